This design comes from an exercise in tuning for small area, a short achievable clock period and few clock cycles per item on the open sky130 flow, not from production work. RTL that was checked went through simulation tests only; none was proved equivalent to the original. The runs stand in the order in which they began. Some may have run side by side, so a run need not build on the results above it, and the first need not be the original design. Not every run is shown, and edits may drop behaviour that the tests do not exercise. No functional check of the RTL was part of runs 3 to 6, 8, 14 to 19, 23 to 27, 36 to 41 and 45.

==> flow/design.v <==
`timescale 1ns / 1ps
module Control(
    input [1:0] Opcode,
    output [7:0] CtrlSign
    );
	assign CtrlSign = (Opcode == 2'b00) ? 8'b11000001 :
					(Opcode == 2'b01) ? 8'b01101010 :
					(Opcode == 2'b10) ? 8'b00100100 :
					8'b00010000;
endmodule
`timescale 1ns / 1ps
module State_Control(
    input [1:0] State,
    output State_Reg_Write,
    output State_Memory,
    output State_PC
    );
	assign State_Memory = (State == 2'b00);
	assign State_Reg_Write = (State == 2'b01);
	assign State_PC = (State == 2'b10);
endmodule
`timescale 1ns / 1ps
module Freq_Div(
    input CLK_IN,
    input RST,
    output reg [1:0] State
    );
	always @(posedge CLK_IN or posedge RST) begin
		if(RST) begin
			State <= 2'b00;
		end else begin
			if(State == 2'b10) begin
				State <= 2'b00;
			end else begin
				State <= State + 2'b01;
			end
		end
	end
endmodule
`timescale 1ns / 1ps
module PC(
    input CLK,
    input RST,
    input State_PC,
    input [7:0] NewPC,
    output reg [7:0] PCout
    );
	always @(posedge CLK or posedge RST) begin
		if(RST) begin
			PCout <= 0;
		end else begin
			if(State_PC == 1'b1) begin
				PCout <= NewPC;
			end
		end
	end
endmodule
`timescale 1ns / 1ps
module MUX(
    input [7:0] NumA,
    input [7:0] NumB,
    input Select,
    output [7:0] Result
    );
	assign Result = (Select == 1'b0) ? NumA : NumB;
endmodule
`timescale 1ns / 1ps
module Reg_Data_Select_Converter(
    input [3:0] IN,
    output reg [1:0] OUT
    );
	always @(*) begin
		if(IN[0] == 1) begin
			OUT = 2'b00;
		end else if(IN[1] == 1) begin
			OUT = 2'b01;
		end else if(IN[2] == 1) begin
			OUT = 2'b10;
		end else if(IN[3] == 1) begin
			OUT = 2'b11;
		end else begin
			OUT = 2'b00;
		end
	end
endmodule
`timescale 1ns / 1ps
module Registers(
    input CLK,
    input RST,
    input State_Reg_Write,
    input [1:0] Read_Reg1,
    input [1:0] Read_Reg2,
    input [1:0] Write_Reg,
    input [7:0] Reg_Write_Data,
    input RegWrite,
	input [1:0] Reg_Data_Select,
	output [7:0] Reg_Data,
    output [7:0] Read_Data1,
    output [7:0] Read_Data2,
    output reg [7:0] Reg_Write_Data_Save
    );
	reg [7:0] register0;
	reg [7:0] register1;
	reg [7:0] register2;
	reg [7:0] register3;
	assign Read_Data1 = (Read_Reg1 == 2'b00) ? register0 :
						(Read_Reg1 == 2'b01) ? register1 :
						(Read_Reg1 == 2'b10) ? register2 :
						register3;
	assign Read_Data2 = (Read_Reg2 == 2'b00) ? register0 :
						(Read_Reg2 == 2'b01) ? register1 :
						(Read_Reg2 == 2'b10) ? register2 :
						register3;
	assign Reg_Data = (Reg_Data_Select == 2'b00) ? register0 :
					  (Reg_Data_Select == 2'b01) ? register1 :
					  (Reg_Data_Select == 2'b10) ? register2 :
					  register3;
	always @(posedge CLK or posedge RST) begin
		if(RST) begin
			register0 <= 0;
			register1 <= 0;
			register2 <= 0;
			register3 <= 0;
			Reg_Write_Data_Save <= 0;
		end else begin
			if(State_Reg_Write == 1'b1) begin
				Reg_Write_Data_Save <= Reg_Write_Data;
				if(RegWrite == 1'b1) begin
					case(Write_Reg)
						2'b00 : register0 <= Reg_Write_Data;
						2'b01 : register1 <= Reg_Write_Data;
						2'b10 : register2 <= Reg_Write_Data;
						2'b11 : register3 <= Reg_Write_Data;
					endcase
				end
			end
		end
	end
endmodule
`timescale 1ns / 1ps
module ALU(
    input [7:0] NumA,
    input [7:0] NumB,
    input ALUOP,
    output [7:0] Result
    );
	assign Result = NumA + NumB;
endmodule
`timescale 1ns / 1ps
module v8_to_5_Compressor(
    input [7:0] Address8bits,
    output [4:0] Address5bits
    );
	assign Address5bits = Address8bits[4:0];
endmodule
`timescale 1ns / 1ps
module Data_Memory(
    input CLK,
    input RST,
    input State_Memory,
    input [4:0] Address,
    input [7:0] Write_Data,
    input MemRead,
    input MemWrite,
    output reg [7:0] Read_Data
    );
	reg [255:0] mem;
	genvar i;
	generate
		for(i = 0; i < 32; i = i + 1) begin : word
			always @(posedge CLK or posedge RST) begin
				if(RST) begin
					mem[8*i +: 8] <= (i < 16) ? i : (16 - i);
				end else begin
					if(State_Memory == 1'b1 && MemWrite == 1'b1 && Address == i) begin
						mem[8*i +: 8] <= Write_Data;
					end
				end
			end
		end
	endgenerate
	always @(posedge CLK) begin
		if(State_Memory == 1'b1 && MemRead == 1'b1) begin
			Read_Data <= mem[8*Address +: 8];
		end
	end
endmodule
`timescale 1ns / 1ps
module Sign_Extend(
    input [1:0] IN,
    output [7:0] OUT
    );
	assign OUT = (IN[1] == 1) ? 8'b11111100 + IN : 8'b00000000 + IN;
endmodule
`timescale 1ns / 1ps
module v7_Segment(
    input [3:0] hex,
    output reg [6:0] seg
    );
	always @(*) begin
		case(hex)
			4'b0000 : seg = 7'b0111111;
			4'b0001 : seg = 7'b0000110;
			4'b0010 : seg = 7'b1011011;
			4'b0011 : seg = 7'b1001111;
			4'b0100 : seg = 7'b1100110;
			4'b0101 : seg = 7'b1101101;
			4'b0110 : seg = 7'b1111101;
			4'b0111 : seg = 7'b0000111;
			4'b1000 : seg = 7'b1111111;
			4'b1001 : seg = 7'b1101111;
			4'b1010 : seg = 7'b1110111;
			4'b1011 : seg = 7'b1111100;
			4'b1100 : seg = 7'b0111001;
			4'b1101 : seg = 7'b1011110;
			4'b1110 : seg = 7'b1111001;
			4'b1111 : seg = 7'b1110001;
		endcase
	end
endmodule
`timescale 1ns / 1ps
module Microprocessor(
    input [7:0] Instruction,
    input CLK_IN,
    input RST,
	input [3:0] SEL_REG,
    output [7:0] Read_Address,	 
    output [6:0] SEG1,   
	output [6:0] SEG2,	 
	output [6:0] SEG3,   
	output [6:0] SEG4,	 
	output [6:0] SEG5,   
	output [6:0] SEG6	 
    );
	wire CLK;				 
	wire State_PC;			 
	wire [1:0] State;		 
	wire [7:0] CtrlSign;	 
	wire [7:0] Imm;			 
	wire [7:0] Read_Data1;		 
	wire [7:0] Read_Data2;		 
	wire [7:0] ALU_Result;	 
	wire [7:0] Read_Data;	 
	wire [7:0] Reg_Write_Data_Save;	 
	wire State_Reg_Write;	 
	wire State_Memory;		 
	wire [7:0] NewPC;
	wire [1:0] Write_Reg;
	wire [7:0] Reg_Write_Data;	
	wire [7:0] ALU_Input2;
	wire [4:0] ALU_Result_5;		 
	wire [1:0] Reg_Data_Select;		 
	wire [7:0] Reg_Data;
	assign CLK = CLK_IN;
	Freq_Div FD1(.CLK_IN(CLK_IN), .RST(RST), .State(State));	 
	State_Control SC1(.State(State), .State_Reg_Write(State_Reg_Write), .State_Memory(State_Memory), .State_PC(State_PC));	 
	Control C1(.Opcode(Instruction[7:6]), .CtrlSign(CtrlSign));	 
	PC P1(.CLK(CLK), .RST(RST), .State_PC(State_PC), .NewPC(CtrlSign[4] ? (Read_Address + 8'b00000001 + Imm) : (Read_Address + 8'b00000001)), .PCout(Read_Address));
	assign Write_Reg = (CtrlSign[7] == 1) ? Instruction[1:0] : Instruction[3:2];
	MUX M2(.NumA(ALU_Result), .NumB(Read_Data), .Select(CtrlSign[1]), .Result(Reg_Write_Data));
	Reg_Data_Select_Converter RDSC1(.IN(SEL_REG), .OUT(Reg_Data_Select));
	Registers R1(.CLK(CLK), .RST(RST), .State_Reg_Write(State_Reg_Write), .Read_Reg1(Instruction[5:4]), 
				.Read_Reg2(Instruction[3:2]), .Write_Reg(Write_Reg), .Reg_Write_Data(Reg_Write_Data), 
				.RegWrite(CtrlSign[6]), .Read_Data1(Read_Data1), .Read_Data2(Read_Data2), 
				.Reg_Write_Data_Save(Reg_Write_Data_Save), .Reg_Data_Select(Reg_Data_Select),
				.Reg_Data(Reg_Data));
	MUX M3(.NumA(Read_Data2), .NumB(Imm), .Select(CtrlSign[5]), .Result(ALU_Input2));
	ALU A1(.NumA(Read_Data1), .NumB(ALU_Input2), .ALUOP(CtrlSign[0]), .Result(ALU_Result));
	v8_to_5_Compressor COMP1(.Address8bits(ALU_Result), .Address5bits(ALU_Result_5));
	Data_Memory D1(.CLK(CLK), .RST(RST), .State_Memory(State_Memory), .Address(ALU_Result_5),
				.Write_Data(Read_Data2), .MemRead(CtrlSign[3]), .MemWrite(CtrlSign[2]), .Read_Data(Read_Data));
	Sign_Extend SE1(.IN(Instruction[1:0]), .OUT(Imm));
	v7_Segment V1(.hex(Reg_Write_Data_Save[7:4]), .seg(SEG1));
	v7_Segment V2(.hex(Reg_Write_Data_Save[3:0]), .seg(SEG2));
	v7_Segment V3(.hex(Read_Address[7:4]), .seg(SEG3));
	v7_Segment V4(.hex(Read_Address[3:0]), .seg(SEG4));
	v7_Segment V5(.hex(Reg_Data[7:4]), .seg(SEG5));
	v7_Segment V6(.hex(Reg_Data[3:0]), .seg(SEG6));
endmodule
==> flow/run.sh <==
#!/bin/bash
# synth_recipe.tcl (not shown) runs the flow's synth.tcl, then flattens the netlist and writes it again
# the make line also repeats each setting of config.mk as NAME=value (left out here)
make -C /OpenROAD-flow-scripts/flow DESIGN_CONFIG=/design/flow/config.mk WORK_HOME=/design/flow/orfs CLKGATE_MAP_FILE= SYNTH_SCRIPT=/design/flow/synth_recipe.tcl finish
==> flow/config.mk <==
export PLATFORM = sky130hd
export DESIGN_NAME = Microprocessor
export DESIGN_NICKNAME = Microprocessor
export VERILOG_FILES = /design/flow/design.v
export SDC_FILE = /design/flow/constraint.sdc
export NUM_CORES = 4
export LEC_CHECK = 0
export CAP_MARGIN = 20
export CORE_MARGIN = 2
export CORE_UTILIZATION = 40
export SLEW_MARGIN = 20
==> flow/constraint.sdc <==
create_clock -name core_clock -period 6.0 [get_ports {CLK_IN}]
set_input_delay 1.2000 -clock core_clock [delete_from_list [all_inputs] [get_ports {CLK_IN}]]
set_output_delay 1.2000 -clock core_clock [all_outputs]
set_load 0.01 [all_outputs]
==> results.sh, run 1 <==
export IMPL_status="timing/DRC/antenna clean"
export IMPL_synth_async_sr_flop_share_pct=97.5
export IMPL_multi_input_area_um2=8980
export IMPL_arrival_ns=4.46
export IMPL_use_met3_pct=2.07
export IMPL_numPortBuffers=63
export IMPL_synth_ff_type="dfrtp_1"
export IMPL_end_kind="output port"
export IMPL_antenna_found_initial=0
export IMPL_hpwl_um=27000
export IMPL_clock_path_buffers=3
export IMPL_synth_edf_count=8
export IMPL_cts_max_level=2
export IMPL_drt_total_wl_um=40600
export IMPL_numCtsBuffers=35
export IMPL_fin_crit_ns=5.66
export IMPL_crit_chain="clkdlybuf4s50_1 > nor3_2 > nor2_1 > mux2i_1 > inv_1 > ha_1 > nor2_1 > a211oi_1 > a21o_1 > clkdlybuf4s50_1"
export IMPL_synthesis_area_um2=17500
export IMPL_yosysSeqAreaShare_pct=45.9
export IMPL_hp_start="D1.mem[9]$_DFFE_PP0P_"
export IMPL_tightestPinTransition_ns=0.865
export IMPL_worstSkewPairLatency_ns=0.52
export IMPL_grt_max_degree=129
export IMPL_cp_slowest_stage_delay_ns=0.76
export IMPL_gp_congestion=0.811
export IMPL_start_util_pct=40.6
export IMPL_clk_pin_slew_worst_paths_ns=0.06
export IMPL_post_route_cell_area_um2=20000
export IMPL_critPathTopFamily="buffers and inverters"
export IMPL_vias=10900
export IMPL_synthesis_instances=1324
export IMPL_max_cap_violations=0
export IMPL_fillers=3914
export IMPL_synth_largest_area_cell="dfrtp_1"
export IMPL_synth_top_family_by_area="multiplexers"
export IMPL_rsz0062_at_grt="no"
export IMPL_grt_overflow_total=0
export IMPL_synthAdderAreaFrac_pct=4.58
export IMPL_criticalPathCategory="input pin to output port"
export IMPL_synth_top_area_share_pct=26.0
export IMPL_antennaDiodeCount=0
export IMPL_drive_gt1_share_pct=43.6
export IMPL_detail_route_wl_per_cell_um=20.5
export IMPL_yosys_area_share_simple_pct=7.91
export IMPL_drc_errors=0
export IMPL_hold_viol=0
export IMPL_finalCritPeriodShare_pct=94.4
export IMPL_dieArea_um2=45500
export IMPL_rows=76
export IMPL_max_slew_margin_rel_pct=42.3
export IMPL_finalSetupViolations=0
export IMPL_areaGrowthSynthToFinish_pct=14.2
export IMPL_coreArea_um2=43200
export IMPL_grt_pass1_vias=11100
export IMPL_syn_avg_cell_area_um2=13.2
export IMPL_crit_start="SEL_REG[1]"
export IMPL_fin_setup_tns_ns=0
export IMPL_synth_compound_area_share_pct=6.54
export IMPL_track_usage_pct=18.2
export IMPL_die_h_um=213
export IMPL_r2r_start="R1.register0[0]$_DFFE_PP0P_"
export IMPL_whs_ns=0.490
export IMPL_ios=64
export IMPL_dpl_cell_area_um2=18900
export IMPL_yosys_area_share_xor_xnor_pct=1.46
export IMPL_root_buffer="clkbuf_16"
export IMPL_drtPass1Iterations=5
export IMPL_hold_class="flop to flop"
export IMPL_synthTopCellsByArea="dfrtp_1 (26%), dfstp_2 (19%), mux2_2 (16%)"
export IMPL_seqCellArea_um2=8050
export IMPL_final_nets=1450
export IMPL_use_met1_pct=25.3
export IMPL_yosys_warnings=6
export IMPL_drv_slew=0
export IMPL_crit_buf_inv=3
export IMPL_drt_iter0_markers=644
export IMPL_synth_seq_cells=314
export IMPL_postCtsSetupRepairBufs=0
export IMPL_synthDistinctLibCells=68
export IMPL_vias_per_cell=5.50
export IMPL_fmax_mhz=177
export IMPL_cts_tree="yes"
export IMPL_cp_start_kind="input pin"
export IMPL_crit_slowest_cell="clkdlybuf4s50_1"
export IMPL_dieWidth_um=213
export IMPL_crit_required_ns=4.80
export IMPL_cts_num_sinks=314
export IMPL_grt_pass1_wl_um=64400
export IMPL_crit_fanout=14
export IMPL_syn_nets=1401
export IMPL_synth_mux_area_share_pct=30.4
export IMPL_ant_nets=0
export IMPL_cts_resized=0
export IMPL_skew_ns=0.0184
export IMPL_met2_usage_pct=30.9
export IMPL_grt_busiest_layer="met2"
export IMPL_cts_hold_buf=0
==> cell type report <==
cell class / count / share of cell area (%)
inverters: 46 / 0.881
multi-input cells: 877 / 44.8
repair buffers: 99 / 4.93
clock inverters: 9 / 0.331
well taps: 585 / 3.65
flip-flops and latches: 314 / 40.2
clock buffers: 53 / 5.17
==> sequential cells by signal, summed over array words and instances, names as in the netlist <==
signal,count
D1.mem,256
D1.Read_Data,8
P1.PCout,8
R1.Reg_Write_Data_Save,8
R1.register0,8
R1.register1,8
R1.register2,8
R1.register3,8
FD1.State,2
==> layout by cell type, fill, tap and decap left out, types with 8 or more instances in the layout <==
cell type,n
nand2_1,90
mux2_2,247
mux2i_1,17
xnor2_1,9
buf_4,29
mux2_1,12
nor2_1,50
nor2b_1,12
edfxtp_1,8
a21o_1,10
a21oi_1,51
inv_1,45
dfrtp_1,182
clkbuf_16,36
clkdlybuf4s50_1,63
mux4_2,100
o21ai_0,59
a22oi_1,13
ha_1,60
dfstp_2,124
nor3_4,19
nand2b_1,9
clkbuf_1,10
nor3_1,11
==> kinds of logic (layout without fill, tap and decap cells) <==
family	after synthesis	after routing
AND/OR/NAND/NOR	233	233
multiplexers	376	376
buffers and inverters	133	207
AO/OA/AOI/OAI	184	184
XOR/XNOR	21	21
flip-flops	314	314
adder cells (fa/ha/maj)	63	63
==> worst reg2reg max path, delay by kind of cell, from the launching register on <==
family | cells | cell delay [ns]
adders and majority gates | 2 | 0.98
buffers and inverters | 1 | 0.08
DFF | 1 | 0.44
muxes | 3 | 1.25
and+or+nand+nor | 3 | 1.08
==> layer usage <==
metal	vias to the layer above	share of wire [%]
li1	4963	-
met4	0	1.6
met1	5682	46
met3	42	3.8
met5	-	0
met2	218	49
==> synth_stat cells (all sizes together) (4+ instances only) <==
cell / n
mux2: 259
dfrtp: 182
dfstp: 124
mux4: 100
nand2: 93
clkbuf: 61
ha: 61
o21ai: 61
a21oi: 52
nor2: 50
inv: 46
nor3: 36
buf: 26
mux2i: 17
nand3: 14
a22oi: 13
nor2b: 12
xnor2: 11
a21o: 10
nand2b: 10
xor2: 10
edfxtp: 8
and3: 7
o32a: 6
a211oi: 5
a31oi: 5
nor3b: 5
o21bai: 4
o22a: 4
==> through the flow <==
stage          cells  setup WS, ns  util, %
2_1_floorplan   1324         0.830        -
3_3_place_gp    1921         0.335     43.8
3_5_place_dp    1921         0.251     43.8
4_1_cts         1983         0.235     46.4
5_1_grt         1983        0.0505     46.4
6_report        1983         0.336     46.4
==> path summary, 6_finish.rpt <==
path                       cells past startpoint  slack [ns]                       to
hold reg to reg                                1        0.49    D1.mem[9]$_DFFE_PP0P_
max in group asynchronous                      3        4.00   D1.mem[43]$_DFFE_PP0P_
setup / recovery                              10        0.34                  SEG6[3]
min in group asynchronous                      2        1.17  D1.mem[113]$_DFFE_PP1P_
setup reg to reg                               9        2.06   D1.mem[63]$_DFFE_PP0P_
hold / removal                                 1        0.49    D1.mem[9]$_DFFE_PP0P_
Testbench counts, summed over its fixed seeds: cycles 18,231, instructions 6,109.
Power of run 1 is not shown: the default activity estimate is doubtful for this run.
==> run 2: changes to the inputs <==
--- a/flow/design.v
+++ b/flow/design.v
@@ -41,17 +41,15 @@
 module PC(
     input CLK,
     input RST,
-    input State_PC,
-    input [7:0] NewPC,
+    input Jump,
+    input [7:0] Imm,
     output reg [7:0] PCout
     );
 	always @(posedge CLK or posedge RST) begin
 		if(RST) begin
 			PCout <= 0;
 		end else begin
-			if(State_PC == 1'b1) begin
-				PCout <= NewPC;
-			end
+			PCout <= PCout + 8'd1 + (Jump ? Imm : 8'd0);
 		end
 	end
 endmodule
@@ -87,12 +85,12 @@
 module Registers(
     input CLK,
     input RST,
-    input State_Reg_Write,
     input [1:0] Read_Reg1,
     input [1:0] Read_Reg2,
     input [1:0] Write_Reg,
     input [7:0] Reg_Write_Data,
     input RegWrite,
+    input [7:0] Result,
 	input [1:0] Reg_Data_Select,
 	output [7:0] Reg_Data,
     output [7:0] Read_Data1,
@@ -115,25 +113,26 @@
 					  (Reg_Data_Select == 2'b01) ? register1 :
 					  (Reg_Data_Select == 2'b10) ? register2 :
 					  register3;
-	always @(posedge CLK or posedge RST) begin
+	always @(posedge CLK) begin
 		if(RST) begin
 			register0 <= 0;
 			register1 <= 0;
 			register2 <= 0;
 			register3 <= 0;
+		end else if(RegWrite == 1'b1) begin
+			case(Write_Reg)
+				2'b00 : register0 <= Reg_Write_Data;
+				2'b01 : register1 <= Reg_Write_Data;
+				2'b10 : register2 <= Reg_Write_Data;
+				2'b11 : register3 <= Reg_Write_Data;
+			endcase
+		end
+	end
+	always @(posedge CLK or posedge RST) begin
+		if(RST) begin
 			Reg_Write_Data_Save <= 0;
 		end else begin
-			if(State_Reg_Write == 1'b1) begin
-				Reg_Write_Data_Save <= Reg_Write_Data;
-				if(RegWrite == 1'b1) begin
-					case(Write_Reg)
-						2'b00 : register0 <= Reg_Write_Data;
-						2'b01 : register1 <= Reg_Write_Data;
-						2'b10 : register2 <= Reg_Write_Data;
-						2'b11 : register3 <= Reg_Write_Data;
-					endcase
-				end
-			end
+			Reg_Write_Data_Save <= Result;
 		end
 	end
 endmodule
@@ -157,33 +156,25 @@
 module Data_Memory(
     input CLK,
     input RST,
-    input State_Memory,
     input [4:0] Address,
     input [7:0] Write_Data,
-    input MemRead,
     input MemWrite,
-    output reg [7:0] Read_Data
+    output [7:0] Read_Data
     );
 	reg [255:0] mem;
 	genvar i;
 	generate
 		for(i = 0; i < 32; i = i + 1) begin : word
-			always @(posedge CLK or posedge RST) begin
+			always @(posedge CLK) begin
 				if(RST) begin
 					mem[8*i +: 8] <= (i < 16) ? i : (16 - i);
-				end else begin
-					if(State_Memory == 1'b1 && MemWrite == 1'b1 && Address == i) begin
-						mem[8*i +: 8] <= Write_Data;
-					end
+				end else if(MemWrite == 1'b1 && Address == i) begin
+					mem[8*i +: 8] <= Write_Data;
 				end
 			end
 		end
 	endgenerate
-	always @(posedge CLK) begin
-		if(State_Memory == 1'b1 && MemRead == 1'b1) begin
-			Read_Data <= mem[8*Address +: 8];
-		end
-	end
+	assign Read_Data = mem[8*Address +: 8];
 endmodule
 `timescale 1ns / 1ps
 module Sign_Extend(
@@ -232,44 +223,32 @@
 	output [6:0] SEG5,   
 	output [6:0] SEG6	 
     );
-	wire CLK;				 
-	wire State_PC;			 
-	wire [1:0] State;		 
-	wire [7:0] CtrlSign;	 
-	wire [7:0] Imm;			 
-	wire [7:0] Read_Data1;		 
-	wire [7:0] Read_Data2;		 
-	wire [7:0] ALU_Result;	 
-	wire [7:0] Read_Data;	 
-	wire [7:0] Reg_Write_Data_Save;	 
-	wire State_Reg_Write;	 
-	wire State_Memory;		 
-	wire [7:0] NewPC;
-	wire [1:0] Write_Reg;
-	wire [7:0] Reg_Write_Data;	
-	wire [7:0] ALU_Input2;
-	wire [4:0] ALU_Result_5;		 
-	wire [1:0] Reg_Data_Select;		 
+	wire [1:0] op = Instruction[7:6];
+	wire [1:0] rs = Instruction[5:4];
+	wire [1:0] rt = Instruction[3:2];
+	wire [1:0] rd = Instruction[1:0];
+	wire [7:0] Imm;
+	wire [7:0] Read_Data1, Read_Data2, Read_Data;
 	wire [7:0] Reg_Data;
-	assign CLK = CLK_IN;
-	Freq_Div FD1(.CLK_IN(CLK_IN), .RST(RST), .State(State));	 
-	State_Control SC1(.State(State), .State_Reg_Write(State_Reg_Write), .State_Memory(State_Memory), .State_PC(State_PC));	 
-	Control C1(.Opcode(Instruction[7:6]), .CtrlSign(CtrlSign));	 
-	PC P1(.CLK(CLK), .RST(RST), .State_PC(State_PC), .NewPC(CtrlSign[4] ? (Read_Address + 8'b00000001 + Imm) : (Read_Address + 8'b00000001)), .PCout(Read_Address));
-	assign Write_Reg = (CtrlSign[7] == 1) ? Instruction[1:0] : Instruction[3:2];
-	MUX M2(.NumA(ALU_Result), .NumB(Read_Data), .Select(CtrlSign[1]), .Result(Reg_Write_Data));
+	wire [7:0] Reg_Write_Data_Save;
+	wire [1:0] Reg_Data_Select;
+	Sign_Extend SE1(.IN(Instruction[1:0]), .OUT(Imm));
+	wire is_load  = (op == 2'b01);
+	wire is_store = (op == 2'b10);
+	wire is_jump  = (op == 2'b11);
+	wire [7:0] Sum  = Read_Data1 + Read_Data2;	 
+	wire [7:0] Addr = Read_Data1 + Imm;		 
+	wire [7:0] Result = is_load ? Read_Data : (is_store ? Addr : Sum);
+	PC P1(.CLK(CLK_IN), .RST(RST), .Jump(is_jump), .Imm(Imm), .PCout(Read_Address));
 	Reg_Data_Select_Converter RDSC1(.IN(SEL_REG), .OUT(Reg_Data_Select));
-	Registers R1(.CLK(CLK), .RST(RST), .State_Reg_Write(State_Reg_Write), .Read_Reg1(Instruction[5:4]), 
-				.Read_Reg2(Instruction[3:2]), .Write_Reg(Write_Reg), .Reg_Write_Data(Reg_Write_Data), 
-				.RegWrite(CtrlSign[6]), .Read_Data1(Read_Data1), .Read_Data2(Read_Data2), 
-				.Reg_Write_Data_Save(Reg_Write_Data_Save), .Reg_Data_Select(Reg_Data_Select),
-				.Reg_Data(Reg_Data));
-	MUX M3(.NumA(Read_Data2), .NumB(Imm), .Select(CtrlSign[5]), .Result(ALU_Input2));
-	ALU A1(.NumA(Read_Data1), .NumB(ALU_Input2), .ALUOP(CtrlSign[0]), .Result(ALU_Result));
-	v8_to_5_Compressor COMP1(.Address8bits(ALU_Result), .Address5bits(ALU_Result_5));
-	Data_Memory D1(.CLK(CLK), .RST(RST), .State_Memory(State_Memory), .Address(ALU_Result_5),
-				.Write_Data(Read_Data2), .MemRead(CtrlSign[3]), .MemWrite(CtrlSign[2]), .Read_Data(Read_Data));
-	Sign_Extend SE1(.IN(Instruction[1:0]), .OUT(Imm));
+	Registers R1(.CLK(CLK_IN), .RST(RST), .Read_Reg1(rs), .Read_Reg2(rt),
+				.Write_Reg(is_load ? rt : rd), .Reg_Write_Data(is_load ? Read_Data : Sum),
+				.RegWrite(op[1] == 1'b0), .Result(Result),
+				.Read_Data1(Read_Data1), .Read_Data2(Read_Data2),
+				.Reg_Write_Data_Save(Reg_Write_Data_Save),
+				.Reg_Data_Select(Reg_Data_Select), .Reg_Data(Reg_Data));
+	Data_Memory D1(.CLK(CLK_IN), .RST(RST), .Address(Addr[4:0]),
+				.Write_Data(Read_Data2), .MemWrite(is_store), .Read_Data(Read_Data));
 	v7_Segment V1(.hex(Reg_Write_Data_Save[7:4]), .seg(SEG1));
 	v7_Segment V2(.hex(Reg_Write_Data_Save[3:0]), .seg(SEG2));
 	v7_Segment V3(.hex(Read_Address[7:4]), .seg(SEG3));
==> run 2 against run 1 <==
Still clean on timing, DRC and antenna. Fmax up 1.3%. Cell area down 8.0%. Flip-flop and latch count down 10. Synthesized cell count grew 26%. Critical path type unchanged.
==> results.sh, run 2 <==
export IMPL_status="timing/DRC/antenna clean"
export IMPL_drc_errors=0
export IMPL_drv_slew=0
export IMPL_root_buffer="clkbuf_16"
export IMPL_max_slew_margin_rel_pct=37.1
export IMPL_timing_rr_end="R1.register3[6]$_SDFFE_PP0P_"
export IMPL_crit_chain="clkdlybuf4s50_1 > nor2b_1 > a22oi_1 > nor2_1 > a21oi_1 > o21ai_0 > inv_1 > ha_1 > mux4_2 > inv_1 > clkdlybuf4s50_1"
export IMPL_synth_seq_cells=304
export IMPL_rsz0062_at_grt="no"
export IMPL_drive_gt1_share_pct=15.0
export IMPL_route_met3_wl_um=2580
export IMPL_syn_avg_cell_area_um2=9.55
export IMPL_cts_hold_buf=0
export IMPL_end_kind="output port"
export IMPL_vias=12600
export IMPL_synth_ff_type="dfxtp_1"
export IMPL_start_util_pct=40.3
export IMPL_critPathTopFamily="buffers and inverters"
export IMPL_worst_r2r_path_depth=11
export IMPL_crit_required_ns=4.80
export IMPL_synth_edf_count=0
export IMPL_final_nets=1787
export IMPL_crit_buf_inv=4
export IMPL_skew_ns=0.0161
export IMPL_drtPass1Iterations=7
export IMPL_min_to="D1.mem[193]$_SDFFE_PP0P_"
export IMPL_grt_pass1_wl_um=68000
export IMPL_layout_commonest_cell="dfxtp_1"
export IMPL_dp_cells=2193
export IMPL_drt_total_wl_um=42300
export IMPL_crit_fanout=11
export IMPL_arrival_ns=4.39
export IMPL_die_h_um=203
export IMPL_yosysSeqAreaShare_pct=38.7
export IMPL_yosys_warnings=5
export IMPL_antennaDiodeCount=0
export IMPL_antenna_found_initial=0
export IMPL_ios=64
export IMPL_rows=73
export IMPL_grt_overflow_total=0
export IMPL_clock_path_buffers=3
export IMPL_numCtsBuffers=35
export IMPL_cts_max_level=2
export IMPL_crit_slowest_cell="clkdlybuf4s50_1"
export IMPL_coreArea_um2=39500
export IMPL_synthesis_area_um2=15900
export IMPL_yosysMostFrequentCell="dfxtp_1"
export IMPL_synthDistinctLibCells=58
export IMPL_dieArea_um2=41400
export IMPL_wl_met1_um=18900
export IMPL_tightestPinTransition_ns=0.943
export IMPL_areaGrowthSynthToFinish_pct=15.8
export IMPL_max_cap_violations=0
export IMPL_grt_max_degree=112
export IMPL_criticalPathCategory="input pin to output port"
export IMPL_finalCritPeriodShare_pct=93.2
export IMPL_maxUsedRoutingLayer="met4"
export IMPL_stdcell_count=2255
export IMPL_postCtsSetupRepairBufs=0
export IMPL_vias_per_cell=5.60
export IMPL_clk_pin_slew_worst_paths_ns=0.06
export IMPL_dr_wl_met2_um=19700
export IMPL_hold_class="flop to flop"
export IMPL_synthesis_instances=1667
export IMPL_hp_start="D1.mem[193]$_SDFFE_PP0P_"
export IMPL_syn_nets=1749
export IMPL_r2r_start="R1.register3[0]$_SDFFE_PP0P_"
export IMPL_cts_resized=0
export IMPL_cp_start_kind="input pin"
export IMPL_track_usage_pct=20.5
export IMPL_cts_num_sinks=304
export IMPL_hpwl_um=28600
export IMPL_synth_largest_area_cell="dfxtp_1"
export IMPL_dieWidth_um=203
export IMPL_synth_async_sr_flop_share_pct=5.26
export IMPL_synth_top_area_share_pct=36.2
export IMPL_synthTopCellsByArea="dfxtp_1 (36%), mux4_2 (12%), mux2i_1 (8.7%)"
export IMPL_largest_reg_flops=256
export IMPL_fin_setup_tns_ns=0
export IMPL_detail_route_wl_per_cell_um=18.7
export IMPL_ant_nets=0
export IMPL_whs_path_depth=2
export IMPL_finalSetupViolations=0
export IMPL_gp_congestion=0.889
export IMPL_grt_pass1_vias=12200
export IMPL_drt_iter0_markers=1119
export IMPL_hold_viol=0
export IMPL_numPortBuffers=63
export IMPL_fmax_mhz=179
export IMPL_ys_top_cells_by_count="dfxtp_1 (288), nand2_1 (213), nor2_1 (173)"
export IMPL_worstSkewPairLatency_ns=0.51
export IMPL_top_register="D1.mem"
export IMPL_fillers=3695
export IMPL_r2r_slack_ns=1.93
export IMPL_cp_slowest_stage_delay_ns=0.60
export IMPL_mostFrequentLayoutCells="dfxtp_1 (288), nand2_1 (213), nor2_1 (172)"
export IMPL_fin_crit_ns=5.59
export IMPL_cts_tree="yes"
[run 2: cell count changes after synthesis, moves of 55 or more]
| cell | previous run | this run |
|---|---|---|
| a21oi_1 | 51 | 106 |
| dfrtp_1 | 182 | 16 |
| dfstp_2 | 124 | 0 |
| dfxtp_1 | 0 | 288 |
| mux2_2 | 247 | 12 |
| mux2i_1 | 17 | 139 |
| nand2_1 | 90 | 213 |
| nor2_1 | 50 | 173 |
| o211ai_1 | 2 | 97 |
[run 2: final cells by class]
| cell class | instances | area [um^2] | area share [%] |
|---|---|---|---|
| clock buffers | 48 | 1000 | 5.45 |
| clock inverters | 14 | 133 | 0.719 |
| inverters | 46 | 175 | 0.950 |
| multi-input cells | 1186 | 9090 | 49.3 |
| flip-flops and latches | 304 | 6170 | 33.4 |
| well taps | 525 | 657 | 3.56 |
| repair buffers | 132 | 1210 | 6.58 |
[run 2: per-stage QoR]
step	setup slack [ns]	instance area (um^2)	hold WS [ns]	util, %
final	0.409	18400	0.455	46.6
after global placement	0.426	17300	0.440	43.7
after CTS	0.409	18400	0.452	46.6
after global routing	0.0611	18400	0.474	46.6
after detailed placement	0.396	17300	0.444	43.7
after floorplan	1.46	15900	0.433	-
[run 2: routing by layer]
metal | vias to the layer above | track usage, %
li1 | 6051 | -
met1 | 6109 | 28.3
met2 | 392 | 33.4
met3 | 67 | 3.21
met4 | 0 | 5.94
met5 | - | 0
[run 2: worst reg2reg max path: stages (launching register included)]
cell	delay [ns]
dfxtp_1	0.42
mux4_2	0.32
ha_4	0.14
inv_1	0.05
fa_4	0.94
buf_12	0.31
mux4_2	0.38
mux2i_1	0.32
nand2_1	0.10
a32oi_1	0.35
a21boi_1	0.46
a211oi_1	0.15
[run 2: worst max path at each step]
stage                              start  slack (ns)                      endpoint  cells past startpoint
after CTS                     SEL_REG[1]        0.41                       SEG5[3]                     11
after global placement    Instruction[4]        0.43  R1.register0[6]$_SDFFE_PP0P_                     12
after detailed placement      SEL_REG[1]        0.40                       SEG6[3]                     11
final                         SEL_REG[1]        0.41                       SEG5[3]                     11
after floorplan               SEL_REG[1]        1.46                       SEG5[3]                      9
after global routing          SEL_REG[1]        0.06                       SEG6[3]                     11
[run 2: cell families after synthesis]
| family | Yosys count | share of synthesized area (%) |
|---|---|---|
| compound gates | 361 | 14.3 |
| xor+xnor | 25 | 1.42 |
| mux | 236 | 21.6 |
| buf+inv | 177 | 4.61 |
| simple gates | 496 | 13.8 |
| flops | 304 | 38.7 |
| fa+ha+maj | 68 | 5.49 |
Testbench counts for the RTL of run 2, summed over its fixed seeds: cycles 6,109, instructions 6,109.
Power of run 2 is not shown: the default activity estimate is doubtful for this run.
==> run 3: changes to the inputs <==
--- a/flow/design.v
+++ b/flow/design.v
@@ -162,14 +162,16 @@
     output [7:0] Read_Data
     );
 	reg [255:0] mem;
+	wire [7:0] wd_lo = Write_Data & {8{~RST}};
+	wire [7:0] wd_hi = Write_Data | {8{RST}};
 	genvar i;
 	generate
 		for(i = 0; i < 32; i = i + 1) begin : word
+			wire [7:0] init = (i < 16) ? i : (16 - i);
+			wire       en   = RST | (MemWrite && Address == i);
 			always @(posedge CLK) begin
-				if(RST) begin
-					mem[8*i +: 8] <= (i < 16) ? i : (16 - i);
-				end else if(MemWrite == 1'b1 && Address == i) begin
-					mem[8*i +: 8] <= Write_Data;
+				if(en) begin
+					mem[8*i +: 8] <= (init & wd_hi) | (~init & wd_lo);
 				end
 			end
 		end
--- a/flow/config.mk
+++ b/flow/config.mk
@@ -8,4 +8,5 @@
 export CAP_MARGIN = 20
 export CORE_MARGIN = 2
 export CORE_UTILIZATION = 40
+export SETUP_SLACK_MARGIN = 0
 export SLEW_MARGIN = 20
==> run 3 against run 2 <==
Setup slack worse by 0.11 ns. Sequential share of layout area increased by 17 points. First-iteration DRC count shrank 37%. Flip-flop and latch count unchanged. Largest cell class is now sequential cells. Wire length is 13% lower. Critical path depth is 1 lower. Register-to-register slack lost 0.11 ns. Via count shrank 26%. Die area decreased by 4.6%. Cell area fell by 5.8%. Cell count shrank 25%. Fmax is 1.9% lower. Still clean on timing, DRC and antenna. Highest routed layer unchanged.
==> results.sh, run 3 <==
export IMPL_status="timing/DRC/antenna clean"
export IMPL_largest_reg_flops=256
export IMPL_ios=64
export IMPL_crit_buf_inv=4
export IMPL_max_cap_violations=0
export IMPL_hp_start="R1.register3[2]$_SDFFE_PP0P_"
export IMPL_drive_gt1_share_pct=15.2
export IMPL_synth_edf_count=256
export IMPL_synthDistinctLibCells=62
export IMPL_r2r_slack_ns=1.82
export IMPL_die_h_um=199
export IMPL_synth_ff_type="edfxtp_1"
export IMPL_root_buffer="clkbuf_16"
export IMPL_detail_route_wl_per_cell_um=21.8
export IMPL_cts_resized=0
export IMPL_dieArea_um2=39500
export IMPL_crit_chain="clkdlybuf4s50_1 > nor2b_1 > a22oi_1 > o21ai_0 > mux2_2 > inv_1 > ha_1 > mux4_2 > inv_1 > clkdlybuf4s50_1"
export IMPL_crit_fanout=12
export IMPL_dp_cells=1632
export IMPL_drt_iter0_markers=701
export IMPL_synth_top_area_share_pct=50.7
export IMPL_seqCellArea_um2=8730
export IMPL_hold_class="flop to flop"
export IMPL_drc_errors=0
export IMPL_grt_max_degree=42
export IMPL_arrival_ns=4.50
export IMPL_cp_slowest_stage_delay_ns=0.64
export IMPL_synthesis_instances=1090
export IMPL_min_to="R1.register3[2]$_SDFFE_PP0P_"
export IMPL_fmax_mhz=176
export IMPL_track_usage_pct=18.7
export IMPL_cts_hold_buf=0
export IMPL_skew_ns=0.0483
export IMPL_criticalPathCategory="input pin to output port"
export IMPL_yosysMostFrequentCell="edfxtp_1"
export IMPL_drv_slew=0
export IMPL_drt_total_wl_um=36700
export IMPL_grt_pass1_vias=8999
export IMPL_clk_pin_slew_worst_paths_ns=0.06
export IMPL_critPathTopFamily="buffers and inverters"
export IMPL_yosys_warnings=5
export IMPL_antennaDiodeCount=0
export IMPL_clock_path_buffers=3
export IMPL_grt_pass1_wl_um=55400
export IMPL_tightestPinTransition_ns=0.989
export IMPL_fin_setup_tns_ns=0
export IMPL_coreArea_um2=37500
export IMPL_postCtsSetupRepairBufs=0
export IMPL_cp_start_kind="input pin"
export IMPL_numPortBuffers=63
export IMPL_dieWidth_um=199
export IMPL_crit_slowest_cell="clkdlybuf4s50_1"
export IMPL_start_util_pct=40.5
export IMPL_stdcell_count=1687
export IMPL_whs_path_depth=2
export IMPL_grt_overflow_total=0
export IMPL_synthTopCellsByArea="edfxtp_1 (51%), mux4_2 (13%), ha_1 (5.4%)"
export IMPL_fillers=3318
export IMPL_end_kind="output port"
export IMPL_syn_nets=1171
export IMPL_hold_viol=0
export IMPL_vias=9315
export IMPL_final_nets=1234
export IMPL_hpwl_um=25300
export IMPL_vias_per_cell=5.52
export IMPL_ys_top_cells_by_count="edfxtp_1 (256), nand2_1 (148), mux4_2 (88)"
export IMPL_antenna_found_initial=0
export IMPL_mostFrequentLayoutCells="edfxtp_1 (256), nand2_1 (148), mux4_2 (88)"
export IMPL_synth_largest_area_cell="edfxtp_1"
export IMPL_timing_rr_end="R1.register1[3]$_SDFFE_PP0P_"
export IMPL_areaGrowthSynthToFinish_pct=14.4
export IMPL_cts_num_sinks=304
export IMPL_r2r_start="R1.register2[0]$_SDFFE_PP0P_"
export IMPL_worst_r2r_path_depth=12
export IMPL_finalSetupViolations=0
export IMPL_synth_seq_cells=304
export IMPL_cts_tree="yes"
export IMPL_worstSkewPairLatency_ns=0.59
export IMPL_drtPass1Iterations=5
export IMPL_multi_input_area_um2=6050
export IMPL_dpl_cell_area_um2=16400
export IMPL_post_route_cell_area_um2=17400
export IMPL_synthesis_area_um2=15200
export IMPL_numCtsBuffers=30
export IMPL_layout_commonest_cell="edfxtp_1"
export IMPL_cts_max_level=1
export IMPL_top_register="D1.mem"
export IMPL_fin_crit_ns=5.70
export IMPL_ant_nets=0
export IMPL_gp_congestion=0.840
export IMPL_syn_avg_cell_area_um2=13.9
export IMPL_max_slew_margin_rel_pct=33.8
export IMPL_rows=71
export IMPL_rsz0062_at_grt="no"
export IMPL_finalCritPeriodShare_pct=94.9
export IMPL_yosysSeqAreaShare_pct=57.5
export IMPL_crit_required_ns=4.80
export IMPL_synth_async_sr_flop_share_pct=5.26
-- run 3: cell types whose count changed after synthesis, moves of 19 or more --
cell      previous run  this run
o211ai_1            97         1
nand2_1            213       148
mux2i_1            139        34
nand3_1             43        10
o21ai_0             75        42
nor2_1             173        65
edfxtp_1             0       256
buf_2               26         7
clkbuf_1            96        37
dfxtp_1            288        32
a21oi_1            106        45
-- run 3: final cells by class --
class	count	area share, %
clock buffer	33	4.39
inverter	42	0.908
multi-input combinational	690	34.9
tap	511	3.68
timing repair buffer	85	4.80
sequential	304	50.3
clock inverter	22	1.10
-- run 3: kinds of logic (layout without fill, tap and decap cells) --
group / Yosys count / after routing / synth area share [%]
flops: 304 / 304 / 57.5
mux: 140 / 140 / 17.3
fa+ha+maj: 67 / 67 / 5.62
compound gates: 171 / 171 / 7.17
buf+inv: 96 / 182 / 2.71
xor+xnor: 26 / 26 / 1.55
simple gates: 286 / 286 / 8.16
-- run 3: metrics by stage --
step	hold WS, ns	setup WS, ns	utilization (%)
final	0.508	0.303	46.3
after detailed placement	0.496	0.401	43.8
after floorplan	0.450	1.37	-
after global routing	0.526	0.169	46.3
after CTS	0.503	0.377	46.3
after global placement	0.481	0.421	43.8
-- run 3: tightest hold or removal path, delay by kind of cell, from the launching register on --
kind,cells,cell delay [ns]
flip-flops,1,0.34
AND/OR/NAND/NOR,1,0.07
AO/OA/AOI/OAI,1,0.05
-- run 3: worst max-delay path by stage --
stage,startpoint,to,cells past startpoint
2_1_floorplan,Instruction[4],R1.register2[2]$_SDFFE_PP0P_,14
3_3_place_gp,Instruction[4],R1.register1[3]$_SDFFE_PP0P_,12
3_5_place_dp,SEL_REG[1],SEG5[3],10
4_1_cts,SEL_REG[1],SEG5[3],10
5_1_grt,SEL_REG[1],SEG5[3],10
6_report,SEL_REG[1],SEG5[3],10
-- run 3: layer usage --
metal / vias up / track usage, % / wire (um)
met1: 4723 / 26.7 / 16500
met3: 55 / 3.10 / 2150
met4: 0 / 4.78 / 933
li1: 4259 / - / -
met5: - / 0 / 0
met2: 278 / 29.8 / 17100
Power of run 3 is not shown: the default activity estimate is doubtful for this run.
==> run 4: changes to the inputs <==
--- a/flow/config.mk
+++ b/flow/config.mk
@@ -8,5 +8,5 @@
 export CAP_MARGIN = 20
 export CORE_MARGIN = 2
 export CORE_UTILIZATION = 40
-export SETUP_SLACK_MARGIN = 0
+export SETUP_SLACK_MARGIN = 2
 export SLEW_MARGIN = 20
==> run 4 against run 3 <==
Sequential share of layout area fell by 4.5 points. Flip-flop and latch count unchanged. Via count is 6.5% higher. First-iteration DRC count is 11% higher. Core utilization is 4.5 points higher. Register-to-register slack better by 0.39 ns. Worst hold slack got worse by 0.019 ns. Synthesized cell count unchanged. Highest routed layer unchanged. Setup slack better by 1.4 ns.
==> results.sh, run 4 <==
export IMPL_crit_fanout=5
export IMPL_ios=64
export IMPL_coreArea_um2=37500
export IMPL_numCtsBuffers=34
export IMPL_cts_max_level=2
export IMPL_drive_gt1_share_pct=32.4
export IMPL_drt_iter0_markers=776
export IMPL_clk_pin_slew_worst_paths_ns=0.06
export IMPL_synth_ff_type="edfxtp_1"
export IMPL_syn_avg_cell_area_um2=13.9
export IMPL_drt_total_wl_um=39700
export IMPL_grt_overflow_total=0
export IMPL_skew_ns=0.0176
export IMPL_largest_reg_flops=256
export IMPL_synth_async_sr_flop_share_pct=5.26
export IMPL_ys_top_cells_by_count="edfxtp_1 (256), nand2_1 (148), mux4_2 (88)"
export IMPL_cp_start_kind="input pin"
export IMPL_fillers=3135
export IMPL_root_buffer="clkbuf_16"
export IMPL_vias=9918
export IMPL_layout_commonest_cell="edfxtp_1"
export IMPL_syn_nets=1171
export IMPL_crit_slowest_cell="mux4_2"
export IMPL_fmax_mhz=234
export IMPL_synthTopCellsByArea="edfxtp_1 (51%), mux4_2 (13%), ha_1 (5.4%)"
export IMPL_crit_chain="buf_8 > buf_6 > buf_6 > a22oi_2 > o21ai_1 > mux2_4 > ha_4 > inv_2 > mux4_2 > inv_2 > buf_6"
export IMPL_yosysMostFrequentCell="edfxtp_1"
export IMPL_cpMostUsedCell="buf_6"
export IMPL_cts_num_sinks=304
export IMPL_top_register="D1.mem"
export IMPL_arrival_ns=3.07
export IMPL_cts_hold_buf=0
export IMPL_synth_top_area_share_pct=50.7
export IMPL_max_slew_margin_rel_pct=27.8
export IMPL_multi_input_area_um2=6830
export IMPL_numPortBuffers=63
export IMPL_antennaDiodeCount=0
export IMPL_antenna_found_initial=1
export IMPL_synthesis_area_um2=15200
export IMPL_ant_nets=0
export IMPL_worstSkewPairLatency_ns=0.51
export IMPL_track_usage_pct=20.3
export IMPL_hpwl_um=25500
export IMPL_synth_largest_area_cell="edfxtp_1"
export IMPL_criticalPathCategory="input pin to output port"
export IMPL_yosysSeqAreaShare_pct=57.5
export IMPL_synthDistinctLibCells=62
export IMPL_fin_setup_tns_ns=0
export IMPL_dieArea_um2=39500
export IMPL_grt_pass1_wl_um=59100
export IMPL_vias_per_cell=5.63
export IMPL_post_route_cell_area_um2=19100
export IMPL_rsz0062_at_grt="yes"
export IMPL_gp_congestion=0.844
export IMPL_finalSetupViolations=0
export IMPL_hold_class="flop to flop"
export IMPL_drtPass1Iterations=5
export IMPL_whs_ns=0.489
export IMPL_final_nets=1307
export IMPL_dpl_cell_area_um2=16500
export IMPL_cp_slowest_stage_delay_ns=0.45
export IMPL_areaGrowthSynthToFinish_pct=25.7
export IMPL_grt_pass1_vias=9417
export IMPL_rows=71
export IMPL_yosys_warnings=5
export IMPL_die_h_um=199
export IMPL_seqCellArea_um2=8730
export IMPL_detail_route_wl_per_cell_um=22.5
export IMPL_crit_required_ns=4.80
export IMPL_hold_viol=0
export IMPL_synthesis_instances=1090
export IMPL_grt_max_degree=53
export IMPL_drc_errors=0
export IMPL_tightestPinTransition_ns=1.08
export IMPL_start_util_pct=40.5
export IMPL_synth_seq_cells=304
export IMPL_cts_tree="yes"
export IMPL_status="timing/DRC/antenna clean"
export IMPL_drv_slew=0
export IMPL_mostFrequentLayoutCells="edfxtp_1 (256), nand2_1 (104), mux4_2 (89)"
export IMPL_fin_crit_ns=4.27
export IMPL_clock_path_buffers=3
export IMPL_end_kind="output port"
export IMPL_dieWidth_um=199
export IMPL_max_cap_violations=0
export IMPL_synth_edf_count=256
export IMPL_finalCritPeriodShare_pct=71.1
-- run 4: changes by cell type in the layout (fill, tap and decap cells not counted), sizes merged --
cell | previous run | this run
buf | 22 | 108
clkbuf | 33 | 47
clkdlybuf4s50 | 63 | 41
clkinv | 18 | 13
clkinvlp | 1 | 0
dlygate4sd2 | 0 | 2
inv | 43 | 42
mux2 | 12 | 13
-- run 4: timing repair --
action | in CTS | in global routing
gates cloned | 5 | 2
setup endpoints to repair | 310 | 290
pin swaps | 23 | 33
gates resized for setup | 189 | 111
buffers inserted | 43 | 21
-- run 4: worst paths after layout --
kind	start	endpoint	slack, ns	depth (start not counted)
hold reg to reg	R1.register3[4]$_SDFFE_PP0P_	R1.register3[4]$_SDFFE_PP0P_	0.49	2
min in group asynchronous	RST	R1.Reg_Write_Data_Save[7]$_DFF_PP0_	2.20	4
setup reg to reg	R1.register1[1]$_SDFFE_PP0P_	R1.register0[4]$_SDFFE_PP0P_	2.21	14
setup / recovery	SEL_REG[1]	SEG6[3]	1.73	11
hold / removal	R1.register3[4]$_SDFFE_PP0P_	R1.register3[4]$_SDFFE_PP0P_	0.49	2
max in group asynchronous	RST	P1.PCout[5]$_DFF_PP0_	3.61	4
-- run 4: worst max-delay path, delay by kind of cell --
family / cells / cell delay, ns
AOI/OAI and AO/OA: 2 / 0.29
adders and majority gates: 1 / 0.28
buffers and inverters: 6 / 0.54
muxes: 2 / 0.77
-- run 4: routing by layer --
layer	routed length [um]	global-route usage [%]	vias to the layer above
li1	-	-	4415
met1	16500	27.9	5069
met2	19700	33.8	378
met5	0	0	-
met4	816	5.00	0
met3	2650	3.17	56
-- run 4: final cells by class --
class	count	share of cell area, %
flip-flops and latches	304	45.8
clock buffers	45	4.79
inverters	42	0.899
well taps	511	3.35
clock inverters	15	0.623
repair buffers	153	8.75
multi-input cells	691	35.8
-- run 4: cells by family (layout without fill, tap and decap cells) --
logic type / after synthesis / after routing / share of synthesized area [%]
flip-flops: 304 / 304 / 57.5
AND/OR/NAND/NOR: 286 / 286 / 8.16
AO/OA/AOI/OAI: 171 / 171 / 7.17
multiplexers: 140 / 141 / 17.3
buffers and inverters: 96 / 255 / 2.71
adder cells (fa/ha/maj): 67 / 67 / 5.62
XOR/XNOR: 26 / 26 / 1.55
-- run 4: per-stage QoR --
stage / utilization (%) / std cells / worst slack [ns]
CTS: 49.4 / 1738 / 1.71
global route: 50.9 / 1761 / 1.66
floorplan: - / 1090 / 1.57
global placement: 44.1 / 1630 / 0.383
finish: 50.9 / 1761 / 1.73
detailed placement: 44.1 / 1630 / 0.368
Power of run 4 is not shown: the default activity estimate is doubtful for this run.
==> run 5: changes to the inputs <==
--- a/flow/design.v
+++ b/flow/design.v
@@ -164,11 +164,12 @@
 	reg [255:0] mem;
 	wire [7:0] wd_lo = Write_Data & {8{~RST}};
 	wire [7:0] wd_hi = Write_Data | {8{RST}};
+	wire [31:0] sel = 32'd1 << Address;
 	genvar i;
 	generate
 		for(i = 0; i < 32; i = i + 1) begin : word
 			wire [7:0] init = (i < 16) ? i : (16 - i);
-			wire       en   = RST | (MemWrite && Address == i);
+			wire       en   = RST | (MemWrite & sel[i]);
 			always @(posedge CLK) begin
 				if(en) begin
 					mem[8*i +: 8] <= (init & wd_hi) | (~init & wd_lo);
@@ -176,7 +177,14 @@
 			end
 		end
 	endgenerate
-	assign Read_Data = mem[8*Address +: 8];
+	reg [7:0] rd;
+	integer j;
+	always @(*) begin
+		rd = 8'd0;
+		for(j = 0; j < 32; j = j + 1)
+			rd = rd | (mem[8*j +: 8] & {8{sel[j]}});
+	end
+	assign Read_Data = rd;
 endmodule
 `timescale 1ns / 1ps
 module Sign_Extend(
==> run 5 against run 4 <==
Critical path depth up 5. Flip-flop and latch count unchanged. Still clean on timing, DRC and antenna. Via count up 38%.
==> results.sh, run 5 <==
export IMPL_top_register="D1.mem"
export IMPL_areaGrowthSynthToFinish_pct=34.0
export IMPL_criticalPathCategory="input pin to flop"
export IMPL_syn_nets=1486
export IMPL_grt_overflow_total=0
export IMPL_rows=73
export IMPL_setup_slack_ns=1.55
export IMPL_max_slew_margin_rel_pct=22.3
export IMPL_ant_nets=0
export IMPL_detail_route_wl_per_cell_um=27.6
export IMPL_status="timing/DRC/antenna clean"
export IMPL_grt_pass1_wl_um=87100
export IMPL_synth_largest_area_cell="edfxtp_1"
export IMPL_synth_top_area_share_pct=47.9
export IMPL_cts_max_level=2
export IMPL_drv_slew=0
export IMPL_critPathTopFamily="multiplexers"
export IMPL_drt_total_wl_um=59800
export IMPL_drtPass1Iterations=6
export IMPL_synth_ff_type="edfxtp_1"
export IMPL_finalCritPeriodShare_pct=74.2
export IMPL_drc_errors=0
export IMPL_yosysSeqAreaShare_pct=54.4
export IMPL_arrival_ns=4.84
export IMPL_track_usage_pct=28.5
export IMPL_crit_fanout=5
export IMPL_fin_crit_ns=4.45
export IMPL_yosys_warnings=5
export IMPL_yosysMostFrequentCell="edfxtp_1"
export IMPL_synth_async_sr_flop_share_pct=5.26
export IMPL_synth_edf_count=256
export IMPL_synthDistinctLibCells=83
export IMPL_fin_setup_tns_ns=0
export IMPL_numPortBuffers=63
export IMPL_grt_pass1_vias=13200
export IMPL_hold_viol=0
export IMPL_final_nets=1698
export IMPL_antenna_found_initial=2
export IMPL_largest_reg_flops=256
export IMPL_cpMostUsedCell="buf_6"
export IMPL_clk_pin_slew_worst_paths_ns=0.06
export IMPL_mostFrequentLayoutCells="edfxtp_1 (256), buf_4 (135), nand2_1 (108)"
export IMPL_fmax_mhz=225
export IMPL_cp_start_kind="input pin"
export IMPL_grt_max_degree=34
export IMPL_finalSetupViolations=0
export IMPL_skew_ns=0.0176
export IMPL_layout_commonest_cell="edfxtp_1"
export IMPL_synth_seq_cells=304
export IMPL_ios=64
export IMPL_cts_num_sinks=304
export IMPL_crit_required_ns=6.39
export IMPL_worstSkewPairLatency_ns=0.54
export IMPL_max_cap_violations=0
export IMPL_start_util_pct=40.5
export IMPL_gp_congestion=0.978
export IMPL_vias_per_cell=6.33
export IMPL_hold_class="flop to flop"
export IMPL_fin_util_pct=54.3
export IMPL_antennaDiodeCount=0
export IMPL_dieWidth_um=204
export IMPL_cts_tree="yes"
export IMPL_end_kind="flop"
export IMPL_cp_slowest_stage_delay_ns=0.64
export IMPL_synthTopCellsByArea="edfxtp_1 (48%), ha_1 (4.9%), dfxtp_1 (4.0%)"
export IMPL_seqCellArea_um2=8730
export IMPL_tightestPinTransition_ns=1.16
export IMPL_coreArea_um2=39600
export IMPL_drt_iter0_markers=1947
export IMPL_die_h_um=204
export IMPL_clock_path_buffers=3
export IMPL_syn_avg_cell_area_um2=11.4
export IMPL_ys_top_cells_by_count="edfxtp_1 (256), nand2_1 (135), o21ai_0 (86)"
export IMPL_crit_chain="buf_8 > mux4_2 > ha_4 > fa_2 > buf_6 > buf_6 > buf_6 > buf_12 > mux2_4 > o211ai_1 > a21oi_2 > a2111oi_4 > nand4_1 > buf_6 > nor3_2 > o22ai_1"
export IMPL_whs_ns=0.489
export IMPL_crit_slowest_cell="fa_2"
export IMPL_root_buffer="clkbuf_16"
export IMPL_fillers=3268
export IMPL_post_place_ws_ns=-0.0678
export IMPL_drive_gt1_share_pct=33.1
export IMPL_synthesis_area_um2=16000
export IMPL_rsz0062_at_grt="yes"
export IMPL_numCtsBuffers=34
export IMPL_dieArea_um2=41700
export IMPL_crit_buf_inv=6
export IMPL_multi_input_area_um2=8130
export IMPL_synthesis_instances=1406
export IMPL_hpwl_um=37700
export IMPL_vias=13700
[run 5: cell types whose count changed in the layout (fill, tap and decap cells not counted), sizes merged, moves of 15 or more]
| cell | previous run | this run |
|---|---|---|
| o211ai | 1 | 18 |
| buf | 108 | 224 |
| nand3 | 10 | 64 |
| mux4 | 94 | 21 |
| nor3 | 13 | 29 |
| a21oi | 47 | 76 |
| o21ai | 52 | 89 |
| nand4 | 0 | 33 |
| o22ai | 1 | 16 |
| and3 | 4 | 25 |
[run 5: repair_timing]
item / CTS / global route
setup endpoints to repair: 310 / 179
buffers inserted: 104 / 31
pin swaps: 81 / 53
cloned: 6 / 0
gates resized for setup: 317 / 77
hold buffers: 0 / 0
[run 5: final cells by class]
type                       count  share of cell area [%]
clock buffer                  40                    4.16
clock inverter                20                   0.762
inverter                      49                   0.942
multi-input combinational    956                    37.8
sequential                   304                    40.6
tap                          525                    3.05
timing repair buffer         273                    12.7
[run 5: logic make-up (layout without fill, tap and decap cells)]
| logic type | count (synthesis) | count (layout) | share of synthesized area, % |
|---|---|---|---|
| simple gates | 430 | 430 | 13.4 |
| compound gates | 362 | 362 | 15.2 |
| flops | 304 | 304 | 54.4 |
| buf+inv | 147 | 382 | 3.85 |
| mux | 78 | 79 | 6.71 |
| fa+ha+maj | 66 | 66 | 5.29 |
| xor+xnor | 19 | 19 | 1.13 |
[run 5: final timing paths]
| path | start | endpoint | slack, ns | cells after the start |
|---|---|---|---|---|
| worst max-delay path | Instruction[4] | R1.Reg_Write_Data_Save[4]$_DFF_PP0_ | 1.55 | 16 |
| worst min-delay path | R1.register3[3]$_SDFFE_PP0P_ | R1.register3[3]$_SDFFE_PP0P_ | 0.49 | 2 |
| worst max register to register | R1.register2[0]$_SDFFE_PP0P_ | R1.Reg_Write_Data_Save[4]$_DFF_PP0_ | 1.97 | 15 |
| worst min register to register | R1.register3[3]$_SDFFE_PP0P_ | R1.register3[3]$_SDFFE_PP0P_ | 0.49 | 2 |
| max in group asynchronous | RST | P1.PCout[0]$_DFF_PP0_ | 3.59 | 4 |
| min in group asynchronous | RST | R1.Reg_Write_Data_Save[2]$_DFF_PP0_ | 1.52 | 3 |
[run 5: per-stage QoR]
stage / instance area, um^2 / instances
floorplan: 16600 / 1406
finish: 21500 / 2167
CTS: 20900 / 2135
global placement: 17900 / 1965
global route: 21500 / 2167
detailed placement: 17900 / 1965
[run 5: metal layers]
layer | track usage [%] | routed length (um)
met4 | 13.7 | 3490
met1 | 37.8 | 23000
met2 | 43.7 | 26300
met3 | 7.29 | 6900
met5 | 0 | 13
[run 5: worst register-to-register path, cell delays in order, from the launching register on]
cell and delay [ns]:
dfxtp_1 0.35, mux4_2 0.55, ha_4 0.21, fa_2 0.64
buf_6 0.13, buf_6 0.09, buf_6 0.09, buf_12 0.12
mux2_4 0.30, o211ai_1 0.11, a21oi_2 0.13, a2111oi_4 0.45
nand4_1 0.27, buf_6 0.22, nor3_2 0.11, o22ai_1 0.12
Power of run 5 is not shown: the default activity estimate is doubtful for this run.
==> run 6: changes to the inputs <==
--- a/flow/design.v
+++ b/flow/design.v
@@ -91,8 +91,9 @@
     input [7:0] Reg_Write_Data,
     input RegWrite,
     input [7:0] Result,
-	input [1:0] Reg_Data_Select,
-	output [7:0] Reg_Data,
+	input [3:0] SEL_REG,
+	output [6:0] SEG_High,
+	output [6:0] SEG_Low,
     output [7:0] Read_Data1,
     output [7:0] Read_Data2,
     output reg [7:0] Reg_Write_Data_Save
@@ -109,24 +110,32 @@
 						(Read_Reg2 == 2'b01) ? register1 :
 						(Read_Reg2 == 2'b10) ? register2 :
 						register3;
-	assign Reg_Data = (Reg_Data_Select == 2'b00) ? register0 :
-					  (Reg_Data_Select == 2'b01) ? register1 :
-					  (Reg_Data_Select == 2'b10) ? register2 :
-					  register3;
+	wire [6:0] s0h, s0l, s1h, s1l, s2h, s2l, s3h, s3l;
+	v7_Segment V0H(.hex(register0[7:4]), .seg(s0h));
+	v7_Segment V0L(.hex(register0[3:0]), .seg(s0l));
+	v7_Segment V1H(.hex(register1[7:4]), .seg(s1h));
+	v7_Segment V1L(.hex(register1[3:0]), .seg(s1l));
+	v7_Segment V2H(.hex(register2[7:4]), .seg(s2h));
+	v7_Segment V2L(.hex(register2[3:0]), .seg(s2l));
+	v7_Segment V3H(.hex(register3[7:4]), .seg(s3h));
+	v7_Segment V3L(.hex(register3[3:0]), .seg(s3l));
+	wire p0 = SEL_REG[0] | (SEL_REG[3:1] == 3'b000);
+	wire p1 = ~SEL_REG[0] & SEL_REG[1];
+	wire p2 = ~SEL_REG[0] & ~SEL_REG[1] & SEL_REG[2];
+	wire p3 = ~SEL_REG[0] & ~SEL_REG[1] & ~SEL_REG[2] & SEL_REG[3];
+	assign SEG_High = ({7{p0}} & s0h) | ({7{p1}} & s1h) | ({7{p2}} & s2h) | ({7{p3}} & s3h);
+	assign SEG_Low  = ({7{p0}} & s0l) | ({7{p1}} & s1l) | ({7{p2}} & s2l) | ({7{p3}} & s3l);
+	wire [7:0] wd = Reg_Write_Data & {8{~RST}};
+	wire we = RegWrite & ~RST;
+	wire en0 = RST | (we & (Write_Reg == 2'b00));
+	wire en1 = RST | (we & (Write_Reg == 2'b01));
+	wire en2 = RST | (we & (Write_Reg == 2'b10));
+	wire en3 = RST | (we & (Write_Reg == 2'b11));
 	always @(posedge CLK) begin
-		if(RST) begin
-			register0 <= 0;
-			register1 <= 0;
-			register2 <= 0;
-			register3 <= 0;
-		end else if(RegWrite == 1'b1) begin
-			case(Write_Reg)
-				2'b00 : register0 <= Reg_Write_Data;
-				2'b01 : register1 <= Reg_Write_Data;
-				2'b10 : register2 <= Reg_Write_Data;
-				2'b11 : register3 <= Reg_Write_Data;
-			endcase
-		end
+		if(en0) register0 <= wd;
+		if(en1) register1 <= wd;
+		if(en2) register2 <= wd;
+		if(en3) register3 <= wd;
 	end
 	always @(posedge CLK or posedge RST) begin
 		if(RST) begin
@@ -239,9 +248,7 @@
 	wire [1:0] rd = Instruction[1:0];
 	wire [7:0] Imm;
 	wire [7:0] Read_Data1, Read_Data2, Read_Data;
-	wire [7:0] Reg_Data;
 	wire [7:0] Reg_Write_Data_Save;
-	wire [1:0] Reg_Data_Select;
 	Sign_Extend SE1(.IN(Instruction[1:0]), .OUT(Imm));
 	wire is_load  = (op == 2'b01);
 	wire is_store = (op == 2'b10);
@@ -250,19 +257,16 @@
 	wire [7:0] Addr = Read_Data1 + Imm;		 
 	wire [7:0] Result = is_load ? Read_Data : (is_store ? Addr : Sum);
 	PC P1(.CLK(CLK_IN), .RST(RST), .Jump(is_jump), .Imm(Imm), .PCout(Read_Address));
-	Reg_Data_Select_Converter RDSC1(.IN(SEL_REG), .OUT(Reg_Data_Select));
 	Registers R1(.CLK(CLK_IN), .RST(RST), .Read_Reg1(rs), .Read_Reg2(rt),
 				.Write_Reg(is_load ? rt : rd), .Reg_Write_Data(is_load ? Read_Data : Sum),
 				.RegWrite(op[1] == 1'b0), .Result(Result),
 				.Read_Data1(Read_Data1), .Read_Data2(Read_Data2),
 				.Reg_Write_Data_Save(Reg_Write_Data_Save),
-				.Reg_Data_Select(Reg_Data_Select), .Reg_Data(Reg_Data));
+				.SEL_REG(SEL_REG), .SEG_High(SEG5), .SEG_Low(SEG6));
 	Data_Memory D1(.CLK(CLK_IN), .RST(RST), .Address(Addr[4:0]),
 				.Write_Data(Read_Data2), .MemWrite(is_store), .Read_Data(Read_Data));
 	v7_Segment V1(.hex(Reg_Write_Data_Save[7:4]), .seg(SEG1));
 	v7_Segment V2(.hex(Reg_Write_Data_Save[3:0]), .seg(SEG2));
 	v7_Segment V3(.hex(Read_Address[7:4]), .seg(SEG3));
 	v7_Segment V4(.hex(Read_Address[3:0]), .seg(SEG4));
-	v7_Segment V5(.hex(Reg_Data[7:4]), .seg(SEG5));
-	v7_Segment V6(.hex(Reg_Data[3:0]), .seg(SEG6));
-endmodule
+endmodule
==> run 6 against run 5 <==
Global-route usage about the same. Cell area grew 28%. Critical path depth increased by 3. Die area up 19%. Cell count is 25% higher. Register-to-register slack worse by 0.60 ns. Fmax is 10% lower. Core utilization increased by 3.6 points. First-iteration DRC count down 7.3%. Count of clock-buffer cells in the layout increased by 7. Setup slack got worse by 0.52 ns. Worst hold slack improved by 0.18 ns.
==> results.sh, run 6 <==
export IMPL_ant_nets=0
export IMPL_cp_slowest_stage_delay_ns=0.55
export IMPL_dieArea_um2=49800
export IMPL_fin_crit_ns=4.97
export IMPL_skew_ns=0.0328
export IMPL_post_place_ws_ns=-0.419
export IMPL_rows=80
export IMPL_crit_slowest_cell="mux4_2"
export IMPL_synth_largest_area_cell="edfxtp_1"
export IMPL_synthAdderAreaFrac_pct=7.15
export IMPL_fillers=3792
export IMPL_gp_congestion=1.00
export IMPL_areaGrowthSynthToFinish_pct=43.1
export IMPL_dieWidth_um=223
export IMPL_final_nets=2186
export IMPL_ys_top_cells_by_count="edfxtp_1 (288), nand2_1 (164), ha_1 (105)"
export IMPL_yosys_area_share_xor_xnor_pct=1.32
export IMPL_fin_setup_tns_ns=0
export IMPL_synthDistinctLibCells=105
export IMPL_syn_avg_cell_area_um2=11.7
export IMPL_numCtsBuffers=40
export IMPL_synth_top_family_by_area="compound AO/OA/AOI/OAI gates"
export IMPL_yosysSeqAreaShare_pct=52.9
export IMPL_synth_async_sr_flop_share_pct=4.44
export IMPL_grt_pass1_vias=15900
export IMPL_layout_commonest_cell="buf_4"
export IMPL_synth_mux_area_share_pct=6.64
export IMPL_cts_max_level=2
export IMPL_fin_util_pct=57.8
export IMPL_vias_per_cell=6.04
export IMPL_synthTopCellsByArea="edfxtp_1 (45%), ha_1 (6.8%), dfxtp_1 (5.8%)"
export IMPL_root_buffer="clkbuf_16"
export IMPL_drv_slew=0
export IMPL_synth_edf_count=288
export IMPL_whs_ns=0.670
export IMPL_synthesis_instances=1640
export IMPL_crit_buf_inv=6
export IMPL_vias=16400
export IMPL_fmax_mhz=201
export IMPL_drtPass1Iterations=5
export IMPL_hpwl_um=49500
export IMPL_arrival_ns=5.45
export IMPL_numPortBuffers=63
export IMPL_critPathTopFamily="compound AO/OA/AOI/OAI gates"
export IMPL_cts_num_sinks=360
export IMPL_tightestPinTransition_ns=1.08
export IMPL_cpMostUsedCell="buf_4"
export IMPL_synth_seq_cells=360
export IMPL_drc_errors=0
export IMPL_start_util_pct=40.4
export IMPL_criticalPathCategory="input pin to flop"
export IMPL_status="timing/DRC/antenna clean"
export IMPL_crit_fanout=6
export IMPL_finalCritPeriodShare_pct=82.8
export IMPL_setup_slack_ns=1.03
export IMPL_syn_nets=1762
export IMPL_clk_pin_slew_worst_paths_ns=0.06
export IMPL_finalSetupViolations=0
export IMPL_top_register="D1.mem"
export IMPL_grt_max_degree=39
export IMPL_max_cap_violations=0
export IMPL_drt_iter0_markers=1805
export IMPL_track_usage_pct=28.5
export IMPL_crit_chain="buf_4 > mux4_2 > ha_4 > fa_2 > buf_12 > xnor2_4 > buf_12 > buf_4 > nor3_1 > a221o_1 > a211oi_2 > buf_4 > a41oi_2 > buf_6 > nand2_2 > nand2_4 > ha_4 > mux2_2 > a32oi_2"
export IMPL_crit_required_ns=6.48
export IMPL_ios=64
export IMPL_worstSkewPairLatency_ns=0.59
export IMPL_rsz0062_at_grt="yes"
export IMPL_max_slew_margin_rel_pct=27.7
export IMPL_coreArea_um2=47500
export IMPL_hold_class="flop to flop"
export IMPL_clock_path_buffers=3
export IMPL_antenna_found_initial=2
export IMPL_synth_ff_type="edfxtp_1"
export IMPL_drt_total_wl_um=72600
export IMPL_synth_top_area_share_pct=45.0
export IMPL_yosys_warnings=4
export IMPL_die_h_um=223
export IMPL_largest_reg_flops=256
export IMPL_mostFrequentLayoutCells="buf_4 (308), edfxtp_1 (288), nand2_1 (134)"
export IMPL_yosysMostFrequentCell="edfxtp_1"
export IMPL_detail_route_wl_per_cell_um=26.8
export IMPL_end_kind="flop"
export IMPL_cts_tree="yes"
export IMPL_yosys_area_share_simple_pct=12.2
export IMPL_synth_compound_area_share_pct=16.0
export IMPL_hold_viol=0
export IMPL_synthesis_area_um2=19200
export IMPL_grt_pass1_wl_um=105000
export IMPL_grt_overflow_total=0
export IMPL_cp_start_kind="input pin"
export IMPL_drive_gt1_share_pct=42.7
export IMPL_cts_hold_buf=0
## run 6: cell families (layout without fill, tap and decap cells)
family                   count (synthesis)  after routing
AO/OA/AOI/OAI                          402            403
XOR/XNOR                                25             25
adder cells (fa/ha/maj)                108            108
buffers and inverters                  167            621
flip-flops                             360            360
multiplexers                            97             97
other                                    0              1
AND/OR/NAND/NOR                        481            481
## run 6: repair_timing
item	4_1_cts	5_1_grt
gates resized for setup	312	204
buffers inserted	76	31
pin swaps	119	88
endpoints found under the setup margin	366	239
cloned	4	3
## run 6: final cells by class
cell class / count / area, um^2 / area share (%)
multi-input cells: 1114 / 10600 / 38.6
flip-flops and latches: 360 / 10200 / 37.0
repair buffers: 477 / 4320 / 15.7
clock buffers: 47 / 1040 / 3.80
well taps: 615 / 769 / 2.80
inverters: 71 / 309 / 1.12
clock inverters: 26 / 279 / 1.01
diodes: 1 / 2.50 / 0.00910
## run 6: final timing paths
| kind | slack [ns] | from | cells after the start | end |
|---|---|---|---|---|
| setup / recovery | 1.03 | Instruction[5] | 19 | R1.s1l[1]$_DFF_P_ |
| hold / removal | 0.67 | P1.PCout[1]$_DFF_PP0_ | 1 | P1.PCout[1]$_DFF_PP0_ |
| setup reg to reg | 1.37 | R1.register3[0]$_DFFE_PN_ | 18 | R1.s1l[1]$_DFF_P_ |
| hold reg to reg | 0.67 | P1.PCout[1]$_DFF_PP0_ | 1 | P1.PCout[1]$_DFF_PP0_ |
| max in group asynchronous | 3.79 | RST | 4 | P1.PCout[1]$_DFF_PP0_ |
| min in group asynchronous | 1.84 | RST | 4 | P1.PCout[5]$_DFF_PP0_ |
## run 6: per-layer routing
layer,global-route usage (%),up-vias,wire length [um]
met2,42.9,925,31500
met1,39.2,8147,29800
met5,0,-,0
met4,10.6,0,3360
met3,8.01,188,7920
li1,-,7120,-
## run 6: through the flow
stage | instances | cell area [um^2]
finish | 2711 | 27500
global route | 2710 | 27500
CTS | 2676 | 26300
detailed placement | 2523 | 23100
global placement | 2523 | 23100
floorplan | 1640 | 19800
## run 6: worst register-to-register path, delay by kind of cell (launching register included)
family	cells	cell delay, ns
compound gates	4	1.02
xor+xnor	1	0.23
fa+ha+maj	3	0.92
buf+inv	5	0.87
flops	1	0.42
mux	2	0.81
simple gates	3	0.29
Power of run 6 is not shown: the default activity estimate is doubtful for this run.
==> run 7: changes to the inputs <==
--- a/flow/design.v
+++ b/flow/design.v
@@ -91,9 +91,8 @@
     input [7:0] Reg_Write_Data,
     input RegWrite,
     input [7:0] Result,
-	input [3:0] SEL_REG,
-	output [6:0] SEG_High,
-	output [6:0] SEG_Low,
+	input [1:0] Reg_Data_Select,
+	output [7:0] Reg_Data,
     output [7:0] Read_Data1,
     output [7:0] Read_Data2,
     output reg [7:0] Reg_Write_Data_Save
@@ -110,32 +109,24 @@
 						(Read_Reg2 == 2'b01) ? register1 :
 						(Read_Reg2 == 2'b10) ? register2 :
 						register3;
-	wire [6:0] s0h, s0l, s1h, s1l, s2h, s2l, s3h, s3l;
-	v7_Segment V0H(.hex(register0[7:4]), .seg(s0h));
-	v7_Segment V0L(.hex(register0[3:0]), .seg(s0l));
-	v7_Segment V1H(.hex(register1[7:4]), .seg(s1h));
-	v7_Segment V1L(.hex(register1[3:0]), .seg(s1l));
-	v7_Segment V2H(.hex(register2[7:4]), .seg(s2h));
-	v7_Segment V2L(.hex(register2[3:0]), .seg(s2l));
-	v7_Segment V3H(.hex(register3[7:4]), .seg(s3h));
-	v7_Segment V3L(.hex(register3[3:0]), .seg(s3l));
-	wire p0 = SEL_REG[0] | (SEL_REG[3:1] == 3'b000);
-	wire p1 = ~SEL_REG[0] & SEL_REG[1];
-	wire p2 = ~SEL_REG[0] & ~SEL_REG[1] & SEL_REG[2];
-	wire p3 = ~SEL_REG[0] & ~SEL_REG[1] & ~SEL_REG[2] & SEL_REG[3];
-	assign SEG_High = ({7{p0}} & s0h) | ({7{p1}} & s1h) | ({7{p2}} & s2h) | ({7{p3}} & s3h);
-	assign SEG_Low  = ({7{p0}} & s0l) | ({7{p1}} & s1l) | ({7{p2}} & s2l) | ({7{p3}} & s3l);
-	wire [7:0] wd = Reg_Write_Data & {8{~RST}};
-	wire we = RegWrite & ~RST;
-	wire en0 = RST | (we & (Write_Reg == 2'b00));
-	wire en1 = RST | (we & (Write_Reg == 2'b01));
-	wire en2 = RST | (we & (Write_Reg == 2'b10));
-	wire en3 = RST | (we & (Write_Reg == 2'b11));
+	assign Reg_Data = (Reg_Data_Select == 2'b00) ? register0 :
+					  (Reg_Data_Select == 2'b01) ? register1 :
+					  (Reg_Data_Select == 2'b10) ? register2 :
+					  register3;
 	always @(posedge CLK) begin
-		if(en0) register0 <= wd;
-		if(en1) register1 <= wd;
-		if(en2) register2 <= wd;
-		if(en3) register3 <= wd;
+		if(RST) begin
+			register0 <= 0;
+			register1 <= 0;
+			register2 <= 0;
+			register3 <= 0;
+		end else if(RegWrite == 1'b1) begin
+			case(Write_Reg)
+				2'b00 : register0 <= Reg_Write_Data;
+				2'b01 : register1 <= Reg_Write_Data;
+				2'b10 : register2 <= Reg_Write_Data;
+				2'b11 : register3 <= Reg_Write_Data;
+			endcase
+		end
 	end
 	always @(posedge CLK or posedge RST) begin
 		if(RST) begin
@@ -173,12 +164,11 @@
 	reg [255:0] mem;
 	wire [7:0] wd_lo = Write_Data & {8{~RST}};
 	wire [7:0] wd_hi = Write_Data | {8{RST}};
-	wire [31:0] sel = 32'd1 << Address;
 	genvar i;
 	generate
 		for(i = 0; i < 32; i = i + 1) begin : word
 			wire [7:0] init = (i < 16) ? i : (16 - i);
-			wire       en   = RST | (MemWrite & sel[i]);
+			wire       en   = RST | (MemWrite && Address == i);
 			always @(posedge CLK) begin
 				if(en) begin
 					mem[8*i +: 8] <= (init & wd_hi) | (~init & wd_lo);
@@ -186,14 +176,7 @@
 			end
 		end
 	endgenerate
-	reg [7:0] rd;
-	integer j;
-	always @(*) begin
-		rd = 8'd0;
-		for(j = 0; j < 32; j = j + 1)
-			rd = rd | (mem[8*j +: 8] & {8{sel[j]}});
-	end
-	assign Read_Data = rd;
+	assign Read_Data = mem[8*Address +: 8];
 endmodule
 `timescale 1ns / 1ps
 module Sign_Extend(
@@ -202,31 +185,14 @@
     );
 	assign OUT = (IN[1] == 1) ? 8'b11111100 + IN : 8'b00000000 + IN;
 endmodule
-`timescale 1ns / 1ps
-module v7_Segment(
-    input [3:0] hex,
-    output reg [6:0] seg
-    );
-	always @(*) begin
-		case(hex)
-			4'b0000 : seg = 7'b0111111;
-			4'b0001 : seg = 7'b0000110;
-			4'b0010 : seg = 7'b1011011;
-			4'b0011 : seg = 7'b1001111;
-			4'b0100 : seg = 7'b1100110;
-			4'b0101 : seg = 7'b1101101;
-			4'b0110 : seg = 7'b1111101;
-			4'b0111 : seg = 7'b0000111;
-			4'b1000 : seg = 7'b1111111;
-			4'b1001 : seg = 7'b1101111;
-			4'b1010 : seg = 7'b1110111;
-			4'b1011 : seg = 7'b1111100;
-			4'b1100 : seg = 7'b0111001;
-			4'b1101 : seg = 7'b1011110;
-			4'b1110 : seg = 7'b1111001;
-			4'b1111 : seg = 7'b1110001;
-		endcase
-	end
+module v7_Segment(input [3:0] hex, output [6:0] seg); wire [3:0] h = hex;
+assign seg[0] = ~((~h[3] & ~h[2] & ~h[1] & h[0]) | (~h[3] & h[2] & ~h[1] & ~h[0]) | (h[3] & ~h[2] & h[1] & h[0]) | (h[3] & h[2] & ~h[1] & h[0]));
+assign seg[1] = ~((~h[3] & h[2] & ~h[1] & h[0]) | (h[3] & h[2] & ~h[0]) | (h[3] & h[1] & h[0]) | (h[2] & h[1] & ~h[0]));
+assign seg[2] = ~((~h[3] & ~h[2] & h[1] & ~h[0]) | (h[3] & h[2] & h[1]) | (h[3] & h[2] & ~h[0]));
+assign seg[3] = ~((~h[3] & ~h[2] & ~h[1] & h[0]) | (~h[3] & h[2] & ~h[1] & ~h[0]) | (h[3] & ~h[2] & h[1] & ~h[0]) | (h[2] & h[1] & h[0]));
+assign seg[4] = ~((~h[3] & h[2] & ~h[1]) | (~h[3] & h[0]) | (~h[2] & ~h[1] & h[0]));
+assign seg[5] = ~((~h[3] & ~h[2] & h[1]) | (~h[3] & ~h[2] & h[0]) | (~h[3] & h[1] & h[0]) | (h[3] & h[2] & ~h[1] & h[0]));
+assign seg[6] = ~((~h[3] & ~h[2] & ~h[1]) | (~h[3] & h[2] & h[1] & h[0]) | (h[3] & h[2] & ~h[1] & ~h[0]));
 endmodule
 `timescale 1ns / 1ps
 module Microprocessor(
@@ -248,7 +214,9 @@
 	wire [1:0] rd = Instruction[1:0];
 	wire [7:0] Imm;
 	wire [7:0] Read_Data1, Read_Data2, Read_Data;
+	wire [7:0] Reg_Data;
 	wire [7:0] Reg_Write_Data_Save;
+	wire [1:0] Reg_Data_Select;
 	Sign_Extend SE1(.IN(Instruction[1:0]), .OUT(Imm));
 	wire is_load  = (op == 2'b01);
 	wire is_store = (op == 2'b10);
@@ -257,16 +225,19 @@
 	wire [7:0] Addr = Read_Data1 + Imm;		 
 	wire [7:0] Result = is_load ? Read_Data : (is_store ? Addr : Sum);
 	PC P1(.CLK(CLK_IN), .RST(RST), .Jump(is_jump), .Imm(Imm), .PCout(Read_Address));
+	Reg_Data_Select_Converter RDSC1(.IN(SEL_REG), .OUT(Reg_Data_Select));
 	Registers R1(.CLK(CLK_IN), .RST(RST), .Read_Reg1(rs), .Read_Reg2(rt),
 				.Write_Reg(is_load ? rt : rd), .Reg_Write_Data(is_load ? Read_Data : Sum),
 				.RegWrite(op[1] == 1'b0), .Result(Result),
 				.Read_Data1(Read_Data1), .Read_Data2(Read_Data2),
 				.Reg_Write_Data_Save(Reg_Write_Data_Save),
-				.SEL_REG(SEL_REG), .SEG_High(SEG5), .SEG_Low(SEG6));
+				.Reg_Data_Select(Reg_Data_Select), .Reg_Data(Reg_Data));
 	Data_Memory D1(.CLK(CLK_IN), .RST(RST), .Address(Addr[4:0]),
 				.Write_Data(Read_Data2), .MemWrite(is_store), .Read_Data(Read_Data));
 	v7_Segment V1(.hex(Reg_Write_Data_Save[7:4]), .seg(SEG1));
 	v7_Segment V2(.hex(Reg_Write_Data_Save[3:0]), .seg(SEG2));
 	v7_Segment V3(.hex(Read_Address[7:4]), .seg(SEG3));
 	v7_Segment V4(.hex(Read_Address[3:0]), .seg(SEG4));
-endmodule
+	v7_Segment V5(.hex(Reg_Data[7:4]), .seg(SEG5));
+	v7_Segment V6(.hex(Reg_Data[3:0]), .seg(SEG6));
+endmodule
==> run 7 against run 6 <==
Still clean on timing, DRC and antenna. Setup slack improved by 0.93 ns. Cell count is 32% lower. Core utilization down 7.5 points. Non-clock buffer count fell by 309. Sequential share of layout area is 9.3 points higher. Synthesized cell count decreased by 28%. Register-to-register slack gained 1.0 ns. Fmax increased by 23%. Wire length fell by 39%. Critical endpoint is now SEG5[3].
==> results.sh, run 7 <==
export IMPL_cts_max_level=2
export IMPL_grt_pass1_wl_um=65100
export IMPL_clk_pin_slew_worst_paths_ns=0.06
export IMPL_start_util_pct=40.4
export IMPL_criticalPathCategory="input pin to output port"
export IMPL_synth_top_area_share_pct=50.8
export IMPL_yosys_area_share_xor_xnor_pct=2.26
export IMPL_layout_commonest_cell="edfxtp_1"
export IMPL_fin_crit_ns=4.04
export IMPL_synth_top_family_by_area="multiplexers"
export IMPL_cpMostUsedCell="buf_6"
export IMPL_numPortBuffers=63
export IMPL_rows=71
export IMPL_fmax_mhz=248
export IMPL_yosys_area_share_simple_pct=11.1
export IMPL_areaGrowthSynthToFinish_pct=24.6
export IMPL_synth_seq_cells=304
export IMPL_clock_path_buffers=3
export IMPL_die_h_um=199
export IMPL_crit_slowest_cell="o41ai_4"
export IMPL_finalSetupViolations=0
export IMPL_cp_slowest_stage_delay_ns=0.29
export IMPL_synth_edf_count=256
export IMPL_drv_slew=0
export IMPL_cp_start_kind="input pin"
export IMPL_ios=64
export IMPL_status="timing/DRC/antenna clean"
export IMPL_timing_rr_end="R1.register0[5]$_SDFFE_PP0P_"
export IMPL_fin_setup_tns_ns=0
export IMPL_drive_gt1_share_pct=28.0
export IMPL_synthesis_instances=1180
export IMPL_crit_start="SEL_REG[0]"
export IMPL_numCtsBuffers=34
export IMPL_synthAdderAreaFrac_pct=2.17
export IMPL_worstSetupPathDepth=11
export IMPL_grt_max_degree=61
export IMPL_ys_top_cells_by_count="edfxtp_1 (256), nand2_1 (169), nor2_1 (73)"
export IMPL_hold_viol=0
export IMPL_end_kind="output port"
export IMPL_worstSkewPairLatency_ns=0.55
export IMPL_ant_nets=0
export IMPL_drt_iter0_markers=952
export IMPL_dieWidth_um=199
export IMPL_r2r_start="R1.register3[0]$_SDFFE_PP0P_"
export IMPL_syn_avg_cell_area_um2=12.8
export IMPL_hpwl_um=27900
export IMPL_grt_pass1_vias=10400
export IMPL_mostFrequentLayoutCells="edfxtp_1 (256), nand2_1 (139), buf_4 (72)"
export IMPL_dieArea_um2=39400
export IMPL_cts_tree="yes"
export IMPL_yosysSeqAreaShare_pct=57.6
export IMPL_tightestPinTransition_ns=1.01
export IMPL_critPathTopFamily="compound AO/OA/AOI/OAI gates"
export IMPL_final_nets=1349
export IMPL_finalCritPeriodShare_pct=67.3
export IMPL_grt_overflow_total=0
export IMPL_synthesis_area_um2=15100
export IMPL_antenna_found_initial=1
export IMPL_synth_ff_type="edfxtp_1"
export IMPL_hold_class="flop to flop"
export IMPL_crit_required_ns=4.80
export IMPL_crit_fanout=6
export IMPL_coreArea_um2=37500
export IMPL_rsz0062_at_grt="yes"
export IMPL_synthDistinctLibCells=79
export IMPL_syn_nets=1219
export IMPL_vias=10900
export IMPL_drtPass1Iterations=5
export IMPL_detail_route_wl_per_cell_um=24.0
export IMPL_crit_chain="buf_6 > o21ba_4 > buf_12 > nor2_4 > o41ai_4 > buf_6 > nor2b_4 > and2b_1 > nand3b_1 > o31ai_1 > buf_2"
export IMPL_synth_mux_area_share_pct=12.9
export IMPL_antennaDiodeCount=0
export IMPL_track_usage_pct=22.4
export IMPL_synth_compound_area_share_pct=11.0
export IMPL_largest_reg_flops=256
export IMPL_vias_per_cell=5.89
export IMPL_drc_errors=0
export IMPL_gp_congestion=0.902
export IMPL_synth_largest_area_cell="edfxtp_1"
export IMPL_synth_async_sr_flop_share_pct=5.26
export IMPL_root_buffer="clkbuf_16"
export IMPL_top_register="D1.mem"
export IMPL_yosys_warnings=4
export IMPL_yosysMostFrequentCell="edfxtp_1"
export IMPL_crit_buf_inv=4
export IMPL_max_slew_margin_rel_pct=32.7
export IMPL_cts_hold_buf=0
export IMPL_skew_ns=0.0405
export IMPL_synthTopCellsByArea="edfxtp_1 (51%), mux4_2 (9.2%), dfxtp_1 (4.2%)"
export IMPL_crit_path_end="SEG5[3]"
export IMPL_r2r_slack_ns=2.41
export IMPL_drt_total_wl_um=44200
export IMPL_worst_r2r_path_depth=14
export IMPL_cts_num_sinks=304
export IMPL_arrival_ns=2.84
export IMPL_max_cap_violations=0
run 7: changes by cell type after synthesis, moves of 22 or more:
cell / change
ha_1: -82
nor2_1: -22
a21oi_1: -34
mux2i_1: -26
nand3_1: -35
dfxtp_1: -24
mux4_2: +40
edfxtp_1: -32
inv_1: -41
run 7: kinds of logic after synthesis:
group,count (synthesis)
simple gates,369
flops,304
compound gates,246
mux,103
buf+inv,99
xor+xnor,34
fa+ha+maj,25
run 7: worst min path at each step:
stage | startpoint | endpoint | depth (start not counted)
finish | R1.register2[7]$_SDFFE_PP0P_ | R1.register2[7]$_SDFFE_PP0P_ | 2
global route | R1.register1[7]$_SDFFE_PP0P_ | R1.register1[7]$_SDFFE_PP0P_ | 2
CTS | R1.register2[7]$_SDFFE_PP0P_ | R1.register2[7]$_SDFFE_PP0P_ | 2
detailed placement | R1.register0[7]$_SDFFE_PP0P_ | R1.register0[7]$_SDFFE_PP0P_ | 2
global placement | R1.register0[7]$_SDFFE_PP0P_ | R1.register0[7]$_SDFFE_PP0P_ | 2
floorplan | R1.register0[7]$_SDFFE_PP0P_ | R1.register0[7]$_SDFFE_PP0P_ | 2
run 7: metal layers:
| layer | track usage, % | vias to the layer above | part of all wire, % |
|---|---|---|---|
| met1 | 30.3 | 5505 | 41 |
| met5 | 0 | - | 0.029 |
| met4 | 7.57 | 2 | 3.3 |
| li1 | - | 4773 | - |
| met2 | 36.8 | 483 | 48 |
| met3 | 3.66 | 109 | 7.2 |
run 7: cell type report:
type / instances / area (um^2)
Fill cell: 3224 / 18600
Sequential cell: 304 / 8730
Multi-Input combinational cell: 777 / 6640
Timing Repair Buffer: 168 / 1660
Clock buffer: 42 / 891
Tap cell: 511 / 639
Clock inverter: 18 / 211
Inverter: 25 / 97.6
run 7: per-stage QoR:
step                      setup slack, ns  instance area (um^2)  instances  hold slack [ns]  util (%)
after floorplan                      1.71                 15300       1180            0.471         -
after global placement              0.557                 16500       1704            0.511      43.9
after detailed placement            0.493                 16500       1704            0.511      43.9
after CTS                            1.99                 18300       1821            0.517      48.8
after global routing                 1.87                 18900       1845            0.546      50.3
final                                1.96                 18900       1845            0.517      50.3
run 7: timing repair:
item	CTS	global route
gates cloned	2	0
pin swaps	25	31
endpoints found under the setup margin	310	259
buffers inserted	55	24
resized for setup	159	72
run 7: tightest hold or removal path: cells and delay by family, from the launching register on:
family | cells | cell delay [ns]
AOI/OAI and AO/OA | 1 | 0.07
and+or+nand+nor | 1 | 0.07
DFF | 1 | 0.33
Testbench counts for the RTL of run 7, summed over its fixed seeds: cycles 6,109, instructions 6,109.
Power of run 7 is not shown: the default activity estimate is doubtful for this run.
==> run 8: changes to the inputs <==
--- a/flow/design.v
+++ b/flow/design.v
@@ -91,8 +91,9 @@
     input [7:0] Reg_Write_Data,
     input RegWrite,
     input [7:0] Result,
-	input [1:0] Reg_Data_Select,
-	output [7:0] Reg_Data,
+	input [3:0] SEL_REG,
+	output [6:0] SEG_High,
+	output [6:0] SEG_Low,
     output [7:0] Read_Data1,
     output [7:0] Read_Data2,
     output reg [7:0] Reg_Write_Data_Save
@@ -109,24 +110,32 @@
 						(Read_Reg2 == 2'b01) ? register1 :
 						(Read_Reg2 == 2'b10) ? register2 :
 						register3;
-	assign Reg_Data = (Reg_Data_Select == 2'b00) ? register0 :
-					  (Reg_Data_Select == 2'b01) ? register1 :
-					  (Reg_Data_Select == 2'b10) ? register2 :
-					  register3;
+	wire [6:0] s0h, s0l, s1h, s1l, s2h, s2l, s3h, s3l;
+	v7_Segment V0H(.hex(register0[7:4]), .seg(s0h));
+	v7_Segment V0L(.hex(register0[3:0]), .seg(s0l));
+	v7_Segment V1H(.hex(register1[7:4]), .seg(s1h));
+	v7_Segment V1L(.hex(register1[3:0]), .seg(s1l));
+	v7_Segment V2H(.hex(register2[7:4]), .seg(s2h));
+	v7_Segment V2L(.hex(register2[3:0]), .seg(s2l));
+	v7_Segment V3H(.hex(register3[7:4]), .seg(s3h));
+	v7_Segment V3L(.hex(register3[3:0]), .seg(s3l));
+	wire p0 = SEL_REG[0] | (SEL_REG[3:1] == 3'b000);
+	wire p1 = ~SEL_REG[0] & SEL_REG[1];
+	wire p2 = ~SEL_REG[0] & ~SEL_REG[1] & SEL_REG[2];
+	wire p3 = ~SEL_REG[0] & ~SEL_REG[1] & ~SEL_REG[2] & SEL_REG[3];
+	assign SEG_High = ({7{p0}} & s0h) | ({7{p1}} & s1h) | ({7{p2}} & s2h) | ({7{p3}} & s3h);
+	assign SEG_Low  = ({7{p0}} & s0l) | ({7{p1}} & s1l) | ({7{p2}} & s2l) | ({7{p3}} & s3l);
+	wire [7:0] wd = Reg_Write_Data & {8{~RST}};
+	wire we = RegWrite & ~RST;
+	wire en0 = RST | (we & (Write_Reg == 2'b00));
+	wire en1 = RST | (we & (Write_Reg == 2'b01));
+	wire en2 = RST | (we & (Write_Reg == 2'b10));
+	wire en3 = RST | (we & (Write_Reg == 2'b11));
 	always @(posedge CLK) begin
-		if(RST) begin
-			register0 <= 0;
-			register1 <= 0;
-			register2 <= 0;
-			register3 <= 0;
-		end else if(RegWrite == 1'b1) begin
-			case(Write_Reg)
-				2'b00 : register0 <= Reg_Write_Data;
-				2'b01 : register1 <= Reg_Write_Data;
-				2'b10 : register2 <= Reg_Write_Data;
-				2'b11 : register3 <= Reg_Write_Data;
-			endcase
-		end
+		if(en0) register0 <= wd;
+		if(en1) register1 <= wd;
+		if(en2) register2 <= wd;
+		if(en3) register3 <= wd;
 	end
 	always @(posedge CLK or posedge RST) begin
 		if(RST) begin
@@ -214,9 +223,7 @@
 	wire [1:0] rd = Instruction[1:0];
 	wire [7:0] Imm;
 	wire [7:0] Read_Data1, Read_Data2, Read_Data;
-	wire [7:0] Reg_Data;
 	wire [7:0] Reg_Write_Data_Save;
-	wire [1:0] Reg_Data_Select;
 	Sign_Extend SE1(.IN(Instruction[1:0]), .OUT(Imm));
 	wire is_load  = (op == 2'b01);
 	wire is_store = (op == 2'b10);
@@ -225,19 +232,16 @@
 	wire [7:0] Addr = Read_Data1 + Imm;		 
 	wire [7:0] Result = is_load ? Read_Data : (is_store ? Addr : Sum);
 	PC P1(.CLK(CLK_IN), .RST(RST), .Jump(is_jump), .Imm(Imm), .PCout(Read_Address));
-	Reg_Data_Select_Converter RDSC1(.IN(SEL_REG), .OUT(Reg_Data_Select));
 	Registers R1(.CLK(CLK_IN), .RST(RST), .Read_Reg1(rs), .Read_Reg2(rt),
 				.Write_Reg(is_load ? rt : rd), .Reg_Write_Data(is_load ? Read_Data : Sum),
 				.RegWrite(op[1] == 1'b0), .Result(Result),
 				.Read_Data1(Read_Data1), .Read_Data2(Read_Data2),
 				.Reg_Write_Data_Save(Reg_Write_Data_Save),
-				.Reg_Data_Select(Reg_Data_Select), .Reg_Data(Reg_Data));
+				.SEL_REG(SEL_REG), .SEG_High(SEG5), .SEG_Low(SEG6));
 	Data_Memory D1(.CLK(CLK_IN), .RST(RST), .Address(Addr[4:0]),
 				.Write_Data(Read_Data2), .MemWrite(is_store), .Read_Data(Read_Data));
 	v7_Segment V1(.hex(Reg_Write_Data_Save[7:4]), .seg(SEG1));
 	v7_Segment V2(.hex(Reg_Write_Data_Save[3:0]), .seg(SEG2));
 	v7_Segment V3(.hex(Read_Address[7:4]), .seg(SEG3));
 	v7_Segment V4(.hex(Read_Address[3:0]), .seg(SEG4));
-	v7_Segment V5(.hex(Reg_Data[7:4]), .seg(SEG5));
-	v7_Segment V6(.hex(Reg_Data[3:0]), .seg(SEG6));
-endmodule
+endmodule
==> run 8 against run 7 <==
Sequential share of layout area up 1.9 points. Cell area down 0.32%. Register-to-register slack worse by 0.50 ns. Wire length down 8.1%. Die area up 2.8%. Critical path depth unchanged. First-iteration DRC count down 0.11%. Fmax down 3.9%. Synthesized area up 2.8%. Still clean on timing, DRC and antenna. Critical endpoint is now R1.register0[7]$_DFFE_PP_. Setup slack worse by 0.16 ns. Global-route usage down 2.8 points.
==> results.sh, run 8 <==
export IMPL_status="timing/DRC/antenna clean"
export IMPL_grt_pass1_wl_um=60700
export IMPL_dieArea_um2=40500
export IMPL_finalSetupViolations=0
export IMPL_crit_start="Instruction[1]"
export IMPL_final_nets=1321
export IMPL_top_register="D1.mem"
export IMPL_min_to="P1.PCout[0]$_DFF_PP0_"
export IMPL_hold_viol=0
export IMPL_start_util_pct=40.4
export IMPL_cts_max_level=1
export IMPL_hold_class="flop to flop"
export IMPL_r2r_start="R1.register0[2]$_DFFE_PP_"
export IMPL_finalCritPeriodShare_pct=70.0
export IMPL_worst_r2r_path_depth=10
export IMPL_timing_rr_end="R1.register0[7]$_DFFE_PP_"
export IMPL_hp_start="P1.PCout[0]$_DFF_PP0_"
export IMPL_crit_required_ns=6.28
export IMPL_skew_ns=0.0150
export IMPL_synth_top_area_share_pct=55.6
export IMPL_root_buffer="clkbuf_16"
export IMPL_max_cap_violations=0
export IMPL_synthesis_instances=1195
export IMPL_synth_seq_cells=304
export IMPL_detail_route_wl_per_cell_um=22.3
export IMPL_tightestPinTransition_ns=1.07
export IMPL_cts_hold_buf=0
export IMPL_fin_crit_ns=4.20
export IMPL_clock_path_buffers=3
export IMPL_drv_slew=0
export IMPL_antenna_found_initial=0
export IMPL_cts_num_sinks=304
export IMPL_synth_largest_area_cell="edfxtp_1"
export IMPL_drt_total_wl_um=40600
export IMPL_worstSkewPairLatency_ns=0.58
export IMPL_cts_tree="yes"
export IMPL_whs_path_depth=3
export IMPL_synth_edf_count=288
export IMPL_drive_gt1_share_pct=24.1
export IMPL_vias_per_cell=5.78
export IMPL_fin_util_pct=48.8
export IMPL_fin_setup_tns_ns=0
export IMPL_criticalPathCategory="input pin to flop"
export IMPL_track_usage_pct=19.6
export IMPL_drt_iter0_markers=951
export IMPL_areaGrowthSynthToFinish_pct=20.8
export IMPL_dieWidth_um=201
export IMPL_yosysMostFrequentCell="edfxtp_1"
export IMPL_vias=10500
export IMPL_layout_commonest_cell="edfxtp_1"
export IMPL_rsz0062_at_grt="yes"
export IMPL_grt_max_degree=35
export IMPL_numPortBuffers=63
export IMPL_yosysSeqAreaShare_pct=58.1
export IMPL_arrival_ns=4.48
export IMPL_synthesis_area_um2=15600
export IMPL_multi_input_area_um2=6490
export IMPL_fmax_mhz=238
export IMPL_antennaDiodeCount=0
export IMPL_synthTopCellsByArea="edfxtp_1 (56%), mux4_2 (13%), nand2_1 (4.2%)"
export IMPL_cp_start_kind="input pin"
export IMPL_synth_async_sr_flop_share_pct=5.26
export IMPL_r2r_slack_ns=1.91
export IMPL_yosys_warnings=3
export IMPL_grt_pass1_vias=10000
export IMPL_drtPass1Iterations=6
export IMPL_numCtsBuffers=31
export IMPL_mostFrequentLayoutCells="edfxtp_1 (288), nand2_1 (146), mux4_2 (87)"
export IMPL_ys_top_cells_by_count="edfxtp_1 (288), nand2_1 (175), mux4_2 (87)"
export IMPL_syn_avg_cell_area_um2=13.0
export IMPL_drc_errors=0
export IMPL_end_kind="flop"
export IMPL_ant_nets=0
export IMPL_rows=72
export IMPL_grt_overflow_total=0
export IMPL_largest_reg_flops=256
export IMPL_gp_congestion=0.877
export IMPL_hpwl_um=26600
export IMPL_crit_fanout=5
export IMPL_max_slew_margin_rel_pct=28.6
export IMPL_clk_pin_slew_worst_paths_ns=0.06
export IMPL_ios=64
export IMPL_fillers=3383
export IMPL_coreArea_um2=38600
export IMPL_synth_ff_type="edfxtp_1"
export IMPL_synthDistinctLibCells=63
export IMPL_seqCellArea_um2=9050
export IMPL_syn_nets=1234
export IMPL_die_h_um=201
[run 8: cell type report]
type	instances	area share [%]
Tap cell	518	3.45
Timing Repair Buffer	139	7.77
Multi-Input combinational cell	777	34.5
Inverter	29	0.579
Clock buffer	35	4.20
Sequential cell	304	48.1
Clock inverter	21	1.37
[run 8: how the worst max path moves through the flow]
stage | end | slack [ns] | cells after the start
4_1_cts | R1.register2[6]$_DFFE_PP_ | 1.79 | 14
6_report | R1.register0[7]$_DFFE_PP_ | 1.80 | 11
2_1_floorplan | R1.register0[3]$_DFFE_PP_ | 1.62 | 12
5_1_grt | R1.register0[7]$_DFFE_PP_ | 1.76 | 13
3_3_place_gp | R1.register0[0]$_DFFE_PP_ | 0.34 | 13
3_5_place_dp | R1.register0[0]$_DFFE_PP_ | 0.33 | 13
[run 8: layer usage]
layer	GRT usage, %	wire length [um]	vias up
li1	-	-	4770
met1	26.5	17000	5283
met2	32.6	19600	398
met3	3.17	2770	82
met4	5.67	1220	0
met5	0	0	-
[run 8: kinds of logic (layout without fill, tap and decap cells)]
group | after synthesis | count (layout) | synth area share, %
AND/OR/NAND/NOR | 371 | 371 | 10.9
flip-flops | 304 | 304 | 58.1
AO/OA/AOI/OAI | 243 | 243 | 10.2
buffers and inverters | 114 | 224 | 3.00
multiplexers | 105 | 105 | 13.8
XOR/XNOR | 33 | 33 | 1.86
adder cells (fa/ha/maj) | 25 | 25 | 2.11
[run 8: critical path, cell delays in order]
cell and delay, ns:
clkdlybuf4s50_1 0.50, inv_2 0.08, fa_4 0.55, xnor2_4 0.17
buf_12 0.15, buf_12 0.13, buf_8 0.12, mux4_2 0.53
mux4_2 0.57, a211oi_4 0.38, nor3_4 0.08
[run 8: metrics by stage]
step	hold WS, ns	area (um^2)	cells	worst slack (ns)
global placement	0.866	16800	1716	0.337
global route	0.962	18800	1823	1.76
CTS	0.892	18500	1811	1.79
floorplan	0.683	15700	1195	1.62
detailed placement	0.872	16800	1716	0.327
finish	0.894	18800	1823	1.80
[run 8: repair_timing]
action | in CTS | in global routing
endpoints found under the setup margin | 310 | 206
setup buffers | 37 | 10
gates resized for setup | 108 | 42
gates cloned | 2 | 2
pin swaps | 19 | 14
Power of run 8 is not shown: the default activity estimate is doubtful for this run.
==> run 9: changes to the inputs <==
==> flow/design.v: back to that of run 7 <==
--- a/flow/config.mk
+++ b/flow/config.mk
@@ -5,6 +5,7 @@
 export SDC_FILE = /design/flow/constraint.sdc
 export NUM_CORES = 4
 export LEC_CHECK = 0
+export ABC_CLOCK_PERIOD_IN_PS = 3000
 export CAP_MARGIN = 20
 export CORE_MARGIN = 2
 export CORE_UTILIZATION = 40
==> run 9 against run 8 <==
Still clean on timing, DRC and antenna. Non-clock buffer count is 29 higher. Flip-flop and latch count stayed put. Synthesized area is 2.7% lower. Worst hold slack worse by 0.38 ns. Clock skew is 0.025 ns higher. Die area is 2.7% lower. Via count is 3.2% higher. Critical path type is now input pin to output port. Critical endpoint is now SEG5[3]. Highest routed layer is now met5.
==> results.sh, run 9 <==
export IMPL_status="timing/DRC/antenna clean"
export IMPL_hpwl_um=27900
export IMPL_yosysSeqAreaShare_pct=57.6
export IMPL_numCtsBuffers=34
export IMPL_whs_path_depth=2
export IMPL_grt_pass1_vias=10400
export IMPL_largest_reg_flops=256
export IMPL_syn_avg_cell_area_um2=12.8
export IMPL_dieWidth_um=199
export IMPL_cp_start_kind="input pin"
export IMPL_fin_crit_ns=4.04
export IMPL_grt_max_degree=61
export IMPL_max_slew_margin_rel_pct=32.7
export IMPL_drt_iter0_markers=952
export IMPL_fmax_mhz=248
export IMPL_die_h_um=199
export IMPL_layout_commonest_cell="edfxtp_1"
export IMPL_vias=10900
export IMPL_detail_route_wl_per_cell_um=24.0
export IMPL_finalSetupViolations=0
export IMPL_ys_top_cells_by_count="edfxtp_1 (256), nand2_1 (169), nor2_1 (73)"
export IMPL_crit_fanout=6
export IMPL_yosys_warnings=4
export IMPL_drt_total_wl_um=44200
export IMPL_top_register="D1.mem"
export IMPL_track_usage_pct=22.4
export IMPL_rows=71
export IMPL_end_kind="output port"
export IMPL_syn_nets=1219
export IMPL_cts_max_level=2
export IMPL_synth_async_sr_flop_share_pct=5.26
export IMPL_criticalPathCategory="input pin to output port"
export IMPL_synthesis_instances=1180
export IMPL_clk_pin_slew_worst_paths_ns=0.06
export IMPL_synth_seq_cells=304
export IMPL_areaGrowthSynthToFinish_pct=24.6
export IMPL_final_nets=1349
export IMPL_yosysMostFrequentCell="edfxtp_1"
export IMPL_tightestPinTransition_ns=1.01
export IMPL_ios=64
export IMPL_synth_largest_area_cell="edfxtp_1"
export IMPL_synth_top_area_share_pct=50.8
export IMPL_antenna_found_initial=1
export IMPL_synth_ff_type="edfxtp_1"
export IMPL_crit_required_ns=4.80
export IMPL_cts_tree="yes"
export IMPL_worstSkewPairLatency_ns=0.55
export IMPL_drc_errors=0
export IMPL_finalCritPeriodShare_pct=67.3
export IMPL_drtPass1Iterations=5
export IMPL_synthTopCellsByArea="edfxtp_1 (51%), mux4_2 (9.2%), dfxtp_1 (4.2%)"
export IMPL_numPortBuffers=63
export IMPL_vias_per_cell=5.89
export IMPL_synthesis_area_um2=15100
export IMPL_clock_path_buffers=3
export IMPL_start_util_pct=40.4
export IMPL_synthDistinctLibCells=79
export IMPL_synth_edf_count=256
export IMPL_rsz0062_at_grt="yes"
export IMPL_gp_congestion=0.902
export IMPL_coreArea_um2=37500
export IMPL_fillers=3224
export IMPL_ant_nets=0
export IMPL_hold_class="flop to flop"
export IMPL_worst_r2r_path_depth=14
export IMPL_mostFrequentLayoutCells="edfxtp_1 (256), nand2_1 (139), buf_4 (72)"
export IMPL_max_cap_violations=0
export IMPL_arrival_ns=2.84
export IMPL_fin_setup_tns_ns=0
export IMPL_hold_viol=0
export IMPL_grt_overflow_total=0
export IMPL_drive_gt1_share_pct=28.0
export IMPL_whs_ns=0.517
export IMPL_root_buffer="clkbuf_16"
export IMPL_antennaDiodeCount=0
export IMPL_skew_ns=0.0405
export IMPL_dieArea_um2=39400
export IMPL_grt_pass1_wl_um=65100
export IMPL_drv_slew=0
export IMPL_cts_num_sinks=304
## run 9: worst max-delay path, stage by stage
cell      delay [ns]
buf_6           0.10
o21ba_4         0.28
buf_12          0.13
nor2_4          0.03
o41ai_4         0.29
buf_6           0.17
nor2b_4         0.04
and2b_1         0.18
nand3b_1        0.17
o31ai_1         0.07
buf_2           0.17
## run 9: area by class of cell
cell class | count | area, um^2 | share of cell area (%)
sequential | 304 | 8730 | 46.3
multi-input combinational | 777 | 6640 | 35.2
timing repair buffer | 168 | 1660 | 8.82
clock buffer | 42 | 891 | 4.72
tap | 511 | 639 | 3.39
clock inverter | 18 | 211 | 1.12
inverter | 25 | 97.6 | 0.517
## run 9: cells by family after synthesis
logic type / synth area share (%)
DFF: 57.6
AOI/OAI and AO/OA: 11.0
and+or+nand+nor: 11.1
xor gates and xnor gates: 2.26
buffers and inverters: 2.98
adders and majority gates: 2.17
muxes: 12.9
## run 9: timing repair
action	in CTS	in global routing
hold buffers	0	0
buffers inserted	55	24
endpoints found under the setup margin	310	259
cloned	2	0
pin swaps	25	31
gates resized for setup	159	72
## run 9: worst paths after layout
kind | start | end | slack (ns)
setup / recovery | SEL_REG[0] | SEG5[3] | 1.96
hold / removal | R1.register2[7]$_SDFFE_PP0P_ | R1.register2[7]$_SDFFE_PP0P_ | 0.52
setup reg to reg | R1.register3[0]$_SDFFE_PP0P_ | R1.register0[5]$_SDFFE_PP0P_ | 2.41
hold reg to reg | R1.register2[7]$_SDFFE_PP0P_ | R1.register2[7]$_SDFFE_PP0P_ | 0.52
max in group asynchronous | RST | R1.Reg_Write_Data_Save[6]$_DFF_PP0_ | 3.40
min in group asynchronous | RST | R1.Reg_Write_Data_Save[5]$_DFF_PP0_ | 2.35
## run 9: stage by stage
stage | setup WS [ns] | area [um^2] | util (%) | cells
2_1_floorplan | 1.71 | 15300 | - | 1180
3_3_place_gp | 0.557 | 16500 | 43.9 | 1704
3_5_place_dp | 0.493 | 16500 | 43.9 | 1704
4_1_cts | 1.99 | 18300 | 48.8 | 1821
5_1_grt | 1.87 | 18900 | 50.3 | 1845
6_report | 1.96 | 18900 | 50.3 | 1845
## run 9: metal layers
metal / track usage (%) / routed length [um] / vias to the layer above
li1: - / - / 4773
met4: 7.57 / 1450 / 2
met2: 36.8 / 21400 / 483
met3: 3.66 / 3190 / 109
met5: 0 / 13 / -
met1: 30.3 / 18200 / 5505
Testbench counts for the RTL of run 9, summed over its fixed seeds: cycles 6,109, instructions 6,109.
Power of run 9 is not shown: the default activity estimate is doubtful for this run.
==> run 10: changes to the inputs <==
--- a/flow/config.mk
+++ b/flow/config.mk
@@ -5,9 +5,8 @@
 export SDC_FILE = /design/flow/constraint.sdc
 export NUM_CORES = 4
 export LEC_CHECK = 0
-export ABC_CLOCK_PERIOD_IN_PS = 3000
 export CAP_MARGIN = 20
 export CORE_MARGIN = 2
 export CORE_UTILIZATION = 40
-export SETUP_SLACK_MARGIN = 2
+export SETUP_SLACK_MARGIN = 3
 export SLEW_MARGIN = 20
==> run 10 against run 9 <==
Cell count rose by 5.5%. Die area did not move. Fmax fell by 3.2%. Clock skew fell by 0.030 ns. Global-route usage rose by 1.1 points. Synthesized area did not move. Cell area rose by 11%. First-iteration DRC count rose by 7.5%. Via count rose by 5.3%. Setup slack got worse by 0.13 ns. Critical path depth fell by 1. Critical path type unchanged. Critical endpoint is now SEG5[1]. Largest cell class unchanged.
==> results.sh, run 10 <==
export IMPL_status="timing/DRC/antenna clean"
export IMPL_layout_commonest_cell="edfxtp_1"
export IMPL_numPortBuffers=63
export IMPL_arrival_ns=2.97
export IMPL_antenna_found_initial=0
export IMPL_drive_gt1_share_pct=45.6
export IMPL_synthesis_area_um2=15100
export IMPL_ant_nets=0
export IMPL_grt_overflow_total=0
export IMPL_cts_num_sinks=304
export IMPL_max_cap_violations=0
export IMPL_ys_top_cells_by_count="edfxtp_1 (256), nand2_1 (169), nor2_1 (73)"
export IMPL_fin_crit_ns=4.17
export IMPL_dieArea_um2=39400
export IMPL_fin_setup_tns_ns=0
export IMPL_cts_max_level=1
export IMPL_skew_ns=0.0109
export IMPL_die_h_um=199
export IMPL_hold_viol=0
export IMPL_synth_edf_count=256
export IMPL_ios=64
export IMPL_hpwl_um=29200
export IMPL_areaGrowthSynthToFinish_pct=38.2
export IMPL_finalSetupViolations=0
export IMPL_drtPass1Iterations=5
export IMPL_dp_cells=1714
export IMPL_clock_path_buffers=3
export IMPL_coreArea_um2=37500
export IMPL_fillers=2946
export IMPL_mostFrequentLayoutCells="edfxtp_1 (256), buf_4 (118), nand2_1 (93)"
export IMPL_rsz0062_at_grt="yes"
export IMPL_drc_errors=0
export IMPL_synthDistinctLibCells=79
export IMPL_crit_chain="buf_6 > o21ba_4 > buf_6 > nor2_4 > o41ai_4 > buf_6 > nor2_1 > xor2_1 > a22oi_1 > buf_2"
export IMPL_fmax_mhz=240
export IMPL_drt_iter0_markers=1023
export IMPL_track_usage_pct=23.4
export IMPL_end_kind="output port"
export IMPL_synth_async_sr_flop_share_pct=5.26
export IMPL_root_buffer="clkbuf_16"
export IMPL_synth_ff_type="edfxtp_1"
export IMPL_rows=71
export IMPL_cp_slowest_stage_delay_ns=0.31
export IMPL_gp_congestion=0.940
export IMPL_yosysMostFrequentCell="edfxtp_1"
export IMPL_syn_avg_cell_area_um2=12.8
export IMPL_clk_pin_slew_worst_paths_ns=0.06
export IMPL_grt_pass1_wl_um=68300
export IMPL_final_nets=1449
export IMPL_syn_nets=1219
export IMPL_criticalPathCategory="input pin to output port"
export IMPL_tightestPinTransition_ns=0.972
export IMPL_synth_largest_area_cell="edfxtp_1"
export IMPL_stdcell_count=1946
export IMPL_crit_slowest_cell="o41ai_4"
export IMPL_largest_reg_flops=256
export IMPL_hold_class="flop to flop"
export IMPL_vias_per_cell=5.88
export IMPL_dieWidth_um=199
export IMPL_crit_required_ns=4.80
export IMPL_top_register="D1.mem"
export IMPL_grt_pass1_vias=11000
export IMPL_yosys_warnings=4
export IMPL_detail_route_wl_per_cell_um=24.6
export IMPL_grt_max_degree=36
export IMPL_drv_slew=0
export IMPL_start_util_pct=40.4
export IMPL_cts_tree="yes"
export IMPL_vias=11400
export IMPL_synthTopCellsByArea="edfxtp_1 (51%), mux4_2 (9.2%), dfxtp_1 (4.2%)"
export IMPL_synth_seq_cells=304
export IMPL_drt_total_wl_um=47900
export IMPL_cp_start_kind="input pin"
export IMPL_numCtsBuffers=31
export IMPL_max_slew_margin_rel_pct=35.2
export IMPL_crit_fanout=7
export IMPL_synthesis_instances=1180
export IMPL_yosysSeqAreaShare_pct=57.6
export IMPL_finalCritPeriodShare_pct=69.5
export IMPL_antennaDiodeCount=0
export IMPL_cpMostUsedCell="buf_6"
export IMPL_worstSkewPairLatency_ns=0.60
export IMPL_synth_top_area_share_pct=50.8
-- run 10: cell counts after synthesis --
No cell type changed its count.
-- run 10: timing repair --
item / 4_1_cts / 5_1_grt
hold buffers: 0 / 0
resized for setup: 385 / 202
setup endpoints to repair: 600 / 340
gates cloned: 6 / 3
buffers inserted: 126 / 39
pin swaps: 54 / 76
-- run 10: cells by family after synthesis --
kind of cell | Yosys count | synth area share (%)
and+or+nand+nor | 369 | 11.1
AOI/OAI and AO/OA | 246 | 11.0
DFF | 304 | 57.6
xor gates and xnor gates | 34 | 2.26
buffers and inverters | 99 | 2.98
muxes | 103 | 12.9
adders and majority gates | 25 | 2.17
-- run 10: path summary, 6_finish.rpt --
kind                                         startpoint                             endpoint  slack, ns  depth (start not counted)
min in group asynchronous                           RST  R1.Reg_Write_Data_Save[7]$_DFF_PP0_       1.85                          4
max                                          SEL_REG[0]                              SEG5[1]       1.83                         10
max in group asynchronous                           RST                P1.PCout[6]$_DFF_PP0_       3.90                          4
max reg2reg                R1.register0[3]$_SDFFE_PP0P_         R1.register1[2]$_SDFFE_PP0P_       2.45                         16
min                        R1.register2[7]$_SDFFE_PP0P_         R1.register2[7]$_SDFFE_PP0P_       0.52                          2
min reg2reg                R1.register2[7]$_SDFFE_PP0P_         R1.register2[7]$_SDFFE_PP0P_       0.52                          2
-- run 10: final cells by class --
type	count	area, um^2	area share, %
clock buffers	34	787	3.76
clock inverters	24	229	1.09
inverters	25	96.3	0.460
multi-input cells	779	7720	36.9
flip-flops and latches	304	8750	41.8
well taps	511	639	3.06
repair buffers	269	2700	12.9
-- run 10: metal layers --
metal	wire, um	GRT usage, %	part of all wire (%)	up-vias
met1	19100	31.2	40	5758
met5	0	0	0	-
met2	23500	38.7	49	545
met4	1840	9.43	3.8	0
li1	-	-	-	5014
met3	3420	3.53	7.2	126
-- run 10: stage by stage --
| stage | util, % | setup slack [ns] | hold WS, ns | cell area (um^2) |
|---|---|---|---|---|
| final | 55.8 | 1.83 | 0.521 | 20900 |
| after floorplan | - | 1.71 | 0.473 | 15700 |
| after global routing | 55.8 | 1.77 | 0.537 | 20900 |
| after detailed placement | 44.8 | 0.650 | 0.514 | 16800 |
| after global placement | 44.8 | 0.685 | 0.506 | 16800 |
| after CTS | 52.7 | 1.93 | 0.514 | 19800 |
-- run 10: worst max-delay path, delay by kind of cell --
family                    cells  cell delay (ns)
AOI/OAI and AO/OA             3             0.90
xor gates and xnor gates      1             0.17
and+or+nand+nor               2             0.09
buffers and inverters         4             0.61
Power of run 10 is not shown: the default activity estimate is doubtful for this run.
==> run 11: changes to the inputs <==
--- a/flow/config.mk
+++ b/flow/config.mk
@@ -8,5 +8,6 @@
 export CAP_MARGIN = 20
 export CORE_MARGIN = 2
 export CORE_UTILIZATION = 40
-export SETUP_SLACK_MARGIN = 3
+export CTS_BUF_LIST = sky130_fd_sc_hd__clkbuf_8
+export SETUP_SLACK_MARGIN = 2
 export SLEW_MARGIN = 20
==> run 11 against run 10 <==
Sequential share of layout area is 5.1 points higher. Fmax increased by 2.0%. Synthesized area unchanged. Non-clock buffer count shrank 99. Cell area shrank 11%. Via count fell by 4.9%. Largest cell class unchanged.
==> results.sh, run 11 <==
export IMPL_status="timing/DRC/antenna clean"
export IMPL_synth_top_area_share_pct=50.8
export IMPL_antennaDiodeCount=0
export IMPL_grt_pass1_wl_um=65100
export IMPL_crit_buf_inv=4
export IMPL_critPathTopFamily="compound AO/OA/AOI/OAI gates"
export IMPL_drc_errors=0
export IMPL_synth_ff_type="edfxtp_1"
export IMPL_drt_total_wl_um=44300
export IMPL_numPortBuffers=63
export IMPL_finalSetupViolations=0
export IMPL_crit_fanout=6
export IMPL_drtPass1Iterations=5
export IMPL_synth_largest_area_cell="edfxtp_1"
export IMPL_hold_class="flop to flop"
export IMPL_min_to="R1.register2[7]$_SDFFE_PP0P_"
export IMPL_largest_reg_flops=256
export IMPL_drive_gt1_share_pct=28.3
export IMPL_ys_top_cells_by_count="edfxtp_1 (256), nand2_1 (169), nor2_1 (73)"
export IMPL_die_h_um=199
export IMPL_grt_pass1_vias=10500
export IMPL_hold_viol=0
export IMPL_coreArea_um2=37500
export IMPL_yosysSeqAreaShare_pct=57.6
export IMPL_hp_start="R1.register2[7]$_SDFFE_PP0P_"
export IMPL_syn_avg_cell_area_um2=12.8
export IMPL_crit_slowest_cell="o21ba_4"
export IMPL_cts_tree="yes"
export IMPL_crit_chain="buf_6 > o21ba_4 > nor2_4 > o41ai_4 > buf_4 > buf_6 > or2_4 > nor2_1 > o31ai_2 > buf_2"
export IMPL_crit_required_ns=4.80
export IMPL_arrival_ns=2.89
export IMPL_synthTopCellsByArea="edfxtp_1 (51%), mux4_2 (9.2%), dfxtp_1 (4.2%)"
export IMPL_track_usage_pct=22.4
export IMPL_ios=64
export IMPL_r2r_start="R1.register3[1]$_SDFFE_PP0P_"
export IMPL_final_nets=1367
export IMPL_gp_congestion=0.902
export IMPL_cts_num_sinks=304
export IMPL_timing_rr_end="D1.mem[157]$_DFFE_PP_"
export IMPL_dp_cells=1704
export IMPL_ant_nets=0
export IMPL_post_place_ws_ns=0.493
export IMPL_rsz0062_at_grt="yes"
export IMPL_dpl_cell_area_um2=16500
export IMPL_tightestPinTransition_ns=0.996
export IMPL_synthesis_instances=1180
export IMPL_cts_max_level=2
export IMPL_yosysMostFrequentCell="edfxtp_1"
export IMPL_worst_r2r_path_depth=12
export IMPL_top_register="D1.mem"
export IMPL_start_util_pct=40.4
export IMPL_grt_overflow_total=0
export IMPL_synth_async_sr_flop_share_pct=5.26
export IMPL_max_slew_margin_rel_pct=33.6
export IMPL_mostFrequentLayoutCells="edfxtp_1 (256), nand2_1 (142), buf_4 (79)"
export IMPL_fmax_mhz=245
export IMPL_root_buffer="clkbuf_8"
export IMPL_grt_max_degree=61
export IMPL_cp_slowest_stage_delay_ns=0.32
export IMPL_numCtsBuffers=50
export IMPL_drt_iter0_markers=888
export IMPL_detail_route_wl_per_cell_um=23.6
export IMPL_finalCritPeriodShare_pct=68.1
export IMPL_fin_setup_tns_ns=0
export IMPL_syn_nets=1219
export IMPL_post_route_cell_area_um2=18600
export IMPL_cpMostUsedCell="buf_6"
export IMPL_fin_crit_ns=4.09
export IMPL_hpwl_um=27900
export IMPL_max_cap_violations=0
export IMPL_clk_pin_slew_worst_paths_ns=0.06
export IMPL_stdcell_count=1877
export IMPL_cp_start_kind="input pin"
export IMPL_drv_slew=0
export IMPL_clock_path_buffers=3
export IMPL_skew_ns=0.0308
export IMPL_yosys_warnings=4
export IMPL_layout_commonest_cell="edfxtp_1"
export IMPL_rows=71
export IMPL_vias=10900
export IMPL_synthesis_area_um2=15100
export IMPL_synth_edf_count=256
export IMPL_setup_slack_ns=1.91
export IMPL_vias_per_cell=5.80
export IMPL_r2r_slack_ns=2.47
export IMPL_dieArea_um2=39400
export IMPL_criticalPathCategory="input pin to output port"
export IMPL_whs_path_depth=2
export IMPL_synthDistinctLibCells=79
export IMPL_antenna_found_initial=0
export IMPL_cts_hold_buf=0
export IMPL_areaGrowthSynthToFinish_pct=22.9
export IMPL_end_kind="output port"
export IMPL_synth_seq_cells=304
export IMPL_dieWidth_um=199
export IMPL_worstSkewPairLatency_ns=0.61
## run 11: cell types whose count changed in the layout (fill, tap and decap cells not counted), sizes merged, moves of 7 or more
| cell | before | now |
|---|---|---|
| clkinv | 14 | 23 |
| clkbuf | 44 | 53 |
| buf | 238 | 124 |
| inv | 28 | 39 |
| clkdlybuf4s50 | 8 | 40 |
| clkdlybuf4s15 | 7 | 0 |
## run 11: logic make-up after synthesis
logic type | Yosys count | share of synthesized area (%)
adders and majority gates | 25 | 2.17
DFF | 304 | 57.6
muxes | 103 | 12.9
and+or+nand+nor | 369 | 11.1
AOI/OAI and AO/OA | 246 | 11.0
xor gates and xnor gates | 34 | 2.26
buffers and inverters | 99 | 2.98
## run 11: how the worst max path moves through the flow
stage / start / endpoint / slack, ns / cells past startpoint
final: SEL_REG[0] / SEG5[3] / 1.91 / 10
after global routing: SEL_REG[0] / SEG6[0] / 1.83 / 10
after CTS: Instruction[1] / R1.register3[4]$_SDFFE_PP0P_ / 1.98 / 12
after detailed placement: SEL_REG[1] / SEG6[3] / 0.49 / 8
after global placement: SEL_REG[1] / SEG6[3] / 0.56 / 8
after floorplan: Instruction[4] / R1.Reg_Write_Data_Save[3]$_DFF_PP0_ / 1.71 / 12
## run 11: worst register-to-register path: stages (launching register included)
cell and delay, ns:
dfxtp_1 0.44, mux4_2 0.36, inv_1 0.09, fa_2 0.42
nand2b_4 0.16, a21oi_4 0.22, xor2_4 0.24, buf_4 0.16
buf_4 0.17, nand2_1 0.27, nor2_2 0.29, nand2_1 0.11
nand2_2 0.27
## run 11: what timing repair did
item,4_1_cts,5_1_grt
gates cloned,3,1
endpoints found under the setup margin,310,286
buffers inserted,54,25
gates resized for setup,152,60
pin swaps,23,20
## run 11: final cells by class
type | count | area (um^2)
flip-flops and latches | 304 | 8730
fillers | 3266 | 18900
clock buffers | 50 | 688
well taps | 511 | 639
multi-input cells | 777 | 6590
inverters | 25 | 97.6
repair buffers | 170 | 1640
clock inverters | 40 | 220
## run 11: through the flow
stage	hold WS, ns	util, %
finish	0.527	49.6
global route	0.549	49.6
CTS	0.520	48.3
detailed placement	0.511	43.9
global placement	0.511	43.9
floorplan	0.471	-
## run 11: metal layers
layer	wire, um	track usage (%)	up-vias
met4	1550	8.15	0
met1	18400	30.1	5483
met3	3190	3.61	110
met5	0	0	-
li1	-	-	4836
met2	21100	36.8	453
Power of run 11 is not shown: the default activity estimate is doubtful for this run.
==> run 12: changes to the inputs <==
--- a/flow/config.mk
+++ b/flow/config.mk
@@ -7,7 +7,6 @@
 export LEC_CHECK = 0
 export CAP_MARGIN = 20
 export CORE_MARGIN = 2
-export CORE_UTILIZATION = 40
-export CTS_BUF_LIST = sky130_fd_sc_hd__clkbuf_8
+export CORE_UTILIZATION = 60
 export SETUP_SLACK_MARGIN = 2
 export SLEW_MARGIN = 20
==> run 12 against run 11 <==
Fmax grew 0.63%. Still clean on timing, DRC and antenna. Synthesized cell count is the same. Register-to-register slack lost 0.03 ns. Via count is essentially flat. Critical endpoint is now SEG6[2]. Largest cell class unchanged. Critical path type unchanged. Critical path depth shrank 1. Cell area shrank 1.1%. Worst hold slack lost 0.0053 ns. Flip-flop and latch count is the same. Wire length shrank 1.7%. Sequential share of layout area grew 0.51 points.
==> results.sh, run 12 <==
export IMPL_rows=58
export IMPL_fillers=1639
export IMPL_largest_reg_flops=256
export IMPL_numCtsBuffers=31
export IMPL_gp_congestion=0.953
export IMPL_synthTopCellsByArea="edfxtp_1 (51%), mux4_2 (9.2%), dfxtp_1 (4.2%)"
export IMPL_drtPass1Iterations=5
export IMPL_tightestPinTransition_ns=0.945
export IMPL_max_cap_violations=0
export IMPL_skew_ns=0.0115
export IMPL_cts_hold_buf=0
export IMPL_clk_pin_slew_worst_paths_ns=0.07
export IMPL_hold_class="flop to flop"
export IMPL_worstSkewPairLatency_ns=0.56
export IMPL_grt_overflow_total=0
export IMPL_cts_num_sinks=304
export IMPL_ys_top_cells_by_count="edfxtp_1 (256), nand2_1 (169), nor2_1 (73)"
export IMPL_hold_viol=0
export IMPL_finalCritPeriodShare_pct=67.7
export IMPL_layout_commonest_cell="edfxtp_1"
export IMPL_cts_max_level=1
export IMPL_arrival_ns=2.86
export IMPL_crit_buf_inv=4
export IMPL_end_kind="output port"
export IMPL_clock_path_buffers=3
export IMPL_track_usage_pct=32.8
export IMPL_cp_slowest_stage_delay_ns=0.37
export IMPL_synthesis_area_um2=15100
export IMPL_finalSetupViolations=0
export IMPL_coreArea_um2=25000
export IMPL_cpMostUsedCell="buf_6"
export IMPL_synth_ff_type="edfxtp_1"
export IMPL_grt_pass1_wl_um=63900
export IMPL_rsz0062_at_grt="yes"
export IMPL_cp_start_kind="input pin"
export IMPL_numPortBuffers=63
export IMPL_synthDistinctLibCells=79
export IMPL_vias=10900
export IMPL_synth_async_sr_flop_share_pct=5.26
export IMPL_mostFrequentLayoutCells="edfxtp_1 (256), nand2_1 (137), buf_4 (84)"
export IMPL_fmax_mhz=246
export IMPL_synthesis_instances=1180
export IMPL_die_h_um=163
export IMPL_detail_route_wl_per_cell_um=26.0
export IMPL_cts_tree="yes"
export IMPL_syn_avg_cell_area_um2=12.8
export IMPL_grt_max_degree=43
export IMPL_status="timing/DRC/antenna clean"
export IMPL_dieArea_um2=26500
export IMPL_dieWidth_um=163
export IMPL_final_nets=1355
export IMPL_max_slew_margin_rel_pct=36.9
export IMPL_crit_fanout=7
export IMPL_root_buffer="clkbuf_16"
export IMPL_drv_slew=0
export IMPL_crit_chain="buf_6 > o21ba_4 > buf_6 > nor2_4 > o41a_1 > buf_6 > nor4_4 > a31oi_2 > buf_2"
export IMPL_synth_seq_cells=304
export IMPL_top_register="D1.mem"
export IMPL_ios=64
export IMPL_synth_largest_area_cell="edfxtp_1"
export IMPL_fin_crit_ns=4.06
export IMPL_vias_per_cell=6.52
export IMPL_drt_iter0_markers=1336
export IMPL_antenna_found_initial=1
export IMPL_drive_gt1_share_pct=27.7
export IMPL_start_util_pct=60.7
export IMPL_yosysSeqAreaShare_pct=57.6
export IMPL_antennaDiodeCount=0
export IMPL_grt_pass1_vias=10300
export IMPL_ant_nets=0
export IMPL_drt_total_wl_um=43500
export IMPL_drc_errors=0
export IMPL_synth_top_area_share_pct=50.8
export IMPL_criticalPathCategory="input pin to output port"
export IMPL_crit_slowest_cell="o41a_1"
export IMPL_critPathTopFamily="compound AO/OA/AOI/OAI gates"
export IMPL_hpwl_um=27700
export IMPL_yosys_warnings=4
export IMPL_areaGrowthSynthToFinish_pct=21.6
export IMPL_yosysMostFrequentCell="edfxtp_1"
export IMPL_fin_setup_tns_ns=0
export IMPL_crit_required_ns=4.80
export IMPL_syn_nets=1219
export IMPL_synth_edf_count=256
[run 12: cell count changes in the layout (fill, tap and decap cells not counted), sizes merged, moves of 2 or more]
cell	change
clkinv	-10
buf	+8
bufinv	+2
inv	-13
clkdlybuf4s15	+2
clkbuf	-13
[run 12: logic make-up after synthesis]
group	Yosys count	synth area share (%)
AOI/OAI and AO/OA	246	11.0
xor gates and xnor gates	34	2.26
adders and majority gates	25	2.17
buffers and inverters	99	2.98
DFF	304	57.6
muxes	103	12.9
and+or+nand+nor	369	11.1
[run 12: final timing paths]
check                                             start                                  end  slack [ns]  depth (start not counted)
setup / recovery                             SEL_REG[0]                              SEG6[2]        1.94                          9
hold / removal             R1.register3[7]$_SDFFE_PP0P_         R1.register3[7]$_SDFFE_PP0P_        0.52                          2
setup reg to reg           R1.register2[0]$_SDFFE_PP0P_  R1.Reg_Write_Data_Save[5]$_DFF_PP0_        2.44                         13
hold reg to reg            R1.register3[7]$_SDFFE_PP0P_         R1.register3[7]$_SDFFE_PP0P_        0.52                          2
max in group asynchronous                           RST  R1.Reg_Write_Data_Save[5]$_DFF_PP0_        3.71                          4
min in group asynchronous                           RST  R1.Reg_Write_Data_Save[2]$_DFF_PP0_        1.51                          3
[run 12: routing by layer]
layer  global-route usage, %  up-vias  part of all wire (%)
met4                    13.5        0                   4.9
met5                       0        -                     0
li1                        -     4795                     -
met1                    45.7     5334                    39
met3                    4.13      146                   8.4
met2                    53.0      617                    48
[run 12: cell type report]
class | instances | area, um^2 | area share [%]
Tap cell | 330 | 413 | 2.24
Clock buffer | 38 | 802 | 4.36
Sequential cell | 304 | 8730 | 47.4
Timing Repair Buffer | 177 | 1640 | 8.91
Inverter | 25 | 97.6 | 0.530
Clock inverter | 20 | 185 | 1.01
Multi-Input combinational cell | 777 | 6540 | 35.5
[run 12: stage by stage]
stage          hold WS, ns  setup slack, ns  area (um^2)  utilization, %  instances
6_report             0.521             1.94        18400            73.7       1671
2_1_floorplan        0.471             1.71        15300               -       1180
5_1_grt              0.554             1.89        18400            73.7       1671
3_5_place_dp         0.512            0.603        16300            65.4       1540
3_3_place_gp         0.509            0.636        16300            65.4       1540
4_1_cts              0.518             1.97        18000            72.2       1654
[run 12: what timing repair did]
item / 4_1_cts / 5_1_grt
endpoints found under the setup margin: 310 / 262
pin swaps: 21 / 21
hold endpoints to repair: 0 / 0
gates resized for setup: 142 / 71
gates cloned: 2 / 1
buffers inserted: 54 / 16
[run 12: tightest hold or removal path, stage by stage (launching register included)]
cell and delay (ns):
dfxtp_1 0.34, nand2_1 0.07, o32ai_1 0.07
Power of run 12 is not shown: the default activity estimate is doubtful for this run.
==> run 13: changes to the inputs <==
==> flow/flow/run.sh (new file) <==
#!/bin/bash
# The standard layout (standard.sh: unchanged synthesis, floorplan,
# placement, CTS, routing), with the port buffers that buffer_ports inserts
# made plain buffers instead of the default delay-cell buffers.
set -euo pipefail
export BUFFER_PORTS_ARGS="-buffer_cell sky130_fd_sc_hd__buf_2"
bash standard.sh > standard.log 2>&1
==> flow/standard.sh (new file) <==
#!/bin/bash
# synth_recipe.tcl (not shown) runs the flow's synth.tcl, then flattens the netlist and writes it again
# the make line also repeats each setting of config.mk as NAME=value (left out here)
make -C /OpenROAD-flow-scripts/flow DESIGN_CONFIG=/design/flow/config.mk WORK_HOME=/design/flow/orfs CLKGATE_MAP_FILE= SYNTH_SCRIPT=/design/flow/synth_recipe.tcl "${@:-finish}"
--- a/flow/config.mk
+++ b/flow/config.mk
@@ -7,6 +7,6 @@
 export LEC_CHECK = 0
 export CAP_MARGIN = 20
 export CORE_MARGIN = 2
-export CORE_UTILIZATION = 60
+export CORE_UTILIZATION = 40
 export SETUP_SLACK_MARGIN = 2
 export SLEW_MARGIN = 20
removed: flow/run.sh
==> run 13 against run 12 <==
Still clean. Synthesized area unchanged. Setup slack improved by 0.038 ns. Clock skew increased by 0.015 ns. Fmax increased by 0.95%. Cell area decreased by 0.56%. Count of clock-buffer cells in the layout decreased by 1. Critical path depth unchanged.
==> results.sh, run 13 <==
export IMPL_grt_max_degree=37
export IMPL_route_met3_wl_um=3360
export IMPL_cts_num_sinks=304
export IMPL_synth_async_sr_flop_share_pct=5.26
export IMPL_die_h_um=199
export IMPL_arrival_ns=2.82
export IMPL_dp_cells=1704
export IMPL_hold_class="flop to flop"
export IMPL_worst_r2r_path_depth=11
export IMPL_cts_max_level=2
export IMPL_fillers=3262
export IMPL_synth_top_area_share_pct=50.8
export IMPL_dieWidth_um=199
export IMPL_numPortBuffers=63
export IMPL_ant_nets=0
export IMPL_yosysSeqAreaShare_pct=57.6
export IMPL_start_util_pct=40.4
export IMPL_maxUsedRoutingLayer="met4"
export IMPL_final_nets=1330
export IMPL_syn_avg_cell_area_um2=12.8
export IMPL_drc_errors=0
export IMPL_clock_path_buffers=3
export IMPL_numCtsBuffers=34
export IMPL_finalCritPeriodShare_pct=67.1
export IMPL_top_register="D1.mem"
export IMPL_synthDistinctLibCells=79
export IMPL_cp_start_kind="input pin"
export IMPL_detail_route_wl_per_cell_um=24.2
export IMPL_criticalPathCategory="input pin to output port"
export IMPL_largest_reg_flops=256
export IMPL_cts_tree="yes"
export IMPL_drtPass1Iterations=5
export IMPL_cts_hold_buf=0
export IMPL_rsz0062_at_grt="yes"
export IMPL_fin_crit_ns=4.02
export IMPL_synthesis_instances=1180
export IMPL_grt_pass1_wl_um=64500
export IMPL_synth_ff_type="edfxtp_1"
export IMPL_tightestPinTransition_ns=0.935
export IMPL_status="timing/DRC/antenna clean"
export IMPL_coreArea_um2=37500
export IMPL_crit_fanout=6
export IMPL_drt_iter0_markers=1057
export IMPL_dr_wl_met2_um=20800
export IMPL_hold_viol=0
export IMPL_multi_input_area_um2=6480
export IMPL_ios=64
export IMPL_areaGrowthSynthToFinish_pct=20.9
export IMPL_finalSetupViolations=0
export IMPL_grt_pass1_vias=10200
export IMPL_timing_rr_end="D1.mem[9]$_DFFE_PP_"
export IMPL_synth_edf_count=256
export IMPL_gp_congestion=0.902
export IMPL_worstSkewPairLatency_ns=0.54
export IMPL_rows=71
export IMPL_track_usage_pct=22.5
export IMPL_vias=10700
export IMPL_end_kind="output port"
export IMPL_ys_top_cells_by_count="edfxtp_1 (256), nand2_1 (169), nor2_1 (73)"
export IMPL_stdcell_count=1828
export IMPL_whs_path_depth=2
export IMPL_yosysMostFrequentCell="edfxtp_1"
export IMPL_synthesis_area_um2=15100
export IMPL_hp_start="R1.register3[7]$_SDFFE_PP0P_"
export IMPL_synth_seq_cells=304
export IMPL_clk_pin_slew_worst_paths_ns=0.06
export IMPL_crit_start="SEL_REG[0]"
export IMPL_fin_util_pct=48.8
export IMPL_max_cap_violations=0
export IMPL_antenna_found_initial=1
export IMPL_drive_gt1_share_pct=29.1
export IMPL_fmax_mhz=249
export IMPL_min_to="R1.register3[7]$_SDFFE_PP0P_"
export IMPL_r2r_start="R1.register2[0]$_SDFFE_PP0P_"
export IMPL_root_buffer="clkbuf_16"
export IMPL_crit_required_ns=4.80
export IMPL_vias_per_cell=5.87
export IMPL_synthTopCellsByArea="edfxtp_1 (51%), mux4_2 (9.2%), dfxtp_1 (4.2%)"
export IMPL_skew_ns=0.0264
export IMPL_dieArea_um2=39400
export IMPL_mostFrequentLayoutCells="edfxtp_1 (256), nand2_1 (142), buf_4 (67)"
export IMPL_seqCellArea_um2=8730
export IMPL_fin_setup_tns_ns=0
export IMPL_synth_largest_area_cell="edfxtp_1"
export IMPL_r2r_slack_ns=2.51
export IMPL_drt_total_wl_um=44300
export IMPL_wl_met1_um=18200
export IMPL_grt_overflow_total=0
export IMPL_max_slew_margin_rel_pct=37.7
export IMPL_layout_commonest_cell="edfxtp_1"
export IMPL_drv_slew=0
export IMPL_syn_nets=1219
export IMPL_yosys_warnings=4
export IMPL_hpwl_um=28100
-- run 13: repair_timing --
item                                    CTS  global route
pin swaps                                24            16
cloned                                    3             0
endpoints found under the setup margin  294            76
buffers inserted                         43            16
resized for setup                        54            44
-- run 13: logic make-up (layout without fill, tap and decap cells) --
kind of cell | count (synthesis) | after routing | share of synthesized area [%]
buffers and inverters | 99 | 235 | 2.98
AND/OR/NAND/NOR | 369 | 369 | 11.1
AO/OA/AOI/OAI | 246 | 246 | 11.0
flip-flops | 304 | 304 | 57.6
adder cells (fa/ha/maj) | 25 | 25 | 2.17
multiplexers | 103 | 103 | 12.9
XOR/XNOR | 34 | 34 | 2.26
other | 0 | 1 | 0
-- run 13: worst max-delay path by stage --
stage | to | slack (ns) | depth (start not counted)
after floorplan | R1.Reg_Write_Data_Save[3]$_DFF_PP0_ | 1.71 | 12
after global placement | R1.Reg_Write_Data_Save[7]$_DFF_PP0_ | 0.90 | 11
after detailed placement | R1.register0[1]$_SDFFE_PP0P_ | 0.86 | 13
after CTS | SEG5[3] | 1.95 | 9
after global routing | SEG6[3] | 1.90 | 9
final | SEG5[3] | 1.98 | 9
-- run 13: cell type report --
class / count / share of cell area [%]
Timing Repair Buffer: 149 / 6.63
Antenna cell: 1 / 0.0137
Clock inverter: 24 / 1.54
Multi-Input combinational cell: 777 / 35.4
Inverter: 25 / 0.533
Tap cell: 511 / 3.49
Sequential cell: 304 / 47.7
Clock buffer: 37 / 4.71
-- run 13: routing by layer --
metal  vias up  GRT usage [%]
met4         0           10.2
met2       466           35.9
met5         -              0
met1      5404           29.7
li1       4755              -
met3       110           4.54
-- run 13: worst max-delay path, stage by stage --
cell,delay (ns)
buf_16,0.10
o21ba_4,0.29
nor2_4,0.06
o41ai_4,0.40
buf_4,0.20
or2_4,0.14
nor2_2,0.04
o31ai_2,0.21
buf_2,0.18
-- run 13: through the flow --
stage / cell area (um^2) / worst slack [ns] / hold slack (ns)
CTS: 18000 / 1.95 / 0.521
global route: 18300 / 1.90 / 0.540
detailed placement: 16100 / 0.861 / 0.500
floorplan: 15300 / 1.71 / 0.471
global placement: 16100 / 0.897 / 0.502
finish: 18300 / 1.98 / 0.523
Power of run 13 is not shown: the default activity estimate is doubtful for this run.
==> run 14: changes to the inputs <==
--- a/flow/design.v
+++ b/flow/design.v
@@ -91,8 +91,13 @@
     input [7:0] Reg_Write_Data,
     input RegWrite,
     input [7:0] Result,
-	input [1:0] Reg_Data_Select,
-	output [7:0] Reg_Data,
+	input [3:0] SEL_REG,
+	output [6:0] SEG_High,
+	output [6:0] SEG_Low,
+    output [4:0] Low0,
+    output [4:0] Low1,
+    output [4:0] Low2,
+    output [4:0] Low3,
     output [7:0] Read_Data1,
     output [7:0] Read_Data2,
     output reg [7:0] Reg_Write_Data_Save
@@ -101,6 +106,10 @@
 	reg [7:0] register1;
 	reg [7:0] register2;
 	reg [7:0] register3;
+	assign Low0 = register0[4:0];
+	assign Low1 = register1[4:0];
+	assign Low2 = register2[4:0];
+	assign Low3 = register3[4:0];
 	assign Read_Data1 = (Read_Reg1 == 2'b00) ? register0 :
 						(Read_Reg1 == 2'b01) ? register1 :
 						(Read_Reg1 == 2'b10) ? register2 :
@@ -109,10 +118,21 @@
 						(Read_Reg2 == 2'b01) ? register1 :
 						(Read_Reg2 == 2'b10) ? register2 :
 						register3;
-	assign Reg_Data = (Reg_Data_Select == 2'b00) ? register0 :
-					  (Reg_Data_Select == 2'b01) ? register1 :
-					  (Reg_Data_Select == 2'b10) ? register2 :
-					  register3;
+	wire [6:0] s0h, s0l, s1h, s1l, s2h, s2l, s3h, s3l;
+	v7_Segment V0H(.hex(register0[7:4]), .seg(s0h));
+	v7_Segment V0L(.hex(register0[3:0]), .seg(s0l));
+	v7_Segment V1H(.hex(register1[7:4]), .seg(s1h));
+	v7_Segment V1L(.hex(register1[3:0]), .seg(s1l));
+	v7_Segment V2H(.hex(register2[7:4]), .seg(s2h));
+	v7_Segment V2L(.hex(register2[3:0]), .seg(s2l));
+	v7_Segment V3H(.hex(register3[7:4]), .seg(s3h));
+	v7_Segment V3L(.hex(register3[3:0]), .seg(s3l));
+	wire p0 = SEL_REG[0] | (SEL_REG[3:1] == 3'b000);
+	wire p1 = ~SEL_REG[0] & SEL_REG[1];
+	wire p2 = ~SEL_REG[0] & ~SEL_REG[1] & SEL_REG[2];
+	wire p3 = ~SEL_REG[0] & ~SEL_REG[1] & ~SEL_REG[2] & SEL_REG[3];
+	assign SEG_High = ({7{p0}} & s0h) | ({7{p1}} & s1h) | ({7{p2}} & s2h) | ({7{p3}} & s3h);
+	assign SEG_Low  = ({7{p0}} & s0l) | ({7{p1}} & s1l) | ({7{p2}} & s2l) | ({7{p3}} & s3l);
 	always @(posedge CLK) begin
 		if(RST) begin
 			register0 <= 0;
@@ -147,16 +167,45 @@
 endmodule
 `timescale 1ns / 1ps
 module v8_to_5_Compressor(
-    input [7:0] Address8bits,
-    output [4:0] Address5bits
-    );
-	assign Address5bits = Address8bits[4:0];
+    input [4:0] R0,
+    input [4:0] R1,
+    input [4:0] R2,
+    input [4:0] R3,
+    input [1:0] rs,
+    input [1:0] imm,
+    output [31:0] Line
+    );
+	function [3:0] dec2(input [1:0] v);
+		dec2 = 4'b0001 << v;
+	endfunction
+	function [7:0] dec3(input [2:0] v);
+		dec3 = 8'b00000001 << v;
+	endfunction
+	wire [3:0] L0 = dec2(R0[1:0]), L1 = dec2(R1[1:0]), L2 = dec2(R2[1:0]), L3 = dec2(R3[1:0]);
+	wire [7:0] H0 = dec3(R0[4:2]), H1 = dec3(R1[4:2]), H2 = dec3(R2[4:2]), H3 = dec3(R3[4:2]);
+	wire [3:0] r = dec2(rs);
+	wire [3:0] k = dec2(imm);
+	wire [3:0] L = ({4{r[0]}} & L0) | ({4{r[1]}} & L1) | ({4{r[2]}} & L2) | ({4{r[3]}} & L3);
+	wire [7:0] H = ({8{r[0]}} & H0) | ({8{r[1]}} & H1) | ({8{r[2]}} & H2) | ({8{r[3]}} & H3);
+	wire [3:0] Lr = ({4{k[0]}} & L) | ({4{k[1]}} & {L[2:0], L[3]}) |
+	                ({4{k[2]}} & {L[1:0], L[3:2]}) | ({4{k[3]}} & {L[0], L[3:1]});
+	wire c = (k[1] & L[3]) | (k[2] & (L[2] | L[3])) | (k[3] & ~L[0]);
+	wire up   = c & ~imm[1];
+	wire down = ~c & imm[1];
+	wire keep = ~(up | down);
+	wire [7:0] Hr = ({8{keep}} & H) | ({8{up}} & {H[6:0], H[7]}) | ({8{down}} & {H[0], H[7:1]});
+	genvar i;
+	generate
+		for(i = 0; i < 32; i = i + 1) begin : line
+			assign Line[i] = Lr[i % 4] & Hr[i / 4];
+		end
+	endgenerate
 endmodule
 `timescale 1ns / 1ps
 module Data_Memory(
     input CLK,
     input RST,
-    input [4:0] Address,
+    input [31:0] Line,
     input [7:0] Write_Data,
     input MemWrite,
     output [7:0] Read_Data
@@ -168,7 +217,7 @@
 	generate
 		for(i = 0; i < 32; i = i + 1) begin : word
 			wire [7:0] init = (i < 16) ? i : (16 - i);
-			wire       en   = RST | (MemWrite && Address == i);
+			wire       en   = RST | (MemWrite & Line[i]);
 			always @(posedge CLK) begin
 				if(en) begin
 					mem[8*i +: 8] <= (init & wd_hi) | (~init & wd_lo);
@@ -176,7 +225,14 @@
 			end
 		end
 	endgenerate
-	assign Read_Data = mem[8*Address +: 8];
+	reg [7:0] rd;
+	integer j;
+	always @(*) begin
+		rd = 8'd0;
+		for(j = 0; j < 32; j = j + 1)
+			rd = rd | (mem[8*j +: 8] & {8{Line[j]}});
+	end
+	assign Read_Data = rd;
 endmodule
 `timescale 1ns / 1ps
 module Sign_Extend(
@@ -214,9 +270,9 @@
 	wire [1:0] rd = Instruction[1:0];
 	wire [7:0] Imm;
 	wire [7:0] Read_Data1, Read_Data2, Read_Data;
-	wire [7:0] Reg_Data;
 	wire [7:0] Reg_Write_Data_Save;
-	wire [1:0] Reg_Data_Select;
+	wire [4:0] Low0, Low1, Low2, Low3;
+	wire [31:0] Line;
 	Sign_Extend SE1(.IN(Instruction[1:0]), .OUT(Imm));
 	wire is_load  = (op == 2'b01);
 	wire is_store = (op == 2'b10);
@@ -225,19 +281,19 @@
 	wire [7:0] Addr = Read_Data1 + Imm;		 
 	wire [7:0] Result = is_load ? Read_Data : (is_store ? Addr : Sum);
 	PC P1(.CLK(CLK_IN), .RST(RST), .Jump(is_jump), .Imm(Imm), .PCout(Read_Address));
-	Reg_Data_Select_Converter RDSC1(.IN(SEL_REG), .OUT(Reg_Data_Select));
 	Registers R1(.CLK(CLK_IN), .RST(RST), .Read_Reg1(rs), .Read_Reg2(rt),
 				.Write_Reg(is_load ? rt : rd), .Reg_Write_Data(is_load ? Read_Data : Sum),
 				.RegWrite(op[1] == 1'b0), .Result(Result),
+				.Low0(Low0), .Low1(Low1), .Low2(Low2), .Low3(Low3),
 				.Read_Data1(Read_Data1), .Read_Data2(Read_Data2),
 				.Reg_Write_Data_Save(Reg_Write_Data_Save),
-				.Reg_Data_Select(Reg_Data_Select), .Reg_Data(Reg_Data));
-	Data_Memory D1(.CLK(CLK_IN), .RST(RST), .Address(Addr[4:0]),
+				.SEL_REG(SEL_REG), .SEG_High(SEG5), .SEG_Low(SEG6));
+	v8_to_5_Compressor COMP1(.R0(Low0), .R1(Low1), .R2(Low2), .R3(Low3),
+				.rs(rs), .imm(Instruction[1:0]), .Line(Line));
+	Data_Memory D1(.CLK(CLK_IN), .RST(RST), .Line(Line),
 				.Write_Data(Read_Data2), .MemWrite(is_store), .Read_Data(Read_Data));
 	v7_Segment V1(.hex(Reg_Write_Data_Save[7:4]), .seg(SEG1));
 	v7_Segment V2(.hex(Reg_Write_Data_Save[3:0]), .seg(SEG2));
 	v7_Segment V3(.hex(Read_Address[7:4]), .seg(SEG3));
 	v7_Segment V4(.hex(Read_Address[3:0]), .seg(SEG4));
-	v7_Segment V5(.hex(Reg_Data[7:4]), .seg(SEG5));
-	v7_Segment V6(.hex(Reg_Data[3:0]), .seg(SEG6));
-endmodule
+endmodule
--- a/flow/config.mk
+++ b/flow/config.mk
@@ -10,3 +10,4 @@
 export CORE_UTILIZATION = 40
 export SETUP_SLACK_MARGIN = 2
 export SLEW_MARGIN = 20
+export SYNTH_HIERARCHICAL = 1
==> run 14 against run 13 <==
Via count is 15% higher. Cell count is 12% higher. Worst hold slack better by 0.15 ns.
==> results.sh, run 14 <==
export IMPL_hp_start="R1.register1[1]$_SDFFE_PP0P_"
export IMPL_die_h_um=211
export IMPL_grt_pass1_wl_um=70700
export IMPL_arrival_ns=4.66
export IMPL_crit_start="Instruction[4]"
export IMPL_crit_fanout=8
export IMPL_drt_iter0_markers=1138
export IMPL_mostFrequentLayoutCells="edfxtp_1 (256), a22oi_1 (95), nor2_1 (86)"
export IMPL_layout_commonest_cell="edfxtp_1"
export IMPL_top_register="D1.mem"
export IMPL_synth_seq_cells=304
export IMPL_synth_top_area_share_pct=44.8
export IMPL_grt_overflow_total=0
export IMPL_finalSetupViolations=0
export IMPL_vias=12400
export IMPL_root_buffer="clkbuf_16"
export IMPL_dieArea_um2=44600
export IMPL_grt_pass1_vias=11800
export IMPL_antennaDiodeCount=0
export IMPL_hpwl_um=31300
export IMPL_fin_setup_tns_ns=0
export IMPL_areaGrowthSynthToFinish_pct=11.8
export IMPL_drive_gt1_share_pct=25.7
export IMPL_max_slew_margin_rel_pct=23.8
export IMPL_cts_tree="yes"
export IMPL_yosysSeqAreaShare_pct=50.8
export IMPL_track_usage_pct=20.6
export IMPL_drt_total_wl_um=46400
export IMPL_hold_viol=0
export IMPL_synthesis_instances=1502
export IMPL_start_util_pct=40.8
export IMPL_final_nets=1528
export IMPL_r2r_start="R1.register1[3]$_SDFFE_PP0P_"
export IMPL_synthDistinctLibCells=78
export IMPL_synth_edf_count=256
export IMPL_criticalPathCategory="input pin to flop"
export IMPL_rsz0062_at_grt="yes"
export IMPL_synth_async_sr_flop_share_pct=5.26
export IMPL_ios=64
export IMPL_yosys_warnings=10
export IMPL_yosysMostFrequentCell="edfxtp_1"
export IMPL_dieWidth_um=211
export IMPL_drv_slew=0
export IMPL_syn_avg_cell_area_um2=11.4
export IMPL_antenna_found_initial=0
export IMPL_stdcell_count=2051
export IMPL_synth_largest_area_cell="edfxtp_1"
export IMPL_status="timing/DRC/antenna clean"
export IMPL_clock_path_buffers=3
export IMPL_fmax_mhz=238
export IMPL_cp_start_kind="input pin"
export IMPL_hold_class="flop to flop"
export IMPL_gp_congestion=0.898
export IMPL_clk_pin_slew_worst_paths_ns=0.07
export IMPL_dp_cells=1973
export IMPL_coreArea_um2=42100
export IMPL_crit_required_ns=6.45
export IMPL_finalCritPeriodShare_pct=70.2
export IMPL_grt_max_degree=44
export IMPL_largest_reg_flops=256
export IMPL_skew_ns=0.0124
export IMPL_synth_ff_type="edfxtp_1"
export IMPL_fin_crit_ns=4.21
export IMPL_syn_nets=1542
export IMPL_worstSkewPairLatency_ns=0.59
export IMPL_end_kind="flop"
export IMPL_numPortBuffers=63
export IMPL_synthesis_area_um2=17200
export IMPL_drtPass1Iterations=6
export IMPL_synthTopCellsByArea="edfxtp_1 (45%), a22oi_1 (5.8%), dfxtp_1 (3.7%)"
export IMPL_drc_errors=0
export IMPL_numCtsBuffers=31
export IMPL_cts_num_sinks=304
export IMPL_tightestPinTransition_ns=1.14
export IMPL_max_cap_violations=0
export IMPL_whs_ns=0.673
export IMPL_vias_per_cell=6.04
export IMPL_cts_max_level=1
export IMPL_ys_top_cells_by_count="edfxtp_1 (256), a22oi_1 (133), nor2_1 (106)"
export IMPL_rows=75
export IMPL_detail_route_wl_per_cell_um=22.6
export IMPL_ant_nets=0
[run 14: cell types whose count changed in the layout (fill, tap and decap cells not counted), moves of 41 or more]
cell | before | now
a22oi_1 | 7 | 95
mux4_2 | 63 | 19
buf_4 | 67 | 26
nor3_1 | 11 | 80
nand2_1 | 142 | 72
a22oi_2 | 1 | 59
[run 14: worst max-delay path, cell delays in order]
cell,delay (ns)
buf_8,0.09
mux4_2,0.54
a21oi_2,0.17
o221a_4,0.21
ha_4,0.23
a222oi_1,0.31
buf_4,0.27
nor2_4,0.10
a22oi_2,0.23
nand4_1,0.17
or4_4,0.59
nand2_4,0.10
a21bo_4,0.24
mux2i_1,0.15
nor2_1,0.07
[run 14: timing repair]
| item | CTS | global route |
|---|---|---|
| gates cloned | 0 | 1 |
| resized for setup | 65 | 50 |
| setup endpoints to repair | 48 | 40 |
| hold buffers | 0 | 0 |
| pin swaps | 27 | 20 |
| setup buffers | 6 | 14 |
[run 14: area by class of cell]
type                            instances  area [um^2]
Sequential cell                       304         8740
Tap cell                              539          674
Clock inverter                         22          362
Fill cell                            3785        22900
Clock buffer                           35          791
Timing Repair Buffer                   95          653
Multi-Input combinational cell       1011         7810
Inverter                               45          169
[run 14: modules after synthesis, one instance, submodules excluded]
module	area (um^2)	flops+latches	copies in the design	cells inside
v7_Segment	225	0	12	33
Sign_Extend	60.1	0	1	8
PC	561	8	1	57
Microprocessor	1010	0	1	157
Registers	2420	40	1	224
v8_to_5_Compressor	938	0	1	148
Data_Memory	9480	256	1	512
[run 14: kinds of logic (layout without fill, tap and decap cells)]
| logic type | count (synthesis) | in the layout | synth area share (%) |
|---|---|---|---|
| mux | 71 | 71 | 5.66 |
| buf+inv | 188 | 197 | 6.60 |
| compound gates | 406 | 406 | 17.4 |
| fa+ha+maj | 26 | 26 | 2.03 |
| flops | 304 | 304 | 50.8 |
| simple gates | 481 | 482 | 16.1 |
| xor+xnor | 26 | 26 | 1.33 |
[run 14: path summary, 6_finish.rpt]
path	slack, ns	to	depth (start not counted)
worst max-delay path	1.79	R1.register0[7]$_SDFFE_PP0P_	15
worst min-delay path	0.67	R1.register1[1]$_SDFFE_PP0P_	2
worst max register to register	1.85	R1.register0[7]$_SDFFE_PP0P_	13
worst min register to register	0.67	R1.register1[1]$_SDFFE_PP0P_	2
max in group asynchronous	4.78	P1.PCout[7]$_DFF_PP0_	2
min in group asynchronous	0.96	R1.Reg_Write_Data_Save[3]$_DFF_PP0_	2
[run 14: stage by stage]
stage          area, um^2  utilization [%]  worst slack (ns)
4_1_cts             18800             44.7              1.83
3_3_place_gp        17400             41.2             0.788
6_report            19200             45.6              1.79
3_5_place_dp        17400             41.2             0.747
2_1_floorplan       17300                -              1.51
5_1_grt             19200             45.6              1.72
[run 14: metal layers]
| metal | global-route usage (%) | part of all wire (%) |
|---|---|---|
| met4 | 5.85 | 2.7 |
| met1 | 29.2 | 45 |
| met2 | 33.1 | 47 |
| met3 | 2.66 | 5.8 |
| met5 | 0 | 0 |
Power of run 14 is not shown: the default activity estimate is doubtful for this run.
==> run 15: changes to the inputs <==
--- a/flow/config.mk
+++ b/flow/config.mk
@@ -10,4 +10,3 @@
 export CORE_UTILIZATION = 40
 export SETUP_SLACK_MARGIN = 2
 export SLEW_MARGIN = 20
-export SYNTH_HIERARCHICAL = 1
==> run 15 against run 14 <==
Synthesized cell count up 0.87%. Sequential share of layout area up 0.63 points. Critical path depth down 8. Setup slack better by 0.24 ns. Count of clock-buffer cells in the layout up 5. Global-route usage up 4.7 points. Largest cell class unchanged. First-iteration DRC count up 68%. Die area down 4.5%. Clock skew up 0.020 ns. Cell area down 1.4%.
==> results.sh, run 15 <==
export IMPL_status="timing/DRC/antenna clean"
export IMPL_dpl_cell_area_um2=17400
export IMPL_hold_viol=0
export IMPL_largest_reg_flops=256
export IMPL_grt_overflow_total=0
export IMPL_crit_required_ns=6.27
export IMPL_synth_ff_type="edfxtp_1"
export IMPL_post_place_ws_ns=0.631
export IMPL_grt_pass1_vias=12500
export IMPL_worst_r2r_path_depth=7
export IMPL_whs_path_depth=2
export IMPL_clk_pin_slew_worst_paths_ns=0.06
export IMPL_layout_commonest_cell="edfxtp_1"
export IMPL_track_usage_pct=25.3
export IMPL_synthesis_area_um2=16400
export IMPL_yosysSeqAreaShare_pct=53.2
export IMPL_grt_pass1_wl_um=80200
export IMPL_fillers=3702
export IMPL_timing_rr_end="D1.mem[124]$_DFFE_PP_"
export IMPL_cts_tree="yes"
export IMPL_max_slew_margin_rel_pct=39.4
export IMPL_fmax_mhz=252
export IMPL_synthesis_instances=1515
export IMPL_r2r_slack_ns=2.16
export IMPL_cts_hold_buf=0
export IMPL_synth_top_area_share_pct=46.9
export IMPL_min_to="R1.register2[1]$_SDFFE_PP0P_"
export IMPL_hold_class="flop to flop"
export IMPL_hpwl_um=37000
export IMPL_rows=74
export IMPL_rsz0062_at_grt="yes"
export IMPL_post_route_cell_area_um2=18900
export IMPL_synthTopCellsByArea="edfxtp_1 (47%), dfxtp_1 (3.9%), o21ai_0 (3.4%)"
export IMPL_cts_max_level=1
export IMPL_synth_async_sr_flop_share_pct=5.26
export IMPL_final_nets=1588
export IMPL_numPortBuffers=63
export IMPL_mostFrequentLayoutCells="edfxtp_1 (256), nand2_1 (99), a21oi_1 (96)"
export IMPL_dieArea_um2=42600
export IMPL_vias=13500
export IMPL_synth_largest_area_cell="edfxtp_1"
export IMPL_antenna_found_initial=0
export IMPL_tightestPinTransition_ns=0.902
export IMPL_skew_ns=0.0328
export IMPL_fin_crit_ns=3.97
export IMPL_cp_start_kind="input pin"
export IMPL_detail_route_wl_per_cell_um=26.0
export IMPL_grt_max_degree=50
export IMPL_drv_slew=0
export IMPL_root_buffer="clkbuf_16"
export IMPL_gp_congestion=0.877
export IMPL_drc_errors=0
export IMPL_drt_iter0_markers=1910
export IMPL_fin_setup_tns_ns=0
export IMPL_synth_edf_count=256
export IMPL_dieWidth_um=206
export IMPL_arrival_ns=4.24
export IMPL_yosys_warnings=4
export IMPL_finalCritPeriodShare_pct=66.1
export IMPL_criticalPathCategory="input pin to flop"
export IMPL_crit_fanout=25
export IMPL_synth_seq_cells=304
export IMPL_drt_total_wl_um=54700
export IMPL_ys_top_cells_by_count="edfxtp_1 (256), o21ai_0 (113), nand2_1 (100)"
export IMPL_end_kind="flop"
export IMPL_antennaDiodeCount=0
export IMPL_syn_nets=1555
export IMPL_drive_gt1_share_pct=20.9
export IMPL_ios=64
export IMPL_worstSkewPairLatency_ns=0.59
export IMPL_hp_start="R1.register2[1]$_SDFFE_PP0P_"
export IMPL_cts_num_sinks=304
export IMPL_max_cap_violations=0
export IMPL_ant_nets=0
export IMPL_syn_avg_cell_area_um2=10.8
export IMPL_coreArea_um2=40600
export IMPL_synthDistinctLibCells=87
export IMPL_yosysMostFrequentCell="edfxtp_1"
export IMPL_vias_per_cell=6.39
export IMPL_drtPass1Iterations=7
export IMPL_numCtsBuffers=31
export IMPL_clock_path_buffers=3
export IMPL_stdcell_count=2105
export IMPL_areaGrowthSynthToFinish_pct=15.5
export IMPL_r2r_start="R1.register3[0]$_SDFFE_PP0P_"
export IMPL_top_register="D1.mem"
export IMPL_setup_slack_ns=2.03
export IMPL_finalSetupViolations=0
export IMPL_dp_cells=2016
export IMPL_start_util_pct=40.3
export IMPL_die_h_um=206
## run 15: cell count changes in the layout (fill, tap and decap cells not counted), sizes merged, moves of 27 or more
cell / delta
a21o: -27
a21oi: +70
a22o: +30
a22oi: -118
mux2i: -46
nand3: +49
nor3: -68
o21ai: +71
## run 15: critical path, stage by stage
cell	delay, ns
buf_8	0.18
mux4_2	0.62
a32oi_2	0.54
nand2_1	0.53
buf_4	0.38
o21ai_1	0.49
buf_4	0.28
## run 15: final cells by class
class                      count  area (um^2)  share of cell area (%)
clock buffer                  40          820                    4.33
tap                          532          666                    3.51
sequential                   304         8740                    46.1
inverter                      36          136                   0.720
timing repair buffer         120          817                    4.31
clock inverter                18          183                   0.964
multi-input combinational   1055         7580                    40.0
## run 15: kinds of logic (layout without fill, tap and decap cells)
family | after synthesis | in the layout | share of synthesized area [%]
xor+xnor | 31 | 31 | 1.66
flops | 304 | 304 | 53.2
fa+ha+maj | 28 | 28 | 2.24
mux | 27 | 27 | 3.12
simple gates | 464 | 465 | 14.6
compound gates | 504 | 504 | 20.9
buf+inv | 157 | 214 | 4.27
## run 15: worst max path at each step
stage	startpoint	cells past startpoint	to	slack (ns)
after floorplan	Instruction[4]	15	R1.Reg_Write_Data_Save[2]$_DFF_PP0_	1.76
after global placement	Instruction[5]	15	R1.Reg_Write_Data_Save[0]$_DFF_PP0_	0.71
after detailed placement	Instruction[5]	15	R1.Reg_Write_Data_Save[0]$_DFF_PP0_	0.63
after CTS	Instruction[4]	15	R1.register1[5]$_SDFFE_PP0P_	2.00
after global routing	Instruction[4]	15	R1.register1[0]$_SDFFE_PP0P_	1.90
final	Instruction[5]	7	D1.mem[124]$_DFFE_PP_	2.03
## run 15: routing by layer
| metal | GRT usage (%) | share of wire, % | vias to the layer above | wire [um] |
|---|---|---|---|---|
| li1 | - | - | 5992 | - |
| met1 | 33.4 | 40 | 6692 | 22000 |
| met2 | 42.7 | 49 | 670 | 26600 |
| met3 | 3.63 | 7.8 | 105 | 4270 |
| met4 | 8.42 | 3.2 | 0 | 1730 |
| met5 | 0 | 0 | - | 0 |
## run 15: metrics by stage
stage | hold WS, ns | util [%]
after CTS | 0.610 | 46.2
after global routing | 0.640 | 46.6
after detailed placement | 0.650 | 42.7
final | 0.605 | 46.6
after floorplan | 0.601 | -
after global placement | 0.634 | 42.7
## run 15: repair_timing
item	in CTS	in global routing
setup endpoints to repair	301	59
pin swaps	15	6
buffers inserted	16	14
cloned	1	0
gates resized for setup	55	23
Power of run 15 is not shown: the default activity estimate is doubtful for this run.
==> run 16: changes to the inputs <==
--- a/flow/design.v
+++ b/flow/design.v
@@ -94,10 +94,6 @@
 	input [3:0] SEL_REG,
 	output [6:0] SEG_High,
 	output [6:0] SEG_Low,
-    output [4:0] Low0,
-    output [4:0] Low1,
-    output [4:0] Low2,
-    output [4:0] Low3,
     output [7:0] Read_Data1,
     output [7:0] Read_Data2,
     output reg [7:0] Reg_Write_Data_Save
@@ -106,10 +102,6 @@
 	reg [7:0] register1;
 	reg [7:0] register2;
 	reg [7:0] register3;
-	assign Low0 = register0[4:0];
-	assign Low1 = register1[4:0];
-	assign Low2 = register2[4:0];
-	assign Low3 = register3[4:0];
 	assign Read_Data1 = (Read_Reg1 == 2'b00) ? register0 :
 						(Read_Reg1 == 2'b01) ? register1 :
 						(Read_Reg1 == 2'b10) ? register2 :
@@ -167,45 +159,16 @@
 endmodule
 `timescale 1ns / 1ps
 module v8_to_5_Compressor(
-    input [4:0] R0,
-    input [4:0] R1,
-    input [4:0] R2,
-    input [4:0] R3,
-    input [1:0] rs,
-    input [1:0] imm,
-    output [31:0] Line
-    );
-	function [3:0] dec2(input [1:0] v);
-		dec2 = 4'b0001 << v;
-	endfunction
-	function [7:0] dec3(input [2:0] v);
-		dec3 = 8'b00000001 << v;
-	endfunction
-	wire [3:0] L0 = dec2(R0[1:0]), L1 = dec2(R1[1:0]), L2 = dec2(R2[1:0]), L3 = dec2(R3[1:0]);
-	wire [7:0] H0 = dec3(R0[4:2]), H1 = dec3(R1[4:2]), H2 = dec3(R2[4:2]), H3 = dec3(R3[4:2]);
-	wire [3:0] r = dec2(rs);
-	wire [3:0] k = dec2(imm);
-	wire [3:0] L = ({4{r[0]}} & L0) | ({4{r[1]}} & L1) | ({4{r[2]}} & L2) | ({4{r[3]}} & L3);
-	wire [7:0] H = ({8{r[0]}} & H0) | ({8{r[1]}} & H1) | ({8{r[2]}} & H2) | ({8{r[3]}} & H3);
-	wire [3:0] Lr = ({4{k[0]}} & L) | ({4{k[1]}} & {L[2:0], L[3]}) |
-	                ({4{k[2]}} & {L[1:0], L[3:2]}) | ({4{k[3]}} & {L[0], L[3:1]});
-	wire c = (k[1] & L[3]) | (k[2] & (L[2] | L[3])) | (k[3] & ~L[0]);
-	wire up   = c & ~imm[1];
-	wire down = ~c & imm[1];
-	wire keep = ~(up | down);
-	wire [7:0] Hr = ({8{keep}} & H) | ({8{up}} & {H[6:0], H[7]}) | ({8{down}} & {H[0], H[7:1]});
-	genvar i;
-	generate
-		for(i = 0; i < 32; i = i + 1) begin : line
-			assign Line[i] = Lr[i % 4] & Hr[i / 4];
-		end
-	endgenerate
+    input [7:0] Address8bits,
+    output [4:0] Address5bits
+    );
+	assign Address5bits = Address8bits[4:0];
 endmodule
 `timescale 1ns / 1ps
 module Data_Memory(
     input CLK,
     input RST,
-    input [31:0] Line,
+    input [4:0] Address,
     input [7:0] Write_Data,
     input MemWrite,
     output [7:0] Read_Data
@@ -217,7 +180,7 @@
 	generate
 		for(i = 0; i < 32; i = i + 1) begin : word
 			wire [7:0] init = (i < 16) ? i : (16 - i);
-			wire       en   = RST | (MemWrite & Line[i]);
+			wire       en   = RST | (MemWrite && Address == i);
 			always @(posedge CLK) begin
 				if(en) begin
 					mem[8*i +: 8] <= (init & wd_hi) | (~init & wd_lo);
@@ -225,14 +188,7 @@
 			end
 		end
 	endgenerate
-	reg [7:0] rd;
-	integer j;
-	always @(*) begin
-		rd = 8'd0;
-		for(j = 0; j < 32; j = j + 1)
-			rd = rd | (mem[8*j +: 8] & {8{Line[j]}});
-	end
-	assign Read_Data = rd;
+	assign Read_Data = mem[8*Address +: 8];
 endmodule
 `timescale 1ns / 1ps
 module Sign_Extend(
@@ -271,8 +227,6 @@
 	wire [7:0] Imm;
 	wire [7:0] Read_Data1, Read_Data2, Read_Data;
 	wire [7:0] Reg_Write_Data_Save;
-	wire [4:0] Low0, Low1, Low2, Low3;
-	wire [31:0] Line;
 	Sign_Extend SE1(.IN(Instruction[1:0]), .OUT(Imm));
 	wire is_load  = (op == 2'b01);
 	wire is_store = (op == 2'b10);
@@ -284,13 +238,10 @@
 	Registers R1(.CLK(CLK_IN), .RST(RST), .Read_Reg1(rs), .Read_Reg2(rt),
 				.Write_Reg(is_load ? rt : rd), .Reg_Write_Data(is_load ? Read_Data : Sum),
 				.RegWrite(op[1] == 1'b0), .Result(Result),
-				.Low0(Low0), .Low1(Low1), .Low2(Low2), .Low3(Low3),
 				.Read_Data1(Read_Data1), .Read_Data2(Read_Data2),
 				.Reg_Write_Data_Save(Reg_Write_Data_Save),
 				.SEL_REG(SEL_REG), .SEG_High(SEG5), .SEG_Low(SEG6));
-	v8_to_5_Compressor COMP1(.R0(Low0), .R1(Low1), .R2(Low2), .R3(Low3),
-				.rs(rs), .imm(Instruction[1:0]), .Line(Line));
-	Data_Memory D1(.CLK(CLK_IN), .RST(RST), .Line(Line),
+	Data_Memory D1(.CLK(CLK_IN), .RST(RST), .Address(Addr[4:0]),
 				.Write_Data(Read_Data2), .MemWrite(is_store), .Read_Data(Read_Data));
 	v7_Segment V1(.hex(Reg_Write_Data_Save[7:4]), .seg(SEG1));
 	v7_Segment V2(.hex(Reg_Write_Data_Save[3:0]), .seg(SEG2));
==> run 16 against run 15 <==
Still clean. Cell area shrank 1.8%. Clock skew shrank 0.010 ns. Die area shrank 4.1%. Cell count shrank 9.2%. First-iteration DRC count shrank 33%. Critical path type unchanged. Highest routed layer unchanged.
==> results.sh, run 16 <==
export IMPL_status="timing/DRC/antenna clean"
export IMPL_synthesis_instances=1297
export IMPL_synth_top_area_share_pct=48.9
export IMPL_seqCellArea_um2=8730
export IMPL_numCtsBuffers=34
export IMPL_vias_per_cell=5.83
export IMPL_cts_num_sinks=304
export IMPL_synth_mux_area_share_pct=13.9
export IMPL_detail_route_wl_per_cell_um=22.4
export IMPL_fin_crit_ns=4.27
export IMPL_synth_compound_area_share_pct=12.0
export IMPL_grt_pass1_wl_um=64500
export IMPL_synth_async_sr_flop_share_pct=5.26
export IMPL_grt_overflow_total=0
export IMPL_antennaDiodeCount=0
export IMPL_hp_start="R1.register2[6]$_SDFFE_PP0P_"
export IMPL_fin_util_pct=48.0
export IMPL_start_util_pct=40.6
export IMPL_synth_edf_count=256
export IMPL_areaGrowthSynthToFinish_pct=18.4
export IMPL_ant_nets=0
export IMPL_cts_max_level=2
export IMPL_final_nets=1409
export IMPL_drc_errors=0
export IMPL_crit_fanout=7
export IMPL_hold_viol=0
export IMPL_dpl_cell_area_um2=16600
export IMPL_drtPass1Iterations=6
export IMPL_synth_ff_type="edfxtp_1"
export IMPL_max_cap_violations=0
export IMPL_synthAdderAreaFrac_pct=2.09
export IMPL_numPortBuffers=63
export IMPL_yosys_area_share_xor_xnor_pct=2.33
export IMPL_post_route_cell_area_um2=18600
export IMPL_hold_class="flop to flop"
export IMPL_yosysSeqAreaShare_pct=55.6
export IMPL_multi_input_area_um2=6970
export IMPL_criticalPathCategory="input pin to flop"
export IMPL_hpwl_um=26800
export IMPL_clk_pin_slew_worst_paths_ns=0.05
export IMPL_drt_total_wl_um=42800
export IMPL_fillers=3361
export IMPL_ios=64
export IMPL_gp_congestion=0.848
export IMPL_yosysMostFrequentCell="edfxtp_1"
export IMPL_cts_tree="yes"
export IMPL_synth_seq_cells=304
export IMPL_worstSkewPairLatency_ns=0.52
export IMPL_max_slew_margin_rel_pct=12.5
export IMPL_fmax_mhz=234
export IMPL_yosys_warnings=3
export IMPL_antenna_found_initial=0
export IMPL_critPathTopFamily="multiplexers"
export IMPL_syn_nets=1336
export IMPL_cp_slowest_stage_delay_ns=0.53
export IMPL_crit_start="Instruction[4]"
export IMPL_largest_reg_flops=256
export IMPL_die_h_um=202
export IMPL_dieWidth_um=202
export IMPL_crit_slowest_cell="mux4_2"
export IMPL_finalSetupViolations=0
export IMPL_root_buffer="clkbuf_16"
export IMPL_track_usage_pct=20.7
export IMPL_top_register="D1.mem"
export IMPL_rsz0062_at_grt="yes"
export IMPL_synthesis_area_um2=15700
export IMPL_layout_commonest_cell="edfxtp_1"
export IMPL_crit_required_ns=6.39
export IMPL_synthDistinctLibCells=69
export IMPL_end_kind="flop"
export IMPL_dieArea_um2=40900
export IMPL_mostFrequentLayoutCells="edfxtp_1 (256), nand2_1 (136), a21oi_1 (101)"
export IMPL_cts_hold_buf=0
export IMPL_fin_setup_tns_ns=0
export IMPL_crit_buf_inv=5
export IMPL_grt_pass1_vias=10400
export IMPL_arrival_ns=4.66
export IMPL_coreArea_um2=38700
export IMPL_drt_iter0_markers=1279
export IMPL_skew_ns=0.0227
export IMPL_r2r_start="R1.register0[0]$_SDFFE_PP0P_"
export IMPL_syn_avg_cell_area_um2=12.1
export IMPL_finalCritPeriodShare_pct=71.1
export IMPL_drive_gt1_share_pct=25.8
export IMPL_vias=11200
export IMPL_cp_start_kind="input pin"
export IMPL_ys_top_cells_by_count="edfxtp_1 (256), nand2_1 (172), a21oi_1 (106)"
export IMPL_rows=72
export IMPL_synthTopCellsByArea="edfxtp_1 (49%), mux4_2 (11%), nand2_1 (4.1%)"
export IMPL_clock_path_buffers=3
export IMPL_synth_top_family_by_area="multiplexers"
export IMPL_crit_chain="buf_12 > mux4_2 > ha_4 > inv_2 > fa_4 > xnor2_4 > buf_6 > buf_12 > buf_12 > mux4_2 > mux4_2 > nand2_2 > o211ai_1 > o211a_1 > a21o_1"
export IMPL_grt_max_degree=66
export IMPL_synth_largest_area_cell="edfxtp_1"
export IMPL_drv_slew=0
export IMPL_yosys_area_share_simple_pct=10.9
export IMPL_tightestPinTransition_ns=1.31
## run 16: cell count changes after synthesis, sizes merged, moves of 32 or more
cell,before,now
a22oi,36,4
nand3,71,13
o22ai,47,2
nand2,100,172
o21ai,124,88
mux4,19,85
## run 16: final cells by class
| class | instances | share of cell area [%] |
|---|---|---|
| Clock buffer | 41 | 4.77 |
| Clock inverter | 19 | 0.679 |
| Inverter | 31 | 0.632 |
| Multi-Input combinational cell | 866 | 37.5 |
| Sequential cell | 304 | 46.9 |
| Tap cell | 518 | 3.48 |
| Timing Repair Buffer | 133 | 6.06 |
## run 16: what timing repair did
item                                    in CTS  in global routing
buffers inserted                            31                 19
endpoints found under the setup margin     301                254
pin swaps                                   22                  9
gates cloned                                 3                  0
resized for setup                           50                 68
endpoints found under the hold margin        0                  0
## run 16: worst register-to-register path, delay by kind of cell (launching register included)
family	cells	cell delay, ns
mux	3	1.44
flops	1	0.68
compound gates	3	0.62
fa+ha+maj	2	0.61
buf+inv	4	0.43
xor+xnor	1	0.18
simple gates	1	0.09
## run 16: worst paths after layout
check                                                           end  slack (ns)  cells after the start
worst max-delay path                   R1.register2[0]$_SDFFE_PP0P_        1.73                     15
worst min-delay path                   R1.register2[6]$_SDFFE_PP0P_        0.66                      2
worst max register to register         R1.register2[0]$_SDFFE_PP0P_        1.84                     14
worst min register to register         R1.register2[6]$_SDFFE_PP0P_        0.66                      2
max in group asynchronous       R1.Reg_Write_Data_Save[3]$_DFF_PP0_        3.73                      3
min in group asynchronous       R1.Reg_Write_Data_Save[4]$_DFF_PP0_        1.30                      2
## run 16: logic make-up after synthesis
logic type               after synthesis
XOR/XNOR                              41
flip-flops                           304
adder cells (fa/ha/maj)               25
AND/OR/NAND/NOR                      383
multiplexers                         108
AO/OA/AOI/OAI                        309
buffers and inverters                127
## run 16: through the flow
| stage | worst slack (ns) | std cells | hold WS, ns |
|---|---|---|---|
| after floorplan | 1.56 | 1297 | 0.650 |
| after global placement | 0.743 | 1799 | 0.637 |
| after detailed placement | 0.672 | 1799 | 0.653 |
| after CTS | 1.75 | 1893 | 0.650 |
| after global routing | 1.67 | 1912 | 0.689 |
| final | 1.73 | 1912 | 0.661 |
## run 16: routing by layer
metal	up-vias	global-route usage, %	wire, um
met2	438	33.9	20600
met1	5583	28.8	18300
met3	62	3.66	3060
met4	0	4.98	872
met5	-	0	0
li1	5069	-	-
Power of run 16 is not shown: the default activity estimate is doubtful for this run.
==> run 17: changes to the inputs <==
==> flow/design.v: back to that of run 14 <==
--- a/flow/config.mk
+++ b/flow/config.mk
@@ -8,5 +8,5 @@
 export CAP_MARGIN = 20
 export CORE_MARGIN = 2
 export CORE_UTILIZATION = 40
-export SETUP_SLACK_MARGIN = 2
+export SETUP_SLACK_MARGIN = 3
 export SLEW_MARGIN = 20
==> run 17 against run 16 <==
Sequential share of layout area decreased by 6.4 points. Worst hold slack got worse by 0.11 ns. First-iteration DRC count grew 41%. Cell count up 17%. Synthesized cell count up 17%. Cell area is 17% higher. Register-to-register slack better by 0.31 ns. Die area rose by 4.2%. Highest routed layer unchanged.
==> results.sh, run 17 <==
export IMPL_start_util_pct=40.3
export IMPL_arrival_ns=4.39
export IMPL_yosysSeqAreaShare_pct=53.2
export IMPL_grt_overflow_total=0
export IMPL_cp_slowest_stage_delay_ns=0.62
export IMPL_tightestPinTransition_ns=1.07
export IMPL_numCtsBuffers=31
export IMPL_cts_hold_buf=0
export IMPL_fin_crit_ns=3.95
export IMPL_ys_top_cells_by_count="edfxtp_1 (256), o21ai_0 (113), nand2_1 (100)"
export IMPL_hpwl_um=37800
export IMPL_status="timing/DRC/antenna clean"
export IMPL_vias_per_cell=6.48
export IMPL_largest_reg_flops=256
export IMPL_cts_max_level=1
export IMPL_cpMostUsedCell="buf_12"
export IMPL_synth_seq_cells=304
export IMPL_synthesis_area_um2=16400
export IMPL_ios=64
export IMPL_crit_buf_inv=3
export IMPL_drive_gt1_share_pct=36.1
export IMPL_grt_pass1_vias=13400
export IMPL_synth_top_area_share_pct=46.9
export IMPL_cts_tree="yes"
export IMPL_fin_setup_tns_ns=0
export IMPL_fmax_mhz=253
export IMPL_crit_fanout=7
export IMPL_max_slew_margin_rel_pct=28.8
export IMPL_crit_chain="buf_12 > buf_12 > nor4_2 > a31oi_4 > nand3_1 > o21a_1 > o22ai_4 > ha_4 > buf_6 > a221o_4 > a222oi_1 > and4b_2 > nand2_1 > a221o_1"
export IMPL_synthTopCellsByArea="edfxtp_1 (47%), dfxtp_1 (3.9%), o21ai_0 (3.4%)"
export IMPL_synth_ff_type="edfxtp_1"
export IMPL_synthesis_instances=1515
export IMPL_final_nets=1722
export IMPL_antenna_found_initial=1
export IMPL_drt_iter0_markers=1809
export IMPL_yosysMostFrequentCell="edfxtp_1"
export IMPL_crit_slowest_cell="a222oi_1"
export IMPL_vias=14500
export IMPL_clk_pin_slew_worst_paths_ns=0.06
export IMPL_cts_num_sinks=304
export IMPL_track_usage_pct=27.3
export IMPL_synthDistinctLibCells=87
export IMPL_skew_ns=0.0289
export IMPL_layout_commonest_cell="edfxtp_1"
export IMPL_grt_max_degree=47
export IMPL_synth_largest_area_cell="edfxtp_1"
export IMPL_detail_route_wl_per_cell_um=27.1
export IMPL_dieWidth_um=206
export IMPL_cp_start_kind="input pin"
export IMPL_synth_edf_count=256
export IMPL_clock_path_buffers=3
export IMPL_max_cap_violations=0
export IMPL_crit_required_ns=6.44
export IMPL_r2r_slack_ns=2.15
export IMPL_finalCritPeriodShare_pct=65.8
export IMPL_hold_class="flop to flop"
export IMPL_rsz0062_at_grt="yes"
export IMPL_rows=74
export IMPL_coreArea_um2=40600
export IMPL_critPathTopFamily="compound AO/OA/AOI/OAI gates"
export IMPL_end_kind="flop"
export IMPL_areaGrowthSynthToFinish_pct=32.5
export IMPL_ant_nets=0
export IMPL_numPortBuffers=63
export IMPL_root_buffer="clkbuf_16"
export IMPL_drv_slew=0
export IMPL_drtPass1Iterations=6
export IMPL_syn_nets=1555
export IMPL_die_h_um=206
export IMPL_dieArea_um2=42600
export IMPL_finalSetupViolations=0
export IMPL_yosys_warnings=4
export IMPL_hold_viol=0
export IMPL_synth_async_sr_flop_share_pct=5.26
export IMPL_top_register="D1.mem"
export IMPL_worstSkewPairLatency_ns=0.59
export IMPL_drt_total_wl_um=60700
export IMPL_grt_pass1_wl_um=86300
export IMPL_criticalPathCategory="input pin to flop"
export IMPL_gp_congestion=0.897
export IMPL_antennaDiodeCount=0
export IMPL_drc_errors=0
export IMPL_mostFrequentLayoutCells="edfxtp_1 (256), a21oi_1 (89), nand2_1 (88), buf_4 (88), nor2_1 (78)"
export IMPL_syn_avg_cell_area_um2=10.8
## run 17: area by class of cell
cell class                      count  area (um^2)
Fill cell                        3363        18900
Sequential cell                   304         8810
Multi-Input combinational cell   1060         8700
Timing Repair Buffer              249         2480
Clock buffer                       45          842
Tap cell                          532          666
Inverter                           36          138
Clock inverter                     11         88.8
## run 17: per-stage QoR
step | utilization, % | hold WS, ns | cells | instance area, um^2 | setup WS [ns]
after floorplan | - | 0.601 | 1515 | 17200 | 1.76
after global placement | 43.5 | 0.612 | 2020 | 17700 | 0.765
after detailed placement | 43.5 | 0.631 | 2020 | 17700 | 0.678
after CTS | 51.1 | 0.566 | 2198 | 20800 | 2.18
after global routing | 53.5 | 0.581 | 2237 | 21700 | 1.99
final | 53.5 | 0.552 | 2237 | 21700 | 2.05
## run 17: what timing repair did
item,CTS,global route
setup buffers,116,37
gates resized for setup,227,145
hold endpoints to repair,0,0
pin swaps,80,72
endpoints found under the setup margin,321,329
cloned,6,2
## run 17: final timing paths
kind                                              start                             endpoint  cells after the start
setup / recovery                         Instruction[4]  R1.Reg_Write_Data_Save[2]$_DFF_PP0_                     14
hold / removal             R1.register0[2]$_SDFFE_PP0P_         R1.register0[2]$_SDFFE_PP0P_                      2
setup reg to reg           R1.register3[0]$_SDFFE_PP0P_  R1.Reg_Write_Data_Save[2]$_DFF_PP0_                     11
hold reg to reg            R1.register0[2]$_SDFFE_PP0P_         R1.register0[2]$_SDFFE_PP0P_                      2
max in group asynchronous                           RST                P1.PCout[2]$_DFF_PP0_                      2
min in group asynchronous                           RST  R1.Reg_Write_Data_Save[0]$_DFF_PP0_                      2
## run 17: tightest hold or removal path, stage by stage, from the launching register on
cell and delay (ns):
dfxtp_4 0.38, nand3_1 0.09, o21ai_2 0.05
## run 17: kinds of logic (layout without fill, tap and decap cells)
family          Yosys count  count (layout)  share of synthesized area [%]
compound gates          504             504                           20.9
simple gates            464             470                           14.6
flops                   304             304                           53.2
buf+inv                 157             341                           4.27
xor+xnor                 31              31                           1.66
fa+ha+maj                28              28                           2.24
mux                      27              27                           3.12
## run 17: metal layers
metal / global-route usage, % / wire length, um / vias to the layer above
met1: 36.1 / 23600 / 7196
met4: 10.5 / 2760 / 0
met2: 44.8 / 28800 / 855
li1: - / - / 6280
met5: 0 / 0 / -
met3: 4.48 / 5600 / 165
Power of run 17 is not shown: the default activity estimate is doubtful for this run.
==> run 18: changes to the inputs <==
--- a/flow/config.mk
+++ b/flow/config.mk
@@ -8,5 +8,5 @@
 export CAP_MARGIN = 20
 export CORE_MARGIN = 2
 export CORE_UTILIZATION = 40
-export SETUP_SLACK_MARGIN = 3
+export SETUP_SLACK_MARGIN = 2.5
 export SLEW_MARGIN = 20
==> run 18 against run 17 <==
Still clean on timing, DRC and antenna. Worst hold slack gained 0.021 ns. Cell area shrank 3.8%. Global-route usage shrank 0.40 points. Cell count shrank 2.1%. Core utilization shrank 2.0 points. Setup slack gained 0.060 ns. Sequential share of layout area grew 1.3 points. Synthesized cell count is the same. Flip-flop and latch count is the same. Count of clock-buffer cells in the layout shrank 7. Via count shrank 2.8%. Clock skew shrank 0.0022 ns.
==> results.sh, run 18 <==
export IMPL_drt_total_wl_um=58300
export IMPL_hold_viol=0
export IMPL_yosysSeqAreaShare_pct=53.2
export IMPL_ys_top_cells_by_count="edfxtp_1 (256), o21ai_0 (113), nand2_1 (100)"
export IMPL_gp_congestion=0.909
export IMPL_drt_iter0_markers=1953
export IMPL_syn_nets=1555
export IMPL_synth_ff_type="edfxtp_1"
export IMPL_final_nets=1673
export IMPL_drive_gt1_share_pct=32.4
export IMPL_fmax_mhz=257
export IMPL_ant_nets=0
export IMPL_arrival_ns=4.29
export IMPL_detail_route_wl_per_cell_um=26.6
export IMPL_synth_largest_area_cell="edfxtp_1"
export IMPL_track_usage_pct=26.9
export IMPL_numCtsBuffers=34
export IMPL_grt_pass1_wl_um=84500
export IMPL_grt_pass1_vias=13000
export IMPL_crit_buf_inv=7
export IMPL_worstSkewPairLatency_ns=0.54
export IMPL_synth_seq_cells=304
export IMPL_finalSetupViolations=0
export IMPL_finalCritPeriodShare_pct=64.8
export IMPL_fin_setup_tns_ns=0
export IMPL_synthesis_instances=1515
export IMPL_max_slew_margin_rel_pct=26.8
export IMPL_rsz0062_at_grt="yes"
export IMPL_dp_cells=2025
export IMPL_worst_r2r_path_depth=12
export IMPL_top_register="D1.mem"
export IMPL_cp_start_kind="input pin"
export IMPL_vias=14100
export IMPL_grt_overflow_total=0
export IMPL_fin_crit_ns=3.89
export IMPL_mostFrequentLayoutCells="edfxtp_1 (256), buf_4 (95), a21oi_1 (93)"
export IMPL_whs_path_depth=2
export IMPL_antenna_found_initial=2
export IMPL_hold_class="flop to flop"
export IMPL_die_h_um=206
export IMPL_crit_fanout=6
export IMPL_grt_max_degree=44
export IMPL_synthTopCellsByArea="edfxtp_1 (47%), dfxtp_1 (3.9%), o21ai_0 (3.4%)"
export IMPL_dieArea_um2=42600
export IMPL_drtPass1Iterations=9
export IMPL_stdcell_count=2190
export IMPL_crit_slowest_cell="mux4_2"
export IMPL_cp_slowest_stage_delay_ns=0.52
export IMPL_syn_avg_cell_area_um2=10.8
export IMPL_root_buffer="clkbuf_16"
export IMPL_crit_chain="buf_12 > mux4_2 > inv_2 > o21a_1 > o22ai_4 > ha_4 > buf_12 > buf_6 > o21ai_4 > buf_12 > nand3_4 > buf_6 > a221oi_1 > nand4_1 > a211oi_4 > buf_6 > o31ai_1"
export IMPL_cts_tree="yes"
export IMPL_fillers=3496
export IMPL_hpwl_um=37300
export IMPL_end_kind="flop"
export IMPL_cts_max_level=2
export IMPL_clock_path_buffers=3
export IMPL_dieWidth_um=206
export IMPL_ios=64
export IMPL_areaGrowthSynthToFinish_pct=27.5
export IMPL_crit_path_end="R1.register3[5]$_SDFFE_PP0P_"
export IMPL_skew_ns=0.0267
export IMPL_timing_rr_end="R1.register0[0]$_SDFFE_PP0P_"
export IMPL_drv_slew=0
export IMPL_drc_errors=0
export IMPL_synthesis_area_um2=16400
export IMPL_crit_required_ns=6.40
export IMPL_layout_commonest_cell="edfxtp_1"
export IMPL_criticalPathCategory="input pin to flop"
export IMPL_synth_top_area_share_pct=46.9
export IMPL_yosys_warnings=4
export IMPL_cts_num_sinks=304
export IMPL_synth_edf_count=256
export IMPL_clk_pin_slew_worst_paths_ns=0.06
export IMPL_rows=74
export IMPL_max_cap_violations=0
export IMPL_yosysMostFrequentCell="edfxtp_1"
export IMPL_critPathTopFamily="compound AO/OA/AOI/OAI gates"
export IMPL_largest_reg_flops=256
export IMPL_start_util_pct=40.3
export IMPL_vias_per_cell=6.43
export IMPL_coreArea_um2=40600
export IMPL_antennaDiodeCount=0
export IMPL_tightestPinTransition_ns=1.10
export IMPL_synth_async_sr_flop_share_pct=5.26
export IMPL_crit_start="Instruction[4]"
export IMPL_r2r_start="R1.register1[1]$_SDFFE_PP0P_"
export IMPL_synthDistinctLibCells=87
export IMPL_worstSetupPathDepth=17
export IMPL_status="timing/DRC/antenna clean"
export IMPL_r2r_slack_ns=2.24
export IMPL_numPortBuffers=63
-- run 18: metrics by stage --
step / util, % / hold slack, ns / instance area, um^2 / setup slack, ns
2_1_floorplan: - / 0.601 / 17100 / 1.76
3_3_place_gp: 43.4 / 0.604 / 17600 / 0.677
3_5_place_dp: 43.4 / 0.624 / 17600 / 0.617
4_1_cts: 49.6 / 0.569 / 20200 / 2.11
5_1_grt: 51.4 / 0.594 / 20900 / 1.98
6_report: 51.4 / 0.573 / 20900 / 2.11
-- run 18: how the worst min path moves through the flow --
stage                                       startpoint                             endpoint  slack, ns
after global placement    R1.register0[2]$_SDFFE_PP0P_         R1.register0[2]$_SDFFE_PP0P_       0.60
after CTS                 R1.register0[2]$_SDFFE_PP0P_         R1.register0[2]$_SDFFE_PP0P_       0.57
after global routing      R1.register0[2]$_SDFFE_PP0P_         R1.register0[2]$_SDFFE_PP0P_       0.59
after floorplan                   D1.mem[45]$_DFFE_PP_  R1.Reg_Write_Data_Save[5]$_DFF_PP0_       0.60
final                     R1.register0[2]$_SDFFE_PP0P_         R1.register0[2]$_SDFFE_PP0P_       0.57
after detailed placement  R1.register0[2]$_SDFFE_PP0P_         R1.register0[2]$_SDFFE_PP0P_       0.62
-- run 18: kinds of logic after synthesis --
group | count (synthesis) | share of synthesized area [%]
flops | 304 | 53.2
xor+xnor | 31 | 1.66
buf+inv | 157 | 4.27
fa+ha+maj | 28 | 2.24
compound gates | 504 | 20.9
mux | 27 | 3.12
simple gates | 464 | 14.6
-- run 18: area by class of cell --
class / instances / area, um^2 / share of cell area [%]
Multi-Input combinational cell: 1058 / 8470 / 40.5
Clock inverter: 23 / 243 / 1.16
Clock buffer: 38 / 887 / 4.24
Inverter: 36 / 138 / 0.658
Tap cell: 532 / 666 / 3.18
Timing Repair Buffer: 199 / 1750 / 8.37
Sequential cell: 304 / 8760 / 41.9
-- run 18: what timing repair did --
action / in CTS / in global routing
setup endpoints to repair: 310 / 231
cloned: 4 / 1
buffers inserted: 73 / 26
pin swaps: 55 / 60
resized for setup: 187 / 87
hold buffers: 0 / 0
-- run 18: per-layer routing --
layer,wire (um),GRT usage [%]
met5,0,0
met3,5180,4.68
met1,23400,36.1
met4,2490,10.0
met2,27300,43.5
-- run 18: tightest hold or removal path: stages (launching register included) --
cell,delay (ns)
dfxtp_2,0.39
nand3_1,0.09
o21ai_1,0.06
Power of run 18 is not shown: the default activity estimate is doubtful for this run.
==> run 19: changes to the inputs <==
==> flow/flow/run.sh (replaced) <==
#!/bin/bash
# The standard layout (standard.sh), with the standard synthesis run
# unchanged first. The layout steps then run with:
#  - plain buffers (buf_2) on the ports instead of delay-cell buffers,
#  - timing repair allowed to change a cell's footprint (sky130hd's
#    config.mk restricts the floorplan and CTS repairs to same-footprint
#    swaps).
set -euo pipefail
bash standard.sh synth > synth.log 2>&1
bash standard.sh "BUFFER_PORTS_ARGS=-buffer_cell sky130_fd_sc_hd__buf_2" MATCH_CELL_FOOTPRINT=0 finish > layout.log 2>&1
--- a/flow/config.mk
+++ b/flow/config.mk
@@ -8,5 +8,5 @@
 export CAP_MARGIN = 20
 export CORE_MARGIN = 2
 export CORE_UTILIZATION = 40
-export SETUP_SLACK_MARGIN = 2.5
+export SETUP_SLACK_MARGIN = 2
 export SLEW_MARGIN = 20
==> run 19 against run 18 <==
Still clean. Via count decreased by 2.1%. Non-clock buffer count down 41. Cell area is 6.5% lower. Die area unchanged. Largest cell class unchanged.
==> results.sh, run 19 <==
export IMPL_cp_slowest_stage_delay_ns=0.58
export IMPL_mostFrequentLayoutCells="edfxtp_1 (256), nand2_1 (99), a21oi_1 (96)"
export IMPL_crit_chain="buf_16 > mux4_2 > inv_2 > o21a_1 > o22ai_4 > ha_4 > buf_12 > o21ai_2 > nand3_4 > buf_4 > a22oi_1 > o22ai_1 > or4_4 > nor4_4 > buf_4 > o31ai_1"
export IMPL_start_util_pct=40.3
export IMPL_clock_path_buffers=3
export IMPL_top_register="D1.mem"
export IMPL_crit_slowest_cell="or4_4"
export IMPL_numPortBuffers=63
export IMPL_largest_reg_flops=256
export IMPL_max_slew_margin_rel_pct=31.5
export IMPL_drtPass1Iterations=8
export IMPL_yosysSeqAreaShare_pct=53.2
export IMPL_track_usage_pct=25.6
export IMPL_criticalPathCategory="input pin to flop"
export IMPL_hpwl_um=37700
export IMPL_cts_hold_buf=0
export IMPL_whs_ns=0.606
export IMPL_arrival_ns=4.40
export IMPL_cts_tree="yes"
export IMPL_layout_commonest_cell="edfxtp_1"
export IMPL_finalSetupViolations=0
export IMPL_synth_top_area_share_pct=46.9
export IMPL_synthesis_area_um2=16400
export IMPL_grt_overflow_total=0
export IMPL_worstSkewPairLatency_ns=0.56
export IMPL_vias_per_cell=6.44
export IMPL_syn_nets=1555
export IMPL_detail_route_wl_per_cell_um=26.4
export IMPL_final_nets=1627
export IMPL_end_kind="flop"
export IMPL_synth_edf_count=256
export IMPL_syn_avg_cell_area_um2=10.8
export IMPL_hold_class="flop to flop"
export IMPL_grt_max_degree=44
export IMPL_drc_errors=0
export IMPL_drt_iter0_markers=2292
export IMPL_grt_pass1_vias=12300
export IMPL_synth_async_sr_flop_share_pct=5.26
export IMPL_cp_start_kind="input pin"
export IMPL_ys_top_cells_by_count="edfxtp_1 (256), o21ai_0 (113), nand2_1 (100)"
export IMPL_post_route_cell_area_um2=19500
export IMPL_finalCritPeriodShare_pct=66.3
export IMPL_hold_viol=0
export IMPL_synth_ff_type="edfxtp_1"
export IMPL_synth_largest_area_cell="edfxtp_1"
export IMPL_rsz0062_at_grt="yes"
export IMPL_yosys_warnings=4
export IMPL_max_cap_violations=0
export IMPL_cts_max_level=1
export IMPL_grt_pass1_wl_um=80800
export IMPL_yosysMostFrequentCell="edfxtp_1"
export IMPL_areaGrowthSynthToFinish_pct=19.2
export IMPL_numCtsBuffers=31
export IMPL_dpl_cell_area_um2=17400
export IMPL_root_buffer="clkbuf_16"
export IMPL_gp_congestion=0.939
export IMPL_skew_ns=0.0105
export IMPL_status="timing/DRC/antenna clean"
export IMPL_fmax_mhz=251
export IMPL_synthTopCellsByArea="edfxtp_1 (47%), dfxtp_1 (3.9%), o21ai_0 (3.4%)"
export IMPL_synthesis_instances=1515
export IMPL_dieWidth_um=206
export IMPL_clk_pin_slew_worst_paths_ns=0.06
export IMPL_synthDistinctLibCells=87
export IMPL_cts_num_sinks=304
export IMPL_cpMostUsedCell="buf_4"
export IMPL_synth_seq_cells=304
export IMPL_vias=13800
export IMPL_fin_setup_tns_ns=0
export IMPL_ios=64
export IMPL_die_h_um=206
export IMPL_crit_fanout=6
export IMPL_antenna_found_initial=1
export IMPL_coreArea_um2=40600
export IMPL_crit_required_ns=6.42
export IMPL_dieArea_um2=42600
export IMPL_rows=74
export IMPL_tightestPinTransition_ns=1.02
export IMPL_drive_gt1_share_pct=23.6
export IMPL_drt_total_wl_um=56600
export IMPL_ant_nets=0
export IMPL_fin_crit_ns=3.98
export IMPL_drv_slew=0
-- run 19: cell counts after synthesis --
Identical to the previous run, type by type.
-- run 19: cell families (layout without fill, tap and decap cells) --
group | count (synthesis) | in the layout | share of synthesized area (%)
fa+ha+maj | 28 | 28 | 2.24
compound gates | 504 | 505 | 20.9
mux | 27 | 27 | 3.12
buf+inv | 157 | 249 | 4.27
flops | 304 | 304 | 53.2
other cells | 0 | 1 | 0
simple gates | 464 | 465 | 14.6
xor+xnor | 31 | 31 | 1.66
-- run 19: critical path, delay by kind of cell --
kind            cells  cell delay, ns
fa+ha+maj           1            0.25
buf+inv             5            0.72
simple gates        3            0.94
mux                 1            0.52
compound gates      6            0.76
-- run 19: metrics by stage --
step	setup slack, ns	utilization (%)	instances
after floorplan	1.78	-	1515
after global placement	0.268	42.9	2016
after detailed placement	0.260	42.9	2016
after CTS	2.00	46.6	2099
after global routing	1.91	48.1	2141
final	2.02	48.1	2142
-- run 19: cell type report --
type,count,area [um^2]
clock buffer,35,791
sequential,304,8740
fill,3608,21100
inverter,36,136
antenna,1,2.50
tap,532,666
clock inverter,20,255
multi-input combinational,1056,7740
timing repair buffer,158,1210
-- run 19: path summary, 6_finish.rpt --
path                                              start                                   to  slack (ns)  cells after the start
setup / recovery                         Instruction[4]         R1.register0[0]$_SDFFE_PP0P_        2.02                     16
hold / removal             R1.register2[1]$_SDFFE_PP0P_         R1.register2[1]$_SDFFE_PP0P_        0.61                      2
setup reg to reg           R1.register1[1]$_SDFFE_PP0P_         R1.register0[0]$_SDFFE_PP0P_        2.16                     14
hold reg to reg            R1.register2[1]$_SDFFE_PP0P_         R1.register2[1]$_SDFFE_PP0P_        0.61                      2
max in group asynchronous                           RST  R1.Reg_Write_Data_Save[0]$_DFF_PP0_        4.43                      2
min in group asynchronous                           RST                P1.PCout[2]$_DFF_PP0_        1.09                      2
-- run 19: timing repair --
action / CTS / global route
setup endpoints to repair: 289 / 52
cloned: 1 / 3
pin swaps: 11 / 22
resized for setup: 57 / 51
buffers inserted: 27 / 39
-- run 19: per-layer routing --
| layer | track usage, % | share of wire [%] | wire, um | up-vias |
|---|---|---|---|---|
| met2 | 40.2 | 46 | 26100 | 826 |
| met1 | 35.5 | 40 | 22900 | 6775 |
| met4 | 9.92 | 4.1 | 2300 | 0 |
| met5 | 0 | 0 | 0 | - |
| li1 | - | - | - | 6066 |
| met3 | 4.24 | 9.5 | 5350 | 128 |
Power of run 19 is not shown: the default activity estimate is doubtful for this run.
==> run 20: changes to the inputs <==
==> flow/design.v: back to that of run 7 <==
==> run 20 against run 19 <==
Setup slack got worse by 0.082 ns. First-iteration DRC count fell by 50%. Sequential share of layout area rose by 2.2 points. Still clean on timing, DRC and antenna. Wire length fell by 19%. Synthesized area fell by 7.6%. Core utilization rose by 1.5 points. Flip-flop and latch count did not move. Clock skew rose by 0.013 ns. Critical path depth fell by 7. Fmax fell by 2.0%. Critical endpoint is now SEG5[6]. Global-route usage fell by 3.1 points. Count of clock-buffer cells in the layout rose by 11.
==> results.sh, run 20 <==
export IMPL_cts_tree="yes"
export IMPL_cp_start_kind="input pin"
export IMPL_mostFrequentLayoutCells="edfxtp_1 (256), nand2_1 (136), buf_4 (88)"
export IMPL_synth_largest_area_cell="edfxtp_1"
export IMPL_worst_r2r_path_depth=11
export IMPL_yosysMostFrequentCell="edfxtp_1"
export IMPL_synthesis_area_um2=15100
export IMPL_ios=64
export IMPL_synthDistinctLibCells=79
export IMPL_timing_rr_end="R1.register0[6]$_SDFFE_PP0P_"
export IMPL_drive_gt1_share_pct=30.6
export IMPL_yosys_area_share_xor_xnor_pct=2.26
export IMPL_track_usage_pct=22.5
export IMPL_yosys_warnings=4
export IMPL_dieArea_um2=39400
export IMPL_antenna_found_initial=0
export IMPL_synth_async_sr_flop_share_pct=5.26
export IMPL_post_route_cell_area_um2=18600
export IMPL_synthAdderAreaFrac_pct=2.17
export IMPL_vias_per_cell=5.92
export IMPL_coreArea_um2=37500
export IMPL_numPortBuffers=63
export IMPL_cts_num_sinks=304
export IMPL_end_kind="output port"
export IMPL_synth_top_area_share_pct=50.8
export IMPL_max_cap_violations=0
export IMPL_hold_class="flop to flop"
export IMPL_yosys_area_share_simple_pct=11.1
export IMPL_syn_nets=1219
export IMPL_fmax_mhz=246
export IMPL_clock_path_buffers=3
export IMPL_grt_max_degree=33
export IMPL_top_register="D1.mem"
export IMPL_drc_errors=0
export IMPL_drv_slew=0
export IMPL_worstSkewPairLatency_ns=0.53
export IMPL_max_slew_margin_rel_pct=20.8
export IMPL_die_h_um=199
export IMPL_grt_pass1_wl_um=65100
export IMPL_status="timing/DRC/antenna clean"
export IMPL_dieWidth_um=199
export IMPL_synth_compound_area_share_pct=11.0
export IMPL_yosysSeqAreaShare_pct=57.6
export IMPL_synthesis_instances=1180
export IMPL_synth_edf_count=256
export IMPL_min_to="R1.register2[7]$_SDFFE_PP0P_"
export IMPL_layout_commonest_cell="edfxtp_1"
export IMPL_clk_pin_slew_worst_paths_ns=0.06
export IMPL_synthTopCellsByArea="edfxtp_1 (51%), mux4_2 (9.2%), dfxtp_1 (4.2%)"
export IMPL_synth_seq_cells=304
export IMPL_use_met1_pct=30.6
export IMPL_grt_overflow_total=0
export IMPL_ant_nets=0
export IMPL_hp_start="R1.register2[7]$_SDFFE_PP0P_"
export IMPL_finalCritPeriodShare_pct=67.7
export IMPL_use_met3_pct=3.83
export IMPL_synth_mux_area_share_pct=12.9
export IMPL_cts_max_level=2
export IMPL_syn_avg_cell_area_um2=12.8
export IMPL_detail_route_wl_per_cell_um=24.5
export IMPL_crit_required_ns=4.80
export IMPL_largest_reg_flops=256
export IMPL_rows=71
export IMPL_ys_top_cells_by_count="edfxtp_1 (256), nand2_1 (169), nor2_1 (73)"
export IMPL_hpwl_um=29400
export IMPL_skew_ns=0.0234
export IMPL_fin_crit_ns=4.06
export IMPL_numCtsBuffers=34
export IMPL_drt_total_wl_um=45600
export IMPL_finalSetupViolations=0
export IMPL_vias=11000
export IMPL_criticalPathCategory="input pin to output port"
export IMPL_synth_ff_type="edfxtp_1"
export IMPL_drt_iter0_markers=1138
export IMPL_rsz0062_at_grt="yes"
export IMPL_dpl_cell_area_um2=16100
export IMPL_hold_viol=0
export IMPL_synth_top_family_by_area="multiplexers"
export IMPL_grt_pass1_vias=10200
export IMPL_whs_path_depth=2
export IMPL_grt_busiest_layer="met2"
export IMPL_arrival_ns=2.86
export IMPL_root_buffer="clkbuf_16"
export IMPL_crit_fanout=8
export IMPL_drtPass1Iterations=6
export IMPL_r2r_start="R1.register1[0]$_SDFFE_PP0P_"
export IMPL_areaGrowthSynthToFinish_pct=22.8
export IMPL_met2_usage_pct=36.4
export IMPL_gp_congestion=0.913
export IMPL_r2r_slack_ns=2.40
export IMPL_final_nets=1362
export IMPL_tightestPinTransition_ns=1.19
export IMPL_fin_setup_tns_ns=0
export IMPL_start_util_pct=40.4
[run 20: changes by cell type in the layout (fill, tap and decap cells not counted), sizes merged, moves of 28 or more]
| cell | delta |
|---|---|
| a21oi | -50 |
| a22o | -30 |
| a22oi | -28 |
| mux4 | +51 |
| nand2 | +69 |
| nand3 | -47 |
| o21ai | -59 |
[run 20: repair_timing]
item | 4_1_cts | 5_1_grt
resized for setup | 56 | 67
hold buffers | 0 | 0
gates cloned | 1 | 4
setup endpoints to repair | 310 | 178
endpoints found under the hold margin | 0 | 0
pin swaps | 21 | 28
buffers inserted | 52 | 35
[run 20: final cells by class]
class                           count  area (um^2)
Tap cell                          511          639
Fill cell                        3230        18900
Clock inverter                     15          125
Multi-Input combinational cell    777         6510
Inverter                           25         97.6
Clock buffer                       46          937
Timing Repair Buffer              181         1550
Antenna cell                        1         2.50
Sequential cell                   304         8730
[run 20: kinds of logic after synthesis]
| kind of cell | after synthesis |
|---|---|
| adder cells (fa/ha/maj) | 25 |
| buffers and inverters | 99 |
| AND/OR/NAND/NOR | 369 |
| multiplexers | 103 |
| flip-flops | 304 |
| AO/OA/AOI/OAI | 246 |
| XOR/XNOR | 34 |
[run 20: through the flow]
step	instances	util (%)	hold slack, ns	setup WS, ns
final	1860	49.6	0.555	1.94
after global routing	1859	49.6	0.577	1.88
after floorplan	1180	-	0.471	1.71
after detailed placement	1706	43.0	0.541	0.882
after CTS	1820	47.8	0.543	1.97
after global placement	1706	43.0	0.526	0.866
[run 20: how the worst max path moves through the flow]
stage | start | endpoint | slack (ns) | cells after the start
after global placement | Instruction[4] | R1.register3[4]$_SDFFE_PP0P_ | 0.87 | 11
after detailed placement | Instruction[4] | R1.register3[4]$_SDFFE_PP0P_ | 0.88 | 11
after CTS | SEL_REG[0] | SEG6[3] | 1.97 | 9
after global routing | SEL_REG[0] | SEG5[0] | 1.88 | 9
after floorplan | Instruction[4] | R1.Reg_Write_Data_Save[3]$_DFF_PP0_ | 1.71 | 12
final | SEL_REG[1] | SEG5[6] | 1.94 | 9
[run 20: routing by layer]
| layer | part of all wire [%] | wire length [um] |
|---|---|---|
| met4 | 3.8 | 1750 |
| met2 | 47 | 21500 |
| met5 | 0 | 0 |
| met3 | 8.2 | 3750 |
| met1 | 41 | 18600 |
[run 20: critical path: stages]
cell and delay, ns:
buf_12 0.09, nand2b_4 0.22, buf_6 0.13, o22ai_4 0.05
o41a_1 0.54, nand2b_1 0.25, a21oi_2 0.16, a31oi_1 0.06
buf_2 0.15
Testbench counts for the RTL of run 20, summed over its fixed seeds: cycles 6,109, instructions 6,109.
Power of run 20 is not shown: the default activity estimate is doubtful for this run.
==> run 21: changes to the inputs <==
==> flow/flow/run.sh (replaced) <==
#!/bin/bash
# The standard layout (standard.sh: unchanged synthesis, floorplan,
# placement, CTS, routing), with the port buffers that buffer_ports inserts
# made plain buffers instead of the default delay-cell buffers.
set -euo pipefail
export BUFFER_PORTS_ARGS="-buffer_cell sky130_fd_sc_hd__buf_2"
bash standard.sh > standard.log 2>&1
--- a/flow/config.mk
+++ b/flow/config.mk
@@ -8,5 +8,6 @@
 export CAP_MARGIN = 20
 export CORE_MARGIN = 2
 export CORE_UTILIZATION = 40
+export CTS_BUF_LIST = sky130_fd_sc_hd__clkbuf_8
 export SETUP_SLACK_MARGIN = 2
 export SLEW_MARGIN = 20
==> run 21 against run 20 <==
Setup slack better by 0.032 ns. Largest cell class unchanged. Register-to-register slack better by 0.04 ns. Critical endpoint unchanged. Die area stayed put. Still clean on timing, DRC and antenna. Cell count is 0.65% lower.
==> results.sh, run 21 <==
export IMPL_gp_congestion=0.902
export IMPL_synthDistinctLibCells=79
export IMPL_tightestPinTransition_ns=0.941
export IMPL_numCtsBuffers=49
export IMPL_layout_commonest_cell="edfxtp_1"
export IMPL_top_register="D1.mem"
export IMPL_rsz0062_at_grt="yes"
export IMPL_finalCritPeriodShare_pct=67.1
export IMPL_max_cap_violations=0
export IMPL_grt_overflow_total=0
export IMPL_drv_slew=0
export IMPL_yosys_warnings=4
export IMPL_yosysSeqAreaShare_pct=57.6
export IMPL_syn_avg_cell_area_um2=12.8
export IMPL_synth_async_sr_flop_share_pct=5.26
export IMPL_ys_top_cells_by_count="edfxtp_1 (256), nand2_1 (169), nor2_1 (73)"
export IMPL_synth_largest_area_cell="edfxtp_1"
export IMPL_grt_pass1_vias=10200
export IMPL_end_kind="output port"
export IMPL_cts_num_sinks=304
export IMPL_ant_nets=0
export IMPL_post_place_ws_ns=0.861
export IMPL_multi_input_area_um2=6390
export IMPL_synthesis_instances=1180
export IMPL_arrival_ns=2.83
export IMPL_fmax_mhz=248
export IMPL_syn_nets=1219
export IMPL_status="timing/DRC/antenna clean"
export IMPL_fin_crit_ns=4.03
export IMPL_root_buffer="clkbuf_8"
export IMPL_largest_reg_flops=256
export IMPL_synthesis_area_um2=15100
export IMPL_hold_viol=0
export IMPL_criticalPathCategory="input pin to output port"
export IMPL_skew_ns=0.0282
export IMPL_synth_edf_count=256
export IMPL_whs_ns=0.525
export IMPL_cp_slowest_stage_delay_ns=0.41
export IMPL_cts_max_level=2
export IMPL_crit_required_ns=4.80
export IMPL_grt_pass1_wl_um=63900
export IMPL_dieArea_um2=39400
export IMPL_rows=71
export IMPL_vias=10800
export IMPL_cp_start_kind="input pin"
export IMPL_hpwl_um=28100
export IMPL_crit_slowest_cell="o41ai_4"
export IMPL_die_h_um=199
export IMPL_vias_per_cell=5.83
export IMPL_antennaDiodeCount=0
export IMPL_drtPass1Iterations=6
export IMPL_fin_setup_tns_ns=0
export IMPL_drive_gt1_share_pct=27.7
export IMPL_crit_chain="buf_16 > o21ba_4 > nor2_4 > o41ai_4 > buf_4 > and2_4 > nand2b_4 > a21oi_2 > a31oi_1 > buf_2"
export IMPL_max_slew_margin_rel_pct=37.2
export IMPL_drt_iter0_markers=1092
export IMPL_crit_buf_inv=3
export IMPL_coreArea_um2=37500
export IMPL_dieWidth_um=199
export IMPL_worstSkewPairLatency_ns=0.61
export IMPL_final_nets=1335
export IMPL_grt_max_degree=37
export IMPL_stdcell_count=1848
export IMPL_drc_errors=0
export IMPL_clk_pin_slew_worst_paths_ns=0.06
export IMPL_critPathTopFamily="compound AO/OA/AOI/OAI gates"
export IMPL_start_util_pct=40.4
export IMPL_detail_route_wl_per_cell_um=23.9
export IMPL_cts_hold_buf=0
export IMPL_dp_cells=1704
export IMPL_drt_total_wl_um=44200
export IMPL_hold_class="flop to flop"
export IMPL_synth_seq_cells=304
export IMPL_fillers=3349
export IMPL_synth_ff_type="edfxtp_1"
export IMPL_synthTopCellsByArea="edfxtp_1 (51%), mux4_2 (9.2%), dfxtp_1 (4.2%)"
export IMPL_mostFrequentLayoutCells="edfxtp_1 (256), nand2_1 (142), nor2_1 (67)"
export IMPL_setup_slack_ns=1.97
export IMPL_yosysMostFrequentCell="edfxtp_1"
export IMPL_ios=64
export IMPL_areaGrowthSynthToFinish_pct=18.0
export IMPL_seqCellArea_um2=8730
export IMPL_numPortBuffers=63
export IMPL_crit_fanout=6
export IMPL_antenna_found_initial=2
export IMPL_finalSetupViolations=0
export IMPL_track_usage_pct=22.2
export IMPL_cts_tree="yes"
export IMPL_synth_top_area_share_pct=50.8
export IMPL_clock_path_buffers=3
run 21: cell count changes in the layout (fill, tap and decap cells not counted), moves of 6 or more:
cell / change
buf_4: -30
clkbuf_1: -9
clkbuf_16: -39
clkbuf_8: +47
inv_1: +22
nand2_1: +6
nand2_2: -6
run 21: timing repair:
action / 4_1_cts / 5_1_grt
gates cloned: 2 / 1
endpoints found under the setup margin: 294 / 97
gates resized for setup: 46 / 37
setup buffers: 29 / 20
pin swaps: 17 / 17
run 21: tightest hold or removal path: stages, from the launching register on:
cell and delay [ns]:
dfxtp_1 0.34, nand2_1 0.07, o32ai_1 0.07
run 21: through the flow:
step	instance area [um^2]	util, %
floorplan	15300	-
global placement	16100	43.0
detailed placement	16100	43.0
CTS	17500	46.7
global route	17900	47.7
finish	17900	47.7
run 21: worst paths after layout:
path	endpoint	start	slack, ns	cells after the start
worst max-delay path	SEG5[6]	SEL_REG[0]	1.97	10
worst min-delay path	R1.register1[7]$_SDFFE_PP0P_	R1.register1[7]$_SDFFE_PP0P_	0.52	2
worst max register to register	R1.Reg_Write_Data_Save[3]$_DFF_PP0_	R1.register2[0]$_SDFFE_PP0P_	2.44	13
worst min register to register	R1.register1[7]$_SDFFE_PP0P_	R1.register1[7]$_SDFFE_PP0P_	0.52	2
max in group asynchronous	R1.Reg_Write_Data_Save[6]$_DFF_PP0_	RST	4.06	3
min in group asynchronous	P1.PCout[7]$_DFF_PP0_	RST	1.70	3
run 21: final cells by class:
| type | count | share of cell area [%] |
|---|---|---|
| Tap cell | 511 | 3.58 |
| Multi-Input combinational cell | 777 | 35.8 |
| Timing Repair Buffer | 139 | 6.24 |
| Sequential cell | 304 | 48.8 |
| Inverter | 25 | 0.546 |
| Clock buffer | 49 | 3.77 |
| Clock inverter | 43 | 1.26 |
run 21: logic make-up after synthesis:
group / count (synthesis) / share of synthesized area (%)
AOI/OAI and AO/OA: 246 / 11.0
and+or+nand+nor: 369 / 11.1
buffers and inverters: 99 / 2.98
muxes: 103 / 12.9
DFF: 304 / 57.6
adders and majority gates: 25 / 2.17
xor gates and xnor gates: 34 / 2.26
run 21: per-layer routing:
metal,vias up,global-route usage (%),routed length (um)
li1,4756,-,-
met1,5337,29.0,17800
met2,554,35.4,20600
met3,136,4.90,3880
met4,0,10.1,1970
met5,-,0,0
Power of run 21 is not shown: the default activity estimate is doubtful for this run.
==> run 22: changes to the inputs <==
--- a/flow/config.mk
+++ b/flow/config.mk
@@ -8,6 +8,6 @@
 export CAP_MARGIN = 20
 export CORE_MARGIN = 2
 export CORE_UTILIZATION = 40
-export CTS_BUF_LIST = sky130_fd_sc_hd__clkbuf_8
+export CTS_BUF_LIST = sky130_fd_sc_hd__clkbuf_4 sky130_fd_sc_hd__clkbuf_8
 export SETUP_SLACK_MARGIN = 2
 export SLEW_MARGIN = 20
==> run 22 against run 21 <==
Critical endpoint is now SEG5[0]. Die area stayed put. Highest routed layer unchanged. Cell count is 1.1% higher. Worst hold slack got worse by 0.0013 ns.
==> results.sh, run 22 <==
export IMPL_detail_route_wl_per_cell_um=23.7
export IMPL_clock_path_buffers=3
export IMPL_clk_pin_slew_worst_paths_ns=0.06
export IMPL_ys_top_cells_by_count="edfxtp_1 (256), nand2_1 (169), nor2_1 (73)"
export IMPL_finalCritPeriodShare_pct=68.0
export IMPL_synthesis_area_um2=15100
export IMPL_drt_iter0_markers=1107
export IMPL_largest_reg_flops=256
export IMPL_drive_gt1_share_pct=30.8
export IMPL_r2r_start="R1.register2[0]$_SDFFE_PP0P_"
export IMPL_fin_crit_ns=4.08
export IMPL_hold_viol=0
export IMPL_max_cap_violations=0
export IMPL_post_route_cell_area_um2=18200
export IMPL_synth_top_area_share_pct=50.8
export IMPL_grt_max_degree=37
export IMPL_skew_ns=0.0280
export IMPL_crit_start="SEL_REG[1]"
export IMPL_track_usage_pct=22.1
export IMPL_synthTopCellsByArea="edfxtp_1 (51%), mux4_2 (9.2%), dfxtp_1 (4.2%)"
export IMPL_vias=10800
export IMPL_areaGrowthSynthToFinish_pct=19.9
export IMPL_coreArea_um2=37500
export IMPL_worstSkewPairLatency_ns=0.61
export IMPL_hold_class="flop to flop"
export IMPL_grt_overflow_total=0
export IMPL_arrival_ns=2.88
export IMPL_whs_path_depth=2
export IMPL_crit_path_end="SEG5[0]"
export IMPL_synth_ff_type="edfxtp_1"
export IMPL_grt_pass1_wl_um=63800
export IMPL_crit_fanout=7
export IMPL_timing_rr_end="D1.mem[91]$_DFFE_PP_"
export IMPL_numPortBuffers=63
export IMPL_drv_slew=0
export IMPL_fmax_mhz=245
export IMPL_rows=71
export IMPL_synth_seq_cells=304
export IMPL_worst_r2r_path_depth=12
export IMPL_yosysMostFrequentCell="edfxtp_1"
export IMPL_dieWidth_um=199
export IMPL_rsz0062_at_grt="yes"
export IMPL_mostFrequentLayoutCells="edfxtp_1 (256), nand2_1 (141), buf_4 (73)"
export IMPL_layout_commonest_cell="edfxtp_1"
export IMPL_die_h_um=199
export IMPL_final_nets=1353
export IMPL_dieArea_um2=39400
export IMPL_status="timing/DRC/antenna clean"
export IMPL_drc_errors=0
export IMPL_cts_num_sinks=304
export IMPL_antenna_found_initial=1
export IMPL_cp_start_kind="input pin"
export IMPL_yosysSeqAreaShare_pct=57.6
export IMPL_numCtsBuffers=49
export IMPL_max_slew_margin_rel_pct=38.4
export IMPL_synth_async_sr_flop_share_pct=5.26
export IMPL_yosys_warnings=4
export IMPL_cts_hold_buf=0
export IMPL_criticalPathCategory="input pin to output port"
export IMPL_tightestPinTransition_ns=0.924
export IMPL_finalSetupViolations=0
export IMPL_end_kind="output port"
export IMPL_drt_total_wl_um=44400
export IMPL_crit_required_ns=4.80
export IMPL_dpl_cell_area_um2=16100
export IMPL_gp_congestion=0.902
export IMPL_drtPass1Iterations=6
export IMPL_top_register="D1.mem"
export IMPL_cts_max_level=2
export IMPL_vias_per_cell=5.79
export IMPL_ios=64
export IMPL_synth_largest_area_cell="edfxtp_1"
export IMPL_grt_pass1_vias=10300
export IMPL_root_buffer="clkbuf_8"
export IMPL_syn_nets=1219
export IMPL_syn_avg_cell_area_um2=12.8
export IMPL_cts_tree="yes"
export IMPL_start_util_pct=40.4
export IMPL_fin_setup_tns_ns=0
export IMPL_ant_nets=0
export IMPL_r2r_slack_ns=2.43
export IMPL_hpwl_um=28100
export IMPL_synthesis_instances=1180
export IMPL_synthDistinctLibCells=79
export IMPL_synth_edf_count=256
==> run 22: per-layer routing <==
| metal | GRT usage [%] | up-vias | wire (um) |
|---|---|---|---|
| li1 | - | 4794 | - |
| met1 | 29.0 | 5407 | 18200 |
| met2 | 35.4 | 490 | 20700 |
| met3 | 4.73 | 123 | 3540 |
| met4 | 10.1 | 0 | 1980 |
| met5 | 0 | - | 0 |
==> run 22: final cells by class <==
cell class	instances	area, um^2
multi-input combinational	777	6430
timing repair buffer	157	1270
clock buffer	71	840
clock inverter	21	143
fill	3315	19300
tap	511	639
antenna	2	5.00
sequential	304	8730
inverter	25	97.6
==> run 22: repair_timing <==
item | in CTS | in global routing
cloned | 2 | 1
setup endpoints to repair | 294 | 96
gates resized for setup | 46 | 48
hold endpoints to repair | 0 | 0
setup buffers | 29 | 38
pin swaps | 17 | 23
==> run 22: kinds of logic (layout without fill, tap and decap cells) <==
family                     after synthesis  count (layout)  share of synthesized area [%]
AOI/OAI and AO/OA                      246             246                           11.0
xor gates and xnor gates                34              34                           2.26
adders and majority gates               25              25                           2.17
buffers and inverters                   99             274                           2.98
DFF                                    304             304                           57.6
muxes                                  103             103                           12.9
other                                    0               2                              0
and+or+nand+nor                        369             369                           11.1
==> run 22: worst max-delay path, cell delays in order <==
cell and delay, ns:
buf_8 0.09, nand2b_4 0.16, buf_12 0.12, o22ai_4 0.06, o41ai_4 0.34, buf_6 0.18
nor2b_4 0.05, and2b_1 0.16, buf_4 0.13, mux2i_1 0.18, buf_2 0.18
==> run 22: metrics by stage <==
step / hold slack (ns) / setup WS, ns / std cells / util (%)
2_1_floorplan: 0.471 / 1.71 / 1180 / -
3_3_place_gp: 0.502 / 0.897 / 1704 / 43.0
3_5_place_dp: 0.500 / 0.861 / 1704 / 43.0
4_1_cts: 0.521 / 1.95 / 1827 / 47.0
5_1_grt: 0.540 / 1.87 / 1866 / 48.4
6_report: 0.523 / 1.92 / 1868 / 48.4
==> run 22: worst min path at each step <==
| stage | start | to | slack [ns] |
|---|---|---|---|
| 2_1_floorplan | R1.register0[7]$_SDFFE_PP0P_ | R1.register0[7]$_SDFFE_PP0P_ | 0.47 |
| 3_3_place_gp | R1.register2[7]$_SDFFE_PP0P_ | R1.register2[7]$_SDFFE_PP0P_ | 0.50 |
| 3_5_place_dp | R1.register3[7]$_SDFFE_PP0P_ | R1.register3[7]$_SDFFE_PP0P_ | 0.50 |
| 4_1_cts | R1.register3[7]$_SDFFE_PP0P_ | R1.register3[7]$_SDFFE_PP0P_ | 0.52 |
| 5_1_grt | R1.register3[7]$_SDFFE_PP0P_ | R1.register3[7]$_SDFFE_PP0P_ | 0.54 |
| 6_report | R1.register1[7]$_SDFFE_PP0P_ | R1.register1[7]$_SDFFE_PP0P_ | 0.52 |
Power of run 22 is not shown: the default activity estimate is doubtful for this run.
==> run 23: changes to the inputs <==
--- a/flow/design.v
+++ b/flow/design.v
@@ -113,7 +113,7 @@
 					  (Reg_Data_Select == 2'b01) ? register1 :
 					  (Reg_Data_Select == 2'b10) ? register2 :
 					  register3;
-	always @(posedge CLK) begin
+	always @(posedge CLK or posedge RST) begin
 		if(RST) begin
 			register0 <= 0;
 			register1 <= 0;
--- a/flow/config.mk
+++ b/flow/config.mk
@@ -8,6 +8,6 @@
 export CAP_MARGIN = 20
 export CORE_MARGIN = 2
 export CORE_UTILIZATION = 40
-export CTS_BUF_LIST = sky130_fd_sc_hd__clkbuf_4 sky130_fd_sc_hd__clkbuf_8
+export CTS_BUF_LIST = sky130_fd_sc_hd__clkbuf_8
 export SETUP_SLACK_MARGIN = 2
 export SLEW_MARGIN = 20
==> run 23 against run 22 <==
Sequential share of layout area up 2.8 points. Core utilization down 0.37 points. Highest routed layer unchanged. Clock skew down 0.0025 ns. Synthesized cell count down 11%. Die area down 3.2%. Cell area down 3.8%. Cell count down 11%. Largest cell class unchanged.
==> results.sh, run 23 <==
export IMPL_status="timing/DRC/antenna clean"
export IMPL_grt_overflow_total=0
export IMPL_min_to="R1.register3[7]$_DFFE_PP0P_"
export IMPL_hold_viol=0
export IMPL_syn_nets=1085
export IMPL_layout_commonest_cell="edfxtp_1"
export IMPL_grt_busiest_layer="met2"
export IMPL_grt_pass1_vias=9259
export IMPL_rsz0062_at_grt="yes"
export IMPL_yosys_warnings=4
export IMPL_cp_start_kind="input pin"
export IMPL_synth_seq_cells=304
export IMPL_r2r_start="R1.register0[1]$_DFFE_PP0P_"
export IMPL_skew_ns=0.0256
export IMPL_whs_path_depth=2
export IMPL_areaGrowthSynthToFinish_pct=19.2
export IMPL_drtPass1Iterations=5
export IMPL_numCtsBuffers=48
export IMPL_arrival_ns=4.60
export IMPL_cts_hold_buf=0
export IMPL_rows=70
export IMPL_start_util_pct=40.3
export IMPL_track_usage_pct=20.2
export IMPL_cts_max_level=2
export IMPL_gp_congestion=0.811
export IMPL_ios=64
export IMPL_vias=9548
export IMPL_drive_gt1_share_pct=32.5
export IMPL_max_slew_margin_rel_pct=43.6
export IMPL_vias_per_cell=5.72
export IMPL_coreArea_um2=36300
export IMPL_synth_async_sr_flop_share_pct=15.8
export IMPL_finalSetupViolations=0
export IMPL_grt_pass1_wl_um=57800
export IMPL_fmax_mhz=240
export IMPL_yosysSeqAreaShare_pct=60.7
export IMPL_ant_nets=0
export IMPL_synthDistinctLibCells=57
export IMPL_clock_path_buffers=3
export IMPL_synth_edf_count=256
export IMPL_worst_r2r_path_depth=13
export IMPL_max_cap_violations=0
export IMPL_root_buffer="clkbuf_8"
export IMPL_met2_usage_pct=33.0
export IMPL_fin_setup_tns_ns=0
export IMPL_hp_start="R1.register3[7]$_DFFE_PP0P_"
export IMPL_drt_total_wl_um=38600
export IMPL_crit_required_ns=6.43
export IMPL_numPortBuffers=63
export IMPL_timing_rr_end="R1.register1[4]$_DFFE_PP0P_"
export IMPL_antennaDiodeCount=0
export IMPL_whs_ns=0.546
export IMPL_drt_iter0_markers=753
export IMPL_dieArea_um2=38200
export IMPL_use_met1_pct=28.2
export IMPL_crit_fanout=7
export IMPL_hpwl_um=24400
export IMPL_finalCritPeriodShare_pct=69.4
export IMPL_synth_top_area_share_pct=52.5
export IMPL_synth_largest_area_cell="edfxtp_1"
export IMPL_drv_slew=0
export IMPL_yosysMostFrequentCell="edfxtp_1"
export IMPL_drc_errors=0
export IMPL_final_nets=1202
export IMPL_syn_avg_cell_area_um2=14.0
export IMPL_ys_top_cells_by_count="edfxtp_1 (256), nand2_1 (154), mux4_2 (92)"
export IMPL_criticalPathCategory="input pin to flop"
export IMPL_detail_route_wl_per_cell_um=23.2
export IMPL_largest_reg_flops=256
export IMPL_r2r_slack_ns=2.20
export IMPL_use_met3_pct=3.44
export IMPL_cts_tree="yes"
export IMPL_cts_num_sinks=304
export IMPL_hold_class="flop to flop"
export IMPL_die_h_um=195
export IMPL_synthesis_instances=1046
export IMPL_synthesis_area_um2=14700
export IMPL_mostFrequentLayoutCells="edfxtp_1 (256), nand2_1 (130), mux4_2 (92)"
export IMPL_top_register="D1.mem"
export IMPL_synthTopCellsByArea="edfxtp_1 (52%), mux4_2 (14%), dfrtp_1 (8.2%)"
export IMPL_worstSkewPairLatency_ns=0.59
export IMPL_synth_ff_type="edfxtp_1"
export IMPL_antenna_found_initial=0
export IMPL_tightestPinTransition_ns=0.845
export IMPL_fin_crit_ns=4.17
export IMPL_end_kind="flop"
export IMPL_grt_max_degree=54
export IMPL_dieWidth_um=195
export IMPL_clk_pin_slew_worst_paths_ns=0.06
-- run 23: cell types whose count changed in the layout (fill, tap and decap cells not counted), moves of 11 or more --
| cell | previous run | this run |
|---|---|---|
| buf_4 | 73 | 42 |
| nand3_1 | 24 | 6 |
| mux4_2 | 63 | 92 |
| nor2_1 | 66 | 51 |
| mux2i_1 | 24 | 7 |
| o22ai_1 | 17 | 1 |
| o21ai_0 | 47 | 30 |
| dfxtp_1 | 32 | 0 |
| dfrtp_1 | 16 | 48 |
| clkbuf_4 | 23 | 0 |
| nand2_1 | 141 | 130 |
-- run 23: timing repair --
| item | CTS | global route |
|---|---|---|
| resized for setup | 51 | 51 |
| pin swaps | 25 | 18 |
| setup buffers | 39 | 12 |
| cloned | 2 | 3 |
| setup endpoints to repair | 294 | 94 |
-- run 23: area by class of cell --
class / instances / area [um^2]
Inverter: 22 / 83.8
Sequential cell: 304 / 8890
Fill cell: 3091 / 18900
Tap cell: 468 / 586
Multi-Input combinational cell: 659 / 5910
Timing Repair Buffer: 128 / 1090
Clock buffer: 51 / 702
Clock inverter: 36 / 211
-- run 23: metrics by stage --
step,cells,util (%),setup slack [ns],area [um^2]
2_1_floorplan,1046,-,1.73,14900
3_3_place_gp,1525,42.9,0.583,15600
3_5_place_dp,1525,42.9,0.584,15600
4_1_cts,1653,47.2,1.77,17200
5_1_grt,1668,48.1,1.78,17500
6_report,1668,48.1,1.83,17500
-- run 23: how the worst max path moves through the flow --
stage	slack (ns)	end	start
after floorplan	1.73	R1.register0[6]$_DFFE_PP0P_	Instruction[4]
after global placement	0.58	R1.register0[7]$_DFFE_PP0P_	Instruction[4]
after detailed placement	0.58	R1.register0[7]$_DFFE_PP0P_	Instruction[4]
after CTS	1.77	R1.register1[3]$_DFFE_PP0P_	Instruction[4]
after global routing	1.78	R1.register1[4]$_DFFE_PP0P_	Instruction[4]
final	1.83	R1.register1[4]$_DFFE_PP0P_	Instruction[4]
-- run 23: logic make-up (layout without fill, tap and decap cells) --
family / count (synthesis) / in the layout / synth area share (%)
DFF: 304 / 304 / 60.7
and+or+nand+nor: 296 / 296 / 8.92
AOI/OAI and AO/OA: 192 / 192 / 8.28
muxes: 112 / 115 / 15.6
buffers and inverters: 86 / 237 / 2.40
xor gates and xnor gates: 30 / 30 / 1.84
adders and majority gates: 26 / 26 / 2.31
-- run 23: critical path, stage by stage --
cell and delay, ns:
buf_12 0.11, mux4_2 0.38, ha_4 0.15, inv_2 0.03
fa_4 0.47, xnor2_4 0.21, buf_12 0.16, buf_8 0.12
buf_16 0.13, buf_6 0.10, mux4_2 0.55, mux4_2 0.50
a22oi_2 0.18, and2b_2 0.22, o21ai_1 0.07
-- run 23: layer usage --
metal	vias up	part of all wire, %
met5	-	0
met4	0	2.0
met3	59	7.0
met2	387	48
met1	4851	42
li1	4251	-
Power of run 23 is not shown: the default activity estimate is doubtful for this run.
==> run 24: changes to the inputs <==
--- a/flow/design.v
+++ b/flow/design.v
@@ -91,8 +91,13 @@
     input [7:0] Reg_Write_Data,
     input RegWrite,
     input [7:0] Result,
-	input [1:0] Reg_Data_Select,
-	output [7:0] Reg_Data,
+	input [3:0] SEL_REG,
+	output [6:0] SEG_High,
+	output [6:0] SEG_Low,
+    output [4:0] Low0,
+    output [4:0] Low1,
+    output [4:0] Low2,
+    output [4:0] Low3,
     output [7:0] Read_Data1,
     output [7:0] Read_Data2,
     output reg [7:0] Reg_Write_Data_Save
@@ -101,6 +106,10 @@
 	reg [7:0] register1;
 	reg [7:0] register2;
 	reg [7:0] register3;
+	assign Low0 = register0[4:0];
+	assign Low1 = register1[4:0];
+	assign Low2 = register2[4:0];
+	assign Low3 = register3[4:0];
 	assign Read_Data1 = (Read_Reg1 == 2'b00) ? register0 :
 						(Read_Reg1 == 2'b01) ? register1 :
 						(Read_Reg1 == 2'b10) ? register2 :
@@ -109,10 +118,21 @@
 						(Read_Reg2 == 2'b01) ? register1 :
 						(Read_Reg2 == 2'b10) ? register2 :
 						register3;
-	assign Reg_Data = (Reg_Data_Select == 2'b00) ? register0 :
-					  (Reg_Data_Select == 2'b01) ? register1 :
-					  (Reg_Data_Select == 2'b10) ? register2 :
-					  register3;
+	wire [6:0] s0h, s0l, s1h, s1l, s2h, s2l, s3h, s3l;
+	v7_Segment V0H(.hex(register0[7:4]), .seg(s0h));
+	v7_Segment V0L(.hex(register0[3:0]), .seg(s0l));
+	v7_Segment V1H(.hex(register1[7:4]), .seg(s1h));
+	v7_Segment V1L(.hex(register1[3:0]), .seg(s1l));
+	v7_Segment V2H(.hex(register2[7:4]), .seg(s2h));
+	v7_Segment V2L(.hex(register2[3:0]), .seg(s2l));
+	v7_Segment V3H(.hex(register3[7:4]), .seg(s3h));
+	v7_Segment V3L(.hex(register3[3:0]), .seg(s3l));
+	wire p0 = SEL_REG[0] | (SEL_REG[3:1] == 3'b000);
+	wire p1 = ~SEL_REG[0] & SEL_REG[1];
+	wire p2 = ~SEL_REG[0] & ~SEL_REG[1] & SEL_REG[2];
+	wire p3 = ~SEL_REG[0] & ~SEL_REG[1] & ~SEL_REG[2] & SEL_REG[3];
+	assign SEG_High = ({7{p0}} & s0h) | ({7{p1}} & s1h) | ({7{p2}} & s2h) | ({7{p3}} & s3h);
+	assign SEG_Low  = ({7{p0}} & s0l) | ({7{p1}} & s1l) | ({7{p2}} & s2l) | ({7{p3}} & s3l);
 	always @(posedge CLK or posedge RST) begin
 		if(RST) begin
 			register0 <= 0;
@@ -147,16 +167,45 @@
 endmodule
 `timescale 1ns / 1ps
 module v8_to_5_Compressor(
-    input [7:0] Address8bits,
-    output [4:0] Address5bits
-    );
-	assign Address5bits = Address8bits[4:0];
+    input [4:0] R0,
+    input [4:0] R1,
+    input [4:0] R2,
+    input [4:0] R3,
+    input [1:0] rs,
+    input [1:0] imm,
+    output [31:0] Line
+    );
+	function [3:0] dec2(input [1:0] v);
+		dec2 = 4'b0001 << v;
+	endfunction
+	function [7:0] dec3(input [2:0] v);
+		dec3 = 8'b00000001 << v;
+	endfunction
+	wire [3:0] L0 = dec2(R0[1:0]), L1 = dec2(R1[1:0]), L2 = dec2(R2[1:0]), L3 = dec2(R3[1:0]);
+	wire [7:0] H0 = dec3(R0[4:2]), H1 = dec3(R1[4:2]), H2 = dec3(R2[4:2]), H3 = dec3(R3[4:2]);
+	wire [3:0] r = dec2(rs);
+	wire [3:0] k = dec2(imm);
+	wire [3:0] L = ({4{r[0]}} & L0) | ({4{r[1]}} & L1) | ({4{r[2]}} & L2) | ({4{r[3]}} & L3);
+	wire [7:0] H = ({8{r[0]}} & H0) | ({8{r[1]}} & H1) | ({8{r[2]}} & H2) | ({8{r[3]}} & H3);
+	wire [3:0] Lr = ({4{k[0]}} & L) | ({4{k[1]}} & {L[2:0], L[3]}) |
+	                ({4{k[2]}} & {L[1:0], L[3:2]}) | ({4{k[3]}} & {L[0], L[3:1]});
+	wire c = (k[1] & L[3]) | (k[2] & (L[2] | L[3])) | (k[3] & ~L[0]);
+	wire up   = c & ~imm[1];
+	wire down = ~c & imm[1];
+	wire keep = ~(up | down);
+	wire [7:0] Hr = ({8{keep}} & H) | ({8{up}} & {H[6:0], H[7]}) | ({8{down}} & {H[0], H[7:1]});
+	genvar i;
+	generate
+		for(i = 0; i < 32; i = i + 1) begin : line
+			assign Line[i] = Lr[i % 4] & Hr[i / 4];
+		end
+	endgenerate
 endmodule
 `timescale 1ns / 1ps
 module Data_Memory(
     input CLK,
     input RST,
-    input [4:0] Address,
+    input [31:0] Line,
     input [7:0] Write_Data,
     input MemWrite,
     output [7:0] Read_Data
@@ -168,7 +217,7 @@
 	generate
 		for(i = 0; i < 32; i = i + 1) begin : word
 			wire [7:0] init = (i < 16) ? i : (16 - i);
-			wire       en   = RST | (MemWrite && Address == i);
+			wire       en   = RST | (MemWrite & Line[i]);
 			always @(posedge CLK) begin
 				if(en) begin
 					mem[8*i +: 8] <= (init & wd_hi) | (~init & wd_lo);
@@ -176,7 +225,14 @@
 			end
 		end
 	endgenerate
-	assign Read_Data = mem[8*Address +: 8];
+	reg [7:0] rd;
+	integer j;
+	always @(*) begin
+		rd = 8'd0;
+		for(j = 0; j < 32; j = j + 1)
+			rd = rd | (mem[8*j +: 8] & {8{Line[j]}});
+	end
+	assign Read_Data = rd;
 endmodule
 `timescale 1ns / 1ps
 module Sign_Extend(
@@ -214,9 +270,9 @@
 	wire [1:0] rd = Instruction[1:0];
 	wire [7:0] Imm;
 	wire [7:0] Read_Data1, Read_Data2, Read_Data;
-	wire [7:0] Reg_Data;
 	wire [7:0] Reg_Write_Data_Save;
-	wire [1:0] Reg_Data_Select;
+	wire [4:0] Low0, Low1, Low2, Low3;
+	wire [31:0] Line;
 	Sign_Extend SE1(.IN(Instruction[1:0]), .OUT(Imm));
 	wire is_load  = (op == 2'b01);
 	wire is_store = (op == 2'b10);
@@ -225,19 +281,19 @@
 	wire [7:0] Addr = Read_Data1 + Imm;		 
 	wire [7:0] Result = is_load ? Read_Data : (is_store ? Addr : Sum);
 	PC P1(.CLK(CLK_IN), .RST(RST), .Jump(is_jump), .Imm(Imm), .PCout(Read_Address));
-	Reg_Data_Select_Converter RDSC1(.IN(SEL_REG), .OUT(Reg_Data_Select));
 	Registers R1(.CLK(CLK_IN), .RST(RST), .Read_Reg1(rs), .Read_Reg2(rt),
 				.Write_Reg(is_load ? rt : rd), .Reg_Write_Data(is_load ? Read_Data : Sum),
 				.RegWrite(op[1] == 1'b0), .Result(Result),
+				.Low0(Low0), .Low1(Low1), .Low2(Low2), .Low3(Low3),
 				.Read_Data1(Read_Data1), .Read_Data2(Read_Data2),
 				.Reg_Write_Data_Save(Reg_Write_Data_Save),
-				.Reg_Data_Select(Reg_Data_Select), .Reg_Data(Reg_Data));
-	Data_Memory D1(.CLK(CLK_IN), .RST(RST), .Address(Addr[4:0]),
+				.SEL_REG(SEL_REG), .SEG_High(SEG5), .SEG_Low(SEG6));
+	v8_to_5_Compressor COMP1(.R0(Low0), .R1(Low1), .R2(Low2), .R3(Low3),
+				.rs(rs), .imm(Instruction[1:0]), .Line(Line));
+	Data_Memory D1(.CLK(CLK_IN), .RST(RST), .Line(Line),
 				.Write_Data(Read_Data2), .MemWrite(is_store), .Read_Data(Read_Data));
 	v7_Segment V1(.hex(Reg_Write_Data_Save[7:4]), .seg(SEG1));
 	v7_Segment V2(.hex(Reg_Write_Data_Save[3:0]), .seg(SEG2));
 	v7_Segment V3(.hex(Read_Address[7:4]), .seg(SEG3));
 	v7_Segment V4(.hex(Read_Address[3:0]), .seg(SEG4));
-	v7_Segment V5(.hex(Reg_Data[7:4]), .seg(SEG5));
-	v7_Segment V6(.hex(Reg_Data[3:0]), .seg(SEG6));
-endmodule
+endmodule
==> run 24 against run 23 <==
Via count grew 46%. Non-clock buffer count up 38. Critical path depth down 5. Largest cell class unchanged. Critical path type unchanged. Synthesized area rose by 12%. Highest routed layer unchanged. Clock skew is 0.0098 ns higher. Synthesized cell count is 39% higher. Count of clock-buffer cells in the layout up 2. Wire length is 54% higher. Flip-flop and latch count stayed put. Cell area grew 11%. Register-to-register slack got worse by 0.17 ns. Setup slack better by 0.088 ns.
==> results.sh, run 24 <==
export IMPL_status="timing/DRC/antenna clean"
export IMPL_mostFrequentLayoutCells="edfxtp_1 (256), nand2_1 (111), nor2_1 (90)"
export IMPL_clk_pin_slew_worst_paths_ns=0.06
export IMPL_maxUsedRoutingLayer="met4"
export IMPL_whs_path_depth=2
export IMPL_ant_nets=0
export IMPL_drc_errors=0
export IMPL_crit_chain="buf_12 > buf_4 > or3b_2 > o32ai_1 > o21ai_0 > nand3_4 > buf_4 > buf_4 > nand2_1 > o21ai_2"
export IMPL_grt_overflow_total=0
export IMPL_drtPass1Iterations=6
export IMPL_r2r_slack_ns=2.03
export IMPL_drv_slew=0
export IMPL_synthTopCellsByArea="edfxtp_1 (47%), dfrtp_1 (7.3%), o21ai_0 (3.3%)"
export IMPL_rsz0062_at_grt="yes"
export IMPL_yosysMostFrequentCell="edfxtp_1"
export IMPL_ios=64
export IMPL_cts_num_sinks=304
export IMPL_syn_nets=1499
export IMPL_layout_commonest_cell="edfxtp_1"
export IMPL_numPortBuffers=63
export IMPL_detail_route_wl_per_cell_um=27.9
export IMPL_synth_async_sr_flop_share_pct=15.8
export IMPL_numCtsBuffers=49
export IMPL_areaGrowthSynthToFinish_pct=18.2
export IMPL_cp_start_kind="input pin"
export IMPL_dieWidth_um=206
export IMPL_r2r_start="R1.register0[0]$_DFFE_PP0P_"
export IMPL_dr_wl_met2_um=27000
export IMPL_top_register="D1.mem"
export IMPL_route_met3_wl_um=6420
export IMPL_root_buffer="clkbuf_8"
export IMPL_grt_pass1_vias=12600
export IMPL_yosys_warnings=4
export IMPL_synth_largest_area_cell="edfxtp_1"
export IMPL_cp_slowest_stage_delay_ns=0.72
export IMPL_syn_avg_cell_area_um2=11.2
export IMPL_worstSkewPairLatency_ns=0.63
export IMPL_largest_reg_flops=256
export IMPL_synthesis_instances=1459
export IMPL_clock_path_buffers=3
export IMPL_min_to="R1.register1[0]$_DFFE_PP0P_"
export IMPL_finalSetupViolations=0
export IMPL_crit_buf_inv=4
export IMPL_grt_max_degree=56
export IMPL_hold_viol=0
export IMPL_cts_max_level=2
export IMPL_synth_seq_cells=304
export IMPL_hp_start="R1.register1[0]$_DFFE_PP0P_"
export IMPL_arrival_ns=4.32
export IMPL_vias=13900
export IMPL_timing_rr_end="R1.register0[7]$_DFFE_PP0P_"
export IMPL_wl_met1_um=23000
export IMPL_drive_gt1_share_pct=24.0
export IMPL_fin_setup_tns_ns=0
export IMPL_criticalPathCategory="input pin to flop"
export IMPL_drt_iter0_markers=2081
export IMPL_fillers=3661
export IMPL_track_usage_pct=27.4
export IMPL_crit_required_ns=6.24
export IMPL_antennaDiodeCount=0
export IMPL_max_slew_margin_rel_pct=16.4
export IMPL_synthDistinctLibCells=83
export IMPL_worst_r2r_path_depth=12
export IMPL_hpwl_um=39900
export IMPL_dieArea_um2=42500
export IMPL_hold_class="flop to flop"
export IMPL_end_kind="flop"
export IMPL_crit_fanout=17
export IMPL_fmax_mhz=245
export IMPL_start_util_pct=40.3
export IMPL_synth_top_area_share_pct=47.0
export IMPL_finalCritPeriodShare_pct=68.0
export IMPL_critPathTopFamily="compound AO/OA/AOI/OAI gates"
export IMPL_drt_total_wl_um=59400
export IMPL_vias_per_cell=6.53
export IMPL_ys_top_cells_by_count="edfxtp_1 (256), nand2_1 (113), o21ai_0 (107)"
export IMPL_tightestPinTransition_ns=1.25
export IMPL_synthesis_area_um2=16300
export IMPL_max_cap_violations=0
export IMPL_rows=74
export IMPL_die_h_um=206
export IMPL_final_nets=1604
export IMPL_cts_tree="yes"
export IMPL_fin_crit_ns=4.08
export IMPL_grt_pass1_wl_um=84600
export IMPL_antenna_found_initial=1
export IMPL_yosysSeqAreaShare_pct=54.4
export IMPL_crit_slowest_cell="o21ai_2"
export IMPL_cpMostUsedCell="buf_4"
export IMPL_coreArea_um2=40600
export IMPL_skew_ns=0.0354
export IMPL_synth_ff_type="edfxtp_1"
export IMPL_synth_edf_count=256
export IMPL_gp_congestion=0.955
[run 24: how the worst max path moves through the flow]
stage,cells after the start,to,slack (ns),from
after floorplan,16,R1.register0[2]$_DFFE_PP0P_,1.53,Instruction[5]
after global placement,15,R1.Reg_Write_Data_Save[1]$_DFF_PP0_,0.68,Instruction[5]
after detailed placement,16,R1.register3[7]$_DFFE_PP0P_,0.54,Instruction[5]
after CTS,15,R1.register1[7]$_DFFE_PP0P_,1.95,Instruction[4]
after global routing,16,R1.register1[7]$_DFFE_PP0P_,1.89,Instruction[5]
final,10,D1.mem[133]$_DFFE_PP_,1.92,Instruction[4]
[run 24: cell type report]
type                            instances  area [um^2]  share of cell area (%)
Timing Repair Buffer                  166         1200                    6.19
Clock buffer                           53          729                    3.78
Clock inverter                         34          184                   0.952
Tap cell                              532          666                    3.45
Sequential cell                       304         8900                    46.1
Multi-Input combinational cell       1001         7480                    38.7
Inverter                               42          165                   0.855
[run 24: repair_timing]
| action | CTS | global route |
|---|---|---|
| gates cloned | 4 | 1 |
| endpoints found under the setup margin | 282 | 78 |
| buffers inserted | 24 | 22 |
| gates resized for setup | 69 | 45 |
| pin swaps | 25 | 36 |
| hold buffers | 0 | 0 |
[run 24: through the flow]
stage               std cells  instance area, um^2  utilization [%]  hold slack, ns  worst slack (ns)
global placement         1994                17500             43.2           0.677             0.679
floorplan                1459                16700                -           0.610              1.53
global route             2132                19300             47.6           0.711              1.89
detailed placement       1994                17500             43.2           0.707             0.541
finish                   2132                19300             47.6           0.680              1.92
CTS                      2109                18900             46.7           0.685              1.95
[run 24: worst reg2reg max path: stages (launching register included)]
cell and delay (ns):
dfrtp_2 0.54, nand2_1 0.17, mux4_2 0.54, o22ai_4 0.23, ha_4 0.22, a21boi_1 0.56
nor3_4 0.12, nor2_1 0.54, a221o_1 0.36, nor2_1 0.07, nor4b_4 0.15, buf_6 0.15
o31ai_1 0.22
[run 24: per-layer routing]
layer	vias up	track usage (%)
met2	922	43.2
met4	0	12.0
met1	6841	36.5
met5	-	0
met3	198	5.90
li1	5961	-
[run 24: cells by family (layout without fill, tap and decap cells)]
group / Yosys count / after routing / synth area share (%)
buffers and inverters: 158 / 295 / 4.02
flip-flops: 304 / 304 / 54.4
AND/OR/NAND/NOR: 421 / 424 / 13.3
adder cells (fa/ha/maj): 27 / 27 / 2.19
AO/OA/AOI/OAI: 492 / 493 / 21.4
multiplexers: 24 / 24 / 2.94
XOR/XNOR: 33 / 33 / 1.77
Power of run 24 is not shown: the default activity estimate is doubtful for this run.
==> run 25: changes to the inputs <==
--- a/flow/design.v
+++ b/flow/design.v
@@ -91,13 +91,8 @@
     input [7:0] Reg_Write_Data,
     input RegWrite,
     input [7:0] Result,
-	input [3:0] SEL_REG,
-	output [6:0] SEG_High,
-	output [6:0] SEG_Low,
-    output [4:0] Low0,
-    output [4:0] Low1,
-    output [4:0] Low2,
-    output [4:0] Low3,
+	input [1:0] Reg_Data_Select,
+	output [7:0] Reg_Data,
     output [7:0] Read_Data1,
     output [7:0] Read_Data2,
     output reg [7:0] Reg_Write_Data_Save
@@ -106,10 +101,6 @@
 	reg [7:0] register1;
 	reg [7:0] register2;
 	reg [7:0] register3;
-	assign Low0 = register0[4:0];
-	assign Low1 = register1[4:0];
-	assign Low2 = register2[4:0];
-	assign Low3 = register3[4:0];
 	assign Read_Data1 = (Read_Reg1 == 2'b00) ? register0 :
 						(Read_Reg1 == 2'b01) ? register1 :
 						(Read_Reg1 == 2'b10) ? register2 :
@@ -118,21 +109,10 @@
 						(Read_Reg2 == 2'b01) ? register1 :
 						(Read_Reg2 == 2'b10) ? register2 :
 						register3;
-	wire [6:0] s0h, s0l, s1h, s1l, s2h, s2l, s3h, s3l;
-	v7_Segment V0H(.hex(register0[7:4]), .seg(s0h));
-	v7_Segment V0L(.hex(register0[3:0]), .seg(s0l));
-	v7_Segment V1H(.hex(register1[7:4]), .seg(s1h));
-	v7_Segment V1L(.hex(register1[3:0]), .seg(s1l));
-	v7_Segment V2H(.hex(register2[7:4]), .seg(s2h));
-	v7_Segment V2L(.hex(register2[3:0]), .seg(s2l));
-	v7_Segment V3H(.hex(register3[7:4]), .seg(s3h));
-	v7_Segment V3L(.hex(register3[3:0]), .seg(s3l));
-	wire p0 = SEL_REG[0] | (SEL_REG[3:1] == 3'b000);
-	wire p1 = ~SEL_REG[0] & SEL_REG[1];
-	wire p2 = ~SEL_REG[0] & ~SEL_REG[1] & SEL_REG[2];
-	wire p3 = ~SEL_REG[0] & ~SEL_REG[1] & ~SEL_REG[2] & SEL_REG[3];
-	assign SEG_High = ({7{p0}} & s0h) | ({7{p1}} & s1h) | ({7{p2}} & s2h) | ({7{p3}} & s3h);
-	assign SEG_Low  = ({7{p0}} & s0l) | ({7{p1}} & s1l) | ({7{p2}} & s2l) | ({7{p3}} & s3l);
+	assign Reg_Data = (Reg_Data_Select == 2'b00) ? register0 :
+					  (Reg_Data_Select == 2'b01) ? register1 :
+					  (Reg_Data_Select == 2'b10) ? register2 :
+					  register3;
 	always @(posedge CLK or posedge RST) begin
 		if(RST) begin
 			register0 <= 0;
@@ -167,45 +147,16 @@
 endmodule
 `timescale 1ns / 1ps
 module v8_to_5_Compressor(
-    input [4:0] R0,
-    input [4:0] R1,
-    input [4:0] R2,
-    input [4:0] R3,
-    input [1:0] rs,
-    input [1:0] imm,
-    output [31:0] Line
-    );
-	function [3:0] dec2(input [1:0] v);
-		dec2 = 4'b0001 << v;
-	endfunction
-	function [7:0] dec3(input [2:0] v);
-		dec3 = 8'b00000001 << v;
-	endfunction
-	wire [3:0] L0 = dec2(R0[1:0]), L1 = dec2(R1[1:0]), L2 = dec2(R2[1:0]), L3 = dec2(R3[1:0]);
-	wire [7:0] H0 = dec3(R0[4:2]), H1 = dec3(R1[4:2]), H2 = dec3(R2[4:2]), H3 = dec3(R3[4:2]);
-	wire [3:0] r = dec2(rs);
-	wire [3:0] k = dec2(imm);
-	wire [3:0] L = ({4{r[0]}} & L0) | ({4{r[1]}} & L1) | ({4{r[2]}} & L2) | ({4{r[3]}} & L3);
-	wire [7:0] H = ({8{r[0]}} & H0) | ({8{r[1]}} & H1) | ({8{r[2]}} & H2) | ({8{r[3]}} & H3);
-	wire [3:0] Lr = ({4{k[0]}} & L) | ({4{k[1]}} & {L[2:0], L[3]}) |
-	                ({4{k[2]}} & {L[1:0], L[3:2]}) | ({4{k[3]}} & {L[0], L[3:1]});
-	wire c = (k[1] & L[3]) | (k[2] & (L[2] | L[3])) | (k[3] & ~L[0]);
-	wire up   = c & ~imm[1];
-	wire down = ~c & imm[1];
-	wire keep = ~(up | down);
-	wire [7:0] Hr = ({8{keep}} & H) | ({8{up}} & {H[6:0], H[7]}) | ({8{down}} & {H[0], H[7:1]});
-	genvar i;
-	generate
-		for(i = 0; i < 32; i = i + 1) begin : line
-			assign Line[i] = Lr[i % 4] & Hr[i / 4];
-		end
-	endgenerate
+    input [7:0] Address8bits,
+    output [4:0] Address5bits
+    );
+	assign Address5bits = Address8bits[4:0];
 endmodule
 `timescale 1ns / 1ps
 module Data_Memory(
     input CLK,
     input RST,
-    input [31:0] Line,
+    input [4:0] Address,
     input [7:0] Write_Data,
     input MemWrite,
     output [7:0] Read_Data
@@ -217,7 +168,7 @@
 	generate
 		for(i = 0; i < 32; i = i + 1) begin : word
 			wire [7:0] init = (i < 16) ? i : (16 - i);
-			wire       en   = RST | (MemWrite & Line[i]);
+			wire       en   = RST | (MemWrite && Address == i);
 			always @(posedge CLK) begin
 				if(en) begin
 					mem[8*i +: 8] <= (init & wd_hi) | (~init & wd_lo);
@@ -225,14 +176,19 @@
 			end
 		end
 	endgenerate
-	reg [7:0] rd;
-	integer j;
-	always @(*) begin
-		rd = 8'd0;
-		for(j = 0; j < 32; j = j + 1)
-			rd = rd | (mem[8*j +: 8] & {8{Line[j]}});
-	end
-	assign Read_Data = rd;
+	function [7:0] sel4(input [1:0] s, input [7:0] a, input [7:0] b, input [7:0] c, input [7:0] d);
+		sel4 = s[1] ? (s[0] ? d : c) : (s[0] ? b : a);
+	endfunction
+	wire [7:0] l1 [0:7];
+	generate
+		for(i = 0; i < 8; i = i + 1) begin : lev1
+			assign l1[i] = sel4(Address[1:0], mem[32*i +: 8], mem[32*i+8 +: 8],
+								mem[32*i+16 +: 8], mem[32*i+24 +: 8]);
+		end
+	endgenerate
+	wire [7:0] l2a = sel4(Address[3:2], l1[0], l1[1], l1[2], l1[3]);
+	wire [7:0] l2b = sel4(Address[3:2], l1[4], l1[5], l1[6], l1[7]);
+	assign Read_Data = Address[4] ? l2b : l2a;
 endmodule
 `timescale 1ns / 1ps
 module Sign_Extend(
@@ -270,9 +226,9 @@
 	wire [1:0] rd = Instruction[1:0];
 	wire [7:0] Imm;
 	wire [7:0] Read_Data1, Read_Data2, Read_Data;
+	wire [7:0] Reg_Data;
 	wire [7:0] Reg_Write_Data_Save;
-	wire [4:0] Low0, Low1, Low2, Low3;
-	wire [31:0] Line;
+	wire [1:0] Reg_Data_Select;
 	Sign_Extend SE1(.IN(Instruction[1:0]), .OUT(Imm));
 	wire is_load  = (op == 2'b01);
 	wire is_store = (op == 2'b10);
@@ -281,19 +237,19 @@
 	wire [7:0] Addr = Read_Data1 + Imm;		 
 	wire [7:0] Result = is_load ? Read_Data : (is_store ? Addr : Sum);
 	PC P1(.CLK(CLK_IN), .RST(RST), .Jump(is_jump), .Imm(Imm), .PCout(Read_Address));
+	Reg_Data_Select_Converter RDSC1(.IN(SEL_REG), .OUT(Reg_Data_Select));
 	Registers R1(.CLK(CLK_IN), .RST(RST), .Read_Reg1(rs), .Read_Reg2(rt),
 				.Write_Reg(is_load ? rt : rd), .Reg_Write_Data(is_load ? Read_Data : Sum),
 				.RegWrite(op[1] == 1'b0), .Result(Result),
-				.Low0(Low0), .Low1(Low1), .Low2(Low2), .Low3(Low3),
 				.Read_Data1(Read_Data1), .Read_Data2(Read_Data2),
 				.Reg_Write_Data_Save(Reg_Write_Data_Save),
-				.SEL_REG(SEL_REG), .SEG_High(SEG5), .SEG_Low(SEG6));
-	v8_to_5_Compressor COMP1(.R0(Low0), .R1(Low1), .R2(Low2), .R3(Low3),
-				.rs(rs), .imm(Instruction[1:0]), .Line(Line));
-	Data_Memory D1(.CLK(CLK_IN), .RST(RST), .Line(Line),
+				.Reg_Data_Select(Reg_Data_Select), .Reg_Data(Reg_Data));
+	Data_Memory D1(.CLK(CLK_IN), .RST(RST), .Address(Addr[4:0]),
 				.Write_Data(Read_Data2), .MemWrite(is_store), .Read_Data(Read_Data));
 	v7_Segment V1(.hex(Reg_Write_Data_Save[7:4]), .seg(SEG1));
 	v7_Segment V2(.hex(Reg_Write_Data_Save[3:0]), .seg(SEG2));
 	v7_Segment V3(.hex(Read_Address[7:4]), .seg(SEG3));
 	v7_Segment V4(.hex(Read_Address[3:0]), .seg(SEG4));
-endmodule
+	v7_Segment V5(.hex(Reg_Data[7:4]), .seg(SEG5));
+	v7_Segment V6(.hex(Reg_Data[3:0]), .seg(SEG6));
+endmodule
==> run 25 against run 24 <==
Critical endpoint is now R1.register3[6]$_DFFE_PP0P_. First-iteration DRC count down 68%. Count of clock-buffer cells in the layout rose by 4. Die area is 10% lower. Synthesized cell count shrank 32%. Register-to-register slack about the same. Synthesized area fell by 10%. Non-clock buffer count fell by 29. Critical path type unchanged. Cell count shrank 23%. Clock skew is 0.022 ns higher. Cell area decreased by 6.1%. Setup slack lost 0.21 ns.
==> results.sh, run 25 <==
export IMPL_synth_compound_area_share_pct=7.34
export IMPL_grt_pass1_wl_um=56900
export IMPL_top_register="D1.mem"
export IMPL_cp_start_kind="input pin"
export IMPL_status="timing/DRC/antenna clean"
export IMPL_detail_route_wl_per_cell_um=23.3
export IMPL_largest_reg_flops=256
export IMPL_fmax_mhz=233
export IMPL_gp_congestion=0.800
export IMPL_synth_async_sr_flop_share_pct=15.8
export IMPL_arrival_ns=4.77
export IMPL_crit_required_ns=6.48
export IMPL_seqCellArea_um2=8890
export IMPL_fin_setup_tns_ns=0
export IMPL_grt_overflow_total=0
export IMPL_synthTopCellsByArea="edfxtp_1 (52%), mux4_2 (15%), dfrtp_1 (8.2%)"
export IMPL_vias=9353
export IMPL_ys_top_cells_by_count="edfxtp_1 (256), mux4_2 (95), nand2_1 (89)"
export IMPL_areaGrowthSynthToFinish_pct=23.9
export IMPL_finalCritPeriodShare_pct=71.6
export IMPL_clk_pin_slew_worst_paths_ns=0.06
export IMPL_yosysSeqAreaShare_pct=60.7
export IMPL_yosys_warnings=4
export IMPL_crit_path_end="R1.register3[6]$_DFFE_PP0P_"
export IMPL_syn_nets=1029
export IMPL_worst_r2r_path_depth=13
export IMPL_drt_total_wl_um=37900
export IMPL_synth_top_family_by_area="multiplexers"
export IMPL_mostFrequentLayoutCells="edfxtp_1 (256), mux4_2 (95), nand2_1 (69)"
export IMPL_yosysMostFrequentCell="edfxtp_1"
export IMPL_tightestPinTransition_ns=1.13
export IMPL_numPortBuffers=63
export IMPL_criticalPathCategory="input pin to flop"
export IMPL_fin_util_pct=49.9
export IMPL_crit_start="Instruction[4]"
export IMPL_r2r_slack_ns=2.02
export IMPL_vias_per_cell=5.73
export IMPL_skew_ns=0.0573
export IMPL_grt_busiest_layer="met2"
export IMPL_antenna_found_initial=0
export IMPL_drtPass1Iterations=5
export IMPL_synth_mux_area_share_pct=18.6
export IMPL_cts_max_level=2
export IMPL_hold_class="flop to flop"
export IMPL_dieArea_um2=38200
export IMPL_die_h_um=195
export IMPL_synth_ff_type="edfxtp_1"
export IMPL_hold_viol=0
export IMPL_numCtsBuffers=52
export IMPL_yosys_area_share_simple_pct=6.73
export IMPL_hpwl_um=23700
export IMPL_drc_errors=0
export IMPL_rsz0062_at_grt="yes"
export IMPL_max_cap_violations=0
export IMPL_crit_fanout=8
export IMPL_finalSetupViolations=0
export IMPL_use_met1_pct=26.4
export IMPL_r2r_start="R1.register0[1]$_DFFE_PP0P_"
export IMPL_synthAdderAreaFrac_pct=2.31
export IMPL_multi_input_area_um2=6200
export IMPL_drive_gt1_share_pct=38.1
export IMPL_fin_crit_ns=4.29
export IMPL_synthDistinctLibCells=50
export IMPL_coreArea_um2=36300
export IMPL_fillers=3026
export IMPL_cts_tree="yes"
export IMPL_post_route_cell_area_um2=18100
export IMPL_rows=70
export IMPL_drv_slew=0
export IMPL_max_slew_margin_rel_pct=24.7
export IMPL_hp_start="R1.register3[2]$_DFFE_PP0P_"
export IMPL_use_met3_pct=3.92
export IMPL_whs_path_depth=1
export IMPL_met2_usage_pct=33.5
export IMPL_yosys_area_share_xor_xnor_pct=1.91
export IMPL_drt_iter0_markers=663
export IMPL_synth_seq_cells=304
export IMPL_final_nets=1163
export IMPL_start_util_pct=40.3
export IMPL_dieWidth_um=195
export IMPL_synthesis_area_um2=14600
export IMPL_ios=64
export IMPL_layout_commonest_cell="edfxtp_1"
export IMPL_synth_edf_count=256
export IMPL_grt_max_degree=50
export IMPL_worstSkewPairLatency_ns=0.62
export IMPL_synth_largest_area_cell="edfxtp_1"
export IMPL_syn_avg_cell_area_um2=14.8
export IMPL_grt_pass1_vias=9251
export IMPL_cts_num_sinks=304
export IMPL_clock_path_buffers=3
export IMPL_ant_nets=0
export IMPL_timing_rr_end="R1.register3[6]$_DFFE_PP0P_"
export IMPL_track_usage_pct=19.9
export IMPL_end_kind="flop"
export IMPL_root_buffer="clkbuf_8"
export IMPL_synthesis_instances=990
export IMPL_synth_top_area_share_pct=52.5
export IMPL_dpl_cell_area_um2=15800
## run 25: changes by cell type after synthesis, sizes merged, moves of 28 or more
cell / change
mux4: +76
nor2: -53
o21ai: -51
a22oi: -43
clkbuf: -42
mux2: +31
nand4: -28
## run 25: how the worst min path moves through the flow
stage	end	slack, ns
2_1_floorplan	R1.register0[2]$_DFFE_PP0P_	0.51
5_1_grt	R1.register3[2]$_DFFE_PP0P_	0.58
3_5_place_dp	R1.register3[2]$_DFFE_PP0P_	0.55
4_1_cts	R1.register3[2]$_DFFE_PP0P_	0.56
3_3_place_gp	R1.register1[6]$_DFFE_PP0P_	0.54
6_report	R1.register3[2]$_DFFE_PP0P_	0.57
## run 25: final cells by class
| class | count | area share, % |
|---|---|---|
| flip-flops and latches | 304 | 49.0 |
| multi-input cells | 601 | 34.1 |
| repair buffers | 137 | 7.03 |
| clock buffers | 57 | 4.32 |
| well taps | 468 | 3.23 |
| clock inverters | 34 | 1.67 |
| inverters | 28 | 0.607 |
| diodes | 2 | 0.0276 |
## run 25: metrics by stage
step | hold WS [ns] | setup slack (ns) | instances
floorplan | 0.512 | 1.45 | 990
global placement | 0.540 | 0.570 | 1481
detailed placement | 0.546 | 0.522 | 1481
CTS | 0.559 | 1.69 | 1609
global route | 0.579 | 1.64 | 1629
finish | 0.565 | 1.71 | 1631
## run 25: repair_timing
| item | CTS | global route |
|---|---|---|
| hold buffers | 0 | 0 |
| cloned | 3 | 2 |
| setup endpoints to repair | 212 | 277 |
| buffers inserted | 34 | 18 |
| pin swaps | 16 | 26 |
| gates resized for setup | 77 | 71 |
## run 25: logic make-up after synthesis
group,after synthesis
fa+ha+maj,26
mux,149
xor+xnor,32
simple gates,213
buf+inv,87
compound gates,179
flops,304
## run 25: layer usage
metal	vias to the layer above	routed length, um
met5	-	0
met4	0	884
met3	66	2070
met2	291	19000
met1	4853	16000
li1	4143	-
## run 25: worst max-delay path: stages
cell and delay (ns):
buf_4 0.19, mux4_2 0.61, ha_2 0.44, xnor2_4 0.15, buf_8 0.15, buf_12 0.14, buf_12 0.12, mux4_2 0.49
mux4_2 0.53, mux2i_4 0.20, nand2_1 0.08, o21a_2 0.18, mux2_4 0.26
Power of run 25 is not shown: the default activity estimate is doubtful for this run.
==> run 26: changes to the inputs <==
--- a/flow/design.v
+++ b/flow/design.v
@@ -55,43 +55,36 @@
 endmodule
 `timescale 1ns / 1ps
 module MUX(
-    input [7:0] NumA,
-    input [7:0] NumB,
-    input Select,
-    output [7:0] Result
-    );
-	assign Result = (Select == 1'b0) ? NumA : NumB;
+    input [3:0] S,
+    input [7:0] A,
+    input [7:0] B,
+    input [7:0] C,
+    input [7:0] D,
+    output [7:0] Y
+    );
+	assign Y = ({8{S[0]}} & A) | ({8{S[1]}} & B) | ({8{S[2]}} & C) | ({8{S[3]}} & D);
 endmodule
 `timescale 1ns / 1ps
 module Reg_Data_Select_Converter(
     input [3:0] IN,
-    output reg [1:0] OUT
-    );
-	always @(*) begin
-		if(IN[0] == 1) begin
-			OUT = 2'b00;
-		end else if(IN[1] == 1) begin
-			OUT = 2'b01;
-		end else if(IN[2] == 1) begin
-			OUT = 2'b10;
-		end else if(IN[3] == 1) begin
-			OUT = 2'b11;
-		end else begin
-			OUT = 2'b00;
-		end
-	end
+    output [3:0] OUT
+    );
+	assign OUT[0] = IN[0] | (IN[3:1] == 3'b000);
+	assign OUT[1] = ~IN[0] & IN[1];
+	assign OUT[2] = ~IN[0] & ~IN[1] & IN[2];
+	assign OUT[3] = ~IN[0] & ~IN[1] & ~IN[2] & IN[3];
 endmodule
 `timescale 1ns / 1ps
 module Registers(
     input CLK,
     input RST,
-    input [1:0] Read_Reg1,
-    input [1:0] Read_Reg2,
+    input [3:0] Read_Reg1,	 
+    input [3:0] Read_Reg2,	 
     input [1:0] Write_Reg,
     input [7:0] Reg_Write_Data,
     input RegWrite,
     input [7:0] Result,
-	input [1:0] Reg_Data_Select,
+	input [3:0] Reg_Data_Select,	 
 	output [7:0] Reg_Data,
     output [7:0] Read_Data1,
     output [7:0] Read_Data2,
@@ -101,18 +94,9 @@
 	reg [7:0] register1;
 	reg [7:0] register2;
 	reg [7:0] register3;
-	assign Read_Data1 = (Read_Reg1 == 2'b00) ? register0 :
-						(Read_Reg1 == 2'b01) ? register1 :
-						(Read_Reg1 == 2'b10) ? register2 :
-						register3;
-	assign Read_Data2 = (Read_Reg2 == 2'b00) ? register0 :
-						(Read_Reg2 == 2'b01) ? register1 :
-						(Read_Reg2 == 2'b10) ? register2 :
-						register3;
-	assign Reg_Data = (Reg_Data_Select == 2'b00) ? register0 :
-					  (Reg_Data_Select == 2'b01) ? register1 :
-					  (Reg_Data_Select == 2'b10) ? register2 :
-					  register3;
+	MUX RM1(.S(Read_Reg1), .A(register0), .B(register1), .C(register2), .D(register3), .Y(Read_Data1));
+	MUX RM2(.S(Read_Reg2), .A(register0), .B(register1), .C(register2), .D(register3), .Y(Read_Data2));
+	MUX RM3(.S(Reg_Data_Select), .A(register0), .B(register1), .C(register2), .D(register3), .Y(Reg_Data));
 	always @(posedge CLK or posedge RST) begin
 		if(RST) begin
 			register0 <= 0;
@@ -176,18 +160,18 @@
 			end
 		end
 	endgenerate
-	function [7:0] sel4(input [1:0] s, input [7:0] a, input [7:0] b, input [7:0] c, input [7:0] d);
-		sel4 = s[1] ? (s[0] ? d : c) : (s[0] ? b : a);
-	endfunction
+	wire [3:0] s10 = 4'b0001 << Address[1:0];
+	wire [3:0] s32 = 4'b0001 << Address[3:2];
 	wire [7:0] l1 [0:7];
 	generate
 		for(i = 0; i < 8; i = i + 1) begin : lev1
-			assign l1[i] = sel4(Address[1:0], mem[32*i +: 8], mem[32*i+8 +: 8],
-								mem[32*i+16 +: 8], mem[32*i+24 +: 8]);
+			MUX M(.S(s10), .A(mem[32*i +: 8]), .B(mem[32*i+8 +: 8]),
+				.C(mem[32*i+16 +: 8]), .D(mem[32*i+24 +: 8]), .Y(l1[i]));
 		end
 	endgenerate
-	wire [7:0] l2a = sel4(Address[3:2], l1[0], l1[1], l1[2], l1[3]);
-	wire [7:0] l2b = sel4(Address[3:2], l1[4], l1[5], l1[6], l1[7]);
+	wire [7:0] l2a, l2b;
+	MUX M2A(.S(s32), .A(l1[0]), .B(l1[1]), .C(l1[2]), .D(l1[3]), .Y(l2a));
+	MUX M2B(.S(s32), .A(l1[4]), .B(l1[5]), .C(l1[6]), .D(l1[7]), .Y(l2b));
 	assign Read_Data = Address[4] ? l2b : l2a;
 endmodule
 `timescale 1ns / 1ps
@@ -228,8 +212,19 @@
 	wire [7:0] Read_Data1, Read_Data2, Read_Data;
 	wire [7:0] Reg_Data;
 	wire [7:0] Reg_Write_Data_Save;
-	wire [1:0] Reg_Data_Select;
-	Sign_Extend SE1(.IN(Instruction[1:0]), .OUT(Imm));
+	wire [3:0] Reg_Data_Select;
+	assign Imm = {{6{Instruction[1]}}, Instruction[1:0]};
+	function [6:0] seg7(input [3:0] h);
+		begin
+		seg7[0] = ~((~h[3] & ~h[2] & ~h[1] & h[0]) | (~h[3] & h[2] & ~h[1] & ~h[0]) | (h[3] & ~h[2] & h[1] & h[0]) | (h[3] & h[2] & ~h[1] & h[0]));
+		seg7[1] = ~((~h[3] & h[2] & ~h[1] & h[0]) | (h[3] & h[2] & ~h[0]) | (h[3] & h[1] & h[0]) | (h[2] & h[1] & ~h[0]));
+		seg7[2] = ~((~h[3] & ~h[2] & h[1] & ~h[0]) | (h[3] & h[2] & h[1]) | (h[3] & h[2] & ~h[0]));
+		seg7[3] = ~((~h[3] & ~h[2] & ~h[1] & h[0]) | (~h[3] & h[2] & ~h[1] & ~h[0]) | (h[3] & ~h[2] & h[1] & ~h[0]) | (h[2] & h[1] & h[0]));
+		seg7[4] = ~((~h[3] & h[2] & ~h[1]) | (~h[3] & h[0]) | (~h[2] & ~h[1] & h[0]));
+		seg7[5] = ~((~h[3] & ~h[2] & h[1]) | (~h[3] & ~h[2] & h[0]) | (~h[3] & h[1] & h[0]) | (h[3] & h[2] & ~h[1] & h[0]));
+		seg7[6] = ~((~h[3] & ~h[2] & ~h[1]) | (~h[3] & h[2] & h[1] & h[0]) | (h[3] & h[2] & ~h[1] & ~h[0]));
+		end
+	endfunction
 	wire is_load  = (op == 2'b01);
 	wire is_store = (op == 2'b10);
 	wire is_jump  = (op == 2'b11);
@@ -238,7 +233,7 @@
 	wire [7:0] Result = is_load ? Read_Data : (is_store ? Addr : Sum);
 	PC P1(.CLK(CLK_IN), .RST(RST), .Jump(is_jump), .Imm(Imm), .PCout(Read_Address));
 	Reg_Data_Select_Converter RDSC1(.IN(SEL_REG), .OUT(Reg_Data_Select));
-	Registers R1(.CLK(CLK_IN), .RST(RST), .Read_Reg1(rs), .Read_Reg2(rt),
+	Registers R1(.CLK(CLK_IN), .RST(RST), .Read_Reg1(4'b0001 << rs), .Read_Reg2(4'b0001 << rt),
 				.Write_Reg(is_load ? rt : rd), .Reg_Write_Data(is_load ? Read_Data : Sum),
 				.RegWrite(op[1] == 1'b0), .Result(Result),
 				.Read_Data1(Read_Data1), .Read_Data2(Read_Data2),
@@ -246,10 +241,10 @@
 				.Reg_Data_Select(Reg_Data_Select), .Reg_Data(Reg_Data));
 	Data_Memory D1(.CLK(CLK_IN), .RST(RST), .Address(Addr[4:0]),
 				.Write_Data(Read_Data2), .MemWrite(is_store), .Read_Data(Read_Data));
-	v7_Segment V1(.hex(Reg_Write_Data_Save[7:4]), .seg(SEG1));
-	v7_Segment V2(.hex(Reg_Write_Data_Save[3:0]), .seg(SEG2));
-	v7_Segment V3(.hex(Read_Address[7:4]), .seg(SEG3));
-	v7_Segment V4(.hex(Read_Address[3:0]), .seg(SEG4));
-	v7_Segment V5(.hex(Reg_Data[7:4]), .seg(SEG5));
-	v7_Segment V6(.hex(Reg_Data[3:0]), .seg(SEG6));
-endmodule
+	assign SEG1 = seg7(Reg_Write_Data_Save[7:4]);
+	assign SEG2 = seg7(Reg_Write_Data_Save[3:0]);
+	assign SEG3 = seg7(Read_Address[7:4]);
+	assign SEG4 = seg7(Read_Address[3:0]);
+	assign SEG5 = seg7(Reg_Data[7:4]);
+	assign SEG6 = seg7(Reg_Data[3:0]);
+endmodule
==> run 26 against run 25 <==
Critical path depth decreased by 2. Flip-flop and latch count unchanged. Synthesized cell count increased by 4.0%. Cell area increased by 0.20%. Global-route usage increased by 0.22 points. Setup slack improved by 0.16 ns. Synthesized area increased by 0.34%. Count of clock-buffer cells in the layout decreased by 3. Core utilization about the same. Critical endpoint is now SEG6[0]. First-iteration DRC count increased by 17%. Fmax increased by 3.9%.
==> results.sh, run 26 <==
export IMPL_ios=64
export IMPL_final_nets=1218
export IMPL_min_to="R1.register1[4]$_DFFE_PP0P_"
export IMPL_timing_rr_end="R1.register0[3]$_DFFE_PP0P_"
export IMPL_track_usage_pct=20.1
export IMPL_cts_num_sinks=304
export IMPL_antenna_found_initial=2
export IMPL_worstSkewPairLatency_ns=0.61
export IMPL_cts_hold_buf=0
export IMPL_rsz0062_at_grt="yes"
export IMPL_tightestPinTransition_ns=0.964
export IMPL_clk_pin_slew_worst_paths_ns=0.05
export IMPL_synth_edf_count=256
export IMPL_synthesis_area_um2=14700
export IMPL_cts_max_level=2
export IMPL_fmax_mhz=242
export IMPL_max_slew_margin_rel_pct=35.7
export IMPL_r2r_slack_ns=2.23
export IMPL_syn_avg_cell_area_um2=14.3
export IMPL_finalCritPeriodShare_pct=68.9
export IMPL_hp_start="R1.register1[4]$_DFFE_PP0P_"
export IMPL_wl_met1_um=16800
export IMPL_yosysSeqAreaShare_pct=60.5
export IMPL_drt_iter0_markers=777
export IMPL_top_register="D1.mem"
export IMPL_end_kind="output port"
export IMPL_dieArea_um2=38300
export IMPL_hold_class="flop to flop"
export IMPL_dieWidth_um=196
export IMPL_crit_required_ns=4.80
export IMPL_drive_gt1_share_pct=36.6
export IMPL_synth_async_sr_flop_share_pct=15.8
export IMPL_coreArea_um2=36400
export IMPL_start_util_pct=40.3
export IMPL_status="timing/DRC/antenna clean"
export IMPL_cts_tree="yes"
export IMPL_gp_congestion=0.836
export IMPL_synth_ff_type="edfxtp_1"
export IMPL_maxUsedRoutingLayer="met5"
export IMPL_crit_buf_inv=5
export IMPL_syn_nets=1069
export IMPL_dr_wl_met2_um=18600
export IMPL_synth_seq_cells=304
export IMPL_detail_route_wl_per_cell_um=23.1
export IMPL_cp_slowest_stage_delay_ns=0.35
export IMPL_grt_pass1_wl_um=57600
export IMPL_synthDistinctLibCells=72
export IMPL_grt_overflow_total=0
export IMPL_fin_crit_ns=4.13
export IMPL_criticalPathCategory="input pin to output port"
export IMPL_crit_chain="buf_12 > o31ai_1 > buf_4 > a222oi_1 > buf_4 > buf_6 > and2_4 > o21ai_2 > o21ai_2 > a22oi_2 > buf_2"
export IMPL_synthesis_instances=1030
export IMPL_cp_start_kind="input pin"
export IMPL_grt_max_degree=49
export IMPL_numPortBuffers=63
export IMPL_drt_total_wl_um=39100
export IMPL_die_h_um=196
export IMPL_yosys_warnings=4
export IMPL_yosysMostFrequentCell="edfxtp_1"
export IMPL_mostFrequentLayoutCells="edfxtp_1 (256), mux4_2 (68), buf_4 (68)"
export IMPL_ys_top_cells_by_count="edfxtp_1 (256), nand2_1 (94), nor2_1 (70)"
export IMPL_synthTopCellsByArea="edfxtp_1 (52%), mux4_2 (9.5%), dfrtp_1 (8.2%)"
export IMPL_drv_slew=0
export IMPL_r2r_start="R1.register3[0]$_DFFE_PP0P_"
export IMPL_antennaDiodeCount=0
export IMPL_crit_fanout=7
export IMPL_grt_pass1_vias=9328
export IMPL_vias=9822
export IMPL_numCtsBuffers=51
export IMPL_vias_per_cell=5.81
export IMPL_drc_errors=0
export IMPL_drtPass1Iterations=5
export IMPL_rows=70
export IMPL_worst_r2r_path_depth=13
export IMPL_hpwl_um=24000
export IMPL_arrival_ns=2.93
export IMPL_synth_top_area_share_pct=52.3
export IMPL_fin_setup_tns_ns=0
export IMPL_route_met3_wl_um=2670
export IMPL_skew_ns=0.0449
export IMPL_root_buffer="clkbuf_8"
export IMPL_synth_largest_area_cell="edfxtp_1"
export IMPL_areaGrowthSynthToFinish_pct=23.7
export IMPL_critPathTopFamily="compound AO/OA/AOI/OAI gates"
export IMPL_crit_slowest_cell="o31ai_1"
export IMPL_hold_viol=0
export IMPL_largest_reg_flops=256
export IMPL_whs_path_depth=2
export IMPL_ant_nets=0
export IMPL_finalSetupViolations=0
export IMPL_max_cap_violations=0
export IMPL_layout_commonest_cell="edfxtp_1"
export IMPL_clock_path_buffers=3
## run 26: changes by cell type in the layout (fill, tap and decap cells not counted), moves of 7 or more
cell     previous run  this run
nand2_2            14        23
o21ai_1            13         5
buf_4              43        68
nor2_1             38        54
o21ai_0            31        24
mux2_4             28         0
buf_12             23        16
mux4_2             95        68
nor2_2              3        11
mux4_1              0        13
a21oi_2             5        16
## run 26: worst min-delay path: stages (launching register included)
cell     delay, ns
dfrtp_1       0.41
inv_1         0.07
mux2i_1       0.06
## run 26: area by class of cell
class                      count  area (um^2)
timing repair buffer         162         1450
clock buffer                  54          743
fill                        3041        18300
clock inverter                42          248
inverter                      23         92.6
sequential                   304         8890
multi-input combinational    637         6180
tap                          468          586
## run 26: timing repair
item                                   4_1_cts  5_1_grt
pin swaps                                   30       50
gates resized for setup                     96       70
setup endpoints to repair                  310      231
buffers inserted                            40       32
cloned                                       4        2
endpoints found under the hold margin        0        0
## run 26: per-stage QoR
| step | instance area (um^2) | hold WS, ns | std cells | worst slack [ns] | utilization, % |
|---|---|---|---|---|---|
| 6_report | 18200 | 0.572 | 1690 | 1.87 | 49.9 |
| 3_3_place_gp | 15700 | 0.558 | 1516 | 0.996 | 43.2 |
| 3_5_place_dp | 15700 | 0.570 | 1516 | 0.933 | 43.2 |
| 2_1_floorplan | 15100 | 0.518 | 1030 | 1.87 | - |
| 5_1_grt | 18200 | 0.606 | 1690 | 1.80 | 49.9 |
| 4_1_cts | 17500 | 0.580 | 1656 | 1.86 | 48.1 |
## run 26: kinds of logic after synthesis
group,count (synthesis),share of synthesized area (%)
simple gates,251,7.82
xor+xnor,26,1.55
fa+ha+maj,25,2.28
compound gates,228,10.2
flops,304,60.5
mux,107,14.7
buf+inv,89,2.97
## run 26: worst max path at each step
stage          slack (ns)                                   to  cells after the start      startpoint
3_5_place_dp         0.93          R1.register0[6]$_DFFE_PP0P_                     13  Instruction[5]
3_3_place_gp          1.0  R1.Reg_Write_Data_Save[1]$_DFF_PP0_                      9  Instruction[5]
5_1_grt              1.80                              SEG6[0]                     11      SEL_REG[1]
4_1_cts              1.86          R1.register0[6]$_DFFE_PP0P_                     13  Instruction[5]
6_report             1.87                              SEG6[0]                     11      SEL_REG[1]
2_1_floorplan        1.87                D1.mem[128]$_DFFE_PP_                     11  Instruction[5]
## run 26: routing by layer
| metal | track usage [%] | vias to the layer above |
|---|---|---|
| met5 | 0 | - |
| met3 | 4.25 | 73 |
| met4 | 6.37 | 2 |
| met2 | 32.2 | 375 |
| li1 | - | 4349 |
| met1 | 27.8 | 5023 |
Power of run 26 is not shown: the default activity estimate is doubtful for this run.
==> run 27: changes to the inputs <==
--- a/flow/config.mk
+++ b/flow/config.mk
@@ -11,3 +11,4 @@
 export CTS_BUF_LIST = sky130_fd_sc_hd__clkbuf_8
 export SETUP_SLACK_MARGIN = 2
 export SLEW_MARGIN = 20
+export SYNTH_HIERARCHICAL = 1
==> run 27 against run 26 <==
First-iteration DRC count decreased by 2.8%. Sequential share of layout area down 0.76 points. Still clean on timing, DRC and antenna. Synthesized cell count grew 14%. Flip-flop and latch count stayed put. Synthesized area up 4.7%. Die area up 4.6%. Clock skew shrank 0.028 ns.
==> results.sh, run 27 <==
export IMPL_status="timing/DRC/antenna clean"
export IMPL_synthDistinctLibCells=69
export IMPL_fmax_mhz=234
export IMPL_detail_route_wl_per_cell_um=23.2
export IMPL_fin_util_pct=48.9
export IMPL_fin_crit_ns=4.27
export IMPL_start_util_pct=40.8
export IMPL_top_register="D1.mem"
export IMPL_clock_path_buffers=3
export IMPL_antenna_found_initial=1
export IMPL_arrival_ns=4.71
export IMPL_criticalPathCategory="input pin to flop"
export IMPL_gp_congestion=0.855
export IMPL_vias_per_cell=5.72
export IMPL_timing_rr_end="R1.register0[7]$_DFFE_PP0P_"
export IMPL_numPortBuffers=63
export IMPL_vias=10600
export IMPL_synthesis_instances=1177
export IMPL_ys_top_cells_by_count="edfxtp_1 (256), a22oi_1 (143), nand2_1 (123)"
export IMPL_whs_ns=0.564
export IMPL_finalSetupViolations=0
export IMPL_hold_viol=0
export IMPL_whs_path_depth=1
export IMPL_synthTopCellsByArea="edfxtp_1 (50%), dfrtp_1 (7.8%), a22oi_1 (7.0%)"
export IMPL_drive_gt1_share_pct=37.6
export IMPL_synth_seq_cells=304
export IMPL_cts_num_sinks=304
export IMPL_dieArea_um2=40100
export IMPL_r2r_start="R1.register2[0]$_DFFE_PP0P_"
export IMPL_drtPass1Iterations=7
export IMPL_grt_pass1_wl_um=63600
export IMPL_ios=64
export IMPL_cts_tree="yes"
export IMPL_end_kind="flop"
export IMPL_drv_slew=0
export IMPL_numCtsBuffers=49
export IMPL_max_cap_violations=0
export IMPL_hp_start="R1.register3[2]$_DFFE_PP0P_"
export IMPL_drt_total_wl_um=42700
export IMPL_cp_start_kind="input pin"
export IMPL_ant_nets=0
export IMPL_drc_errors=0
export IMPL_synth_largest_area_cell="edfxtp_1"
export IMPL_setup_slack_ns=1.73
export IMPL_drt_iter0_markers=755
export IMPL_crit_required_ns=6.44
export IMPL_synth_edf_count=256
export IMPL_yosysSeqAreaShare_pct=57.8
export IMPL_rows=71
export IMPL_hpwl_um=25500
export IMPL_grt_max_degree=51
export IMPL_largest_reg_flops=256
export IMPL_track_usage_pct=20.6
export IMPL_r2r_slack_ns=2.22
export IMPL_yosysMostFrequentCell="edfxtp_1"
export IMPL_worstSkewPairLatency_ns=0.56
export IMPL_hold_class="flop to flop"
export IMPL_tightestPinTransition_ns=1.04
export IMPL_synth_async_sr_flop_share_pct=15.8
export IMPL_layout_commonest_cell="edfxtp_1"
export IMPL_skew_ns=0.0168
export IMPL_yosys_warnings=10
export IMPL_antennaDiodeCount=0
export IMPL_min_to="R1.register3[2]$_DFFE_PP0P_"
export IMPL_post_place_ws_ns=0.731
export IMPL_final_nets=1333
export IMPL_syn_avg_cell_area_um2=13.1
export IMPL_grt_overflow_total=0
export IMPL_synth_top_area_share_pct=50.0
export IMPL_clk_pin_slew_worst_paths_ns=0.06
export IMPL_coreArea_um2=37800
export IMPL_rsz0062_at_grt="yes"
export IMPL_crit_fanout=8
export IMPL_root_buffer="clkbuf_8"
export IMPL_die_h_um=200
export IMPL_max_slew_margin_rel_pct=30.0
export IMPL_crit_start="Instruction[5]"
export IMPL_mostFrequentLayoutCells="edfxtp_1 (256), a22oi_2 (140), nand2_1 (102)"
export IMPL_areaGrowthSynthToFinish_pct=20.0
export IMPL_dieWidth_um=200
export IMPL_synth_ff_type="edfxtp_1"
export IMPL_cts_max_level=2
export IMPL_synthesis_area_um2=15400
export IMPL_syn_nets=1215
export IMPL_worst_r2r_path_depth=16
export IMPL_finalCritPeriodShare_pct=71.1
export IMPL_fin_setup_tns_ns=0
export IMPL_grt_pass1_vias=10500
==> run 27: cell types whose count changed after synthesis, sizes merged, moves of 27 or more <==
cell,delta
nor2,-50
mux2,+42
mux4,-81
a21oi,-37
nand2,+28
buf,+27
a22oi,+198
==> run 27: timing repair <==
item | in CTS | in global routing
gates resized for setup | 88 | 70
hold buffers | 0 | 0
setup endpoints to repair | 142 | 70
pin swaps | 34 | 34
buffers inserted | 22 | 14
gates cloned | 11 | 5
==> run 27: worst max-delay path by stage <==
stage,end,cells past startpoint
final,R1.register1[4]$_DFFE_PP0P_,21
after global placement,R1.register0[6]$_DFFE_PP0P_,19
after floorplan,R1.register1[0]$_DFFE_PP0P_,18
after CTS,R1.register3[4]$_DFFE_PP0P_,21
after detailed placement,R1.register3[3]$_DFFE_PP0P_,18
after global routing,R1.register1[7]$_DFFE_PP0P_,21
==> run 27: per-layer routing <==
metal  track usage (%)  wire [um]  share of wire [%]
met5                 0          0                  0
met4              7.46       1590                3.7
met3              3.45       2410                5.7
met2              33.8      20300                 48
met1              27.6      18400                 43
==> run 27: critical path: stages <==
cell        delay [ns]
buf_12            0.09
nor2b_4           0.20
a22oi_2           0.10
nand2_2           0.11
ha_4              0.14
inv_2             0.04
fa_1              0.59
inv_2             0.08
buf_12            0.13
nand2b_4          0.08
clkinvlp_4        0.12
buf_12            0.17
buf_12            0.14
buf_16            0.15
a22oi_2           0.16
nand2_1           0.09
a22oi_2           0.13
nand2_1           0.11
mux2_4            0.31
mux2_4            0.30
mux2_4            0.27
==> run 27: layout make-up <==
class / count / area (um^2)
clock buffers: 50 / 688
fillers: 3250 / 19300
well taps: 511 / 639
repair buffers: 153 / 1470
multi-input cells: 749 / 6340
inverters: 38 / 168
clock inverters: 40 / 272
flip-flops and latches: 304 / 8890
==> run 27: metrics by stage <==
stage | cells | instance area, um^2
after global routing | 1845 | 18500
after global placement | 1703 | 16200
after floorplan | 1177 | 15600
final | 1845 | 18500
after detailed placement | 1703 | 16200
after CTS | 1826 | 18000
==> run 27: logic make-up after synthesis <==
| kind of cell | after synthesis | synth area share [%] |
|---|---|---|
| xor+xnor | 20 | 1.19 |
| fa+ha+maj | 24 | 2.10 |
| flops | 304 | 57.8 |
| simple gates | 265 | 9.03 |
| mux | 53 | 3.81 |
| compound gates | 385 | 20.4 |
| buf+inv | 126 | 5.72 |
==> run 27: modules after synthesis (local to each module, per instance) <==
module                     cell area [um^2]  copies in the design  cells inside
Data_Memory                            8330                     1           340
Microprocessor                         2110                     1           334
Registers                              1420                     1            77
PC                                      561                     1            57
MUX                                     225                    13            28
Reg_Data_Select_Converter              40.0                     1             5
Power of run 27 is not shown: the default activity estimate is doubtful for this run.
==> run 28: changes to the inputs <==
==> flow/design.v: back to that of run 7 <==
--- a/flow/config.mk
+++ b/flow/config.mk
@@ -7,8 +7,8 @@
 export LEC_CHECK = 0
 export CAP_MARGIN = 20
 export CORE_MARGIN = 2
-export CORE_UTILIZATION = 40
+export CORE_UTILIZATION = 55
 export CTS_BUF_LIST = sky130_fd_sc_hd__clkbuf_8
+export PLACE_DENSITY = 0.75
 export SETUP_SLACK_MARGIN = 2
 export SLEW_MARGIN = 20
-export SYNTH_HIERARCHICAL = 1
==> run 28 against run 27 <==
Sequential share of layout area up 0.48 points. Core utilization up 18 points. Cell area down 2.8%. Count of clock-buffer cells in the layout up 3. Still clean on timing, DRC and antenna. Cell count down 8.5%. Via count up 6.1%. Flip-flop and latch count unchanged. Register-to-register slack better by 0.15 ns. Highest routed layer unchanged. Critical endpoint is now SEG5[3].
==> results.sh, run 28 <==
export IMPL_synth_top_area_share_pct=50.8
export IMPL_vias=11200
export IMPL_finalCritPeriodShare_pct=70.2
export IMPL_synthTopCellsByArea="edfxtp_1 (51%), mux4_2 (9.2%), dfxtp_1 (4.2%)"
export IMPL_yosysMostFrequentCell="edfxtp_1"
export IMPL_crit_chain="buf_8 > nand2b_4 > buf_12 > buf_6 > o22ai_4 > o41a_1 > buf_1 > o31ai_1 > buf_2"
export IMPL_ys_top_cells_by_count="edfxtp_1 (256), nand2_1 (169), nor2_1 (73)"
export IMPL_numPortBuffers=63
export IMPL_syn_avg_cell_area_um2=12.8
export IMPL_synthesis_area_um2=15100
export IMPL_crit_fanout=5
export IMPL_synthesis_instances=1180
export IMPL_crit_required_ns=4.80
export IMPL_hold_class="flop to flop"
export IMPL_drt_iter0_markers=1535
export IMPL_coreArea_um2=27000
export IMPL_crit_path_end="SEG5[3]"
export IMPL_timing_rr_end="R1.register0[3]$_SDFFE_PP0P_"
export IMPL_synth_edf_count=256
export IMPL_grt_overflow_total=0
export IMPL_cp_slowest_stage_delay_ns=0.41
export IMPL_mostFrequentLayoutCells="edfxtp_1 (256), nand2_1 (140), nor2_1 (65)"
export IMPL_drt_total_wl_um=43000
export IMPL_vias_per_cell=6.64
export IMPL_tightestPinTransition_ns=1.08
export IMPL_post_place_ws_ns=0.957
export IMPL_rows=60
export IMPL_grt_max_degree=44
export IMPL_grt_pass1_wl_um=62300
export IMPL_setup_slack_ns=1.79
export IMPL_clk_pin_slew_worst_paths_ns=0.06
export IMPL_cts_max_level=2
export IMPL_track_usage_pct=29.0
export IMPL_status="timing/DRC/antenna clean"
export IMPL_synth_ff_type="edfxtp_1"
export IMPL_skew_ns=0.0314
export IMPL_hold_viol=0
export IMPL_fmax_mhz=238
export IMPL_cts_tree="yes"
export IMPL_synthDistinctLibCells=79
export IMPL_layout_commonest_cell="edfxtp_1"
export IMPL_hpwl_um=27000
export IMPL_fin_crit_ns=4.21
export IMPL_crit_slowest_cell="o41a_1"
export IMPL_post_route_cell_area_um2=18000
export IMPL_synth_async_sr_flop_share_pct=5.26
export IMPL_clock_path_buffers=3
export IMPL_grt_pass1_vias=10500
export IMPL_fin_setup_tns_ns=0
export IMPL_arrival_ns=3.01
export IMPL_root_buffer="clkbuf_8"
export IMPL_dpl_cell_area_um2=15900
export IMPL_rsz0062_at_grt="yes"
export IMPL_synth_seq_cells=304
export IMPL_synth_largest_area_cell="edfxtp_1"
export IMPL_final_nets=1353
export IMPL_top_register="D1.mem"
export IMPL_start_util_pct=56.0
export IMPL_worst_r2r_path_depth=11
export IMPL_r2r_slack_ns=2.37
export IMPL_largest_reg_flops=256
export IMPL_whs_path_depth=2
export IMPL_criticalPathCategory="input pin to output port"
export IMPL_numCtsBuffers=48
export IMPL_yosys_warnings=4
export IMPL_drv_slew=0
export IMPL_fin_util_pct=66.5
export IMPL_areaGrowthSynthToFinish_pct=18.6
export IMPL_r2r_start="R1.register3[1]$_SDFFE_PP0P_"
export IMPL_end_kind="output port"
export IMPL_cp_start_kind="input pin"
export IMPL_ios=64
export IMPL_antenna_found_initial=0
export IMPL_die_h_um=170
export IMPL_crit_start="SEL_REG[1]"
export IMPL_max_cap_violations=0
export IMPL_finalSetupViolations=0
export IMPL_ant_nets=0
export IMPL_crit_buf_inv=5
export IMPL_cts_num_sinks=304
export IMPL_yosysSeqAreaShare_pct=57.6
export IMPL_worstSkewPairLatency_ns=0.59
export IMPL_gp_congestion=0.939
export IMPL_critPathTopFamily="compound AO/OA/AOI/OAI gates"
export IMPL_dieWidth_um=170
export IMPL_dieArea_um2=28900
export IMPL_drtPass1Iterations=7
export IMPL_detail_route_wl_per_cell_um=25.5
export IMPL_worstSetupPathDepth=9
export IMPL_drive_gt1_share_pct=29.3
export IMPL_syn_nets=1219
export IMPL_max_slew_margin_rel_pct=28.2
export IMPL_antennaDiodeCount=0
export IMPL_drc_errors=0
==> run 28: layer usage <==
metal  GRT usage, %  routed length, um
met1           38.7              15800
met3           5.40               4620
met5              0                  0
met2           47.2              20500
met4           12.5               2150
==> run 28: cell type report <==
| cell class | count | area, um^2 |
|---|---|---|
| Tap cell | 341 | 427 |
| Multi-Input combinational cell | 777 | 6490 |
| Clock buffer | 53 | 729 |
| Clock inverter | 30 | 191 |
| Fill cell | 1872 | 9060 |
| Timing Repair Buffer | 158 | 1300 |
| Inverter | 25 | 97.6 |
| Sequential cell | 304 | 8730 |
==> run 28: cell families after synthesis <==
kind of cell	share of synthesized area, %
simple gates	11.1
mux	12.9
fa+ha+maj	2.17
xor+xnor	2.26
buf+inv	2.98
compound gates	11.0
flops	57.6
==> run 28: worst min-delay path by stage <==
stage	start	endpoint
after floorplan	R1.register0[7]$_SDFFE_PP0P_	R1.register0[7]$_SDFFE_PP0P_
after global placement	R1.register2[7]$_SDFFE_PP0P_	R1.register2[7]$_SDFFE_PP0P_
after detailed placement	R1.register1[7]$_SDFFE_PP0P_	R1.register1[7]$_SDFFE_PP0P_
after CTS	R1.register1[7]$_SDFFE_PP0P_	R1.register1[7]$_SDFFE_PP0P_
after global routing	R1.register1[7]$_SDFFE_PP0P_	R1.register1[7]$_SDFFE_PP0P_
final	R1.register3[7]$_SDFFE_PP0P_	R1.register3[7]$_SDFFE_PP0P_
==> run 28: per-stage QoR <==
stage	std cells	hold WS [ns]
after floorplan	1180	0.471
after global placement	1535	0.497
after detailed placement	1535	0.506
after CTS	1661	0.518
after global routing	1688	0.563
final	1688	0.539
==> run 28: worst reg2reg max path, delay by kind of cell (launching register included) <==
family          cells  cell delay, ns
mux                 2            0.90
compound gates      3            0.80
xor+xnor            1            0.34
simple gates        2            0.34
fa+ha+maj           1            0.46
buf+inv             2            0.25
flops               1            0.42
==> run 28: timing repair <==
| action | in CTS | in global routing |
|---|---|---|
| endpoints found under the setup margin | 304 | 159 |
| gates cloned | 0 | 2 |
| setup buffers | 43 | 25 |
| gates resized for setup | 28 | 81 |
| hold buffers | 0 | 0 |
| pin swaps | 15 | 22 |
Testbench counts for the RTL of run 28, summed over its fixed seeds: cycles 6,109, instructions 6,109.
Power of run 28 is not shown: the default activity estimate is doubtful for this run.
==> run 29: changes to the inputs <==
--- a/flow/config.mk
+++ b/flow/config.mk
@@ -7,8 +7,7 @@
 export LEC_CHECK = 0
 export CAP_MARGIN = 20
 export CORE_MARGIN = 2
-export CORE_UTILIZATION = 55
+export CORE_UTILIZATION = 40
 export CTS_BUF_LIST = sky130_fd_sc_hd__clkbuf_8
-export PLACE_DENSITY = 0.75
-export SETUP_SLACK_MARGIN = 2
+export SETUP_SLACK_MARGIN = 2.3
 export SLEW_MARGIN = 20
==> run 29 against run 28 <==
Still clean on timing, DRC and antenna. Non-clock buffer count up 46. Register-to-register slack gained 0.12 ns. Global-route usage fell by 6.0 points. Core utilization fell by 15 points. Highest routed layer is now met5. Fmax up 4.7%. Synthesized area is the same. Wire length up 7.8%. Count of clock-buffer cells in the layout down 2. Sequential share of layout area down 3.7 points. First-iteration DRC count down 39%. Setup slack better by 0.19 ns.
==> results.sh, run 29 <==
export IMPL_syn_nets=1219
export IMPL_mostFrequentLayoutCells="edfxtp_1 (256), nand2_1 (124), buf_4 (81)"
export IMPL_max_slew_margin_rel_pct=13.9
export IMPL_fillers=3185
export IMPL_cts_num_sinks=304
export IMPL_yosysSeqAreaShare_pct=57.6
export IMPL_tightestPinTransition_ns=1.29
export IMPL_grt_pass1_wl_um=67000
export IMPL_drt_total_wl_um=46400
export IMPL_synth_edf_count=256
export IMPL_end_kind="output port"
export IMPL_drv_slew=0
export IMPL_die_h_um=199
export IMPL_crit_required_ns=4.80
export IMPL_antennaDiodeCount=0
export IMPL_ant_nets=0
export IMPL_drt_iter0_markers=944
export IMPL_synth_ff_type="edfxtp_1"
export IMPL_dieWidth_um=199
export IMPL_synthDistinctLibCells=79
export IMPL_numPortBuffers=63
export IMPL_yosys_warnings=4
export IMPL_root_buffer="clkbuf_8"
export IMPL_worst_r2r_path_depth=12
export IMPL_timing_rr_end="R1.Reg_Write_Data_Save[4]$_DFF_PP0_"
export IMPL_numCtsBuffers=50
export IMPL_rsz0062_at_grt="yes"
export IMPL_finalSetupViolations=0
export IMPL_synth_async_sr_flop_share_pct=5.26
export IMPL_synth_seq_cells=304
export IMPL_start_util_pct=40.4
export IMPL_vias=11200
export IMPL_route_met3_wl_um=3680
export IMPL_yosysMostFrequentCell="edfxtp_1"
export IMPL_areaGrowthSynthToFinish_pct=28.5
export IMPL_cts_max_level=2
export IMPL_worstSkewPairLatency_ns=0.62
export IMPL_synthTopCellsByArea="edfxtp_1 (51%), mux4_2 (9.2%), dfxtp_1 (4.2%)"
export IMPL_detail_route_wl_per_cell_um=24.3
export IMPL_layout_commonest_cell="edfxtp_1"
export IMPL_drc_errors=0
export IMPL_skew_ns=0.0445
export IMPL_cp_start_kind="input pin"
export IMPL_rows=71
export IMPL_r2r_slack_ns=2.49
export IMPL_dieArea_um2=39400
export IMPL_grt_overflow_total=0
export IMPL_seqCellArea_um2=8730
export IMPL_criticalPathCategory="input pin to output port"
export IMPL_grt_max_degree=43
export IMPL_crit_start="SEL_REG[0]"
export IMPL_largest_reg_flops=256
export IMPL_antenna_found_initial=1
export IMPL_ys_top_cells_by_count="edfxtp_1 (256), nand2_1 (169), nor2_1 (73)"
export IMPL_hold_viol=0
export IMPL_synthesis_area_um2=15100
export IMPL_fin_setup_tns_ns=0
export IMPL_grt_pass1_vias=10400
export IMPL_arrival_ns=2.82
export IMPL_final_nets=1401
export IMPL_clk_pin_slew_worst_paths_ns=0.05
export IMPL_wl_met1_um=19400
export IMPL_drive_gt1_share_pct=38.5
export IMPL_fmax_mhz=249
export IMPL_ios=64
export IMPL_clock_path_buffers=3
export IMPL_syn_avg_cell_area_um2=12.8
export IMPL_hp_start="R1.register2[7]$_SDFFE_PP0P_"
export IMPL_track_usage_pct=23.0
export IMPL_crit_fanout=6
export IMPL_multi_input_area_um2=7070
export IMPL_fin_crit_ns=4.02
export IMPL_r2r_start="R1.register0[0]$_SDFFE_PP0P_"
export IMPL_crit_path_end="SEG6[0]"
export IMPL_finalCritPeriodShare_pct=67.0
export IMPL_gp_congestion=0.881
export IMPL_status="timing/DRC/antenna clean"
export IMPL_dr_wl_met2_um=21500
export IMPL_maxUsedRoutingLayer="met5"
export IMPL_cts_hold_buf=0
export IMPL_hpwl_um=28800
export IMPL_coreArea_um2=37500
export IMPL_synth_top_area_share_pct=50.8
export IMPL_hold_class="flop to flop"
export IMPL_top_register="D1.mem"
export IMPL_synth_largest_area_cell="edfxtp_1"
export IMPL_drtPass1Iterations=6
export IMPL_vias_per_cell=5.87
export IMPL_cts_tree="yes"
export IMPL_max_cap_violations=0
export IMPL_synthesis_instances=1180
## run 29: repair_timing
action,4_1_cts,5_1_grt
resized for setup,72,158
cloned,7,5
pin swaps,31,59
setup endpoints to repair,310,294
buffers inserted,63,42
## run 29: cell families (layout without fill, tap and decap cells)
family / after synthesis / after routing / share of synthesized area, %
AO/OA/AOI/OAI: 246 / 246 / 11.0
XOR/XNOR: 34 / 34 / 2.26
adder cells (fa/ha/maj): 25 / 25 / 2.17
buffers and inverters: 99 / 318 / 2.98
flip-flops: 304 / 304 / 57.6
multiplexers: 103 / 103 / 12.9
AND/OR/NAND/NOR: 369 / 369 / 11.1
## run 29: area by class of cell
class,instances,area share (%)
clock buffer,51,3.61
clock inverter,38,1.22
inverter,25,0.502
multi-input combinational,777,36.3
sequential,304,44.9
tap,511,3.29
timing repair buffer,204,10.2
## run 29: worst max-delay path: stages
cell,delay (ns)
buf_16,0.10
o21ba_4,0.28
nor2_1,0.09
o41a_1,0.49
buf_6,0.17
xnor2_2,0.12
o21ai_1,0.16
a22oi_2,0.06
buf_2,0.14
## run 29: metal layers
metal	GRT usage, %	vias up
met4	7.90	2
met2	36.6	530
met1	31.7	5668
met3	4.54	113
met5	0	-
li1	-	4895
## run 29: worst min path at each step
stage | endpoint | slack [ns] | cells after the start
after global placement | R1.register2[7]$_SDFFE_PP0P_ | 0.50 | 2
after detailed placement | R1.register2[7]$_SDFFE_PP0P_ | 0.51 | 2
after CTS | R1.register2[7]$_SDFFE_PP0P_ | 0.51 | 2
after floorplan | R1.register0[7]$_SDFFE_PP0P_ | 0.47 | 2
after global routing | R1.register2[7]$_SDFFE_PP0P_ | 0.53 | 2
final | R1.register2[7]$_SDFFE_PP0P_ | 0.51 | 2
## run 29: metrics by stage
step	setup WS (ns)	hold slack, ns	instance area (um^2)	util [%]	instances
final	1.98	0.510	19500	51.9	1910
after floorplan	1.71	0.473	15700	-	1180
after global placement	1.10	0.504	16400	43.7	1704
after global routing	1.91	0.528	19500	51.9	1910
after CTS	2.01	0.508	18400	49.0	1863
after detailed placement	1.07	0.507	16400	43.7	1704
Power of run 29 is not shown: the default activity estimate is doubtful for this run.
==> run 30: changes to the inputs <==
--- a/flow/config.mk
+++ b/flow/config.mk
@@ -9,5 +9,5 @@
 export CORE_MARGIN = 2
 export CORE_UTILIZATION = 40
 export CTS_BUF_LIST = sky130_fd_sc_hd__clkbuf_8
-export SETUP_SLACK_MARGIN = 2.3
+export SETUP_SLACK_MARGIN = 1.8
 export SLEW_MARGIN = 20
==> run 30 against run 29 <==
Register-to-register slack got worse by 0.16 ns. Count of clock-buffer cells in the layout down 1. Setup slack lost 0.14 ns. Critical path depth grew 3. Synthesized area is the same. Cell count decreased by 4.1%. Die area unchanged. Sequential share of layout area grew 4.9 points. Critical endpoint is now R1.Reg_Write_Data_Save[3]$_DFF_PP0_. Largest cell class unchanged.
==> results.sh, run 30 <==
export IMPL_synthDistinctLibCells=79
export IMPL_top_register="D1.mem"
export IMPL_crit_buf_inv=4
export IMPL_post_place_ws_ns=0.928
export IMPL_largest_reg_flops=256
export IMPL_fmax_mhz=240
export IMPL_yosys_warnings=4
export IMPL_syn_avg_cell_area_um2=12.8
export IMPL_hpwl_um=29400
export IMPL_fin_crit_ns=4.16
export IMPL_final_nets=1325
export IMPL_clock_path_buffers=3
export IMPL_layout_commonest_cell="edfxtp_1"
export IMPL_areaGrowthSynthToFinish_pct=15.9
export IMPL_cts_hold_buf=0
export IMPL_crit_chain="buf_4 > mux4_2 > ha_4 > inv_2 > fa_2 > xnor2_4 > buf_4 > bufbuf_16 > mux4_2 > a22oi_1 > and4_1 > o22ai_1"
export IMPL_ant_nets=0
export IMPL_track_usage_pct=22.5
export IMPL_crit_required_ns=6.44
export IMPL_numCtsBuffers=50
export IMPL_hold_class="flop to flop"
export IMPL_critPathTopFamily="multiplexers"
export IMPL_synth_top_area_share_pct=50.8
export IMPL_synth_seq_cells=304
export IMPL_cts_num_sinks=304
export IMPL_worstSetupPathDepth=12
export IMPL_vias=10700
export IMPL_detail_route_wl_per_cell_um=24.2
export IMPL_drv_slew=0
export IMPL_synth_ff_type="edfxtp_1"
export IMPL_clk_pin_slew_worst_paths_ns=0.06
export IMPL_rows=71
export IMPL_worst_r2r_path_depth=11
export IMPL_synth_largest_area_cell="edfxtp_1"
export IMPL_dieArea_um2=39400
export IMPL_tightestPinTransition_ns=1.06
export IMPL_vias_per_cell=5.84
export IMPL_grt_max_degree=38
export IMPL_cp_slowest_stage_delay_ns=0.50
export IMPL_yosysMostFrequentCell="edfxtp_1"
export IMPL_status="timing/DRC/antenna clean"
export IMPL_synthesis_instances=1180
export IMPL_ys_top_cells_by_count="edfxtp_1 (256), nand2_1 (169), nor2_1 (73)"
export IMPL_cp_start_kind="input pin"
export IMPL_drc_errors=0
export IMPL_crit_slowest_cell="mux4_2"
export IMPL_grt_pass1_vias=10000
export IMPL_max_slew_margin_rel_pct=29.1
export IMPL_drt_total_wl_um=44300
export IMPL_finalSetupViolations=0
export IMPL_grt_overflow_total=0
export IMPL_synthesis_area_um2=15100
export IMPL_numPortBuffers=63
export IMPL_criticalPathCategory="input pin to flop"
export IMPL_mostFrequentLayoutCells="edfxtp_1 (256), nand2_1 (144), nor2_1 (70)"
export IMPL_gp_congestion=0.893
export IMPL_cts_tree="yes"
export IMPL_synth_edf_count=256
export IMPL_r2r_start="R1.register1[0]$_SDFFE_PP0P_"
export IMPL_finalCritPeriodShare_pct=69.4
export IMPL_timing_rr_end="R1.Reg_Write_Data_Save[3]$_DFF_PP0_"
export IMPL_hold_viol=0
export IMPL_skew_ns=0.0507
export IMPL_drt_iter0_markers=967
export IMPL_arrival_ns=4.60
export IMPL_setup_slack_ns=1.84
export IMPL_crit_path_end="R1.Reg_Write_Data_Save[3]$_DFF_PP0_"
export IMPL_crit_start="Instruction[4]"
export IMPL_root_buffer="clkbuf_8"
export IMPL_synth_async_sr_flop_share_pct=5.26
export IMPL_grt_pass1_wl_um=64700
export IMPL_fin_util_pct=46.8
export IMPL_start_util_pct=40.4
export IMPL_fin_setup_tns_ns=0
export IMPL_end_kind="flop"
export IMPL_worstSkewPairLatency_ns=0.62
export IMPL_antenna_found_initial=0
export IMPL_synthTopCellsByArea="edfxtp_1 (51%), mux4_2 (9.2%), dfxtp_1 (4.2%)"
export IMPL_crit_fanout=19
export IMPL_yosysSeqAreaShare_pct=57.6
export IMPL_drive_gt1_share_pct=25.4
export IMPL_r2r_slack_ns=2.33
export IMPL_dieWidth_um=199
export IMPL_hp_start="R1.register1[7]$_SDFFE_PP0P_"
export IMPL_coreArea_um2=37500
export IMPL_rsz0062_at_grt="yes"
export IMPL_die_h_um=199
export IMPL_drtPass1Iterations=5
export IMPL_ios=64
export IMPL_cts_max_level=2
export IMPL_max_cap_violations=0
export IMPL_syn_nets=1219
run 30: logic make-up after synthesis:
family,after synthesis,share of synthesized area (%)
fa+ha+maj,25,2.17
buf+inv,99,2.98
flops,304,57.6
xor+xnor,34,2.26
simple gates,369,11.1
compound gates,246,11.0
mux,103,12.9
run 30: worst min-delay path by stage:
| stage | to | slack (ns) | cells after the start |
|---|---|---|---|
| after global placement | R1.register3[7]$_SDFFE_PP0P_ | 0.51 | 2 |
| after CTS | R1.register1[7]$_SDFFE_PP0P_ | 0.53 | 2 |
| after floorplan | R1.register0[7]$_SDFFE_PP0P_ | 0.47 | 2 |
| after detailed placement | R1.register2[7]$_SDFFE_PP0P_ | 0.51 | 2 |
| after global routing | R1.register1[7]$_SDFFE_PP0P_ | 0.54 | 2 |
| final | R1.register1[7]$_SDFFE_PP0P_ | 0.53 | 2 |
run 30: layout make-up:
class | instances | area, um^2
Tap cell | 511 | 639
Antenna cell | 1 | 2.50
Clock buffer | 50 | 688
Sequential cell | 304 | 8730
Fill cell | 3406 | 19900
Timing Repair Buffer | 127 | 903
Clock inverter | 36 | 189
Inverter | 25 | 101
Multi-Input combinational cell | 778 | 6290
run 30: timing repair:
item,4_1_cts,5_1_grt
pin swaps,4,9
endpoints found under the setup margin,182,112
cloned,2,0
setup buffers,16,19
gates resized for setup,18,26
run 30: stage by stage:
step	instances	hold WS (ns)	area, um^2
finish	1832	0.528	17500
global route	1831	0.540	17500
global placement	1708	0.506	16100
detailed placement	1708	0.514	16100
floorplan	1180	0.465	15200
CTS	1812	0.528	17300
run 30: worst register-to-register path, cell delays in order (launching register included):
cell	delay, ns
dfxtp_1	0.38
mux4_2	0.31
ha_4	0.15
inv_2	0.04
fa_2	0.48
xnor2_4	0.33
buf_4	0.20
bufbuf_16	0.32
mux4_2	0.51
a22oi_1	0.19
and4_1	0.45
o22ai_1	0.17
run 30: per-layer routing:
| metal | track usage [%] | up-vias | wire (um) |
|---|---|---|---|
| met4 | 7.77 | 0 | 1410 |
| met3 | 3.24 | 92 | 3110 |
| met5 | 0 | - | 0 |
| met1 | 30.6 | 5389 | 18600 |
| li1 | - | 4742 | - |
| met2 | 36.9 | 473 | 21100 |
Power of run 30 is not shown: the default activity estimate is doubtful for this run.
==> run 31: changes to the inputs <==
--- a/flow/config.mk
+++ b/flow/config.mk
@@ -9,5 +9,7 @@
 export CORE_MARGIN = 2
 export CORE_UTILIZATION = 40
 export CTS_BUF_LIST = sky130_fd_sc_hd__clkbuf_8
-export SETUP_SLACK_MARGIN = 1.8
+export CTS_CLUSTER_DIAMETER = 50
+export CTS_CLUSTER_SIZE = 18
+export SETUP_SLACK_MARGIN = 2
 export SLEW_MARGIN = 20
==> run 31 against run 30 <==
Still clean. Register-to-register slack gained 0.07 ns. Worst hold slack gained 0.0036 ns. Flip-flop and latch count is the same. Cell area grew 1.6%. Sequential share of layout area shrank 0.76 points. Synthesized cell count is the same. Cell count shrank 0.44%. Via count shrank 0.53%. Global-route usage shrank 0.66 points. Synthesized area is the same. Non-clock buffer count grew 28. Highest routed layer unchanged.
==> results.sh, run 31 <==
export IMPL_status="timing/DRC/antenna clean"
export IMPL_numCtsBuffers=29
export IMPL_synthesis_instances=1180
export IMPL_final_nets=1331
export IMPL_r2r_slack_ns=2.40
export IMPL_dieArea_um2=39400
export IMPL_ios=64
export IMPL_synth_ff_type="edfxtp_1"
export IMPL_drive_gt1_share_pct=28.8
export IMPL_r2r_start="R1.register3[0]$_SDFFE_PP0P_"
export IMPL_coreArea_um2=37500
export IMPL_areaGrowthSynthToFinish_pct=17.7
export IMPL_skew_ns=0.0380
export IMPL_fin_crit_ns=4.03
export IMPL_dp_cells=1704
export IMPL_fillers=3331
export IMPL_cts_num_sinks=304
export IMPL_layout_commonest_cell="edfxtp_1"
export IMPL_gp_congestion=0.902
export IMPL_vias=10600
export IMPL_grt_pass1_wl_um=63000
export IMPL_dieWidth_um=199
export IMPL_synthesis_area_um2=15100
export IMPL_worstSetupPathDepth=11
export IMPL_end_kind="output port"
export IMPL_numPortBuffers=63
export IMPL_clk_pin_slew_worst_paths_ns=0.10
export IMPL_start_util_pct=40.4
export IMPL_drc_errors=0
export IMPL_synth_seq_cells=304
export IMPL_synth_top_area_share_pct=50.8
export IMPL_max_cap_violations=0
export IMPL_crit_fanout=8
export IMPL_detail_route_wl_per_cell_um=24.1
export IMPL_hpwl_um=28100
export IMPL_syn_avg_cell_area_um2=12.8
export IMPL_ant_nets=0
export IMPL_hold_viol=0
export IMPL_seqCellArea_um2=8730
export IMPL_cp_slowest_stage_delay_ns=0.33
export IMPL_clock_path_buffers=3
export IMPL_fin_util_pct=47.5
export IMPL_min_to="R1.register3[7]$_SDFFE_PP0P_"
export IMPL_rsz0062_at_grt="yes"
export IMPL_dpl_cell_area_um2=16100
export IMPL_max_slew_margin_rel_pct=36.7
export IMPL_ys_top_cells_by_count="edfxtp_1 (256), nand2_1 (169), nor2_1 (73)"
export IMPL_mostFrequentLayoutCells="edfxtp_1 (256), nand2_1 (141), buf_4 (71)"
export IMPL_antenna_found_initial=1
export IMPL_grt_max_degree=37
export IMPL_fmax_mhz=248
export IMPL_crit_slowest_cell="o41ai_4"
export IMPL_hp_start="R1.register3[7]$_SDFFE_PP0P_"
export IMPL_stdcell_count=1824
export IMPL_synthTopCellsByArea="edfxtp_1 (51%), mux4_2 (9.2%), dfxtp_1 (4.2%)"
export IMPL_finalCritPeriodShare_pct=67.1
export IMPL_tightestPinTransition_ns=0.950
export IMPL_worstSkewPairLatency_ns=0.66
export IMPL_drv_slew=0
export IMPL_drt_iter0_markers=1303
export IMPL_multi_input_area_um2=6410
export IMPL_crit_required_ns=4.80
export IMPL_drtPass1Iterations=5
export IMPL_critPathTopFamily="buffers and inverters"
export IMPL_synth_async_sr_flop_share_pct=5.26
export IMPL_cts_max_level=1
export IMPL_timing_rr_end="R1.Reg_Write_Data_Save[6]$_DFF_PP0_"
export IMPL_syn_nets=1219
export IMPL_synth_largest_area_cell="edfxtp_1"
export IMPL_yosysSeqAreaShare_pct=57.6
export IMPL_synthDistinctLibCells=79
export IMPL_largest_reg_flops=256
export IMPL_hold_class="flop to flop"
export IMPL_finalSetupViolations=0
export IMPL_die_h_um=199
export IMPL_cts_hold_buf=0
export IMPL_top_register="D1.mem"
export IMPL_drt_total_wl_um=44000
export IMPL_whs_path_depth=2
export IMPL_vias_per_cell=5.83
export IMPL_post_route_cell_area_um2=17800
export IMPL_yosys_warnings=4
export IMPL_cp_start_kind="input pin"
export IMPL_cts_tree="yes"
export IMPL_yosysMostFrequentCell="edfxtp_1"
export IMPL_criticalPathCategory="input pin to output port"
export IMPL_fin_setup_tns_ns=0
export IMPL_grt_overflow_total=0
export IMPL_arrival_ns=2.83
export IMPL_root_buffer="clkbuf_8"
export IMPL_worst_r2r_path_depth=13
export IMPL_synth_edf_count=256
export IMPL_track_usage_pct=21.8
export IMPL_crit_buf_inv=5
export IMPL_rows=71
export IMPL_crit_chain="buf_6 > nor3_4 > buf_4 > buf_4 > o41ai_4 > buf_6 > nor2b_4 > and2b_1 > nand3b_1 > o31ai_2 > buf_2"
export IMPL_grt_pass1_vias=9962
export IMPL_antennaDiodeCount=0
-- run 31: cell families after synthesis --
family | synth area share, %
AND/OR/NAND/NOR | 11.1
flip-flops | 57.6
AO/OA/AOI/OAI | 11.0
multiplexers | 12.9
buffers and inverters | 2.98
XOR/XNOR | 2.26
adder cells (fa/ha/maj) | 2.17
-- run 31: worst min-delay path, cell delays in order (launching register included) --
cell	delay (ns)
dfxtp_1	0.35
nand2_1	0.07
o32ai_1	0.07
-- run 31: layer usage --
layer  wire length [um]  part of all wire (%)  global-route usage [%]  vias to the layer above
met4               1920                   4.4                    9.07                        0
li1                   -                     -                       -                     4731
met3               3080                   7.0                    3.98                      114
met5                  0                     0                       0                        -
met2              20600                    47                    34.9                      475
met1              18300                    42                    29.4                     5319
-- run 31: final cells by class --
cell class | count | share of cell area (%)
multi-input combinational | 777 | 36.0
tap | 511 | 3.59
timing repair buffer | 155 | 6.95
clock buffer | 29 | 2.24
inverter | 25 | 0.548
sequential | 304 | 49.0
clock inverter | 23 | 1.69
-- run 31: worst max path at each step --
stage                         startpoint                                  end  slack (ns)
after floorplan           Instruction[4]  R1.Reg_Write_Data_Save[3]$_DFF_PP0_        1.71
after global placement    Instruction[4]  R1.Reg_Write_Data_Save[7]$_DFF_PP0_        0.90
after detailed placement  Instruction[4]         R1.register0[1]$_SDFFE_PP0P_        0.86
after CTS                     SEL_REG[0]                              SEG5[3]        1.97
after global routing          SEL_REG[1]                              SEG5[3]        1.87
final                         SEL_REG[2]                              SEG5[3]        1.97
-- run 31: per-stage QoR --
step | hold WS (ns) | worst slack [ns]
final | 0.531 | 1.97
after floorplan | 0.471 | 1.71
after global placement | 0.502 | 0.897
after detailed placement | 0.500 | 0.861
after CTS | 0.525 | 1.97
after global routing | 0.545 | 1.87
-- run 31: what timing repair did --
item / 4_1_cts / 5_1_grt
cloned: 2 / 1
endpoints found under the setup margin: 286 / 143
setup buffers: 29 / 36
pin swaps: 15 / 24
gates resized for setup: 49 / 35
Power of run 31 is not shown: the default activity estimate is doubtful for this run.
==> run 32: changes to the inputs <==
==> flow/design.v (replaced) <==
`timescale 1ns / 1ps
module Control(
    input [1:0] Opcode,
    output [7:0] CtrlSign
    );
	assign CtrlSign = (Opcode == 2'b00) ? 8'b11000001 :
					(Opcode == 2'b01) ? 8'b01101010 :
					(Opcode == 2'b10) ? 8'b00100100 :
					8'b00010000;
endmodule
`timescale 1ns / 1ps
module State_Control(
    input [1:0] State,
    output State_Reg_Write,
    output State_Memory,
    output State_PC
    );
	assign State_Memory = (State == 2'b00);
	assign State_Reg_Write = (State == 2'b01);
	assign State_PC = (State == 2'b10);
endmodule
`timescale 1ns / 1ps
module Freq_Div(
    input CLK_IN,
    input RST,
    output reg [1:0] State
    );
	always @(posedge CLK_IN or posedge RST) begin
		if(RST) begin
			State <= 2'b00;
		end else begin
			if(State == 2'b10) begin
				State <= 2'b00;
			end else begin
				State <= State + 2'b01;
			end
		end
	end
endmodule
`timescale 1ns / 1ps
module PC(
    input CLK,
    input RST,
    input Jump,
    input [7:0] Imm,
    output reg [7:0] PCout
    );
	always @(posedge CLK or posedge RST) begin
		if(RST) begin
			PCout <= 0;
		end else begin
			PCout <= PCout + 8'd1 + (Jump ? Imm : 8'd0);
		end
	end
endmodule
`timescale 1ns / 1ps
module MUX(
    input [3:0] S,
    input [7:0] A,
    input [7:0] B,
    input [7:0] C,
    input [7:0] D,
    output [7:0] Y
    );
	assign Y = ({8{S[0]}} & A) | ({8{S[1]}} & B) | ({8{S[2]}} & C) | ({8{S[3]}} & D);
endmodule
`timescale 1ns / 1ps
module Reg_Data_Select_Converter(
    input [3:0] IN,
    output [3:0] OUT
    );
	assign OUT[0] = IN[0] | (IN[3:1] == 3'b000);
	assign OUT[1] = ~IN[0] & IN[1];
	assign OUT[2] = ~IN[0] & ~IN[1] & IN[2];
	assign OUT[3] = ~IN[0] & ~IN[1] & ~IN[2] & IN[3];
endmodule
`timescale 1ns / 1ps
module Registers(
    input CLK,
    input RST,
    input [3:0] Read_Reg1,	 
    input [3:0] Read_Reg2,	 
	input [3:0] Reg_Data_Select,	 
    input [7:0] Mem_Low,
    input [7:0] Mem_High,
    input [7:0] Sum,
    input [3:0] Sel_Low,
    input [3:0] Sel_High,
    input [3:0] Sel_Sum,
    input [7:0] Result_Other,	 
    input [3:0] Result_Sel,	 
	output [7:0] Reg_Data,
    output [7:0] Read_Data1,
    output [7:0] Read_Data2,
    output [1:0] Low0,
    output [1:0] Low1,
    output [1:0] Low2,
    output [1:0] Low3,
    output reg [7:0] Reg_Write_Data_Save
    );
	reg [7:0] register0;
	reg [7:0] register1;
	reg [7:0] register2;
	reg [7:0] register3;
	assign Low0 = register0[1:0];
	assign Low1 = register1[1:0];
	assign Low2 = register2[1:0];
	assign Low3 = register3[1:0];
	MUX RM1(.S(Read_Reg1), .A(register0), .B(register1), .C(register2), .D(register3), .Y(Read_Data1));
	MUX RM2(.S(Read_Reg2), .A(register0), .B(register1), .C(register2), .D(register3), .Y(Read_Data2));
	MUX RM3(.S(Reg_Data_Select), .A(register0), .B(register1), .C(register2), .D(register3), .Y(Reg_Data));
	wire [3:0] hold = ~(Sel_Low | Sel_High | Sel_Sum);
	wire [7:0] n0, n1, n2, n3, nr;
	ALU W0(.S({hold[0], Sel_Sum[0], Sel_High[0], Sel_Low[0]}), .A(Mem_Low), .B(Mem_High), .C(Sum), .D(register0), .Y(n0));
	ALU W1(.S({hold[1], Sel_Sum[1], Sel_High[1], Sel_Low[1]}), .A(Mem_Low), .B(Mem_High), .C(Sum), .D(register1), .Y(n1));
	ALU W2(.S({hold[2], Sel_Sum[2], Sel_High[2], Sel_Low[2]}), .A(Mem_Low), .B(Mem_High), .C(Sum), .D(register2), .Y(n2));
	ALU W3(.S({hold[3], Sel_Sum[3], Sel_High[3], Sel_Low[3]}), .A(Mem_Low), .B(Mem_High), .C(Sum), .D(register3), .Y(n3));
	ALU WR(.S(Result_Sel), .A(Mem_Low), .B(Mem_High), .C(Sum), .D(Result_Other), .Y(nr));
	always @(posedge CLK or posedge RST) begin
		if(RST) begin
			register0 <= 0;
			register1 <= 0;
			register2 <= 0;
			register3 <= 0;
			Reg_Write_Data_Save <= 0;
		end else begin
			register0 <= n0;
			register1 <= n1;
			register2 <= n2;
			register3 <= n3;
			Reg_Write_Data_Save <= nr;
		end
	end
endmodule
`timescale 1ns / 1ps
module ALU(
    input [3:0] S,
    input [7:0] A,
    input [7:0] B,
    input [7:0] C,
    input [7:0] D,
    output [7:0] Y
    );
	assign Y = ({8{S[0]}} & A) | ({8{S[1]}} & B) | ({8{S[2]}} & C) | ({8{S[3]}} & D);
endmodule
`timescale 1ns / 1ps
module v8_to_5_Compressor(
    input [1:0] R0,
    input [1:0] R1,
    input [1:0] R2,
    input [1:0] R3,
    input [3:0] rs,		 
    input [3:0] imm,	 
    output [3:0] Line
    );
	wire [3:0] L0 = 4'b0001 << R0;
	wire [3:0] L1 = 4'b0001 << R1;
	wire [3:0] L2 = 4'b0001 << R2;
	wire [3:0] L3 = 4'b0001 << R3;
	wire [3:0] L = ({4{rs[0]}} & L0) | ({4{rs[1]}} & L1) | ({4{rs[2]}} & L2) | ({4{rs[3]}} & L3);
	assign Line = ({4{imm[0]}} & L) | ({4{imm[1]}} & {L[2:0], L[3]}) |
	              ({4{imm[2]}} & {L[1:0], L[3:2]}) | ({4{imm[3]}} & {L[0], L[3:1]});
endmodule
`timescale 1ns / 1ps
module Data_Memory(
    input CLK,
    input RST,
    input [3:0] Low,		 
    input [4:2] Address,	 
    input [7:0] Write_Data,
    input MemWrite,
    output [7:0] Read_Low,	 
    output [7:0] Read_High	 
    );
	reg [255:0] mem;
	wire [7:0] wd_lo = Write_Data & {8{~RST}};
	wire [7:0] wd_hi = Write_Data | {8{RST}};
	wire [7:0] High = 8'b00000001 << Address[4:2];
	genvar i;
	generate
		for(i = 0; i < 32; i = i + 1) begin : word
			wire [7:0] init = (i < 16) ? i : (16 - i);
			wire       en   = RST | (MemWrite & Low[i % 4] & High[i / 4]);
			always @(posedge CLK) begin
				if(en) begin
					mem[8*i +: 8] <= (init & wd_hi) | (~init & wd_lo);
				end
			end
		end
	endgenerate
	wire [3:0] s32 = 4'b0001 << Address[3:2];
	wire [7:0] l1 [0:7];
	generate
		for(i = 0; i < 8; i = i + 1) begin : lev1
			MUX M(.S(Low), .A(mem[32*i +: 8]), .B(mem[32*i+8 +: 8]),
				.C(mem[32*i+16 +: 8]), .D(mem[32*i+24 +: 8]), .Y(l1[i]));
		end
	endgenerate
	MUX M2A(.S(s32), .A(l1[0]), .B(l1[1]), .C(l1[2]), .D(l1[3]), .Y(Read_Low));
	MUX M2B(.S(s32), .A(l1[4]), .B(l1[5]), .C(l1[6]), .D(l1[7]), .Y(Read_High));
endmodule
`timescale 1ns / 1ps
module Sign_Extend(
    input [1:0] IN,
    output [7:0] OUT
    );
	assign OUT = (IN[1] == 1) ? 8'b11111100 + IN : 8'b00000000 + IN;
endmodule
module v7_Segment(input [3:0] hex, output [6:0] seg); wire [3:0] h = hex;
assign seg[0] = ~((~h[3] & ~h[2] & ~h[1] & h[0]) | (~h[3] & h[2] & ~h[1] & ~h[0]) | (h[3] & ~h[2] & h[1] & h[0]) | (h[3] & h[2] & ~h[1] & h[0]));
assign seg[1] = ~((~h[3] & h[2] & ~h[1] & h[0]) | (h[3] & h[2] & ~h[0]) | (h[3] & h[1] & h[0]) | (h[2] & h[1] & ~h[0]));
assign seg[2] = ~((~h[3] & ~h[2] & h[1] & ~h[0]) | (h[3] & h[2] & h[1]) | (h[3] & h[2] & ~h[0]));
assign seg[3] = ~((~h[3] & ~h[2] & ~h[1] & h[0]) | (~h[3] & h[2] & ~h[1] & ~h[0]) | (h[3] & ~h[2] & h[1] & ~h[0]) | (h[2] & h[1] & h[0]));
assign seg[4] = ~((~h[3] & h[2] & ~h[1]) | (~h[3] & h[0]) | (~h[2] & ~h[1] & h[0]));
assign seg[5] = ~((~h[3] & ~h[2] & h[1]) | (~h[3] & ~h[2] & h[0]) | (~h[3] & h[1] & h[0]) | (h[3] & h[2] & ~h[1] & h[0]));
assign seg[6] = ~((~h[3] & ~h[2] & ~h[1]) | (~h[3] & h[2] & h[1] & h[0]) | (h[3] & h[2] & ~h[1] & ~h[0]));
endmodule
`timescale 1ns / 1ps
module Microprocessor(
    input [7:0] Instruction,
    input CLK_IN,
    input RST,
	input [3:0] SEL_REG,
    output [7:0] Read_Address,	 
    output [6:0] SEG1,   
	output [6:0] SEG2,	 
	output [6:0] SEG3,   
	output [6:0] SEG4,	 
	output [6:0] SEG5,   
	output [6:0] SEG6	 
    );
	wire [1:0] op = Instruction[7:6];
	wire [1:0] rs = Instruction[5:4];
	wire [1:0] rt = Instruction[3:2];
	wire [1:0] rd = Instruction[1:0];
	wire [7:0] Imm;
	wire [7:0] Read_Data1, Read_Data2;
	wire [7:0] Reg_Data;
	wire [7:0] Reg_Write_Data_Save;
	wire [3:0] Reg_Data_Select;
	assign Imm = {{6{Instruction[1]}}, Instruction[1:0]};
	function [6:0] seg7(input [3:0] h);
		begin
		seg7[0] = ~((~h[3] & ~h[2] & ~h[1] & h[0]) | (~h[3] & h[2] & ~h[1] & ~h[0]) | (h[3] & ~h[2] & h[1] & h[0]) | (h[3] & h[2] & ~h[1] & h[0]));
		seg7[1] = ~((~h[3] & h[2] & ~h[1] & h[0]) | (h[3] & h[2] & ~h[0]) | (h[3] & h[1] & h[0]) | (h[2] & h[1] & ~h[0]));
		seg7[2] = ~((~h[3] & ~h[2] & h[1] & ~h[0]) | (h[3] & h[2] & h[1]) | (h[3] & h[2] & ~h[0]));
		seg7[3] = ~((~h[3] & ~h[2] & ~h[1] & h[0]) | (~h[3] & h[2] & ~h[1] & ~h[0]) | (h[3] & ~h[2] & h[1] & ~h[0]) | (h[2] & h[1] & h[0]));
		seg7[4] = ~((~h[3] & h[2] & ~h[1]) | (~h[3] & h[0]) | (~h[2] & ~h[1] & h[0]));
		seg7[5] = ~((~h[3] & ~h[2] & h[1]) | (~h[3] & ~h[2] & h[0]) | (~h[3] & h[1] & h[0]) | (h[3] & h[2] & ~h[1] & h[0]));
		seg7[6] = ~((~h[3] & ~h[2] & ~h[1]) | (~h[3] & h[2] & h[1] & h[0]) | (h[3] & h[2] & ~h[1] & ~h[0]));
		end
	endfunction
	wire is_load  = (op == 2'b01);
	wire is_store = (op == 2'b10);
	wire is_jump  = (op == 2'b11);
	wire [7:0] Sum  = Read_Data1 + Read_Data2;	 
	wire [7:0] Addr = Read_Data1 + Imm;		 
	wire [3:0] rs1 = 4'b0001 << rs;
	wire [3:0] rt1 = 4'b0001 << rt;
	wire [3:0] rd1 = 4'b0001 << rd;
	wire [3:0] im1 = 4'b0001 << Instruction[1:0];
	PC P1(.CLK(CLK_IN), .RST(RST), .Jump(is_jump), .Imm(Imm), .PCout(Read_Address));
	Reg_Data_Select_Converter RDSC1(.IN(SEL_REG), .OUT(Reg_Data_Select));
	wire [1:0] Low0, Low1, Low2, Low3;
	wire [3:0] Low;
	v8_to_5_Compressor COMP1(.R0(Low0), .R1(Low1), .R2(Low2), .R3(Low3),
				.rs(rs1), .imm(im1), .Line(Low));
	wire [7:0] Mem_Low, Mem_High;
	Data_Memory D1(.CLK(CLK_IN), .RST(RST), .Low(Low), .Address(Addr[4:2]),
				.Write_Data(Read_Data2), .MemWrite(is_store),
				.Read_Low(Mem_Low), .Read_High(Mem_High));
	wire is_add = (op == 2'b00);
	wire [3:0] ld = {4{is_load}} & rt1;
	wire [3:0] Sel_Low  = ld & {4{~Addr[4]}};
	wire [3:0] Sel_High = ld & {4{Addr[4]}};
	wire [3:0] Sel_Sum  = {4{is_add}} & rd1;
	wire [3:0] Result_Sel = {is_store, op[1] == op[0], is_load & Addr[4], is_load & ~Addr[4]};
	Registers R1(.CLK(CLK_IN), .RST(RST), .Read_Reg1(rs1), .Read_Reg2(rt1),
				.Reg_Data_Select(Reg_Data_Select),
				.Mem_Low(Mem_Low), .Mem_High(Mem_High), .Sum(Sum),
				.Sel_Low(Sel_Low), .Sel_High(Sel_High), .Sel_Sum(Sel_Sum),
				.Result_Other(Addr), .Result_Sel(Result_Sel),
				.Reg_Data(Reg_Data), .Read_Data1(Read_Data1), .Read_Data2(Read_Data2),
				.Low0(Low0), .Low1(Low1), .Low2(Low2), .Low3(Low3),
				.Reg_Write_Data_Save(Reg_Write_Data_Save));
	assign SEG1 = seg7(Reg_Write_Data_Save[7:4]);
	assign SEG2 = seg7(Reg_Write_Data_Save[3:0]);
	assign SEG3 = seg7(Read_Address[7:4]);
	assign SEG4 = seg7(Read_Address[3:0]);
	assign SEG5 = seg7(Reg_Data[7:4]);
	assign SEG6 = seg7(Reg_Data[3:0]);
endmodule
--- a/flow/config.mk
+++ b/flow/config.mk
@@ -13,3 +13,4 @@
 export CTS_CLUSTER_SIZE = 18
 export SETUP_SLACK_MARGIN = 2
 export SLEW_MARGIN = 20
+export SYNTH_HIERARCHICAL = 1
==> run 32 against run 31 <==
Via count up 7.2%. Non-clock buffer count rose by 7. First-iteration DRC count is 2.7% lower. Register-to-register slack gained 0.02 ns. Synthesized cell count increased by 9.6%. Critical path depth decreased by 1. Sequential share of layout area rose by 0.10 points. Cell count up 5.4%.
==> results.sh, run 32 <==
export IMPL_cp_start_kind="input pin"
export IMPL_vias=11400
export IMPL_synth_compound_area_share_pct=23.9
export IMPL_coreArea_um2=39800
export IMPL_vias_per_cell=5.94
export IMPL_cp_slowest_stage_delay_ns=0.30
export IMPL_cts_tree="yes"
export IMPL_cts_hold_buf=0
export IMPL_synthesis_instances=1293
export IMPL_rsz0062_at_grt="yes"
export IMPL_root_buffer="clkbuf_8"
export IMPL_end_kind="output port"
export IMPL_setup_slack_ns=2.02
export IMPL_antenna_found_initial=0
export IMPL_fin_crit_ns=3.98
export IMPL_cts_max_level=1
export IMPL_synth_mux_area_share_pct=0.434
export IMPL_ys_top_cells_by_count="edfxtp_1 (256), a22oi_1 (192), nand2_1 (158)"
export IMPL_track_usage_pct=21.6
export IMPL_synthAdderAreaFrac_pct=2.31
export IMPL_drtPass1Iterations=7
export IMPL_yosys_area_share_simple_pct=9.87
export IMPL_finalSetupViolations=0
export IMPL_cpMostUsedCell="buf_6"
export IMPL_synth_largest_area_cell="edfxtp_1"
export IMPL_synth_top_family_by_area="compound AO/OA/AOI/OAI gates"
export IMPL_antennaDiodeCount=0
export IMPL_synth_edf_count=256
export IMPL_dieArea_um2=42000
export IMPL_synth_async_sr_flop_share_pct=15.8
export IMPL_synthesis_area_um2=16100
export IMPL_largest_reg_flops=256
export IMPL_fmax_mhz=251
export IMPL_drive_gt1_share_pct=29.1
export IMPL_syn_avg_cell_area_um2=12.5
export IMPL_cts_num_sinks=304
export IMPL_synth_seq_cells=304
export IMPL_yosysMostFrequentCell="edfxtp_1"
export IMPL_crit_fanout=8
export IMPL_rows=73
export IMPL_yosys_area_share_xor_xnor_pct=1.03
export IMPL_hold_viol=0
export IMPL_grt_max_degree=51
export IMPL_hpwl_um=30100
export IMPL_numCtsBuffers=29
export IMPL_ant_nets=0
export IMPL_synthTopCellsByArea="edfxtp_1 (48%), a22oi_1 (8.9%), a22oi_2 (8.4%)"
export IMPL_drt_iter0_markers=1268
export IMPL_tightestPinTransition_ns=1.12
export IMPL_drv_slew=0
export IMPL_layout_commonest_cell="edfxtp_1"
export IMPL_areaGrowthSynthToFinish_pct=12.2
export IMPL_drt_total_wl_um=45900
export IMPL_gp_congestion=0.906
export IMPL_mostFrequentLayoutCells="edfxtp_1 (256), a22oi_1 (184), nand2_1 (147)"
export IMPL_synth_top_area_share_pct=47.6
export IMPL_clock_path_buffers=3
export IMPL_start_util_pct=40.5
export IMPL_top_register="D1.mem"
export IMPL_drc_errors=0
export IMPL_hold_class="flop to flop"
export IMPL_arrival_ns=2.78
export IMPL_dieWidth_um=205
export IMPL_final_nets=1418
export IMPL_finalCritPeriodShare_pct=66.4
export IMPL_criticalPathCategory="input pin to output port"
export IMPL_worstSkewPairLatency_ns=0.64
export IMPL_max_slew_margin_rel_pct=24.9
export IMPL_fin_setup_tns_ns=0
export IMPL_fin_util_pct=45.5
export IMPL_detail_route_wl_per_cell_um=23.9
export IMPL_status="timing/DRC/antenna clean"
export IMPL_grt_pass1_vias=11000
export IMPL_grt_overflow_total=0
export IMPL_yosys_warnings=10
export IMPL_max_cap_violations=0
export IMPL_yosysSeqAreaShare_pct=55.1
export IMPL_synthDistinctLibCells=52
export IMPL_grt_pass1_wl_um=67900
export IMPL_ios=64
export IMPL_skew_ns=0.0305
export IMPL_numPortBuffers=63
export IMPL_crit_chain="buf_6 > nor3_2 > or2_4 > a22oi_2 > nand2_2 > buf_6 > xnor2_2 > a21oi_1 > o32a_1 > buf_2"
export IMPL_clk_pin_slew_worst_paths_ns=0.08
export IMPL_crit_slowest_cell="a22oi_2"
export IMPL_die_h_um=205
export IMPL_crit_required_ns=4.80
export IMPL_post_place_ws_ns=0.785
export IMPL_synth_ff_type="edfxtp_1"
export IMPL_syn_nets=1335
[run 32: changes by cell type after synthesis, sizes merged, moves of 15 or more]
| cell | delta |
|---|---|
| o21bai | +38 |
| buf | +55 |
| dfxtp | -32 |
| o22ai | -24 |
| o21ai | -27 |
| clkbuf | -15 |
| nor2 | -59 |
| inv | +20 |
| mux2i | -19 |
| a21oi | -17 |
| mux4 | -70 |
| dfrtp | +32 |
| a22oi | +292 |
[run 32: layout make-up]
| class | count | area, um^2 |
|---|---|---|
| well taps | 525 | 657 |
| fillers | 3675 | 21700 |
| clock inverters | 23 | 250 |
| clock buffers | 29 | 399 |
| multi-input cells | 834 | 6600 |
| repair buffers | 162 | 1140 |
| inverters | 45 | 173 |
| flip-flops and latches | 304 | 8890 |
[run 32: per-stage QoR]
| stage | cells | hold WS [ns] | area [um^2] |
|---|---|---|---|
| finish | 1922 | 0.592 | 18100 |
| global route | 1922 | 0.607 | 18100 |
| CTS | 1905 | 0.580 | 17700 |
| detailed placement | 1836 | 0.553 | 16700 |
| global placement | 1835 | 0.548 | 16700 |
| floorplan | 1293 | 0.511 | 16100 |
[run 32: modules after synthesis, one instance, submodules excluded]
module | cells | times used
ALU | 28 | 5
Data_Memory | 329 | 1
MUX | 28 | 13
Microprocessor | 308 | 1
PC | 57 | 1
Reg_Data_Select_Converter | 5 | 1
Registers | 53 | 1
v8_to_5_Compressor | 37 | 1
[run 32: kinds of logic after synthesis]
| kind of cell | after synthesis |
|---|---|
| and+or+nand+nor | 314 |
| DFF | 304 |
| xor gates and xnor gates | 19 |
| buffers and inverters | 159 |
| muxes | 7 |
| AOI/OAI and AO/OA | 462 |
| adders and majority gates | 28 |
[run 32: worst paths after layout]
path                            slack (ns)  cells past startpoint                       from                        end
worst max-delay path                  2.02                     10                 SEL_REG[1]                    SEG6[0]
worst min-delay path                  0.59                      2  R1.register1[2]$_DFF_PP0_  R1.register1[2]$_DFF_PP0_
worst max register to register        2.42                     11  R1.register1[1]$_DFF_PP0_  R1.register1[2]$_DFF_PP0_
worst min register to register        0.59                      2  R1.register1[2]$_DFF_PP0_  R1.register1[2]$_DFF_PP0_
max in group asynchronous             4.50                      3                        RST  R1.register1[7]$_DFF_PP0_
min in group asynchronous             0.96                      2                        RST      P1.PCout[0]$_DFF_PP0_
[run 32: routing by layer]
layer	GRT usage (%)	routed length [um]	up-vias
met3	2.61	2950	98
met4	8.09	1660	0
met1	28.8	19300	5725
met5	0	0	-
met2	36.0	22000	407
li1	-	-	5180
[run 32: critical path, delay by kind of cell]
family,cells,cell delay [ns]
xor+xnor,1,0.11
buf+inv,3,0.38
simple gates,3,0.47
compound gates,3,0.60
[run 32: timing repair]
item                       in CTS  in global routing
pin swaps                      12                 22
buffers inserted               15                 15
gates resized for setup        42                 51
gates cloned                    2                  2
setup endpoints to repair     310                202
Testbench counts for the RTL of run 32, summed over its fixed seeds: cycles 6,109, instructions 6,109.
Power of run 32 is not shown: the default activity estimate is doubtful for this run.
==> run 33: changes to the inputs <==
--- a/flow/config.mk
+++ b/flow/config.mk
@@ -11,6 +11,6 @@
 export CTS_BUF_LIST = sky130_fd_sc_hd__clkbuf_8
 export CTS_CLUSTER_DIAMETER = 50
 export CTS_CLUSTER_SIZE = 18
-export SETUP_SLACK_MARGIN = 2
+export SETUP_SLACK_MARGIN = 2.6
 export SLEW_MARGIN = 20
 export SYNTH_HIERARCHICAL = 1
==> run 33 against run 32 <==
Still clean. Cell area rose by 15%. First-iteration DRC count is 2.0% higher. Cell count is 5.4% higher. Flip-flop and latch count stayed put. Critical path type unchanged.
==> results.sh, run 33 <==
export IMPL_status="timing/DRC/antenna clean"
export IMPL_layout_commonest_cell="edfxtp_1"
export IMPL_end_kind="output port"
export IMPL_tightestPinTransition_ns=1.10
export IMPL_root_buffer="clkbuf_8"
export IMPL_drive_gt1_share_pct=44.6
export IMPL_max_cap_violations=0
export IMPL_die_h_um=205
export IMPL_r2r_slack_ns=2.66
export IMPL_grt_max_degree=51
export IMPL_fmax_mhz=254
export IMPL_cts_max_level=1
export IMPL_mostFrequentLayoutCells="edfxtp_1 (256), a22oi_2 (172), nand2_1 (130)"
export IMPL_drt_total_wl_um=48600
export IMPL_dieArea_um2=42000
export IMPL_met2_usage_pct=35.8
export IMPL_whs_path_depth=2
export IMPL_syn_avg_cell_area_um2=12.5
export IMPL_multi_input_area_um2=7740
export IMPL_numPortBuffers=63
export IMPL_drtPass1Iterations=9
export IMPL_crit_fanout=5
export IMPL_hp_start="R1.register2[2]$_DFF_PP0_"
export IMPL_max_slew_margin_rel_pct=26.9
export IMPL_ys_top_cells_by_count="edfxtp_1 (256), a22oi_1 (192), nand2_1 (158)"
export IMPL_timing_rr_end="R1.register1[6]$_DFF_PP0_"
export IMPL_fillers=3234
export IMPL_min_to="R1.register2[2]$_DFF_PP0_"
export IMPL_synthTopCellsByArea="edfxtp_1 (48%), a22oi_1 (8.9%), a22oi_2 (8.4%)"
export IMPL_cts_tree="yes"
export IMPL_crit_required_ns=4.80
export IMPL_worstSkewPairLatency_ns=0.64
export IMPL_stdcell_count=2025
export IMPL_cp_start_kind="input pin"
export IMPL_finalCritPeriodShare_pct=65.7
export IMPL_drt_iter0_markers=1293
export IMPL_synth_seq_cells=304
export IMPL_hold_viol=0
export IMPL_areaGrowthSynthToFinish_pct=28.5
export IMPL_setup_slack_ns=2.06
export IMPL_rows=73
export IMPL_antenna_found_initial=0
export IMPL_yosysSeqAreaShare_pct=55.1
export IMPL_grt_pass1_wl_um=71600
export IMPL_use_met3_pct=3.25
export IMPL_synth_edf_count=256
export IMPL_fin_crit_ns=3.94
export IMPL_synthesis_area_um2=16100
export IMPL_criticalPathCategory="input pin to output port"
export IMPL_r2r_start="R1.register2[0]$_DFF_PP0_"
export IMPL_synth_ff_type="edfxtp_1"
export IMPL_dieWidth_um=205
export IMPL_top_register="D1.mem"
export IMPL_vias=12100
export IMPL_synthesis_instances=1293
export IMPL_rsz0062_at_grt="yes"
export IMPL_seqCellArea_um2=8890
export IMPL_dp_cells=1803
export IMPL_yosysMostFrequentCell="edfxtp_1"
export IMPL_arrival_ns=2.74
export IMPL_hold_class="flop to flop"
export IMPL_track_usage_pct=22.4
export IMPL_synth_async_sr_flop_share_pct=15.8
export IMPL_yosys_warnings=10
export IMPL_synth_largest_area_cell="edfxtp_1"
export IMPL_finalSetupViolations=0
export IMPL_post_place_ws_ns=0.868
export IMPL_grt_busiest_layer="met2"
export IMPL_grt_overflow_total=0
export IMPL_synth_top_area_share_pct=47.6
export IMPL_use_met1_pct=30.5
export IMPL_numCtsBuffers=31
export IMPL_drc_errors=0
export IMPL_detail_route_wl_per_cell_um=24.0
export IMPL_fin_setup_tns_ns=0
export IMPL_largest_reg_flops=256
export IMPL_ios=64
export IMPL_hpwl_um=29000
export IMPL_ant_nets=0
export IMPL_gp_congestion=0.887
export IMPL_synthDistinctLibCells=52
export IMPL_cts_num_sinks=304
export IMPL_drv_slew=0
export IMPL_cts_hold_buf=0
export IMPL_final_nets=1517
export IMPL_clock_path_buffers=3
export IMPL_syn_nets=1335
export IMPL_skew_ns=0.0301
export IMPL_grt_pass1_vias=11600
export IMPL_coreArea_um2=39800
export IMPL_worst_r2r_path_depth=15
export IMPL_clk_pin_slew_worst_paths_ns=0.10
export IMPL_start_util_pct=40.5
export IMPL_vias_per_cell=5.98
run 33: per-stage QoR:
stage	area, um^2	utilization [%]	hold WS, ns
2_1_floorplan	16700	-	0.511
3_3_place_gp	16900	42.5	0.552
3_5_place_dp	16900	42.5	0.573
4_1_cts	19900	50.0	0.588
5_1_grt	20700	52.1	0.647
6_report	20700	52.1	0.614
run 33: repair_timing:
action,CTS,global route
buffers inserted,113,41
gates resized for setup,205,92
setup endpoints to repair,310,313
gates cloned,8,2
pin swaps,119,78
run 33: area by class of cell:
class | instances | area share [%]
tap | 525 | 3.17
multi-input combinational | 836 | 37.3
clock buffer | 31 | 2.06
inverter | 45 | 0.911
timing repair buffer | 257 | 12.1
clock inverter | 26 | 1.47
antenna | 1 | 0.0121
sequential | 304 | 42.9
run 33: critical path, cell delays in order:
cell and delay (ns):
buf_8 0.11, nor4b_4 0.27, buf_6 0.18, a22oi_2 0.07, nand2_2 0.15, inv_2 0.08, or3_1 0.38, o21ai_2 0.08
a21oi_2 0.07, buf_2 0.15
run 33: cells by family (layout without fill, tap and decap cells):
group | after synthesis | in the layout | share of synthesized area [%]
compound gates | 462 | 465 | 23.9
simple gates | 314 | 317 | 9.87
flops | 304 | 304 | 55.1
buf+inv | 159 | 359 | 7.35
fa+ha+maj | 28 | 28 | 2.31
xor+xnor | 19 | 19 | 1.03
mux | 7 | 7 | 0.434
other cells | 0 | 1 | 0
run 33: worst max path at each step:
stage | from | end | slack, ns
after detailed placement | Instruction[5] | R1.Reg_Write_Data_Save[0]$_DFF_PP0_ | 0.87
after CTS | SEL_REG[1] | SEG6[3] | 2.08
after floorplan | Instruction[5] | D1.mem[104]$_DFFE_PP_ | 2.24
after global routing | SEL_REG[1] | SEG6[2] | 2.02
after global placement | Instruction[5] | R1.Reg_Write_Data_Save[0]$_DFF_PP0_ | 0.94
final | SEL_REG[1] | SEG6[6] | 2.06
run 33: modules after synthesis, one instance, submodules excluded:
module / copies in the design / area [um^2] / cells
Microprocessor: 1 / 1930 / 308
Data_Memory: 1 / 8160 / 329
Reg_Data_Select_Converter: 1 / 40.0 / 5
ALU: 5 / 225 / 28
MUX: 13 / 225 / 28
Registers: 1 / 1100 / 53
PC: 1 / 561 / 57
v8_to_5_Compressor: 1 / 289 / 37
run 33: metal layers:
metal	up-vias	wire length [um]
li1	5381	-
met1	6095	20400
met2	514	22900
met3	119	3310
met4	0	2010
met5	-	0
Power of run 33 is not shown: the default activity estimate is doubtful for this run.
==> run 34: changes to the inputs <==
--- a/flow/config.mk
+++ b/flow/config.mk
@@ -11,6 +11,5 @@
 export CTS_BUF_LIST = sky130_fd_sc_hd__clkbuf_8
 export CTS_CLUSTER_DIAMETER = 50
 export CTS_CLUSTER_SIZE = 18
-export SETUP_SLACK_MARGIN = 2.6
+export SETUP_SLACK_MARGIN = 2.4
 export SLEW_MARGIN = 20
-export SYNTH_HIERARCHICAL = 1
==> run 34 against run 33 <==
Still clean on timing, DRC and antenna. Critical path depth increased by 1. Via count decreased by 8.7%. Sequential share of layout area increased by 5.7 points. Core utilization decreased by 0.74 points. Register-to-register slack got worse by 0.29 ns. Count of clock-buffer cells in the layout increased by 2. First-iteration DRC count increased by 6.9%. Cell area decreased by 12%. Flip-flop and latch count unchanged. Setup slack got worse by 0.11 ns. Clock skew decreased by 0.011 ns. Die area decreased by 9.8%. Critical endpoint is now SEG5[3]. Highest routed layer unchanged.
==> results.sh, run 34 <==
export IMPL_drt_total_wl_um=45700
export IMPL_areaGrowthSynthToFinish_pct=25.9
export IMPL_dieWidth_um=195
export IMPL_max_cap_violations=0
export IMPL_rows=69
export IMPL_fin_util_pct=51.3
export IMPL_setup_slack_ns=1.95
export IMPL_skew_ns=0.0192
export IMPL_start_util_pct=40.7
export IMPL_synth_ff_type="edfxtp_1"
export IMPL_synth_async_sr_flop_share_pct=15.8
export IMPL_r2r_slack_ns=2.37
export IMPL_ys_top_cells_by_count="edfxtp_1 (256), a22oi_1 (114), nand2_1 (113)"
export IMPL_worstSkewPairLatency_ns=0.61
export IMPL_hp_start="R1.register3[4]$_DFF_PP0_"
export IMPL_fin_crit_ns=4.05
export IMPL_crit_start="SEL_REG[1]"
export IMPL_track_usage_pct=23.5
export IMPL_yosys_warnings=4
export IMPL_cts_tree="yes"
export IMPL_timing_rr_end="R1.register3[7]$_DFF_PP0_"
export IMPL_fmax_mhz=247
export IMPL_ios=64
export IMPL_largest_reg_flops=256
export IMPL_grt_max_degree=70
export IMPL_dp_cells=1591
export IMPL_hold_class="flop to flop"
export IMPL_tightestPinTransition_ns=1.08
export IMPL_cp_slowest_stage_delay_ns=0.38
export IMPL_antennaDiodeCount=0
export IMPL_hold_viol=0
export IMPL_ant_nets=0
export IMPL_numPortBuffers=63
export IMPL_root_buffer="clkbuf_8"
export IMPL_drtPass1Iterations=7
export IMPL_top_register="D1.mem"
export IMPL_drive_gt1_share_pct=36.3
export IMPL_r2r_start="R1.register0[1]$_DFF_PP0_"
export IMPL_worst_r2r_path_depth=10
export IMPL_hpwl_um=26600
export IMPL_yosysMostFrequentCell="edfxtp_1"
export IMPL_syn_avg_cell_area_um2=12.9
export IMPL_grt_pass1_wl_um=67500
export IMPL_critPathTopFamily="simple AND/OR/NAND/NOR gates"
export IMPL_grt_pass1_vias=10600
export IMPL_drc_errors=0
export IMPL_arrival_ns=2.85
export IMPL_drv_slew=0
export IMPL_synth_largest_area_cell="edfxtp_1"
export IMPL_crit_fanout=8
export IMPL_yosysSeqAreaShare_pct=61.2
export IMPL_clock_path_buffers=3
export IMPL_antenna_found_initial=0
export IMPL_criticalPathCategory="input pin to output port"
export IMPL_status="timing/DRC/antenna clean"
export IMPL_cts_num_sinks=304
export IMPL_post_place_ws_ns=1.25
export IMPL_drt_iter0_markers=1382
export IMPL_crit_buf_inv=4
export IMPL_min_to="R1.register3[4]$_DFF_PP0_"
export IMPL_synth_top_area_share_pct=52.9
export IMPL_gp_congestion=0.926
export IMPL_synth_seq_cells=304
export IMPL_synthesis_instances=1127
export IMPL_finalCritPeriodShare_pct=67.5
export IMPL_end_kind="output port"
export IMPL_finalSetupViolations=0
export IMPL_clk_pin_slew_worst_paths_ns=0.09
export IMPL_die_h_um=195
export IMPL_cts_max_level=1
export IMPL_stdcell_count=1750
export IMPL_synth_edf_count=256
export IMPL_fin_setup_tns_ns=0
export IMPL_final_nets=1307
export IMPL_whs_path_depth=2
export IMPL_cp_start_kind="input pin"
export IMPL_numCtsBuffers=30
export IMPL_max_slew_margin_rel_pct=27.7
export IMPL_mostFrequentLayoutCells="edfxtp_1 (256), a22oi_1 (87), buf_4 (79)"
export IMPL_synthDistinctLibCells=51
export IMPL_detail_route_wl_per_cell_um=26.1
export IMPL_crit_required_ns=4.80
export IMPL_syn_nets=1169
export IMPL_layout_commonest_cell="edfxtp_1"
export IMPL_grt_overflow_total=0
export IMPL_crit_chain="buf_12 > nor3b_4 > buf_6 > a22oi_2 > nor2_1 > a221oi_2 > buf_4 > or3_1 > a21oi_2 > nor2_2 > buf_2"
export IMPL_synthTopCellsByArea="edfxtp_1 (53%), dfrtp_1 (8.3%), a22oi_1 (5.9%)"
export IMPL_vias_per_cell=6.32
export IMPL_dieArea_um2=37900
export IMPL_crit_slowest_cell="or3_1"
export IMPL_synthesis_area_um2=14500
export IMPL_vias=11100
export IMPL_rsz0062_at_grt="yes"
export IMPL_coreArea_um2=35700
run 34: layout make-up:
type | count | area, um^2
repair buffers | 169 | 1460
multi-input cells | 733 | 6650
clock buffers | 33 | 454
flip-flops and latches | 304 | 8890
inverters | 27 | 116
well taps | 461 | 577
fillers | 2973 | 17400
clock inverters | 23 | 154
run 34: timing repair:
| item | 4_1_cts | 5_1_grt |
|---|---|---|
| gates cloned | 8 | 2 |
| gates resized for setup | 96 | 73 |
| pin swaps | 28 | 31 |
| hold buffers | 0 | 0 |
| endpoints found under the setup margin | 310 | 310 |
| setup buffers | 64 | 29 |
| endpoints found under the hold margin | 0 | 0 |
run 34: worst register-to-register path, delay by kind of cell, from the launching register on:
kind	cells	cell delay [ns]
compound gates	5	1.14
buf+inv	2	0.40
flops	1	0.54
mux	2	1.20
simple gates	1	0.21
run 34: through the flow:
step	instance area [um^2]	hold slack [ns]
6_report	18300	0.610
2_1_floorplan	15400	0.510
5_1_grt	18300	0.628
3_3_place_gp	15800	0.560
3_5_place_dp	15800	0.566
4_1_cts	17600	0.593
run 34: how the worst max path moves through the flow:
stage	to	slack, ns	cells after the start
2_1_floorplan	SEG6[0]	2.08	9
3_3_place_gp	R1.Reg_Write_Data_Save[1]$_DFF_PP0_	1.24	10
3_5_place_dp	R1.Reg_Write_Data_Save[2]$_DFF_PP0_	1.25	10
4_1_cts	SEG5[0]	2.02	12
5_1_grt	SEG5[3]	1.87	11
6_report	SEG5[3]	1.95	11
run 34: kinds of logic (layout without fill, tap and decap cells):
logic type | after synthesis | count (layout) | share of synthesized area [%]
adder cells (fa/ha/maj) | 28 | 28 | 2.57
flip-flops | 304 | 304 | 61.2
AO/OA/AOI/OAI | 388 | 388 | 19.5
multiplexers | 26 | 31 | 3.78
XOR/XNOR | 29 | 29 | 1.75
AND/OR/NAND/NOR | 254 | 257 | 8.53
buffers and inverters | 98 | 252 | 2.71
run 34: layer usage:
metal	up-vias	GRT usage [%]	routed length, um
met2	598	36.5	21100
met4	0	8.06	1400
met3	94	4.23	4290
met5	-	0	0
met1	5562	33.3	18900
li1	4801	-	-
Power of run 34 is not shown: the default activity estimate is doubtful for this run.
==> run 35: changes to the inputs <==
--- a/flow/config.mk
+++ b/flow/config.mk
@@ -11,5 +11,5 @@
 export CTS_BUF_LIST = sky130_fd_sc_hd__clkbuf_8
 export CTS_CLUSTER_DIAMETER = 50
 export CTS_CLUSTER_SIZE = 18
-export SETUP_SLACK_MARGIN = 2.4
+export SETUP_SLACK_MARGIN = 2
 export SLEW_MARGIN = 20
==> run 35 against run 34 <==
Non-clock buffer count decreased by 60. Wire length decreased by 11%. Global-route usage decreased by 2.4 points. Highest routed layer unchanged. Worst hold slack improved by 0.0036 ns. First-iteration DRC count decreased by 11%. Via count decreased by 5.0%. Sequential share of layout area increased by 4.6 points. Synthesized area unchanged. Setup slack improved by 0.029 ns. Core utilization decreased by 4.4 points.
==> results.sh, run 35 <==
export IMPL_tightestPinTransition_ns=0.995
export IMPL_cp_start_kind="input pin"
export IMPL_drt_total_wl_um=40700
export IMPL_syn_avg_cell_area_um2=12.9
export IMPL_grt_overflow_total=0
export IMPL_die_h_um=195
export IMPL_worst_r2r_path_depth=8
export IMPL_synthTopCellsByArea="edfxtp_1 (53%), dfrtp_1 (8.3%), a22oi_1 (5.9%)"
export IMPL_hold_viol=0
export IMPL_cts_tree="yes"
export IMPL_grt_pass1_wl_um=62000
export IMPL_ant_nets=0
export IMPL_status="timing/DRC/antenna clean"
export IMPL_rsz0062_at_grt="yes"
export IMPL_coreArea_um2=35700
export IMPL_top_register="D1.mem"
export IMPL_start_util_pct=40.7
export IMPL_synth_seq_cells=304
export IMPL_finalCritPeriodShare_pct=67.0
export IMPL_r2r_slack_ns=2.31
export IMPL_max_cap_violations=0
export IMPL_mostFrequentLayoutCells="edfxtp_1 (256), a22oi_1 (107), nand2_1 (75)"
export IMPL_synth_top_area_share_pct=52.9
export IMPL_clk_pin_slew_worst_paths_ns=0.11
export IMPL_track_usage_pct=21.1
export IMPL_numCtsBuffers=29
export IMPL_antennaDiodeCount=0
export IMPL_crit_required_ns=4.80
export IMPL_gp_congestion=0.919
export IMPL_whs_path_depth=2
export IMPL_drive_gt1_share_pct=24.3
export IMPL_vias=10500
export IMPL_layout_commonest_cell="edfxtp_1"
export IMPL_hold_class="flop to flop"
export IMPL_hpwl_um=25900
export IMPL_drv_slew=0
export IMPL_finalSetupViolations=0
export IMPL_max_slew_margin_rel_pct=33.7
export IMPL_root_buffer="clkbuf_8"
export IMPL_drtPass1Iterations=6
export IMPL_synth_edf_count=256
export IMPL_fin_crit_ns=4.02
export IMPL_fin_util_pct=46.9
export IMPL_worstSkewPairLatency_ns=0.60
export IMPL_synthesis_instances=1127
export IMPL_yosysMostFrequentCell="edfxtp_1"
export IMPL_rows=69
export IMPL_syn_nets=1169
export IMPL_vias_per_cell=6.24
export IMPL_largest_reg_flops=256
export IMPL_grt_pass1_vias=10100
export IMPL_cts_hold_buf=0
export IMPL_ys_top_cells_by_count="edfxtp_1 (256), a22oi_1 (114), nand2_1 (113)"
export IMPL_drc_errors=0
export IMPL_grt_max_degree=73
export IMPL_criticalPathCategory="input pin to output port"
export IMPL_whs_ns=0.613
export IMPL_fmax_mhz=249
export IMPL_yosys_warnings=4
export IMPL_numPortBuffers=63
export IMPL_dieArea_um2=37900
export IMPL_final_nets=1241
export IMPL_r2r_start="R1.register0[1]$_DFF_PP0_"
export IMPL_ios=64
export IMPL_synth_ff_type="edfxtp_1"
export IMPL_synth_async_sr_flop_share_pct=15.8
export IMPL_end_kind="output port"
export IMPL_synth_largest_area_cell="edfxtp_1"
export IMPL_drt_iter0_markers=1230
export IMPL_clock_path_buffers=3
export IMPL_antenna_found_initial=0
export IMPL_synthesis_area_um2=14500
export IMPL_areaGrowthSynthToFinish_pct=15.1
export IMPL_hp_start="R1.register3[5]$_DFF_PP0_"
export IMPL_yosysSeqAreaShare_pct=61.2
export IMPL_skew_ns=0.0270
export IMPL_min_to="R1.register3[5]$_DFF_PP0_"
export IMPL_cts_max_level=1
export IMPL_arrival_ns=2.82
export IMPL_detail_route_wl_per_cell_um=24.2
export IMPL_fin_setup_tns_ns=0
export IMPL_timing_rr_end="R1.register1[2]$_DFF_PP0_"
export IMPL_cts_num_sinks=304
export IMPL_synthDistinctLibCells=51
export IMPL_crit_fanout=8
export IMPL_dieWidth_um=195
## run 35: critical path, cell delays in order
cell	delay [ns]
buf_8	0.10
nor3b_4	0.23
buf_12	0.16
a22oi_2	0.06
nor2_1	0.16
a221oi_2	0.05
buf_4	0.16
or3_4	0.38
a21oi_2	0.12
nor2_1	0.06
buf_2	0.14
## run 35: cell type report
cell class / count / area, um^2
clock inverter: 24 / 290
fill: 3118 / 18900
tap: 461 / 577
sequential: 304 / 8890
inverter: 27 / 105
timing repair buffer: 109 / 729
multi-input combinational: 728 / 5730
clock buffer: 29 / 399
## run 35: kinds of logic (layout without fill, tap and decap cells)
| family | after synthesis | in the layout | synth area share (%) |
|---|---|---|---|
| AOI/OAI and AO/OA | 388 | 388 | 19.5 |
| adders and majority gates | 28 | 28 | 2.57 |
| muxes | 26 | 28 | 3.78 |
| xor gates and xnor gates | 29 | 29 | 1.75 |
| and+or+nand+nor | 254 | 255 | 8.53 |
| DFF | 304 | 304 | 61.2 |
| buffers and inverters | 98 | 189 | 2.71 |
## run 35: metrics by stage
stage,setup WS [ns],cell area [um^2],std cells
finish,1.98,16700,1682
floorplan,1.99,14700,1127
CTS,1.92,16400,1668
global placement,1.16,15300,1593
global route,1.89,16700,1682
detailed placement,1.06,15300,1593
## run 35: worst max-delay path by stage
stage,from,to,cells after the start
after floorplan,Instruction[4],D1.mem[120]$_DFFE_PP_,11
after global placement,Instruction[5],R1.Reg_Write_Data_Save[5]$_DFF_PP0_,10
after detailed placement,Instruction[5],R1.register0[0]$_DFF_PP0_,10
after CTS,Instruction[4],D1.mem[53]$_DFFE_PP_,13
after global routing,SEL_REG[2],SEG5[3],11
final,SEL_REG[2],SEG5[3],11
## run 35: per-layer routing
layer  global-route usage, %  vias to the layer above  share of wire [%]
met5                       0                        -                  0
met4                    6.44                        0                2.7
met3                    2.76                       69                7.1
met2                    33.5                      497                 47
met1                    30.2                     5283                 44
li1                        -                     4648                  -
## run 35: what timing repair did
| action | in CTS | in global routing |
|---|---|---|
| pin swaps | 10 | 19 |
| gates cloned | 3 | 1 |
| endpoints found under the hold margin | 0 | 0 |
| gates resized for setup | 40 | 56 |
| endpoints found under the setup margin | 270 | 304 |
| buffers inserted | 19 | 13 |
Power of run 35 is not shown: the default activity estimate is doubtful for this run.
==> run 36: changes to the inputs <==
--- a/flow/design.v
+++ b/flow/design.v
@@ -80,7 +80,6 @@
     input RST,
     input [3:0] Read_Reg1,	 
     input [3:0] Read_Reg2,	 
-	input [3:0] Reg_Data_Select,	 
     input [7:0] Mem_Low,
     input [7:0] Mem_High,
     input [7:0] Sum,
@@ -89,7 +88,10 @@
     input [3:0] Sel_Sum,
     input [7:0] Result_Other,	 
     input [3:0] Result_Sel,	 
-	output [7:0] Reg_Data,
+    output [7:0] Reg0,
+    output [7:0] Reg1,
+    output [7:0] Reg2,
+    output [7:0] Reg3,
     output [7:0] Read_Data1,
     output [7:0] Read_Data2,
     output [1:0] Low0,
@@ -108,28 +110,27 @@
 	assign Low3 = register3[1:0];
 	MUX RM1(.S(Read_Reg1), .A(register0), .B(register1), .C(register2), .D(register3), .Y(Read_Data1));
 	MUX RM2(.S(Read_Reg2), .A(register0), .B(register1), .C(register2), .D(register3), .Y(Read_Data2));
-	MUX RM3(.S(Reg_Data_Select), .A(register0), .B(register1), .C(register2), .D(register3), .Y(Reg_Data));
-	wire [3:0] hold = ~(Sel_Low | Sel_High | Sel_Sum);
+	assign Reg0 = register0;
+	assign Reg1 = register1;
+	assign Reg2 = register2;
+	assign Reg3 = register3;
+	wire [3:0] sl = Sel_Low & {4{~RST}};
+	wire [3:0] sh = Sel_High & {4{~RST}};
+	wire [3:0] ss = Sel_Sum & {4{~RST}};
+	wire [3:0] hold = ~(Sel_Low | Sel_High | Sel_Sum) & {4{~RST}};
+	wire [3:0] rsel = Result_Sel & {4{~RST}};
 	wire [7:0] n0, n1, n2, n3, nr;
-	ALU W0(.S({hold[0], Sel_Sum[0], Sel_High[0], Sel_Low[0]}), .A(Mem_Low), .B(Mem_High), .C(Sum), .D(register0), .Y(n0));
-	ALU W1(.S({hold[1], Sel_Sum[1], Sel_High[1], Sel_Low[1]}), .A(Mem_Low), .B(Mem_High), .C(Sum), .D(register1), .Y(n1));
-	ALU W2(.S({hold[2], Sel_Sum[2], Sel_High[2], Sel_Low[2]}), .A(Mem_Low), .B(Mem_High), .C(Sum), .D(register2), .Y(n2));
-	ALU W3(.S({hold[3], Sel_Sum[3], Sel_High[3], Sel_Low[3]}), .A(Mem_Low), .B(Mem_High), .C(Sum), .D(register3), .Y(n3));
-	ALU WR(.S(Result_Sel), .A(Mem_Low), .B(Mem_High), .C(Sum), .D(Result_Other), .Y(nr));
-	always @(posedge CLK or posedge RST) begin
-		if(RST) begin
-			register0 <= 0;
-			register1 <= 0;
-			register2 <= 0;
-			register3 <= 0;
-			Reg_Write_Data_Save <= 0;
-		end else begin
-			register0 <= n0;
-			register1 <= n1;
-			register2 <= n2;
-			register3 <= n3;
-			Reg_Write_Data_Save <= nr;
-		end
+	ALU W0(.S({hold[0], ss[0], sh[0], sl[0]}), .A(Mem_Low), .B(Mem_High), .C(Sum), .D(register0), .Y(n0));
+	ALU W1(.S({hold[1], ss[1], sh[1], sl[1]}), .A(Mem_Low), .B(Mem_High), .C(Sum), .D(register1), .Y(n1));
+	ALU W2(.S({hold[2], ss[2], sh[2], sl[2]}), .A(Mem_Low), .B(Mem_High), .C(Sum), .D(register2), .Y(n2));
+	ALU W3(.S({hold[3], ss[3], sh[3], sl[3]}), .A(Mem_Low), .B(Mem_High), .C(Sum), .D(register3), .Y(n3));
+	ALU WR(.S(rsel), .A(Mem_Low), .B(Mem_High), .C(Sum), .D(Result_Other), .Y(nr));
+	always @(posedge CLK) begin
+		register0 <= n0;
+		register1 <= n1;
+		register2 <= n2;
+		register3 <= n3;
+		Reg_Write_Data_Save <= nr;
 	end
 endmodule
 `timescale 1ns / 1ps
@@ -235,7 +236,7 @@
 	wire [1:0] rd = Instruction[1:0];
 	wire [7:0] Imm;
 	wire [7:0] Read_Data1, Read_Data2;
-	wire [7:0] Reg_Data;
+	wire [7:0] Reg0, Reg1, Reg2, Reg3;
 	wire [7:0] Reg_Write_Data_Save;
 	wire [3:0] Reg_Data_Select;
 	assign Imm = {{6{Instruction[1]}}, Instruction[1:0]};
@@ -276,17 +277,19 @@
 	wire [3:0] Sel_Sum  = {4{is_add}} & rd1;
 	wire [3:0] Result_Sel = {is_store, op[1] == op[0], is_load & Addr[4], is_load & ~Addr[4]};
 	Registers R1(.CLK(CLK_IN), .RST(RST), .Read_Reg1(rs1), .Read_Reg2(rt1),
-				.Reg_Data_Select(Reg_Data_Select),
 				.Mem_Low(Mem_Low), .Mem_High(Mem_High), .Sum(Sum),
 				.Sel_Low(Sel_Low), .Sel_High(Sel_High), .Sel_Sum(Sel_Sum),
 				.Result_Other(Addr), .Result_Sel(Result_Sel),
-				.Reg_Data(Reg_Data), .Read_Data1(Read_Data1), .Read_Data2(Read_Data2),
+				.Reg0(Reg0), .Reg1(Reg1), .Reg2(Reg2), .Reg3(Reg3), .Read_Data1(Read_Data1), .Read_Data2(Read_Data2),
 				.Low0(Low0), .Low1(Low1), .Low2(Low2), .Low3(Low3),
 				.Reg_Write_Data_Save(Reg_Write_Data_Save));
 	assign SEG1 = seg7(Reg_Write_Data_Save[7:4]);
 	assign SEG2 = seg7(Reg_Write_Data_Save[3:0]);
 	assign SEG3 = seg7(Read_Address[7:4]);
 	assign SEG4 = seg7(Read_Address[3:0]);
-	assign SEG5 = seg7(Reg_Data[7:4]);
-	assign SEG6 = seg7(Reg_Data[3:0]);
-endmodule
+	wire [6:0] h0 = seg7(Reg0[7:4]), h1 = seg7(Reg1[7:4]), h2 = seg7(Reg2[7:4]), h3 = seg7(Reg3[7:4]);
+	wire [6:0] l0 = seg7(Reg0[3:0]), l1 = seg7(Reg1[3:0]), l2 = seg7(Reg2[3:0]), l3 = seg7(Reg3[3:0]);
+	wire [3:0] p = Reg_Data_Select;
+	assign SEG5 = ({7{p[0]}} & h0) | ({7{p[1]}} & h1) | ({7{p[2]}} & h2) | ({7{p[3]}} & h3);
+	assign SEG6 = ({7{p[0]}} & l0) | ({7{p[1]}} & l1) | ({7{p[2]}} & l2) | ({7{p[3]}} & l3);
+endmodule
--- a/flow/config.mk
+++ b/flow/config.mk
@@ -11,5 +11,5 @@
 export CTS_BUF_LIST = sky130_fd_sc_hd__clkbuf_8
 export CTS_CLUSTER_DIAMETER = 50
 export CTS_CLUSTER_SIZE = 18
-export SETUP_SLACK_MARGIN = 2
+export SETUP_SLACK_MARGIN = 2.2
 export SLEW_MARGIN = 20
==> run 36 against run 35 <==
Critical path depth down 2. Count of clock-buffer cells in the layout decreased by 2. Fmax is 7.0% higher. Still clean on timing, DRC and antenna. Worst hold slack better by 0.026 ns.
==> results.sh, run 36 <==
export IMPL_yosysSeqAreaShare_pct=55.8
export IMPL_tightestPinTransition_ns=1.05
export IMPL_fmax_mhz=266
export IMPL_synthDistinctLibCells=61
export IMPL_vias=12100
export IMPL_clock_path_buffers=3
export IMPL_crit_slowest_cell="mux4_2"
export IMPL_syn_avg_cell_area_um2=11.4
export IMPL_crit_required_ns=6.46
export IMPL_drt_total_wl_um=47300
export IMPL_layout_commonest_cell="edfxtp_1"
export IMPL_cts_num_sinks=304
export IMPL_cts_tree="yes"
export IMPL_syn_nets=1408
export IMPL_yosys_warnings=4
export IMPL_largest_reg_flops=256
export IMPL_synth_edf_count=256
export IMPL_antennaDiodeCount=0
export IMPL_grt_pass1_vias=11300
export IMPL_gp_congestion=0.929
export IMPL_whs_ns=0.639
export IMPL_numCtsBuffers=27
export IMPL_root_buffer="clkbuf_8"
export IMPL_timing_rr_end="R1.Reg_Write_Data_Save[4]$_DFF_P_"
export IMPL_drv_slew=0
export IMPL_ys_top_cells_by_count="edfxtp_1 (256), nand2_1 (150), a22oi_1 (120)"
export IMPL_post_route_cell_area_um2=17700
export IMPL_hold_viol=0
export IMPL_skew_ns=0.0203
export IMPL_final_nets=1439
export IMPL_finalSetupViolations=0
export IMPL_fin_util_pct=45.9
export IMPL_hold_class="flop to flop"
export IMPL_fin_setup_tns_ns=0
export IMPL_synthesis_instances=1366
export IMPL_synth_top_area_share_pct=49.4
export IMPL_rows=72
export IMPL_crit_chain="buf_6 > mux4_2 > mux4_2 > buf_6 > a22o_1 > a221oi_1 > o22ai_1 > nor3_4 > o221ai_1"
export IMPL_max_cap_violations=0
export IMPL_die_h_um=201
export IMPL_drc_errors=0
export IMPL_critPathTopFamily="multiplexers"
export IMPL_status="timing/DRC/antenna clean"
export IMPL_yosysMostFrequentCell="edfxtp_1"
export IMPL_drive_gt1_share_pct=20.2
export IMPL_top_register="D1.mem"
export IMPL_finalCritPeriodShare_pct=62.6
export IMPL_hpwl_um=30100
export IMPL_whs_path_depth=2
export IMPL_seqCellArea_um2=8700
export IMPL_cp_slowest_stage_delay_ns=0.68
export IMPL_clk_pin_slew_worst_paths_ns=0.10
export IMPL_synth_ff_type="edfxtp_1"
export IMPL_dieArea_um2=40500
export IMPL_vias_per_cell=6.24
export IMPL_dpl_cell_area_um2=16400
export IMPL_synth_largest_area_cell="edfxtp_1"
export IMPL_synth_seq_cells=304
export IMPL_hp_start="R1.register1[7]$_DFF_P_"
export IMPL_coreArea_um2=38600
export IMPL_crit_buf_inv=2
export IMPL_synthTopCellsByArea="edfxtp_1 (49%), a22oi_1 (5.8%), dfxtp_1 (5.1%)"
export IMPL_cts_max_level=1
export IMPL_mostFrequentLayoutCells="edfxtp_1 (256), a22oi_1 (119), nand2_1 (113)"
export IMPL_antenna_found_initial=0
export IMPL_synth_async_sr_flop_share_pct=2.63
export IMPL_ant_nets=0
export IMPL_fillers=3549
export IMPL_numPortBuffers=63
export IMPL_start_util_pct=40.4
export IMPL_arrival_ns=4.21
export IMPL_dieWidth_um=201
export IMPL_rsz0062_at_grt="yes"
export IMPL_crit_start="Instruction[5]"
export IMPL_drtPass1Iterations=5
export IMPL_grt_max_degree=40
export IMPL_grt_overflow_total=0
export IMPL_cp_start_kind="input pin"
export IMPL_track_usage_pct=22.6
export IMPL_r2r_slack_ns=2.28
export IMPL_max_slew_margin_rel_pct=29.8
export IMPL_cts_hold_buf=0
export IMPL_multi_input_area_um2=6770
export IMPL_crit_fanout=12
export IMPL_fin_crit_ns=3.76
export IMPL_end_kind="flop"
export IMPL_ios=64
export IMPL_criticalPathCategory="input pin to flop"
export IMPL_worst_r2r_path_depth=9
export IMPL_detail_route_wl_per_cell_um=24.4
export IMPL_r2r_start="R1.register3[0]$_DFF_P_"
export IMPL_worstSkewPairLatency_ns=0.59
export IMPL_min_to="R1.register1[7]$_DFF_P_"
export IMPL_areaGrowthSynthToFinish_pct=13.5
export IMPL_grt_pass1_wl_um=70500
export IMPL_synthesis_area_um2=15600
export IMPL_drt_iter0_markers=1386
[run 36: cell count changes after synthesis, moves of 12 or more]
cell      before  now
a21oi_1       63  101
a221oi_1      39   24
dfxtp_1        0   40
clkbuf_1      59   86
dfrtp_1       48    8
inv_1         26   40
nand2_1      113  150
nor2b_1       16   29
o311ai_0       0   12
o221ai_1      36   52
o21ai_0       32   57
nor3_1         5   18
[run 36: area by class of cell]
cell class              count  area share, %
flip-flops and latches    304           49.2
multi-input cells         918           38.3
repair buffers            106           4.66
well taps                 518           3.67
clock buffers              27           2.10
clock inverters            23           1.23
inverters                  40          0.849
[run 36: cell families after synthesis]
logic type      Yosys count  share of synthesized area (%)
fa+ha+maj                29                           2.46
xor+xnor                 30                           1.69
flops                   304                           55.8
buf+inv                 148                           3.83
mux                      29                           3.74
simple gates            352                           11.1
compound gates          474                           21.4
[run 36: worst max path at each step]
stage               cells past startpoint  slack [ns]                                end
floorplan                              12        2.20               D1.mem[24]$_DFFE_PP_
global route                           10        2.16            R1.register0[7]$_DFF_P_
finish                                  9        2.24  R1.Reg_Write_Data_Save[4]$_DFF_P_
detailed placement                      8        1.06  R1.Reg_Write_Data_Save[2]$_DFF_P_
global placement                        8        1.09  R1.Reg_Write_Data_Save[2]$_DFF_P_
CTS                                     9        2.17               D1.mem[97]$_DFFE_PP_
[run 36: timing repair]
action,in CTS,in global routing
setup endpoints to repair,297,297
setup buffers,11,13
hold endpoints to repair,0,0
resized for setup,23,49
gates cloned,4,2
pin swaps,3,8
[run 36: through the flow]
step           instances  setup WS (ns)
2_1_floorplan       1366           2.20
3_3_place_gp        1856           1.09
3_5_place_dp        1856           1.06
4_1_cts             1921           2.17
5_1_grt             1936           2.16
6_report            1936           2.24
[run 36: worst register-to-register path: cells and delay by family (launching register included)]
kind,cells,cell delay (ns)
AOI/OAI and AO/OA,4,0.98
and+or+nand+nor,2,0.69
buffers and inverters,1,0.21
DFF,1,0.48
muxes,2,1.23
[run 36: layer usage]
layer  track usage (%)  wire length (um)
met5                 0                 0
met4              6.28              1410
met3              3.22              3400
met2              37.0             22200
met1              31.6             20200
Power of run 36 is not shown: the default activity estimate is doubtful for this run.
==> run 37: changes to the inputs <==
--- a/flow/config.mk
+++ b/flow/config.mk
@@ -11,5 +11,5 @@
 export CTS_BUF_LIST = sky130_fd_sc_hd__clkbuf_8
 export CTS_CLUSTER_DIAMETER = 50
 export CTS_CLUSTER_SIZE = 18
-export SETUP_SLACK_MARGIN = 2.2
+export SETUP_SLACK_MARGIN = 2.5
 export SLEW_MARGIN = 20
==> run 37 against run 36 <==
Non-clock buffer count increased by 32. Register-to-register slack improved by 0.21 ns. Highest routed layer unchanged. Still clean. Sequential share of layout area decreased by 2.7 points. Synthesized cell count unchanged. Critical path type unchanged.
==> results.sh, run 37 <==
export IMPL_hold_class="flop to flop"
export IMPL_dp_cells=1852
export IMPL_fin_crit_ns=3.57
export IMPL_ys_top_cells_by_count="edfxtp_1 (256), nand2_1 (150), a22oi_1 (120)"
export IMPL_layout_commonest_cell="edfxtp_1"
export IMPL_syn_nets=1408
export IMPL_synthesis_instances=1366
export IMPL_start_util_pct=40.4
export IMPL_drt_iter0_markers=1425
export IMPL_ios=64
export IMPL_worst_r2r_path_depth=10
export IMPL_vias=12400
export IMPL_rows=72
export IMPL_synth_seq_cells=304
export IMPL_numCtsBuffers=28
export IMPL_r2r_slack_ns=2.49
export IMPL_coreArea_um2=38600
export IMPL_drc_errors=0
export IMPL_dieWidth_um=201
export IMPL_vias_per_cell=6.29
export IMPL_fmax_mhz=280
export IMPL_gp_congestion=0.941
export IMPL_finalCritPeriodShare_pct=59.5
export IMPL_detail_route_wl_per_cell_um=24.9
export IMPL_areaGrowthSynthToFinish_pct=20.6
export IMPL_antenna_found_initial=0
export IMPL_crit_fanout=12
export IMPL_synthesis_area_um2=15600
export IMPL_clk_pin_slew_worst_paths_ns=0.10
export IMPL_skew_ns=0.0269
export IMPL_whs_path_depth=2
export IMPL_grt_pass1_wl_um=73500
export IMPL_synthDistinctLibCells=61
export IMPL_min_to="R1.register2[7]$_DFF_P_"
export IMPL_die_h_um=201
export IMPL_cts_max_level=1
export IMPL_dieArea_um2=40500
export IMPL_root_buffer="clkbuf_8"
export IMPL_drive_gt1_share_pct=30.1
export IMPL_status="timing/DRC/antenna clean"
export IMPL_antennaDiodeCount=0
export IMPL_timing_rr_end="R1.register1[7]$_DFF_P_"
export IMPL_hold_viol=0
export IMPL_track_usage_pct=23.6
export IMPL_fin_setup_tns_ns=0
export IMPL_rsz0062_at_grt="yes"
export IMPL_synth_largest_area_cell="edfxtp_1"
export IMPL_synth_ff_type="edfxtp_1"
export IMPL_hp_start="R1.register2[7]$_DFF_P_"
export IMPL_fillers=3430
export IMPL_yosysSeqAreaShare_pct=55.8
export IMPL_criticalPathCategory="input pin to flop"
export IMPL_largest_reg_flops=256
export IMPL_stdcell_count=1970
export IMPL_r2r_start="R1.register0[1]$_DFF_P_"
export IMPL_cts_num_sinks=304
export IMPL_drtPass1Iterations=5
export IMPL_hpwl_um=30500
export IMPL_yosys_warnings=4
export IMPL_top_register="D1.mem"
export IMPL_arrival_ns=4.05
export IMPL_grt_overflow_total=0
export IMPL_ant_nets=0
export IMPL_crit_required_ns=6.48
export IMPL_yosysMostFrequentCell="edfxtp_1"
export IMPL_numPortBuffers=63
export IMPL_syn_avg_cell_area_um2=11.4
export IMPL_synth_async_sr_flop_share_pct=2.63
export IMPL_synth_edf_count=256
export IMPL_grt_pass1_vias=11800
export IMPL_synthTopCellsByArea="edfxtp_1 (49%), a22oi_1 (5.8%), dfxtp_1 (5.1%)"
export IMPL_drv_slew=0
export IMPL_cts_tree="yes"
export IMPL_clock_path_buffers=3
export IMPL_cp_start_kind="input pin"
export IMPL_final_nets=1473
export IMPL_end_kind="flop"
export IMPL_drt_total_wl_um=49100
export IMPL_synth_top_area_share_pct=49.4
export IMPL_max_slew_margin_rel_pct=39.1
export IMPL_worstSkewPairLatency_ns=0.61
export IMPL_mostFrequentLayoutCells="edfxtp_1 (256), a22oi_1 (117), nand2_1 (99)"
export IMPL_cts_hold_buf=0
export IMPL_finalSetupViolations=0
export IMPL_grt_max_degree=41
export IMPL_max_cap_violations=0
export IMPL_tightestPinTransition_ns=0.914
## run 37: per-layer routing
layer	GRT usage (%)	vias to the layer above	routed length (um)
met5	0	-	0
met2	38.6	644	23000
li1	-	5483	-
met1	31.9	6147	20200
met3	3.85	108	4280
met4	8.01	0	1640
## run 37: area by class of cell
class | instances | area, um^2 | area share, %
repair buffers | 138 | 1130 | 6.04
clock inverters | 22 | 219 | 1.17
well taps | 518 | 648 | 3.45
clock buffers | 29 | 399 | 2.12
flip-flops and latches | 304 | 8730 | 46.5
inverters | 40 | 150 | 0.799
multi-input cells | 919 | 7500 | 39.9
## run 37: timing repair
| action | CTS | global route |
|---|---|---|
| pin swaps | 29 | 42 |
| resized for setup | 137 | 101 |
| endpoints found under the hold margin | 0 | 0 |
| gates cloned | 5 | 1 |
| setup endpoints to repair | 310 | 310 |
| buffers inserted | 53 | 8 |
## run 37: kinds of logic after synthesis
| logic type | count (synthesis) | share of synthesized area, % |
|---|---|---|
| AND/OR/NAND/NOR | 352 | 11.1 |
| flip-flops | 304 | 55.8 |
| adder cells (fa/ha/maj) | 29 | 2.46 |
| multiplexers | 29 | 3.74 |
| XOR/XNOR | 30 | 1.69 |
| AO/OA/AOI/OAI | 474 | 21.4 |
| buffers and inverters | 148 | 3.83 |
## run 37: worst max-delay path by stage
stage	startpoint	endpoint	slack (ns)	depth (start not counted)
2_1_floorplan	Instruction[4]	R1.register0[7]$_DFF_P_	2.26	9
3_3_place_gp	Instruction[4]	R1.register3[1]$_DFF_P_	1.08	9
3_5_place_dp	Instruction[4]	R1.register0[1]$_DFF_P_	1.01	9
4_1_cts	Instruction[4]	R1.register1[4]$_DFF_P_	2.46	12
5_1_grt	Instruction[4]	R1.register1[7]$_DFF_P_	2.40	10
6_report	Instruction[5]	R1.register1[7]$_DFF_P_	2.43	10
## run 37: per-stage QoR
step | area [um^2] | util (%) | setup WS (ns) | hold slack [ns]
6_report | 18800 | 48.7 | 2.43 | 0.594
5_1_grt | 18800 | 48.7 | 2.40 | 0.616
4_1_cts | 18300 | 47.4 | 2.46 | 0.594
3_5_place_dp | 16500 | 42.8 | 1.01 | 0.643
3_3_place_gp | 16500 | 42.8 | 1.08 | 0.635
2_1_floorplan | 16000 | - | 2.26 | 0.612
## run 37: worst max-delay path: stages
cell and delay (ns):
buf_8 0.14, mux4_2 0.57, mux4_2 0.65, buf_4 0.21
a22oi_2 0.27, a31oi_1 0.19, a2111oi_4 0.36, buf_6 0.18
a2bb2oi_2 0.17, o211ai_1 0.10
Power of run 37 is not shown: the default activity estimate is doubtful for this run.
==> run 38: changes to the inputs <==
--- a/flow/config.mk
+++ b/flow/config.mk
@@ -11,5 +11,5 @@
 export CTS_BUF_LIST = sky130_fd_sc_hd__clkbuf_8
 export CTS_CLUSTER_DIAMETER = 50
 export CTS_CLUSTER_SIZE = 18
-export SETUP_SLACK_MARGIN = 2.5
+export SETUP_SLACK_MARGIN = 2.8
 export SLEW_MARGIN = 20
==> run 38 against run 37 <==
Still clean. Clock skew increased by 0.011 ns. Synthesized cell count stayed put. Worst hold slack lost 0.015 ns. Highest routed layer unchanged. Critical endpoint is now R1.register3[7]$_DFF_P_.
==> results.sh, run 38 <==
export IMPL_status="timing/DRC/antenna clean"
export IMPL_die_h_um=201
export IMPL_yosys_warnings=4
export IMPL_numCtsBuffers=27
export IMPL_crit_fanout=7
export IMPL_dieWidth_um=201
export IMPL_arrival_ns=4.05
export IMPL_clk_pin_slew_worst_paths_ns=0.11
export IMPL_syn_avg_cell_area_um2=11.4
export IMPL_max_cap_violations=0
export IMPL_crit_chain="buf_16 > mux4_2 > mux4_2 > buf_12 > buf_6 > a22o_1 > a221o_1 > a2111oi_4 > buf_6 > a2bb2oi_2 > o211ai_1"
export IMPL_track_usage_pct=24.9
export IMPL_cp_start_kind="input pin"
export IMPL_coreArea_um2=38600
export IMPL_yosysSeqAreaShare_pct=55.8
export IMPL_tightestPinTransition_ns=1.13
export IMPL_multi_input_area_um2=8190
export IMPL_fin_crit_ns=3.59
export IMPL_ios=64
export IMPL_vias_per_cell=6.30
export IMPL_cts_tree="yes"
export IMPL_synth_ff_type="edfxtp_1"
export IMPL_ys_top_cells_by_count="edfxtp_1 (256), nand2_1 (150), a22oi_1 (120)"
export IMPL_layout_commonest_cell="edfxtp_1"
export IMPL_grt_overflow_total=0
export IMPL_yosysMostFrequentCell="edfxtp_1"
export IMPL_whs_path_depth=2
export IMPL_vias=12700
export IMPL_drv_slew=0
export IMPL_drt_iter0_markers=1247
export IMPL_dieArea_um2=40500
export IMPL_cts_hold_buf=0
export IMPL_root_buffer="clkbuf_8"
export IMPL_seqCellArea_um2=8750
export IMPL_drtPass1Iterations=5
export IMPL_synth_seq_cells=304
export IMPL_synthesis_area_um2=15600
export IMPL_cts_num_sinks=304
export IMPL_crit_buf_inv=4
export IMPL_max_slew_margin_rel_pct=24.0
export IMPL_criticalPathCategory="input pin to flop"
export IMPL_synthesis_instances=1366
export IMPL_crit_slowest_cell="mux4_2"
export IMPL_synth_edf_count=256
export IMPL_rows=72
export IMPL_antennaDiodeCount=0
export IMPL_fin_setup_tns_ns=0
export IMPL_grt_max_degree=48
export IMPL_largest_reg_flops=256
export IMPL_areaGrowthSynthToFinish_pct=29.4
export IMPL_synthDistinctLibCells=61
export IMPL_syn_nets=1408
export IMPL_cp_slowest_stage_delay_ns=0.58
export IMPL_ant_nets=0
export IMPL_gp_congestion=0.907
export IMPL_antenna_found_initial=0
export IMPL_synth_top_area_share_pct=49.4
export IMPL_end_kind="flop"
export IMPL_finalCritPeriodShare_pct=59.8
export IMPL_worst_r2r_path_depth=11
export IMPL_synth_async_sr_flop_share_pct=2.63
export IMPL_detail_route_wl_per_cell_um=25.7
export IMPL_synth_largest_area_cell="edfxtp_1"
export IMPL_fmax_mhz=279
export IMPL_hold_viol=0
export IMPL_drt_total_wl_um=51900
export IMPL_numPortBuffers=63
export IMPL_hpwl_um=30600
export IMPL_start_util_pct=40.4
export IMPL_drive_gt1_share_pct=39.9
export IMPL_fillers=3315
export IMPL_final_nets=1524
export IMPL_finalSetupViolations=0
export IMPL_skew_ns=0.0378
export IMPL_critPathTopFamily="compound AO/OA/AOI/OAI gates"
export IMPL_worstSkewPairLatency_ns=0.61
export IMPL_grt_pass1_wl_um=77000
export IMPL_grt_pass1_vias=12400
export IMPL_hold_class="flop to flop"
export IMPL_rsz0062_at_grt="yes"
export IMPL_crit_required_ns=6.46
export IMPL_clock_path_buffers=3
export IMPL_cts_max_level=1
export IMPL_synthTopCellsByArea="edfxtp_1 (49%), a22oi_1 (5.8%), dfxtp_1 (5.1%)"
export IMPL_mostFrequentLayoutCells="edfxtp_1 (256), a22oi_1 (99), nand2_1 (75)"
export IMPL_worstSetupPathDepth=11
export IMPL_top_register="D1.mem"
export IMPL_drc_errors=0
[run 38: cell counts after synthesis]
No cell type changed its count.
[run 38: metrics by stage]
| step | utilization [%] | setup WS [ns] | cells | area [um^2] | hold WS, ns |
|---|---|---|---|---|---|
| detailed placement | 42.7 | 1.08 | 1849 | 16500 | 0.633 |
| global route | 52.3 | 2.35 | 2018 | 20200 | 0.601 |
| finish | 52.3 | 2.41 | 2018 | 20200 | 0.579 |
| floorplan | - | 2.26 | 1366 | 16000 | 0.612 |
| CTS | 50.3 | 2.45 | 1995 | 19400 | 0.614 |
| global placement | 42.7 | 1.11 | 1848 | 16500 | 0.624 |
[run 38: final cells by class]
| type | count | share of cell area (%) |
|---|---|---|
| Clock buffer | 27 | 1.84 |
| Inverter | 40 | 0.745 |
| Multi-Input combinational cell | 922 | 40.7 |
| Clock inverter | 20 | 0.813 |
| Timing Repair Buffer | 187 | 9.31 |
| Sequential cell | 304 | 43.4 |
| Tap cell | 518 | 3.22 |
[run 38: repair_timing]
action | CTS | global route
gates cloned | 12 | 1
pin swaps | 76 | 63
buffers inserted | 87 | 21
resized for setup | 300 | 134
endpoints found under the setup margin | 315 | 424
[run 38: cells by family after synthesis]
| kind of cell | count (synthesis) | synth area share (%) |
|---|---|---|
| compound gates | 474 | 21.4 |
| simple gates | 352 | 11.1 |
| flops | 304 | 55.8 |
| buf+inv | 148 | 3.83 |
| xor+xnor | 30 | 1.69 |
| mux | 29 | 3.74 |
| fa+ha+maj | 29 | 2.46 |
[run 38: routing by layer]
layer	GRT usage, %	routed length [um]	vias up
met3	3.74	3900	124
met2	41.9	25300	579
li1	-	-	5600
met5	0	0	-
met1	33.0	20900	6408
met4	8.27	1810	0
[run 38: path summary, 6_finish.rpt]
check	start	end	slack, ns
worst min register to register	R1.register1[7]$_DFF_P_	R1.register1[7]$_DFF_P_	0.58
worst max register to register	R1.register2[0]$_DFF_P_	R1.register3[7]$_DFF_P_	2.47
worst min-delay path	R1.register1[7]$_DFF_P_	R1.register1[7]$_DFF_P_	0.58
worst max-delay path	Instruction[4]	R1.register3[7]$_DFF_P_	2.41
min in group asynchronous	RST	P1.PCout[7]$_DFF_PP0_	0.85
max in group asynchronous	RST	P1.PCout[2]$_DFF_PP0_	4.72
[run 38: worst reg2reg max path: stages (launching register included)]
cell       delay, ns
dfxtp_2         0.50
nor2_1          0.17
mux4_2          0.55
mux4_2          0.53
buf_12          0.17
buf_6           0.13
a22o_1          0.24
a221o_1         0.38
a2111oi_4       0.34
buf_6           0.18
a2bb2oi_2       0.13
o211ai_1        0.08
Power of run 38 is not shown: the default activity estimate is doubtful for this run.
==> run 39: changes to the inputs <==
--- a/flow/design.v
+++ b/flow/design.v
@@ -80,6 +80,7 @@
     input RST,
     input [3:0] Read_Reg1,	 
     input [3:0] Read_Reg2,	 
+	input [3:0] Reg_Data_Select,	 
     input [7:0] Mem_Low,
     input [7:0] Mem_High,
     input [7:0] Sum,
@@ -88,10 +89,7 @@
     input [3:0] Sel_Sum,
     input [7:0] Result_Other,	 
     input [3:0] Result_Sel,	 
-    output [7:0] Reg0,
-    output [7:0] Reg1,
-    output [7:0] Reg2,
-    output [7:0] Reg3,
+	output [7:0] Reg_Data,
     output [7:0] Read_Data1,
     output [7:0] Read_Data2,
     output [1:0] Low0,
@@ -110,10 +108,7 @@
 	assign Low3 = register3[1:0];
 	MUX RM1(.S(Read_Reg1), .A(register0), .B(register1), .C(register2), .D(register3), .Y(Read_Data1));
 	MUX RM2(.S(Read_Reg2), .A(register0), .B(register1), .C(register2), .D(register3), .Y(Read_Data2));
-	assign Reg0 = register0;
-	assign Reg1 = register1;
-	assign Reg2 = register2;
-	assign Reg3 = register3;
+	MUX RM3(.S(Reg_Data_Select), .A(register0), .B(register1), .C(register2), .D(register3), .Y(Reg_Data));
 	wire [3:0] sl = Sel_Low & {4{~RST}};
 	wire [3:0] sh = Sel_High & {4{~RST}};
 	wire [3:0] ss = Sel_Sum & {4{~RST}};
@@ -236,7 +231,7 @@
 	wire [1:0] rd = Instruction[1:0];
 	wire [7:0] Imm;
 	wire [7:0] Read_Data1, Read_Data2;
-	wire [7:0] Reg0, Reg1, Reg2, Reg3;
+	wire [7:0] Reg_Data;
 	wire [7:0] Reg_Write_Data_Save;
 	wire [3:0] Reg_Data_Select;
 	assign Imm = {{6{Instruction[1]}}, Instruction[1:0]};
@@ -277,19 +272,17 @@
 	wire [3:0] Sel_Sum  = {4{is_add}} & rd1;
 	wire [3:0] Result_Sel = {is_store, op[1] == op[0], is_load & Addr[4], is_load & ~Addr[4]};
 	Registers R1(.CLK(CLK_IN), .RST(RST), .Read_Reg1(rs1), .Read_Reg2(rt1),
+				.Reg_Data_Select(Reg_Data_Select),
 				.Mem_Low(Mem_Low), .Mem_High(Mem_High), .Sum(Sum),
 				.Sel_Low(Sel_Low), .Sel_High(Sel_High), .Sel_Sum(Sel_Sum),
 				.Result_Other(Addr), .Result_Sel(Result_Sel),
-				.Reg0(Reg0), .Reg1(Reg1), .Reg2(Reg2), .Reg3(Reg3), .Read_Data1(Read_Data1), .Read_Data2(Read_Data2),
+				.Reg_Data(Reg_Data), .Read_Data1(Read_Data1), .Read_Data2(Read_Data2),
 				.Low0(Low0), .Low1(Low1), .Low2(Low2), .Low3(Low3),
 				.Reg_Write_Data_Save(Reg_Write_Data_Save));
 	assign SEG1 = seg7(Reg_Write_Data_Save[7:4]);
 	assign SEG2 = seg7(Reg_Write_Data_Save[3:0]);
 	assign SEG3 = seg7(Read_Address[7:4]);
 	assign SEG4 = seg7(Read_Address[3:0]);
-	wire [6:0] h0 = seg7(Reg0[7:4]), h1 = seg7(Reg1[7:4]), h2 = seg7(Reg2[7:4]), h3 = seg7(Reg3[7:4]);
-	wire [6:0] l0 = seg7(Reg0[3:0]), l1 = seg7(Reg1[3:0]), l2 = seg7(Reg2[3:0]), l3 = seg7(Reg3[3:0]);
-	wire [3:0] p = Reg_Data_Select;
-	assign SEG5 = ({7{p[0]}} & h0) | ({7{p[1]}} & h1) | ({7{p[2]}} & h2) | ({7{p[3]}} & h3);
-	assign SEG6 = ({7{p[0]}} & l0) | ({7{p[1]}} & l1) | ({7{p[2]}} & l2) | ({7{p[3]}} & l3);
-endmodule
+	assign SEG5 = seg7(Reg_Data[7:4]);
+	assign SEG6 = seg7(Reg_Data[3:0]);
+endmodule
--- a/flow/config.mk
+++ b/flow/config.mk
@@ -11,5 +11,5 @@
 export CTS_BUF_LIST = sky130_fd_sc_hd__clkbuf_8
 export CTS_CLUSTER_DIAMETER = 50
 export CTS_CLUSTER_SIZE = 18
-export SETUP_SLACK_MARGIN = 2.8
+export SETUP_SLACK_MARGIN = 2
 export SLEW_MARGIN = 20
==> run 39 against run 38 <==
Critical path depth decreased by 1. Global-route usage decreased by 3.3 points. Still clean on timing, DRC and antenna. Highest routed layer unchanged. Sequential share of layout area increased by 8.4 points.
==> results.sh, run 39 <==
export IMPL_yosysMostFrequentCell="edfxtp_1"
export IMPL_fin_setup_tns_ns=0
export IMPL_synthesis_area_um2=14400
export IMPL_synth_async_sr_flop_share_pct=2.63
export IMPL_critPathTopFamily="compound AO/OA/AOI/OAI gates"
export IMPL_synth_seq_cells=304
export IMPL_max_slew_margin_rel_pct=30.3
export IMPL_drt_total_wl_um=42000
export IMPL_grt_pass1_wl_um=62500
export IMPL_drv_slew=0
export IMPL_yosys_area_share_xor_xnor_pct=1.58
export IMPL_synthesis_instances=1151
export IMPL_grt_max_degree=37
export IMPL_synthAdderAreaFrac_pct=2.58
export IMPL_vias=10600
export IMPL_hp_start="R1.register3[7]$_DFF_P_"
export IMPL_grt_pass1_vias=10100
export IMPL_yosys_warnings=4
export IMPL_top_register="D1.mem"
export IMPL_tightestPinTransition_ns=1.05
export IMPL_hpwl_um=27100
export IMPL_rows=69
export IMPL_yosys_area_share_simple_pct=9.23
export IMPL_rsz0062_at_grt="yes"
export IMPL_crit_fanout=8
export IMPL_crit_required_ns=4.80
export IMPL_antenna_found_initial=2
export IMPL_max_cap_violations=0
export IMPL_clock_path_buffers=3
export IMPL_root_buffer="clkbuf_8"
export IMPL_finalSetupViolations=0
export IMPL_numCtsBuffers=29
export IMPL_drc_errors=0
export IMPL_criticalPathCategory="input pin to output port"
export IMPL_coreArea_um2=35600
export IMPL_vias_per_cell=6.15
export IMPL_ios=64
export IMPL_die_h_um=194
export IMPL_cts_num_sinks=304
export IMPL_synthDistinctLibCells=56
export IMPL_drt_iter0_markers=1144
export IMPL_crit_start="SEL_REG[2]"
export IMPL_hold_class="flop to flop"
export IMPL_largest_reg_flops=256
export IMPL_synth_compound_area_share_pct=19.6
export IMPL_fillers=3169
export IMPL_gp_congestion=0.918
export IMPL_end_kind="output port"
export IMPL_synth_top_area_share_pct=53.3
export IMPL_dieArea_um2=37600
export IMPL_fmax_mhz=250
export IMPL_areaGrowthSynthToFinish_pct=16.2
export IMPL_synth_top_family_by_area="compound AO/OA/AOI/OAI gates"
export IMPL_syn_nets=1193
export IMPL_detail_route_wl_per_cell_um=24.4
export IMPL_mostFrequentLayoutCells="edfxtp_1 (256), a22oi_1 (116), nand2_1 (90)"
export IMPL_status="timing/DRC/antenna clean"
export IMPL_cp_slowest_stage_delay_ns=0.30
export IMPL_track_usage_pct=21.5
export IMPL_worstSkewPairLatency_ns=0.60
export IMPL_ant_nets=0
export IMPL_fin_crit_ns=4.00
export IMPL_hold_viol=0
export IMPL_skew_ns=0.0208
export IMPL_grt_overflow_total=0
export IMPL_crit_slowest_cell="o21ai_4"
export IMPL_antennaDiodeCount=0
export IMPL_start_util_pct=40.6
export IMPL_crit_chain="buf_8 > nor3b_4 > buf_6 > a22oi_1 > o21ai_4 > buf_6 > buf_4 > a211oi_1 > a31oi_1 > buf_2"
export IMPL_numPortBuffers=63
export IMPL_arrival_ns=2.80
export IMPL_layout_commonest_cell="edfxtp_1"
export IMPL_ys_top_cells_by_count="edfxtp_1 (256), a22oi_1 (124), nand2_1 (120)"
export IMPL_cts_tree="yes"
export IMPL_cpMostUsedCell="buf_6"
export IMPL_synth_ff_type="edfxtp_1"
export IMPL_syn_avg_cell_area_um2=12.5
export IMPL_finalCritPeriodShare_pct=66.7
export IMPL_synth_mux_area_share_pct=3.81
export IMPL_crit_buf_inv=5
export IMPL_r2r_start="R1.register2[0]$_DFF_P_"
export IMPL_drive_gt1_share_pct=24.6
export IMPL_yosysSeqAreaShare_pct=60.2
export IMPL_synth_edf_count=256
export IMPL_dieWidth_um=194
export IMPL_synth_largest_area_cell="edfxtp_1"
export IMPL_clk_pin_slew_worst_paths_ns=0.09
export IMPL_post_route_cell_area_um2=16800
export IMPL_final_nets=1279
export IMPL_cp_start_kind="input pin"
export IMPL_cts_max_level=1
export IMPL_drtPass1Iterations=6
export IMPL_dpl_cell_area_um2=15300
export IMPL_synthTopCellsByArea="edfxtp_1 (53%), a22oi_1 (6.5%), dfxtp_1 (5.6%)"
-- run 39: cell types whose count changed after synthesis, moves of 8 or more --
cell	before	now
nand4_1	8	0
nand2_1	150	120
clkbuf_1	86	58
o221ai_1	52	36
nor2_1	55	43
o311ai_0	12	0
inv_1	40	26
o21ai_0	57	34
nor3_1	18	9
nor2b_1	29	18
a21oi_1	101	66
a221oi_1	24	35
-- run 39: cells by family (layout without fill, tap and decap cells) --
family,count (synthesis),count (layout)
DFF,304,304
and+or+nand+nor,271,272
AOI/OAI and AO/OA,391,391
adders and majority gates,28,28
buffers and inverters,105,211
xor gates and xnor gates,26,26
muxes,26,28
-- run 39: layout make-up --
class | instances | area [um^2] | share of cell area (%)
Inverter | 28 | 108 | 0.642
Clock buffer | 31 | 427 | 2.55
Clock inverter | 23 | 259 | 1.55
Tap cell | 461 | 577 | 3.44
Multi-Input combinational cell | 745 | 5810 | 34.7
Timing Repair Buffer | 129 | 888 | 5.30
Sequential cell | 304 | 8690 | 51.8
-- run 39: routing by layer --
| metal | track usage, % | wire length, um | up-vias |
|---|---|---|---|
| met5 | 0 | 0 | - |
| met2 | 34.9 | 20100 | 458 |
| met1 | 29.7 | 17700 | 5311 |
| met4 | 6.85 | 1330 | 0 |
| li1 | - | - | 4742 |
| met3 | 3.69 | 2950 | 81 |
-- run 39: final timing paths --
kind,to,slack [ns],cells past startpoint
max in group asynchronous,P1.PCout[3]$_DFF_PP0_,4.49,2
worst max-delay path,SEG6[2],2.00,10
worst max register to register,R1.Reg_Write_Data_Save[7]$_DFF_P_,2.31,10
worst min register to register,R1.register3[7]$_DFF_P_,0.55,2
worst min-delay path,R1.register3[7]$_DFF_P_,0.55,2
min in group asynchronous,P1.PCout[2]$_DFF_PP0_,0.98,2
-- run 39: repair_timing --
item,in CTS,in global routing
cloned,2,1
hold buffers,0,0
pin swaps,9,24
setup buffers,25,22
gates resized for setup,37,62
endpoints found under the setup margin,115,293
-- run 39: worst min-delay path, delay by kind of cell, from the launching register on --
kind	cells	cell delay, ns
DFF	1	0.35
AOI/OAI and AO/OA	1	0.08
and+or+nand+nor	1	0.07
-- run 39: per-stage QoR --
step / worst slack (ns) / utilization, % / instances / hold slack [ns]
2_1_floorplan: 1.95 / - / 1151 / 0.479
3_3_place_gp: 1.13 / 42.9 / 1617 / 0.520
3_5_place_dp: 1.10 / 42.9 / 1617 / 0.536
4_1_cts: 1.92 / 46.0 / 1698 / 0.548
5_1_grt: 1.90 / 47.1 / 1721 / 0.567
6_report: 2.00 / 47.1 / 1721 / 0.553
Power of run 39 is not shown: the default activity estimate is doubtful for this run.
==> run 40: changes to the inputs <==
==> flow/design.v: back to that of run 36 <==
--- a/flow/config.mk
+++ b/flow/config.mk
@@ -11,5 +11,6 @@
 export CTS_BUF_LIST = sky130_fd_sc_hd__clkbuf_8
 export CTS_CLUSTER_DIAMETER = 50
 export CTS_CLUSTER_SIZE = 18
-export SETUP_SLACK_MARGIN = 2
+export SETUP_SLACK_MARGIN = 2.5
 export SLEW_MARGIN = 20
+export SYNTH_HIERARCHICAL = 1
==> run 40 against run 39 <==
Worst hold slack gained 0.10 ns. First-iteration DRC count grew 16%. Core utilization grew 2.6 points. Cell area grew 25%. Non-clock buffer count grew 66.
==> results.sh, run 40 <==
export IMPL_status="timing/DRC/antenna clean"
export IMPL_top_register="D1.mem"
export IMPL_synthDistinctLibCells=68
export IMPL_criticalPathCategory="input pin to output port"
export IMPL_layout_commonest_cell="edfxtp_1"
export IMPL_setup_slack_ns=2.39
export IMPL_hold_class="flop to flop"
export IMPL_fmax_mhz=277
export IMPL_synthesis_area_um2=17100
export IMPL_cp_start_kind="input pin"
export IMPL_hpwl_um=32800
export IMPL_worstSkewPairLatency_ns=0.60
export IMPL_finalSetupViolations=0
export IMPL_dieArea_um2=44400
export IMPL_ys_top_cells_by_count="edfxtp_1 (256), nand2_1 (190), a22oi_1 (181)"
export IMPL_end_kind="output port"
export IMPL_drive_gt1_share_pct=36.3
export IMPL_cts_tree="yes"
export IMPL_hold_viol=0
export IMPL_arrival_ns=2.41
export IMPL_yosysMostFrequentCell="edfxtp_1"
export IMPL_yosys_warnings=10
export IMPL_detail_route_wl_per_cell_um=24.2
export IMPL_synthesis_instances=1506
export IMPL_synth_async_sr_flop_share_pct=2.63
export IMPL_synth_largest_area_cell="edfxtp_1"
export IMPL_syn_nets=1548
export IMPL_vias=13200
export IMPL_crit_fanout=5
export IMPL_cts_num_sinks=304
export IMPL_antennaDiodeCount=0
export IMPL_skew_ns=0.0245
export IMPL_rows=75
export IMPL_drtPass1Iterations=5
export IMPL_crit_required_ns=4.80
export IMPL_drt_total_wl_um=52500
export IMPL_grt_overflow_total=0
export IMPL_grt_pass1_vias=12200
export IMPL_yosysSeqAreaShare_pct=50.8
export IMPL_grt_max_degree=67
export IMPL_cts_max_level=1
export IMPL_final_nets=1648
export IMPL_ios=64
export IMPL_synth_top_area_share_pct=44.9
export IMPL_ant_nets=0
export IMPL_tightestPinTransition_ns=1.10
export IMPL_largest_reg_flops=256
export IMPL_coreArea_um2=42000
export IMPL_vias_per_cell=6.11
export IMPL_grt_pass1_wl_um=76600
export IMPL_dpl_cell_area_um2=17700
export IMPL_syn_avg_cell_area_um2=11.4
export IMPL_areaGrowthSynthToFinish_pct=22.3
export IMPL_max_cap_violations=0
export IMPL_mostFrequentLayoutCells="edfxtp_1 (256), nand2_1 (166), a22oi_2 (143)"
export IMPL_finalCritPeriodShare_pct=60.1
export IMPL_drc_errors=0
export IMPL_max_slew_margin_rel_pct=26.5
export IMPL_numPortBuffers=63
export IMPL_fin_crit_ns=3.61
export IMPL_cts_hold_buf=0
export IMPL_rsz0062_at_grt="yes"
export IMPL_root_buffer="clkbuf_8"
export IMPL_drv_slew=0
export IMPL_post_route_cell_area_um2=20900
export IMPL_die_h_um=211
export IMPL_synth_seq_cells=304
export IMPL_track_usage_pct=22.5
export IMPL_clock_path_buffers=3
export IMPL_fin_setup_tns_ns=0
export IMPL_drt_iter0_markers=1326
export IMPL_fin_util_pct=49.8
export IMPL_start_util_pct=40.7
export IMPL_post_place_ws_ns=0.990
export IMPL_synth_ff_type="edfxtp_1"
export IMPL_synth_edf_count=256
export IMPL_synthTopCellsByArea="edfxtp_1 (45%), a22oi_1 (7.9%), a22oi_2 (7.5%)"
export IMPL_clk_pin_slew_worst_paths_ns=0.09
export IMPL_numCtsBuffers=29
export IMPL_antenna_found_initial=0
export IMPL_dieWidth_um=211
export IMPL_gp_congestion=0.919
## run 40: changes by cell type after synthesis, moves of 21 or more
cell	before	now
o21bai_1	5	42
a21oi_1	66	44
mux4_2	23	0
a22oi_1	124	181
a221oi_1	35	0
nand2b_1	14	35
clkbuf_1	58	30
buf_6	2	71
a22oi_2	0	102
nor2b_1	18	43
a22o_1	33	0
nand2_1	120	190
## run 40: critical path, cell delays in order
cell and delay [ns]:
buf_12 0.11, or2_4 0.27, o21ai_2 0.06, a21oi_1 0.04
or4_1 0.55, buf_2 0.16
## run 40: final timing paths
path	from	cells past startpoint	slack (ns)	to
max	SEL_REG[0]	6	2.39	SEG5[4]
min	R1.register1[6]$_DFF_P_	2	0.66	R1.register1[6]$_DFF_P_
max reg2reg	R1.register1[1]$_DFF_P_	11	2.58	R1.Reg_Write_Data_Save[6]$_DFF_P_
min reg2reg	R1.register1[6]$_DFF_P_	2	0.66	R1.register1[6]$_DFF_P_
max in group asynchronous	RST	2	4.66	P1.PCout[1]$_DFF_PP0_
min in group asynchronous	RST	2	1.08	P1.PCout[5]$_DFF_PP0_
## run 40: timing repair
item / CTS / global route
setup endpoints to repair: 310 / 308
gates cloned: 4 / 2
setup buffers: 53 / 55
pin swaps: 40 / 62
gates resized for setup: 96 / 167
## run 40: layer usage
metal	wire, um	vias to the layer above	GRT usage (%)
li1	-	5983	-
met1	22300	6606	31.2
met2	24500	537	36.0
met3	3770	111	3.18
met4	1940	0	8.09
met5	0	-	0
## run 40: final cells by class
type,instances,area [um^2]
Fill cell,3603,21100
Multi-Input combinational cell,1032,8740
Sequential cell,304,8720
Timing Repair Buffer,195,1860
Tap cell,539,674
Clock buffer,29,399
Clock inverter,25,333
Inverter,44,184
## run 40: cell families (layout without fill, tap and decap cells)
kind of cell,after synthesis,in the layout,share of synthesized area [%]
fa+ha+maj,28,28,2.18
xor+xnor,22,22,1.13
buf+inv,175,293,7.30
simple gates,452,455,13.7
compound gates,520,522,24.6
flops,304,304,50.8
mux,5,5,0.293
## run 40: modules after synthesis, one instance, submodules excluded
module / copies in the design / cells
ALU: 5 / 28
Data_Memory: 1 / 329
MUX: 12 / 28
Microprocessor: 1 / 532
PC: 1 / 57
Reg_Data_Select_Converter: 1 / 5
Registers: 1 / 70
v8_to_5_Compressor: 1 / 37
## run 40: through the flow
stage	hold slack, ns	cells
after global placement	0.753	2000
after global routing	0.693	2168
final	0.657	2168
after detailed placement	0.759	2000
after floorplan	0.483	1506
after CTS	0.684	2111
Power of run 40 is not shown: the default activity estimate is doubtful for this run.
==> run 41: changes to the inputs <==
--- a/flow/config.mk
+++ b/flow/config.mk
@@ -11,6 +11,6 @@
 export CTS_BUF_LIST = sky130_fd_sc_hd__clkbuf_8
 export CTS_CLUSTER_DIAMETER = 50
 export CTS_CLUSTER_SIZE = 18
-export SETUP_SLACK_MARGIN = 2.5
+export SETUP_SLACK_MARGIN = 2.2
 export SLEW_MARGIN = 20
 export SYNTH_HIERARCHICAL = 1
==> run 41 against run 40 <==
Sequential share of layout area is 4.2 points higher. Cell area is 9.5% lower. Via count is 3.4% lower. Global-route usage is 0.72 points lower. Cell count is 3.3% lower. Flip-flop and latch count stayed put. Register-to-register slack worse by 0.21 ns. Critical path depth is 7 higher. Synthesized area stayed put. Die area stayed put.
==> results.sh, run 41 <==
export IMPL_cts_max_level=1
export IMPL_yosysSeqAreaShare_pct=50.8
export IMPL_worst_r2r_path_depth=11
export IMPL_crit_slowest_cell="o41ai_4"
export IMPL_worstSkewPairLatency_ns=0.63
export IMPL_drc_errors=0
export IMPL_cts_tree="yes"
export IMPL_timing_rr_end="R1.register2[2]$_DFF_P_"
export IMPL_drt_iter0_markers=1547
export IMPL_numPortBuffers=63
export IMPL_end_kind="flop"
export IMPL_grt_pass1_wl_um=74000
export IMPL_ant_nets=0
export IMPL_max_slew_margin_rel_pct=33.6
export IMPL_crit_start="Instruction[4]"
export IMPL_ys_top_cells_by_count="edfxtp_1 (256), nand2_1 (190), a22oi_1 (181)"
export IMPL_fillers=3867
export IMPL_dieWidth_um=211
export IMPL_synthesis_instances=1506
export IMPL_crit_path_end="R1.register2[2]$_DFF_P_"
export IMPL_r2r_start="R1.register2[1]$_DFF_P_"
export IMPL_cp_start_kind="input pin"
export IMPL_rows=75
export IMPL_syn_avg_cell_area_um2=11.4
export IMPL_ios=64
export IMPL_fmax_mhz=264
export IMPL_criticalPathCategory="input pin to flop"
export IMPL_yosys_warnings=10
export IMPL_grt_pass1_vias=11800
export IMPL_detail_route_wl_per_cell_um=23.5
export IMPL_cp_slowest_stage_delay_ns=0.74
export IMPL_fin_setup_tns_ns=0
export IMPL_max_cap_violations=0
export IMPL_track_usage_pct=21.8
export IMPL_crit_required_ns=6.50
export IMPL_finalCritPeriodShare_pct=63.0
export IMPL_mostFrequentLayoutCells="edfxtp_1 (256), nand2_1 (186), a22oi_1 (181)"
export IMPL_coreArea_um2=42000
export IMPL_hold_class="flop to flop"
export IMPL_syn_nets=1548
export IMPL_vias_per_cell=6.10
export IMPL_final_nets=1580
export IMPL_root_buffer="clkbuf_8"
export IMPL_layout_commonest_cell="edfxtp_1"
export IMPL_crit_fanout=32
export IMPL_synth_seq_cells=304
export IMPL_antennaDiodeCount=0
export IMPL_cts_hold_buf=0
export IMPL_antenna_found_initial=0
export IMPL_synth_ff_type="edfxtp_1"
export IMPL_clock_path_buffers=3
export IMPL_areaGrowthSynthToFinish_pct=10.7
export IMPL_synth_top_area_share_pct=44.9
export IMPL_arrival_ns=4.28
export IMPL_drtPass1Iterations=7
export IMPL_vias=12800
export IMPL_top_register="D1.mem"
export IMPL_synthDistinctLibCells=68
export IMPL_die_h_um=211
export IMPL_fin_crit_ns=3.78
export IMPL_finalSetupViolations=0
export IMPL_r2r_slack_ns=2.37
export IMPL_synth_largest_area_cell="edfxtp_1"
export IMPL_drt_total_wl_um=49200
export IMPL_drv_slew=0
export IMPL_cts_num_sinks=304
export IMPL_clk_pin_slew_worst_paths_ns=0.10
export IMPL_hpwl_um=32200
export IMPL_skew_ns=0.0309
export IMPL_largest_reg_flops=256
export IMPL_grt_max_degree=70
export IMPL_start_util_pct=40.7
export IMPL_drive_gt1_share_pct=24.6
export IMPL_dieArea_um2=44400
export IMPL_numCtsBuffers=27
export IMPL_grt_overflow_total=0
export IMPL_synth_async_sr_flop_share_pct=2.63
export IMPL_yosysMostFrequentCell="edfxtp_1"
export IMPL_synth_edf_count=256
export IMPL_tightestPinTransition_ns=0.994
export IMPL_synthTopCellsByArea="edfxtp_1 (45%), a22oi_1 (7.9%), a22oi_2 (7.5%)"
export IMPL_hold_viol=0
export IMPL_crit_chain="buf_2 > nor2b_4 > nor3b_2 > o41ai_4 > o2111ai_4 > buf_12 > buf_12 > a22oi_1 > nand2_1 > a22oi_1 > nand2_1 > a22oi_1 > nand2_1"
export IMPL_gp_congestion=0.895
export IMPL_rsz0062_at_grt="yes"
export IMPL_synthesis_area_um2=17100
export IMPL_status="timing/DRC/antenna clean"
-- run 41: cell count changes in the layout (fill, tap and decap cells not counted), sizes merged, moves of 2 or more --
cell / previous run / this run
clkinvlp: 7 / 4
nor2b: 47 / 45
buf: 194 / 131
inv: 46 / 50
clkinv: 12 / 6
-- run 41: logic make-up (layout without fill, tap and decap cells) --
kind of cell | Yosys count | after routing | share of synthesized area (%)
AOI/OAI and AO/OA | 520 | 522 | 24.6
xor gates and xnor gates | 22 | 22 | 1.13
adders and majority gates | 28 | 28 | 2.18
buffers and inverters | 175 | 223 | 7.30
DFF | 304 | 304 | 50.8
muxes | 5 | 5 | 0.293
and+or+nand+nor | 452 | 453 | 13.7
-- run 41: layout make-up --
type | instances | area [um^2] | share of cell area [%]
Clock buffer | 29 | 399 | 2.11
Inverter | 44 | 180 | 0.951
Timing Repair Buffer | 131 | 957 | 5.05
Multi-Input combinational cell | 1030 | 7820 | 41.3
Tap cell | 539 | 674 | 3.56
Sequential cell | 304 | 8690 | 45.9
Clock inverter | 19 | 223 | 1.18
-- run 41: critical path, delay by kind of cell --
kind | cells | cell delay [ns]
AOI/OAI and AO/OA | 5 | 1.72
and+or+nand+nor | 5 | 0.83
buffers and inverters | 3 | 0.53
-- run 41: repair_timing --
action	in CTS	in global routing
endpoints found under the hold margin	0	0
endpoints found under the setup margin	308	225
cloned	3	0
setup buffers	20	11
pin swaps	3	6
gates resized for setup	67	25
-- run 41: layer usage --
layer	share of wire (%)	track usage [%]	vias to the layer above
li1	-	-	5818
met1	43	31.3	6362
met2	46	34.4	527
met3	7.7	3.05	86
met4	2.7	6.00	0
met5	0	0	-
-- run 41: Yosys stat by module (local to each module, per instance), excerpt --
module	flops+latches	cells inside	times used
MUX	0	28	12
v8_to_5_Compressor	0	37	1
Data_Memory	256	329	1
ALU	0	28	5
Registers	40	70	1
Reg_Data_Select_Converter	0	5	1
Microprocessor	0	532	1
-- run 41: worst min-delay path by stage --
stage                            startpoint                      end  slack, ns  cells past startpoint
detailed placement  R1.register0[3]$_DFF_P_  R1.register0[3]$_DFF_P_       0.74                      2
global placement    R1.register0[3]$_DFF_P_  R1.register0[3]$_DFF_P_       0.74                      2
finish              R1.register1[0]$_DFF_P_  R1.register1[0]$_DFF_P_       0.72                      2
floorplan           R1.register1[7]$_DFF_P_  R1.register1[7]$_DFF_P_       0.48                      2
CTS                 R1.register0[3]$_DFF_P_  R1.register0[3]$_DFF_P_       0.76                      2
global route        R1.register1[0]$_DFF_P_  R1.register1[0]$_DFF_P_       0.77                      2
-- run 41: per-stage QoR --
step	hold WS, ns	cell area (um^2)	cells	utilization (%)	worst slack (ns)
after detailed placement	0.738	17500	2014	41.6	0.747
after global placement	0.737	17500	2014	41.6	0.917
after global routing	0.771	18900	2096	45.0	2.14
after CTS	0.755	18700	2085	44.5	2.16
final	0.722	18900	2096	45.0	2.22
after floorplan	0.483	17200	1506	-	2.14
Power of run 41 is not shown: the default activity estimate is doubtful for this run.
==> run 42: changes to the inputs <==
==> flow/design.v: back to that of run 32 <==
--- a/flow/config.mk
+++ b/flow/config.mk
@@ -7,10 +7,10 @@
 export LEC_CHECK = 0
 export CAP_MARGIN = 20
 export CORE_MARGIN = 2
-export CORE_UTILIZATION = 40
+export CORE_UTILIZATION = 50
 export CTS_BUF_LIST = sky130_fd_sc_hd__clkbuf_8
 export CTS_CLUSTER_DIAMETER = 50
 export CTS_CLUSTER_SIZE = 18
-export SETUP_SLACK_MARGIN = 2.2
+export PLACE_DENSITY = 0.65
+export SETUP_SLACK_MARGIN = 2
 export SLEW_MARGIN = 20
-export SYNTH_HIERARCHICAL = 1
==> run 42 against run 41 <==
Critical path depth is 3 lower. Sequential share of layout area grew 7.0 points. Critical path type is now input pin to output port. Clock skew down 0.0051 ns. Largest cell class unchanged. Synthesized cell count fell by 25%. Setup slack got worse by 0.27 ns. Core utilization up 14 points. Via count shrank 17%.
==> results.sh, run 42 <==
export IMPL_status="timing/DRC/antenna clean"
export IMPL_hpwl_um=24600
export IMPL_cts_max_level=1
export IMPL_antennaDiodeCount=0
export IMPL_layout_commonest_cell="edfxtp_1"
export IMPL_yosysSeqAreaShare_pct=61.2
export IMPL_drt_iter0_markers=1179
export IMPL_synthesis_area_um2=14500
export IMPL_arrival_ns=2.85
export IMPL_numPortBuffers=63
export IMPL_synth_ff_type="edfxtp_1"
export IMPL_max_cap_violations=0
export IMPL_grt_max_degree=51
export IMPL_clock_path_buffers=3
export IMPL_rows=62
export IMPL_cts_num_sinks=304
export IMPL_drive_gt1_share_pct=24.8
export IMPL_crit_fanout=4
export IMPL_crit_slowest_cell="a221o_1"
export IMPL_root_buffer="clkbuf_8"
export IMPL_syn_nets=1169
export IMPL_ys_top_cells_by_count="edfxtp_1 (256), a22oi_1 (114), nand2_1 (113)"
export IMPL_hold_class="flop to flop"
export IMPL_cp_start_kind="input pin"
export IMPL_fillers=2260
export IMPL_synthDistinctLibCells=51
export IMPL_areaGrowthSynthToFinish_pct=15.7
export IMPL_dieWidth_um=174
export IMPL_die_h_um=174
export IMPL_mostFrequentLayoutCells="edfxtp_1 (256), a22oi_1 (106), nand2_1 (82)"
export IMPL_synth_seq_cells=304
export IMPL_crit_chain="buf_4 > nor3b_4 > buf_4 > a22oi_2 > nor2_2 > a221o_1 > or3_1 > a21oi_1 > nor2_1 > buf_2"
export IMPL_syn_avg_cell_area_um2=12.9
export IMPL_largest_reg_flops=256
export IMPL_cp_slowest_stage_delay_ns=0.33
export IMPL_finalSetupViolations=0
export IMPL_yosysMostFrequentCell="edfxtp_1"
export IMPL_cpMostUsedCell="buf_4"
export IMPL_cts_tree="yes"
export IMPL_vias=10600
export IMPL_synth_largest_area_cell="edfxtp_1"
export IMPL_synth_edf_count=256
export IMPL_fmax_mhz=247
export IMPL_ios=64
export IMPL_synth_top_area_share_pct=52.9
export IMPL_drt_total_wl_um=39600
export IMPL_drtPass1Iterations=6
export IMPL_grt_pass1_wl_um=59300
export IMPL_drc_errors=0
export IMPL_fin_crit_ns=4.05
export IMPL_critPathTopFamily="compound AO/OA/AOI/OAI gates"
export IMPL_worstSkewPairLatency_ns=0.61
export IMPL_coreArea_um2=28600
export IMPL_detail_route_wl_per_cell_um=24.4
export IMPL_antenna_found_initial=1
export IMPL_max_slew_margin_rel_pct=27.4
export IMPL_drv_slew=0
export IMPL_finalCritPeriodShare_pct=67.6
export IMPL_crit_required_ns=4.80
export IMPL_top_register="D1.mem"
export IMPL_gp_congestion=0.962
export IMPL_ant_nets=0
export IMPL_skew_ns=0.0258
export IMPL_tightestPinTransition_ns=1.08
export IMPL_track_usage_pct=25.3
export IMPL_end_kind="output port"
export IMPL_grt_pass1_vias=10000
export IMPL_numCtsBuffers=29
export IMPL_synthesis_instances=1127
export IMPL_crit_buf_inv=3
export IMPL_rsz0062_at_grt="yes"
export IMPL_cts_hold_buf=0
export IMPL_final_nets=1255
export IMPL_dieArea_um2=30400
export IMPL_vias_per_cell=6.54
export IMPL_clk_pin_slew_worst_paths_ns=0.10
export IMPL_criticalPathCategory="input pin to output port"
export IMPL_synth_async_sr_flop_share_pct=15.8
export IMPL_hold_viol=0
export IMPL_fin_setup_tns_ns=0
export IMPL_start_util_pct=50.8
export IMPL_yosys_warnings=4
export IMPL_synthTopCellsByArea="edfxtp_1 (53%), dfrtp_1 (8.3%), a22oi_1 (5.9%)"
export IMPL_grt_overflow_total=0
run 42: cell types whose count changed in the layout (fill, tap and decap cells not counted), sizes merged, moves of 23 or more:
cell    previous run  this run
a221oi             0        39
a22o               0        37
a22oi            283       114
dfrtp              8        48
dfxtp             40         0
mux4               0        25
nand2            190       113
nand2b            38        11
nor2b             45        16
o21ai             55        32
o21bai            42         7
run 42: worst paths after layout:
| kind | from | to | slack (ns) | depth (start not counted) |
|---|---|---|---|---|
| worst max-delay path | SEL_REG[3] | SEG6[3] | 1.95 | 10 |
| worst min-delay path | R1.register1[4]$_DFF_PP0_ | R1.register1[4]$_DFF_PP0_ | 0.61 | 2 |
| worst max register to register | R1.register2[1]$_DFF_PP0_ | R1.register3[2]$_DFF_PP0_ | 2.34 | 9 |
| worst min register to register | R1.register1[4]$_DFF_PP0_ | R1.register1[4]$_DFF_PP0_ | 0.61 | 2 |
| max in group asynchronous | RST | R1.register2[7]$_DFF_PP0_ | 4.09 | 3 |
| min in group asynchronous | RST | R1.Reg_Write_Data_Save[2]$_DFF_PP0_ | 0.87 | 2 |
run 42: kinds of logic after synthesis:
logic type,share of synthesized area [%]
adder cells (fa/ha/maj),2.57
AO/OA/AOI/OAI,19.5
multiplexers,3.78
AND/OR/NAND/NOR,8.53
buffers and inverters,2.71
flip-flops,61.2
XOR/XNOR,1.75
run 42: layer usage:
| metal | GRT usage (%) | up-vias | wire length, um |
|---|---|---|---|
| li1 | - | 4671 | - |
| met1 | 36.8 | 5244 | 16400 |
| met2 | 39.4 | 579 | 18200 |
| met3 | 3.89 | 93 | 3660 |
| met4 | 7.95 | 2 | 1300 |
| met5 | 0.801 | - | 16 |
run 42: timing repair:
action	4_1_cts	5_1_grt
setup endpoints to repair	108	285
pin swaps	8	28
buffers inserted	22	25
endpoints found under the hold margin	0	0
cloned	2	1
resized for setup	27	85
run 42: final cells by class:
type | instances | area (um^2) | share of cell area, %
Clock buffer | 30 | 413 | 2.46
Clock inverter | 24 | 233 | 1.38
Inverter | 27 | 105 | 0.625
Multi-Input combinational cell | 728 | 5790 | 34.4
Sequential cell | 304 | 8890 | 52.9
Tap cell | 384 | 480 | 2.86
Timing Repair Buffer | 123 | 905 | 5.38
run 42: stage by stage:
step,utilization (%),hold slack (ns),setup slack [ns],instance area [um^2],std cells
after floorplan,-,0.503,1.99,14700,1127
after global placement,53.3,0.552,0.961,15300,1516
after detailed placement,53.3,0.559,0.955,15300,1516
after CTS,56.8,0.583,1.97,16300,1594
after global routing,58.7,0.636,1.90,16800,1620
final,58.7,0.612,1.95,16800,1620
run 42: worst min-delay path: cells and delay by family, from the launching register on:
kind,cells,cell delay [ns]
flip-flops,1,0.42
AO/OA/AOI/OAI,2,0.16
Testbench counts for the RTL of run 42, summed over its fixed seeds: cycles 6,109, instructions 6,109.
Power of run 42 is not shown: the default activity estimate is doubtful for this run.
==> run 43: changes to the inputs <==
--- a/flow/config.mk
+++ b/flow/config.mk
@@ -7,10 +7,10 @@
 export LEC_CHECK = 0
 export CAP_MARGIN = 20
 export CORE_MARGIN = 2
-export CORE_UTILIZATION = 50
+export CORE_UTILIZATION = 40
 export CTS_BUF_LIST = sky130_fd_sc_hd__clkbuf_8
 export CTS_CLUSTER_DIAMETER = 50
 export CTS_CLUSTER_SIZE = 18
-export PLACE_DENSITY = 0.65
+export GPL_ROUTABILITY_DRIVEN = 0
 export SETUP_SLACK_MARGIN = 2
 export SLEW_MARGIN = 20
==> run 43 against run 42 <==
Still clean. Wire length grew 2.8%. Count of clock-buffer cells in the layout shrank 1. Fmax grew 0.87%.
==> results.sh, run 43 <==
export IMPL_finalCritPeriodShare_pct=67.0
export IMPL_vias_per_cell=6.24
export IMPL_skew_ns=0.0270
export IMPL_mostFrequentLayoutCells="edfxtp_1 (256), a22oi_1 (107), nand2_1 (75)"
export IMPL_max_slew_margin_rel_pct=33.7
export IMPL_root_buffer="clkbuf_8"
export IMPL_antenna_found_initial=0
export IMPL_arrival_ns=2.82
export IMPL_drt_total_wl_um=40700
export IMPL_start_util_pct=40.7
export IMPL_fin_crit_ns=4.02
export IMPL_hold_viol=0
export IMPL_areaGrowthSynthToFinish_pct=15.1
export IMPL_dieArea_um2=37900
export IMPL_antennaDiodeCount=0
export IMPL_numCtsBuffers=29
export IMPL_yosys_warnings=4
export IMPL_criticalPathCategory="input pin to output port"
export IMPL_final_nets=1241
export IMPL_cp_start_kind="input pin"
export IMPL_track_usage_pct=21.1
export IMPL_fillers=3118
export IMPL_worstSkewPairLatency_ns=0.60
export IMPL_drive_gt1_share_pct=24.3
export IMPL_synth_top_area_share_pct=52.9
export IMPL_finalSetupViolations=0
export IMPL_grt_overflow_total=0
export IMPL_synth_seq_cells=304
export IMPL_synthesis_area_um2=14500
export IMPL_fin_util_pct=46.9
export IMPL_largest_reg_flops=256
export IMPL_top_register="D1.mem"
export IMPL_coreArea_um2=35700
export IMPL_cts_tree="yes"
export IMPL_ios=64
export IMPL_synth_edf_count=256
export IMPL_clock_path_buffers=3
export IMPL_clk_pin_slew_worst_paths_ns=0.11
export IMPL_synthesis_instances=1127
export IMPL_hpwl_um=25900
export IMPL_numPortBuffers=63
export IMPL_syn_nets=1169
export IMPL_rsz0062_at_grt="yes"
export IMPL_crit_required_ns=4.80
export IMPL_synth_async_sr_flop_share_pct=15.8
export IMPL_tightestPinTransition_ns=0.995
export IMPL_detail_route_wl_per_cell_um=24.2
export IMPL_die_h_um=195
export IMPL_cts_hold_buf=0
export IMPL_hold_class="flop to flop"
export IMPL_drv_slew=0
export IMPL_fin_setup_tns_ns=0
export IMPL_whs_ns=0.613
export IMPL_drc_errors=0
export IMPL_cts_num_sinks=304
export IMPL_grt_pass1_vias=10100
export IMPL_grt_pass1_wl_um=62000
export IMPL_synth_largest_area_cell="edfxtp_1"
export IMPL_syn_avg_cell_area_um2=12.9
export IMPL_crit_fanout=8
export IMPL_layout_commonest_cell="edfxtp_1"
export IMPL_vias=10500
export IMPL_cts_max_level=1
export IMPL_dieWidth_um=195
export IMPL_status="timing/DRC/antenna clean"
export IMPL_rows=69
export IMPL_grt_max_degree=73
export IMPL_end_kind="output port"
export IMPL_yosysMostFrequentCell="edfxtp_1"
export IMPL_max_cap_violations=0
export IMPL_drtPass1Iterations=6
export IMPL_synth_ff_type="edfxtp_1"
export IMPL_drt_iter0_markers=1230
export IMPL_synthTopCellsByArea="edfxtp_1 (53%), dfrtp_1 (8.3%), a22oi_1 (5.9%)"
export IMPL_yosysSeqAreaShare_pct=61.2
export IMPL_fmax_mhz=249
export IMPL_ant_nets=0
export IMPL_ys_top_cells_by_count="edfxtp_1 (256), a22oi_1 (114), nand2_1 (113)"
export IMPL_synthDistinctLibCells=51
==> run 43: critical path, cell delays in order <==
cell and delay (ns):
buf_8 0.10, nor3b_4 0.23, buf_12 0.16, a22oi_2 0.06, nor2_1 0.16, a221oi_2 0.05
buf_4 0.16, or3_4 0.38, a21oi_2 0.12, nor2_1 0.06, buf_2 0.14
==> run 43: per-layer routing <==
layer	vias to the layer above	part of all wire, %	global-route usage, %
met1	5283	44	30.2
met4	0	2.7	6.44
met5	-	0	0
met2	497	47	33.5
li1	4648	-	-
met3	69	7.1	2.76
==> run 43: cell type report <==
type	instances	area, um^2	area share (%)
clock buffer	29	399	2.39
clock inverter	24	290	1.74
inverter	27	105	0.629
multi-input combinational	728	5730	34.3
sequential	304	8890	53.2
tap	461	577	3.45
timing repair buffer	109	729	4.36
==> run 43: worst paths after layout <==
check / end / slack (ns) / cells past startpoint / start
hold reg to reg: R1.register3[5]$_DFF_PP0_ / 0.61 / 2 / R1.register3[5]$_DFF_PP0_
setup / recovery: SEG5[3] / 1.98 / 11 / SEL_REG[2]
min in group asynchronous: R1.register1[6]$_DFF_PP0_ / 0.87 / 2 / RST
hold / removal: R1.register3[5]$_DFF_PP0_ / 0.61 / 2 / R1.register3[5]$_DFF_PP0_
setup reg to reg: R1.register1[2]$_DFF_PP0_ / 2.31 / 8 / R1.register0[1]$_DFF_PP0_
max in group asynchronous: P1.PCout[0]$_DFF_PP0_ / 3.83 / 4 / RST
==> run 43: logic make-up (layout without fill, tap and decap cells) <==
family / count (synthesis) / count (layout) / share of synthesized area, %
compound gates: 388 / 388 / 19.5
xor+xnor: 29 / 29 / 1.75
fa+ha+maj: 28 / 28 / 2.57
buf+inv: 98 / 189 / 2.71
flops: 304 / 304 / 61.2
mux: 26 / 28 / 3.78
simple gates: 254 / 255 / 8.53
==> run 43: timing repair <==
item                                    in CTS  in global routing
setup buffers                               19                 13
endpoints found under the setup margin     270                304
pin swaps                                   10                 19
gates resized for setup                     40                 56
cloned                                       3                  1
==> run 43: stage by stage <==
stage	setup slack, ns	cells	area, um^2
after global placement	1.16	1593	15300
after floorplan	1.99	1127	14700
after CTS	1.92	1668	16400
final	1.98	1682	16700
after detailed placement	1.06	1593	15300
after global routing	1.89	1682	16700
Power of run 43 is not shown: the default activity estimate is doubtful for this run.
==> run 44: changes to the inputs <==
==> flow/flow/run.sh (replaced) <==
#!/bin/bash
# The standard layout (standard.sh), with the standard synthesis run
# unchanged first. The layout steps then run with:
#  - plain buffers (buf_2) on the ports instead of delay-cell buffers,
#  - timing repair allowed to change a cell's footprint (sky130hd's
#    config.mk restricts the floorplan and CTS repairs to same-footprint
#    swaps).
set -euo pipefail
bash standard.sh synth > synth.log 2>&1
bash standard.sh "BUFFER_PORTS_ARGS=-buffer_cell sky130_fd_sc_hd__buf_2" MATCH_CELL_FOOTPRINT=0 finish > layout.log 2>&1
--- a/flow/config.mk
+++ b/flow/config.mk
@@ -11,6 +11,5 @@
 export CTS_BUF_LIST = sky130_fd_sc_hd__clkbuf_8
 export CTS_CLUSTER_DIAMETER = 50
 export CTS_CLUSTER_SIZE = 18
-export GPL_ROUTABILITY_DRIVEN = 0
 export SETUP_SLACK_MARGIN = 2
 export SLEW_MARGIN = 20
==> run 44 against run 43 <==
Clock skew shrank 0.0087 ns. Register-to-register slack about the same. Sequential share of layout area increased by 0.16 points. Cell area shrank 0.29%. Critical endpoint unchanged. Highest routed layer unchanged.
==> results.sh, run 44 <==
export IMPL_status="timing/DRC/antenna clean"
export IMPL_yosysSeqAreaShare_pct=61.2
export IMPL_grt_overflow_total=0
export IMPL_finalCritPeriodShare_pct=67.0
export IMPL_finalSetupViolations=0
export IMPL_ys_top_cells_by_count="edfxtp_1 (256), a22oi_1 (114), nand2_1 (113)"
export IMPL_ant_nets=0
export IMPL_vias=10500
export IMPL_arrival_ns=2.82
export IMPL_crit_buf_inv=4
export IMPL_fmax_mhz=249
export IMPL_r2r_start="R1.register0[1]$_DFF_PP0_"
export IMPL_numCtsBuffers=28
export IMPL_yosysMostFrequentCell="edfxtp_1"
export IMPL_rsz0062_at_grt="yes"
export IMPL_grt_pass1_vias=10100
export IMPL_drt_total_wl_um=41200
export IMPL_synthDistinctLibCells=51
export IMPL_synth_largest_area_cell="edfxtp_1"
export IMPL_cp_start_kind="input pin"
export IMPL_max_cap_violations=0
export IMPL_grt_pass1_wl_um=62200
export IMPL_cts_tree="yes"
export IMPL_cp_slowest_stage_delay_ns=0.39
export IMPL_largest_reg_flops=256
export IMPL_hold_viol=0
export IMPL_rows=69
export IMPL_drt_iter0_markers=1147
export IMPL_drc_errors=0
export IMPL_synth_edf_count=256
export IMPL_dieWidth_um=195
export IMPL_synth_seq_cells=304
export IMPL_hp_start="R1.register3[4]$_DFF_PP0_"
export IMPL_hold_class="flop to flop"
export IMPL_ios=64
export IMPL_layout_commonest_cell="edfxtp_1"
export IMPL_synthesis_area_um2=14500
export IMPL_r2r_slack_ns=2.30
export IMPL_final_nets=1236
export IMPL_vias_per_cell=6.25
export IMPL_cts_max_level=1
export IMPL_crit_required_ns=4.80
export IMPL_coreArea_um2=35700
export IMPL_criticalPathCategory="input pin to output port"
export IMPL_end_kind="output port"
export IMPL_track_usage_pct=21.2
export IMPL_fin_util_pct=46.8
export IMPL_worstSkewPairLatency_ns=0.59
export IMPL_crit_chain="buf_8 > nor3b_4 > buf_12 > a22oi_2 > nor2_1 > a221oi_2 > buf_4 > or3_4 > a21oi_2 > nor2_1 > buf_2"
export IMPL_timing_rr_end="R1.register1[3]$_DFF_PP0_"
export IMPL_fin_crit_ns=4.02
export IMPL_grt_max_degree=65
export IMPL_cpMostUsedCell="nor2_1"
export IMPL_drtPass1Iterations=5
export IMPL_synth_ff_type="edfxtp_1"
export IMPL_antennaDiodeCount=0
export IMPL_whs_path_depth=2
export IMPL_die_h_um=195
export IMPL_skew_ns=0.0183
export IMPL_synthesis_instances=1127
export IMPL_antenna_found_initial=0
export IMPL_fin_setup_tns_ns=0
export IMPL_drive_gt1_share_pct=23.4
export IMPL_min_to="R1.register3[4]$_DFF_PP0_"
export IMPL_hpwl_um=26300
export IMPL_dieArea_um2=37900
export IMPL_cts_hold_buf=0
export IMPL_cts_num_sinks=304
export IMPL_clock_path_buffers=3
export IMPL_syn_avg_cell_area_um2=12.9
export IMPL_crit_slowest_cell="or3_4"
export IMPL_drv_slew=0
export IMPL_gp_congestion=0.930
export IMPL_mostFrequentLayoutCells="edfxtp_1 (256), a22oi_1 (107), nand2_1 (76)"
export IMPL_yosys_warnings=4
export IMPL_crit_fanout=8
export IMPL_clk_pin_slew_worst_paths_ns=0.09
export IMPL_start_util_pct=40.7
export IMPL_tightestPinTransition_ns=1.07
export IMPL_worst_r2r_path_depth=9
export IMPL_synth_async_sr_flop_share_pct=15.8
export IMPL_areaGrowthSynthToFinish_pct=14.7
export IMPL_numPortBuffers=63
export IMPL_syn_nets=1169
export IMPL_critPathTopFamily="simple AND/OR/NAND/NOR gates"
export IMPL_synthTopCellsByArea="edfxtp_1 (53%), dfrtp_1 (8.3%), a22oi_1 (5.9%)"
export IMPL_top_register="D1.mem"
export IMPL_max_slew_margin_rel_pct=28.3
export IMPL_synth_top_area_share_pct=52.9
export IMPL_root_buffer="clkbuf_8"
export IMPL_detail_route_wl_per_cell_um=24.6
run 44: kinds of logic after synthesis:
logic type | share of synthesized area [%]
AO/OA/AOI/OAI | 19.5
multiplexers | 3.78
flip-flops | 61.2
buffers and inverters | 2.71
XOR/XNOR | 1.75
AND/OR/NAND/NOR | 8.53
adder cells (fa/ha/maj) | 2.57
run 44: worst max-delay path by stage:
stage / startpoint / to / slack [ns] / cells after the start
after floorplan: SEL_REG[0] / SEG6[0] / 1.98 / 9
after CTS: SEL_REG[1] / SEG5[3] / 2.00 / 11
final: SEL_REG[2] / SEG5[3] / 1.98 / 11
after global routing: SEL_REG[3] / SEG6[0] / 1.91 / 11
after global placement: Instruction[5] / R1.register3[3]$_DFF_PP0_ / 1.12 / 10
after detailed placement: Instruction[5] / R1.register1[3]$_DFF_PP0_ / 1.07 / 10
run 44: through the flow:
step / instance area, um^2 / hold WS [ns] / worst slack (ns) / instances
finish: 16700 / 0.606 / 1.98 / 1677
global route: 16700 / 0.616 / 1.91 / 1677
CTS: 16400 / 0.590 / 2.00 / 1665
detailed placement: 15400 / 0.566 / 1.07 / 1594
global placement: 15400 / 0.561 / 1.12 / 1594
floorplan: 14700 / 0.503 / 1.98 / 1127
run 44: worst reg2reg max path: cells and delay by family, from the launching register on:
| family | cells | cell delay (ns) |
|---|---|---|
| AOI/OAI and AO/OA | 4 | 0.94 |
| muxes | 2 | 1.24 |
| DFF | 1 | 0.52 |
| buffers and inverters | 1 | 0.29 |
| and+or+nand+nor | 2 | 0.56 |
run 44: layout make-up:
cell class | instances | area [um^2]
Fill cell | 3153 | 19000
Sequential cell | 304 | 8890
Multi-Input combinational cell | 727 | 5690
Timing Repair Buffer | 106 | 719
Tap cell | 461 | 577
Clock buffer | 28 | 385
Clock inverter | 24 | 302
Inverter | 27 | 106
run 44: layer usage:
| layer | track usage (%) | vias to the layer above | routed length, um |
|---|---|---|---|
| met5 | 0 | - | 0 |
| met3 | 2.92 | 63 | 3080 |
| li1 | - | 4633 | - |
| met4 | 5.38 | 0 | 835 |
| met1 | 29.7 | 5313 | 17500 |
| met2 | 34.9 | 469 | 19700 |
run 44: timing repair:
action / 4_1_cts / 5_1_grt
pin swaps: 7 / 25
hold endpoints to repair: 0 / 0
cloned: 2 / 0
endpoints found under the setup margin: 170 / 276
setup buffers: 17 / 12
gates resized for setup: 35 / 58
Power of run 44 is not shown: the default activity estimate is doubtful for this run.
==> run 45: changes to the inputs <==
==> flow/design.v: back to that of run 36 <==
--- a/flow/config.mk
+++ b/flow/config.mk
@@ -11,5 +11,5 @@
 export CTS_BUF_LIST = sky130_fd_sc_hd__clkbuf_8
 export CTS_CLUSTER_DIAMETER = 50
 export CTS_CLUSTER_SIZE = 18
-export SETUP_SLACK_MARGIN = 2
+export SETUP_SLACK_MARGIN = 2.4
 export SLEW_MARGIN = 20
==> run 45 against run 44 <==
Still clean on timing, DRC and antenna. Clock skew increased by 0.00069 ns. Core utilization increased by 1.1 points. Synthesized cell count increased by 21%. Highest routed layer unchanged.
==> results.sh, run 45 <==
export IMPL_final_nets=1476
export IMPL_cp_start_kind="input pin"
export IMPL_track_usage_pct=23.6
export IMPL_layout_commonest_cell="edfxtp_1"
export IMPL_synth_edf_count=256
export IMPL_ios=64
export IMPL_root_buffer="clkbuf_8"
export IMPL_synth_seq_cells=304
export IMPL_largest_reg_flops=256
export IMPL_crit_required_ns=6.48
export IMPL_clk_pin_slew_worst_paths_ns=0.10
export IMPL_synthTopCellsByArea="edfxtp_1 (49%), a22oi_1 (5.8%), dfxtp_1 (5.1%)"
export IMPL_drive_gt1_share_pct=26.1
export IMPL_arrival_ns=4.11
export IMPL_ys_top_cells_by_count="edfxtp_1 (256), nand2_1 (150), a22oi_1 (120)"
export IMPL_r2r_start="R1.register0[1]$_DFF_P_"
export IMPL_start_util_pct=40.4
export IMPL_hold_viol=0
export IMPL_antenna_found_initial=2
export IMPL_status="timing/DRC/antenna clean"
export IMPL_fin_setup_tns_ns=0
export IMPL_synth_ff_type="edfxtp_1"
export IMPL_drtPass1Iterations=5
export IMPL_syn_nets=1408
export IMPL_numPortBuffers=63
export IMPL_detail_route_wl_per_cell_um=25.2
export IMPL_cts_hold_buf=0
export IMPL_grt_overflow_total=0
export IMPL_synth_top_area_share_pct=49.4
export IMPL_fillers=3457
export IMPL_r2r_slack_ns=2.45
export IMPL_drt_iter0_markers=1700
export IMPL_dieWidth_um=201
export IMPL_rows=72
export IMPL_dieArea_um2=40500
export IMPL_die_h_um=201
export IMPL_rsz0062_at_grt="yes"
export IMPL_finalCritPeriodShare_pct=60.6
export IMPL_yosys_warnings=4
export IMPL_synthesis_area_um2=15600
export IMPL_ant_nets=0
export IMPL_tightestPinTransition_ns=1.20
export IMPL_max_slew_margin_rel_pct=19.7
export IMPL_gp_congestion=0.911
export IMPL_clock_path_buffers=3
export IMPL_vias_per_cell=6.31
export IMPL_coreArea_um2=38600
export IMPL_fmax_mhz=275
export IMPL_hold_class="flop to flop"
export IMPL_skew_ns=0.0190
export IMPL_drt_total_wl_um=49700
export IMPL_crit_fanout=11
export IMPL_crit_path_end="R1.register2[0]$_DFF_P_"
export IMPL_worstSkewPairLatency_ns=0.58
export IMPL_grt_max_degree=36
export IMPL_grt_pass1_wl_um=73000
export IMPL_grt_pass1_vias=11300
export IMPL_timing_rr_end="R1.register2[7]$_DFF_P_"
export IMPL_finalSetupViolations=0
export IMPL_drv_slew=0
export IMPL_mostFrequentLayoutCells="edfxtp_1 (256), a22oi_1 (118), nand2_1 (110)"
export IMPL_max_cap_violations=0
export IMPL_cts_tree="yes"
export IMPL_vias=12400
export IMPL_yosysSeqAreaShare_pct=55.8
export IMPL_synth_async_sr_flop_share_pct=2.63
export IMPL_synthesis_instances=1366
export IMPL_syn_avg_cell_area_um2=11.4
export IMPL_top_register="D1.mem"
export IMPL_synth_largest_area_cell="edfxtp_1"
export IMPL_synthDistinctLibCells=61
export IMPL_criticalPathCategory="input pin to flop"
export IMPL_worst_r2r_path_depth=11
export IMPL_crit_start="Instruction[4]"
export IMPL_fin_crit_ns=3.63
export IMPL_cts_max_level=1
export IMPL_drc_errors=0
export IMPL_areaGrowthSynthToFinish_pct=18.4
export IMPL_numCtsBuffers=26
export IMPL_hpwl_um=30600
export IMPL_cts_num_sinks=304
export IMPL_yosysMostFrequentCell="edfxtp_1"
export IMPL_end_kind="flop"
-- run 45: changes by cell type in the layout (fill, tap and decap cells not counted), moves of 17 or more --
cell,delta
nand2_4,+17
dfxtp_2,+17
a21oi_1,+36
nand2_1,+34
buf_4,+28
a221oi_1,-20
dfrtp_1,-40
o21ai_0,+30
dfxtp_1,+23
-- run 45: stage by stage --
step / instance area (um^2) / worst slack (ns) / std cells / utilization [%] / hold slack (ns)
4_1_cts: 17800 / 2.36 / 1941 / 46.2 / 0.655
3_3_place_gp: 16500 / 1.03 / 1852 / 42.7 / 0.619
2_1_floorplan: 15900 / 2.26 / 1366 / - / 0.611
3_5_place_dp: 16500 / 0.951 / 1853 / 42.7 / 0.640
6_report: 18400 / 2.37 / 1971 / 47.8 / 0.608
5_1_grt: 18400 / 2.34 / 1970 / 47.8 / 0.648
-- run 45: cells by family (layout without fill, tap and decap cells) --
kind of cell               after synthesis  count (layout)  share of synthesized area, %
AOI/OAI and AO/OA                      474             474                          21.4
xor gates and xnor gates                30              30                          1.69
adders and majority gates               29              29                          2.46
buffers and inverters                  148             227                          3.83
DFF                                    304             304                          55.8
muxes                                   29              34                          3.74
other                                    0               1                             0
and+or+nand+nor                        352             354                          11.1
-- run 45: cell type report --
type	count	area [um^2]	area share (%)
sequential	304	8710	47.2
tap	518	648	3.52
clock buffer	28	385	2.09
antenna	1	2.50	0.0136
multi-input combinational	921	7200	39.0
timing repair buffer	141	1130	6.16
inverter	40	154	0.835
clock inverter	18	204	1.11
-- run 45: critical path, stage by stage --
cell      delay [ns]
buf_16          0.11
mux4_2          0.53
ha_1            0.47
a21oi_4         0.13
xnor2_4         0.40
nand2b_4        0.21
buf_4           0.21
a21oi_1         0.42
nor4_4          0.05
buf_4           0.18
o221ai_1        0.17
-- run 45: worst min path at each step --
| stage | from | to | slack, ns | cells after the start |
|---|---|---|---|---|
| final | R1.register2[7]$_DFF_P_ | R1.register2[7]$_DFF_P_ | 0.61 | 2 |
| after floorplan | R1.register2[1]$_DFF_P_ | R1.register2[1]$_DFF_P_ | 0.61 | 3 |
| after global routing | R1.register2[7]$_DFF_P_ | R1.register2[7]$_DFF_P_ | 0.65 | 2 |
| after CTS | R1.register1[7]$_DFF_P_ | R1.register1[7]$_DFF_P_ | 0.66 | 2 |
| after detailed placement | R1.register1[7]$_DFF_P_ | R1.register1[7]$_DFF_P_ | 0.64 | 2 |
| after global placement | R1.register1[7]$_DFF_P_ | R1.register1[7]$_DFF_P_ | 0.62 | 2 |
-- run 45: repair_timing --
action,CTS,global route
gates resized for setup,66,84
cloned,9,2
pin swaps,10,25
endpoints found under the setup margin,307,205
buffers inserted,33,27
-- run 45: metal layers --
layer	routed length (um)	track usage, %	vias to the layer above	part of all wire (%)
met5	0	0	-	0
met4	1380	6.70	0	2.8
met3	4740	3.40	98	9.5
met2	23100	37.9	715	46
met1	20500	33.4	6127	41
li1	-	-	5495	-
Power of run 45 is not shown: the default activity estimate is doubtful for this run.

## afterwards: timing with drivers on the ports
No port has a modelled driver above. Below, the same layouts with a new extraction and two added sets of constraints.
Step 1 (the two cells are an assumption about what drives the block):
set clk [get_ports {CLK_IN}]
set_driving_cell -lib_cell sky130_fd_sc_hd__clkbuf_16 $clk
set_driving_cell -lib_cell sky130_fd_sc_hd__buf_2 [delete_from_list [all_inputs] $clk]
Step 2 times the ports against the registers' clock, not the clock port: input delays grow and output delays shrink by t, the midpoint of the rising clock arrivals with the driver on.
Slacks: ideal ports / drivers / drivers and shift; pairs: ideal ports / drivers.
run	shift t [ns]	slack for setup (ns)	latest minus earliest clock arrival (ns)
run 1	0.565	0.336 / 0.298 / 0.298	0.019 / 0.019
run 2	0.559	0.409 / 0.387 / 0.365	0.016 / 0.016
run 3	0.615	0.303 / 0.280 / 0.280	0.048 / 0.049
run 4	0.557	1.734 / 1.694 / 1.211	0.018 / 0.018
run 5	0.584	1.549 / 1.546 / 0.962	0.017 / 0.018
run 6	0.623	1.030 / 1.052 / 0.429	0.035 / 0.035
run 7	0.582	1.964 / 1.931 / 1.444	0.040 / 0.040
run 8	0.627	1.801 / 1.801 / 1.174	0.015 / 0.016
run 9	0.582	1.964 / 1.931 / 1.444	0.040 / 0.040
run 10	0.643	1.832 / 1.786 / 1.461	0.018 / 0.018
run 11	0.643	1.912 / 1.878 / 1.404	0.031 / 0.031
run 12	0.609	1.938 / 1.870 / 1.388	0.012 / 0.012
run 13	0.573	1.976 / 1.911 / 1.460	0.027 / 0.026
run 14	0.639	1.791 / 1.756 / 1.117	0.013 / 0.012
run 15	0.631	2.031 / 2.029 / 1.399	0.035 / 0.035
run 16	0.552	1.733 / 1.715 / 1.163	0.024 / 0.024
run 17	0.622	2.050 / 2.023 / 1.401	0.030 / 0.030
run 18	0.580	2.110 / 2.058 / 1.478	0.027 / 0.026
run 19	0.605	2.022 / 1.935 / 1.331	0.010 / 0.011
run 20	0.571	1.940 / 1.878 / 1.377	0.024 / 0.024
run 21	0.652	1.972 / 1.912 / 1.394	0.039 / 0.038
run 22	0.648	1.920 / 1.864 / 1.372	0.036 / 0.036
run 23	0.619	1.833 / 1.826 / 1.207	0.025 / 0.026
run 24	0.663	1.921 / 1.918 / 1.254	0.035 / 0.035
run 25	0.643	1.706 / 1.718 / 1.075	0.059 / 0.060
run 26	0.631	1.866 / 1.817 / 1.273	0.047 / 0.047
run 27	0.601	1.732 / 1.714 / 1.114	0.017 / 0.017
run 28	0.615	1.790 / 1.732 / 1.338	0.037 / 0.037
run 29	0.643	1.978 / 1.917 / 1.452	0.049 / 0.049
run 30	0.639	1.839 / 1.856 / 1.217	0.051 / 0.051
run 31	0.685	1.973 / 1.929 / 1.325	0.039 / 0.038
run 32	0.680	2.016 / 1.973 / 1.421	0.033 / 0.032
run 33	0.677	2.058 / 2.008 / 1.653	0.031 / 0.030
run 34	0.644	1.952 / 1.903 / 1.677	0.021 / 0.022
run 35	0.638	1.981 / 1.930 / 1.423	0.028 / 0.028
run 36	0.627	2.244 / 2.237 / 1.609	0.020 / 0.021
run 37	0.640	2.430 / 2.377 / 1.737	0.033 / 0.032
run 38	0.637	2.413 / 2.358 / 1.721	0.042 / 0.042
run 39	0.637	1.999 / 1.948 / 1.390	0.021 / 0.021
run 40	0.641	2.393 / 2.320 / 1.853	0.026 / 0.027
run 41	0.662	2.219 / 2.244 / 1.583	0.031 / 0.030
run 42	0.641	1.946 / 1.882 / 1.421	0.027 / 0.027
run 43	0.638	1.981 / 1.930 / 1.423	0.028 / 0.028
run 44	0.631	1.979 / 1.938 / 1.439	0.024 / 0.024
run 45	0.619	2.366 / 2.305 / 1.687	0.027 / 0.027
After both steps every run listed still meets setup and hold. For run 37, which loses most, drivers alone change the setup slack by -0.053 ns; drivers and shift together by -0.693 ns.
